Source: an optimization exercise on an open RTL-to-GDS flow (aim: small area and a short achievable clock period). Production flows keep margins and buffers that such runs may drop. The RTL was checked by simulation tests, not by an equivalence proof against the original design. Order is by start time. A run may have started before the one above it ended, and the first run may already hold edits. Not every run is shown, and edits may drop behaviour that the tests do not exercise.

File: flow/design.v
module div64_top (
  input          clk,
  input  [63:0]  a,
  input  [63:0]  b,
  output [63:0]  quotient,
  output [63:0]  remainder
);
  reg  [63:0] a_q;
  reg  [63:0] b_q;
  reg  [63:0] q_q;
  reg  [63:0] r_q;
  wire [63:0] q;
  wire [63:0] r;
  divider u_core (.a(a_q), .b(b_q), .quotient(q), .remainder(r));
  always @(posedge clk) begin
    a_q <= a;
    b_q <= b;
    q_q <= q;
    r_q <= r;
  end
  assign quotient  = q_q;
  assign remainder = r_q;
endmodule

module divider (a, b, quotient, remainder);
  input  [63:0] a;
  input  [63:0] b;
  output [63:0] quotient;
  output [63:0] remainder;
  localparam NR = 33;    
  wire bz = ~|b;
  wire [63:0] b0 = b;
  wire t5 = ~|b0[63:32];
  wire [63:0] b1 = t5 ? {b0[31:0], 32'd0} : b0;
  wire t4 = ~|b1[63:48];
  wire [63:0] b2 = t4 ? {b1[47:0], 16'd0} : b1;
  wire t3 = ~|b2[63:56];
  wire [63:0] b3 = t3 ? {b2[55:0], 8'd0} : b2;
  wire t2 = ~|b3[63:60];
  wire [63:0] b4 = t2 ? {b3[59:0], 4'd0} : b3;
  wire t1 = ~|b4[63:62];
  wire [63:0] b5 = t1 ? {b4[61:0], 2'd0} : b4;
  wire t0 = ~b5[63];
  wire [63:0] D  = t0 ? {b5[62:0], 1'b0} : b5;
  wire [5:0] s = {t5, t4, t3, t2, t1, t0} & {6{~bz}};
  wire [127:0] X = {64'd0, a} << s;
  reg signed [6:0] m2, m1, m0, mm1;
  always @* begin
    case (D[62:60])
      3'd0: begin m2 = 7'sd12; mm1 = -7'sd13; end
      3'd1: begin m2 = 7'sd14; mm1 = -7'sd15; end
      3'd2: begin m2 = 7'sd15; mm1 = -7'sd16; end
      3'd3: begin m2 = 7'sd16; mm1 = -7'sd18; end
      3'd4: begin m2 = 7'sd18; mm1 = -7'sd20; end
      3'd5: begin m2 = 7'sd19; mm1 = -7'sd21; end
      3'd6: begin m2 = 7'sd20; mm1 = -7'sd22; end
      default: begin m2 = 7'sd22; mm1 = -7'sd24; end
    endcase
    m1 = D[62] ? 7'sd6 : 7'sd4;
    m0 = D[62] ? ((D[61:60] == 2'd3) ? -7'sd8 : -7'sd6) : -7'sd5;
  end
  wire [64:0] S [0:NR];
  wire [64:0] C [0:NR];
  wire [NR-1:0] qp2, qp1, qn1, qn2;
  assign S[0] = {3'd0, X[127:66]};
  assign C[0] = 65'd0;
  genvar j, k;
  generate
    for (j = 0; j < NR; j = j + 1) begin : row
      wire signed [6:0] y = S[j][64:58] + C[j][64:58];
      wire ge2 = y >= m2;
      wire ge1 = y >= m1;
      wire ge0 = y >= m0;
      wire gem = y >= mm1;
      wire sub = ge1;                        
      wire two = ge2 | ~gem;                 
      wire one = (ge1 & ~ge2) | (~ge0 & gem);  
      assign qp2[NR-1-j] = ge2;
      assign qp1[NR-1-j] = ge1 & ~ge2;
      assign qn1[NR-1-j] = ~ge0 & gem;
      assign qn2[NR-1-j] = ~gem;
      wire [64:0] dk  = {1'b0, D};
      wire [64:0] dk1 = {D, 1'b0};
      wire [64:0] m   = ((dk & {65{one}}) | (dk1 & {65{two}})) ^ {65{sub}};
      wire [64:0] sa  = {S[j][62:0], X[2*(NR-1-j)+1 -: 2]};
      wire [64:0] ca  = {C[j][62:0], 2'b00};
      wire [64:0] mj  = (sa & ca) | (sa & m) | (ca & m);
      assign S[j+1] = sa ^ ca ^ m;
      assign C[j+1] = {mj[63:0], sub};
    end
  endgenerate
  wire [64:0] P  = S[NR] + C[NR];
  wire neg = P[64];
  wire [64:0] dx = {1'b0, D};
  wire [64:0] s3 = S[NR] ^ C[NR] ^ dx;
  wire [64:0] c3 = (S[NR] & C[NR]) | (S[NR] & dx) | (C[NR] & dx);
  wire [64:0] P2 = s3 + {c3[63:0], 1'b0};
  wire [63:0] R  = neg ? P2[63:0] : P[63:0];
  wire [65:0] QP, QN;
  generate
    for (k = 0; k < NR; k = k + 1) begin : qd
      assign QP[2*k+1:2*k] = {qp2[k], qp1[k]};
      assign QN[2*k+1:2*k] = {qn2[k], qn1[k]};
    end
  endgenerate
  wire [63:0] Q = QP[63:0] + ~QN[63:0] + {63'd0, ~neg};
  assign quotient  = Q | {64{bz}};
  assign remainder = R >> s;
endmodule
File: flow/run.sh
#!/bin/bash
# synth_recipe.tcl (not shown) runs the flow's synth.tcl, then flattens the netlist and writes it again
# the make line also repeats each setting of config.mk as NAME=value (left out here)
make -C /OpenROAD-flow-scripts/flow DESIGN_CONFIG=/design/flow/config.mk WORK_HOME=/design/flow/orfs CLKGATE_MAP_FILE= SYNTH_SCRIPT=/design/flow/synth_recipe.tcl finish
File: flow/config.mk
export PLATFORM = sky130hd
export DESIGN_NAME = div64_top
export DESIGN_NICKNAME = div64_top
export VERILOG_FILES = /design/flow/design.v
export SDC_FILE = /design/flow/constraint.sdc
export NUM_CORES = 8
export LEC_CHECK = 0
export ABC_AREA = 1
export CAP_MARGIN = 50
export CORE_MARGIN = 2
export CORE_UTILIZATION = 35
export SLEW_MARGIN = 40
File: flow/constraint.sdc
create_clock -name core_clock -period 350.0 [get_ports {clk}]
set_input_delay 70.0000 -clock core_clock [delete_from_list [all_inputs] [get_ports {clk}]]
set_output_delay 70.0000 -clock core_clock [all_outputs]
set_load 0.01 [all_outputs]
==> results of run 1 <==
cell type report:
class,count,area [um2]
Clock inverter,16,214
Timing Repair Buffer,675,6730
Clock buffer,50,1070
Multi-Input combinational cell,12200,111000
Inverter,1991,7490
Sequential cell,256,5120
Antenna cell,36,90.1
Fill cell,37500,227000
Tap cell,4816,6030
per-stage QoR:
stage | worst slack (ns) | hold WS (ns) | utilization (%) | instance area [um2] | std cells
global route | 177.14 | 1.44 | 37.8 | 138000 | 20000
CTS | 190.06 | 1.49 | 37.6 | 137000 | 20000
floorplan | 202.74 | 0.808 | - | 129000 | 15900
detailed placement | 190.46 | 1.46 | 37.3 | 136000 | 19900
global placement | 192.30 | 1.45 | 37.1 | 135000 | 19900
finish | 190.86 | 1.37 | 37.8 | 138000 | 20100
layer usage:
| layer | vias up | global-route usage (%) | share of wire [%] | wire, um |
|---|---|---|---|---|
| li1 | 51500 | - | - | - |
| met2 | 6226 | 39.7 | 42 | 218000 |
| met4 | 30 | 13.5 | 5.7 | 29600 |
| met1 | 57700 | 35.9 | 41 | 210000 |
| met5 | - | 0 | 0.039 | 204 |
| met3 | 1128 | 8.59 | 12 | 59900 |
cell families after synthesis:
kind of cell / count (synthesis)
compound gates: 3685
buf+inv: 3383
fa+ha+maj: 3070
simple gates: 3025
xor+xnor: 2376
flops: 256
mux: 70
other cells: 1
flip-flops by register name, summed over array words and instances (netlist names):
signal,flops
a_q,64
q_q,64
b_q,64
r_q,64
placed cells by master, fill, tap and decap left out, types with 33 or more instances in the layout:
cell	synthesis	final
fa_1	2083	2083
xor2_1	2071	2071
o22ai_1	2017	2017
inv_1	1979	1972
nand2_1	1550	1479
ha_1	987	922
nand3_1	915	902
o21ai_0	724	703
a21oi_1	537	534
nor2_1	395	387
xnor2_1	305	305
buf_4	4	299
dfxtp_1	256	256
clkdlybuf4s50_1	0	256
mux2i_1	70	70
nand2_2	0	66
ha_2	0	65
a21boi_0	62	62
buf_12	0	62
or2_2	56	56
nand4_1	55	55
o311ai_0	56	55
clkbuf_16	0	39
o21a_1	38	38
a31oi_1	39	37
diode_2	0	36
a21o_1	34	34
o21bai_1	34	33
o211ai_1	33	33
==> impl_results.rst, run 1 <==
.. list-table::
   :header-rows: 1

   * - Metric
     - Value
   * - Status
     - finished clean
   * - Worst path depth
     - about 930
   * - Type of origin of the critical path
     - flop
   * - Global-route wire length before repair
     - roughly 770,000 um
   * - Pin count of the biggest net entering global routing
     - ~100
   * - Endpoint of the worst hold path
     - r_q[34]
   * - Type of the worst setup path
     - reg2reg
   * - Total negative slack for setup checks
     - 0 ns
   * - DRC violations left
     - 0
   * - Remaining global-route overflow
     - 0
   * - Actual slew at the worst max-slew pin
     - 0.933 ns
   * - Num rows
     - ~220
   * - Maximum achievable frequency
     - ~6.3 MHz
   * - Full die area
     - between 300,000 and 400,000 um2
   * - Fraction of registers with async set/reset
     - 0%
   * - Cell type group with the largest total delay on the critical path
     - adder cells
   * - Worst reg2reg path endpoint
     - q_q[62]
   * - Dominant combinational cell family by area after synthesis
     - adder cells
   * - Reg-to-reg critical path startpoint
     - b_q[35]
   * - Yosys top cell area share
     - 32.5%
   * - Final antenna-violating net count
     - 0
   * - Leading cell type by number of instances after synthesis
     - fa_1
   * - WP data arrival
     - around 160 ns
   * - Ratio of final minimum period to clock period
     - 45.5%
   * - CP Launch Point
     - b_q[35]
   * - Worst-case clock skew
     - around 0.051 ns
   * - Layout cells sized above 1
     - 4.87%
   * - Io pins
     - approximately 260
   * - Detailed-route vias per instance
     - about 5.8
   * - Final layout net count
     - 18,400
   * - Number of gates resized after CTS
     - 0
   * - Average footprint of a synthesized cell
     - about 8.1 um2
   * - Global Route Usage Sum
     - between 20% and 30%
   * - Worst-case headroom to the max-slew limit
     - about 38%
   * - CP required
     - 350.61 ns
   * - Netlist area before placement
     - approximately 130,000 um2
   * - Synthesized net count
     - 19,100
   * - Cell count of the worst reg-to-reg path
     - 768
   * - Xor-xnor portion of the synthesized cell area
     - about 16%
   * - Final critical path time including I/O delays and setup
     - ~160 ns
   * - Final Wtd Congestion
     - roughly 1.1
   * - Standard cell core area
     - 366,000 um2
   * - Post-synthesis adder-cell area fraction
     - a little over two fifths
   * - DIE WIDTH
     - 610 um
   * - Routed vias
     - between 100k and 150k
   * - Starting density of the core
     - 35.2%
   * - Synth cell count leaders
     - 2,083 x fa_1, 2,071 x xor2_1, 2,017 x o22ai_1, 1,979 x inv_1, 1,550 x nand2_1
   * - Final number of setup-violating endpoints
     - 0
   * - Top cell type by total area after synthesis
     - fa_1
   * - Capture point of the worst path
     - q_q[62]
   * - Worst-skew pair later-pin latency
     - 0.73 ns
   * - Unique cell type count in the Yosys netlist
     - 53
   * - Multiplexer share of the synthesized area
     - 0.545%
   * - Compound-gate portion of the synthesized area
     - ~17%
   * - Cells after Synth
     - between 15,000 and 20,000
   * - Number of clock buffers inserted by TritonCTS
     - 38
   * - Count of synthesis-stage warnings from yosys
     - 2
   * - Vias in the first global route
     - between 100k and 150k
   * - Number of maximum-capacitance constraint violations
     - 0
   * - Detailed placement HPWL
     - roughly 420,000 um
   * - RSZ-0062 raised after global routing
     - no
   * - Number of enable flip-flop cells after synthesis
     - 0
   * - Post-detailed-routing wire length
     - slightly above 500,000 um
   * - Final-report max-slew violation count
     - 0
   * - Average wire length per cell after detail routing
     - about 26 um
   * - Number of setup buffers added after CTS
     - 0
   * - Max stage delay on crit path
     - 0.68 ns
   * - Register area share after synthesis
     - under 10%
   * - TritonCTS clock tree
     - done
   * - Critical path's most frequent cell
     - inv_1
   * - Worst hold stages
     - 6
   * - CTS Sinks
     - ~260
   * - Hold path startpoint
     - b_q[3]
   * - Standard cell with the maximum stage delay on the critical path
     - o31ai_1
   * - Clock root buffer
     - clkbuf_16
   * - CP Buf/Inv Count
     - roughly 170
   * - Number of register bits inferred by synthesis
     - between 200 and 300
   * - Clock buffer depth
     - 3
   * - Initial antenna violation count
     - 42
   * - Largest driver fanout on the critical path
     - 64
   * - Number of buffers inserted for hold repair after clock tree synthesis
     - 0
   * - Share of synthesized cell area in and, or, nand and nor gates
     - 10.0%
   * - Clock-pin transition on the worst setup and hold timing paths
     - 0.06 ns
   * - Quantity of I/O buffers inserted on ports
     - ~260
   * - Number of design-rule violations left by the first detailed-router iteration
     - approximately 14,000
   * - Number of failing hold endpoints at the final stage
     - 0
   * - Vertical die dimension
     - 610 um
   * - Drt first pass iters
     - 7
   * - Largest cells by area after synthesis
     - fa_1 32%, xor2_1 14%, o22ai_1 9.8%
   * - Number of levels in the clock H-tree
     - 2
   * - Most used DFF post-synth
     - dfxtp_1
   * - Element type at the critical path end
     - flop
   * - Layout Area Growth over Synthesis
     - 7.54%
   * - Setup slack on the worst flop-to-flop path
     - roughly 190 ns
   * - Min-Delay Path Class
     - reg2reg
Power of run 1 is not shown: the default activity estimate is doubtful for this run.
## Run 2: large edit since run 1, in outline
flow/design.v: 109 -> 5897 lines; modules unchanged: 1
  divider: edited, 85 -> 245 lines, not shown
  dv_norm: new, 1063 lines, not shown
  dv_d3: new, 727 lines, not shown
  dv_row0: new, 148 lines, not shown
  dv_row: new, 222 lines, not shown
  dv_row1: new, 223 lines, not shown
  dv_rowl: new, 224 lines, not shown
  dv_pre: new, 41 lines
  dv_qds: new, 90 lines
  dv_qds1: new, 84 lines
  dv_qds0: new, 31 lines
  dv_static: new, 17 lines
  dv_qglue0: new, 11 lines
  dv_qglue: new, 18 lines
  dv_final: new, 2596 lines, shown in part
  dv_lzc: new, 36 lines
  c_inv: new, 5 lines
  c_buf8: new, 5 lines
  c_nand2: new, 5 lines
  c_nor2: new, 5 lines
  c_and2: new, 5 lines
  c_or2: new, 5 lines
  c_nand3: new, 5 lines
  c_nor3: new, 5 lines
  c_xor2: new, 5 lines
  c_xnor2: new, 5 lines
  c_aoi21: new, 5 lines
  c_oai21: new, 5 lines
  c_aoi22: new, 5 lines
  c_aoi222: new, 5 lines
  and 5 more new or edited modules, 5 of them shown
==> module dv_pre as of run 2 <==
module dv_pre (a, b, y);
  input [5:0] a;
  input [5:0] b;
  output [5:0] y;
  wire n_1, n_3, n_5, n_7, n_9, n_11, n_13, n_15, n_17, n_19, n_21, n_23, n_27, n_29, n_31, n_33;
  wire n_35, n_37, n_39, n_41, n_43, n_45, n_47, n_49, n_51, n_53, n_55, n_57;
  c_nand2 u2 (.a(a[0]), .b(b[0]), .y(n_1));
  c_nand2 u4 (.a(a[1]), .b(b[1]), .y(n_3));
  c_nand2 u6 (.a(a[2]), .b(b[2]), .y(n_5));
  c_nand2 u8 (.a(a[3]), .b(b[3]), .y(n_7));
  c_nand2 u10 (.a(a[4]), .b(b[4]), .y(n_9));
  c_nand2 u12 (.a(a[5]), .b(b[5]), .y(n_11));
  c_nor2 u14 (.a(a[0]), .b(b[0]), .y(n_13));
  c_nor2 u16 (.a(a[1]), .b(b[1]), .y(n_15));
  c_nor2 u18 (.a(a[2]), .b(b[2]), .y(n_17));
  c_nor2 u20 (.a(a[3]), .b(b[3]), .y(n_19));
  c_nor2 u22 (.a(a[4]), .b(b[4]), .y(n_21));
  c_nor2 u24 (.a(a[5]), .b(b[5]), .y(n_23));
  c_xor2 u26 (.a(a[0]), .b(b[0]), .y(y[0]));
  c_xor2 u28 (.a(a[1]), .b(b[1]), .y(n_27));
  c_xor2 u30 (.a(a[2]), .b(b[2]), .y(n_29));
  c_xor2 u32 (.a(a[3]), .b(b[3]), .y(n_31));
  c_xor2 u34 (.a(a[4]), .b(b[4]), .y(n_33));
  c_xor2 u36 (.a(a[5]), .b(b[5]), .y(n_35));
  c_oai21 u38 (.a(n_15), .b(n_1), .c(n_3), .y(n_37));
  c_oai21 u40 (.a(n_19), .b(n_5), .c(n_7), .y(n_39));
  c_nor2 u42 (.a(n_19), .b(n_17), .y(n_41));
  c_oai21 u44 (.a(n_23), .b(n_9), .c(n_11), .y(n_43));
  c_nor2 u46 (.a(n_23), .b(n_21), .y(n_45));
  c_inv u48 (.a(n_37), .y(n_47));
  c_oai21 u50 (.a(n_17), .b(n_47), .c(n_5), .y(n_49));
  c_aoi21 u52 (.a(n_41), .b(n_37), .c(n_39), .y(n_51));
  c_oai21 u54 (.a(n_21), .b(n_51), .c(n_9), .y(n_53));
  c_inv u56 (.a(n_51), .y(n_55));
  c_aoi21 u58 (.a(n_45), .b(n_55), .c(n_43), .y(n_57));
  c_xnor2 u60 (.a(n_27), .b(n_1), .y(y[1]));
  c_xor2 u62 (.a(n_29), .b(n_37), .y(y[2]));
  c_xor2 u64 (.a(n_31), .b(n_49), .y(y[3]));
  c_xnor2 u66 (.a(n_33), .b(n_51), .y(y[4]));
  c_xor2 u68 (.a(n_35), .b(n_53), .y(y[5]));
endmodule
==> module dv_qds as of run 2 <==
module dv_qds (a, mt, s59, c59, st, n, sub, m1, m2, m3);
  input [5:0] a;
  input [6:0] mt;
  input s59;
  input c59;
  input [5:0] st;
  output n;
  output sub;
  output m1;
  output m2;
  output m3;
  wire n_1, n_3, n_5, n_7, n_9, n_11, n_13, n_15, n_17, n_19, n_21, n_23, n_25, n_27, n_29, n_31;
  wire n_33, n_35, n_37, n_39, n_41, n_43, n_45, n_47, n_49, n_51, n_53, n_55, n_57, n_59, n_61, n_63;
  wire n_65, n_67, n_69, n_71, n_73, n_75, n_77, n_79, n_81, n_83, n_87, n_89, n_91, n_93, n_95, n_97;
  wire n_99, n_101, n_103, n_105, n_107, n_109, n_111, n_113, n_115, n_117, n_119, n_121, n_123, n_125, n_127, n_129;
  wire n_131, n_135, n_137, n_141;
  c_and2 u2 (.a(s59), .b(c59), .y(n_1));
  c_or2 u4 (.a(s59), .b(c59), .y(n_3));
  c_aoi21 u6 (.a(n_3), .b(mt[0]), .c(n_1), .y(n_5));
  c_nand2 u8 (.a(a[0]), .b(mt[1]), .y(n_7));
  c_nand2 u10 (.a(a[1]), .b(mt[2]), .y(n_9));
  c_nand2 u12 (.a(a[2]), .b(mt[3]), .y(n_11));
  c_nand2 u14 (.a(a[3]), .b(mt[4]), .y(n_13));
  c_nand2 u16 (.a(a[4]), .b(mt[5]), .y(n_15));
  c_nand2 u18 (.a(a[5]), .b(mt[6]), .y(n_17));
  c_nor2 u20 (.a(a[0]), .b(mt[1]), .y(n_19));
  c_nor2 u22 (.a(a[1]), .b(mt[2]), .y(n_21));
  c_nor2 u24 (.a(a[2]), .b(mt[3]), .y(n_23));
  c_nor2 u26 (.a(a[3]), .b(mt[4]), .y(n_25));
  c_nor2 u28 (.a(a[4]), .b(mt[5]), .y(n_27));
  c_nor2 u30 (.a(a[5]), .b(mt[6]), .y(n_29));
  c_xor2 u32 (.a(a[0]), .b(mt[1]), .y(n_31));
  c_xor2 u34 (.a(a[1]), .b(mt[2]), .y(n_33));
  c_xor2 u36 (.a(a[2]), .b(mt[3]), .y(n_35));
  c_xor2 u38 (.a(a[3]), .b(mt[4]), .y(n_37));
  c_xor2 u40 (.a(a[4]), .b(mt[5]), .y(n_39));
  c_xor2 u42 (.a(a[5]), .b(mt[6]), .y(n_41));
  c_oai21 u44 (.a(n_19), .b(n_5), .c(n_7), .y(n_43));
  c_oai21 u46 (.a(n_23), .b(n_9), .c(n_11), .y(n_45));
  c_nor2 u48 (.a(n_23), .b(n_21), .y(n_47));
  c_oai21 u50 (.a(n_27), .b(n_13), .c(n_15), .y(n_49));
  c_nor2 u52 (.a(n_27), .b(n_25), .y(n_51));
  c_inv u54 (.a(n_43), .y(n_53));
  c_oai21 u56 (.a(n_21), .b(n_53), .c(n_9), .y(n_55));
  c_aoi21 u58 (.a(n_47), .b(n_43), .c(n_45), .y(n_57));
  c_inv u60 (.a(n_49), .y(n_59));
  c_oai21 u62 (.a(n_29), .b(n_59), .c(n_17), .y(n_61));
  c_inv u64 (.a(n_51), .y(n_63));
  c_nor2 u66 (.a(n_29), .b(n_63), .y(n_65));
  c_oai21 u68 (.a(n_25), .b(n_57), .c(n_13), .y(n_67));
  c_inv u70 (.a(n_57), .y(n_69));
  c_aoi21 u72 (.a(n_51), .b(n_69), .c(n_49), .y(n_71));
  c_aoi21 u74 (.a(n_65), .b(n_69), .c(n_61), .y(n_73));
  c_xnor2 u76 (.a(n_31), .b(n_5), .y(n_75));
  c_xor2 u78 (.a(n_33), .b(n_43), .y(n_77));
  c_xor2 u80 (.a(n_35), .b(n_55), .y(n_79));
  c_xnor2 u82 (.a(n_37), .b(n_57), .y(n_81));
  c_xor2 u84 (.a(n_39), .b(n_67), .y(n_83));
  c_xnor2 u86 (.a(n_41), .b(n_71), .y(n));
  c_nand3 u88 (.a(n_77), .b(n_75), .c(st[1]), .y(n_87));
  c_nor3 u90 (.a(n_83), .b(n_81), .c(n_79), .y(n_89));
  c_nand2 u92 (.a(n_89), .b(n_87), .y(n_91));
  c_nand2 u94 (.a(st[4]), .b(n_75), .y(n_93));
  c_nand2 u96 (.a(st[0]), .b(n_93), .y(n_95));
  c_aoi22 u98 (.a(n_77), .b(n_95), .c(n_75), .d(st[2]), .y(n_97));
  c_inv u100 (.a(n_97), .y(n_99));
  c_aoi211 u102 (.a(n_79), .b(n_99), .c(n_83), .d(n_81), .y(n_101));
  c_nand3 u104 (.a(n_83), .b(n_81), .c(n_79), .y(n_103));
  c_nand2 u106 (.a(n_77), .b(n_75), .y(n_105));
  c_nor2 u108 (.a(n_103), .b(n_105), .y(n_107));
  c_nand3 u110 (.a(st[0]), .b(n_77), .c(n_75), .y(n_109));
  c_inv u112 (.a(n_79), .y(n_111));
  c_nand2 u114 (.a(n_111), .b(n_109), .y(n_113));
  c_nand3 u116 (.a(n_83), .b(n_81), .c(n_113), .y(n_115));
  c_nor3 u118 (.a(n_79), .b(n_77), .c(st[0]), .y(n_117));
  c_nand2 u120 (.a(st[3]), .b(n_75), .y(n_119));
  c_nand2 u122 (.a(n_117), .b(n_119), .y(n_121));
  c_nand3 u124 (.a(n_79), .b(n_77), .c(n_75), .y(n_123));
  c_nor2 u126 (.a(st[5]), .b(n_123), .y(n_125));
  c_aoi21 u128 (.a(n_81), .b(n_121), .c(n_125), .y(n_127));
  c_inv u130 (.a(n_83), .y(n_129));
  c_nor2 u132 (.a(n_129), .b(n_127), .y(n_131));
  c_mux2i u134 (.a0(n_101), .a1(n_131), .s(n), .y(m3));
  c_nand2 u136 (.a(n_115), .b(n_131), .y(n_135));
  c_nand2 u138 (.a(n_91), .b(n_101), .y(n_137));
  c_mux2i u140 (.a0(n_137), .a1(n_135), .s(n), .y(m2));
  c_or2 u142 (.a(n_107), .b(n_115), .y(n_141));
  c_mux2i u144 (.a0(n_91), .a1(n_141), .s(n), .y(m1));
  c_inv u146 (.a(n), .y(sub));
endmodule
==> module dv_qds1 as of run 2 <==
module dv_qds1 (a, mt, s59, st, n, sub, m1, m2, m3);
  input [5:0] a;
  input [6:0] mt;
  input s59;
  input [5:0] st;
  output n;
  output sub;
  output m1;
  output m2;
  output m3;
  wire n_1, n_3, n_5, n_7, n_9, n_11, n_13, n_15, n_17, n_19, n_21, n_23, n_25, n_27, n_29, n_31;
  wire n_33, n_35, n_37, n_39, n_41, n_43, n_45, n_47, n_49, n_51, n_53, n_55, n_57, n_59, n_61, n_63;
  wire n_65, n_67, n_69, n_71, n_73, n_75, n_79, n_81, n_83, n_85, n_87, n_89, n_91, n_93, n_95, n_97;
  wire n_99, n_101, n_103, n_105, n_107, n_109, n_111, n_113, n_115, n_117, n_119, n_121, n_123, n_127, n_129, n_133;
  c_nand2 u2 (.a(s59), .b(mt[0]), .y(n_1));
  c_nand2 u4 (.a(a[0]), .b(mt[1]), .y(n_3));
  c_nand2 u6 (.a(a[1]), .b(mt[2]), .y(n_5));
  c_nand2 u8 (.a(a[2]), .b(mt[3]), .y(n_7));
  c_nand2 u10 (.a(a[3]), .b(mt[4]), .y(n_9));
  c_nand2 u12 (.a(a[4]), .b(mt[5]), .y(n_11));
  c_nor2 u14 (.a(a[0]), .b(mt[1]), .y(n_13));
  c_nor2 u16 (.a(a[1]), .b(mt[2]), .y(n_15));
  c_nor2 u18 (.a(a[2]), .b(mt[3]), .y(n_17));
  c_nor2 u20 (.a(a[3]), .b(mt[4]), .y(n_19));
  c_nor2 u22 (.a(a[4]), .b(mt[5]), .y(n_21));
  c_inv u24 (.a(mt[6]), .y(n_23));
  c_xor2 u26 (.a(a[0]), .b(mt[1]), .y(n_25));
  c_xor2 u28 (.a(a[1]), .b(mt[2]), .y(n_27));
  c_xor2 u30 (.a(a[2]), .b(mt[3]), .y(n_29));
  c_xor2 u32 (.a(a[3]), .b(mt[4]), .y(n_31));
  c_xor2 u34 (.a(a[4]), .b(mt[5]), .y(n_33));
  c_oai21 u36 (.a(n_13), .b(n_1), .c(n_3), .y(n_35));
  c_oai21 u38 (.a(n_17), .b(n_5), .c(n_7), .y(n_37));
  c_nor2 u40 (.a(n_17), .b(n_15), .y(n_39));
  c_oai21 u42 (.a(n_21), .b(n_9), .c(n_11), .y(n_41));
  c_nor2 u44 (.a(n_21), .b(n_19), .y(n_43));
  c_inv u46 (.a(n_35), .y(n_45));
  c_oai21 u48 (.a(n_15), .b(n_45), .c(n_5), .y(n_47));
  c_aoi21 u50 (.a(n_39), .b(n_35), .c(n_37), .y(n_49));
  c_inv u52 (.a(n_41), .y(n_51));
  c_nor2 u54 (.a(n_23), .b(n_51), .y(n_53));
  c_inv u56 (.a(n_43), .y(n_55));
  c_nor2 u58 (.a(n_23), .b(n_55), .y(n_57));
  c_oai21 u60 (.a(n_19), .b(n_49), .c(n_9), .y(n_59));
  c_inv u62 (.a(n_49), .y(n_61));
  c_aoi21 u64 (.a(n_43), .b(n_61), .c(n_41), .y(n_63));
  c_aoi21 u66 (.a(n_57), .b(n_61), .c(n_53), .y(n_65));
  c_xnor2 u68 (.a(n_25), .b(n_1), .y(n_67));
  c_xor2 u70 (.a(n_27), .b(n_35), .y(n_69));
  c_xor2 u72 (.a(n_29), .b(n_47), .y(n_71));
  c_xnor2 u74 (.a(n_31), .b(n_49), .y(n_73));
  c_xor2 u76 (.a(n_33), .b(n_59), .y(n_75));
  c_xnor2 u78 (.a(mt[6]), .b(n_63), .y(n));
  c_nand3 u80 (.a(n_69), .b(n_67), .c(st[1]), .y(n_79));
  c_nor3 u82 (.a(n_75), .b(n_73), .c(n_71), .y(n_81));
  c_nand2 u84 (.a(n_81), .b(n_79), .y(n_83));
  c_nand2 u86 (.a(st[4]), .b(n_67), .y(n_85));
  c_nand2 u88 (.a(st[0]), .b(n_85), .y(n_87));
  c_aoi22 u90 (.a(n_69), .b(n_87), .c(n_67), .d(st[2]), .y(n_89));
  c_inv u92 (.a(n_89), .y(n_91));
  c_aoi211 u94 (.a(n_71), .b(n_91), .c(n_75), .d(n_73), .y(n_93));
  c_nand3 u96 (.a(n_75), .b(n_73), .c(n_71), .y(n_95));
  c_nand2 u98 (.a(n_69), .b(n_67), .y(n_97));
  c_nor2 u100 (.a(n_95), .b(n_97), .y(n_99));
  c_nand3 u102 (.a(st[0]), .b(n_69), .c(n_67), .y(n_101));
  c_inv u104 (.a(n_71), .y(n_103));
  c_nand2 u106 (.a(n_103), .b(n_101), .y(n_105));
  c_nand3 u108 (.a(n_75), .b(n_73), .c(n_105), .y(n_107));
  c_nor3 u110 (.a(n_71), .b(n_69), .c(st[0]), .y(n_109));
  c_nand2 u112 (.a(st[3]), .b(n_67), .y(n_111));
  c_nand2 u114 (.a(n_109), .b(n_111), .y(n_113));
  c_nand3 u116 (.a(n_71), .b(n_69), .c(n_67), .y(n_115));
  c_nor2 u118 (.a(st[5]), .b(n_115), .y(n_117));
  c_aoi21 u120 (.a(n_73), .b(n_113), .c(n_117), .y(n_119));
  c_inv u122 (.a(n_75), .y(n_121));
  c_nor2 u124 (.a(n_121), .b(n_119), .y(n_123));
  c_mux2i u126 (.a0(n_93), .a1(n_123), .s(n), .y(m3));
  c_nand2 u128 (.a(n_107), .b(n_123), .y(n_127));
  c_nand2 u130 (.a(n_83), .b(n_93), .y(n_129));
  c_mux2i u132 (.a0(n_129), .a1(n_127), .s(n), .y(m2));
  c_or2 u134 (.a(n_99), .b(n_107), .y(n_133));
  c_mux2i u136 (.a0(n_83), .a1(n_133), .s(n), .y(m1));
  c_inv u138 (.a(n), .y(sub));
endmodule
==> module dv_qds0 as of run 2 <==
module dv_qds0 (y, st, m1, m2, m3);
  input [2:0] y;
  input [5:0] st;
  output m1;
  output m2;
  output m3;
  wire n_1, n_3, n_5, n_7, n_9, n_11, n_13, n_15, n_17, n_19, n_21, n_23, n_25, n_27, n_29, n_31;
  wire n_33, n_35, n_39;
  c_nand3 u2 (.a(y[1]), .b(y[0]), .c(st[1]), .y(n_1));
  c_inv u4 (.a(y[2]), .y(n_3));
  c_nand2 u6 (.a(n_3), .b(n_1), .y(n_5));
  c_nand2 u8 (.a(st[4]), .b(y[0]), .y(n_7));
  c_nand2 u10 (.a(st[0]), .b(n_7), .y(n_9));
  c_aoi22 u12 (.a(y[1]), .b(n_9), .c(y[0]), .d(st[2]), .y(n_11));
  c_inv u14 (.a(n_11), .y(n_13));
  c_nand2 u16 (.a(y[2]), .b(n_13), .y(n_15));
  c_nand2 u18 (.a(y[1]), .b(y[0]), .y(n_17));
  c_nand3 u20 (.a(st[0]), .b(y[1]), .c(y[0]), .y(n_19));
  c_inv u22 (.a(y[2]), .y(n_21));
  c_nand2 u24 (.a(n_21), .b(n_19), .y(n_23));
  c_nor3 u26 (.a(y[2]), .b(y[1]), .c(st[0]), .y(n_25));
  c_nand2 u28 (.a(st[3]), .b(y[0]), .y(n_27));
  c_nand2 u30 (.a(n_25), .b(n_27), .y(n_29));
  c_nand3 u32 (.a(y[2]), .b(y[1]), .c(y[0]), .y(n_31));
  c_nor2 u34 (.a(st[5]), .b(n_31), .y(n_33));
  c_inv u36 (.a(n_33), .y(n_35));
  c_inv u38 (.a(n_15), .y(m3));
  c_nand2 u40 (.a(n_5), .b(n_15), .y(n_39));
  c_inv u42 (.a(n_39), .y(m2));
  c_inv u44 (.a(n_5), .y(m1));
endmodule
==> module dv_static as of run 2 <==
module dv_static (i, st);
  input [1:0] i;
  output [5:0] st;
  wire n_1, n_3, n_5, n_7, n_9, n_11;
  c_inv u2 (.a(i[1]), .y(n_1));
  c_inv u4 (.a(i[0]), .y(n_3));
  c_nor2 u6 (.a(i[1]), .b(i[0]), .y(n_5));
  c_nor2 u8 (.a(i[1]), .b(n_3), .y(n_7));
  c_nor2 u10 (.a(n_1), .b(i[0]), .y(n_9));
  c_nand2 u12 (.a(i[1]), .b(i[0]), .y(n_11));
  c_buf8 u14 (.a(i[1]), .y(st[0]));
  c_buf8 u16 (.a(n_1), .y(st[1]));
  c_buf8 u18 (.a(n_5), .y(st[2]));
  c_buf8 u20 (.a(n_7), .y(st[3]));
  c_buf8 u22 (.a(n_9), .y(st[4]));
  c_buf8 u24 (.a(n_11), .y(st[5]));
endmodule
==> module dv_qglue0 as of run 2 <==
module dv_qglue0 (m1, m2, m3, g, p);
  input m1;
  input m2;
  input m3;
  output [1:0] g;
  output [1:0] p;
  c_nor2 u2 (.a(m1), .b(m3), .y(p[0]));
  c_inv u4 (.a(p[0]), .y(g[0]));
  c_nor2 u6 (.a(m2), .b(m3), .y(p[1]));
  c_inv u8 (.a(p[1]), .y(g[1]));
endmodule
==> module dv_qglue as of run 2 <==
module dv_qglue (n, m1, m2, m3, g, t, p);
  input n;
  input m1;
  input m2;
  input m3;
  output [1:0] g;
  output [1:0] t;
  output [1:0] p;
  wire n_3, n_11;
  c_nor2 u2 (.a(m1), .b(m3), .y(p[0]));
  c_inv u4 (.a(p[0]), .y(n_3));
  c_nor2 u6 (.a(p[0]), .b(n), .y(g[0]));
  c_nand2 u8 (.a(n_3), .b(n), .y(t[0]));
  c_nor2 u10 (.a(m2), .b(m3), .y(p[1]));
  c_inv u12 (.a(p[1]), .y(n_11));
  c_nor2 u14 (.a(p[1]), .b(n), .y(g[1]));
  c_nand2 u16 (.a(n_11), .b(n), .y(t[1]));
endmodule
==> module dv_final as of run 2, first 24 of 2596 lines <==
module dv_final (S, C, D, s, bz, qg, qt, qp, quotient, remainder);
  input [65:0] S;
  input [65:0] C;
  input [63:0] D;
  input [5:0] s;
  input bz;
  input [63:0] qg;
  input [63:0] qt;
  input [63:0] qp;
  output [63:0] quotient;
  output [63:0] remainder;
  wire n_1, n_3, n_5, n_7, n_9, n_11, n_13, n_15, n_17, n_19, n_21, n_23, n_25, n_27, n_29, n_31;
  wire n_33, n_35, n_37, n_39, n_41, n_43, n_45, n_47, n_49, n_51, n_53, n_55, n_57, n_59, n_61, n_63;
  wire n_65, n_67, n_69, n_71, n_73, n_75, n_77, n_79, n_81, n_83, n_85, n_87, n_89, n_91, n_93, n_95;
  wire n_97, n_99, n_101, n_103, n_105, n_107, n_109, n_111, n_113, n_115, n_117, n_119, n_121, n_123, n_125, n_127;
  wire n_129, n_131, n_133, n_135, n_137, n_139, n_141, n_143, n_145, n_147, n_149, n_151, n_153, n_155, n_157, n_159;
  wire n_161, n_163, n_165, n_167, n_169, n_171, n_173, n_175, n_177, n_179, n_181, n_183, n_185, n_187, n_189, n_191;
  wire n_193, n_195, n_197, n_199, n_201, n_203, n_205, n_207, n_209, n_211, n_213, n_215, n_217, n_219, n_221, n_223;
  wire n_225, n_227, n_229, n_231, n_233, n_235, n_237, n_239, n_241, n_243, n_245, n_247, n_249, n_251, n_253, n_255;
  wire n_257, n_259, n_261, n_263, n_265, n_267, n_269, n_271, n_273, n_275, n_277, n_279, n_281, n_283, n_285, n_287;
  wire n_289, n_291, n_293, n_295, n_297, n_299, n_301, n_303, n_305, n_307, n_309, n_311, n_313, n_315, n_317, n_319;
  wire n_321, n_323, n_325, n_327, n_329, n_331, n_333, n_335, n_337, n_339, n_341, n_343, n_345, n_347, n_349, n_351;
  wire n_353, n_355, n_357, n_359, n_361, n_363, n_365, n_367, n_369, n_371, n_373, n_375, n_377, n_379, n_381, n_383;
  wire n_385, n_387, n_389, n_391, n_393, n_395, n_397, n_399, n_401, n_403, n_405, n_407, n_409, n_411, n_413, n_415;
==> module dv_lzc as of run 2 <==
module dv_lzc (b, s, bz);
  input  [63:0] b;
  output [5:0] s;
  output bz;
  wire [31:0] v1; wire [31:0] l1;
  wire [15:0] v2; wire [31:0] l2;
  wire [7:0]  v3; wire [23:0] l3;
  wire [3:0]  v4; wire [15:0] l4;
  wire [1:0]  v5; wire [9:0]  l5;
  genvar i;
  generate
    for (i = 0; i < 32; i = i + 1) begin : g1
      assign v1[i] = b[2*i+1] | b[2*i];
      assign l1[i] = ~b[2*i+1];
    end
    for (i = 0; i < 16; i = i + 1) begin : g2
      assign v2[i] = v1[2*i+1] | v1[2*i];
      assign l2[2*i+1:2*i] = v1[2*i+1] ? {1'b0, l1[2*i+1]} : {1'b1, l1[2*i]};
    end
    for (i = 0; i < 8; i = i + 1) begin : g3
      assign v3[i] = v2[2*i+1] | v2[2*i];
      assign l3[3*i+2:3*i] = v2[2*i+1] ? {1'b0, l2[4*i+3:4*i+2]} : {1'b1, l2[4*i+1:4*i]};
    end
    for (i = 0; i < 4; i = i + 1) begin : g4
      assign v4[i] = v3[2*i+1] | v3[2*i];
      assign l4[4*i+3:4*i] = v3[2*i+1] ? {1'b0, l3[6*i+5:6*i+3]} : {1'b1, l3[6*i+2:6*i]};
    end
    for (i = 0; i < 2; i = i + 1) begin : g5
      assign v5[i] = v4[2*i+1] | v4[2*i];
      assign l5[5*i+4:5*i] = v4[2*i+1] ? {1'b0, l4[8*i+7:8*i+4]} : {1'b1, l4[8*i+3:8*i]};
    end
  endgenerate
  wire [5:0] lz = v5[1] ? {1'b0, l5[9:5]} : {1'b1, l5[4:0]};
  assign bz = ~(v5[1] | v5[0]);
  assign s = lz & {6{~bz}};
endmodule
==> module c_inv as of run 2 <==
module c_inv (a, y);
  input a;
  output y;
  assign y = ~a;
endmodule
==> module c_buf8 as of run 2 <==
module c_buf8 (a, y);
  input a;
  output y;
  assign y = a;
endmodule
==> module c_nand2 as of run 2 <==
module c_nand2 (a, b, y);
  input a, b;
  output y;
  assign y = ~(a & b);
endmodule
==> module c_nor2 as of run 2 <==
module c_nor2 (a, b, y);
  input a, b;
  output y;
  assign y = ~(a | b);
endmodule
==> module c_and2 as of run 2 <==
module c_and2 (a, b, y);
  input a, b;
  output y;
  assign y = a & b;
endmodule
==> module c_or2 as of run 2 <==
module c_or2 (a, b, y);
  input a, b;
  output y;
  assign y = a | b;
endmodule
==> module c_nand3 as of run 2 <==
module c_nand3 (a, b, c, y);
  input a, b, c;
  output y;
  assign y = ~(a & b & c);
endmodule
==> module c_nor3 as of run 2 <==
module c_nor3 (a, b, c, y);
  input a, b, c;
  output y;
  assign y = ~(a | b | c);
endmodule
==> module c_xor2 as of run 2 <==
module c_xor2 (a, b, y);
  input a, b;
  output y;
  assign y = a ^ b;
endmodule
==> module c_xnor2 as of run 2 <==
module c_xnor2 (a, b, y);
  input a, b;
  output y;
  assign y = ~(a ^ b);
endmodule
==> module c_aoi21 as of run 2 <==
module c_aoi21 (a, b, c, y);
  input a, b, c;
  output y;
  assign y = ~((a & b) | c);
endmodule
==> module c_oai21 as of run 2 <==
module c_oai21 (a, b, c, y);
  input a, b, c;
  output y;
  assign y = ~((a | b) & c);
endmodule
==> module c_aoi22 as of run 2 <==
module c_aoi22 (a, b, c, d, y);
  input a, b, c, d;
  output y;
  assign y = ~((a & b) | (c & d));
endmodule
==> module c_aoi222 as of run 2 <==
module c_aoi222 (a, b, c, d, e, f, y);
  input a, b, c, d, e, f;
  output y;
  assign y = ~((a & b) | (c & d) | (e & f));
endmodule
==> module c_mux2 as of run 2 <==
module c_mux2 (a0, a1, s, y);
  input a0, a1, s;
  output y;
  assign y = s ? a1 : a0;
endmodule
==> module c_mux2i as of run 2 <==
module c_mux2i (a0, a1, s, y);
  input a0, a1, s;
  output y;
  assign y = ~(s ? a1 : a0);
endmodule
==> module c_aoi211 as of run 2 <==
module c_aoi211 (a, b, c, d, y);
  input a, b, c, d;
  output y;
  assign y = ~((a & b) | c | d);
endmodule
==> module c_ha as of run 2 <==
module c_ha (a, b, s, co);
  input a, b;
  output s, co;
  assign s = a ^ b;
  assign co = a & b;
endmodule
==> module c_fa as of run 2 <==
module c_fa (a, b, c, s, co);
  input a, b, c;
  output s, co;
  assign s = a ^ b ^ c;
  assign co = (a & b) | (a & c) | (b & c);
endmodule
--- a/flow/config.mk
+++ b/flow/config.mk
@@ -5,8 +5,10 @@
 export SDC_FILE = /design/flow/constraint.sdc
 export NUM_CORES = 8
 export LEC_CHECK = 0
-export ABC_AREA = 1
+export ABC_AREA = 0
 export CAP_MARGIN = 50
 export CORE_MARGIN = 2
 export CORE_UTILIZATION = 35
+export GPL_TIMING_DRIVEN = 0
 export SLEW_MARGIN = 40
+export SYNTH_HIERARCHICAL = 1
==> impl_results.rst, run 2 <==
.. list-table::
   :header-rows: 1

   * - Metric
     - Value
   * - Status
     - finished clean
   * - Post-detailed-routing wire length
     - 525,000 um
   * - Vertical die dimension
     - ~620 um
   * - Detailed placement HPWL
     - around 400,000 um
   * - Element type at the critical path end
     - flop
   * - Quantity of I/O buffers inserted on ports
     - 256
   * - RSZ-0062 raised after global routing
     - no
   * - Type of the worst setup path
     - reg2reg
   * - Layout cells sized above 1
     - 10.9%
   * - Clock-pin transition on the worst setup and hold timing paths
     - 0.06 ns
   * - Max stage delay on crit path
     - between 0.6 and 0.7 ns
   * - Pin count of the biggest net entering global routing
     - 65
   * - Drt first pass iters
     - 17
   * - Synthesized net count
     - around 16,000
   * - Final critical path time including I/O delays and setup
     - about 100 ns
   * - Global Route Usage Sum
     - approximately a quarter
   * - Commonest cells after routing, fill and taps aside
     - 2,313 x xnor2_1, 2,016 x a222oi_1, 1,985 x fa_1
   * - Detailed-route vias per instance
     - between 6 and 7
   * - Final layout net count
     - ~17,000
   * - Remaining global-route overflow
     - 0
   * - Number of gates resized after CTS
     - 0
   * - Total negative slack for setup checks
     - 0 ns
   * - Number of clock buffers inserted by TritonCTS
     - 30
   * - Ratio of final minimum period to clock period
     - between 20% and 30%
   * - Count of synthesis-stage warnings from yosys
     - 37
   * - Worst-skew pair later-pin latency
     - 0.75 ns
   * - Io pins
     - roughly 260
   * - Worst-case clock skew
     - 0.0360 ns
   * - Netlist area before placement
     - between 100,000 and 150,000 um2
   * - Cells after Synth
     - approximately 14,000
   * - TritonCTS clock tree
     - done
   * - Clock buffer depth
     - 3
   * - Full die area
     - ~380,000 um2
   * - Number of setup buffers added after CTS
     - 0
   * - DRC violations left
     - 0
   * - DIE WIDTH
     - between 600 and 700 um
   * - Critical path's most frequent cell
     - o21ai_1
   * - Type of origin of the critical path
     - flop
   * - Core utilization of the finished layout
     - 39.1%
   * - Number of failing hold endpoints at the final stage
     - 0
   * - Final Wtd Congestion
     - 0.978
   * - Worst-case headroom to the max-slew limit
     - a little under two fifths
   * - Clock root buffer
     - clkbuf_16
   * - Largest driver fanout on the critical path
     - between 50 and 60
   * - Standard cell with the maximum stage delay on the critical path
     - nor4_1
   * - Layout Area Growth over Synthesis
     - 11.3%
   * - Starting density of the core
     - 35.1%
   * - Final antenna-violating net count
     - 0
   * - Final-report max-slew violation count
     - 0
   * - Standard cell core area
     - 379,000 um2
   * - Num rows
     - around 230
   * - Global-route wire length before repair
     - about 800,000 um
   * - CTS Sinks
     - between 200 and 300
   * - Number of design-rule violations left by the first detailed-router iteration
     - approximately 24,000
   * - CP required
     - roughly 350 ns
   * - Vias in the first global route
     - between 100k and 150k
   * - Average footprint of a synthesized cell
     - approximately 9.6 um2
   * - Setup slack after layout
     - between 200 and 250 ns
   * - WP data arrival
     - about 100 ns
   * - Number of levels in the clock H-tree
     - 1
   * - Average wire length per cell after detail routing
     - 26.9 um
   * - Maximum achievable frequency
     - 9.84 MHz
   * - Setup WS pre-CTS
     - between 200 and 250 ns
   * - Final number of setup-violating endpoints
     - 0
   * - Actual slew at the worst max-slew pin
     - about 0.94 ns
   * - Routed vias
     - around 120k
   * - Number of buffers inserted for hold repair after clock tree synthesis
     - 0
   * - Commonest non-fill, non-tap cell in the layout
     - xnor2_1
   * - Initial antenna violation count
     - 11
   * - Min-Delay Path Class
     - reg2reg
   * - Number of maximum-capacitance constraint violations
     - 0
-- run 2: critical path, delay by kind of cell, from the launching register on --
kind / cells / cell delay, ns
mux: 38 / 15.52
buf+inv: 71 / 10.39
compound gates: 122 / 25.64
flops: 1 / 0.37
simple gates: 145 / 20.22
xor+xnor: 64 / 28.14
fa+ha+maj: 1 / 0.64
-- run 2: routing by layer --
| metal | share of wire (%) | wire length (um) | GRT usage (%) | up-vias |
|---|---|---|---|---|
| met5 | 0.0076 | 40 | 0 | - |
| met4 | 6.0 | 31700 | 14.6 | 6 |
| met3 | 10 | 53700 | 6.13 | 1024 |
| met2 | 44 | 232000 | 41.2 | 7027 |
| met1 | 40 | 208000 | 33.5 | 62800 |
| li1 | - | - | - | 53500 |
-- run 2: metrics by stage --
stage	std cells	cell area, um2	hold slack (ns)
2_1_floorplan	13900	133000	0.956
3_3_place_gp	19200	142000	1.71
3_5_place_dp	19400	145000	1.17
4_1_cts	19400	146000	1.19
5_1_grt	19500	148000	1.23
6_report	19600	148000	1.19
-- run 2: final timing paths --
path,start,end,slack [ns],depth (start not counted)
worst max-delay path,b_q[30],r_q[1],248.39,441
worst min-delay path,b_q[31],r_q[63],1.19,7
worst max register to register,b_q[30],r_q[1],248.39,441
worst min register to register,b_q[31],r_q[63],1.19,7
-- run 2: cell type report --
cell class	count	area, um2
Timing Repair Buffer	552	6860
Clock buffer	39	866
Sequential cell	256	5120
Fill cell	37900	231000
Buffer	319	2610
Multi-Input combinational cell	12800	124000
Tap cell	5016	6280
Antenna cell	7	17.5
Clock inverter	14	155
Inverter	540	2030
Power of run 2 is left out: the tool's default activity adds up to more than one toggle a clock period on the data nets, which glitch-free logic cannot reach.
==> run 3: changes to the inputs <==
==> flow/flow/run.sh (new file) <==
#!/bin/bash
# Layout flow: the standard flow (standard.sh, its synthesis included),
# with one addition: before detailed placement, repair.tcl runs the
# resizer's timing repair with a setup margin (the clock and the
# constraints stay the design's). Every tool's output goes to a log file
# in this folder.
set -euo pipefail
W=$(pwd)
export PRE_DETAIL_PLACE_TCL="$W/flow/repair.tcl"
export MY_SETUP_MARGIN=279.5
bash standard.sh > log_layout.txt 2>&1
==> flow/flow/repair.tcl (new file) <==
# Sourced before detailed placement (PRE_DETAIL_PLACE_TCL): the resizer's
# timing repair on the placed design with a setup margin, so that it
# shortens the critical path although the clock period is met with room.
# Pin swapping and gate cloning are left out (they change the netlist's
# structure beyond sizing and buffering).
source $::env(PLATFORM_DIR)/setRC.tcl
if { [env_var_exists_and_non_empty DONT_USE_CELLS] } {
  set_dont_use $::env(DONT_USE_CELLS)
}
estimate_parasitics -placement
report_worst_slack
log_cmd repair_timing -setup -setup_margin $::env(MY_SETUP_MARGIN) -repair_tns 0 \
  -skip_gate_cloning -skip_pin_swap
estimate_parasitics -placement
report_worst_slack
report_design_area
==> flow/standard.sh (new file) <==
#!/bin/bash
# synth_recipe.tcl (not shown) runs the flow's synth.tcl, then flattens the netlist and writes it again
# the make line also repeats each setting of config.mk as NAME=value (left out here)
make -C /OpenROAD-flow-scripts/flow DESIGN_CONFIG=/design/flow/config.mk WORK_HOME=/design/flow/orfs CLKGATE_MAP_FILE= SYNTH_SCRIPT=/design/flow/synth_recipe.tcl "${@:-finish}"
removed: flow/run.sh
==> impl_results.rst, run 3 <==
.. list-table::
   :header-rows: 1

   * - Metric
     - Value
   * - CP Buf/Inv Count
     - just over 80
   * - Final critical path time including I/O delays and setup
     - 79.87 ns
   * - Pin count of the biggest net entering global routing
     - 65
   * - Element type at the critical path end
     - flop
   * - Setup WS pre-CTS
     - approximately 270 ns
   * - Largest driver fanout on the critical path
     - 29
   * - Clock root buffer
     - clkbuf_16
   * - Clock buffer depth
     - 3
   * - Number of setup buffers added after CTS
     - 0
   * - Critical path's most frequent cell
     - o21ai_2
   * - Number of buffers inserted for hold repair after clock tree synthesis
     - 0
   * - Standard cell with the maximum stage delay on the critical path
     - fa_1
   * - Number of design-rule violations left by the first detailed-router iteration
     - ~24,000
   * - Detailed placement HPWL
     - about 420,000 um
   * - Number of gates resized after CTS
     - 0
   * - Final-report max-slew violation count
     - 0
   * - Initial antenna violation count
     - 21
   * - Number of clock buffers inserted by TritonCTS
     - 30
   * - Number of levels in the clock H-tree
     - 1
   * - Standard cell core area
     - approximately 380,000 um2
   * - Worst-skew pair later-pin latency
     - 0.75 ns
   * - Io pins
     - between 200 and 300
   * - Final antenna-violating net count
     - 0
   * - Full die area
     - between 300,000 and 400,000 um2
   * - Ratio of final minimum period to clock period
     - between 20 and 25%
   * - Min-Delay Path Class
     - reg2reg
   * - Netlist area before placement
     - 133,000 um2
   * - Status
     - finished clean
   * - Final number of setup-violating endpoints
     - 0
   * - Setup slack after layout
     - about 270 ns
   * - Final layout net count
     - roughly 17,000
   * - Number of failing hold endpoints at the final stage
     - 0
   * - Post-detailed-routing wire length
     - ~550,000 um
   * - Global Route Usage Sum
     - 27.4%
   * - Worst-case clock skew
     - ~0.036 ns
   * - Type of origin of the critical path
     - flop
   * - Global-route wire length before repair
     - 827,000 um
   * - RSZ-0062 raised after global routing
     - no
   * - Count of synthesis-stage warnings from yosys
     - 37
   * - Cells after Synth
     - approximately 14,000
   * - Average wire length per cell after detail routing
     - ~27 um
   * - Total negative slack for setup checks
     - 0 ns
   * - Average footprint of a synthesized cell
     - approximately 9.6 um2
   * - Commonest non-fill, non-tap cell in the layout
     - xnor2_1
   * - Remaining global-route overflow
     - 0
   * - Num rows
     - about 230
   * - Vias in the first global route
     - approximately 130k
   * - Quantity of I/O buffers inserted on ports
     - around 260
   * - Layout cells sized above 1
     - a little under 20%
   * - Type of the worst setup path
     - reg2reg
   * - DIE WIDTH
     - ~620 um
   * - Smallest hold slack
     - between 1 and 1.5 ns
   * - Final Wtd Congestion
     - 0.978
   * - Drt first pass iters
     - 17
   * - Max stage delay on crit path
     - approximately 0.67 ns
   * - Clock-pin transition on the worst setup and hold timing paths
     - ~0.070 ns
   * - Layout Area Growth over Synthesis
     - 19.5%
   * - Actual slew at the worst max-slew pin
     - between 1 and 1.5 ns
   * - TritonCTS clock tree
     - done
   * - CP required
     - ~350 ns
   * - Routed vias
     - 129,000
   * - DRC violations left
     - 0
   * - Starting density of the core
     - 35.1%
   * - Maximum achievable frequency
     - 12.5 MHz
   * - Filler instances
     - ~37,000
   * - Cell type group with the largest total delay on the critical path
     - compound AO/OA/AOI/OAI gates
   * - Commonest cells after routing, fill and taps aside
     - 2,260 x xnor2_1, 2,016 x a222oi_1, 1,977 x fa_1
   * - Detailed-route vias per instance
     - approximately 6.4
   * - Vertical die dimension
     - roughly 620 um
   * - Synthesized net count
     - around 16,000
   * - WP data arrival
     - roughly 80 ns
   * - CTS Sinks
     - 256
   * - Worst-case headroom to the max-slew limit
     - 33.3%
   * - Number of maximum-capacitance constraint violations
     - 0
-- run 3: cell count changes in the layout (fill, tap and decap cells not counted), sizes merged --
cell	change
clkinvlp	+7
clkbuf	-6
clkinv	-1
bufinv	+1
buf	+671
bufbuf	+1
inv	-5
diode	+4
-- run 3: final cells by class --
type / count / area (um2) / area share (%)
multi-input cells: 12800 / 129000 / 81.1
repair buffers: 1219 / 12600 / 7.95
well taps: 5016 / 6280 / 3.95
flip-flops and latches: 256 / 5140 / 3.23
plain buffers: 319 / 2900 / 1.83
inverters: 540 / 2050 / 1.29
clock buffers: 38 / 832 / 0.523
clock inverters: 16 / 181 / 0.114
diodes: 11 / 27.5 / 0.0173
-- run 3: final timing paths --
| check | startpoint | cells after the start | end | slack, ns |
|---|---|---|---|---|
| setup / recovery | b_q[7] | 434 | r_q[0] | 270.13 |
| hold / removal | b_q[47] | 8 | r_q[63] | 1.26 |
| setup reg to reg | b_q[7] | 434 | r_q[0] | 270.13 |
| hold reg to reg | b_q[47] | 8 | r_q[63] | 1.26 |
-- run 3: per-layer routing --
layer	vias to the layer above	part of all wire [%]	track usage (%)
met5	-	0.029	0
met4	24	6.4	16.1
met3	1227	11	7.01
met2	7674	45	43.2
met1	65200	38	33.9
li1	54800	-	-
-- run 3: worst min-delay path: cells and delay by family (launching register included) --
family                 cells  cell delay (ns)
and+or+nand+nor            3             0.29
AOI/OAI and AO/OA          2             0.24
DFF                        1             0.35
buffers and inverters      3             0.32
-- run 3: through the flow --
step	instances	instance area, um2	util, %
2_1_floorplan	13900	133000	-
3_3_place_gp	19200	142000	37.5
3_5_place_dp	20100	156000	41.3
4_1_cts	20100	157000	41.6
5_1_grt	20200	159000	42.0
6_report	20200	159000	42.0
Power of run 3 is left out for the same reason.
==> run 4: changes to the inputs <==
==> flow/flow/run.sh (replaced) <==
#!/bin/bash
set -euo pipefail
W=$(pwd)
export PRE_DETAIL_PLACE_TCL="$W/flow/repair.tcl"
export MY_SETUP_MARGIN=279.5
bash standard.sh cts > log_layout_1.txt 2>&1
export SETUP_SLACK_MARGIN=279.5
export TNS_END_PERCENT=0
export SKIP_PIN_SWAP=1
export SKIP_GATE_CLONING=1
bash standard.sh > log_layout_2.txt 2>&1
==> impl_results.rst, run 4 <==
.. list-table::
   :header-rows: 1

   * - Metric
     - Value
   * - Status
     - finished clean
   * - Pin count of the biggest net entering global routing
     - between 60 and 70
   * - Worst-skew pair later-pin latency
     - between 0.7 and 0.8 ns
   * - Hold path startpoint
     - b_q[47]
   * - Post-detailed-routing wire length
     - 552,000 um
   * - TritonCTS clock tree
     - done
   * - Clock-pin transition on the worst setup and hold timing paths
     - 0.07 ns
   * - Final critical path time including I/O delays and setup
     - between 70 and 80 ns
   * - DRC violations left
     - 0
   * - Routed vias
     - between 100k and 150k
   * - Average wire length per cell after detail routing
     - 27.0 um
   * - Global-route wire length before repair
     - roughly 830,000 um
   * - CP required
     - about 350 ns
   * - Quantity of I/O buffers inserted on ports
     - 256
   * - Met1 wire length
     - 209,000 um
   * - DIE WIDTH
     - about 620 um
   * - Worst reg2reg path endpoint
     - r_q[0]
   * - Initial antenna violation count
     - 16
   * - Final Wtd Congestion
     - approximately 0.98
   * - Reg-to-reg critical path startpoint
     - b_q[42]
   * - Drt first pass iters
     - 14
   * - Max stage delay on crit path
     - 0.61 ns
   * - Final number of setup-violating endpoints
     - 0
   * - Maximum achievable frequency
     - 12.7 MHz
   * - Cell type group with the largest total delay on the critical path
     - compound AO/OA/AOI/OAI gates
   * - Detailed-route vias per instance
     - between 6 and 7
   * - Type of origin of the critical path
     - flop
   * - Commonest cells after routing, fill and taps aside
     - 2,238 x xnor2_1, 2,016 x a222oi_1, 1,970 x fa_1
   * - Num rows
     - around 230
   * - Io pins
     - around 260
   * - Ratio of final minimum period to clock period
     - between 20% and 30%
   * - CP Launch Point
     - b_q[42]
   * - Full die area
     - between 300,000 and 400,000 um2
   * - Total negative slack for setup checks
     - 0 ns
   * - Worst-case headroom to the max-slew limit
     - 33.6%
   * - Number of clock buffers inserted by TritonCTS
     - 30
   * - Filler instances
     - 36,300
   * - Element type at the critical path end
     - flop
   * - Final antenna-violating net count
     - 0
   * - Netlist area before placement
     - 133,000 um2
   * - Type of the worst setup path
     - reg2reg
   * - Routed wire length on met3
     - 59,800 um
   * - Number of design-rule violations left by the first detailed-router iteration
     - approximately 24,000
   * - Final layout net count
     - roughly 18,000
   * - Clock buffer depth
     - 3
   * - Critical path's most frequent cell
     - buf_4
   * - Vias in the first global route
     - ~130k
   * - Largest driver fanout on the critical path
     - 10
   * - Average footprint of a synthesized cell
     - 9.55 um2
   * - Cell count of the worst reg-to-reg path
     - 449
   * - Min-Delay Path Class
     - reg2reg
   * - Actual slew at the worst max-slew pin
     - 0.996 ns
   * - Layout cells sized above 1
     - about 22%
   * - WP data arrival
     - slightly below 80 ns
   * - Remaining global-route overflow
     - 0
   * - Cells after Synth
     - about 14,000
   * - Count of synthesis-stage warnings from yosys
     - 37
   * - Standard cell with the maximum stage delay on the critical path
     - a222oi_1
   * - Uppermost layer routed
     - met5
   * - Commonest non-fill, non-tap cell in the layout
     - xnor2_1
   * - Endpoint of the worst hold path
     - r_q[63]
   * - Standard cell core area
     - roughly 380,000 um2
   * - Layout Area Growth over Synthesis
     - 21.9%
   * - Vertical die dimension
     - slightly above 600 um
   * - Global Route Usage Sum
     - between 20 and 30%
   * - Worst hold stages
     - 8
   * - CP Buf/Inv Count
     - 88
   * - Worst-case clock skew
     - 0.0426 ns
   * - Synthesized net count
     - roughly 16,000
   * - CTS Sinks
     - roughly 260
   * - RSZ-0062 raised after global routing
     - yes
   * - Starting density of the core
     - a little over a third
   * - Met2 routed wirelength
     - 247,000 um
   * - Final-report max-slew violation count
     - 0
   * - Number of maximum-capacitance constraint violations
     - 0
   * - Number of failing hold endpoints at the final stage
     - 0
   * - Clock root buffer
     - clkbuf_16
   * - Detailed placement HPWL
     - 421,000 um
   * - Number of levels in the clock H-tree
     - 1
   * - Setup slack on the worst flop-to-flop path
     - between 200 and 300 ns
## run 4: layout make-up
class / count / area (um2) / share of cell area [%]
tap: 5016 / 6280 / 3.87
multi-input combinational: 12800 / 131000 / 80.6
timing repair buffer: 1397 / 14100 / 8.68
clock inverter: 16 / 181 / 0.112
antenna: 10 / 25.0 / 0.0154
clock buffer: 38 / 832 / 0.513
buffer: 319 / 2920 / 1.80
sequential: 256 / 5140 / 3.17
inverter: 540 / 2050 / 1.27
## run 4: worst register-to-register path: cells and delay by family (launching register included)
family | cells | cell delay [ns]
flops | 1 | 0.36
fa+ha+maj | 2 | 1.14
simple gates | 106 | 14.05
compound gates | 144 | 25.52
buf+inv | 88 | 11.85
mux | 43 | 9.10
xor+xnor | 66 | 16.59
## run 4: stage by stage
step / std cells / worst slack, ns / area (um2) / utilization, % / hold WS [ns]
CTS: 20100 / 271.30 / 157000 / 41.6 / 1.27
global placement: 19200 / 241.32 / 142000 / 37.5 / 1.71
finish: 20400 / 271.26 / 162000 / 42.8 / 1.25
global route: 20400 / 266.42 / 162000 / 42.8 / 1.33
floorplan: 13900 / 266.29 / 133000 / - / 0.956
detailed placement: 20100 / 271.79 / 156000 / 41.3 / 1.26
## run 4: repair_timing
action / in CTS / in global routing
gates resized for setup: 0 / 346
hold buffers: 0 / 0
setup buffers: 0 / 178
setup endpoints to repair: 0 / 256
endpoints found under the hold margin: 0 / 0
## run 4: worst max-delay path by stage
stage	slack, ns	cells after the start	end
detailed placement	271.79	421	r_q[11]
global placement	241.32	416	q_q[63]
global route	266.42	472	r_q[0]
CTS	271.30	441	r_q[18]
finish	271.26	449	r_q[0]
floorplan	266.29	438	r_q[0]
## run 4: metal layers
metal,track usage [%],vias to the layer above
met2,43.2,7676
met4,16.1,18
met3,7.01,1312
li1,-,55200
met5,0,-
met1,33.9,65700
Power of run 4 is left out for the same reason.
==> run 5: changes to the inputs <==
--- a/flow/flow/run.sh
+++ b/flow/flow/run.sh
@@ -1,6 +1,19 @@
 #!/bin/bash
+# Layout flow: the standard flow (standard.sh, its synthesis included)
+# with these additions (the clock and the constraints stay the design's):
+#  - after floorplanning, downsize.tcl sets logic cells that synthesis had
+#    given a larger drive back to drive strength 1;
+#  - ports are buffered with sky130_fd_sc_hd__buf_1;
+#  - before detailed placement, repair.tcl runs the resizer's timing repair
+#    with a setup margin;
+#  - from global routing on, the standard flow's own timing repair after
+#    global routing runs with the same setup margin, on the worst path
+#    only, without pin swapping or gate cloning.
+# Every tool's output goes to a log file in this folder.
 set -euo pipefail
 W=$(pwd)
+export POST_FLOORPLAN_TCL="$W/flow/downsize.tcl"
+export BUFFER_PORTS_ARGS="-buffer_cell sky130_fd_sc_hd__buf_1"
 export PRE_DETAIL_PLACE_TCL="$W/flow/repair.tcl"
 export MY_SETUP_MARGIN=279.5
 bash standard.sh cts > log_layout_1.txt 2>&1
==> flow/flow/downsize.tcl (new file) <==
# POST_FLOORPLAN_TCL: logic cells that synthesis gave a larger drive go back
# to drive strength 1 (same function); the timing repair after placement
# sizes up what the critical path needs.
set db [ord::get_db]
set block [[$db getChip] getBlock]
set n 0
foreach inst [$block getInsts] {
  set m [[$inst getMaster] getName]
  if { [regexp {^(sky130_fd_sc_hd__(a21oi|a22oi|a211oi|a221oi|a222oi|nor2|nor3|nor4|nand2|nand3|nand4|o21ai|o22ai|mux2|mux2i|xor2|xnor2|inv|and2|or2|a21o|o21a))_([0-9]+)$} $m -> base fn size] } {
    if { $size == 1 } { continue }
    set nm [$db findMaster ${base}_1]
    if { $nm != "NULL" && $nm != "" } {
      $inst swapMaster $nm
      incr n
    }
  }
}
puts "downsize: $n instances set to drive strength 1"
--- a/flow/config.mk
+++ b/flow/config.mk
@@ -8,7 +8,7 @@
 export ABC_AREA = 0
 export CAP_MARGIN = 50
 export CORE_MARGIN = 2
-export CORE_UTILIZATION = 35
+export CORE_UTILIZATION = 55
 export GPL_TIMING_DRIVEN = 0
 export SLEW_MARGIN = 40
 export SYNTH_HIERARCHICAL = 1
==> impl_results.rst, run 5 <==
.. list-table::
   :header-rows: 1

   * - Metric
     - Value
   * - Detailed placement HPWL
     - between 400,000 and 500,000 um
   * - Setup WS pre-CTS
     - between 200 and 300 ns
   * - Netlist area before placement
     - 133,000 um2
   * - Final-report max-slew violation count
     - 0
   * - Worst-case headroom to the max-slew limit
     - between 30% and 40%
   * - Standard cell core area
     - 241,000 um2
   * - DIE WIDTH
     - 496 um
   * - Number of clock buffers inserted by TritonCTS
     - 31
   * - Worst-case clock skew
     - around 0.046 ns
   * - Number of maximum-capacitance constraint violations
     - 0
   * - Cells after Synth
     - 13,900
   * - Largest driver fanout on the critical path
     - 32
   * - Commonest cells after routing, fill and taps aside
     - 2,261 x xnor2_1, 2,016 x a222oi_1, 1,968 x fa_1
   * - Number of design-rule violations left by the first detailed-router iteration
     - 26,100
   * - Num rows
     - 180
   * - Cell type group with the largest total delay on the critical path
     - compound AO/OA/AOI/OAI gates
   * - Global Route Usage Sum
     - 43.4%
   * - Average footprint of a synthesized cell
     - ~9.6 um2
   * - Full die area
     - 246,000 um2
   * - Drt first pass iters
     - 19
   * - Initial antenna violation count
     - 14
   * - Final layout net count
     - 17,400
   * - Type of origin of the critical path
     - flop
   * - Max stage delay on crit path
     - roughly 0.65 ns
   * - Average wire length per cell after detail routing
     - 30.2 um
   * - Synthesized net count
     - 16,200
   * - Area of combinational cells with multiple inputs
     - roughly 130,000 um2
   * - Vertical die dimension
     - 496 um
   * - Worst-skew pair later-pin latency
     - ~0.75 ns
   * - CP Buf/Inv Count
     - 90
   * - DRC violations left
     - 0
   * - Final number of setup-violating endpoints
     - 0
   * - Count of synthesis-stage warnings from yosys
     - 37
   * - Status
     - finished clean
   * - Quantity of I/O buffers inserted on ports
     - roughly 260
   * - Type of the worst setup path
     - reg2reg
   * - Clock buffer depth
     - 3
   * - Fin cells
     - 18,300
   * - Pin count of the biggest net entering global routing
     - 65
   * - Maximum achievable frequency
     - roughly 12 MHz
   * - RSZ-0062 raised after global routing
     - yes
   * - CP required
     - about 350 ns
   * - Critical path's most frequent cell
     - o21ai_2
   * - Ratio of final minimum period to clock period
     - 23.6%
   * - Standard cell with the maximum stage delay on the critical path
     - xor2_1
   * - TritonCTS clock tree
     - done
   * - Element type at the critical path end
     - flop
   * - Vias in the first global route
     - roughly 130k
   * - Remaining global-route overflow
     - 0
   * - Min-Delay Path Class
     - reg2reg
   * - Actual slew at the worst max-slew pin
     - approximately 1.0 ns
   * - WP data arrival
     - 83.34 ns
   * - Total area of sequential cells
     - 5130 um2
   * - Clock root buffer
     - clkbuf_16
   * - Total negative slack for setup checks
     - 0 ns
   * - Clock-pin transition on the worst setup and hold timing paths
     - ~0.070 ns
   * - Layout cells sized above 1
     - 14.5%
   * - Final critical path time including I/O delays and setup
     - around 83 ns
   * - Number of levels in the clock H-tree
     - 1
   * - Setup slack after layout
     - 267.25 ns
   * - Post-detailed-routing wire length
     - around 550,000 um
   * - Detailed-route vias per instance
     - between 7 and 8
   * - Cell count after placement
     - approximately 18,000
   * - Final Wtd Congestion
     - around 1
   * - Commonest non-fill, non-tap cell in the layout
     - xnor2_1
   * - Global-route wire length before repair
     - slightly above 800,000 um
   * - Filler instances
     - 20,100
   * - Io pins
     - 257
   * - Starting density of the core
     - around 55%
   * - Routed vias
     - between 100k and 150k
   * - Number of failing hold endpoints at the final stage
     - 0
   * - CTS Sinks
     - 256
   * - Layout Area Growth over Synthesis
     - 14.0%
   * - Final antenna-violating net count
     - 0
## run 5: changes by cell type in the layout (fill, tap and decap cells not counted), moves of 47 or more
| cell | before | now |
|---|---|---|
| a21oi_1 | 15 | 439 |
| a21oi_2 | 502 | 86 |
| buf_1 | 0 | 256 |
| clkdlybuf4s50_1 | 256 | 0 |
| buf_4 | 1105 | 907 |
| a22oi_1 | 0 | 95 |
| a22oi_2 | 96 | 1 |
| nor2_1 | 1053 | 1141 |
| nor2_2 | 139 | 79 |
| nor3_1 | 6 | 66 |
| nor3_2 | 56 | 2 |
| mux2_4 | 64 | 17 |
| o21ai_1 | 570 | 617 |
## run 5: worst paths after layout
| kind | slack (ns) | depth (start not counted) | end | startpoint |
|---|---|---|---|---|
| worst max-delay path | 267.25 | 436 | r_q[2] | b_q[62] |
| worst max register to register | 267.25 | 436 | r_q[2] | b_q[62] |
| worst min register to register | 1.19 | 7 | r_q[63] | b_q[47] |
| worst min-delay path | 1.19 | 7 | r_q[63] | b_q[47] |
## run 5: metrics by stage
step	util, %	hold slack (ns)	cell area, um2
2_1_floorplan	-	0.956	133000
5_1_grt	63.0	1.28	152000
4_1_cts	61.2	1.21	147000
3_5_place_dp	60.7	1.19	146000
6_report	63.0	1.19	152000
3_3_place_gp	56.0	1.42	135000
## run 5: cell type report
| class | count | share of cell area (%) |
|---|---|---|
| Antenna cell | 7 | 0.0116 |
| Sequential cell | 256 | 3.38 |
| Tap cell | 3185 | 2.63 |
| Inverter | 540 | 1.35 |
| Timing Repair Buffer | 1173 | 7.07 |
| Multi-Input combinational cell | 12800 | 83.0 |
| Buffer | 319 | 1.83 |
| Clock inverter | 19 | 0.178 |
| Clock buffer | 38 | 0.549 |
## run 5: what timing repair did
item	CTS	global route
setup buffers	0	147
hold buffers	0	0
endpoints found under the setup margin	0	256
resized for setup	0	297
## run 5: worst min-delay path, stage by stage (launching register included)
cell and delay, ns:
dfxtp_2 0.36, nor3_1 0.17, a31oi_1 0.16, o21ai_4 0.15, inv_1 0.06, buf_4 0.13
nand2_1 0.07, nor2_1 0.04
## run 5: routing by layer
layer  GRT usage [%]  share of wire, %
met2            67.6                45
met5           0.174             0.016
met3            13.4                12
met4            31.4               8.1
met1            50.6                35
Power of run 5 is left out for the same reason.
==> run 6: changes to the inputs <==
==> flow/flow/run.sh (replaced) <==
#!/bin/bash
# Layout flow: the standard flow (standard.sh, its synthesis included)
# with these additions (the clock and the constraints stay the design's):
#  - after floorplanning, downsize.tcl sets logic cells that synthesis had
#    given a larger drive back to drive strength 1;
#  - ports are buffered with sky130_fd_sc_hd__buf_1;
#  - before detailed placement, repair.tcl runs the resizer's timing repair
#    with a setup margin.
# Every tool's output goes to a log file in this folder.
set -euo pipefail
W=$(pwd)
export POST_FLOORPLAN_TCL="$W/flow/downsize.tcl"
export BUFFER_PORTS_ARGS="-buffer_cell sky130_fd_sc_hd__buf_1"
export PRE_DETAIL_PLACE_TCL="$W/flow/repair.tcl"
export MY_SETUP_MARGIN=279.5
bash standard.sh > log_layout.txt 2>&1
==> impl_results.rst, run 6 <==
.. list-table::
   :header-rows: 1

   * - Metric
     - Value
   * - Number of setup buffers added after CTS
     - 0
   * - Global Route Usage Sum
     - 43.4%
   * - Final layout net count
     - ~17,000
   * - Worst-case clock skew
     - 0.0569 ns
   * - Io pins
     - 257
   * - Num rows
     - 180
   * - Final critical path time including I/O delays and setup
     - roughly 84 ns
   * - CP required
     - about 350 ns
   * - Final number of setup-violating endpoints
     - 0
   * - Min-Delay Path Class
     - reg2reg
   * - Ratio of final minimum period to clock period
     - 24.0%
   * - Drt first pass iters
     - 17
   * - Max stage delay on crit path
     - about 0.62 ns
   * - Commonest cells after routing, fill and taps aside
     - 2,292 x xnor2_1, 2,016 x a222oi_1, 1,972 x fa_1
   * - Type of origin of the critical path
     - flop
   * - Count of synthesis-stage warnings from yosys
     - 37
   * - Final antenna-violating net count
     - 0
   * - Commonest non-fill, non-tap cell in the layout
     - xnor2_1
   * - Starting density of the core
     - between 50% and 60%
   * - CTS Sinks
     - between 200 and 300
   * - Total negative slack for setup checks
     - 0 ns
   * - DRC violations left
     - 0
   * - Clock buffer depth
     - 3
   * - Number of buffers inserted for hold repair after clock tree synthesis
     - 0
   * - Netlist area before placement
     - 133,000 um2
   * - Element type at the critical path end
     - flop
   * - Vias in the first global route
     - about 130k
   * - TritonCTS clock tree
     - done
   * - Reg-to-reg critical path startpoint
     - b_q[42]
   * - Initial antenna violation count
     - 15
   * - WP data arrival
     - around 84 ns
   * - Quantity of I/O buffers inserted on ports
     - roughly 260
   * - Average footprint of a synthesized cell
     - approximately 9.6 um2
   * - Standard cell core area
     - roughly 240,000 um2
   * - Detailed-route vias per instance
     - between 7 and 8
   * - Routed vias
     - 131,000
   * - Number of failing hold endpoints at the final stage
     - 0
   * - Layout cells sized above 1
     - between 10% and 20%
   * - Post-detailed-routing wire length
     - between 500,000 and 600,000 um
   * - Final-report max-slew violation count
     - 0
   * - Detailed placement HPWL
     - between 400,000 and 500,000 um
   * - Worst-skew pair later-pin latency
     - between 0.7 and 0.8 ns
   * - Number of levels in the clock H-tree
     - 1
   * - Cells after Synth
     - 13,900
   * - RSZ-0062 raised after global routing
     - no
   * - DIE WIDTH
     - 496 um
   * - Pin count of the biggest net entering global routing
     - 65
   * - Filler instances
     - roughly 20,000
   * - Remaining global-route overflow
     - 0
   * - Number of clock buffers inserted by TritonCTS
     - 31
   * - Vertical die dimension
     - a little under 500 um
   * - Average wire length per cell after detail routing
     - between 30 and 40 um
   * - Number of design-rule violations left by the first detailed-router iteration
     - 26,300
   * - Status
     - finished clean
   * - Actual slew at the worst max-slew pin
     - about 0.94 ns
   * - CP Launch Point
     - b_q[42]
   * - Final Wtd Congestion
     - 1.03
   * - Hold path startpoint
     - b_q[46]
   * - Clock-pin transition on the worst setup and hold timing paths
     - 0.07 ns
   * - Critical path's most frequent cell
     - xnor2_1
   * - Type of the worst setup path
     - reg2reg
   * - Global-route wire length before repair
     - approximately 830,000 um
   * - Largest driver fanout on the critical path
     - 32
   * - Maximum achievable frequency
     - ~12 MHz
   * - Synthesized net count
     - ~16,000
   * - Full die area
     - approximately 250,000 um2
   * - Layout Area Growth over Synthesis
     - 12.0%
   * - Standard cell with the maximum stage delay on the critical path
     - xor2_1
   * - Clock root buffer
     - clkbuf_16
   * - Worst-case headroom to the max-slew limit
     - between 30% and 40%
   * - Number of gates resized after CTS
     - 0
   * - Number of maximum-capacitance constraint violations
     - 0
run 6: final timing paths:
kind | endpoint | slack [ns] | cells after the start
worst max register to register | r_q[2] | 266.12 | 430
worst min-delay path | r_q[63] | 1.23 | 7
worst max-delay path | r_q[2] | 266.12 | 430
worst min register to register | r_q[63] | 1.23 | 7
run 6: critical path: cells and delay by family, from the launching register on:
| kind | cells | cell delay, ns |
|---|---|---|
| adders and majority gates | 1 | 0.51 |
| buffers and inverters | 71 | 11.17 |
| DFF | 1 | 0.36 |
| muxes | 43 | 9.39 |
| and+or+nand+nor | 111 | 16.78 |
| AOI/OAI and AO/OA | 133 | 25.16 |
| xor gates and xnor gates | 71 | 19.96 |
run 6: layout make-up:
| type | instances | area [um2] | area share [%] |
|---|---|---|---|
| clock buffer | 38 | 832 | 0.558 |
| buffer | 319 | 2760 | 1.85 |
| sequential | 256 | 5120 | 3.44 |
| clock inverter | 19 | 270 | 0.181 |
| tap | 3185 | 3990 | 2.67 |
| multi-input combinational | 12800 | 124000 | 83.5 |
| inverter | 540 | 2040 | 1.37 |
| antenna | 8 | 20.0 | 0.0134 |
| timing repair buffer | 1026 | 9480 | 6.36 |
run 6: routing by layer:
layer,vias to the layer above,global-route usage (%),routed length [um]
met5,-,0.174,103
met4,12,31.4,44100
met3,1760,13.4,65500
met2,9118,67.6,245000
met1,65700,50.6,194000
li1,54500,-,-
run 6: through the flow:
step | hold slack, ns | worst slack (ns) | cell area, um2 | utilization [%] | instances
after CTS | 1.21 | 269.05 | 147000 | 61.2 | 18100
after detailed placement | 1.19 | 269.51 | 146000 | 60.7 | 18100
final | 1.23 | 266.12 | 149000 | 61.9 | 18200
after global placement | 1.42 | 243.59 | 135000 | 56.0 | 17400
after floorplan | 0.956 | 266.29 | 133000 | - | 13900
after global routing | 1.31 | 260.74 | 149000 | 61.9 | 18200
Power of run 6 is left out for the same reason.
==> run 7: changes to the inputs <==
--- a/flow/design.v
+++ b/flow/design.v
@@ -2074,136 +2074,135 @@
   c_buf8 u2 (.a(m1), .y(n_1));
   c_buf8 u4 (.a(m2), .y(n_3));
   c_buf8 u6 (.a(m3), .y(n_5));
-  c_aoi22 u8 (.a(n_1), .b(D[0]), .c(n_5), .d(D3[0]), .y(n_7));
+  c_nand2 u8 (.a(n_1), .b(D[0]), .y(n_7));
   c_ha u11 (.a(sa[0]), .b(n_7), .s(so[0]), .co(co[1]));
-  c_aoi222 u13 (.a(n_1), .b(D[1]), .c(n_3), .d(D[0]), .e(n_5), .f(D3[1]), .y(n_12));
+  c_aoi22 u13 (.a(n_1), .b(D[1]), .c(n_3), .d(D[0]), .y(n_12));
   c_ha u16 (.a(sa[1]), .b(n_12), .s(so[1]), .co(co[2]));
-  c_aoi222 u18 (.a(n_1), .b(D[2]), .c(n_3), .d(D[1]), .e(n_5), .f(D3[2]), .y(n_17));
+  c_aoi22 u18 (.a(n_1), .b(D[2]), .c(n_3), .d(D[1]), .y(n_17));
   c_ha u21 (.a(sa[2]), .b(n_17), .s(so[2]), .co(co[3]));
-  c_aoi222 u23 (.a(n_1), .b(D[3]), .c(n_3), .d(D[2]), .e(n_5), .f(D3[3]), .y(n_22));
+  c_aoi22 u23 (.a(n_1), .b(D[3]), .c(n_3), .d(D[2]), .y(n_22));
   c_ha u26 (.a(sa[3]), .b(n_22), .s(so[3]), .co(co[4]));
-  c_aoi222 u28 (.a(n_1), .b(D[4]), .c(n_3), .d(D[3]), .e(n_5), .f(D3[4]), .y(n_27));
+  c_aoi22 u28 (.a(n_1), .b(D[4]), .c(n_3), .d(D[3]), .y(n_27));
   c_ha u31 (.a(sa[4]), .b(n_27), .s(so[4]), .co(co[5]));
-  c_aoi222 u33 (.a(n_1), .b(D[5]), .c(n_3), .d(D[4]), .e(n_5), .f(D3[5]), .y(n_32));
+  c_aoi22 u33 (.a(n_1), .b(D[5]), .c(n_3), .d(D[4]), .y(n_32));
   c_ha u36 (.a(sa[5]), .b(n_32), .s(so[5]), .co(co[6]));
-  c_aoi222 u38 (.a(n_1), .b(D[6]), .c(n_3), .d(D[5]), .e(n_5), .f(D3[6]), .y(n_37));
+  c_aoi22 u38 (.a(n_1), .b(D[6]), .c(n_3), .d(D[5]), .y(n_37));
   c_ha u41 (.a(sa[6]), .b(n_37), .s(so[6]), .co(co[7]));
-  c_aoi222 u43 (.a(n_1), .b(D[7]), .c(n_3), .d(D[6]), .e(n_5), .f(D3[7]), .y(n_42));
+  c_aoi22 u43 (.a(n_1), .b(D[7]), .c(n_3), .d(D[6]), .y(n_42));
   c_ha u46 (.a(sa[7]), .b(n_42), .s(so[7]), .co(co[8]));
-  c_aoi222 u48 (.a(n_1), .b(D[8]), .c(n_3), .d(D[7]), .e(n_5), .f(D3[8]), .y(n_47));
+  c_aoi22 u48 (.a(n_1), .b(D[8]), .c(n_3), .d(D[7]), .y(n_47));
   c_ha u51 (.a(sa[8]), .b(n_47), .s(so[8]), .co(co[9]));
-  c_aoi222 u53 (.a(n_1), .b(D[9]), .c(n_3), .d(D[8]), .e(n_5), .f(D3[9]), .y(n_52));
+  c_aoi22 u53 (.a(n_1), .b(D[9]), .c(n_3), .d(D[8]), .y(n_52));
   c_ha u56 (.a(sa[9]), .b(n_52), .s(so[9]), .co(co[10]));
-  c_aoi222 u58 (.a(n_1), .b(D[10]), .c(n_3), .d(D[9]), .e(n_5), .f(D3[10]), .y(n_57));
+  c_aoi22 u58 (.a(n_1), .b(D[10]), .c(n_3), .d(D[9]), .y(n_57));
   c_ha u61 (.a(sa[10]), .b(n_57), .s(so[10]), .co(co[11]));
-  c_aoi222 u63 (.a(n_1), .b(D[11]), .c(n_3), .d(D[10]), .e(n_5), .f(D3[11]), .y(n_62));
+  c_aoi22 u63 (.a(n_1), .b(D[11]), .c(n_3), .d(D[10]), .y(n_62));
   c_ha u66 (.a(sa[11]), .b(n_62), .s(so[11]), .co(co[12]));
-  c_aoi222 u68 (.a(n_1), .b(D[12]), .c(n_3), .d(D[11]), .e(n_5), .f(D3[12]), .y(n_67));
+  c_aoi22 u68 (.a(n_1), .b(D[12]), .c(n_3), .d(D[11]), .y(n_67));
   c_ha u71 (.a(sa[12]), .b(n_67), .s(so[12]), .co(co[13]));
-  c_aoi222 u73 (.a(n_1), .b(D[13]), .c(n_3), .d(D[12]), .e(n_5), .f(D3[13]), .y(n_72));
+  c_aoi22 u73 (.a(n_1), .b(D[13]), .c(n_3), .d(D[12]), .y(n_72));
   c_ha u76 (.a(sa[13]), .b(n_72), .s(so[13]), .co(co[14]));
-  c_aoi222 u78 (.a(n_1), .b(D[14]), .c(n_3), .d(D[13]), .e(n_5), .f(D3[14]), .y(n_77));
+  c_aoi22 u78 (.a(n_1), .b(D[14]), .c(n_3), .d(D[13]), .y(n_77));
   c_ha u81 (.a(sa[14]), .b(n_77), .s(so[14]), .co(co[15]));
-  c_aoi222 u83 (.a(n_1), .b(D[15]), .c(n_3), .d(D[14]), .e(n_5), .f(D3[15]), .y(n_82));
+  c_aoi22 u83 (.a(n_1), .b(D[15]), .c(n_3), .d(D[14]), .y(n_82));
   c_ha u86 (.a(sa[15]), .b(n_82), .s(so[15]), .co(co[16]));
-  c_aoi222 u88 (.a(n_1), .b(D[16]), .c(n_3), .d(D[15]), .e(n_5), .f(D3[16]), .y(n_87));
+  c_aoi22 u88 (.a(n_1), .b(D[16]), .c(n_3), .d(D[15]), .y(n_87));
   c_ha u91 (.a(sa[16]), .b(n_87), .s(so[16]), .co(co[17]));
-  c_aoi222 u93 (.a(n_1), .b(D[17]), .c(n_3), .d(D[16]), .e(n_5), .f(D3[17]), .y(n_92));
+  c_aoi22 u93 (.a(n_1), .b(D[17]), .c(n_3), .d(D[16]), .y(n_92));
   c_ha u96 (.a(sa[17]), .b(n_92), .s(so[17]), .co(co[18]));
-  c_aoi222 u98 (.a(n_1), .b(D[18]), .c(n_3), .d(D[17]), .e(n_5), .f(D3[18]), .y(n_97));
+  c_aoi22 u98 (.a(n_1), .b(D[18]), .c(n_3), .d(D[17]), .y(n_97));
   c_ha u101 (.a(sa[18]), .b(n_97), .s(so[18]), .co(co[19]));
-  c_aoi222 u103 (.a(n_1), .b(D[19]), .c(n_3), .d(D[18]), .e(n_5), .f(D3[19]), .y(n_102));
+  c_aoi22 u103 (.a(n_1), .b(D[19]), .c(n_3), .d(D[18]), .y(n_102));
   c_ha u106 (.a(sa[19]), .b(n_102), .s(so[19]), .co(co[20]));
-  c_aoi222 u108 (.a(n_1), .b(D[20]), .c(n_3), .d(D[19]), .e(n_5), .f(D3[20]), .y(n_107));
+  c_aoi22 u108 (.a(n_1), .b(D[20]), .c(n_3), .d(D[19]), .y(n_107));
   c_ha u111 (.a(sa[20]), .b(n_107), .s(so[20]), .co(co[21]));
-  c_aoi222 u113 (.a(n_1), .b(D[21]), .c(n_3), .d(D[20]), .e(n_5), .f(D3[21]), .y(n_112));
+  c_aoi22 u113 (.a(n_1), .b(D[21]), .c(n_3), .d(D[20]), .y(n_112));
   c_ha u116 (.a(sa[21]), .b(n_112), .s(so[21]), .co(co[22]));
-  c_aoi222 u118 (.a(n_1), .b(D[22]), .c(n_3), .d(D[21]), .e(n_5), .f(D3[22]), .y(n_117));
+  c_aoi22 u118 (.a(n_1), .b(D[22]), .c(n_3), .d(D[21]), .y(n_117));
   c_ha u121 (.a(sa[22]), .b(n_117), .s(so[22]), .co(co[23]));
-  c_aoi222 u123 (.a(n_1), .b(D[23]), .c(n_3), .d(D[22]), .e(n_5), .f(D3[23]), .y(n_122));
+  c_aoi22 u123 (.a(n_1), .b(D[23]), .c(n_3), .d(D[22]), .y(n_122));
   c_ha u126 (.a(sa[23]), .b(n_122), .s(so[23]), .co(co[24]));
-  c_aoi222 u128 (.a(n_1), .b(D[24]), .c(n_3), .d(D[23]), .e(n_5), .f(D3[24]), .y(n_127));
+  c_aoi22 u128 (.a(n_1), .b(D[24]), .c(n_3), .d(D[23]), .y(n_127));
   c_ha u131 (.a(sa[24]), .b(n_127), .s(so[24]), .co(co[25]));
-  c_aoi222 u133 (.a(n_1), .b(D[25]), .c(n_3), .d(D[24]), .e(n_5), .f(D3[25]), .y(n_132));
+  c_aoi22 u133 (.a(n_1), .b(D[25]), .c(n_3), .d(D[24]), .y(n_132));
   c_ha u136 (.a(sa[25]), .b(n_132), .s(so[25]), .co(co[26]));
-  c_aoi222 u138 (.a(n_1), .b(D[26]), .c(n_3), .d(D[25]), .e(n_5), .f(D3[26]), .y(n_137));
+  c_aoi22 u138 (.a(n_1), .b(D[26]), .c(n_3), .d(D[25]), .y(n_137));
   c_ha u141 (.a(sa[26]), .b(n_137), .s(so[26]), .co(co[27]));
-  c_aoi222 u143 (.a(n_1), .b(D[27]), .c(n_3), .d(D[26]), .e(n_5), .f(D3[27]), .y(n_142));
+  c_aoi22 u143 (.a(n_1), .b(D[27]), .c(n_3), .d(D[26]), .y(n_142));
   c_ha u146 (.a(sa[27]), .b(n_142), .s(so[27]), .co(co[28]));
-  c_aoi222 u148 (.a(n_1), .b(D[28]), .c(n_3), .d(D[27]), .e(n_5), .f(D3[28]), .y(n_147));
+  c_aoi22 u148 (.a(n_1), .b(D[28]), .c(n_3), .d(D[27]), .y(n_147));
   c_ha u151 (.a(sa[28]), .b(n_147), .s(so[28]), .co(co[29]));
-  c_aoi222 u153 (.a(n_1), .b(D[29]), .c(n_3), .d(D[28]), .e(n_5), .f(D3[29]), .y(n_152));
+  c_aoi22 u153 (.a(n_1), .b(D[29]), .c(n_3), .d(D[28]), .y(n_152));
   c_ha u156 (.a(sa[29]), .b(n_152), .s(so[29]), .co(co[30]));
-  c_aoi222 u158 (.a(n_1), .b(D[30]), .c(n_3), .d(D[29]), .e(n_5), .f(D3[30]), .y(n_157));
+  c_aoi22 u158 (.a(n_1), .b(D[30]), .c(n_3), .d(D[29]), .y(n_157));
   c_ha u161 (.a(sa[30]), .b(n_157), .s(so[30]), .co(co[31]));
-  c_aoi222 u163 (.a(n_1), .b(D[31]), .c(n_3), .d(D[30]), .e(n_5), .f(D3[31]), .y(n_162));
+  c_aoi22 u163 (.a(n_1), .b(D[31]), .c(n_3), .d(D[30]), .y(n_162));
   c_ha u166 (.a(sa[31]), .b(n_162), .s(so[31]), .co(co[32]));
-  c_aoi222 u168 (.a(n_1), .b(D[32]), .c(n_3), .d(D[31]), .e(n_5), .f(D3[32]), .y(n_167));
+  c_aoi22 u168 (.a(n_1), .b(D[32]), .c(n_3), .d(D[31]), .y(n_167));
   c_ha u171 (.a(sa[32]), .b(n_167), .s(so[32]), .co(co[33]));
-  c_aoi222 u173 (.a(n_1), .b(D[33]), .c(n_3), .d(D[32]), .e(n_5), .f(D3[33]), .y(n_172));
+  c_aoi22 u173 (.a(n_1), .b(D[33]), .c(n_3), .d(D[32]), .y(n_172));
   c_ha u176 (.a(sa[33]), .b(n_172), .s(so[33]), .co(co[34]));
-  c_aoi222 u178 (.a(n_1), .b(D[34]), .c(n_3), .d(D[33]), .e(n_5), .f(D3[34]), .y(n_177));
+  c_aoi22 u178 (.a(n_1), .b(D[34]), .c(n_3), .d(D[33]), .y(n_177));
   c_ha u181 (.a(sa[34]), .b(n_177), .s(so[34]), .co(co[35]));
-  c_aoi222 u183 (.a(n_1), .b(D[35]), .c(n_3), .d(D[34]), .e(n_5), .f(D3[35]), .y(n_182));
+  c_aoi22 u183 (.a(n_1), .b(D[35]), .c(n_3), .d(D[34]), .y(n_182));
   c_ha u186 (.a(sa[35]), .b(n_182), .s(so[35]), .co(co[36]));
-  c_aoi222 u188 (.a(n_1), .b(D[36]), .c(n_3), .d(D[35]), .e(n_5), .f(D3[36]), .y(n_187));
+  c_aoi22 u188 (.a(n_1), .b(D[36]), .c(n_3), .d(D[35]), .y(n_187));
   c_ha u191 (.a(sa[36]), .b(n_187), .s(so[36]), .co(co[37]));
-  c_aoi222 u193 (.a(n_1), .b(D[37]), .c(n_3), .d(D[36]), .e(n_5), .f(D3[37]), .y(n_192));
+  c_aoi22 u193 (.a(n_1), .b(D[37]), .c(n_3), .d(D[36]), .y(n_192));
   c_ha u196 (.a(sa[37]), .b(n_192), .s(so[37]), .co(co[38]));
-  c_aoi222 u198 (.a(n_1), .b(D[38]), .c(n_3), .d(D[37]), .e(n_5), .f(D3[38]), .y(n_197));
+  c_aoi22 u198 (.a(n_1), .b(D[38]), .c(n_3), .d(D[37]), .y(n_197));
   c_ha u201 (.a(sa[38]), .b(n_197), .s(so[38]), .co(co[39]));
-  c_aoi222 u203 (.a(n_1), .b(D[39]), .c(n_3), .d(D[38]), .e(n_5), .f(D3[39]), .y(n_202));
+  c_aoi22 u203 (.a(n_1), .b(D[39]), .c(n_3), .d(D[38]), .y(n_202));
   c_ha u206 (.a(sa[39]), .b(n_202), .s(so[39]), .co(co[40]));
-  c_aoi222 u208 (.a(n_1), .b(D[40]), .c(n_3), .d(D[39]), .e(n_5), .f(D3[40]), .y(n_207));
+  c_aoi22 u208 (.a(n_1), .b(D[40]), .c(n_3), .d(D[39]), .y(n_207));
   c_ha u211 (.a(sa[40]), .b(n_207), .s(so[40]), .co(co[41]));
-  c_aoi222 u213 (.a(n_1), .b(D[41]), .c(n_3), .d(D[40]), .e(n_5), .f(D3[41]), .y(n_212));
+  c_aoi22 u213 (.a(n_1), .b(D[41]), .c(n_3), .d(D[40]), .y(n_212));
   c_ha u216 (.a(sa[41]), .b(n_212), .s(so[41]), .co(co[42]));
-  c_aoi222 u218 (.a(n_1), .b(D[42]), .c(n_3), .d(D[41]), .e(n_5), .f(D3[42]), .y(n_217));
+  c_aoi22 u218 (.a(n_1), .b(D[42]), .c(n_3), .d(D[41]), .y(n_217));
   c_ha u221 (.a(sa[42]), .b(n_217), .s(so[42]), .co(co[43]));
-  c_aoi222 u223 (.a(n_1), .b(D[43]), .c(n_3), .d(D[42]), .e(n_5), .f(D3[43]), .y(n_222));
+  c_aoi22 u223 (.a(n_1), .b(D[43]), .c(n_3), .d(D[42]), .y(n_222));
   c_ha u226 (.a(sa[43]), .b(n_222), .s(so[43]), .co(co[44]));
-  c_aoi222 u228 (.a(n_1), .b(D[44]), .c(n_3), .d(D[43]), .e(n_5), .f(D3[44]), .y(n_227));
+  c_aoi22 u228 (.a(n_1), .b(D[44]), .c(n_3), .d(D[43]), .y(n_227));
   c_ha u231 (.a(sa[44]), .b(n_227), .s(so[44]), .co(co[45]));
-  c_aoi222 u233 (.a(n_1), .b(D[45]), .c(n_3), .d(D[44]), .e(n_5), .f(D3[45]), .y(n_232));
+  c_aoi22 u233 (.a(n_1), .b(D[45]), .c(n_3), .d(D[44]), .y(n_232));
   c_ha u236 (.a(sa[45]), .b(n_232), .s(so[45]), .co(co[46]));
-  c_aoi222 u238 (.a(n_1), .b(D[46]), .c(n_3), .d(D[45]), .e(n_5), .f(D3[46]), .y(n_237));
+  c_aoi22 u238 (.a(n_1), .b(D[46]), .c(n_3), .d(D[45]), .y(n_237));
   c_ha u241 (.a(sa[46]), .b(n_237), .s(so[46]), .co(co[47]));
-  c_aoi222 u243 (.a(n_1), .b(D[47]), .c(n_3), .d(D[46]), .e(n_5), .f(D3[47]), .y(n_242));
+  c_aoi22 u243 (.a(n_1), .b(D[47]), .c(n_3), .d(D[46]), .y(n_242));
   c_ha u246 (.a(sa[47]), .b(n_242), .s(so[47]), .co(co[48]));
-  c_aoi222 u248 (.a(n_1), .b(D[48]), .c(n_3), .d(D[47]), .e(n_5), .f(D3[48]), .y(n_247));
+  c_aoi22 u248 (.a(n_1), .b(D[48]), .c(n_3), .d(D[47]), .y(n_247));
   c_ha u251 (.a(sa[48]), .b(n_247), .s(so[48]), .co(co[49]));
-  c_aoi222 u253 (.a(n_1), .b(D[49]), .c(n_3), .d(D[48]), .e(n_5), .f(D3[49]), .y(n_252));
+  c_aoi22 u253 (.a(n_1), .b(D[49]), .c(n_3), .d(D[48]), .y(n_252));
   c_ha u256 (.a(sa[49]), .b(n_252), .s(so[49]), .co(co[50]));
-  c_aoi222 u258 (.a(n_1), .b(D[50]), .c(n_3), .d(D[49]), .e(n_5), .f(D3[50]), .y(n_257));
+  c_aoi22 u258 (.a(n_1), .b(D[50]), .c(n_3), .d(D[49]), .y(n_257));
   c_ha u261 (.a(sa[50]), .b(n_257), .s(so[50]), .co(co[51]));
-  c_aoi222 u263 (.a(n_1), .b(D[51]), .c(n_3), .d(D[50]), .e(n_5), .f(D3[51]), .y(n_262));
+  c_aoi22 u263 (.a(n_1), .b(D[51]), .c(n_3), .d(D[50]), .y(n_262));
   c_ha u266 (.a(sa[51]), .b(n_262), .s(so[51]), .co(co[52]));
-  c_aoi222 u268 (.a(n_1), .b(D[52]), .c(n_3), .d(D[51]), .e(n_5), .f(D3[52]), .y(n_267));
+  c_aoi22 u268 (.a(n_1), .b(D[52]), .c(n_3), .d(D[51]), .y(n_267));
   c_ha u271 (.a(sa[52]), .b(n_267), .s(so[52]), .co(co[53]));
-  c_aoi222 u273 (.a(n_1), .b(D[53]), .c(n_3), .d(D[52]), .e(n_5), .f(D3[53]), .y(n_272));
+  c_aoi22 u273 (.a(n_1), .b(D[53]), .c(n_3), .d(D[52]), .y(n_272));
   c_ha u276 (.a(sa[53]), .b(n_272), .s(so[53]), .co(co[54]));
-  c_aoi222 u278 (.a(n_1), .b(D[54]), .c(n_3), .d(D[53]), .e(n_5), .f(D3[54]), .y(n_277));
+  c_aoi22 u278 (.a(n_1), .b(D[54]), .c(n_3), .d(D[53]), .y(n_277));
   c_ha u281 (.a(sa[54]), .b(n_277), .s(so[54]), .co(co[55]));
-  c_aoi222 u283 (.a(n_1), .b(D[55]), .c(n_3), .d(D[54]), .e(n_5), .f(D3[55]), .y(n_282));
+  c_aoi22 u283 (.a(n_1), .b(D[55]), .c(n_3), .d(D[54]), .y(n_282));
   c_ha u286 (.a(sa[55]), .b(n_282), .s(so[55]), .co(co[56]));
-  c_aoi222 u288 (.a(n_1), .b(D[56]), .c(n_3), .d(D[55]), .e(n_5), .f(D3[56]), .y(n_287));
+  c_aoi22 u288 (.a(n_1), .b(D[56]), .c(n_3), .d(D[55]), .y(n_287));
   c_ha u291 (.a(sa[56]), .b(n_287), .s(so[56]), .co(co[57]));
-  c_aoi222 u293 (.a(n_1), .b(D[57]), .c(n_3), .d(D[56]), .e(n_5), .f(D3[57]), .y(n_292));
+  c_aoi22 u293 (.a(n_1), .b(D[57]), .c(n_3), .d(D[56]), .y(n_292));
   c_ha u296 (.a(sa[57]), .b(n_292), .s(so[57]), .co(co[58]));
-  c_aoi222 u298 (.a(n_1), .b(D[58]), .c(n_3), .d(D[57]), .e(n_5), .f(D3[58]), .y(n_297));
+  c_aoi22 u298 (.a(n_1), .b(D[58]), .c(n_3), .d(D[57]), .y(n_297));
   c_ha u301 (.a(sa[58]), .b(n_297), .s(so[58]), .co(co[59]));
-  c_aoi222 u303 (.a(m1), .b(D[59]), .c(m2), .d(D[58]), .e(m3), .f(D3[59]), .y(mt[0]));
+  c_aoi22 u303 (.a(m1), .b(D[59]), .c(m2), .d(D[58]), .y(mt[0]));
   c_ha u306 (.a(sa[59]), .b(mt[0]), .s(so[59]), .co(co[60]));
-  c_aoi222 u308 (.a(m1), .b(D[60]), .c(m2), .d(D[59]), .e(m3), .f(D3[60]), .y(mt[1]));
+  c_aoi22 u308 (.a(m1), .b(D[60]), .c(m2), .d(D[59]), .y(mt[1]));
   c_ha u311 (.a(sa[60]), .b(mt[1]), .s(so[60]), .co(co[61]));
-  c_aoi222 u313 (.a(m1), .b(D[61]), .c(m2), .d(D[60]), .e(m3), .f(D3[61]), .y(mt[2]));
+  c_aoi22 u313 (.a(m1), .b(D[61]), .c(m2), .d(D[60]), .y(mt[2]));
   c_ha u316 (.a(sa[61]), .b(mt[2]), .s(so[61]), .co(co[62]));
-  c_aoi222 u318 (.a(m1), .b(D[62]), .c(m2), .d(D[61]), .e(m3), .f(D3[62]), .y(mt[3]));
+  c_aoi22 u318 (.a(m1), .b(D[62]), .c(m2), .d(D[61]), .y(mt[3]));
   c_ha u321 (.a(sa[62]), .b(mt[3]), .s(so[62]), .co(co[63]));
-  c_aoi222 u323 (.a(m1), .b(D[63]), .c(m2), .d(D[62]), .e(m3), .f(D3[63]), .y(mt[4]));
+  c_aoi222 u323 (.a(m1), .b(D[63]), .c(m2), .d(D[62]), .e(m3), .f(D[63]), .y(mt[4]));
   c_ha u326 (.a(sa[63]), .b(mt[4]), .s(so[63]), .co(co[64]));
-  c_aoi22 u328 (.a(m2), .b(D[63]), .c(m3), .d(D3[64]), .y(mt[5]));
-  c_nand2 u330 (.a(m3), .b(D3[65]), .y(mt[6]));
+  c_aoi22 u328 (.a(m2), .b(D[63]), .c(m3), .d(D[63]), .y(mt[5]));
 endmodule
 module dv_row (sa, ca, D, D3, sub, m1, m2, m3, so, co, mt);
   input [65:0] sa;
@@ -3016,9 +3015,9 @@
   output m2;
   output m3;
   wire n_1, n_3, n_5, n_7, n_9, n_11, n_13, n_15, n_17, n_19, n_21, n_23, n_25, n_27, n_29, n_31;
-  wire n_33, n_35, n_37, n_39, n_41, n_43, n_45, n_47, n_49, n_51, n_53, n_55, n_57, n_59, n_61, n_63;
-  wire n_65, n_67, n_69, n_71, n_73, n_75, n_79, n_81, n_83, n_85, n_87, n_89, n_91, n_93, n_95, n_97;
-  wire n_99, n_101, n_103, n_105, n_107, n_109, n_111, n_113, n_115, n_117, n_119, n_121, n_123, n_127, n_129, n_133;
+  wire n_33, n_35, n_37, n_39, n_41, n_43, n_45, n_47, n_49, n_51, n_53, n_55, n_57, n_59, n_63, n_65;
+  wire n_67, n_69, n_71, n_73, n_75, n_77, n_79, n_81, n_83, n_85, n_87, n_89, n_91, n_93, n_95, n_97;
+  wire n_99, n_101, n_103, n_105, n_107, n_109, n_111, n_113, n_115, n_117, n_119, n_123, n_125, n_129;
   c_nand2 u2 (.a(s59), .b(mt[0]), .y(n_1));
   c_nand2 u4 (.a(a[0]), .b(mt[1]), .y(n_3));
   c_nand2 u6 (.a(a[1]), .b(mt[2]), .y(n_5));
@@ -3030,64 +3029,62 @@
   c_nor2 u18 (.a(a[2]), .b(mt[3]), .y(n_17));
   c_nor2 u20 (.a(a[3]), .b(mt[4]), .y(n_19));
   c_nor2 u22 (.a(a[4]), .b(mt[5]), .y(n_21));
-  c_inv u24 (.a(mt[6]), .y(n_23));
-  c_xor2 u26 (.a(a[0]), .b(mt[1]), .y(n_25));
-  c_xor2 u28 (.a(a[1]), .b(mt[2]), .y(n_27));
-  c_xor2 u30 (.a(a[2]), .b(mt[3]), .y(n_29));
-  c_xor2 u32 (.a(a[3]), .b(mt[4]), .y(n_31));
-  c_xor2 u34 (.a(a[4]), .b(mt[5]), .y(n_33));
-  c_oai21 u36 (.a(n_13), .b(n_1), .c(n_3), .y(n_35));
-  c_oai21 u38 (.a(n_17), .b(n_5), .c(n_7), .y(n_37));
-  c_nor2 u40 (.a(n_17), .b(n_15), .y(n_39));
-  c_oai21 u42 (.a(n_21), .b(n_9), .c(n_11), .y(n_41));
-  c_nor2 u44 (.a(n_21), .b(n_19), .y(n_43));
-  c_inv u46 (.a(n_35), .y(n_45));
-  c_oai21 u48 (.a(n_15), .b(n_45), .c(n_5), .y(n_47));
-  c_aoi21 u50 (.a(n_39), .b(n_35), .c(n_37), .y(n_49));
-  c_inv u52 (.a(n_41), .y(n_51));
-  c_nor2 u54 (.a(n_23), .b(n_51), .y(n_53));
-  c_inv u56 (.a(n_43), .y(n_55));
-  c_nor2 u58 (.a(n_23), .b(n_55), .y(n_57));
-  c_oai21 u60 (.a(n_19), .b(n_49), .c(n_9), .y(n_59));
-  c_inv u62 (.a(n_49), .y(n_61));
-  c_aoi21 u64 (.a(n_43), .b(n_61), .c(n_41), .y(n_63));
-  c_aoi21 u66 (.a(n_57), .b(n_61), .c(n_53), .y(n_65));
-  c_xnor2 u68 (.a(n_25), .b(n_1), .y(n_67));
-  c_xor2 u70 (.a(n_27), .b(n_35), .y(n_69));
-  c_xor2 u72 (.a(n_29), .b(n_47), .y(n_71));
-  c_xnor2 u74 (.a(n_31), .b(n_49), .y(n_73));
-  c_xor2 u76 (.a(n_33), .b(n_59), .y(n_75));
-  c_xnor2 u78 (.a(mt[6]), .b(n_63), .y(n));
-  c_nand3 u80 (.a(n_69), .b(n_67), .c(st[1]), .y(n_79));
-  c_nor3 u82 (.a(n_75), .b(n_73), .c(n_71), .y(n_81));
-  c_nand2 u84 (.a(n_81), .b(n_79), .y(n_83));
-  c_nand2 u86 (.a(st[4]), .b(n_67), .y(n_85));
-  c_nand2 u88 (.a(st[0]), .b(n_85), .y(n_87));
-  c_aoi22 u90 (.a(n_69), .b(n_87), .c(n_67), .d(st[2]), .y(n_89));
-  c_inv u92 (.a(n_89), .y(n_91));
-  c_aoi211 u94 (.a(n_71), .b(n_91), .c(n_75), .d(n_73), .y(n_93));
-  c_nand3 u96 (.a(n_75), .b(n_73), .c(n_71), .y(n_95));
-  c_nand2 u98 (.a(n_69), .b(n_67), .y(n_97));
-  c_nor2 u100 (.a(n_95), .b(n_97), .y(n_99));
-  c_nand3 u102 (.a(st[0]), .b(n_69), .c(n_67), .y(n_101));
-  c_inv u104 (.a(n_71), .y(n_103));
-  c_nand2 u106 (.a(n_103), .b(n_101), .y(n_105));
-  c_nand3 u108 (.a(n_75), .b(n_73), .c(n_105), .y(n_107));
-  c_nor3 u110 (.a(n_71), .b(n_69), .c(st[0]), .y(n_109));
-  c_nand2 u112 (.a(st[3]), .b(n_67), .y(n_111));
-  c_nand2 u114 (.a(n_109), .b(n_111), .y(n_113));
-  c_nand3 u116 (.a(n_71), .b(n_69), .c(n_67), .y(n_115));
-  c_nor2 u118 (.a(st[5]), .b(n_115), .y(n_117));
-  c_aoi21 u120 (.a(n_73), .b(n_113), .c(n_117), .y(n_119));
-  c_inv u122 (.a(n_75), .y(n_121));
-  c_nor2 u124 (.a(n_121), .b(n_119), .y(n_123));
-  c_mux2i u126 (.a0(n_93), .a1(n_123), .s(n), .y(m3));
-  c_nand2 u128 (.a(n_107), .b(n_123), .y(n_127));
-  c_nand2 u130 (.a(n_83), .b(n_93), .y(n_129));
-  c_mux2i u132 (.a0(n_129), .a1(n_127), .s(n), .y(m2));
-  c_or2 u134 (.a(n_99), .b(n_107), .y(n_133));
-  c_mux2i u136 (.a0(n_83), .a1(n_133), .s(n), .y(m1));
-  c_inv u138 (.a(n), .y(sub));
+  c_xor2 u24 (.a(a[0]), .b(mt[1]), .y(n_23));
+  c_xor2 u26 (.a(a[1]), .b(mt[2]), .y(n_25));
+  c_xor2 u28 (.a(a[2]), .b(mt[3]), .y(n_27));
+  c_xor2 u30 (.a(a[3]), .b(mt[4]), .y(n_29));
+  c_xor2 u32 (.a(a[4]), .b(mt[5]), .y(n_31));
+  c_oai21 u34 (.a(n_13), .b(n_1), .c(n_3), .y(n_33));
+  c_oai21 u36 (.a(n_17), .b(n_5), .c(n_7), .y(n_35));
+  c_nor2 u38 (.a(n_17), .b(n_15), .y(n_37));
+  c_oai21 u40 (.a(n_21), .b(n_9), .c(n_11), .y(n_39));
+  c_nor2 u42 (.a(n_21), .b(n_19), .y(n_41));
+  c_inv u44 (.a(n_33), .y(n_43));
+  c_oai21 u46 (.a(n_15), .b(n_43), .c(n_5), .y(n_45));
+  c_aoi21 u48 (.a(n_37), .b(n_33), .c(n_35), .y(n_47));
+  c_inv u50 (.a(n_39), .y(n_49));
+  c_inv u52 (.a(n_49), .y(n_51));
+  c_inv u54 (.a(n_41), .y(n_53));
+  c_inv u56 (.a(n_53), .y(n_55));
+  c_oai21 u58 (.a(n_19), .b(n_47), .c(n_9), .y(n_57));
+  c_inv u60 (.a(n_47), .y(n_59));
+  c_aoi21 u62 (.a(n_41), .b(n_59), .c(n_39), .y(n));
+  c_aoi21 u64 (.a(n_55), .b(n_59), .c(n_51), .y(n_63));
+  c_xnor2 u66 (.a(n_23), .b(n_1), .y(n_65));
+  c_xor2 u68 (.a(n_25), .b(n_33), .y(n_67));
+  c_xor2 u70 (.a(n_27), .b(n_45), .y(n_69));
+  c_xnor2 u72 (.a(n_29), .b(n_47), .y(n_71));
+  c_xor2 u74 (.a(n_31), .b(n_57), .y(n_73));
+  c_nand3 u76 (.a(n_67), .b(n_65), .c(st[1]), .y(n_75));
+  c_nor3 u78 (.a(n_73), .b(n_71), .c(n_69), .y(n_77));
+  c_nand2 u80 (.a(n_77), .b(n_75), .y(n_79));
+  c_nand2 u82 (.a(st[4]), .b(n_65), .y(n_81));
+  c_nand2 u84 (.a(st[0]), .b(n_81), .y(n_83));
+  c_aoi22 u86 (.a(n_67), .b(n_83), .c(n_65), .d(st[2]), .y(n_85));
+  c_inv u88 (.a(n_85), .y(n_87));
+  c_aoi211 u90 (.a(n_69), .b(n_87), .c(n_73), .d(n_71), .y(n_89));
+  c_nand3 u92 (.a(n_73), .b(n_71), .c(n_69), .y(n_91));
+  c_nand2 u94 (.a(n_67), .b(n_65), .y(n_93));
+  c_nor2 u96 (.a(n_91), .b(n_93), .y(n_95));
+  c_nand3 u98 (.a(st[0]), .b(n_67), .c(n_65), .y(n_97));
+  c_inv u100 (.a(n_69), .y(n_99));
+  c_nand2 u102 (.a(n_99), .b(n_97), .y(n_101));
+  c_nand3 u104 (.a(n_73), .b(n_71), .c(n_101), .y(n_103));
+  c_nor3 u106 (.a(n_69), .b(n_67), .c(st[0]), .y(n_105));
+  c_nand2 u108 (.a(st[3]), .b(n_65), .y(n_107));
+  c_nand2 u110 (.a(n_105), .b(n_107), .y(n_109));
+  c_nand3 u112 (.a(n_69), .b(n_67), .c(n_65), .y(n_111));
+  c_nor2 u114 (.a(st[5]), .b(n_111), .y(n_113));
+  c_aoi21 u116 (.a(n_71), .b(n_109), .c(n_113), .y(n_115));
+  c_inv u118 (.a(n_73), .y(n_117));
+  c_nor2 u120 (.a(n_117), .b(n_115), .y(n_119));
+  c_mux2i u122 (.a0(n_89), .a1(n_119), .s(n), .y(m3));
+  c_nand2 u124 (.a(n_103), .b(n_119), .y(n_123));
+  c_nand2 u126 (.a(n_79), .b(n_89), .y(n_125));
+  c_mux2i u128 (.a0(n_125), .a1(n_123), .s(n), .y(m2));
+  c_or2 u130 (.a(n_95), .b(n_103), .y(n_129));
+  c_mux2i u132 (.a0(n_79), .a1(n_129), .s(n), .y(m1));
+  c_inv u134 (.a(n), .y(sub));
 endmodule
 module dv_qds0 (y, st, m1, m2, m3);
   input [2:0] y;
--- a/flow/config.mk
+++ b/flow/config.mk
@@ -8,7 +8,7 @@
 export ABC_AREA = 0
 export CAP_MARGIN = 50
 export CORE_MARGIN = 2
-export CORE_UTILIZATION = 55
+export CORE_UTILIZATION = 35
 export GPL_TIMING_DRIVEN = 0
 export SLEW_MARGIN = 40
 export SYNTH_HIERARCHICAL = 1
==> impl_results.rst, run 7 <==
.. list-table::
   :header-rows: 1

   * - Metric
     - Value
   * - Number of design-rule violations left by the first detailed-router iteration
     - 23,900
   * - Layout cells sized above 1
     - 11.7%
   * - Number of clock buffers inserted by TritonCTS
     - 30
   * - Synthesized net count
     - 16,200
   * - Post-detailed-routing wire length
     - 527,000 um
   * - RSZ-0062 raised after global routing
     - no
   * - GR peak layer
     - met2
   * - DIE WIDTH
     - around 620 um
   * - Actual slew at the worst max-slew pin
     - about 0.94 ns
   * - Average wire length per cell after detail routing
     - between 20 and 30 um
   * - Average footprint of a synthesized cell
     - 9.56 um2
   * - DRC violations left
     - 0
   * - GR Layer Usage met3
     - 5.72%
   * - Max stage delay on crit path
     - around 0.68 ns
   * - Worst-case clock skew
     - 0.0393 ns
   * - Final antenna-violating net count
     - 0
   * - WP data arrival
     - around 80 ns
   * - Global Route Usage Sum
     - between 20% and 30%
   * - Vertical die dimension
     - 621 um
   * - Drt first pass iters
     - 14
   * - Pin count of the biggest net entering global routing
     - 65
   * - Clock-pin transition on the worst setup and hold timing paths
     - ~0.060 ns
   * - Num rows
     - between 200 and 250
   * - Worst-skew pair later-pin latency
     - approximately 0.76 ns
   * - Standard cell core area
     - 379,000 um2
   * - TritonCTS clock tree
     - done
   * - Type of origin of the critical path
     - flop
   * - Final critical path time including I/O delays and setup
     - ~79 ns
   * - Critical path's most frequent cell
     - nor2_1
   * - Remaining global-route overflow
     - 0
   * - Number of buffers inserted for hold repair after clock tree synthesis
     - 0
   * - Full die area
     - between 300,000 and 400,000 um2
   * - Vias in the first global route
     - 127,000
   * - Final-report max-slew violation count
     - 0
   * - Type of the worst setup path
     - reg2reg
   * - Largest driver fanout on the critical path
     - 32
   * - CTS Sinks
     - between 200 and 300
   * - Layout Area Growth over Synthesis
     - 12.6%
   * - Number of setup buffers added after CTS
     - 0
   * - Quantity of I/O buffers inserted on ports
     - ~260
   * - Min-Delay Path Class
     - reg2reg
   * - Smallest hold slack
     - 1.33 ns
   * - Number of gates resized after CTS
     - 0
   * - Io pins
     - between 200 and 300
   * - Netlist area before placement
     - 133,000 um2
   * - Cell type group with the largest total delay on the critical path
     - compound AO/OA/AOI/OAI gates
   * - Met2 track utilization from global routing
     - 42.3%
   * - Cells after Synth
     - around 14,000
   * - Worst-case headroom to the max-slew limit
     - ~37%
   * - Number of maximum-capacitance constraint violations
     - 0
   * - Ratio of final minimum period to clock period
     - between 20% and 30%
   * - Final number of setup-violating endpoints
     - 0
   * - Routed vias
     - roughly 130k
   * - Global-route wire length before repair
     - 802,000 um
   * - Maximum achievable frequency
     - about 13 MHz
   * - Element type at the critical path end
     - flop
   * - Commonest cells after routing, fill and taps aside
     - 2,284 x xnor2_1, 1,957 x fa_1, 1,954 x a222oi_1
   * - Clock root buffer
     - clkbuf_16
   * - Total negative slack for setup checks
     - 0 ns
   * - Number of failing hold endpoints at the final stage
     - 0
   * - CP required
     - roughly 350 ns
   * - Detailed-route vias per instance
     - around 6.3
   * - Starting density of the core
     - 35.1%
   * - Fraction of met1 tracks used by global routing
     - between 30 and 40%
   * - Commonest non-fill, non-tap cell in the layout
     - xnor2_1
   * - Clock buffer depth
     - 3
   * - Filler instances
     - approximately 38,000
   * - Standard cell with the maximum stage delay on the critical path
     - fa_1
   * - Number of levels in the clock H-tree
     - 1
   * - Final layout net count
     - between 15,000 and 20,000
   * - Count of synthesis-stage warnings from yosys
     - 39
   * - Final Wtd Congestion
     - a little under 1
   * - Status
     - finished clean
   * - Initial antenna violation count
     - 15
   * - CP Buf/Inv Count
     - 68
   * - Detailed placement HPWL
     - approximately 410,000 um
[run 7: path summary, 6_finish.rpt]
path,depth (start not counted),to,slack [ns],start
min reg2reg,8,r_q[63],1.33,b_q[31]
max reg2reg,413,r_q[1],271.21,b_q[2]
max,413,r_q[1],271.21,b_q[2]
min,8,r_q[63],1.33,b_q[31]
[run 7: cell type report]
type	count	area (um2)	area share, %
diodes	9	22.5	0.0150
plain buffers	318	2790	1.86
clock buffers	36	803	0.536
clock inverters	20	193	0.128
inverters	540	2050	1.37
multi-input cells	12800	124000	82.4
flip-flops and latches	256	5130	3.42
well taps	5016	6280	4.19
repair buffers	1005	9160	6.11
[run 7: metrics by stage]
| stage | cells | util, % | cell area (um2) | worst slack, ns |
|---|---|---|---|---|
| floorplan | 13900 | - | 133000 | 267.72 |
| global placement | 19200 | 36.1 | 137000 | 245.49 |
| detailed placement | 19900 | 38.9 | 148000 | 273.17 |
| CTS | 19900 | 39.2 | 149000 | 272.67 |
| global route | 20000 | 39.6 | 150000 | 264.78 |
| finish | 20000 | 39.6 | 150000 | 271.21 |
[run 7: metal layers]
metal,up-vias,wire [um]
met5,-,12
met4,2,32100
met3,1206,53900
met2,7463,237000
met1,63800,205000
li1,54300,-
[run 7: worst register-to-register path, delay by kind of cell, from the launching register on]
kind | cells | cell delay, ns
adder cells (fa/ha/maj) | 1 | 0.68
flip-flops | 1 | 0.37
XOR/XNOR | 68 | 17.64
multiplexers | 42 | 8.37
AND/OR/NAND/NOR | 110 | 17.17
AO/OA/AOI/OAI | 124 | 24.00
buffers and inverters | 68 | 10.36
Power of run 7 is left out for the same reason.
==> run 8: changes to the inputs <==
==> flow/flow/run.sh (replaced) <==
#!/bin/bash
# Layout flow: the standard flow (standard.sh, its synthesis included)
# with these additions (the clock and the constraints stay the design's):
#  - after floorplanning, downsize.tcl sets logic cells that synthesis had
#    given a larger drive back to drive strength 1;
#  - ports are buffered with sky130_fd_sc_hd__buf_1;
#  - from global routing on, the standard flow's own timing repair after
#    global routing runs with a setup margin (SETUP_SLACK_MARGIN), on the
#    worst path only, without pin swapping or gate cloning.
# Every tool's output goes to a log file in this folder.
set -euo pipefail
W=$(pwd)
export POST_FLOORPLAN_TCL="$W/flow/downsize.tcl"
export BUFFER_PORTS_ARGS="-buffer_cell sky130_fd_sc_hd__buf_1"
bash standard.sh cts > log_layout_1.txt 2>&1
export SETUP_SLACK_MARGIN=279.5
export TNS_END_PERCENT=0
export SKIP_PIN_SWAP=1
export SKIP_GATE_CLONING=1
bash standard.sh > log_layout_2.txt 2>&1
removed: flow/flow/repair.tcl
==> impl_results.rst, run 8 <==
.. list-table::
   :header-rows: 1

   * - Metric
     - Value
   * - Status
     - finished clean
   * - Io pins
     - 257
   * - Type of the worst setup path
     - reg2reg
   * - Final Wtd Congestion
     - between 0.9 and 1
   * - Final antenna-violating net count
     - 0
   * - Core utilization of the finished layout
     - 39.9%
   * - Remaining global-route overflow
     - 0
   * - Type of origin of the critical path
     - flop
   * - CP Buf/Inv Count
     - between 90 and 100
   * - Clock buffer depth
     - 3
   * - Global-route wire length before repair
     - roughly 800,000 um
   * - Number of design-rule violations left by the first detailed-router iteration
     - 24,400
   * - TritonCTS clock tree
     - done
   * - Full die area
     - 385,000 um2
   * - Worst hold stages
     - 8
   * - Routed vias
     - 127,000
   * - Filler instances
     - about 38,000
   * - Number of clock buffers inserted by TritonCTS
     - 31
   * - Clock root buffer
     - clkbuf_16
   * - Average footprint of a synthesized cell
     - 9.56 um2
   * - RSZ-0062 raised after global routing
     - yes
   * - Initial antenna violation count
     - 13
   * - Netlist area before placement
     - between 100,000 and 150,000 um2
   * - Hold path startpoint
     - b_q[30]
   * - Max stage delay on crit path
     - around 0.62 ns
   * - Post-detailed-routing wire length
     - about 530,000 um
   * - Count of synthesis-stage warnings from yosys
     - 39
   * - Number of maximum-capacitance constraint violations
     - 0
   * - CP Launch Point
     - b_q[42]
   * - Ratio of final minimum period to clock period
     - between 20% and 30%
   * - Pin count of the biggest net entering global routing
     - between 60 and 70
   * - Synthesized net count
     - 16,200
   * - Commonest non-fill, non-tap cell in the layout
     - xnor2_1
   * - Setup slack after layout
     - roughly 270 ns
   * - Detailed-route vias per instance
     - approximately 6.4
   * - Global Route Usage Sum
     - approximately a quarter
   * - CTS Sinks
     - 256
   * - Commonest cells after routing, fill and taps aside
     - 2,246 x xnor2_1, 1,954 x a222oi_1, 1,941 x fa_1
   * - Standard cell with the maximum stage delay on the critical path
     - fa_2
   * - WP data arrival
     - between 80 and 90 ns
   * - Setup slack on the worst flop-to-flop path
     - about 270 ns
   * - Setup WS pre-CTS
     - approximately 250 ns
   * - DIE WIDTH
     - 621 um
   * - Area of combinational cells with multiple inputs
     - ~120,000 um2
   * - Reg-to-reg critical path startpoint
     - b_q[42]
   * - Total area of sequential cells
     - 5130 um2
   * - Number of failing hold endpoints at the final stage
     - 0
   * - Num rows
     - ~230
   * - Critical path's most frequent cell
     - o21ai_2
   * - Final layout net count
     - about 17,000
   * - Quantity of I/O buffers inserted on ports
     - between 200 and 300
   * - Largest driver fanout on the critical path
     - 24
   * - Starting density of the core
     - about a third
   * - Actual slew at the worst max-slew pin
     - ~0.91 ns
   * - Final-report max-slew violation count
     - 0
   * - Worst path depth
     - 441
   * - Drt first pass iters
     - 15
   * - Maximum achievable frequency
     - ~12 MHz
   * - Vias in the first global route
     - between 100k and 150k
   * - Total negative slack for setup checks
     - 0 ns
   * - Cell type group with the largest total delay on the critical path
     - compound AO/OA/AOI/OAI gates
   * - Standard cell core area
     - between 300,000 and 400,000 um2
   * - Worst-skew pair later-pin latency
     - between 0.7 and 0.8 ns
   * - Vertical die dimension
     - about 620 um
   * - Worst-case headroom to the max-slew limit
     - approximately 39%
   * - Element type at the critical path end
     - flop
   * - Number of buffers inserted for hold repair after clock tree synthesis
     - 0
   * - Final number of setup-violating endpoints
     - 0
   * - Average wire length per cell after detail routing
     - ~27 um
   * - Min-Delay Path Class
     - reg2reg
   * - Final critical path time including I/O delays and setup
     - roughly 81 ns
   * - Cells after Synth
     - between 10,000 and 15,000
   * - Smallest hold slack
     - approximately 1.4 ns
   * - Worst-case clock skew
     - roughly 0.071 ns
   * - Cell count of the worst reg-to-reg path
     - between 400 and 500
   * - DRC violations left
     - 0
   * - Clock-pin transition on the worst setup and hold timing paths
     - around 0.070 ns
   * - Layout cells sized above 1
     - about an eighth
   * - Detailed placement HPWL
     - approximately 400,000 um
   * - CP required
     - roughly 350 ns
   * - Number of levels in the clock H-tree
     - 1
   * - Layout Area Growth over Synthesis
     - 13.6%
==> run 8: per-layer routing <==
layer	track usage (%)	vias to the layer above	part of all wire, %
li1	-	54300	-
met1	32.6	63900	38
met2	40.9	7597	45
met3	5.39	1208	11
met4	13.2	6	5.9
met5	0	-	0.011
==> run 8: area by class of cell <==
cell class              count  area share (%)
multi-input cells       12800            82.4
repair buffers            994            6.13
well taps                5016            4.15
flip-flops and latches    256            3.40
plain buffers             318            1.85
inverters                 540            1.36
clock buffers              37           0.541
clock inverters            20           0.160
diodes                      6         0.00993
==> run 8: worst register-to-register path, delay by kind of cell (launching register included) <==
family,cells,cell delay [ns]
and+or+nand+nor,110,16.45
AOI/OAI and AO/OA,130,24.23
buffers and inverters,91,12.22
adders and majority gates,1,0.62
xor gates and xnor gates,65,17.51
muxes,44,8.93
DFF,1,0.34
==> run 8: metrics by stage <==
step	instances	cell area, um2
after detailed placement	19400	140000
after global routing	20000	151000
after floorplan	13900	133000
after CTS	19500	141000
final	20000	151000
after global placement	19200	137000
==> run 8: path summary, 6_finish.rpt <==
kind                                 to
worst max-delay path             r_q[0]
worst min-delay path            r_q[63]
worst max register to register   r_q[0]
worst min register to register  r_q[63]
==> run 8: timing repair <==
item | CTS | global route
endpoints found under the setup margin | 0 | 256
buffers inserted | 0 | 431
gates resized for setup | 0 | 1093
Power of run 8 is left out for the same reason.
## Run 9: large edit since run 8, in outline
flow/design.v: 5894 -> 6003 lines; modules unchanged: 27
  divider: edited, 245 -> 247 lines, not shown
  dv_norm: edited, 1063 -> 1077 lines, shown in part
  dv_d3: edited, 727 -> 743 lines
  dv_row: edited, 222 -> 237 lines
  dv_row1: edited, 223 -> 238 lines
  dv_rowl: edited, 224 -> 239 lines
  dv_qds: edited, 90 -> 102 lines
  dv_qds1: edited, 82 -> 94 lines
  dv_qds0: edited, 31 -> 34 lines
  c_aoi221: new, 5 lines
==> module dv_norm as of run 9, first 22 of 1077 lines <==
module dv_norm (a, b, D, Dr, Dn, X, s, bz);
  input [63:0] a;
  input [63:0] b;
  output [63:0] D;
  output [63:0] Dr;
  output [5:0] Dn;
  output [126:0] X;
  output [5:0] s;
  output bz;
  wire n_1, n_3, n_5, n_7, n_9, n_11, n_13, n_15, n_17, n_19, n_21, n_23, n_25, n_27, n_29, n_31;
  wire n_33, n_35, n_37, n_39, n_41, n_43, n_45, n_47, n_49, n_51, n_53, n_55, n_57, n_59, n_61, n_63;
  wire n_65, n_67, n_69, n_71, n_73, n_75, n_77, n_79, n_81, n_83, n_85, n_87, n_89, n_91, n_93, n_95;
  wire n_97, n_99, n_101, n_103, n_105, n_107, n_109, n_111, n_113, n_115, n_117, n_119, n_121, n_123, n_125, n_127;
  wire n_129, n_131, n_133, n_135, n_137, n_139, n_141, n_143, n_145, n_147, n_149, n_151, n_153, n_155, n_157, n_159;
  wire n_161, n_163, n_165, n_167, n_169, n_171, n_173, n_175, n_177, n_179, n_181, n_183, n_185, n_187, n_189, n_191;
  wire n_193, n_195, n_197, n_199, n_201, n_203, n_205, n_207, n_209, n_211, n_213, n_215, n_217, n_219, n_221, n_223;
  wire n_225, n_227, n_229, n_231, n_233, n_235, n_237, n_239, n_241, n_243, n_245, n_247, n_249, n_251, n_253, n_255;
  wire n_257, n_259, n_261, n_263, n_265, n_267, n_269, n_271, n_273, n_275, n_277, n_279, n_281, n_283, n_285, n_287;
  wire n_289, n_291, n_293, n_295, n_297, n_299, n_301, n_303, n_305, n_307, n_309, n_311, n_313, n_315, n_317, n_319;
  wire n_321, n_323, n_325, n_327, n_329, n_331, n_333, n_335, n_337, n_339, n_341, n_343, n_345, n_347, n_349, n_351;
  wire n_353, n_355, n_357, n_359, n_361, n_363, n_365, n_367, n_369, n_371, n_373, n_375, n_377, n_379, n_381, n_383;
  wire n_385, n_387, n_389, n_391, n_393, n_395, n_397, n_399, n_401, n_403, n_405, n_407, n_409, n_411, n_413, n_415;
==> module dv_d3, changes in run 9 <==
@@ -1,6 +1,7 @@
-module dv_d3 (D, D3r);
+module dv_d3 (D, D3r, D3n);
   input [63:0] D;
   output [65:0] D3r;
+  output [6:0] D3n;
   wire n_1, n_3, n_5, n_7, n_9, n_11, n_13, n_15, n_17, n_19, n_21, n_23, n_25, n_27, n_29, n_31;
   wire n_33, n_35, n_37, n_39, n_41, n_43, n_45, n_47, n_49, n_51, n_53, n_55, n_57, n_59, n_61, n_63;
   wire n_65, n_67, n_69, n_71, n_73, n_75, n_77, n_79, n_81, n_83, n_85, n_87, n_89, n_91, n_93, n_95;
@@ -35,7 +36,8 @@
   wire n_995, n_997, n_999, n_1001, n_1003, n_1005, n_1007, n_1009, n_1011, n_1013, n_1015, n_1017, n_1019, n_1021, n_1023, n_1025;
   wire n_1027, n_1029, n_1031, n_1033, n_1035, n_1037, n_1039, n_1041, n_1043, n_1045, n_1047, n_1049, n_1051, n_1053, n_1055, n_1057;
   wire n_1059, n_1061, n_1063, n_1065, n_1067, n_1069, n_1071, n_1073, n_1075, n_1077, n_1079, n_1081, n_1083, n_1085, n_1087, n_1089;
-  wire n_1091, n_1093, n_1095, n_1097, n_1099, n_1101, n_1103, n_1105, n_1107, n_1109, n_1111, n_1239;
+  wire n_1091, n_1093, n_1095, n_1097, n_1099, n_1101, n_1103, n_1105, n_1107, n_1109, n_1111, n_1239, n_1363, n_1369, n_1375, n_1381;
+  wire n_1387, n_1393, n_1399;
   wire [65:0] D3;
   c_nand2 u2 (.a(D[1]), .b(D[0]), .y(n_1));
   c_nand2 u4 (.a(D[2]), .b(D[1]), .y(n_3));
@@ -718,10 +720,24 @@
   c_buf8 u1358 (.a(D3[57]), .y(D3r[57]));
   c_buf8 u1360 (.a(D3[58]), .y(D3r[58]));
   c_buf8 u1362 (.a(D3[59]), .y(D3r[59]));
-  c_buf8 u1364 (.a(D3[60]), .y(D3r[60]));
-  c_buf8 u1366 (.a(D3[61]), .y(D3r[61]));
-  c_buf8 u1368 (.a(D3[62]), .y(D3r[62]));
-  c_buf8 u1370 (.a(D3[63]), .y(D3r[63]));
-  c_buf8 u1372 (.a(D3[64]), .y(D3r[64]));
-  c_buf8 u1374 (.a(D3[65]), .y(D3r[65]));
+  c_inv u1364 (.a(D3[59]), .y(n_1363));
+  c_buf8 u1366 (.a(n_1363), .y(D3n[0]));
+  c_buf8 u1368 (.a(D3[60]), .y(D3r[60]));
+  c_inv u1370 (.a(D3[60]), .y(n_1369));
+  c_buf8 u1372 (.a(n_1369), .y(D3n[1]));
+  c_buf8 u1374 (.a(D3[61]), .y(D3r[61]));
+  c_inv u1376 (.a(D3[61]), .y(n_1375));
+  c_buf8 u1378 (.a(n_1375), .y(D3n[2]));
+  c_buf8 u1380 (.a(D3[62]), .y(D3r[62]));
+  c_inv u1382 (.a(D3[62]), .y(n_1381));
+  c_buf8 u1384 (.a(n_1381), .y(D3n[3]));
+  c_buf8 u1386 (.a(D3[63]), .y(D3r[63]));
+  c_inv u1388 (.a(D3[63]), .y(n_1387));
+  c_buf8 u1390 (.a(n_1387), .y(D3n[4]));
+  c_buf8 u1392 (.a(D3[64]), .y(D3r[64]));
+  c_inv u1394 (.a(D3[64]), .y(n_1393));
+  c_buf8 u1396 (.a(n_1393), .y(D3n[5]));
+  c_buf8 u1398 (.a(D3[65]), .y(D3r[65]));
+  c_inv u1400 (.a(D3[65]), .y(n_1399));
+  c_buf8 u1402 (.a(n_1399), .y(D3n[6]));
 endmodule
==> module dv_row, changes in run 9 <==
@@ -1,4 +1,4 @@
-module dv_row (sa, ca, D, D3, sub, m1, m2, m3, so, co, mt);
+module dv_row (sa, ca, D, D3, sub, m1, m2, m3, p1, p2, p3, n1, n2, n3, Dn, D3n, so, co, mt);
   input [65:0] sa;
   input [65:0] ca;
   input [63:0] D;
@@ -7,6 +7,14 @@
   input m1;
   input m2;
   input m3;
+  input p1;
+  input p2;
+  input p3;
+  input n1;
+  input n2;
+  input n3;
+  input [5:0] Dn;
+  input [6:0] D3n;
   output [65:0] so;
   output [65:0] co;
   output [6:0] mt;
@@ -17,8 +25,8 @@
   wire n_219, n_221, n_226, n_228, n_233, n_235, n_240, n_242, n_247, n_249, n_254, n_256, n_261, n_263, n_268, n_270;
   wire n_275, n_277, n_282, n_284, n_289, n_291, n_296, n_298, n_303, n_305, n_310, n_312, n_317, n_319, n_324, n_326;
   wire n_331, n_333, n_338, n_340, n_345, n_347, n_352, n_354, n_359, n_361, n_366, n_368, n_373, n_375, n_380, n_382;
-  wire n_387, n_389, n_394, n_396, n_401, n_403, n_408, n_410, n_415, n_417, n_422, n_429, n_436, n_443, n_450, n_457;
-  wire n_461;
+  wire n_387, n_389, n_394, n_396, n_401, n_403, n_408, n_410, n_415, n_417, n_422, n_424, n_431, n_433, n_440, n_442;
+  wire n_449, n_451, n_458, n_460, n_467, n_469, n_473, n_475;
   c_buf8 u2 (.a(sub), .y(n_1));
   c_buf8 u4 (.a(m1), .y(n_3));
   c_buf8 u6 (.a(m2), .y(n_5));
@@ -200,23 +208,30 @@
   c_aoi222 u416 (.a(n_3), .b(D[58]), .c(n_5), .d(D[57]), .e(n_7), .f(D3[58]), .y(n_415));
   c_xnor2 u418 (.a(n_415), .b(n_1), .y(n_417));
   c_fa u421 (.a(sa[58]), .b(ca[58]), .c(n_417), .s(so[58]), .co(co[59]));
-  c_aoi222 u423 (.a(m1), .b(D[59]), .c(m2), .d(D[58]), .e(m3), .f(D3[59]), .y(n_422));
-  c_xnor2 u425 (.a(n_422), .b(sub), .y(mt[0]));
-  c_fa u428 (.a(sa[59]), .b(ca[59]), .c(mt[0]), .s(so[59]), .co(co[60]));
-  c_aoi222 u430 (.a(m1), .b(D[60]), .c(m2), .d(D[59]), .e(m3), .f(D3[60]), .y(n_429));
-  c_xnor2 u432 (.a(n_429), .b(sub), .y(mt[1]));
-  c_fa u435 (.a(sa[60]), .b(ca[60]), .c(mt[1]), .s(so[60]), .co(co[61]));
-  c_aoi222 u437 (.a(m1), .b(D[61]), .c(m2), .d(D[60]), .e(m3), .f(D3[61]), .y(n_436));
-  c_xnor2 u439 (.a(n_436), .b(sub), .y(mt[2]));
-  c_fa u442 (.a(sa[61]), .b(ca[61]), .c(mt[2]), .s(so[61]), .co(co[62]));
-  c_aoi222 u444 (.a(m1), .b(D[62]), .c(m2), .d(D[61]), .e(m3), .f(D3[62]), .y(n_443));
-  c_xnor2 u446 (.a(n_443), .b(sub), .y(mt[3]));
-  c_fa u449 (.a(sa[62]), .b(ca[62]), .c(mt[3]), .s(so[62]), .co(co[63]));
-  c_aoi222 u451 (.a(m1), .b(D[63]), .c(m2), .d(D[62]), .e(m3), .f(D3[63]), .y(n_450));
-  c_xnor2 u453 (.a(n_450), .b(sub), .y(mt[4]));
-  c_fa u456 (.a(sa[63]), .b(ca[63]), .c(mt[4]), .s(so[63]), .co(co[64]));
-  c_aoi22 u458 (.a(m2), .b(D[63]), .c(m3), .d(D3[64]), .y(n_457));
-  c_xnor2 u460 (.a(n_457), .b(sub), .y(mt[5]));
-  c_nand2 u462 (.a(m3), .b(D3[65]), .y(n_461));
-  c_xnor2 u464 (.a(n_461), .b(sub), .y(mt[6]));
+  c_aoi222 u423 (.a(p1), .b(Dn[1]), .c(p2), .d(Dn[0]), .e(p3), .f(D3n[0]), .y(n_422));
+  c_aoi222 u425 (.a(n3), .b(D3[59]), .c(n1), .d(D[59]), .e(n2), .f(D[58]), .y(n_424));
+  c_nand2 u427 (.a(n_422), .b(n_424), .y(mt[0]));
+  c_fa u430 (.a(sa[59]), .b(ca[59]), .c(mt[0]), .s(so[59]), .co(co[60]));
+  c_aoi222 u432 (.a(p1), .b(Dn[2]), .c(p2), .d(Dn[1]), .e(p3), .f(D3n[1]), .y(n_431));
+  c_aoi222 u434 (.a(n3), .b(D3[60]), .c(n1), .d(D[60]), .e(n2), .f(D[59]), .y(n_433));
+  c_nand2 u436 (.a(n_431), .b(n_433), .y(mt[1]));
+  c_fa u439 (.a(sa[60]), .b(ca[60]), .c(mt[1]), .s(so[60]), .co(co[61]));
+  c_aoi222 u441 (.a(p1), .b(Dn[3]), .c(p2), .d(Dn[2]), .e(p3), .f(D3n[2]), .y(n_440));
+  c_aoi222 u443 (.a(n3), .b(D3[61]), .c(n1), .d(D[61]), .e(n2), .f(D[60]), .y(n_442));
+  c_nand2 u445 (.a(n_440), .b(n_442), .y(mt[2]));
+  c_fa u448 (.a(sa[61]), .b(ca[61]), .c(mt[2]), .s(so[61]), .co(co[62]));
+  c_aoi222 u450 (.a(p1), .b(Dn[4]), .c(p2), .d(Dn[3]), .e(p3), .f(D3n[3]), .y(n_449));
+  c_aoi222 u452 (.a(n3), .b(D3[62]), .c(n1), .d(D[62]), .e(n2), .f(D[61]), .y(n_451));
+  c_nand2 u454 (.a(n_449), .b(n_451), .y(mt[3]));
+  c_fa u457 (.a(sa[62]), .b(ca[62]), .c(mt[3]), .s(so[62]), .co(co[63]));
+  c_aoi222 u459 (.a(p1), .b(Dn[5]), .c(p2), .d(Dn[4]), .e(p3), .f(D3n[4]), .y(n_458));
+  c_aoi222 u461 (.a(n3), .b(D3[63]), .c(n1), .d(D[63]), .e(n2), .f(D[62]), .y(n_460));
+  c_nand2 u463 (.a(n_458), .b(n_460), .y(mt[4]));
+  c_fa u466 (.a(sa[63]), .b(ca[63]), .c(mt[4]), .s(so[63]), .co(co[64]));
+  c_aoi221 u468 (.a(p2), .b(Dn[5]), .c(p3), .d(D3n[5]), .e(p1), .y(n_467));
+  c_aoi22 u470 (.a(n3), .b(D3[64]), .c(n2), .d(D[63]), .y(n_469));
+  c_nand2 u472 (.a(n_467), .b(n_469), .y(mt[5]));
+  c_aoi211 u474 (.a(p3), .b(D3n[6]), .c(p1), .d(p2), .y(n_473));
+  c_nand2 u476 (.a(n3), .b(D3[65]), .y(n_475));
+  c_nand2 u478 (.a(n_473), .b(n_475), .y(mt[6]));
 endmodule
==> module dv_row1, changes in run 9 <==
@@ -1,4 +1,4 @@
-module dv_row1 (sa, ca, D, D3, sub, m1, m2, m3, so, co, mt);
+module dv_row1 (sa, ca, D, D3, sub, m1, m2, m3, p1, p2, p3, n1, n2, n3, Dn, D3n, so, co, mt);
   input [65:0] sa;
   input [65:0] ca;
   input [63:0] D;
@@ -7,6 +7,14 @@
   input m1;
   input m2;
   input m3;
+  input p1;
+  input p2;
+  input p3;
+  input n1;
+  input n2;
+  input n3;
+  input [5:0] Dn;
+  input [6:0] D3n;
   output [65:0] so;
   output [65:0] co;
   output [6:0] mt;
@@ -17,8 +25,8 @@
   wire n_220, n_222, n_227, n_229, n_234, n_236, n_241, n_243, n_248, n_250, n_255, n_257, n_262, n_264, n_269, n_271;
   wire n_276, n_278, n_283, n_285, n_290, n_292, n_297, n_299, n_304, n_306, n_311, n_313, n_318, n_320, n_325, n_327;
   wire n_332, n_334, n_339, n_341, n_346, n_348, n_353, n_355, n_360, n_362, n_367, n_369, n_374, n_376, n_381, n_383;
-  wire n_388, n_390, n_395, n_397, n_402, n_404, n_409, n_411, n_416, n_418, n_423, n_430, n_437, n_444, n_451, n_458;
-  wire n_462;
+  wire n_388, n_390, n_395, n_397, n_402, n_404, n_409, n_411, n_416, n_418, n_423, n_425, n_432, n_434, n_441, n_443;
+  wire n_450, n_452, n_459, n_461, n_468, n_470, n_474, n_476;
   c_buf8 u2 (.a(sub), .y(n_1));
   c_buf8 u4 (.a(m1), .y(n_3));
   c_buf8 u6 (.a(m2), .y(n_5));
@@ -201,23 +209,30 @@
   c_aoi222 u417 (.a(n_3), .b(D[58]), .c(n_5), .d(D[57]), .e(n_7), .f(D3[58]), .y(n_416));
   c_xnor2 u419 (.a(n_416), .b(n_1), .y(n_418));
   c_fa u422 (.a(sa[58]), .b(ca[58]), .c(n_418), .s(so[58]), .co(co[59]));
-  c_aoi222 u424 (.a(m1), .b(D[59]), .c(m2), .d(D[58]), .e(m3), .f(D3[59]), .y(n_423));
-  c_xnor2 u426 (.a(n_423), .b(sub), .y(mt[0]));
-  c_fa u429 (.a(sa[59]), .b(ca[59]), .c(mt[0]), .s(so[59]), .co(co[60]));
-  c_aoi222 u431 (.a(m1), .b(D[60]), .c(m2), .d(D[59]), .e(m3), .f(D3[60]), .y(n_430));
-  c_xnor2 u433 (.a(n_430), .b(sub), .y(mt[1]));
-  c_fa u436 (.a(sa[60]), .b(ca[60]), .c(mt[1]), .s(so[60]), .co(co[61]));
-  c_aoi222 u438 (.a(m1), .b(D[61]), .c(m2), .d(D[60]), .e(m3), .f(D3[61]), .y(n_437));
-  c_xnor2 u440 (.a(n_437), .b(sub), .y(mt[2]));
-  c_fa u443 (.a(sa[61]), .b(ca[61]), .c(mt[2]), .s(so[61]), .co(co[62]));
-  c_aoi222 u445 (.a(m1), .b(D[62]), .c(m2), .d(D[61]), .e(m3), .f(D3[62]), .y(n_444));
-  c_xnor2 u447 (.a(n_444), .b(sub), .y(mt[3]));
-  c_fa u450 (.a(sa[62]), .b(ca[62]), .c(mt[3]), .s(so[62]), .co(co[63]));
-  c_aoi222 u452 (.a(m1), .b(D[63]), .c(m2), .d(D[62]), .e(m3), .f(D3[63]), .y(n_451));
-  c_xnor2 u454 (.a(n_451), .b(sub), .y(mt[4]));
-  c_fa u457 (.a(sa[63]), .b(ca[63]), .c(mt[4]), .s(so[63]), .co(co[64]));
-  c_aoi22 u459 (.a(m2), .b(D[63]), .c(m3), .d(D3[64]), .y(n_458));
-  c_xnor2 u461 (.a(n_458), .b(sub), .y(mt[5]));
-  c_nand2 u463 (.a(m3), .b(D3[65]), .y(n_462));
-  c_xnor2 u465 (.a(n_462), .b(sub), .y(mt[6]));
+  c_aoi222 u424 (.a(p1), .b(Dn[1]), .c(p2), .d(Dn[0]), .e(p3), .f(D3n[0]), .y(n_423));
+  c_aoi222 u426 (.a(n3), .b(D3[59]), .c(n1), .d(D[59]), .e(n2), .f(D[58]), .y(n_425));
+  c_nand2 u428 (.a(n_423), .b(n_425), .y(mt[0]));
+  c_fa u431 (.a(sa[59]), .b(ca[59]), .c(mt[0]), .s(so[59]), .co(co[60]));
+  c_aoi222 u433 (.a(p1), .b(Dn[2]), .c(p2), .d(Dn[1]), .e(p3), .f(D3n[1]), .y(n_432));
+  c_aoi222 u435 (.a(n3), .b(D3[60]), .c(n1), .d(D[60]), .e(n2), .f(D[59]), .y(n_434));
+  c_nand2 u437 (.a(n_432), .b(n_434), .y(mt[1]));
+  c_fa u440 (.a(sa[60]), .b(ca[60]), .c(mt[1]), .s(so[60]), .co(co[61]));
+  c_aoi222 u442 (.a(p1), .b(Dn[3]), .c(p2), .d(Dn[2]), .e(p3), .f(D3n[2]), .y(n_441));
+  c_aoi222 u444 (.a(n3), .b(D3[61]), .c(n1), .d(D[61]), .e(n2), .f(D[60]), .y(n_443));
+  c_nand2 u446 (.a(n_441), .b(n_443), .y(mt[2]));
+  c_fa u449 (.a(sa[61]), .b(ca[61]), .c(mt[2]), .s(so[61]), .co(co[62]));
+  c_aoi222 u451 (.a(p1), .b(Dn[4]), .c(p2), .d(Dn[3]), .e(p3), .f(D3n[3]), .y(n_450));
+  c_aoi222 u453 (.a(n3), .b(D3[62]), .c(n1), .d(D[62]), .e(n2), .f(D[61]), .y(n_452));
+  c_nand2 u455 (.a(n_450), .b(n_452), .y(mt[3]));
+  c_fa u458 (.a(sa[62]), .b(ca[62]), .c(mt[3]), .s(so[62]), .co(co[63]));
+  c_aoi222 u460 (.a(p1), .b(Dn[5]), .c(p2), .d(Dn[4]), .e(p3), .f(D3n[4]), .y(n_459));
+  c_aoi222 u462 (.a(n3), .b(D3[63]), .c(n1), .d(D[63]), .e(n2), .f(D[62]), .y(n_461));
+  c_nand2 u464 (.a(n_459), .b(n_461), .y(mt[4]));
+  c_fa u467 (.a(sa[63]), .b(ca[63]), .c(mt[4]), .s(so[63]), .co(co[64]));
+  c_aoi221 u469 (.a(p2), .b(Dn[5]), .c(p3), .d(D3n[5]), .e(p1), .y(n_468));
+  c_aoi22 u471 (.a(n3), .b(D3[64]), .c(n2), .d(D[63]), .y(n_470));
+  c_nand2 u473 (.a(n_468), .b(n_470), .y(mt[5]));
+  c_aoi211 u475 (.a(p3), .b(D3n[6]), .c(p1), .d(p2), .y(n_474));
+  c_nand2 u477 (.a(n3), .b(D3[65]), .y(n_476));
+  c_nand2 u479 (.a(n_474), .b(n_476), .y(mt[6]));
 endmodule
==> module dv_rowl, changes in run 9 <==
@@ -1,4 +1,4 @@
-module dv_rowl (sa, ca, D, D3, sub, m1, m2, m3, so, co, mt);
+module dv_rowl (sa, ca, D, D3, sub, m1, m2, m3, p1, p2, p3, n1, n2, n3, Dn, D3n, so, co, mt);
   input [65:0] sa;
   input [65:0] ca;
   input [63:0] D;
@@ -7,6 +7,14 @@
   input m1;
   input m2;
   input m3;
+  input p1;
+  input p2;
+  input p3;
+  input n1;
+  input n2;
+  input n3;
+  input [5:0] Dn;
+  input [6:0] D3n;
   output [65:0] so;
   output [65:0] co;
   output [6:0] mt;
@@ -17,8 +25,8 @@
   wire n_219, n_221, n_226, n_228, n_233, n_235, n_240, n_242, n_247, n_249, n_254, n_256, n_261, n_263, n_268, n_270;
   wire n_275, n_277, n_282, n_284, n_289, n_291, n_296, n_298, n_303, n_305, n_310, n_312, n_317, n_319, n_324, n_326;
   wire n_331, n_333, n_338, n_340, n_345, n_347, n_352, n_354, n_359, n_361, n_366, n_368, n_373, n_375, n_380, n_382;
-  wire n_387, n_389, n_394, n_396, n_401, n_403, n_408, n_410, n_415, n_417, n_422, n_429, n_436, n_443, n_450, n_457;
-  wire n_464, n_469;
+  wire n_387, n_389, n_394, n_396, n_401, n_403, n_408, n_410, n_415, n_417, n_422, n_424, n_431, n_433, n_440, n_442;
+  wire n_449, n_451, n_458, n_460, n_467, n_469, n_476, n_478, n_483;
   c_buf8 u2 (.a(sub), .y(n_1));
   c_buf8 u4 (.a(m1), .y(n_3));
   c_buf8 u6 (.a(m2), .y(n_5));
@@ -200,25 +208,32 @@
   c_aoi222 u416 (.a(n_3), .b(D[58]), .c(n_5), .d(D[57]), .e(n_7), .f(D3[58]), .y(n_415));
   c_xnor2 u418 (.a(n_415), .b(n_1), .y(n_417));
   c_fa u421 (.a(sa[58]), .b(ca[58]), .c(n_417), .s(so[58]), .co(co[59]));
-  c_aoi222 u423 (.a(m1), .b(D[59]), .c(m2), .d(D[58]), .e(m3), .f(D3[59]), .y(n_422));
-  c_xnor2 u425 (.a(n_422), .b(sub), .y(mt[0]));
-  c_fa u428 (.a(sa[59]), .b(ca[59]), .c(mt[0]), .s(so[59]), .co(co[60]));
-  c_aoi222 u430 (.a(m1), .b(D[60]), .c(m2), .d(D[59]), .e(m3), .f(D3[60]), .y(n_429));
-  c_xnor2 u432 (.a(n_429), .b(sub), .y(mt[1]));
-  c_fa u435 (.a(sa[60]), .b(ca[60]), .c(mt[1]), .s(so[60]), .co(co[61]));
-  c_aoi222 u437 (.a(m1), .b(D[61]), .c(m2), .d(D[60]), .e(m3), .f(D3[61]), .y(n_436));
-  c_xnor2 u439 (.a(n_436), .b(sub), .y(mt[2]));
-  c_fa u442 (.a(sa[61]), .b(ca[61]), .c(mt[2]), .s(so[61]), .co(co[62]));
-  c_aoi222 u444 (.a(m1), .b(D[62]), .c(m2), .d(D[61]), .e(m3), .f(D3[62]), .y(n_443));
-  c_xnor2 u446 (.a(n_443), .b(sub), .y(mt[3]));
-  c_fa u449 (.a(sa[62]), .b(ca[62]), .c(mt[3]), .s(so[62]), .co(co[63]));
-  c_aoi222 u451 (.a(m1), .b(D[63]), .c(m2), .d(D[62]), .e(m3), .f(D3[63]), .y(n_450));
-  c_xnor2 u453 (.a(n_450), .b(sub), .y(mt[4]));
-  c_fa u456 (.a(sa[63]), .b(ca[63]), .c(mt[4]), .s(so[63]), .co(co[64]));
-  c_aoi22 u458 (.a(m2), .b(D[63]), .c(m3), .d(D3[64]), .y(n_457));
-  c_xnor2 u460 (.a(n_457), .b(sub), .y(mt[5]));
-  c_fa u463 (.a(sa[64]), .b(ca[64]), .c(mt[5]), .s(so[64]), .co(co[65]));
-  c_nand2 u465 (.a(m3), .b(D3[65]), .y(n_464));
-  c_xnor2 u467 (.a(n_464), .b(sub), .y(mt[6]));
-  c_fa u470 (.a(sa[65]), .b(ca[65]), .c(mt[6]), .s(so[65]), .co(n_469));
+  c_aoi222 u423 (.a(p1), .b(Dn[1]), .c(p2), .d(Dn[0]), .e(p3), .f(D3n[0]), .y(n_422));
+  c_aoi222 u425 (.a(n3), .b(D3[59]), .c(n1), .d(D[59]), .e(n2), .f(D[58]), .y(n_424));
+  c_nand2 u427 (.a(n_422), .b(n_424), .y(mt[0]));
+  c_fa u430 (.a(sa[59]), .b(ca[59]), .c(mt[0]), .s(so[59]), .co(co[60]));
+  c_aoi222 u432 (.a(p1), .b(Dn[2]), .c(p2), .d(Dn[1]), .e(p3), .f(D3n[1]), .y(n_431));
+  c_aoi222 u434 (.a(n3), .b(D3[60]), .c(n1), .d(D[60]), .e(n2), .f(D[59]), .y(n_433));
+  c_nand2 u436 (.a(n_431), .b(n_433), .y(mt[1]));
+  c_fa u439 (.a(sa[60]), .b(ca[60]), .c(mt[1]), .s(so[60]), .co(co[61]));
+  c_aoi222 u441 (.a(p1), .b(Dn[3]), .c(p2), .d(Dn[2]), .e(p3), .f(D3n[2]), .y(n_440));
+  c_aoi222 u443 (.a(n3), .b(D3[61]), .c(n1), .d(D[61]), .e(n2), .f(D[60]), .y(n_442));
+  c_nand2 u445 (.a(n_440), .b(n_442), .y(mt[2]));
+  c_fa u448 (.a(sa[61]), .b(ca[61]), .c(mt[2]), .s(so[61]), .co(co[62]));
+  c_aoi222 u450 (.a(p1), .b(Dn[4]), .c(p2), .d(Dn[3]), .e(p3), .f(D3n[3]), .y(n_449));
+  c_aoi222 u452 (.a(n3), .b(D3[62]), .c(n1), .d(D[62]), .e(n2), .f(D[61]), .y(n_451));
+  c_nand2 u454 (.a(n_449), .b(n_451), .y(mt[3]));
+  c_fa u457 (.a(sa[62]), .b(ca[62]), .c(mt[3]), .s(so[62]), .co(co[63]));
+  c_aoi222 u459 (.a(p1), .b(Dn[5]), .c(p2), .d(Dn[4]), .e(p3), .f(D3n[4]), .y(n_458));
+  c_aoi222 u461 (.a(n3), .b(D3[63]), .c(n1), .d(D[63]), .e(n2), .f(D[62]), .y(n_460));
+  c_nand2 u463 (.a(n_458), .b(n_460), .y(mt[4]));
+  c_fa u466 (.a(sa[63]), .b(ca[63]), .c(mt[4]), .s(so[63]), .co(co[64]));
+  c_aoi221 u468 (.a(p2), .b(Dn[5]), .c(p3), .d(D3n[5]), .e(p1), .y(n_467));
+  c_aoi22 u470 (.a(n3), .b(D3[64]), .c(n2), .d(D[63]), .y(n_469));
+  c_nand2 u472 (.a(n_467), .b(n_469), .y(mt[5]));
+  c_fa u475 (.a(sa[64]), .b(ca[64]), .c(mt[5]), .s(so[64]), .co(co[65]));
+  c_aoi211 u477 (.a(p3), .b(D3n[6]), .c(p1), .d(p2), .y(n_476));
+  c_nand2 u479 (.a(n3), .b(D3[65]), .y(n_478));
+  c_nand2 u481 (.a(n_476), .b(n_478), .y(mt[6]));
+  c_fa u484 (.a(sa[65]), .b(ca[65]), .c(mt[6]), .s(so[65]), .co(n_483));
 endmodule
==> module dv_qds, changes in run 9 <==
@@ -1,4 +1,4 @@
-module dv_qds (a, mt, s59, c59, st, n, sub, m1, m2, m3);
+module dv_qds (a, mt, s59, c59, st, n, sub, m1, m2, m3, p1, p2, p3, n1, n2, n3);
   input [5:0] a;
   input [6:0] mt;
   input s59;
@@ -9,6 +9,12 @@
   output m1;
   output m2;
   output m3;
+  output p1;
+  output p2;
+  output p3;
+  output n1;
+  output n2;
+  output n3;
   wire n_1, n_3, n_5, n_7, n_9, n_11, n_13, n_15, n_17, n_19, n_21, n_23, n_25, n_27, n_29, n_31;
   wire n_33, n_35, n_37, n_39, n_41, n_43, n_45, n_47, n_49, n_51, n_53, n_55, n_57, n_59, n_61, n_63;
   wire n_65, n_67, n_69, n_71, n_73, n_75, n_77, n_79, n_81, n_83, n_87, n_89, n_91, n_93, n_95, n_97;
@@ -87,4 +93,10 @@
   c_or2 u142 (.a(n_107), .b(n_115), .y(n_141));
   c_mux2i u144 (.a0(n_91), .a1(n_141), .s(n), .y(m1));
   c_inv u146 (.a(n), .y(sub));
+  c_nor2 u148 (.a(n), .b(n_101), .y(p3));
+  c_nor2 u150 (.a(n), .b(n_137), .y(p2));
+  c_nor2 u152 (.a(n), .b(n_91), .y(p1));
+  c_nor2 u154 (.a(sub), .b(n_131), .y(n3));
+  c_nor2 u156 (.a(sub), .b(n_135), .y(n2));
+  c_nor2 u158 (.a(sub), .b(n_141), .y(n1));
 endmodule
==> module dv_qds1, changes in run 9 <==
@@ -1,4 +1,4 @@
-module dv_qds1 (a, mt, s59, st, n, sub, m1, m2, m3);
+module dv_qds1 (a, mt, s59, st, n, sub, m1, m2, m3, p1, p2, p3, n1, n2, n3);
   input [5:0] a;
   input [6:0] mt;
   input s59;
@@ -8,6 +8,12 @@
   output m1;
   output m2;
   output m3;
+  output p1;
+  output p2;
+  output p3;
+  output n1;
+  output n2;
+  output n3;
   wire n_1, n_3, n_5, n_7, n_9, n_11, n_13, n_15, n_17, n_19, n_21, n_23, n_25, n_27, n_29, n_31;
   wire n_33, n_35, n_37, n_39, n_41, n_43, n_45, n_47, n_49, n_51, n_53, n_55, n_57, n_59, n_63, n_65;
   wire n_67, n_69, n_71, n_73, n_75, n_77, n_79, n_81, n_83, n_85, n_87, n_89, n_91, n_93, n_95, n_97;
@@ -79,4 +85,10 @@
   c_or2 u130 (.a(n_95), .b(n_103), .y(n_129));
   c_mux2i u132 (.a0(n_79), .a1(n_129), .s(n), .y(m1));
   c_inv u134 (.a(n), .y(sub));
+  c_nor2 u136 (.a(n), .b(n_89), .y(p3));
+  c_nor2 u138 (.a(n), .b(n_125), .y(p2));
+  c_nor2 u140 (.a(n), .b(n_79), .y(p1));
+  c_nor2 u142 (.a(sub), .b(n_119), .y(n3));
+  c_nor2 u144 (.a(sub), .b(n_123), .y(n2));
+  c_nor2 u146 (.a(sub), .b(n_129), .y(n1));
 endmodule
==> module dv_qds0, changes in run 9 <==
@@ -5,7 +5,7 @@
   output m2;
   output m3;
   wire n_1, n_3, n_5, n_7, n_9, n_11, n_13, n_15, n_17, n_19, n_21, n_23, n_25, n_27, n_29, n_31;
-  wire n_33, n_35, n_39;
+  wire n_33, n_35, n_39, n_45, n_47, n_49;
   c_nand3 u2 (.a(y[1]), .b(y[0]), .c(st[1]), .y(n_1));
   c_inv u4 (.a(y[2]), .y(n_3));
   c_nand2 u6 (.a(n_3), .b(n_1), .y(n_5));
@@ -28,4 +28,7 @@
   c_nand2 u40 (.a(n_5), .b(n_15), .y(n_39));
   c_inv u42 (.a(n_39), .y(m2));
   c_inv u44 (.a(n_5), .y(m1));
+  c_inv u46 (.a(n_15), .y(n_45));
+  c_inv u48 (.a(n_39), .y(n_47));
+  c_inv u50 (.a(n_5), .y(n_49));
 endmodule
==> module c_aoi221 as of run 9 <==
module c_aoi221 (a, b, c, d, e, y);
  input a, b, c, d, e;
  output y;
  assign y = ~((a & b) | (c & d) | e);
endmodule
==> flow/flow/run.sh (replaced) <==
#!/bin/bash
# Layout flow: the standard flow (standard.sh, its synthesis included)
# with these additions (the clock and the constraints stay the design's):
#  - after floorplanning, downsize.tcl sets logic cells that synthesis had
#    given a larger drive back to drive strength 1;
#  - ports are buffered with sky130_fd_sc_hd__buf_1;
#  - before detailed placement, repair.tcl runs the resizer's timing repair
#    with a setup margin.
# Every tool's output goes to a log file in this folder.
set -euo pipefail
W=$(pwd)
export POST_FLOORPLAN_TCL="$W/flow/downsize.tcl"
export BUFFER_PORTS_ARGS="-buffer_cell sky130_fd_sc_hd__buf_1"
export PRE_DETAIL_PLACE_TCL="$W/flow/repair.tcl"
export MY_SETUP_MARGIN=279.5
bash standard.sh > log_layout.txt 2>&1
==> flow/flow/repair.tcl (new file) <==
# Sourced before detailed placement (PRE_DETAIL_PLACE_TCL): the resizer's
# timing repair on the placed design with a setup margin, so that it
# shortens the critical path although the clock period is met with room.
# Pin swapping and gate cloning are left out (they change the netlist's
# structure beyond sizing and buffering).
source $::env(PLATFORM_DIR)/setRC.tcl
if { [env_var_exists_and_non_empty DONT_USE_CELLS] } {
  set_dont_use $::env(DONT_USE_CELLS)
}
estimate_parasitics -placement
report_worst_slack
log_cmd repair_timing -setup -setup_margin $::env(MY_SETUP_MARGIN) -repair_tns 0 \
  -skip_gate_cloning -skip_pin_swap
estimate_parasitics -placement
report_worst_slack
report_design_area
==> impl_results.rst, run 9 <==
.. list-table::
   :header-rows: 1

   * - Metric
     - Value
   * - Starting density of the core
     - between 30% and 40%
   * - Worst-case clock skew
     - about 0.032 ns
   * - Setup slack on the worst flop-to-flop path
     - roughly 280 ns
   * - Number of design-rule violations left by the first detailed-router iteration
     - around 27,000
   * - Standard cell core area
     - 385,000 um2
   * - Clock-pin transition on the worst setup and hold timing paths
     - about 0.07 ns
   * - Number of maximum-capacitance constraint violations
     - 0
   * - Worst-case headroom to the max-slew limit
     - ~32%
   * - Min-Delay Path Class
     - reg2reg
   * - Average wire length per cell after detail routing
     - 27.8 um
   * - Clock buffer depth
     - 3
   * - Status
     - finished clean
   * - Reg-to-reg critical path startpoint
     - b_q[47]
   * - Num rows
     - between 200 and 250
   * - DIE WIDTH
     - between 600 and 700 um
   * - Number of clock buffers inserted by TritonCTS
     - 31
   * - Final number of setup-violating endpoints
     - 0
   * - Detailed-route vias per instance
     - about 6.5
   * - Global-route wire length before repair
     - around 840,000 um
   * - Type of the worst setup path
     - reg2reg
   * - Worst-skew pair later-pin latency
     - 0.75 ns
   * - Fin cells
     - around 20,000
   * - Standard cell with the maximum stage delay on the critical path
     - fa_1
   * - Type of origin of the critical path
     - flop
   * - Commonest non-fill, non-tap cell in the layout
     - a222oi_1
   * - Final antenna-violating net count
     - 0
   * - Largest driver fanout on the critical path
     - 59
   * - Pin count of the biggest net entering global routing
     - between 60 and 70
   * - Netlist area before placement
     - ~140,000 um2
   * - Max stage delay on crit path
     - roughly 0.67 ns
   * - Total area of sequential cells
     - approximately 5100 um2
   * - Detailed placement HPWL
     - ~430,000 um
   * - Worst reg2reg path endpoint
     - r_q[2]
   * - Number of setup buffers added after CTS
     - 0
   * - Io pins
     - 257
   * - Full die area
     - 391,000 um2
   * - Commonest cells after routing, fill and taps aside
     - 2,109 x a222oi_1, 2,075 x xnor2_1, 1,977 x fa_1
   * - Final critical path time including I/O delays and setup
     - 73.97 ns
   * - Layout Area Growth over Synthesis
     - 10.2%
   * - Cells after Synth
     - between 10,000 and 15,000
   * - Routed vias
     - around 130k
   * - Global Route Usage Sum
     - 27.5%
   * - TritonCTS clock tree
     - done
   * - CP required
     - about 350 ns
   * - Number of buffers inserted for hold repair after clock tree synthesis
     - 0
   * - Average footprint of a synthesized cell
     - about 9.4 um2
   * - Worst hold stages
     - 7
   * - Vertical die dimension
     - 626 um
   * - Element type at the critical path end
     - flop
   * - CTS Sinks
     - between 200 and 300
   * - Synthesized net count
     - approximately 17,000
   * - Number of levels in the clock H-tree
     - 1
   * - Vias in the first global route
     - 128,000
   * - Area of combinational cells with multiple inputs
     - roughly 130,000 um2
   * - RSZ-0062 raised after global routing
     - no
   * - Clock root buffer
     - clkbuf_16
   * - Final-report max-slew violation count
     - 0
   * - Setup WS pre-CTS
     - 277.89 ns
   * - Ratio of final minimum period to clock period
     - a little over a fifth
   * - Actual slew at the worst max-slew pin
     - 1.02 ns
   * - Maximum achievable frequency
     - 13.5 MHz
   * - Core utilization of the finished layout
     - between 30 and 40%
   * - Setup slack after layout
     - ~280 ns
   * - Cell count after placement
     - roughly 20,000
   * - Hold path startpoint
     - b_q[31]
   * - Initial antenna violation count
     - 18
   * - Filler instances
     - between 30,000 and 40,000
   * - Quantity of I/O buffers inserted on ports
     - about 260
   * - Number of gates resized after CTS
     - 0
   * - Final layout net count
     - about 17,000
   * - Count of synthesis-stage warnings from yosys
     - 39
   * - Layout cells sized above 1
     - 9.10%
   * - Drt first pass iters
     - 14
   * - Total negative slack for setup checks
     - 0 ns
   * - Post-detailed-routing wire length
     - 559,000 um
   * - DRC violations left
     - 0
   * - Number of failing hold endpoints at the final stage
     - 0
   * - Remaining global-route overflow
     - 0
   * - Cell count of the worst reg-to-reg path
     - ~420
   * - Critical path's most frequent cell
     - nand2_1
   * - WP data arrival
     - about 75 ns
   * - Final Wtd Congestion
     - around 0.98
   * - Endpoint of the worst hold path
     - r_q[63]
==> run 9: changes by cell type in the layout (fill, tap and decap cells not counted), moves of 50 or more <==
| cell | previous run | this run |
|---|---|---|
| buf_4 | 696 | 421 |
| a222oi_1 | 1954 | 2109 |
| mux2i_2 | 112 | 39 |
| nor2_1 | 1144 | 1237 |
| xnor2_2 | 73 | 17 |
| nor2_2 | 70 | 120 |
| mux2i_1 | 930 | 1029 |
| o21ai_2 | 90 | 37 |
| xnor2_1 | 2246 | 2075 |
| nand2_1 | 1289 | 1528 |
| o21ai_1 | 613 | 678 |
==> run 9: worst max-delay path, delay by kind of cell (launching register included) <==
kind | cells | cell delay (ns)
AND/OR/NAND/NOR | 174 | 28.99
adder cells (fa/ha/maj) | 3 | 1.86
buffers and inverters | 54 | 6.38
flip-flops | 1 | 0.38
AO/OA/AOI/OAI | 135 | 23.21
XOR/XNOR | 35 | 8.92
multiplexers | 15 | 3.79
==> run 9: layer usage <==
metal	vias up	wire (um)	global-route usage [%]	share of wire, %
li1	55700	-	-	-
met1	65000	212000	34.2	38
met2	8420	243000	42.5	44
met3	1293	63700	7.14	11
met4	20	39300	16.9	7.0
met5	-	447	0.148	0.080
==> run 9: how the worst max path moves through the flow <==
stage              end     from  slack [ns]
2_1_floorplan   r_q[0]  b_q[62]      276.72
3_3_place_gp   q_q[32]  b_q[26]      236.95
3_5_place_dp   r_q[16]  b_q[54]      277.89
4_1_cts        r_q[16]  b_q[54]      277.73
5_1_grt        r_q[16]  b_q[58]      270.24
6_report        r_q[2]  b_q[47]      276.03
==> run 9: per-stage QoR <==
stage / hold slack [ns] / area, um2
2_1_floorplan: 0.956 / 135000
3_3_place_gp: 1.71 / 139000
3_5_place_dp: 1.20 / 147000
4_1_cts: 1.22 / 148000
5_1_grt: 1.27 / 149000
6_report: 1.23 / 149000
==> run 9: area by class of cell <==
type                            instances  share of cell area (%)
Inverter                              553                    1.45
Clock buffer                           37                   0.549
Sequential cell                       256                    3.44
Clock inverter                         18                   0.154
Timing Repair Buffer                  647                    4.20
Multi-Input combinational cell      13200                    83.9
Tap cell                             5060                    4.25
Antenna cell                           17                  0.0285
Buffer                                331                    2.03
Power of run 9 is left out for the same reason.
==> run 10: changes to the inputs <==
==> flow/flow/repair.tcl (replaced) <==
# Sourced before detailed placement (PRE_DETAIL_PLACE_TCL): the resizer's
# timing repair on the placed design with a setup margin, so that it
# shortens the critical path although the clock period is met with room.
# The wire resistance and capacitance per micron are taken 25% above the
# platform's placement estimate, as routed wires come out longer. Pin
# swapping and gate cloning are left out (they change the netlist's
# structure beyond sizing and buffering).
source $::env(PLATFORM_DIR)/setRC.tcl
if { [env_var_exists_and_non_empty DONT_USE_CELLS] } {
  set_dont_use $::env(DONT_USE_CELLS)
}
set_wire_rc -signal -resistance [expr {8.929e-04 * 1.25}] -capacitance [expr {1.72375e-04 * 1.25}]
estimate_parasitics -placement
report_worst_slack
log_cmd repair_timing -setup -setup_margin $::env(MY_SETUP_MARGIN) -repair_tns 0 \
  -skip_gate_cloning -skip_pin_swap
estimate_parasitics -placement
report_worst_slack
report_design_area
source $::env(PLATFORM_DIR)/setRC.tcl
==> impl_results.rst, run 10 <==
.. list-table::
   :header-rows: 1

   * - Metric
     - Value
   * - Global Route Usage Sum
     - around 28%
   * - Number of gates resized after CTS
     - 0
   * - Number of clock buffers inserted by TritonCTS
     - 34
   * - Final layout net count
     - ~18,000
   * - Clock buffer depth
     - 3
   * - Worst-case headroom to the max-slew limit
     - 35.8%
   * - Number of buffers inserted for hold repair after clock tree synthesis
     - 0
   * - CP Buf/Inv Count
     - slightly below 50
   * - Critical path's most frequent cell
     - nand2_1
   * - CP required
     - 350.55 ns
   * - Num rows
     - around 230
   * - Clock root buffer
     - clkbuf_16
   * - Cells after Synth
     - approximately 14,000
   * - Worst-case clock skew
     - approximately 0.045 ns
   * - Final Wtd Congestion
     - 0.982
   * - Maximum achievable frequency
     - around 14 MHz
   * - RSZ-0062 raised after global routing
     - no
   * - Total negative slack for setup checks
     - 0 ns
   * - Final-report max-slew violation count
     - 0
   * - Layout Area Growth over Synthesis
     - 13.2%
   * - Filler instances
     - 38,400
   * - Element type at the critical path end
     - flop
   * - Initial antenna violation count
     - 15
   * - Final critical path time including I/O delays and setup
     - between 70 and 80 ns
   * - Detailed placement HPWL
     - approximately 430,000 um
   * - Count of synthesis-stage warnings from yosys
     - 39
   * - CTS Sinks
     - ~260
   * - Number of maximum-capacitance constraint violations
     - 0
   * - Routed vias
     - between 100k and 150k
   * - Actual slew at the worst max-slew pin
     - between 0.9 and 1 ns
   * - Netlist area before placement
     - around 140,000 um2
   * - Setup WS pre-CTS
     - 279.43 ns
   * - Max stage delay on crit path
     - ~0.63 ns
   * - Average wire length per cell after detail routing
     - between 20 and 30 um
   * - Vertical die dimension
     - roughly 630 um
   * - Detailed-route vias per instance
     - approximately 6.5
   * - Largest driver fanout on the critical path
     - 64
   * - Full die area
     - slightly below 400,000 um2
   * - Post-detailed-routing wire length
     - 566,000 um
   * - Worst-skew pair later-pin latency
     - 0.72 ns
   * - Number of failing hold endpoints at the final stage
     - 0
   * - Type of origin of the critical path
     - flop
   * - Pin count of the biggest net entering global routing
     - 67
   * - Final antenna-violating net count
     - 0
   * - Setup slack after layout
     - 278.06 ns
   * - Standard cell with the maximum stage delay on the critical path
     - fa_1
   * - Type of the worst setup path
     - reg2reg
   * - Cell type group with the largest total delay on the critical path
     - simple AND/OR/NAND/NOR gates
   * - Layout cells sized above 1
     - 12.3%
   * - Io pins
     - 257
   * - Number of design-rule violations left by the first detailed-router iteration
     - between 20,000 and 30,000
   * - Final number of setup-violating endpoints
     - 0
   * - Starting density of the core
     - approximately a third
   * - Number of setup buffers added after CTS
     - 0
   * - Clock-pin transition on the worst setup and hold timing paths
     - approximately 0.060 ns
   * - Quantity of I/O buffers inserted on ports
     - 256
   * - Global-route wire length before repair
     - 853,000 um
   * - Standard cell core area
     - roughly 390,000 um2
   * - WP data arrival
     - around 72 ns
   * - Remaining global-route overflow
     - 0
   * - Status
     - finished clean
   * - Vias in the first global route
     - 132,000
   * - Commonest cells after routing, fill and taps aside
     - 2,109 x a222oi_1, 2,050 x xnor2_1, 1,956 x fa_1
   * - Average footprint of a synthesized cell
     - between 9 and 10 um2
   * - Synthesized net count
     - 16,600
   * - Smallest hold slack
     - between 1 and 1.5 ns
   * - Drt first pass iters
     - 17
   * - Min-Delay Path Class
     - reg2reg
   * - Commonest non-fill, non-tap cell in the layout
     - a222oi_1
   * - Ratio of final minimum period to clock period
     - between 20% and 30%
   * - DIE WIDTH
     - between 600 and 700 um
   * - Number of levels in the clock H-tree
     - 2
   * - DRC violations left
     - 0
   * - Core utilization of the finished layout
     - between 30% and 40%
   * - TritonCTS clock tree
     - done
## run 10: through the flow
step	area (um2)	cells
finish	153000	20400
global route	153000	20300
CTS	152000	20300
detailed placement	151000	20300
global placement	139000	19700
floorplan	135000	14300
## run 10: routing by layer
metal,vias to the layer above,global-route usage (%),routed length [um]
li1,56100,-,-
met4,22,17.9,40700
met3,1418,7.62,66200
met5,-,0.185,153
met2,8700,43.2,247000
met1,65900,34.5,213000
## run 10: final cells by class
| type | count | area (um2) | share of cell area (%) |
|---|---|---|---|
| sequential | 256 | 5130 | 3.35 |
| timing repair buffer | 879 | 7930 | 5.18 |
| clock buffer | 40 | 873 | 0.570 |
| antenna | 5 | 12.5 | 0.00817 |
| clock inverter | 20 | 328 | 0.214 |
| buffer | 331 | 3520 | 2.30 |
| inverter | 553 | 2180 | 1.42 |
| multi-input combinational | 13200 | 127000 | 82.8 |
| tap | 5060 | 6330 | 4.13 |
## run 10: final timing paths
kind / startpoint / end / slack, ns / cells past startpoint
worst max register to register: b_q[22] / r_q[2] / 278.06 / 396
worst min-delay path: b_q[30] / r_q[63] / 1.21 / 7
worst max-delay path: b_q[22] / r_q[2] / 278.06 / 396
worst min register to register: b_q[30] / r_q[63] / 1.21 / 7
## run 10: tightest hold or removal path: stages, from the launching register on
cell and delay (ns):
dfxtp_1 0.44, nor2_1 0.10, o311ai_1 0.15, o21ai_4 0.15, inv_1 0.08, buf_4 0.10
nand2_1 0.07, nor2_1 0.08
Power of run 10 is left out for the same reason.
==> run 11: changes to the inputs <==
--- a/flow/design.v
+++ b/flow/design.v
@@ -70,68 +70,100 @@
   wire [65:0] S31, C31;
   wire [65:0] S32, C32;
   wire [6:0] MT0;
+  wire [5:0] MX0, MY0;
   wire [5:0] A0;
   wire [6:0] MT1;
+  wire [5:0] MX1, MY1;
   wire [5:0] A1;
   wire [6:0] MT2;
+  wire [5:0] MX2, MY2;
   wire [5:0] A2;
   wire [6:0] MT3;
+  wire [5:0] MX3, MY3;
   wire [5:0] A3;
   wire [6:0] MT4;
+  wire [5:0] MX4, MY4;
   wire [5:0] A4;
   wire [6:0] MT5;
+  wire [5:0] MX5, MY5;
   wire [5:0] A5;
   wire [6:0] MT6;
+  wire [5:0] MX6, MY6;
   wire [5:0] A6;
   wire [6:0] MT7;
+  wire [5:0] MX7, MY7;
   wire [5:0] A7;
   wire [6:0] MT8;
+  wire [5:0] MX8, MY8;
   wire [5:0] A8;
   wire [6:0] MT9;
+  wire [5:0] MX9, MY9;
   wire [5:0] A9;
   wire [6:0] MT10;
+  wire [5:0] MX10, MY10;
   wire [5:0] A10;
   wire [6:0] MT11;
+  wire [5:0] MX11, MY11;
   wire [5:0] A11;
   wire [6:0] MT12;
+  wire [5:0] MX12, MY12;
   wire [5:0] A12;
   wire [6:0] MT13;
+  wire [5:0] MX13, MY13;
   wire [5:0] A13;
   wire [6:0] MT14;
+  wire [5:0] MX14, MY14;
   wire [5:0] A14;
   wire [6:0] MT15;
+  wire [5:0] MX15, MY15;
   wire [5:0] A15;
   wire [6:0] MT16;
+  wire [5:0] MX16, MY16;
   wire [5:0] A16;
   wire [6:0] MT17;
+  wire [5:0] MX17, MY17;
   wire [5:0] A17;
   wire [6:0] MT18;
+  wire [5:0] MX18, MY18;
   wire [5:0] A18;
   wire [6:0] MT19;
+  wire [5:0] MX19, MY19;
   wire [5:0] A19;
   wire [6:0] MT20;
+  wire [5:0] MX20, MY20;
   wire [5:0] A20;
   wire [6:0] MT21;
+  wire [5:0] MX21, MY21;
   wire [5:0] A21;
   wire [6:0] MT22;
+  wire [5:0] MX22, MY22;
   wire [5:0] A22;
   wire [6:0] MT23;
+  wire [5:0] MX23, MY23;
   wire [5:0] A23;
   wire [6:0] MT24;
+  wire [5:0] MX24, MY24;
   wire [5:0] A24;
   wire [6:0] MT25;
+  wire [5:0] MX25, MY25;
   wire [5:0] A25;
   wire [6:0] MT26;
+  wire [5:0] MX26, MY26;
   wire [5:0] A26;
   wire [6:0] MT27;
+  wire [5:0] MX27, MY27;
   wire [5:0] A27;
   wire [6:0] MT28;
+  wire [5:0] MX28, MY28;
   wire [5:0] A28;
   wire [6:0] MT29;
+  wire [5:0] MX29, MY29;
   wire [5:0] A29;
   wire [6:0] MT30;
+  wire [5:0] MX30, MY30;
   wire [5:0] A30;
   wire [6:0] MT31;
+  wire [5:0] MX31, MY31;
   wire [5:0] A31;
   wire [31:0] nq, sub, m1, m2, m3, p1, p2, p3, n1, n2, n3;
   wire [5:0] st;
@@ -144,127 +176,127 @@
   dv_qglue0 u_g0 (.m1(m1[0]), .m2(m2[0]), .m3(m3[0]), .g(qg[63:62]), .p(qp[63:62]));
   assign A0 = {1'b0, X[126:122]};
   dv_qds1 u_q1 (.a(A0), .mt(MT0), .s59(X[121]), .st(st), .n(nq[1]), .sub(sub[1]), .m1(m1[1]), .m2(m2[1]), .m3(m3[1]), .p1(p1[1]), .p2(p2[1]), .p3(p3[1]), .n1(n1[1]), .n2(n2[1]), .n3(n3[1]));
-  dv_row1 u_r1 (.sa({S1[63:0], X[61:60]}), .ca({C1[63:1], 3'b100}), .D(Dr), .D3(D3r), .sub(sub[1]), .m1(m1[1]), .m2(m2[1]), .m3(m3[1]), .p1(p1[1]), .p2(p2[1]), .p3(p3[1]), .n1(n1[1]), .n2(n2[1]), .n3(n3[1]), .Dn(Dn), .D3n(D3n), .so(S2), .co(C2), .mt(MT1));
+  dv_row1 u_r1 (.sa({S1[63:0], X[61:60]}), .ca({C1[63:1], 3'b100}), .D(Dr), .D3(D3r), .sub(sub[1]), .m1(m1[1]), .m2(m2[1]), .m3(m3[1]), .p1(p1[1]), .p2(p2[1]), .p3(p3[1]), .n1(n1[1]), .n2(n2[1]), .n3(n3[1]), .Dn(Dn), .D3n(D3n), .mx(MX1), .my(MY1), .so(S2), .co(C2), .mt(MT1));
   dv_pre u_p1 (.a(S1[63:58]), .b(C1[63:58]), .y(A1));
   dv_qglue u_g1 (.n(nq[1]), .m1(m1[1]), .m2(m2[1]), .m3(m3[1]), .g(qg[61:60]), .t(qt[61:60]), .p(qp[61:60]));
-  dv_qds u_q2 (.a(A1), .mt(MT1), .s59(S1[57]), .c59(C1[57]), .st(st), .n(nq[2]), .sub(sub[2]), .m1(m1[2]), .m2(m2[2]), .m3(m3[2]), .p1(p1[2]), .p2(p2[2]), .p3(p3[2]), .n1(n1[2]), .n2(n2[2]), .n3(n3[2]));
-  dv_row u_r2 (.sa({S2[63:0], X[59:58]}), .ca({C2[63:1], sub[1], 2'b00}), .D(Dr), .D3(D3r), .sub(sub[2]), .m1(m1[2]), .m2(m2[2]), .m3(m3[2]), .p1(p1[2]), .p2(p2[2]), .p3(p3[2]), .n1(n1[2]), .n2(n2[2]), .n3(n3[2]), .Dn(Dn), .D3n(D3n), .so(S3), .co(C3), .mt(MT2));
+  dv_qds u_q2 (.a(A1), .mt(MT1), .mx(MX1), .my(MY1), .s59(S1[57]), .c59(C1[57]), .st(st), .n(nq[2]), .sub(sub[2]), .m1(m1[2]), .m2(m2[2]), .m3(m3[2]), .p1(p1[2]), .p2(p2[2]), .p3(p3[2]), .n1(n1[2]), .n2(n2[2]), .n3(n3[2]));
+  dv_row u_r2 (.sa({S2[63:0], X[59:58]}), .ca({C2[63:1], sub[1], 2'b00}), .D(Dr), .D3(D3r), .sub(sub[2]), .m1(m1[2]), .m2(m2[2]), .m3(m3[2]), .p1(p1[2]), .p2(p2[2]), .p3(p3[2]), .n1(n1[2]), .n2(n2[2]), .n3(n3[2]), .Dn(Dn), .D3n(D3n), .mx(MX2), .my(MY2), .so(S3), .co(C3), .mt(MT2));
   dv_pre u_p2 (.a(S2[63:58]), .b(C2[63:58]), .y(A2));
   dv_qglue u_g2 (.n(nq[2]), .m1(m1[2]), .m2(m2[2]), .m3(m3[2]), .g(qg[59:58]), .t(qt[59:58]), .p(qp[59:58]));
-  dv_qds u_q3 (.a(A2), .mt(MT2), .s59(S2[57]), .c59(C2[57]), .st(st), .n(nq[3]), .sub(sub[3]), .m1(m1[3]), .m2(m2[3]), .m3(m3[3]), .p1(p1[3]), .p2(p2[3]), .p3(p3[3]), .n1(n1[3]), .n2(n2[3]), .n3(n3[3]));
-  dv_row u_r3 (.sa({S3[63:0], X[57:56]}), .ca({C3[63:1], sub[2], 2'b00}), .D(Dr), .D3(D3r), .sub(sub[3]), .m1(m1[3]), .m2(m2[3]), .m3(m3[3]), .p1(p1[3]), .p2(p2[3]), .p3(p3[3]), .n1(n1[3]), .n2(n2[3]), .n3(n3[3]), .Dn(Dn), .D3n(D3n), .so(S4), .co(C4), .mt(MT3));
+  dv_qds u_q3 (.a(A2), .mt(MT2), .mx(MX2), .my(MY2), .s59(S2[57]), .c59(C2[57]), .st(st), .n(nq[3]), .sub(sub[3]), .m1(m1[3]), .m2(m2[3]), .m3(m3[3]), .p1(p1[3]), .p2(p2[3]), .p3(p3[3]), .n1(n1[3]), .n2(n2[3]), .n3(n3[3]));
+  dv_row u_r3 (.sa({S3[63:0], X[57:56]}), .ca({C3[63:1], sub[2], 2'b00}), .D(Dr), .D3(D3r), .sub(sub[3]), .m1(m1[3]), .m2(m2[3]), .m3(m3[3]), .p1(p1[3]), .p2(p2[3]), .p3(p3[3]), .n1(n1[3]), .n2(n2[3]), .n3(n3[3]), .Dn(Dn), .D3n(D3n), .mx(MX3), .my(MY3), .so(S4), .co(C4), .mt(MT3));
   dv_pre u_p3 (.a(S3[63:58]), .b(C3[63:58]), .y(A3));
   dv_qglue u_g3 (.n(nq[3]), .m1(m1[3]), .m2(m2[3]), .m3(m3[3]), .g(qg[57:56]), .t(qt[57:56]), .p(qp[57:56]));
-  dv_qds u_q4 (.a(A3), .mt(MT3), .s59(S3[57]), .c59(C3[57]), .st(st), .n(nq[4]), .sub(sub[4]), .m1(m1[4]), .m2(m2[4]), .m3(m3[4]), .p1(p1[4]), .p2(p2[4]), .p3(p3[4]), .n1(n1[4]), .n2(n2[4]), .n3(n3[4]));
-  dv_row u_r4 (.sa({S4[63:0], X[55:54]}), .ca({C4[63:1], sub[3], 2'b00}), .D(Dr), .D3(D3r), .sub(sub[4]), .m1(m1[4]), .m2(m2[4]), .m3(m3[4]), .p1(p1[4]), .p2(p2[4]), .p3(p3[4]), .n1(n1[4]), .n2(n2[4]), .n3(n3[4]), .Dn(Dn), .D3n(D3n), .so(S5), .co(C5), .mt(MT4));
+  dv_qds u_q4 (.a(A3), .mt(MT3), .mx(MX3), .my(MY3), .s59(S3[57]), .c59(C3[57]), .st(st), .n(nq[4]), .sub(sub[4]), .m1(m1[4]), .m2(m2[4]), .m3(m3[4]), .p1(p1[4]), .p2(p2[4]), .p3(p3[4]), .n1(n1[4]), .n2(n2[4]), .n3(n3[4]));
+  dv_row u_r4 (.sa({S4[63:0], X[55:54]}), .ca({C4[63:1], sub[3], 2'b00}), .D(Dr), .D3(D3r), .sub(sub[4]), .m1(m1[4]), .m2(m2[4]), .m3(m3[4]), .p1(p1[4]), .p2(p2[4]), .p3(p3[4]), .n1(n1[4]), .n2(n2[4]), .n3(n3[4]), .Dn(Dn), .D3n(D3n), .mx(MX4), .my(MY4), .so(S5), .co(C5), .mt(MT4));
   dv_pre u_p4 (.a(S4[63:58]), .b(C4[63:58]), .y(A4));
   dv_qglue u_g4 (.n(nq[4]), .m1(m1[4]), .m2(m2[4]), .m3(m3[4]), .g(qg[55:54]), .t(qt[55:54]), .p(qp[55:54]));
-  dv_qds u_q5 (.a(A4), .mt(MT4), .s59(S4[57]), .c59(C4[57]), .st(st), .n(nq[5]), .sub(sub[5]), .m1(m1[5]), .m2(m2[5]), .m3(m3[5]), .p1(p1[5]), .p2(p2[5]), .p3(p3[5]), .n1(n1[5]), .n2(n2[5]), .n3(n3[5]));
-  dv_row u_r5 (.sa({S5[63:0], X[53:52]}), .ca({C5[63:1], sub[4], 2'b00}), .D(Dr), .D3(D3r), .sub(sub[5]), .m1(m1[5]), .m2(m2[5]), .m3(m3[5]), .p1(p1[5]), .p2(p2[5]), .p3(p3[5]), .n1(n1[5]), .n2(n2[5]), .n3(n3[5]), .Dn(Dn), .D3n(D3n), .so(S6), .co(C6), .mt(MT5));
+  dv_qds u_q5 (.a(A4), .mt(MT4), .mx(MX4), .my(MY4), .s59(S4[57]), .c59(C4[57]), .st(st), .n(nq[5]), .sub(sub[5]), .m1(m1[5]), .m2(m2[5]), .m3(m3[5]), .p1(p1[5]), .p2(p2[5]), .p3(p3[5]), .n1(n1[5]), .n2(n2[5]), .n3(n3[5]));
+  dv_row u_r5 (.sa({S5[63:0], X[53:52]}), .ca({C5[63:1], sub[4], 2'b00}), .D(Dr), .D3(D3r), .sub(sub[5]), .m1(m1[5]), .m2(m2[5]), .m3(m3[5]), .p1(p1[5]), .p2(p2[5]), .p3(p3[5]), .n1(n1[5]), .n2(n2[5]), .n3(n3[5]), .Dn(Dn), .D3n(D3n), .mx(MX5), .my(MY5), .so(S6), .co(C6), .mt(MT5));
   dv_pre u_p5 (.a(S5[63:58]), .b(C5[63:58]), .y(A5));
   dv_qglue u_g5 (.n(nq[5]), .m1(m1[5]), .m2(m2[5]), .m3(m3[5]), .g(qg[53:52]), .t(qt[53:52]), .p(qp[53:52]));
-  dv_qds u_q6 (.a(A5), .mt(MT5), .s59(S5[57]), .c59(C5[57]), .st(st), .n(nq[6]), .sub(sub[6]), .m1(m1[6]), .m2(m2[6]), .m3(m3[6]), .p1(p1[6]), .p2(p2[6]), .p3(p3[6]), .n1(n1[6]), .n2(n2[6]), .n3(n3[6]));
-  dv_row u_r6 (.sa({S6[63:0], X[51:50]}), .ca({C6[63:1], sub[5], 2'b00}), .D(Dr), .D3(D3r), .sub(sub[6]), .m1(m1[6]), .m2(m2[6]), .m3(m3[6]), .p1(p1[6]), .p2(p2[6]), .p3(p3[6]), .n1(n1[6]), .n2(n2[6]), .n3(n3[6]), .Dn(Dn), .D3n(D3n), .so(S7), .co(C7), .mt(MT6));
+  dv_qds u_q6 (.a(A5), .mt(MT5), .mx(MX5), .my(MY5), .s59(S5[57]), .c59(C5[57]), .st(st), .n(nq[6]), .sub(sub[6]), .m1(m1[6]), .m2(m2[6]), .m3(m3[6]), .p1(p1[6]), .p2(p2[6]), .p3(p3[6]), .n1(n1[6]), .n2(n2[6]), .n3(n3[6]));
+  dv_row u_r6 (.sa({S6[63:0], X[51:50]}), .ca({C6[63:1], sub[5], 2'b00}), .D(Dr), .D3(D3r), .sub(sub[6]), .m1(m1[6]), .m2(m2[6]), .m3(m3[6]), .p1(p1[6]), .p2(p2[6]), .p3(p3[6]), .n1(n1[6]), .n2(n2[6]), .n3(n3[6]), .Dn(Dn), .D3n(D3n), .mx(MX6), .my(MY6), .so(S7), .co(C7), .mt(MT6));
   dv_pre u_p6 (.a(S6[63:58]), .b(C6[63:58]), .y(A6));
   dv_qglue u_g6 (.n(nq[6]), .m1(m1[6]), .m2(m2[6]), .m3(m3[6]), .g(qg[51:50]), .t(qt[51:50]), .p(qp[51:50]));
-  dv_qds u_q7 (.a(A6), .mt(MT6), .s59(S6[57]), .c59(C6[57]), .st(st), .n(nq[7]), .sub(sub[7]), .m1(m1[7]), .m2(m2[7]), .m3(m3[7]), .p1(p1[7]), .p2(p2[7]), .p3(p3[7]), .n1(n1[7]), .n2(n2[7]), .n3(n3[7]));
-  dv_row u_r7 (.sa({S7[63:0], X[49:48]}), .ca({C7[63:1], sub[6], 2'b00}), .D(Dr), .D3(D3r), .sub(sub[7]), .m1(m1[7]), .m2(m2[7]), .m3(m3[7]), .p1(p1[7]), .p2(p2[7]), .p3(p3[7]), .n1(n1[7]), .n2(n2[7]), .n3(n3[7]), .Dn(Dn), .D3n(D3n), .so(S8), .co(C8), .mt(MT7));
+  dv_qds u_q7 (.a(A6), .mt(MT6), .mx(MX6), .my(MY6), .s59(S6[57]), .c59(C6[57]), .st(st), .n(nq[7]), .sub(sub[7]), .m1(m1[7]), .m2(m2[7]), .m3(m3[7]), .p1(p1[7]), .p2(p2[7]), .p3(p3[7]), .n1(n1[7]), .n2(n2[7]), .n3(n3[7]));
+  dv_row u_r7 (.sa({S7[63:0], X[49:48]}), .ca({C7[63:1], sub[6], 2'b00}), .D(Dr), .D3(D3r), .sub(sub[7]), .m1(m1[7]), .m2(m2[7]), .m3(m3[7]), .p1(p1[7]), .p2(p2[7]), .p3(p3[7]), .n1(n1[7]), .n2(n2[7]), .n3(n3[7]), .Dn(Dn), .D3n(D3n), .mx(MX7), .my(MY7), .so(S8), .co(C8), .mt(MT7));
   dv_pre u_p7 (.a(S7[63:58]), .b(C7[63:58]), .y(A7));
   dv_qglue u_g7 (.n(nq[7]), .m1(m1[7]), .m2(m2[7]), .m3(m3[7]), .g(qg[49:48]), .t(qt[49:48]), .p(qp[49:48]));
-  dv_qds u_q8 (.a(A7), .mt(MT7), .s59(S7[57]), .c59(C7[57]), .st(st), .n(nq[8]), .sub(sub[8]), .m1(m1[8]), .m2(m2[8]), .m3(m3[8]), .p1(p1[8]), .p2(p2[8]), .p3(p3[8]), .n1(n1[8]), .n2(n2[8]), .n3(n3[8]));
-  dv_row u_r8 (.sa({S8[63:0], X[47:46]}), .ca({C8[63:1], sub[7], 2'b00}), .D(Dr), .D3(D3r), .sub(sub[8]), .m1(m1[8]), .m2(m2[8]), .m3(m3[8]), .p1(p1[8]), .p2(p2[8]), .p3(p3[8]), .n1(n1[8]), .n2(n2[8]), .n3(n3[8]), .Dn(Dn), .D3n(D3n), .so(S9), .co(C9), .mt(MT8));
+  dv_qds u_q8 (.a(A7), .mt(MT7), .mx(MX7), .my(MY7), .s59(S7[57]), .c59(C7[57]), .st(st), .n(nq[8]), .sub(sub[8]), .m1(m1[8]), .m2(m2[8]), .m3(m3[8]), .p1(p1[8]), .p2(p2[8]), .p3(p3[8]), .n1(n1[8]), .n2(n2[8]), .n3(n3[8]));
+  dv_row u_r8 (.sa({S8[63:0], X[47:46]}), .ca({C8[63:1], sub[7], 2'b00}), .D(Dr), .D3(D3r), .sub(sub[8]), .m1(m1[8]), .m2(m2[8]), .m3(m3[8]), .p1(p1[8]), .p2(p2[8]), .p3(p3[8]), .n1(n1[8]), .n2(n2[8]), .n3(n3[8]), .Dn(Dn), .D3n(D3n), .mx(MX8), .my(MY8), .so(S9), .co(C9), .mt(MT8));
   dv_pre u_p8 (.a(S8[63:58]), .b(C8[63:58]), .y(A8));
   dv_qglue u_g8 (.n(nq[8]), .m1(m1[8]), .m2(m2[8]), .m3(m3[8]), .g(qg[47:46]), .t(qt[47:46]), .p(qp[47:46]));
-  dv_qds u_q9 (.a(A8), .mt(MT8), .s59(S8[57]), .c59(C8[57]), .st(st), .n(nq[9]), .sub(sub[9]), .m1(m1[9]), .m2(m2[9]), .m3(m3[9]), .p1(p1[9]), .p2(p2[9]), .p3(p3[9]), .n1(n1[9]), .n2(n2[9]), .n3(n3[9]));
-  dv_row u_r9 (.sa({S9[63:0], X[45:44]}), .ca({C9[63:1], sub[8], 2'b00}), .D(Dr), .D3(D3r), .sub(sub[9]), .m1(m1[9]), .m2(m2[9]), .m3(m3[9]), .p1(p1[9]), .p2(p2[9]), .p3(p3[9]), .n1(n1[9]), .n2(n2[9]), .n3(n3[9]), .Dn(Dn), .D3n(D3n), .so(S10), .co(C10), .mt(MT9));
+  dv_qds u_q9 (.a(A8), .mt(MT8), .mx(MX8), .my(MY8), .s59(S8[57]), .c59(C8[57]), .st(st), .n(nq[9]), .sub(sub[9]), .m1(m1[9]), .m2(m2[9]), .m3(m3[9]), .p1(p1[9]), .p2(p2[9]), .p3(p3[9]), .n1(n1[9]), .n2(n2[9]), .n3(n3[9]));
+  dv_row u_r9 (.sa({S9[63:0], X[45:44]}), .ca({C9[63:1], sub[8], 2'b00}), .D(Dr), .D3(D3r), .sub(sub[9]), .m1(m1[9]), .m2(m2[9]), .m3(m3[9]), .p1(p1[9]), .p2(p2[9]), .p3(p3[9]), .n1(n1[9]), .n2(n2[9]), .n3(n3[9]), .Dn(Dn), .D3n(D3n), .mx(MX9), .my(MY9), .so(S10), .co(C10), .mt(MT9));
   dv_pre u_p9 (.a(S9[63:58]), .b(C9[63:58]), .y(A9));
   dv_qglue u_g9 (.n(nq[9]), .m1(m1[9]), .m2(m2[9]), .m3(m3[9]), .g(qg[45:44]), .t(qt[45:44]), .p(qp[45:44]));
-  dv_qds u_q10 (.a(A9), .mt(MT9), .s59(S9[57]), .c59(C9[57]), .st(st), .n(nq[10]), .sub(sub[10]), .m1(m1[10]), .m2(m2[10]), .m3(m3[10]), .p1(p1[10]), .p2(p2[10]), .p3(p3[10]), .n1(n1[10]), .n2(n2[10]), .n3(n3[10]));
-  dv_row u_r10 (.sa({S10[63:0], X[43:42]}), .ca({C10[63:1], sub[9], 2'b00}), .D(Dr), .D3(D3r), .sub(sub[10]), .m1(m1[10]), .m2(m2[10]), .m3(m3[10]), .p1(p1[10]), .p2(p2[10]), .p3(p3[10]), .n1(n1[10]), .n2(n2[10]), .n3(n3[10]), .Dn(Dn), .D3n(D3n), .so(S11), .co(C11), .mt(MT10));
+  dv_qds u_q10 (.a(A9), .mt(MT9), .mx(MX9), .my(MY9), .s59(S9[57]), .c59(C9[57]), .st(st), .n(nq[10]), .sub(sub[10]), .m1(m1[10]), .m2(m2[10]), .m3(m3[10]), .p1(p1[10]), .p2(p2[10]), .p3(p3[10]), .n1(n1[10]), .n2(n2[10]), .n3(n3[10]));
+  dv_row u_r10 (.sa({S10[63:0], X[43:42]}), .ca({C10[63:1], sub[9], 2'b00}), .D(Dr), .D3(D3r), .sub(sub[10]), .m1(m1[10]), .m2(m2[10]), .m3(m3[10]), .p1(p1[10]), .p2(p2[10]), .p3(p3[10]), .n1(n1[10]), .n2(n2[10]), .n3(n3[10]), .Dn(Dn), .D3n(D3n), .mx(MX10), .my(MY10), .so(S11), .co(C11), .mt(MT10));
   dv_pre u_p10 (.a(S10[63:58]), .b(C10[63:58]), .y(A10));
   dv_qglue u_g10 (.n(nq[10]), .m1(m1[10]), .m2(m2[10]), .m3(m3[10]), .g(qg[43:42]), .t(qt[43:42]), .p(qp[43:42]));
-  dv_qds u_q11 (.a(A10), .mt(MT10), .s59(S10[57]), .c59(C10[57]), .st(st), .n(nq[11]), .sub(sub[11]), .m1(m1[11]), .m2(m2[11]), .m3(m3[11]), .p1(p1[11]), .p2(p2[11]), .p3(p3[11]), .n1(n1[11]), .n2(n2[11]), .n3(n3[11]));
-  dv_row u_r11 (.sa({S11[63:0], X[41:40]}), .ca({C11[63:1], sub[10], 2'b00}), .D(Dr), .D3(D3r), .sub(sub[11]), .m1(m1[11]), .m2(m2[11]), .m3(m3[11]), .p1(p1[11]), .p2(p2[11]), .p3(p3[11]), .n1(n1[11]), .n2(n2[11]), .n3(n3[11]), .Dn(Dn), .D3n(D3n), .so(S12), .co(C12), .mt(MT11));
+  dv_qds u_q11 (.a(A10), .mt(MT10), .mx(MX10), .my(MY10), .s59(S10[57]), .c59(C10[57]), .st(st), .n(nq[11]), .sub(sub[11]), .m1(m1[11]), .m2(m2[11]), .m3(m3[11]), .p1(p1[11]), .p2(p2[11]), .p3(p3[11]), .n1(n1[11]), .n2(n2[11]), .n3(n3[11]));
+  dv_row u_r11 (.sa({S11[63:0], X[41:40]}), .ca({C11[63:1], sub[10], 2'b00}), .D(Dr), .D3(D3r), .sub(sub[11]), .m1(m1[11]), .m2(m2[11]), .m3(m3[11]), .p1(p1[11]), .p2(p2[11]), .p3(p3[11]), .n1(n1[11]), .n2(n2[11]), .n3(n3[11]), .Dn(Dn), .D3n(D3n), .mx(MX11), .my(MY11), .so(S12), .co(C12), .mt(MT11));
   dv_pre u_p11 (.a(S11[63:58]), .b(C11[63:58]), .y(A11));
   dv_qglue u_g11 (.n(nq[11]), .m1(m1[11]), .m2(m2[11]), .m3(m3[11]), .g(qg[41:40]), .t(qt[41:40]), .p(qp[41:40]));
-  dv_qds u_q12 (.a(A11), .mt(MT11), .s59(S11[57]), .c59(C11[57]), .st(st), .n(nq[12]), .sub(sub[12]), .m1(m1[12]), .m2(m2[12]), .m3(m3[12]), .p1(p1[12]), .p2(p2[12]), .p3(p3[12]), .n1(n1[12]), .n2(n2[12]), .n3(n3[12]));
-  dv_row u_r12 (.sa({S12[63:0], X[39:38]}), .ca({C12[63:1], sub[11], 2'b00}), .D(Dr), .D3(D3r), .sub(sub[12]), .m1(m1[12]), .m2(m2[12]), .m3(m3[12]), .p1(p1[12]), .p2(p2[12]), .p3(p3[12]), .n1(n1[12]), .n2(n2[12]), .n3(n3[12]), .Dn(Dn), .D3n(D3n), .so(S13), .co(C13), .mt(MT12));
+  dv_qds u_q12 (.a(A11), .mt(MT11), .mx(MX11), .my(MY11), .s59(S11[57]), .c59(C11[57]), .st(st), .n(nq[12]), .sub(sub[12]), .m1(m1[12]), .m2(m2[12]), .m3(m3[12]), .p1(p1[12]), .p2(p2[12]), .p3(p3[12]), .n1(n1[12]), .n2(n2[12]), .n3(n3[12]));
+  dv_row u_r12 (.sa({S12[63:0], X[39:38]}), .ca({C12[63:1], sub[11], 2'b00}), .D(Dr), .D3(D3r), .sub(sub[12]), .m1(m1[12]), .m2(m2[12]), .m3(m3[12]), .p1(p1[12]), .p2(p2[12]), .p3(p3[12]), .n1(n1[12]), .n2(n2[12]), .n3(n3[12]), .Dn(Dn), .D3n(D3n), .mx(MX12), .my(MY12), .so(S13), .co(C13), .mt(MT12));
   dv_pre u_p12 (.a(S12[63:58]), .b(C12[63:58]), .y(A12));
   dv_qglue u_g12 (.n(nq[12]), .m1(m1[12]), .m2(m2[12]), .m3(m3[12]), .g(qg[39:38]), .t(qt[39:38]), .p(qp[39:38]));
-  dv_qds u_q13 (.a(A12), .mt(MT12), .s59(S12[57]), .c59(C12[57]), .st(st), .n(nq[13]), .sub(sub[13]), .m1(m1[13]), .m2(m2[13]), .m3(m3[13]), .p1(p1[13]), .p2(p2[13]), .p3(p3[13]), .n1(n1[13]), .n2(n2[13]), .n3(n3[13]));
-  dv_row u_r13 (.sa({S13[63:0], X[37:36]}), .ca({C13[63:1], sub[12], 2'b00}), .D(Dr), .D3(D3r), .sub(sub[13]), .m1(m1[13]), .m2(m2[13]), .m3(m3[13]), .p1(p1[13]), .p2(p2[13]), .p3(p3[13]), .n1(n1[13]), .n2(n2[13]), .n3(n3[13]), .Dn(Dn), .D3n(D3n), .so(S14), .co(C14), .mt(MT13));
+  dv_qds u_q13 (.a(A12), .mt(MT12), .mx(MX12), .my(MY12), .s59(S12[57]), .c59(C12[57]), .st(st), .n(nq[13]), .sub(sub[13]), .m1(m1[13]), .m2(m2[13]), .m3(m3[13]), .p1(p1[13]), .p2(p2[13]), .p3(p3[13]), .n1(n1[13]), .n2(n2[13]), .n3(n3[13]));
+  dv_row u_r13 (.sa({S13[63:0], X[37:36]}), .ca({C13[63:1], sub[12], 2'b00}), .D(Dr), .D3(D3r), .sub(sub[13]), .m1(m1[13]), .m2(m2[13]), .m3(m3[13]), .p1(p1[13]), .p2(p2[13]), .p3(p3[13]), .n1(n1[13]), .n2(n2[13]), .n3(n3[13]), .Dn(Dn), .D3n(D3n), .mx(MX13), .my(MY13), .so(S14), .co(C14), .mt(MT13));
   dv_pre u_p13 (.a(S13[63:58]), .b(C13[63:58]), .y(A13));
   dv_qglue u_g13 (.n(nq[13]), .m1(m1[13]), .m2(m2[13]), .m3(m3[13]), .g(qg[37:36]), .t(qt[37:36]), .p(qp[37:36]));
-  dv_qds u_q14 (.a(A13), .mt(MT13), .s59(S13[57]), .c59(C13[57]), .st(st), .n(nq[14]), .sub(sub[14]), .m1(m1[14]), .m2(m2[14]), .m3(m3[14]), .p1(p1[14]), .p2(p2[14]), .p3(p3[14]), .n1(n1[14]), .n2(n2[14]), .n3(n3[14]));
-  dv_row u_r14 (.sa({S14[63:0], X[35:34]}), .ca({C14[63:1], sub[13], 2'b00}), .D(Dr), .D3(D3r), .sub(sub[14]), .m1(m1[14]), .m2(m2[14]), .m3(m3[14]), .p1(p1[14]), .p2(p2[14]), .p3(p3[14]), .n1(n1[14]), .n2(n2[14]), .n3(n3[14]), .Dn(Dn), .D3n(D3n), .so(S15), .co(C15), .mt(MT14));
+  dv_qds u_q14 (.a(A13), .mt(MT13), .mx(MX13), .my(MY13), .s59(S13[57]), .c59(C13[57]), .st(st), .n(nq[14]), .sub(sub[14]), .m1(m1[14]), .m2(m2[14]), .m3(m3[14]), .p1(p1[14]), .p2(p2[14]), .p3(p3[14]), .n1(n1[14]), .n2(n2[14]), .n3(n3[14]));
+  dv_row u_r14 (.sa({S14[63:0], X[35:34]}), .ca({C14[63:1], sub[13], 2'b00}), .D(Dr), .D3(D3r), .sub(sub[14]), .m1(m1[14]), .m2(m2[14]), .m3(m3[14]), .p1(p1[14]), .p2(p2[14]), .p3(p3[14]), .n1(n1[14]), .n2(n2[14]), .n3(n3[14]), .Dn(Dn), .D3n(D3n), .mx(MX14), .my(MY14), .so(S15), .co(C15), .mt(MT14));
   dv_pre u_p14 (.a(S14[63:58]), .b(C14[63:58]), .y(A14));
   dv_qglue u_g14 (.n(nq[14]), .m1(m1[14]), .m2(m2[14]), .m3(m3[14]), .g(qg[35:34]), .t(qt[35:34]), .p(qp[35:34]));
-  dv_qds u_q15 (.a(A14), .mt(MT14), .s59(S14[57]), .c59(C14[57]), .st(st), .n(nq[15]), .sub(sub[15]), .m1(m1[15]), .m2(m2[15]), .m3(m3[15]), .p1(p1[15]), .p2(p2[15]), .p3(p3[15]), .n1(n1[15]), .n2(n2[15]), .n3(n3[15]));
-  dv_row u_r15 (.sa({S15[63:0], X[33:32]}), .ca({C15[63:1], sub[14], 2'b00}), .D(Dr), .D3(D3r), .sub(sub[15]), .m1(m1[15]), .m2(m2[15]), .m3(m3[15]), .p1(p1[15]), .p2(p2[15]), .p3(p3[15]), .n1(n1[15]), .n2(n2[15]), .n3(n3[15]), .Dn(Dn), .D3n(D3n), .so(S16), .co(C16), .mt(MT15));
+  dv_qds u_q15 (.a(A14), .mt(MT14), .mx(MX14), .my(MY14), .s59(S14[57]), .c59(C14[57]), .st(st), .n(nq[15]), .sub(sub[15]), .m1(m1[15]), .m2(m2[15]), .m3(m3[15]), .p1(p1[15]), .p2(p2[15]), .p3(p3[15]), .n1(n1[15]), .n2(n2[15]), .n3(n3[15]));
+  dv_row u_r15 (.sa({S15[63:0], X[33:32]}), .ca({C15[63:1], sub[14], 2'b00}), .D(Dr), .D3(D3r), .sub(sub[15]), .m1(m1[15]), .m2(m2[15]), .m3(m3[15]), .p1(p1[15]), .p2(p2[15]), .p3(p3[15]), .n1(n1[15]), .n2(n2[15]), .n3(n3[15]), .Dn(Dn), .D3n(D3n), .mx(MX15), .my(MY15), .so(S16), .co(C16), .mt(MT15));
   dv_pre u_p15 (.a(S15[63:58]), .b(C15[63:58]), .y(A15));
   dv_qglue u_g15 (.n(nq[15]), .m1(m1[15]), .m2(m2[15]), .m3(m3[15]), .g(qg[33:32]), .t(qt[33:32]), .p(qp[33:32]));
-  dv_qds u_q16 (.a(A15), .mt(MT15), .s59(S15[57]), .c59(C15[57]), .st(st), .n(nq[16]), .sub(sub[16]), .m1(m1[16]), .m2(m2[16]), .m3(m3[16]), .p1(p1[16]), .p2(p2[16]), .p3(p3[16]), .n1(n1[16]), .n2(n2[16]), .n3(n3[16]));
-  dv_row u_r16 (.sa({S16[63:0], X[31:30]}), .ca({C16[63:1], sub[15], 2'b00}), .D(Dr), .D3(D3r), .sub(sub[16]), .m1(m1[16]), .m2(m2[16]), .m3(m3[16]), .p1(p1[16]), .p2(p2[16]), .p3(p3[16]), .n1(n1[16]), .n2(n2[16]), .n3(n3[16]), .Dn(Dn), .D3n(D3n), .so(S17), .co(C17), .mt(MT16));
+  dv_qds u_q16 (.a(A15), .mt(MT15), .mx(MX15), .my(MY15), .s59(S15[57]), .c59(C15[57]), .st(st), .n(nq[16]), .sub(sub[16]), .m1(m1[16]), .m2(m2[16]), .m3(m3[16]), .p1(p1[16]), .p2(p2[16]), .p3(p3[16]), .n1(n1[16]), .n2(n2[16]), .n3(n3[16]));
+  dv_row u_r16 (.sa({S16[63:0], X[31:30]}), .ca({C16[63:1], sub[15], 2'b00}), .D(Dr), .D3(D3r), .sub(sub[16]), .m1(m1[16]), .m2(m2[16]), .m3(m3[16]), .p1(p1[16]), .p2(p2[16]), .p3(p3[16]), .n1(n1[16]), .n2(n2[16]), .n3(n3[16]), .Dn(Dn), .D3n(D3n), .mx(MX16), .my(MY16), .so(S17), .co(C17), .mt(MT16));
   dv_pre u_p16 (.a(S16[63:58]), .b(C16[63:58]), .y(A16));
   dv_qglue u_g16 (.n(nq[16]), .m1(m1[16]), .m2(m2[16]), .m3(m3[16]), .g(qg[31:30]), .t(qt[31:30]), .p(qp[31:30]));
-  dv_qds u_q17 (.a(A16), .mt(MT16), .s59(S16[57]), .c59(C16[57]), .st(st), .n(nq[17]), .sub(sub[17]), .m1(m1[17]), .m2(m2[17]), .m3(m3[17]), .p1(p1[17]), .p2(p2[17]), .p3(p3[17]), .n1(n1[17]), .n2(n2[17]), .n3(n3[17]));
-  dv_row u_r17 (.sa({S17[63:0], X[29:28]}), .ca({C17[63:1], sub[16], 2'b00}), .D(Dr), .D3(D3r), .sub(sub[17]), .m1(m1[17]), .m2(m2[17]), .m3(m3[17]), .p1(p1[17]), .p2(p2[17]), .p3(p3[17]), .n1(n1[17]), .n2(n2[17]), .n3(n3[17]), .Dn(Dn), .D3n(D3n), .so(S18), .co(C18), .mt(MT17));
+  dv_qds u_q17 (.a(A16), .mt(MT16), .mx(MX16), .my(MY16), .s59(S16[57]), .c59(C16[57]), .st(st), .n(nq[17]), .sub(sub[17]), .m1(m1[17]), .m2(m2[17]), .m3(m3[17]), .p1(p1[17]), .p2(p2[17]), .p3(p3[17]), .n1(n1[17]), .n2(n2[17]), .n3(n3[17]));
+  dv_row u_r17 (.sa({S17[63:0], X[29:28]}), .ca({C17[63:1], sub[16], 2'b00}), .D(Dr), .D3(D3r), .sub(sub[17]), .m1(m1[17]), .m2(m2[17]), .m3(m3[17]), .p1(p1[17]), .p2(p2[17]), .p3(p3[17]), .n1(n1[17]), .n2(n2[17]), .n3(n3[17]), .Dn(Dn), .D3n(D3n), .mx(MX17), .my(MY17), .so(S18), .co(C18), .mt(MT17));
   dv_pre u_p17 (.a(S17[63:58]), .b(C17[63:58]), .y(A17));
   dv_qglue u_g17 (.n(nq[17]), .m1(m1[17]), .m2(m2[17]), .m3(m3[17]), .g(qg[29:28]), .t(qt[29:28]), .p(qp[29:28]));
-  dv_qds u_q18 (.a(A17), .mt(MT17), .s59(S17[57]), .c59(C17[57]), .st(st), .n(nq[18]), .sub(sub[18]), .m1(m1[18]), .m2(m2[18]), .m3(m3[18]), .p1(p1[18]), .p2(p2[18]), .p3(p3[18]), .n1(n1[18]), .n2(n2[18]), .n3(n3[18]));
-  dv_row u_r18 (.sa({S18[63:0], X[27:26]}), .ca({C18[63:1], sub[17], 2'b00}), .D(Dr), .D3(D3r), .sub(sub[18]), .m1(m1[18]), .m2(m2[18]), .m3(m3[18]), .p1(p1[18]), .p2(p2[18]), .p3(p3[18]), .n1(n1[18]), .n2(n2[18]), .n3(n3[18]), .Dn(Dn), .D3n(D3n), .so(S19), .co(C19), .mt(MT18));
+  dv_qds u_q18 (.a(A17), .mt(MT17), .mx(MX17), .my(MY17), .s59(S17[57]), .c59(C17[57]), .st(st), .n(nq[18]), .sub(sub[18]), .m1(m1[18]), .m2(m2[18]), .m3(m3[18]), .p1(p1[18]), .p2(p2[18]), .p3(p3[18]), .n1(n1[18]), .n2(n2[18]), .n3(n3[18]));
+  dv_row u_r18 (.sa({S18[63:0], X[27:26]}), .ca({C18[63:1], sub[17], 2'b00}), .D(Dr), .D3(D3r), .sub(sub[18]), .m1(m1[18]), .m2(m2[18]), .m3(m3[18]), .p1(p1[18]), .p2(p2[18]), .p3(p3[18]), .n1(n1[18]), .n2(n2[18]), .n3(n3[18]), .Dn(Dn), .D3n(D3n), .mx(MX18), .my(MY18), .so(S19), .co(C19), .mt(MT18));
   dv_pre u_p18 (.a(S18[63:58]), .b(C18[63:58]), .y(A18));
   dv_qglue u_g18 (.n(nq[18]), .m1(m1[18]), .m2(m2[18]), .m3(m3[18]), .g(qg[27:26]), .t(qt[27:26]), .p(qp[27:26]));
-  dv_qds u_q19 (.a(A18), .mt(MT18), .s59(S18[57]), .c59(C18[57]), .st(st), .n(nq[19]), .sub(sub[19]), .m1(m1[19]), .m2(m2[19]), .m3(m3[19]), .p1(p1[19]), .p2(p2[19]), .p3(p3[19]), .n1(n1[19]), .n2(n2[19]), .n3(n3[19]));
-  dv_row u_r19 (.sa({S19[63:0], X[25:24]}), .ca({C19[63:1], sub[18], 2'b00}), .D(Dr), .D3(D3r), .sub(sub[19]), .m1(m1[19]), .m2(m2[19]), .m3(m3[19]), .p1(p1[19]), .p2(p2[19]), .p3(p3[19]), .n1(n1[19]), .n2(n2[19]), .n3(n3[19]), .Dn(Dn), .D3n(D3n), .so(S20), .co(C20), .mt(MT19));
+  dv_qds u_q19 (.a(A18), .mt(MT18), .mx(MX18), .my(MY18), .s59(S18[57]), .c59(C18[57]), .st(st), .n(nq[19]), .sub(sub[19]), .m1(m1[19]), .m2(m2[19]), .m3(m3[19]), .p1(p1[19]), .p2(p2[19]), .p3(p3[19]), .n1(n1[19]), .n2(n2[19]), .n3(n3[19]));
+  dv_row u_r19 (.sa({S19[63:0], X[25:24]}), .ca({C19[63:1], sub[18], 2'b00}), .D(Dr), .D3(D3r), .sub(sub[19]), .m1(m1[19]), .m2(m2[19]), .m3(m3[19]), .p1(p1[19]), .p2(p2[19]), .p3(p3[19]), .n1(n1[19]), .n2(n2[19]), .n3(n3[19]), .Dn(Dn), .D3n(D3n), .mx(MX19), .my(MY19), .so(S20), .co(C20), .mt(MT19));
   dv_pre u_p19 (.a(S19[63:58]), .b(C19[63:58]), .y(A19));
   dv_qglue u_g19 (.n(nq[19]), .m1(m1[19]), .m2(m2[19]), .m3(m3[19]), .g(qg[25:24]), .t(qt[25:24]), .p(qp[25:24]));
-  dv_qds u_q20 (.a(A19), .mt(MT19), .s59(S19[57]), .c59(C19[57]), .st(st), .n(nq[20]), .sub(sub[20]), .m1(m1[20]), .m2(m2[20]), .m3(m3[20]), .p1(p1[20]), .p2(p2[20]), .p3(p3[20]), .n1(n1[20]), .n2(n2[20]), .n3(n3[20]));
-  dv_row u_r20 (.sa({S20[63:0], X[23:22]}), .ca({C20[63:1], sub[19], 2'b00}), .D(Dr), .D3(D3r), .sub(sub[20]), .m1(m1[20]), .m2(m2[20]), .m3(m3[20]), .p1(p1[20]), .p2(p2[20]), .p3(p3[20]), .n1(n1[20]), .n2(n2[20]), .n3(n3[20]), .Dn(Dn), .D3n(D3n), .so(S21), .co(C21), .mt(MT20));
+  dv_qds u_q20 (.a(A19), .mt(MT19), .mx(MX19), .my(MY19), .s59(S19[57]), .c59(C19[57]), .st(st), .n(nq[20]), .sub(sub[20]), .m1(m1[20]), .m2(m2[20]), .m3(m3[20]), .p1(p1[20]), .p2(p2[20]), .p3(p3[20]), .n1(n1[20]), .n2(n2[20]), .n3(n3[20]));
+  dv_row u_r20 (.sa({S20[63:0], X[23:22]}), .ca({C20[63:1], sub[19], 2'b00}), .D(Dr), .D3(D3r), .sub(sub[20]), .m1(m1[20]), .m2(m2[20]), .m3(m3[20]), .p1(p1[20]), .p2(p2[20]), .p3(p3[20]), .n1(n1[20]), .n2(n2[20]), .n3(n3[20]), .Dn(Dn), .D3n(D3n), .mx(MX20), .my(MY20), .so(S21), .co(C21), .mt(MT20));
   dv_pre u_p20 (.a(S20[63:58]), .b(C20[63:58]), .y(A20));
   dv_qglue u_g20 (.n(nq[20]), .m1(m1[20]), .m2(m2[20]), .m3(m3[20]), .g(qg[23:22]), .t(qt[23:22]), .p(qp[23:22]));
-  dv_qds u_q21 (.a(A20), .mt(MT20), .s59(S20[57]), .c59(C20[57]), .st(st), .n(nq[21]), .sub(sub[21]), .m1(m1[21]), .m2(m2[21]), .m3(m3[21]), .p1(p1[21]), .p2(p2[21]), .p3(p3[21]), .n1(n1[21]), .n2(n2[21]), .n3(n3[21]));
-  dv_row u_r21 (.sa({S21[63:0], X[21:20]}), .ca({C21[63:1], sub[20], 2'b00}), .D(Dr), .D3(D3r), .sub(sub[21]), .m1(m1[21]), .m2(m2[21]), .m3(m3[21]), .p1(p1[21]), .p2(p2[21]), .p3(p3[21]), .n1(n1[21]), .n2(n2[21]), .n3(n3[21]), .Dn(Dn), .D3n(D3n), .so(S22), .co(C22), .mt(MT21));
+  dv_qds u_q21 (.a(A20), .mt(MT20), .mx(MX20), .my(MY20), .s59(S20[57]), .c59(C20[57]), .st(st), .n(nq[21]), .sub(sub[21]), .m1(m1[21]), .m2(m2[21]), .m3(m3[21]), .p1(p1[21]), .p2(p2[21]), .p3(p3[21]), .n1(n1[21]), .n2(n2[21]), .n3(n3[21]));
+  dv_row u_r21 (.sa({S21[63:0], X[21:20]}), .ca({C21[63:1], sub[20], 2'b00}), .D(Dr), .D3(D3r), .sub(sub[21]), .m1(m1[21]), .m2(m2[21]), .m3(m3[21]), .p1(p1[21]), .p2(p2[21]), .p3(p3[21]), .n1(n1[21]), .n2(n2[21]), .n3(n3[21]), .Dn(Dn), .D3n(D3n), .mx(MX21), .my(MY21), .so(S22), .co(C22), .mt(MT21));
   dv_pre u_p21 (.a(S21[63:58]), .b(C21[63:58]), .y(A21));
   dv_qglue u_g21 (.n(nq[21]), .m1(m1[21]), .m2(m2[21]), .m3(m3[21]), .g(qg[21:20]), .t(qt[21:20]), .p(qp[21:20]));
-  dv_qds u_q22 (.a(A21), .mt(MT21), .s59(S21[57]), .c59(C21[57]), .st(st), .n(nq[22]), .sub(sub[22]), .m1(m1[22]), .m2(m2[22]), .m3(m3[22]), .p1(p1[22]), .p2(p2[22]), .p3(p3[22]), .n1(n1[22]), .n2(n2[22]), .n3(n3[22]));
-  dv_row u_r22 (.sa({S22[63:0], X[19:18]}), .ca({C22[63:1], sub[21], 2'b00}), .D(Dr), .D3(D3r), .sub(sub[22]), .m1(m1[22]), .m2(m2[22]), .m3(m3[22]), .p1(p1[22]), .p2(p2[22]), .p3(p3[22]), .n1(n1[22]), .n2(n2[22]), .n3(n3[22]), .Dn(Dn), .D3n(D3n), .so(S23), .co(C23), .mt(MT22));
+  dv_qds u_q22 (.a(A21), .mt(MT21), .mx(MX21), .my(MY21), .s59(S21[57]), .c59(C21[57]), .st(st), .n(nq[22]), .sub(sub[22]), .m1(m1[22]), .m2(m2[22]), .m3(m3[22]), .p1(p1[22]), .p2(p2[22]), .p3(p3[22]), .n1(n1[22]), .n2(n2[22]), .n3(n3[22]));
+  dv_row u_r22 (.sa({S22[63:0], X[19:18]}), .ca({C22[63:1], sub[21], 2'b00}), .D(Dr), .D3(D3r), .sub(sub[22]), .m1(m1[22]), .m2(m2[22]), .m3(m3[22]), .p1(p1[22]), .p2(p2[22]), .p3(p3[22]), .n1(n1[22]), .n2(n2[22]), .n3(n3[22]), .Dn(Dn), .D3n(D3n), .mx(MX22), .my(MY22), .so(S23), .co(C23), .mt(MT22));
   dv_pre u_p22 (.a(S22[63:58]), .b(C22[63:58]), .y(A22));
   dv_qglue u_g22 (.n(nq[22]), .m1(m1[22]), .m2(m2[22]), .m3(m3[22]), .g(qg[19:18]), .t(qt[19:18]), .p(qp[19:18]));
-  dv_qds u_q23 (.a(A22), .mt(MT22), .s59(S22[57]), .c59(C22[57]), .st(st), .n(nq[23]), .sub(sub[23]), .m1(m1[23]), .m2(m2[23]), .m3(m3[23]), .p1(p1[23]), .p2(p2[23]), .p3(p3[23]), .n1(n1[23]), .n2(n2[23]), .n3(n3[23]));
-  dv_row u_r23 (.sa({S23[63:0], X[17:16]}), .ca({C23[63:1], sub[22], 2'b00}), .D(Dr), .D3(D3r), .sub(sub[23]), .m1(m1[23]), .m2(m2[23]), .m3(m3[23]), .p1(p1[23]), .p2(p2[23]), .p3(p3[23]), .n1(n1[23]), .n2(n2[23]), .n3(n3[23]), .Dn(Dn), .D3n(D3n), .so(S24), .co(C24), .mt(MT23));
+  dv_qds u_q23 (.a(A22), .mt(MT22), .mx(MX22), .my(MY22), .s59(S22[57]), .c59(C22[57]), .st(st), .n(nq[23]), .sub(sub[23]), .m1(m1[23]), .m2(m2[23]), .m3(m3[23]), .p1(p1[23]), .p2(p2[23]), .p3(p3[23]), .n1(n1[23]), .n2(n2[23]), .n3(n3[23]));
+  dv_row u_r23 (.sa({S23[63:0], X[17:16]}), .ca({C23[63:1], sub[22], 2'b00}), .D(Dr), .D3(D3r), .sub(sub[23]), .m1(m1[23]), .m2(m2[23]), .m3(m3[23]), .p1(p1[23]), .p2(p2[23]), .p3(p3[23]), .n1(n1[23]), .n2(n2[23]), .n3(n3[23]), .Dn(Dn), .D3n(D3n), .mx(MX23), .my(MY23), .so(S24), .co(C24), .mt(MT23));
   dv_pre u_p23 (.a(S23[63:58]), .b(C23[63:58]), .y(A23));
   dv_qglue u_g23 (.n(nq[23]), .m1(m1[23]), .m2(m2[23]), .m3(m3[23]), .g(qg[17:16]), .t(qt[17:16]), .p(qp[17:16]));
-  dv_qds u_q24 (.a(A23), .mt(MT23), .s59(S23[57]), .c59(C23[57]), .st(st), .n(nq[24]), .sub(sub[24]), .m1(m1[24]), .m2(m2[24]), .m3(m3[24]), .p1(p1[24]), .p2(p2[24]), .p3(p3[24]), .n1(n1[24]), .n2(n2[24]), .n3(n3[24]));
-  dv_row u_r24 (.sa({S24[63:0], X[15:14]}), .ca({C24[63:1], sub[23], 2'b00}), .D(Dr), .D3(D3r), .sub(sub[24]), .m1(m1[24]), .m2(m2[24]), .m3(m3[24]), .p1(p1[24]), .p2(p2[24]), .p3(p3[24]), .n1(n1[24]), .n2(n2[24]), .n3(n3[24]), .Dn(Dn), .D3n(D3n), .so(S25), .co(C25), .mt(MT24));
+  dv_qds u_q24 (.a(A23), .mt(MT23), .mx(MX23), .my(MY23), .s59(S23[57]), .c59(C23[57]), .st(st), .n(nq[24]), .sub(sub[24]), .m1(m1[24]), .m2(m2[24]), .m3(m3[24]), .p1(p1[24]), .p2(p2[24]), .p3(p3[24]), .n1(n1[24]), .n2(n2[24]), .n3(n3[24]));
+  dv_row u_r24 (.sa({S24[63:0], X[15:14]}), .ca({C24[63:1], sub[23], 2'b00}), .D(Dr), .D3(D3r), .sub(sub[24]), .m1(m1[24]), .m2(m2[24]), .m3(m3[24]), .p1(p1[24]), .p2(p2[24]), .p3(p3[24]), .n1(n1[24]), .n2(n2[24]), .n3(n3[24]), .Dn(Dn), .D3n(D3n), .mx(MX24), .my(MY24), .so(S25), .co(C25), .mt(MT24));
   dv_pre u_p24 (.a(S24[63:58]), .b(C24[63:58]), .y(A24));
   dv_qglue u_g24 (.n(nq[24]), .m1(m1[24]), .m2(m2[24]), .m3(m3[24]), .g(qg[15:14]), .t(qt[15:14]), .p(qp[15:14]));
-  dv_qds u_q25 (.a(A24), .mt(MT24), .s59(S24[57]), .c59(C24[57]), .st(st), .n(nq[25]), .sub(sub[25]), .m1(m1[25]), .m2(m2[25]), .m3(m3[25]), .p1(p1[25]), .p2(p2[25]), .p3(p3[25]), .n1(n1[25]), .n2(n2[25]), .n3(n3[25]));
-  dv_row u_r25 (.sa({S25[63:0], X[13:12]}), .ca({C25[63:1], sub[24], 2'b00}), .D(Dr), .D3(D3r), .sub(sub[25]), .m1(m1[25]), .m2(m2[25]), .m3(m3[25]), .p1(p1[25]), .p2(p2[25]), .p3(p3[25]), .n1(n1[25]), .n2(n2[25]), .n3(n3[25]), .Dn(Dn), .D3n(D3n), .so(S26), .co(C26), .mt(MT25));
+  dv_qds u_q25 (.a(A24), .mt(MT24), .mx(MX24), .my(MY24), .s59(S24[57]), .c59(C24[57]), .st(st), .n(nq[25]), .sub(sub[25]), .m1(m1[25]), .m2(m2[25]), .m3(m3[25]), .p1(p1[25]), .p2(p2[25]), .p3(p3[25]), .n1(n1[25]), .n2(n2[25]), .n3(n3[25]));
+  dv_row u_r25 (.sa({S25[63:0], X[13:12]}), .ca({C25[63:1], sub[24], 2'b00}), .D(Dr), .D3(D3r), .sub(sub[25]), .m1(m1[25]), .m2(m2[25]), .m3(m3[25]), .p1(p1[25]), .p2(p2[25]), .p3(p3[25]), .n1(n1[25]), .n2(n2[25]), .n3(n3[25]), .Dn(Dn), .D3n(D3n), .mx(MX25), .my(MY25), .so(S26), .co(C26), .mt(MT25));
   dv_pre u_p25 (.a(S25[63:58]), .b(C25[63:58]), .y(A25));
   dv_qglue u_g25 (.n(nq[25]), .m1(m1[25]), .m2(m2[25]), .m3(m3[25]), .g(qg[13:12]), .t(qt[13:12]), .p(qp[13:12]));
-  dv_qds u_q26 (.a(A25), .mt(MT25), .s59(S25[57]), .c59(C25[57]), .st(st), .n(nq[26]), .sub(sub[26]), .m1(m1[26]), .m2(m2[26]), .m3(m3[26]), .p1(p1[26]), .p2(p2[26]), .p3(p3[26]), .n1(n1[26]), .n2(n2[26]), .n3(n3[26]));
-  dv_row u_r26 (.sa({S26[63:0], X[11:10]}), .ca({C26[63:1], sub[25], 2'b00}), .D(Dr), .D3(D3r), .sub(sub[26]), .m1(m1[26]), .m2(m2[26]), .m3(m3[26]), .p1(p1[26]), .p2(p2[26]), .p3(p3[26]), .n1(n1[26]), .n2(n2[26]), .n3(n3[26]), .Dn(Dn), .D3n(D3n), .so(S27), .co(C27), .mt(MT26));
+  dv_qds u_q26 (.a(A25), .mt(MT25), .mx(MX25), .my(MY25), .s59(S25[57]), .c59(C25[57]), .st(st), .n(nq[26]), .sub(sub[26]), .m1(m1[26]), .m2(m2[26]), .m3(m3[26]), .p1(p1[26]), .p2(p2[26]), .p3(p3[26]), .n1(n1[26]), .n2(n2[26]), .n3(n3[26]));
+  dv_row u_r26 (.sa({S26[63:0], X[11:10]}), .ca({C26[63:1], sub[25], 2'b00}), .D(Dr), .D3(D3r), .sub(sub[26]), .m1(m1[26]), .m2(m2[26]), .m3(m3[26]), .p1(p1[26]), .p2(p2[26]), .p3(p3[26]), .n1(n1[26]), .n2(n2[26]), .n3(n3[26]), .Dn(Dn), .D3n(D3n), .mx(MX26), .my(MY26), .so(S27), .co(C27), .mt(MT26));
   dv_pre u_p26 (.a(S26[63:58]), .b(C26[63:58]), .y(A26));
   dv_qglue u_g26 (.n(nq[26]), .m1(m1[26]), .m2(m2[26]), .m3(m3[26]), .g(qg[11:10]), .t(qt[11:10]), .p(qp[11:10]));
-  dv_qds u_q27 (.a(A26), .mt(MT26), .s59(S26[57]), .c59(C26[57]), .st(st), .n(nq[27]), .sub(sub[27]), .m1(m1[27]), .m2(m2[27]), .m3(m3[27]), .p1(p1[27]), .p2(p2[27]), .p3(p3[27]), .n1(n1[27]), .n2(n2[27]), .n3(n3[27]));
-  dv_row u_r27 (.sa({S27[63:0], X[9:8]}), .ca({C27[63:1], sub[26], 2'b00}), .D(Dr), .D3(D3r), .sub(sub[27]), .m1(m1[27]), .m2(m2[27]), .m3(m3[27]), .p1(p1[27]), .p2(p2[27]), .p3(p3[27]), .n1(n1[27]), .n2(n2[27]), .n3(n3[27]), .Dn(Dn), .D3n(D3n), .so(S28), .co(C28), .mt(MT27));
+  dv_qds u_q27 (.a(A26), .mt(MT26), .mx(MX26), .my(MY26), .s59(S26[57]), .c59(C26[57]), .st(st), .n(nq[27]), .sub(sub[27]), .m1(m1[27]), .m2(m2[27]), .m3(m3[27]), .p1(p1[27]), .p2(p2[27]), .p3(p3[27]), .n1(n1[27]), .n2(n2[27]), .n3(n3[27]));
+  dv_row u_r27 (.sa({S27[63:0], X[9:8]}), .ca({C27[63:1], sub[26], 2'b00}), .D(Dr), .D3(D3r), .sub(sub[27]), .m1(m1[27]), .m2(m2[27]), .m3(m3[27]), .p1(p1[27]), .p2(p2[27]), .p3(p3[27]), .n1(n1[27]), .n2(n2[27]), .n3(n3[27]), .Dn(Dn), .D3n(D3n), .mx(MX27), .my(MY27), .so(S28), .co(C28), .mt(MT27));
   dv_pre u_p27 (.a(S27[63:58]), .b(C27[63:58]), .y(A27));
   dv_qglue u_g27 (.n(nq[27]), .m1(m1[27]), .m2(m2[27]), .m3(m3[27]), .g(qg[9:8]), .t(qt[9:8]), .p(qp[9:8]));
-  dv_qds u_q28 (.a(A27), .mt(MT27), .s59(S27[57]), .c59(C27[57]), .st(st), .n(nq[28]), .sub(sub[28]), .m1(m1[28]), .m2(m2[28]), .m3(m3[28]), .p1(p1[28]), .p2(p2[28]), .p3(p3[28]), .n1(n1[28]), .n2(n2[28]), .n3(n3[28]));
-  dv_row u_r28 (.sa({S28[63:0], X[7:6]}), .ca({C28[63:1], sub[27], 2'b00}), .D(Dr), .D3(D3r), .sub(sub[28]), .m1(m1[28]), .m2(m2[28]), .m3(m3[28]), .p1(p1[28]), .p2(p2[28]), .p3(p3[28]), .n1(n1[28]), .n2(n2[28]), .n3(n3[28]), .Dn(Dn), .D3n(D3n), .so(S29), .co(C29), .mt(MT28));
+  dv_qds u_q28 (.a(A27), .mt(MT27), .mx(MX27), .my(MY27), .s59(S27[57]), .c59(C27[57]), .st(st), .n(nq[28]), .sub(sub[28]), .m1(m1[28]), .m2(m2[28]), .m3(m3[28]), .p1(p1[28]), .p2(p2[28]), .p3(p3[28]), .n1(n1[28]), .n2(n2[28]), .n3(n3[28]));
+  dv_row u_r28 (.sa({S28[63:0], X[7:6]}), .ca({C28[63:1], sub[27], 2'b00}), .D(Dr), .D3(D3r), .sub(sub[28]), .m1(m1[28]), .m2(m2[28]), .m3(m3[28]), .p1(p1[28]), .p2(p2[28]), .p3(p3[28]), .n1(n1[28]), .n2(n2[28]), .n3(n3[28]), .Dn(Dn), .D3n(D3n), .mx(MX28), .my(MY28), .so(S29), .co(C29), .mt(MT28));
   dv_pre u_p28 (.a(S28[63:58]), .b(C28[63:58]), .y(A28));
   dv_qglue u_g28 (.n(nq[28]), .m1(m1[28]), .m2(m2[28]), .m3(m3[28]), .g(qg[7:6]), .t(qt[7:6]), .p(qp[7:6]));
-  dv_qds u_q29 (.a(A28), .mt(MT28), .s59(S28[57]), .c59(C28[57]), .st(st), .n(nq[29]), .sub(sub[29]), .m1(m1[29]), .m2(m2[29]), .m3(m3[29]), .p1(p1[29]), .p2(p2[29]), .p3(p3[29]), .n1(n1[29]), .n2(n2[29]), .n3(n3[29]));
-  dv_row u_r29 (.sa({S29[63:0], X[5:4]}), .ca({C29[63:1], sub[28], 2'b00}), .D(Dr), .D3(D3r), .sub(sub[29]), .m1(m1[29]), .m2(m2[29]), .m3(m3[29]), .p1(p1[29]), .p2(p2[29]), .p3(p3[29]), .n1(n1[29]), .n2(n2[29]), .n3(n3[29]), .Dn(Dn), .D3n(D3n), .so(S30), .co(C30), .mt(MT29));
+  dv_qds u_q29 (.a(A28), .mt(MT28), .mx(MX28), .my(MY28), .s59(S28[57]), .c59(C28[57]), .st(st), .n(nq[29]), .sub(sub[29]), .m1(m1[29]), .m2(m2[29]), .m3(m3[29]), .p1(p1[29]), .p2(p2[29]), .p3(p3[29]), .n1(n1[29]), .n2(n2[29]), .n3(n3[29]));
+  dv_row u_r29 (.sa({S29[63:0], X[5:4]}), .ca({C29[63:1], sub[28], 2'b00}), .D(Dr), .D3(D3r), .sub(sub[29]), .m1(m1[29]), .m2(m2[29]), .m3(m3[29]), .p1(p1[29]), .p2(p2[29]), .p3(p3[29]), .n1(n1[29]), .n2(n2[29]), .n3(n3[29]), .Dn(Dn), .D3n(D3n), .mx(MX29), .my(MY29), .so(S30), .co(C30), .mt(MT29));
   dv_pre u_p29 (.a(S29[63:58]), .b(C29[63:58]), .y(A29));
   dv_qglue u_g29 (.n(nq[29]), .m1(m1[29]), .m2(m2[29]), .m3(m3[29]), .g(qg[5:4]), .t(qt[5:4]), .p(qp[5:4]));
-  dv_qds u_q30 (.a(A29), .mt(MT29), .s59(S29[57]), .c59(C29[57]), .st(st), .n(nq[30]), .sub(sub[30]), .m1(m1[30]), .m2(m2[30]), .m3(m3[30]), .p1(p1[30]), .p2(p2[30]), .p3(p3[30]), .n1(n1[30]), .n2(n2[30]), .n3(n3[30]));
-  dv_row u_r30 (.sa({S30[63:0], X[3:2]}), .ca({C30[63:1], sub[29], 2'b00}), .D(Dr), .D3(D3r), .sub(sub[30]), .m1(m1[30]), .m2(m2[30]), .m3(m3[30]), .p1(p1[30]), .p2(p2[30]), .p3(p3[30]), .n1(n1[30]), .n2(n2[30]), .n3(n3[30]), .Dn(Dn), .D3n(D3n), .so(S31), .co(C31), .mt(MT30));
+  dv_qds u_q30 (.a(A29), .mt(MT29), .mx(MX29), .my(MY29), .s59(S29[57]), .c59(C29[57]), .st(st), .n(nq[30]), .sub(sub[30]), .m1(m1[30]), .m2(m2[30]), .m3(m3[30]), .p1(p1[30]), .p2(p2[30]), .p3(p3[30]), .n1(n1[30]), .n2(n2[30]), .n3(n3[30]));
+  dv_row u_r30 (.sa({S30[63:0], X[3:2]}), .ca({C30[63:1], sub[29], 2'b00}), .D(Dr), .D3(D3r), .sub(sub[30]), .m1(m1[30]), .m2(m2[30]), .m3(m3[30]), .p1(p1[30]), .p2(p2[30]), .p3(p3[30]), .n1(n1[30]), .n2(n2[30]), .n3(n3[30]), .Dn(Dn), .D3n(D3n), .mx(MX30), .my(MY30), .so(S31), .co(C31), .mt(MT30));
   dv_pre u_p30 (.a(S30[63:58]), .b(C30[63:58]), .y(A30));
   dv_qglue u_g30 (.n(nq[30]), .m1(m1[30]), .m2(m2[30]), .m3(m3[30]), .g(qg[3:2]), .t(qt[3:2]), .p(qp[3:2]));
-  dv_qds u_q31 (.a(A30), .mt(MT30), .s59(S30[57]), .c59(C30[57]), .st(st), .n(nq[31]), .sub(sub[31]), .m1(m1[31]), .m2(m2[31]), .m3(m3[31]), .p1(p1[31]), .p2(p2[31]), .p3(p3[31]), .n1(n1[31]), .n2(n2[31]), .n3(n3[31]));
-  dv_rowl u_r31 (.sa({S31[63:0], X[1:0]}), .ca({C31[63:1], sub[30], 2'b00}), .D(Dr), .D3(D3r), .sub(sub[31]), .m1(m1[31]), .m2(m2[31]), .m3(m3[31]), .p1(p1[31]), .p2(p2[31]), .p3(p3[31]), .n1(n1[31]), .n2(n2[31]), .n3(n3[31]), .Dn(Dn), .D3n(D3n), .so(S32), .co(C32), .mt(MT31));
+  dv_qds u_q31 (.a(A30), .mt(MT30), .mx(MX30), .my(MY30), .s59(S30[57]), .c59(C30[57]), .st(st), .n(nq[31]), .sub(sub[31]), .m1(m1[31]), .m2(m2[31]), .m3(m3[31]), .p1(p1[31]), .p2(p2[31]), .p3(p3[31]), .n1(n1[31]), .n2(n2[31]), .n3(n3[31]));
+  dv_rowl u_r31 (.sa({S31[63:0], X[1:0]}), .ca({C31[63:1], sub[30], 2'b00}), .D(Dr), .D3(D3r), .sub(sub[31]), .m1(m1[31]), .m2(m2[31]), .m3(m3[31]), .p1(p1[31]), .p2(p2[31]), .p3(p3[31]), .n1(n1[31]), .n2(n2[31]), .n3(n3[31]), .Dn(Dn), .D3n(D3n), .mx(MX31), .my(MY31), .so(S32), .co(C32), .mt(MT31));
   dv_qglue u_g31 (.n(nq[31]), .m1(m1[31]), .m2(m2[31]), .m3(m3[31]), .g(qg[1:0]), .t(qt[1:0]), .p(qp[1:0]));
   dv_final u_f (.S(S32), .C({C32[65:1], sub[31]}), .D(D), .s(s), .bz(bz), .qg(qg), .qt(qt), .qp(qp),
                 .quotient(quotient), .remainder(remainder));
@@ -2236,7 +2268,7 @@
   c_ha u326 (.a(sa[63]), .b(mt[4]), .s(so[63]), .co(co[64]));
   c_aoi22 u328 (.a(m2), .b(D[63]), .c(m3), .d(D[63]), .y(mt[5]));
 endmodule
-module dv_row (sa, ca, D, D3, sub, m1, m2, m3, p1, p2, p3, n1, n2, n3, Dn, D3n, so, co, mt);
+module dv_row (sa, ca, D, D3, sub, m1, m2, m3, p1, p2, p3, n1, n2, n3, Dn, D3n, mx, my, so, co, mt);
   input [65:0] sa;
   input [65:0] ca;
   input [63:0] D;
@@ -2253,6 +2285,8 @@
   input n3;
   input [5:0] Dn;
   input [6:0] D3n;
+  output [5:0] mx;
+  output [5:0] my;
   output [65:0] so;
   output [65:0] co;
   output [6:0] mt;
@@ -2263,8 +2297,7 @@
   wire n_219, n_221, n_226, n_228, n_233, n_235, n_240, n_242, n_247, n_249, n_254, n_256, n_261, n_263, n_268, n_270;
   wire n_275, n_277, n_282, n_284, n_289, n_291, n_296, n_298, n_303, n_305, n_310, n_312, n_317, n_319, n_324, n_326;
   wire n_331, n_333, n_338, n_340, n_345, n_347, n_352, n_354, n_359, n_361, n_366, n_368, n_373, n_375, n_380, n_382;
-  wire n_387, n_389, n_394, n_396, n_401, n_403, n_408, n_410, n_415, n_417, n_422, n_424, n_431, n_433, n_440, n_442;
-  wire n_449, n_451, n_458, n_460, n_467, n_469, n_473, n_475;
+  wire n_387, n_389, n_394, n_396, n_401, n_403, n_408, n_410, n_415, n_417, n_422, n_424;
   c_buf8 u2 (.a(sub), .y(n_1));
   c_buf8 u4 (.a(m1), .y(n_3));
   c_buf8 u6 (.a(m2), .y(n_5));
@@ -2450,30 +2483,30 @@
   c_aoi222 u425 (.a(n3), .b(D3[59]), .c(n1), .d(D[59]), .e(n2), .f(D[58]), .y(n_424));
   c_nand2 u427 (.a(n_422), .b(n_424), .y(mt[0]));
   c_fa u430 (.a(sa[59]), .b(ca[59]), .c(mt[0]), .s(so[59]), .co(co[60]));
-  c_aoi222 u432 (.a(p1), .b(Dn[2]), .c(p2), .d(Dn[1]), .e(p3), .f(D3n[1]), .y(n_431));
-  c_aoi222 u434 (.a(n3), .b(D3[60]), .c(n1), .d(D[60]), .e(n2), .f(D[59]), .y(n_433));
-  c_nand2 u436 (.a(n_431), .b(n_433), .y(mt[1]));
+  c_aoi222 u432 (.a(p1), .b(Dn[2]), .c(p2), .d(Dn[1]), .e(p3), .f(D3n[1]), .y(mx[0]));
+  c_aoi222 u434 (.a(n3), .b(D3[60]), .c(n1), .d(D[60]), .e(n2), .f(D[59]), .y(my[0]));
+  c_nand2 u436 (.a(mx[0]), .b(my[0]), .y(mt[1]));
   c_fa u439 (.a(sa[60]), .b(ca[60]), .c(mt[1]), .s(so[60]), .co(co[61]));
-  c_aoi222 u441 (.a(p1), .b(Dn[3]), .c(p2), .d(Dn[2]), .e(p3), .f(D3n[2]), .y(n_440));
-  c_aoi222 u443 (.a(n3), .b(D3[61]), .c(n1), .d(D[61]), .e(n2), .f(D[60]), .y(n_442));
-  c_nand2 u445 (.a(n_440), .b(n_442), .y(mt[2]));
+  c_aoi222 u441 (.a(p1), .b(Dn[3]), .c(p2), .d(Dn[2]), .e(p3), .f(D3n[2]), .y(mx[1]));
+  c_aoi222 u443 (.a(n3), .b(D3[61]), .c(n1), .d(D[61]), .e(n2), .f(D[60]), .y(my[1]));
+  c_nand2 u445 (.a(mx[1]), .b(my[1]), .y(mt[2]));
   c_fa u448 (.a(sa[61]), .b(ca[61]), .c(mt[2]), .s(so[61]), .co(co[62]));
-  c_aoi222 u450 (.a(p1), .b(Dn[4]), .c(p2), .d(Dn[3]), .e(p3), .f(D3n[3]), .y(n_449));
-  c_aoi222 u452 (.a(n3), .b(D3[62]), .c(n1), .d(D[62]), .e(n2), .f(D[61]), .y(n_451));
-  c_nand2 u454 (.a(n_449), .b(n_451), .y(mt[3]));
+  c_aoi222 u450 (.a(p1), .b(Dn[4]), .c(p2), .d(Dn[3]), .e(p3), .f(D3n[3]), .y(mx[2]));
+  c_aoi222 u452 (.a(n3), .b(D3[62]), .c(n1), .d(D[62]), .e(n2), .f(D[61]), .y(my[2]));
+  c_nand2 u454 (.a(mx[2]), .b(my[2]), .y(mt[3]));
   c_fa u457 (.a(sa[62]), .b(ca[62]), .c(mt[3]), .s(so[62]), .co(co[63]));
-  c_aoi222 u459 (.a(p1), .b(Dn[5]), .c(p2), .d(Dn[4]), .e(p3), .f(D3n[4]), .y(n_458));
-  c_aoi222 u461 (.a(n3), .b(D3[63]), .c(n1), .d(D[63]), .e(n2), .f(D[62]), .y(n_460));
-  c_nand2 u463 (.a(n_458), .b(n_460), .y(mt[4]));
+  c_aoi222 u459 (.a(p1), .b(Dn[5]), .c(p2), .d(Dn[4]), .e(p3), .f(D3n[4]), .y(mx[3]));
+  c_aoi222 u461 (.a(n3), .b(D3[63]), .c(n1), .d(D[63]), .e(n2), .f(D[62]), .y(my[3]));
+  c_nand2 u463 (.a(mx[3]), .b(my[3]), .y(mt[4]));
   c_fa u466 (.a(sa[63]), .b(ca[63]), .c(mt[4]), .s(so[63]), .co(co[64]));
-  c_aoi221 u468 (.a(p2), .b(Dn[5]), .c(p3), .d(D3n[5]), .e(p1), .y(n_467));
-  c_aoi22 u470 (.a(n3), .b(D3[64]), .c(n2), .d(D[63]), .y(n_469));
-  c_nand2 u472 (.a(n_467), .b(n_469), .y(mt[5]));
-  c_aoi211 u474 (.a(p3), .b(D3n[6]), .c(p1), .d(p2), .y(n_473));
-  c_nand2 u476 (.a(n3), .b(D3[65]), .y(n_475));
-  c_nand2 u478 (.a(n_473), .b(n_475), .y(mt[6]));
+  c_aoi221 u468 (.a(p2), .b(Dn[5]), .c(p3), .d(D3n[5]), .e(p1), .y(mx[4]));
+  c_aoi22 u470 (.a(n3), .b(D3[64]), .c(n2), .d(D[63]), .y(my[4]));
+  c_nand2 u472 (.a(mx[4]), .b(my[4]), .y(mt[5]));
+  c_aoi211 u474 (.a(p3), .b(D3n[6]), .c(p1), .d(p2), .y(mx[5]));
+  c_nand2 u476 (.a(n3), .b(D3[65]), .y(my[5]));
+  c_nand2 u478 (.a(mx[5]), .b(my[5]), .y(mt[6]));
 endmodule
-module dv_row1 (sa, ca, D, D3, sub, m1, m2, m3, p1, p2, p3, n1, n2, n3, Dn, D3n, so, co, mt);
+module dv_row1 (sa, ca, D, D3, sub, m1, m2, m3, p1, p2, p3, n1, n2, n3, Dn, D3n, mx, my, so, co, mt);
   input [65:0] sa;
   input [65:0] ca;
   input [63:0] D;
@@ -2490,6 +2523,8 @@
   input n3;
   input [5:0] Dn;
   input [6:0] D3n;
+  output [5:0] mx;
+  output [5:0] my;
   output [65:0] so;
   output [65:0] co;
   output [6:0] mt;
@@ -2500,8 +2535,7 @@
   wire n_220, n_222, n_227, n_229, n_234, n_236, n_241, n_243, n_248, n_250, n_255, n_257, n_262, n_264, n_269, n_271;
   wire n_276, n_278, n_283, n_285, n_290, n_292, n_297, n_299, n_304, n_306, n_311, n_313, n_318, n_320, n_325, n_327;
   wire n_332, n_334, n_339, n_341, n_346, n_348, n_353, n_355, n_360, n_362, n_367, n_369, n_374, n_376, n_381, n_383;
-  wire n_388, n_390, n_395, n_397, n_402, n_404, n_409, n_411, n_416, n_418, n_423, n_425, n_432, n_434, n_441, n_443;
-  wire n_450, n_452, n_459, n_461, n_468, n_470, n_474, n_476;
+  wire n_388, n_390, n_395, n_397, n_402, n_404, n_409, n_411, n_416, n_418, n_423, n_425;
   c_buf8 u2 (.a(sub), .y(n_1));
   c_buf8 u4 (.a(m1), .y(n_3));
   c_buf8 u6 (.a(m2), .y(n_5));
@@ -2688,30 +2722,30 @@
   c_aoi222 u426 (.a(n3), .b(D3[59]), .c(n1), .d(D[59]), .e(n2), .f(D[58]), .y(n_425));
   c_nand2 u428 (.a(n_423), .b(n_425), .y(mt[0]));
   c_fa u431 (.a(sa[59]), .b(ca[59]), .c(mt[0]), .s(so[59]), .co(co[60]));
-  c_aoi222 u433 (.a(p1), .b(Dn[2]), .c(p2), .d(Dn[1]), .e(p3), .f(D3n[1]), .y(n_432));
-  c_aoi222 u435 (.a(n3), .b(D3[60]), .c(n1), .d(D[60]), .e(n2), .f(D[59]), .y(n_434));
-  c_nand2 u437 (.a(n_432), .b(n_434), .y(mt[1]));
+  c_aoi222 u433 (.a(p1), .b(Dn[2]), .c(p2), .d(Dn[1]), .e(p3), .f(D3n[1]), .y(mx[0]));
+  c_aoi222 u435 (.a(n3), .b(D3[60]), .c(n1), .d(D[60]), .e(n2), .f(D[59]), .y(my[0]));
+  c_nand2 u437 (.a(mx[0]), .b(my[0]), .y(mt[1]));
   c_fa u440 (.a(sa[60]), .b(ca[60]), .c(mt[1]), .s(so[60]), .co(co[61]));
-  c_aoi222 u442 (.a(p1), .b(Dn[3]), .c(p2), .d(Dn[2]), .e(p3), .f(D3n[2]), .y(n_441));
-  c_aoi222 u444 (.a(n3), .b(D3[61]), .c(n1), .d(D[61]), .e(n2), .f(D[60]), .y(n_443));
-  c_nand2 u446 (.a(n_441), .b(n_443), .y(mt[2]));
+  c_aoi222 u442 (.a(p1), .b(Dn[3]), .c(p2), .d(Dn[2]), .e(p3), .f(D3n[2]), .y(mx[1]));
+  c_aoi222 u444 (.a(n3), .b(D3[61]), .c(n1), .d(D[61]), .e(n2), .f(D[60]), .y(my[1]));
+  c_nand2 u446 (.a(mx[1]), .b(my[1]), .y(mt[2]));
   c_fa u449 (.a(sa[61]), .b(ca[61]), .c(mt[2]), .s(so[61]), .co(co[62]));
-  c_aoi222 u451 (.a(p1), .b(Dn[4]), .c(p2), .d(Dn[3]), .e(p3), .f(D3n[3]), .y(n_450));
-  c_aoi222 u453 (.a(n3), .b(D3[62]), .c(n1), .d(D[62]), .e(n2), .f(D[61]), .y(n_452));
-  c_nand2 u455 (.a(n_450), .b(n_452), .y(mt[3]));
+  c_aoi222 u451 (.a(p1), .b(Dn[4]), .c(p2), .d(Dn[3]), .e(p3), .f(D3n[3]), .y(mx[2]));
+  c_aoi222 u453 (.a(n3), .b(D3[62]), .c(n1), .d(D[62]), .e(n2), .f(D[61]), .y(my[2]));
+  c_nand2 u455 (.a(mx[2]), .b(my[2]), .y(mt[3]));
   c_fa u458 (.a(sa[62]), .b(ca[62]), .c(mt[3]), .s(so[62]), .co(co[63]));
-  c_aoi222 u460 (.a(p1), .b(Dn[5]), .c(p2), .d(Dn[4]), .e(p3), .f(D3n[4]), .y(n_459));
-  c_aoi222 u462 (.a(n3), .b(D3[63]), .c(n1), .d(D[63]), .e(n2), .f(D[62]), .y(n_461));
-  c_nand2 u464 (.a(n_459), .b(n_461), .y(mt[4]));
+  c_aoi222 u460 (.a(p1), .b(Dn[5]), .c(p2), .d(Dn[4]), .e(p3), .f(D3n[4]), .y(mx[3]));
+  c_aoi222 u462 (.a(n3), .b(D3[63]), .c(n1), .d(D[63]), .e(n2), .f(D[62]), .y(my[3]));
+  c_nand2 u464 (.a(mx[3]), .b(my[3]), .y(mt[4]));
   c_fa u467 (.a(sa[63]), .b(ca[63]), .c(mt[4]), .s(so[63]), .co(co[64]));
-  c_aoi221 u469 (.a(p2), .b(Dn[5]), .c(p3), .d(D3n[5]), .e(p1), .y(n_468));
-  c_aoi22 u471 (.a(n3), .b(D3[64]), .c(n2), .d(D[63]), .y(n_470));
-  c_nand2 u473 (.a(n_468), .b(n_470), .y(mt[5]));
-  c_aoi211 u475 (.a(p3), .b(D3n[6]), .c(p1), .d(p2), .y(n_474));
-  c_nand2 u477 (.a(n3), .b(D3[65]), .y(n_476));
-  c_nand2 u479 (.a(n_474), .b(n_476), .y(mt[6]));
+  c_aoi221 u469 (.a(p2), .b(Dn[5]), .c(p3), .d(D3n[5]), .e(p1), .y(mx[4]));
+  c_aoi22 u471 (.a(n3), .b(D3[64]), .c(n2), .d(D[63]), .y(my[4]));
+  c_nand2 u473 (.a(mx[4]), .b(my[4]), .y(mt[5]));
+  c_aoi211 u475 (.a(p3), .b(D3n[6]), .c(p1), .d(p2), .y(mx[5]));
+  c_nand2 u477 (.a(n3), .b(D3[65]), .y(my[5]));
+  c_nand2 u479 (.a(mx[5]), .b(my[5]), .y(mt[6]));
 endmodule
-module dv_rowl (sa, ca, D, D3, sub, m1, m2, m3, p1, p2, p3, n1, n2, n3, Dn, D3n, so, co, mt);
+module dv_rowl (sa, ca, D, D3, sub, m1, m2, m3, p1, p2, p3, n1, n2, n3, Dn, D3n, mx, my, so, co, mt);
   input [65:0] sa;
   input [65:0] ca;
   input [63:0] D;
@@ -2728,6 +2762,8 @@
   input n3;
   input [5:0] Dn;
   input [6:0] D3n;
+  output [5:0] mx;
+  output [5:0] my;
   output [65:0] so;
   output [65:0] co;
   output [6:0] mt;
@@ -2738,8 +2774,7 @@
   wire n_219, n_221, n_226, n_228, n_233, n_235, n_240, n_242, n_247, n_249, n_254, n_256, n_261, n_263, n_268, n_270;
   wire n_275, n_277, n_282, n_284, n_289, n_291, n_296, n_298, n_303, n_305, n_310, n_312, n_317, n_319, n_324, n_326;
   wire n_331, n_333, n_338, n_340, n_345, n_347, n_352, n_354, n_359, n_361, n_366, n_368, n_373, n_375, n_380, n_382;
-  wire n_387, n_389, n_394, n_396, n_401, n_403, n_408, n_410, n_415, n_417, n_422, n_424, n_431, n_433, n_440, n_442;
-  wire n_449, n_451, n_458, n_460, n_467, n_469, n_476, n_478, n_483;
+  wire n_387, n_389, n_394, n_396, n_401, n_403, n_408, n_410, n_415, n_417, n_422, n_424, n_483;
   c_buf8 u2 (.a(sub), .y(n_1));
   c_buf8 u4 (.a(m1), .y(n_3));
   c_buf8 u6 (.a(m2), .y(n_5));
@@ -2925,29 +2960,29 @@
   c_aoi222 u425 (.a(n3), .b(D3[59]), .c(n1), .d(D[59]), .e(n2), .f(D[58]), .y(n_424));
   c_nand2 u427 (.a(n_422), .b(n_424), .y(mt[0]));
   c_fa u430 (.a(sa[59]), .b(ca[59]), .c(mt[0]), .s(so[59]), .co(co[60]));
-  c_aoi222 u432 (.a(p1), .b(Dn[2]), .c(p2), .d(Dn[1]), .e(p3), .f(D3n[1]), .y(n_431));
-  c_aoi222 u434 (.a(n3), .b(D3[60]), .c(n1), .d(D[60]), .e(n2), .f(D[59]), .y(n_433));
-  c_nand2 u436 (.a(n_431), .b(n_433), .y(mt[1]));
+  c_aoi222 u432 (.a(p1), .b(Dn[2]), .c(p2), .d(Dn[1]), .e(p3), .f(D3n[1]), .y(mx[0]));
+  c_aoi222 u434 (.a(n3), .b(D3[60]), .c(n1), .d(D[60]), .e(n2), .f(D[59]), .y(my[0]));
+  c_nand2 u436 (.a(mx[0]), .b(my[0]), .y(mt[1]));
   c_fa u439 (.a(sa[60]), .b(ca[60]), .c(mt[1]), .s(so[60]), .co(co[61]));
-  c_aoi222 u441 (.a(p1), .b(Dn[3]), .c(p2), .d(Dn[2]), .e(p3), .f(D3n[2]), .y(n_440));
-  c_aoi222 u443 (.a(n3), .b(D3[61]), .c(n1), .d(D[61]), .e(n2), .f(D[60]), .y(n_442));
-  c_nand2 u445 (.a(n_440), .b(n_442), .y(mt[2]));
+  c_aoi222 u441 (.a(p1), .b(Dn[3]), .c(p2), .d(Dn[2]), .e(p3), .f(D3n[2]), .y(mx[1]));
+  c_aoi222 u443 (.a(n3), .b(D3[61]), .c(n1), .d(D[61]), .e(n2), .f(D[60]), .y(my[1]));
+  c_nand2 u445 (.a(mx[1]), .b(my[1]), .y(mt[2]));
   c_fa u448 (.a(sa[61]), .b(ca[61]), .c(mt[2]), .s(so[61]), .co(co[62]));
-  c_aoi222 u450 (.a(p1), .b(Dn[4]), .c(p2), .d(Dn[3]), .e(p3), .f(D3n[3]), .y(n_449));
-  c_aoi222 u452 (.a(n3), .b(D3[62]), .c(n1), .d(D[62]), .e(n2), .f(D[61]), .y(n_451));
-  c_nand2 u454 (.a(n_449), .b(n_451), .y(mt[3]));
+  c_aoi222 u450 (.a(p1), .b(Dn[4]), .c(p2), .d(Dn[3]), .e(p3), .f(D3n[3]), .y(mx[2]));
+  c_aoi222 u452 (.a(n3), .b(D3[62]), .c(n1), .d(D[62]), .e(n2), .f(D[61]), .y(my[2]));
+  c_nand2 u454 (.a(mx[2]), .b(my[2]), .y(mt[3]));
   c_fa u457 (.a(sa[62]), .b(ca[62]), .c(mt[3]), .s(so[62]), .co(co[63]));
-  c_aoi222 u459 (.a(p1), .b(Dn[5]), .c(p2), .d(Dn[4]), .e(p3), .f(D3n[4]), .y(n_458));
-  c_aoi222 u461 (.a(n3), .b(D3[63]), .c(n1), .d(D[63]), .e(n2), .f(D[62]), .y(n_460));
-  c_nand2 u463 (.a(n_458), .b(n_460), .y(mt[4]));
+  c_aoi222 u459 (.a(p1), .b(Dn[5]), .c(p2), .d(Dn[4]), .e(p3), .f(D3n[4]), .y(mx[3]));
+  c_aoi222 u461 (.a(n3), .b(D3[63]), .c(n1), .d(D[63]), .e(n2), .f(D[62]), .y(my[3]));
+  c_nand2 u463 (.a(mx[3]), .b(my[3]), .y(mt[4]));
   c_fa u466 (.a(sa[63]), .b(ca[63]), .c(mt[4]), .s(so[63]), .co(co[64]));
-  c_aoi221 u468 (.a(p2), .b(Dn[5]), .c(p3), .d(D3n[5]), .e(p1), .y(n_467));
-  c_aoi22 u470 (.a(n3), .b(D3[64]), .c(n2), .d(D[63]), .y(n_469));
-  c_nand2 u472 (.a(n_467), .b(n_469), .y(mt[5]));
+  c_aoi221 u468 (.a(p2), .b(Dn[5]), .c(p3), .d(D3n[5]), .e(p1), .y(mx[4]));
+  c_aoi22 u470 (.a(n3), .b(D3[64]), .c(n2), .d(D[63]), .y(my[4]));
+  c_nand2 u472 (.a(mx[4]), .b(my[4]), .y(mt[5]));
   c_fa u475 (.a(sa[64]), .b(ca[64]), .c(mt[5]), .s(so[64]), .co(co[65]));
-  c_aoi211 u477 (.a(p3), .b(D3n[6]), .c(p1), .d(p2), .y(n_476));
-  c_nand2 u479 (.a(n3), .b(D3[65]), .y(n_478));
-  c_nand2 u481 (.a(n_476), .b(n_478), .y(mt[6]));
+  c_aoi211 u477 (.a(p3), .b(D3n[6]), .c(p1), .d(p2), .y(mx[5]));
+  c_nand2 u479 (.a(n3), .b(D3[65]), .y(my[5]));
+  c_nand2 u481 (.a(mx[5]), .b(my[5]), .y(mt[6]));
   c_fa u484 (.a(sa[65]), .b(ca[65]), .c(mt[6]), .s(so[65]), .co(n_483));
 endmodule
 module dv_pre (a, b, y);
@@ -2991,7 +3026,7 @@
   c_xnor2 u66 (.a(n_33), .b(n_51), .y(y[4]));
   c_xor2 u68 (.a(n_35), .b(n_53), .y(y[5]));
 endmodule
-module dv_qds (a, mt, s59, c59, st, n, sub, m1, m2, m3, p1, p2, p3, n1, n2, n3);
+module dv_qds (a, mt, s59, c59, st, n, sub, m1, m2, m3, p1, p2, p3, n1, n2, n3, mx, my);
   input [5:0] a;
   input [6:0] mt;
   input s59;
@@ -3008,90 +3043,99 @@
   output n1;
   output n2;
   output n3;
+  input [5:0] mx;
+  input [5:0] my;
   wire n_1, n_3, n_5, n_7, n_9, n_11, n_13, n_15, n_17, n_19, n_21, n_23, n_25, n_27, n_29, n_31;
   wire n_33, n_35, n_37, n_39, n_41, n_43, n_45, n_47, n_49, n_51, n_53, n_55, n_57, n_59, n_61, n_63;
-  wire n_65, n_67, n_69, n_71, n_73, n_75, n_77, n_79, n_81, n_83, n_87, n_89, n_91, n_93, n_95, n_97;
-  wire n_99, n_101, n_103, n_105, n_107, n_109, n_111, n_113, n_115, n_117, n_119, n_121, n_123, n_125, n_127, n_129;
-  wire n_131, n_135, n_137, n_141;
+  wire n_65, n_67, n_69, n_71, n_73, n_75, n_77, n_79, n_81, n_83, n_85, n_87, n_89, n_91, n_93, n_95;
+  wire n_97, n_101, n_103, n_105, n_107, n_109, n_111, n_113, n_115, n_117, n_119, n_121, n_123, n_125, n_127, n_129;
+  wire n_131, n_133, n_135, n_137, n_139, n_141, n_143, n_145, n_149, n_151, n_155;
   c_and2 u2 (.a(s59), .b(c59), .y(n_1));
   c_or2 u4 (.a(s59), .b(c59), .y(n_3));
   c_aoi21 u6 (.a(n_3), .b(mt[0]), .c(n_1), .y(n_5));
-  c_nand2 u8 (.a(a[0]), .b(mt[1]), .y(n_7));
-  c_nand2 u10 (.a(a[1]), .b(mt[2]), .y(n_9));
-  c_nand2 u12 (.a(a[2]), .b(mt[3]), .y(n_11));
-  c_nand2 u14 (.a(a[3]), .b(mt[4]), .y(n_13));
-  c_nand2 u16 (.a(a[4]), .b(mt[5]), .y(n_15));
-  c_nand2 u18 (.a(a[5]), .b(mt[6]), .y(n_17));
-  c_nor2 u20 (.a(a[0]), .b(mt[1]), .y(n_19));
-  c_nor2 u22 (.a(a[1]), .b(mt[2]), .y(n_21));
-  c_nor2 u24 (.a(a[2]), .b(mt[3]), .y(n_23));
-  c_nor2 u26 (.a(a[3]), .b(mt[4]), .y(n_25));
-  c_nor2 u28 (.a(a[4]), .b(mt[5]), .y(n_27));
-  c_nor2 u30 (.a(a[5]), .b(mt[6]), .y(n_29));
-  c_xor2 u32 (.a(a[0]), .b(mt[1]), .y(n_31));
-  c_xor2 u34 (.a(a[1]), .b(mt[2]), .y(n_33));
-  c_xor2 u36 (.a(a[2]), .b(mt[3]), .y(n_35));
+  c_inv u8 (.a(a[0]), .y(n_7));
+  c_aoi21 u10 (.a(mx[0]), .b(my[0]), .c(n_7), .y(n_9));
+  c_nand3 u12 (.a(n_7), .b(mx[0]), .c(my[0]), .y(n_11));
+  c_xor2 u14 (.a(a[0]), .b(mt[1]), .y(n_13));
+  c_inv u16 (.a(a[1]), .y(n_15));
+  c_aoi21 u18 (.a(mx[1]), .b(my[1]), .c(n_15), .y(n_17));
+  c_nand3 u20 (.a(n_15), .b(mx[1]), .c(my[1]), .y(n_19));
+  c_xor2 u22 (.a(a[1]), .b(mt[2]), .y(n_21));
+  c_inv u24 (.a(a[2]), .y(n_23));
+  c_aoi21 u26 (.a(mx[2]), .b(my[2]), .c(n_23), .y(n_25));
+  c_nand3 u28 (.a(n_23), .b(mx[2]), .c(my[2]), .y(n_27));
+  c_xor2 u30 (.a(a[2]), .b(mt[3]), .y(n_29));
+  c_inv u32 (.a(a[3]), .y(n_31));
+  c_aoi21 u34 (.a(mx[3]), .b(my[3]), .c(n_31), .y(n_33));
+  c_nand3 u36 (.a(n_31), .b(mx[3]), .c(my[3]), .y(n_35));
   c_xor2 u38 (.a(a[3]), .b(mt[4]), .y(n_37));
-  c_xor2 u40 (.a(a[4]), .b(mt[5]), .y(n_39));
-  c_xor2 u42 (.a(a[5]), .b(mt[6]), .y(n_41));
-  c_oai21 u44 (.a(n_19), .b(n_5), .c(n_7), .y(n_43));
-  c_oai21 u46 (.a(n_23), .b(n_9), .c(n_11), .y(n_45));
-  c_nor2 u48 (.a(n_23), .b(n_21), .y(n_47));
-  c_oai21 u50 (.a(n_27), .b(n_13), .c(n_15), .y(n_49));
-  c_nor2 u52 (.a(n_27), .b(n_25), .y(n_51));
-  c_inv u54 (.a(n_43), .y(n_53));
-  c_oai21 u56 (.a(n_21), .b(n_53), .c(n_9), .y(n_55));
-  c_aoi21 u58 (.a(n_47), .b(n_43), .c(n_45), .y(n_57));
-  c_inv u60 (.a(n_49), .y(n_59));
-  c_oai21 u62 (.a(n_29), .b(n_59), .c(n_17), .y(n_61));
-  c_inv u64 (.a(n_51), .y(n_63));
-  c_nor2 u66 (.a(n_29), .b(n_63), .y(n_65));
-  c_oai21 u68 (.a(n_25), .b(n_57), .c(n_13), .y(n_67));
-  c_inv u70 (.a(n_57), .y(n_69));
-  c_aoi21 u72 (.a(n_51), .b(n_69), .c(n_49), .y(n_71));
-  c_aoi21 u74 (.a(n_65), .b(n_69), .c(n_61), .y(n_73));
-  c_xnor2 u76 (.a(n_31), .b(n_5), .y(n_75));
-  c_xor2 u78 (.a(n_33), .b(n_43), .y(n_77));
-  c_xor2 u80 (.a(n_35), .b(n_55), .y(n_79));
-  c_xnor2 u82 (.a(n_37), .b(n_57), .y(n_81));
-  c_xor2 u84 (.a(n_39), .b(n_67), .y(n_83));
-  c_xnor2 u86 (.a(n_41), .b(n_71), .y(n));
-  c_nand3 u88 (.a(n_77), .b(n_75), .c(st[1]), .y(n_87));
-  c_nor3 u90 (.a(n_83), .b(n_81), .c(n_79), .y(n_89));
-  c_nand2 u92 (.a(n_89), .b(n_87), .y(n_91));
-  c_nand2 u94 (.a(st[4]), .b(n_75), .y(n_93));
-  c_nand2 u96 (.a(st[0]), .b(n_93), .y(n_95));
-  c_aoi22 u98 (.a(n_77), .b(n_95), .c(n_75), .d(st[2]), .y(n_97));
-  c_inv u100 (.a(n_97), .y(n_99));
-  c_aoi211 u102 (.a(n_79), .b(n_99), .c(n_83), .d(n_81), .y(n_101));
-  c_nand3 u104 (.a(n_83), .b(n_81), .c(n_79), .y(n_103));
-  c_nand2 u106 (.a(n_77), .b(n_75), .y(n_105));
-  c_nor2 u108 (.a(n_103), .b(n_105), .y(n_107));
-  c_nand3 u110 (.a(st[0]), .b(n_77), .c(n_75), .y(n_109));
-  c_inv u112 (.a(n_79), .y(n_111));
-  c_nand2 u114 (.a(n_111), .b(n_109), .y(n_113));
-  c_nand3 u116 (.a(n_83), .b(n_81), .c(n_113), .y(n_115));
-  c_nor3 u118 (.a(n_79), .b(n_77), .c(st[0]), .y(n_117));
-  c_nand2 u120 (.a(st[3]), .b(n_75), .y(n_119));
-  c_nand2 u122 (.a(n_117), .b(n_119), .y(n_121));
-  c_nand3 u124 (.a(n_79), .b(n_77), .c(n_75), .y(n_123));
-  c_nor2 u126 (.a(st[5]), .b(n_123), .y(n_125));
-  c_aoi21 u128 (.a(n_81), .b(n_121), .c(n_125), .y(n_127));
-  c_inv u130 (.a(n_83), .y(n_129));
-  c_nor2 u132 (.a(n_129), .b(n_127), .y(n_131));
-  c_mux2i u134 (.a0(n_101), .a1(n_131), .s(n), .y(m3));
-  c_nand2 u136 (.a(n_115), .b(n_131), .y(n_135));
-  c_nand2 u138 (.a(n_91), .b(n_101), .y(n_137));
-  c_mux2i u140 (.a0(n_137), .a1(n_135), .s(n), .y(m2));
-  c_or2 u142 (.a(n_107), .b(n_115), .y(n_141));
-  c_mux2i u144 (.a0(n_91), .a1(n_141), .s(n), .y(m1));
-  c_inv u146 (.a(n), .y(sub));
-  c_nor2 u148 (.a(n), .b(n_101), .y(p3));
-  c_nor2 u150 (.a(n), .b(n_137), .y(p2));
-  c_nor2 u152 (.a(n), .b(n_91), .y(p1));
-  c_nor2 u154 (.a(sub), .b(n_131), .y(n3));
-  c_nor2 u156 (.a(sub), .b(n_135), .y(n2));
-  c_nor2 u158 (.a(sub), .b(n_141), .y(n1));
+  c_inv u40 (.a(a[4]), .y(n_39));
+  c_aoi21 u42 (.a(mx[4]), .b(my[4]), .c(n_39), .y(n_41));
+  c_nand3 u44 (.a(n_39), .b(mx[4]), .c(my[4]), .y(n_43));
+  c_xor2 u46 (.a(a[4]), .b(mt[5]), .y(n_45));
+  c_inv u48 (.a(a[5]), .y(n_47));
+  c_aoi21 u50 (.a(mx[5]), .b(my[5]), .c(n_47), .y(n_49));
+  c_nand3 u52 (.a(n_47), .b(mx[5]), .c(my[5]), .y(n_51));
+  c_xor2 u54 (.a(a[5]), .b(mt[6]), .y(n_53));
+  c_inv u56 (.a(n_5), .y(n_55));
+  c_aoi21 u58 (.a(n_11), .b(n_55), .c(n_9), .y(n_57));
+  c_aoi21 u60 (.a(n_27), .b(n_17), .c(n_25), .y(n_59));
+  c_nand2 u62 (.a(n_27), .b(n_19), .y(n_61));
+  c_aoi21 u64 (.a(n_43), .b(n_33), .c(n_41), .y(n_63));
+  c_nand2 u66 (.a(n_43), .b(n_35), .y(n_65));
+  c_inv u68 (.a(n_57), .y(n_67));
+  c_aoi21 u70 (.a(n_19), .b(n_67), .c(n_17), .y(n_69));
+  c_oai21 u72 (.a(n_61), .b(n_57), .c(n_59), .y(n_71));
+  c_inv u74 (.a(n_63), .y(n_73));
+  c_aoi21 u76 (.a(n_51), .b(n_73), .c(n_49), .y(n_75));
+  c_inv u78 (.a(n_65), .y(n_77));
+  c_nand2 u80 (.a(n_51), .b(n_77), .y(n_79));
+  c_aoi21 u82 (.a(n_35), .b(n_71), .c(n_33), .y(n_81));
+  c_inv u84 (.a(n_71), .y(n_83));
+  c_oai21 u86 (.a(n_65), .b(n_83), .c(n_63), .y(n_85));
+  c_oai21 u88 (.a(n_79), .b(n_83), .c(n_75), .y(n_87));
+  c_xnor2 u90 (.a(n_13), .b(n_5), .y(n_89));
+  c_xnor2 u92 (.a(n_21), .b(n_57), .y(n_91));
+  c_xnor2 u94 (.a(n_29), .b(n_69), .y(n_93));
+  c_xor2 u96 (.a(n_37), .b(n_71), .y(n_95));
+  c_xnor2 u98 (.a(n_45), .b(n_81), .y(n_97));
+  c_xor2 u100 (.a(n_53), .b(n_85), .y(n));
+  c_nand3 u102 (.a(n_91), .b(n_89), .c(st[1]), .y(n_101));
+  c_nor3 u104 (.a(n_97), .b(n_95), .c(n_93), .y(n_103));
+  c_nand2 u106 (.a(n_103), .b(n_101), .y(n_105));
+  c_nand2 u108 (.a(st[4]), .b(n_89), .y(n_107));
+  c_nand2 u110 (.a(st[0]), .b(n_107), .y(n_109));
+  c_aoi22 u112 (.a(n_91), .b(n_109), .c(n_89), .d(st[2]), .y(n_111));
+  c_inv u114 (.a(n_111), .y(n_113));
+  c_aoi211 u116 (.a(n_93), .b(n_113), .c(n_97), .d(n_95), .y(n_115));
+  c_nand3 u118 (.a(n_97), .b(n_95), .c(n_93), .y(n_117));
+  c_nand2 u120 (.a(n_91), .b(n_89), .y(n_119));
+  c_nor2 u122 (.a(n_117), .b(n_119), .y(n_121));
+  c_nand3 u124 (.a(st[0]), .b(n_91), .c(n_89), .y(n_123));
+  c_inv u126 (.a(n_93), .y(n_125));
+  c_nand2 u128 (.a(n_125), .b(n_123), .y(n_127));
+  c_nand3 u130 (.a(n_97), .b(n_95), .c(n_127), .y(n_129));
+  c_nor3 u132 (.a(n_93), .b(n_91), .c(st[0]), .y(n_131));
+  c_nand2 u134 (.a(st[3]), .b(n_89), .y(n_133));
+  c_nand2 u136 (.a(n_131), .b(n_133), .y(n_135));
+  c_nand3 u138 (.a(n_93), .b(n_91), .c(n_89), .y(n_137));
+  c_nor2 u140 (.a(st[5]), .b(n_137), .y(n_139));
+  c_aoi21 u142 (.a(n_95), .b(n_135), .c(n_139), .y(n_141));
+  c_inv u144 (.a(n_97), .y(n_143));
+  c_nor2 u146 (.a(n_143), .b(n_141), .y(n_145));
+  c_mux2i u148 (.a0(n_115), .a1(n_145), .s(n), .y(m3));
+  c_nand2 u150 (.a(n_129), .b(n_145), .y(n_149));
+  c_nand2 u152 (.a(n_105), .b(n_115), .y(n_151));
+  c_mux2i u154 (.a0(n_151), .a1(n_149), .s(n), .y(m2));
+  c_or2 u156 (.a(n_121), .b(n_129), .y(n_155));
+  c_mux2i u158 (.a0(n_105), .a1(n_155), .s(n), .y(m1));
+  c_inv u160 (.a(n), .y(sub));
+  c_nor2 u162 (.a(n), .b(n_115), .y(p3));
+  c_nor2 u164 (.a(n), .b(n_151), .y(p2));
+  c_nor2 u166 (.a(n), .b(n_105), .y(p1));
+  c_nor2 u168 (.a(sub), .b(n_145), .y(n3));
+  c_nor2 u170 (.a(sub), .b(n_149), .y(n2));
+  c_nor2 u172 (.a(sub), .b(n_155), .y(n1));
 endmodule
 module dv_qds1 (a, mt, s59, st, n, sub, m1, m2, m3, p1, p2, p3, n1, n2, n3);
   input [5:0] a;
==> flow/flow/repair.tcl (replaced) <==
# Sourced before detailed placement (PRE_DETAIL_PLACE_TCL): the resizer's
# timing repair on the placed design with a setup margin, so that it
# shortens the critical path although the clock period is met with room.
# Pin swapping and gate cloning are left out (they change the netlist's
# structure beyond sizing and buffering).
source $::env(PLATFORM_DIR)/setRC.tcl
if { [env_var_exists_and_non_empty DONT_USE_CELLS] } {
  set_dont_use $::env(DONT_USE_CELLS)
}
estimate_parasitics -placement
report_worst_slack
log_cmd repair_timing -setup -setup_margin $::env(MY_SETUP_MARGIN) -repair_tns 0 \
  -skip_gate_cloning -skip_pin_swap
estimate_parasitics -placement
report_worst_slack
report_design_area
==> impl_results.rst, run 11 <==
.. list-table::
   :header-rows: 1

   * - Metric
     - Value
   * - Clock buffer depth
     - 3
   * - CP required
     - between 300 and 400 ns
   * - Worst path depth
     - a little over 400
   * - CTS Sinks
     - 256
   * - Commonest cells after routing, fill and taps aside
     - 2,109 x a222oi_1, 2,066 x xnor2_1, 1,959 x fa_1
   * - Worst-skew pair later-pin latency
     - 0.73 ns
   * - Layout cells sized above 1
     - under 10%
   * - Vias in the first global route
     - around 130k
   * - TritonCTS clock tree
     - done
   * - Num rows
     - between 200 and 250
   * - Min-Delay Path Class
     - reg2reg
   * - Worst hold stages
     - 7
   * - Filler instances
     - about 39,000
   * - Max stage delay on crit path
     - 0.63 ns
   * - Global Route Usage Sum
     - 26.8%
   * - Final number of setup-violating endpoints
     - 0
   * - Total negative slack for setup checks
     - 0 ns
   * - Fin cells
     - 20,500
   * - Global-route wire length before repair
     - between 800,000 and 900,000 um
   * - Layout Area Growth over Synthesis
     - 9.86%
   * - Count of synthesis-stage warnings from yosys
     - 39
   * - Critical path's most frequent cell
     - nand2_1
   * - Netlist area before placement
     - around 140,000 um2
   * - Starting density of the core
     - a little over a third
   * - Number of maximum-capacitance constraint violations
     - 0
   * - Detailed-route vias per instance
     - 6.46
   * - Final Wtd Congestion
     - around 1.0
   * - Largest driver fanout on the critical path
     - 31
   * - Cell count after placement
     - 20,400
   * - RSZ-0062 raised after global routing
     - no
   * - Io pins
     - about 260
   * - Worst-case clock skew
     - 0.0176 ns
   * - Smallest hold slack
     - about 1.2 ns
   * - DIE WIDTH
     - around 630 um
   * - Quantity of I/O buffers inserted on ports
     - ~260
   * - Setup slack on the worst flop-to-flop path
     - around 280 ns
   * - Synthesized net count
     - 16,800
   * - Element type at the critical path end
     - flop
   * - Number of gates resized after CTS
     - 0
   * - Ratio of final minimum period to clock period
     - a little over a fifth
   * - Number of design-rule violations left by the first detailed-router iteration
     - 29,300
   * - Worst-case headroom to the max-slew limit
     - approximately a third
   * - Clock root buffer
     - clkbuf_16
   * - Cell count of the worst reg-to-reg path
     - ~410
   * - DRC violations left
     - 0
   * - Maximum achievable frequency
     - between 10 and 15 MHz
   * - Average footprint of a synthesized cell
     - between 9 and 10 um2
   * - WP data arrival
     - approximately 75 ns
   * - Detailed placement HPWL
     - between 400,000 and 500,000 um
   * - Standard cell core area
     - between 300,000 and 400,000 um2
   * - Routed vias
     - ~130k
   * - CP Buf/Inv Count
     - 72
   * - Full die area
     - slightly below 400,000 um2
   * - Number of setup buffers added after CTS
     - 0
   * - Commonest non-fill, non-tap cell in the layout
     - a222oi_1
   * - Status
     - finished clean
   * - Number of clock buffers inserted by TritonCTS
     - 28
   * - Actual slew at the worst max-slew pin
     - 0.997 ns
   * - Number of buffers inserted for hold repair after clock tree synthesis
     - 0
   * - Number of failing hold endpoints at the final stage
     - 0
   * - Cell type group with the largest total delay on the critical path
     - compound AO/OA/AOI/OAI gates
   * - Drt first pass iters
     - 14
   * - Clock-pin transition on the worst setup and hold timing paths
     - roughly 0.070 ns
   * - Initial antenna violation count
     - 13
   * - Type of origin of the critical path
     - flop
   * - Final antenna-violating net count
     - 0
   * - Number of levels in the clock H-tree
     - 1
   * - Final layout net count
     - 17,500
   * - Core utilization of the finished layout
     - 38.7%
   * - Post-detailed-routing wire length
     - about 560,000 um
   * - Standard cell with the maximum stage delay on the critical path
     - fa_1
   * - Remaining global-route overflow
     - 0
   * - Cells after Synth
     - approximately 15,000
   * - Vertical die dimension
     - 630 um
   * - Final critical path time including I/O delays and setup
     - between 70 and 80 ns
   * - Final-report max-slew violation count
     - 0
   * - Pin count of the biggest net entering global routing
     - 67
   * - Average wire length per cell after detail routing
     - 27.1 um
   * - Type of the worst setup path
     - reg2reg
run 11: stage by stage:
step	setup WS, ns	area (um2)
after CTS	277.45	150000
final	275.12	151000
after global placement	236.90	140000
after floorplan	275.47	137000
after global routing	268.79	151000
after detailed placement	277.79	149000
run 11: tightest hold or removal path, stage by stage, from the launching register on:
cell	delay (ns)
dfxtp_1	0.47
nor2_1	0.09
o311ai_1	0.14
o21ai_4	0.16
inv_1	0.08
buf_4	0.10
nand2_1	0.06
nor2_1	0.09
run 11: area by class of cell:
class                           count  area [um2]  area share, %
Antenna cell                        4        10.0        0.00664
Buffer                            331        3220           2.14
Clock buffer                       36         802          0.532
Clock inverter                     16         166          0.110
Inverter                          733        2840           1.88
Multi-Input combinational cell  13200      125000           83.1
Sequential cell                   256        5130           3.41
Tap cell                         5197        6500           4.31
Timing Repair Buffer              721        6730           4.46
run 11: final timing paths:
kind,to,start
worst max-delay path,r_q[1],b_q[15]
worst min-delay path,r_q[63],b_q[31]
worst max register to register,r_q[1],b_q[15]
worst min register to register,r_q[63],b_q[31]
run 11: layer usage:
metal	track usage (%)	vias to the layer above	routed length (um)
met3	6.49	1335	63500
met4	15.1	14	36600
met1	33.8	66100	211000
met5	0.0483	-	123
met2	42.0	8515	245000
li1	-	56500	-
Power of run 11 is left out for the same reason.
==> run 12: changes to the inputs <==
==> flow/design.v: back to that of run 9 <==
--- a/flow/flow/run.sh
+++ b/flow/flow/run.sh
@@ -12,5 +12,5 @@
 export POST_FLOORPLAN_TCL="$W/flow/downsize.tcl"
 export BUFFER_PORTS_ARGS="-buffer_cell sky130_fd_sc_hd__buf_1"
 export PRE_DETAIL_PLACE_TCL="$W/flow/repair.tcl"
-export MY_SETUP_MARGIN=279.5
+export MY_SETUP_MARGIN=279.2
 bash standard.sh > log_layout.txt 2>&1
==> flow/flow/repair.tcl (replaced) <==
# Sourced before detailed placement (PRE_DETAIL_PLACE_TCL): the resizer's
# timing repair on the placed design with a setup margin, so that it
# shortens the critical path although the clock period is met with room.
# The wire resistance and capacitance per micron are taken 12% above the
# platform's placement estimate, as routed wires come out longer. Pin
# swapping and gate cloning are left out (they change the netlist's
# structure beyond sizing and buffering).
source $::env(PLATFORM_DIR)/setRC.tcl
if { [env_var_exists_and_non_empty DONT_USE_CELLS] } {
  set_dont_use $::env(DONT_USE_CELLS)
}
set_wire_rc -signal -resistance [expr {8.929e-04 * 1.12}] -capacitance [expr {1.72375e-04 * 1.12}]
estimate_parasitics -placement
report_worst_slack
log_cmd repair_timing -setup -setup_margin $::env(MY_SETUP_MARGIN) -repair_tns 0 \
  -skip_gate_cloning -skip_pin_swap
estimate_parasitics -placement
report_worst_slack
report_design_area
source $::env(PLATFORM_DIR)/setRC.tcl
==> impl_results.rst, run 12 <==
.. list-table::
   :header-rows: 1

   * - Metric
     - Value
   * - Status
     - finished clean
   * - Worst-skew pair later-pin latency
     - 0.75 ns
   * - Largest driver fanout on the critical path
     - 33
   * - Clock buffer depth
     - 3
   * - Final Wtd Congestion
     - 0.982
   * - CTS Sinks
     - around 260
   * - Type of origin of the critical path
     - flop
   * - Standard cell with the maximum stage delay on the critical path
     - fa_1
   * - Number of buffers inserted for hold repair after clock tree synthesis
     - 0
   * - Layout Area Growth over Synthesis
     - 10.9%
   * - Average wire length per cell after detail routing
     - ~28 um
   * - Max stage delay on crit path
     - 0.62 ns
   * - Io pins
     - 257
   * - Vias in the first global route
     - between 100k and 150k
   * - Detailed placement HPWL
     - 431,000 um
   * - DIE WIDTH
     - about 630 um
   * - Final antenna-violating net count
     - 0
   * - Clock-pin transition on the worst setup and hold timing paths
     - around 0.060 ns
   * - RSZ-0062 raised after global routing
     - no
   * - Cells after Synth
     - between 10,000 and 15,000
   * - Average footprint of a synthesized cell
     - around 9.4 um2
   * - Detailed-route vias per instance
     - around 6.5
   * - WP data arrival
     - ~74 ns
   * - Final-report max-slew violation count
     - 0
   * - Global-route wire length before repair
     - between 800,000 and 900,000 um
   * - CP required
     - between 300 and 400 ns
   * - Number of maximum-capacitance constraint violations
     - 0
   * - TritonCTS clock tree
     - done
   * - Full die area
     - a little under 400,000 um2
   * - Commonest cells after routing, fill and taps aside
     - 2,109 x a222oi_1, 2,070 x xnor2_1, 1,966 x fa_1
   * - Filler instances
     - 38,800
   * - Starting density of the core
     - between 30% and 40%
   * - Pin count of the biggest net entering global routing
     - 67
   * - Drt first pass iters
     - 17
   * - Count of synthesis-stage warnings from yosys
     - 39
   * - Global Route Usage Sum
     - between 20% and 30%
   * - Synthesized net count
     - around 17,000
   * - DRC violations left
     - 0
   * - Total negative slack for setup checks
     - 0 ns
   * - Vertical die dimension
     - 626 um
   * - Type of the worst setup path
     - reg2reg
   * - Routed vias
     - 131,000
   * - Smallest hold slack
     - ~1.2 ns
   * - Clock root buffer
     - clkbuf_16
   * - Initial antenna violation count
     - 15
   * - Standard cell core area
     - 385,000 um2
   * - Post-detailed-routing wire length
     - around 560,000 um
   * - Maximum achievable frequency
     - 13.6 MHz
   * - Actual slew at the worst max-slew pin
     - just under 1 ns
   * - Ratio of final minimum period to clock period
     - about a fifth
   * - Final number of setup-violating endpoints
     - 0
   * - Min-Delay Path Class
     - reg2reg
   * - Core utilization of the finished layout
     - between 30% and 40%
   * - Number of clock buffers inserted by TritonCTS
     - 31
   * - Number of levels in the clock H-tree
     - 1
   * - Quantity of I/O buffers inserted on ports
     - approximately 260
   * - Number of design-rule violations left by the first detailed-router iteration
     - roughly 28,000
   * - Commonest non-fill, non-tap cell in the layout
     - a222oi_1
   * - Netlist area before placement
     - around 140,000 um2
   * - Final layout net count
     - 17,300
   * - Remaining global-route overflow
     - 0
   * - Worst-case clock skew
     - 0.0185 ns
   * - Number of setup buffers added after CTS
     - 0
   * - Layout cells sized above 1
     - about 9.9%
   * - Element type at the critical path end
     - flop
   * - Final critical path time including I/O delays and setup
     - about 73 ns
   * - Number of failing hold endpoints at the final stage
     - 0
   * - Number of gates resized after CTS
     - 0
   * - Worst-case headroom to the max-slew limit
     - 34.1%
   * - Num rows
     - about 230
   * - Critical path's most frequent cell
     - nand2_1
run 12: layout make-up:
type | count | area, um2 | area share (%)
multi-input cells | 13200 | 126000 | 83.7
repair buffers | 704 | 6610 | 4.41
well taps | 5060 | 6330 | 4.22
flip-flops and latches | 256 | 5120 | 3.42
plain buffers | 331 | 3200 | 2.13
inverters | 553 | 2170 | 1.45
clock buffers | 38 | 802 | 0.535
clock inverters | 18 | 185 | 0.123
diodes | 12 | 30.0 | 0.0200
run 12: worst paths after layout:
kind                start      end  slack, ns  cells past startpoint
setup / recovery  b_q[47]  r_q[12]     276.61                    408
hold / removal    b_q[30]  r_q[63]       1.24                      7
setup reg to reg  b_q[47]  r_q[12]     276.61                    408
hold reg to reg   b_q[30]  r_q[63]       1.24                      7
run 12: routing by layer:
metal / global-route usage (%) / routed length [um]
met1: 34.4 / 213000
met2: 42.5 / 244000
met3: 7.10 / 63200
met4: 18.1 / 41800
met5: 0.272 / 86
run 12: through the flow:
step                instances  area [um2]  worst slack (ns)
floorplan               14300      135000            276.72
CTS                     20100      149000            278.57
finish                  20200      150000            276.61
detailed placement      20100      148000            278.79
global placement        19700      139000            236.95
global route            20200      150000            271.07
run 12: critical path, delay by kind of cell, from the launching register on:
family | cells | cell delay, ns
fa+ha+maj | 2 | 1.15
mux | 13 | 2.96
flops | 1 | 0.38
buf+inv | 39 | 4.60
compound gates | 138 | 24.48
simple gates | 178 | 28.95
xor+xnor | 38 | 10.43
Power of run 12 is left out for the same reason.
==> run 13: changes to the inputs <==
--- a/flow/flow/run.sh
+++ b/flow/flow/run.sh
@@ -12,5 +12,5 @@
 export POST_FLOORPLAN_TCL="$W/flow/downsize.tcl"
 export BUFFER_PORTS_ARGS="-buffer_cell sky130_fd_sc_hd__buf_1"
 export PRE_DETAIL_PLACE_TCL="$W/flow/repair.tcl"
-export MY_SETUP_MARGIN=279.2
+export MY_SETUP_MARGIN=279.5
 bash standard.sh > log_layout.txt 2>&1
==> flow/flow/repair.tcl (replaced) <==
# Sourced before detailed placement (PRE_DETAIL_PLACE_TCL): the resizer's
# timing repair on the placed design with a setup margin, so that it
# shortens the critical path although the clock period is met with room.
# Pin swapping and gate cloning are left out (they change the netlist's
# structure beyond sizing and buffering).
source $::env(PLATFORM_DIR)/setRC.tcl
if { [env_var_exists_and_non_empty DONT_USE_CELLS] } {
  set_dont_use $::env(DONT_USE_CELLS)
}
estimate_parasitics -placement
report_worst_slack
log_cmd repair_timing -setup -setup_margin $::env(MY_SETUP_MARGIN) -repair_tns 0 \
  -skip_gate_cloning -skip_pin_swap
estimate_parasitics -placement
report_worst_slack
report_design_area
--- a/flow/config.mk
+++ b/flow/config.mk
@@ -8,7 +8,7 @@
 export ABC_AREA = 0
 export CAP_MARGIN = 50
 export CORE_MARGIN = 2
-export CORE_UTILIZATION = 35
+export CORE_UTILIZATION = 45
 export GPL_TIMING_DRIVEN = 0
 export SLEW_MARGIN = 40
 export SYNTH_HIERARCHICAL = 1
==> impl_results.rst, run 13 <==
.. list-table::
   :header-rows: 1

   * - Metric
     - Value
   * - Cell count of the worst reg-to-reg path
     - 402
   * - Global-route wire length before repair
     - 840,000 um
   * - Clock buffer depth
     - 3
   * - WP data arrival
     - around 74 ns
   * - Worst reg2reg path endpoint
     - r_q[11]
   * - Num rows
     - ~200
   * - Status
     - finished clean
   * - Worst-skew pair later-pin latency
     - 0.74 ns
   * - Reg-to-reg critical path startpoint
     - b_q[42]
   * - Average wire length per cell after detail routing
     - approximately 30 um
   * - Standard cell with the maximum stage delay on the critical path
     - fa_1
   * - Total negative slack for setup checks
     - 0 ns
   * - Number of clock buffers inserted by TritonCTS
     - 29
   * - Standard cell core area
     - between 200,000 and 300,000 um2
   * - Netlist area before placement
     - roughly 140,000 um2
   * - Worst hold stages
     - 7
   * - Full die area
     - ~310,000 um2
   * - Detailed-route vias per instance
     - ~6.9
   * - Final Wtd Congestion
     - between 1 and 1.5
   * - Post-detailed-routing wire length
     - roughly 560,000 um
   * - Number of failing hold endpoints at the final stage
     - 0
   * - Ratio of final minimum period to clock period
     - around a fifth
   * - Number of maximum-capacitance constraint violations
     - 0
   * - Setup slack after layout
     - between 200 and 300 ns
   * - Final antenna-violating net count
     - 0
   * - Final-report max-slew violation count
     - 0
   * - Layout Area Growth over Synthesis
     - 8.99%
   * - Clock-pin transition on the worst setup and hold timing paths
     - about 0.060 ns
   * - Initial antenna violation count
     - 9
   * - Final number of setup-violating endpoints
     - 0
   * - Element type at the critical path end
     - flop
   * - RSZ-0062 raised after global routing
     - no
   * - Actual slew at the worst max-slew pin
     - approximately 0.95 ns
   * - Number of setup buffers added after CTS
     - 0
   * - Starting density of the core
     - between 40% and 50%
   * - Quantity of I/O buffers inserted on ports
     - roughly 260
   * - Number of buffers inserted for hold repair after clock tree synthesis
     - 0
   * - Number of design-rule violations left by the first detailed-router iteration
     - ~28,000
   * - Setup slack on the worst flop-to-flop path
     - roughly 280 ns
   * - DIE WIDTH
     - 552 um
   * - Final critical path time including I/O delays and setup
     - ~74 ns
   * - Io pins
     - about 260
   * - Commonest non-fill, non-tap cell in the layout
     - a222oi_1
   * - Average footprint of a synthesized cell
     - around 9.4 um2
   * - Global Route Usage Sum
     - 35.4%
   * - Largest driver fanout on the critical path
     - 42
   * - Pin count of the biggest net entering global routing
     - 67
   * - Detailed placement HPWL
     - between 400,000 and 500,000 um
   * - Placement-stage cell area
     - ~140,000 um2
   * - Layout cells sized above 1
     - under 10%
   * - Remaining global-route overflow
     - 0
   * - Final layout net count
     - approximately 17,000
   * - Synthesized net count
     - between 15,000 and 20,000
   * - Count of synthesis-stage warnings from yosys
     - 39
   * - Drt first pass iters
     - 17
   * - Number of gates resized after CTS
     - 0
   * - Type of the worst setup path
     - reg2reg
   * - CTS Sinks
     - about 260
   * - CP required
     - around 350 ns
   * - Min-Delay Path Class
     - reg2reg
   * - Vias in the first global route
     - 129,000
   * - Setup WS pre-CTS
     - 278.40 ns
   * - DRC violations left
     - 0
   * - Commonest cells after routing, fill and taps aside
     - 2,109 x a222oi_1, 2,074 x xnor2_1, 1,982 x fa_1
   * - Number of levels in the clock H-tree
     - 1
   * - Worst-case clock skew
     - around 0.040 ns
   * - Hold path startpoint
     - b_q[31]
   * - Type of origin of the critical path
     - flop
   * - Core utilization of the finished layout
     - 49.2%
   * - Endpoint of the worst hold path
     - r_q[63]
   * - Routed vias
     - around 130k
   * - Max stage delay on crit path
     - ~0.7 ns
   * - Clock root buffer
     - clkbuf_16
   * - CP Launch Point
     - b_q[42]
   * - TritonCTS clock tree
     - done
   * - Cells after Synth
     - around 14,000
   * - Vertical die dimension
     - about 550 um
   * - Maximum achievable frequency
     - around 14 MHz
   * - Layout Cell Area excl Fill
     - 147,000 um2
   * - Worst-case headroom to the max-slew limit
     - 37.0%
   * - Critical path's most frequent cell
     - nand2_1
## run 13: worst max path at each step
stage	to	cells past startpoint	slack [ns]
3_3_place_gp	q_q[63]	341	237.45
5_1_grt	r_q[11]	412	269.94
3_5_place_dp	r_q[11]	425	278.40
4_1_cts	r_q[11]	416	278.12
2_1_floorplan	r_q[0]	439	276.72
6_report	r_q[11]	402	276.28
## run 13: stage by stage
stage | instances | hold WS (ns)
2_1_floorplan | 14300 | 0.956
6_report | 19000 | 1.26
3_3_place_gp | 18600 | 1.66
3_5_place_dp | 18900 | 1.19
5_1_grt | 19000 | 1.34
4_1_cts | 18900 | 1.21
## run 13: cell type report
cell class,instances,area (um2)
well taps,3958,4950
diodes,11,27.5
plain buffers,331,3090
repair buffers,631,6370
inverters,553,2170
clock inverters,19,244
multi-input cells,13200,125000
flip-flops and latches,256,5120
clock buffers,33,761
fillers,28500,152000
## run 13: critical path: cells and delay by family (launching register included)
family	cells	cell delay (ns)
buf+inv	50	6.35
fa+ha+maj	1	0.70
mux	14	3.27
compound gates	142	25.09
simple gates	158	26.84
flops	1	0.35
xor+xnor	37	10.52
## run 13: routing by layer
layer	global-route usage (%)	wire length [um]	share of wire, %	vias up
li1	-	-	-	55600
met1	43.5	210000	37	65100
met2	53.3	241000	43	8314
met3	10.4	66900	12	1403
met4	24.5	42800	7.6	2
met5	0.156	12	0.0021	-
Power of run 13 is left out for the same reason.
==> run 14: changes to the inputs <==
--- a/flow/config.mk
+++ b/flow/config.mk
@@ -8,7 +8,8 @@
 export ABC_AREA = 0
 export CAP_MARGIN = 50
 export CORE_MARGIN = 2
-export CORE_UTILIZATION = 45
+export CORE_UTILIZATION = 35
 export GPL_TIMING_DRIVEN = 0
+export PLACE_DENSITY = 0.7
 export SLEW_MARGIN = 40
 export SYNTH_HIERARCHICAL = 1
==> impl_results.rst, run 14 <==
.. list-table::
   :header-rows: 1

   * - Metric
     - Value
   * - Status
     - finished clean
   * - Synthesized net count
     - around 17,000
   * - Commonest cells after routing, fill and taps aside
     - 2,109 x a222oi_1, 2,079 x xnor2_1, 1,983 x fa_1
   * - Number of buffers inserted for hold repair after clock tree synthesis
     - 0
   * - Layout cells sized above 1
     - under 10%
   * - Total negative slack for setup checks
     - 0 ns
   * - Layout Area Growth over Synthesis
     - 9.64%
   * - Filler instances
     - ~38,000
   * - Routed vias
     - 133,000
   * - Initial antenna violation count
     - 24
   * - Detailed placement HPWL
     - about 420,000 um
   * - Count of synthesis-stage warnings from yosys
     - 39
   * - Ratio of final minimum period to clock period
     - a little over a fifth
   * - CP required
     - between 300 and 400 ns
   * - DRC violations left
     - 0
   * - Final Wtd Congestion
     - 1.02
   * - Number of levels in the clock H-tree
     - 1
   * - Setup slack on the worst flop-to-flop path
     - around 270 ns
   * - Worst-case clock skew
     - around 0.021 ns
   * - Largest driver fanout on the critical path
     - 32
   * - Num rows
     - 228
   * - Actual slew at the worst max-slew pin
     - around 0.89 ns
   * - Worst hold stages
     - 7
   * - Global-route wire length before repair
     - around 830,000 um
   * - Remaining global-route overflow
     - 0
   * - Netlist area before placement
     - between 100,000 and 150,000 um2
   * - Number of failing hold endpoints at the final stage
     - 0
   * - Clock-pin transition on the worst setup and hold timing paths
     - roughly 0.070 ns
   * - Starting density of the core
     - 35.1%
   * - Vertical die dimension
     - ~630 um
   * - Number of clock buffers inserted by TritonCTS
     - 30
   * - Clock root buffer
     - clkbuf_16
   * - Critical path's most frequent cell
     - nand2_1
   * - Fraction of met1 tracks used by global routing
     - about a third
   * - Full die area
     - between 300,000 and 400,000 um2
   * - Drt first pass iters
     - 17
   * - WP data arrival
     - 75.76 ns
   * - Quantity of I/O buffers inserted on ports
     - between 200 and 300
   * - Post-detailed-routing wire length
     - about 550,000 um
   * - Worst reg2reg path endpoint
     - r_q[3]
   * - GR peak layer
     - met2
   * - Cells after Synth
     - about 14,000
   * - Number of maximum-capacitance constraint violations
     - 0
   * - TritonCTS clock tree
     - done
   * - Number of gates resized after CTS
     - 0
   * - DIE WIDTH
     - ~630 um
   * - Pin count of the biggest net entering global routing
     - 65
   * - Average footprint of a synthesized cell
     - 9.43 um2
   * - GR Layer Usage met3
     - under 10%
   * - Commonest non-fill, non-tap cell in the layout
     - a222oi_1
   * - Hold path startpoint
     - b_q[30]
   * - Reg-to-reg critical path startpoint
     - b_q[15]
   * - RSZ-0062 raised after global routing
     - no
   * - Global Route Usage Sum
     - 26.9%
   * - Average wire length per cell after detail routing
     - ~27 um
   * - Vias in the first global route
     - about 130k
   * - CTS Sinks
     - ~260
   * - Io pins
     - approximately 260
   * - Met2 track utilization from global routing
     - around two fifths
   * - Number of setup buffers added after CTS
     - 0
   * - Maximum achievable frequency
     - ~13 MHz
   * - Type of origin of the critical path
     - flop
   * - Final layout net count
     - 17,200
   * - Final antenna-violating net count
     - 0
   * - Standard cell core area
     - 385,000 um2
   * - Clock buffer depth
     - 3
   * - Type of the worst setup path
     - reg2reg
   * - Worst-case headroom to the max-slew limit
     - 40.6%
   * - Endpoint of the worst hold path
     - r_q[63]
   * - Core utilization of the finished layout
     - 38.5%
   * - Detailed-route vias per instance
     - 6.62
   * - Number of design-rule violations left by the first detailed-router iteration
     - around 30,000
   * - Final critical path time including I/O delays and setup
     - 75.20 ns
   * - Final-report max-slew violation count
     - 0
   * - Element type at the critical path end
     - flop
   * - Max stage delay on crit path
     - 0.62 ns
   * - Final number of setup-violating endpoints
     - 0
   * - Worst-skew pair later-pin latency
     - roughly 0.73 ns
   * - Min-Delay Path Class
     - reg2reg
   * - Standard cell with the maximum stage delay on the critical path
     - mux2i_2
   * - Cell count of the worst reg-to-reg path
     - 414
[run 14: per-stage QoR]
step,hold slack (ns),area [um2],worst slack [ns],cells
after floorplan,0.956,135000,276.72,14300
after global routing,1.28,148000,269.11,20100
after global placement,1.71,139000,238.61,19700
after CTS,1.20,147000,277.32,20000
after detailed placement,1.16,146000,277.65,20000
final,1.19,148000,274.80,20100
[run 14: worst max path at each step]
stage / slack, ns / from / endpoint
floorplan: 276.72 / b_q[62] / r_q[0]
CTS: 277.32 / b_q[42] / r_q[3]
global placement: 238.61 / b_q[22] / q_q[56]
detailed placement: 277.65 / b_q[62] / r_q[17]
finish: 274.80 / b_q[15] / r_q[3]
global route: 269.11 / b_q[15] / r_q[5]
[run 14: final cells by class]
cell class / instances / area [um2] / area share (%)
multi-input combinational: 13200 / 124000 / 83.9
antenna: 18 / 45.0 / 0.0304
clock buffer: 35 / 811 / 0.547
buffer: 331 / 2930 / 1.97
clock inverter: 21 / 228 / 0.154
timing repair buffer: 615 / 6150 / 4.15
tap: 5060 / 6330 / 4.27
sequential: 256 / 5170 / 3.48
inverter: 553 / 2170 / 1.46
[run 14: critical path, delay by kind of cell (launching register included)]
| family | cells | cell delay, ns |
|---|---|---|
| muxes | 13 | 3.65 |
| xor gates and xnor gates | 34 | 8.98 |
| buffers and inverters | 51 | 7.06 |
| DFF | 1 | 0.40 |
| and+or+nand+nor | 174 | 29.45 |
| adders and majority gates | 1 | 0.52 |
| AOI/OAI and AO/OA | 141 | 24.62 |
[run 14: metal layers]
metal | vias up | wire (um)
met5 | - | 71
met3 | 1914 | 74300
met4 | 10 | 44200
li1 | 55600 | -
met1 | 65600 | 196000
met2 | 10000 | 237000
Power of run 14 is left out for the same reason.
==> run 15: too many edits to list; what changed since run 14 <==
flow/design.v: 6003 -> 6422 lines; modules unchanged: 34
  divider: edited, 247 -> 246 lines
  dv_norm: edited, 1077 -> 2240 lines, shown in part
  removed: dv_d3
==> module divider, changes in run 15 <==
@@ -10,8 +10,7 @@
   wire [6:0] D3n;
   wire [65:0] D3r;
   wire [126:0] X;
-  dv_norm u_norm (.a(a), .b(b), .D(D), .Dr(Dr), .Dn(Dn), .X(X), .s(s), .bz(bz));
-  dv_d3 u_d3 (.D(D), .D3r(D3r), .D3n(D3n));
+  dv_norm u_norm (.a(a), .b(b), .D(D), .Dr(Dr), .Dn(Dn), .D3r(D3r), .D3n(D3n), .X(X), .s(s), .bz(bz));
   wire [65:0] S0, C0;
   wire [65:0] S1, C1;
   wire [65:0] S2, C2;
==> module dv_norm, changes in run 15, first 25 of 2196 lines <==
@@ -1,9 +1,11 @@
-module dv_norm (a, b, D, Dr, Dn, X, s, bz);
+module dv_norm (a, b, D, Dr, Dn, D3r, D3n, X, s, bz);
   input [63:0] a;
   input [63:0] b;
   output [63:0] D;
   output [63:0] Dr;
   output [5:0] Dn;
+  output [65:0] D3r;
+  output [6:0] D3n;
   output [126:0] X;
   output [5:0] s;
   output bz;
@@ -54,7 +56,71 @@
   wire n_1677, n_1679, n_1681, n_1683, n_1685, n_1687, n_1689, n_1691, n_1693, n_1695, n_1697, n_1699, n_1701, n_1703, n_1705, n_1707;
   wire n_1709, n_1711, n_1713, n_1715, n_1717, n_1719, n_1721, n_1723, n_1725, n_1727, n_1729, n_1731, n_1733, n_1735, n_1737, n_1739;
   wire n_1741, n_1743, n_1745, n_1747, n_1749, n_1751, n_1753, n_1755, n_1757, n_1759, n_1761, n_1763, n_1765, n_1767, n_1769, n_1771;
-  wire n_1773, n_1775, n_1777, n_1779, n_1781;
+  wire n_1773, n_1775, n_1777, n_1779, n_1781, n_1783, n_1785, n_1787, n_1789, n_1791, n_1793, n_1795, n_1797, n_1799, n_1801, n_1803;
+  wire n_1805, n_1807, n_1809, n_1811, n_1813, n_1815, n_1817, n_1819, n_1821, n_1823, n_1825, n_1827, n_1829, n_1831, n_1833, n_1835;
+  wire n_1837, n_1839, n_1841, n_1843, n_1845, n_1847, n_1849, n_1851, n_1853, n_1855, n_1857, n_1859, n_1861, n_1863, n_1865, n_1867;
+  wire n_1869, n_1871, n_1873, n_1875, n_1877, n_1879, n_1881, n_1883, n_1885, n_1887, n_1889, n_1891, n_1893, n_1895, n_1897, n_1899;
+  wire n_1901, n_1903, n_1905, n_1907, n_1909, n_1911, n_1913, n_1915, n_1917, n_1919, n_1921, n_1923, n_1925, n_1927, n_1929, n_1931;
+  wire n_1933, n_1935, n_1937, n_1939, n_1941, n_1943, n_1945, n_1947, n_1949, n_1951, n_1953, n_1955, n_1957, n_1959, n_1961, n_1963;
+  wire n_1965, n_1967, n_1969, n_1971, n_1973, n_1975, n_1977, n_1979, n_1981, n_1983, n_1985, n_1987, n_1989, n_1991, n_1993, n_1995;
--- a/flow/flow/run.sh
+++ b/flow/flow/run.sh
@@ -12,5 +12,5 @@
 export POST_FLOORPLAN_TCL="$W/flow/downsize.tcl"
 export BUFFER_PORTS_ARGS="-buffer_cell sky130_fd_sc_hd__buf_1"
 export PRE_DETAIL_PLACE_TCL="$W/flow/repair.tcl"
-export MY_SETUP_MARGIN=279.5
+export MY_SETUP_MARGIN=279.2
 bash standard.sh > log_layout.txt 2>&1
==> flow/flow/repair.tcl (replaced) <==
# Sourced before detailed placement (PRE_DETAIL_PLACE_TCL): the resizer's
# timing repair on the placed design with a setup margin, so that it
# shortens the critical path although the clock period is met with room.
# The wire resistance and capacitance per micron are taken 12% above the
# platform's placement estimate, as routed wires come out longer. Pin
# swapping and gate cloning are left out (they change the netlist's
# structure beyond sizing and buffering).
source $::env(PLATFORM_DIR)/setRC.tcl
if { [env_var_exists_and_non_empty DONT_USE_CELLS] } {
  set_dont_use $::env(DONT_USE_CELLS)
}
set_wire_rc -signal -resistance [expr {8.929e-04 * 1.12}] -capacitance [expr {1.72375e-04 * 1.12}]
estimate_parasitics -placement
report_worst_slack
log_cmd repair_timing -setup -setup_margin $::env(MY_SETUP_MARGIN) -repair_tns 0 \
  -skip_gate_cloning -skip_pin_swap
estimate_parasitics -placement
report_worst_slack
report_design_area
source $::env(PLATFORM_DIR)/setRC.tcl
--- a/flow/config.mk
+++ b/flow/config.mk
@@ -10,6 +10,5 @@
 export CORE_MARGIN = 2
 export CORE_UTILIZATION = 35
 export GPL_TIMING_DRIVEN = 0
-export PLACE_DENSITY = 0.7
 export SLEW_MARGIN = 40
 export SYNTH_HIERARCHICAL = 1
==> impl_results.rst, run 15 <==
.. list-table::
   :header-rows: 1

   * - Metric
     - Value
   * - Number of design-rule violations left by the first detailed-router iteration
     - between 20,000 and 30,000
   * - Number of levels in the clock H-tree
     - 1
   * - Number of maximum-capacitance constraint violations
     - 0
   * - Standard cell with the maximum stage delay on the critical path
     - fa_1
   * - Final antenna-violating net count
     - 0
   * - Status
     - finished clean
   * - Clock buffer depth
     - 3
   * - Pin count of the biggest net entering global routing
     - 65
   * - Type of the worst setup path
     - reg2reg
   * - Num rows
     - approximately 230
   * - Number of gates resized after CTS
     - 0
   * - Commonest cells after routing, fill and taps aside
     - 2,109 x a222oi_1, 2,064 x xnor2_1, 1,965 x fa_1
   * - Final number of setup-violating endpoints
     - 0
   * - WP data arrival
     - approximately 74 ns
   * - Actual slew at the worst max-slew pin
     - between 0.9 and 1 ns
   * - CTS Sinks
     - 256
   * - Min-Delay Path Class
     - reg2reg
   * - Clock-pin transition on the worst setup and hold timing paths
     - approximately 0.07 ns
   * - Number of clock buffers inserted by TritonCTS
     - 28
   * - Largest driver fanout on the critical path
     - 64
   * - Final critical path time including I/O delays and setup
     - 73.23 ns
   * - Number of buffers inserted for hold repair after clock tree synthesis
     - 0
   * - Placement-stage cell area
     - roughly 150,000 um2
   * - Netlist area before placement
     - 139,000 um2
   * - Maximum achievable frequency
     - around 14 MHz
   * - Full die area
     - about 400,000 um2
   * - Post-detailed-routing wire length
     - 579,000 um
   * - Vias in the first global route
     - roughly 130k
   * - Final layout net count
     - between 15,000 and 20,000
   * - Total negative slack for setup checks
     - 0 ns
   * - Count of synthesis-stage warnings from yosys
     - 39
   * - Global Route Usage Sum
     - between 20% and 30%
   * - Routed vias
     - ~130k
   * - RSZ-0062 raised after global routing
     - no
   * - Ratio of final minimum period to clock period
     - about a fifth
   * - Worst-case clock skew
     - ~0.027 ns
   * - DRC violations left
     - 0
   * - Initial antenna violation count
     - 23
   * - Average wire length per cell after detail routing
     - between 20 and 30 um
   * - Worst hold stages
     - 12
   * - Element type at the critical path end
     - flop
   * - TritonCTS clock tree
     - done
   * - Starting density of the core
     - between 30% and 40%
   * - Clock root buffer
     - clkbuf_16
   * - Layout Cell Area excl Fill
     - about 150,000 um2
   * - Cell count of the worst reg-to-reg path
     - approximately 400
   * - Commonest non-fill, non-tap cell in the layout
     - a222oi_1
   * - Number of setup buffers added after CTS
     - 0
   * - Max stage delay on crit path
     - 0.62 ns
   * - Critical path's most frequent cell
     - nand2_1
   * - Final Wtd Congestion
     - 1.00
   * - Final-report max-slew violation count
     - 0
   * - Average footprint of a synthesized cell
     - ~9.4 um2
   * - Detailed-route vias per instance
     - 6.50
   * - Drt first pass iters
     - 14
   * - Global-route wire length before repair
     - 866,000 um
   * - Worst-skew pair later-pin latency
     - roughly 0.71 ns
   * - Layout cells sized above 1
     - under 10%
   * - Type of origin of the critical path
     - flop
   * - Quantity of I/O buffers inserted on ports
     - between 200 and 300
   * - Vertical die dimension
     - 634 um
   * - Layout Area Growth over Synthesis
     - 10.4%
   * - Number of failing hold endpoints at the final stage
     - 0
   * - Remaining global-route overflow
     - 0
   * - Cells after Synth
     - approximately 15,000
   * - Standard cell core area
     - 395,000 um2
   * - Io pins
     - 257
   * - Worst-case headroom to the max-slew limit
     - a little under two fifths
   * - CP required
     - between 300 and 400 ns
   * - Smallest hold slack
     - ~1.6 ns
   * - Detailed placement HPWL
     - 442,000 um
   * - Synthesized net count
     - about 17,000
   * - DIE WIDTH
     - between 600 and 700 um
-- run 15: cell type report --
class / instances / area, um2
antenna: 13 / 32.5
buffer: 338 / 3300
clock buffer: 35 / 768
clock inverter: 16 / 154
fill: 39700 / 242000
inverter: 553 / 2170
multi-input combinational: 13600 / 129000
sequential: 256 / 5150
tap: 5242 / 6560
timing repair buffer: 671 / 6450
-- run 15: final timing paths --
| check | from | endpoint | slack [ns] |
|---|---|---|---|
| hold / removal | a_q[63] | q_q[63] | 1.57 |
| setup reg to reg | b_q[26] | r_q[6] | 276.77 |
| setup / recovery | b_q[26] | r_q[6] | 276.77 |
| hold reg to reg | a_q[63] | q_q[63] | 1.57 |
-- run 15: worst max-delay path: cells and delay by family (launching register included) --
kind            cells  cell delay [ns]
xor+xnor           36             8.42
fa+ha+maj           2             1.18
compound gates    137            24.91
simple gates      170            28.80
buf+inv            43             5.60
mux                13             3.05
flops               1             0.46
-- run 15: routing by layer --
layer / global-route usage (%) / wire [um]
met3: 7.68 / 68700
met4: 14.7 / 32600
met1: 35.7 / 226000
met2: 42.2 / 251000
met5: 0 / 159
-- run 15: stage by stage --
stage,util [%],instances,setup WS [ns]
3_5_place_dp,38.2,20600,278.88
4_1_cts,38.5,20700,278.52
3_3_place_gp,36.1,20200,237.86
2_1_floorplan,-,14800,276.90
5_1_grt,38.8,20700,270.89
6_report,38.8,20700,276.77
Power of run 15 is left out for the same reason.
==> run 16: changes to the inputs <==
==> flow/design.v: back to that of run 9 <==
--- a/flow/config.mk
+++ b/flow/config.mk
@@ -8,7 +8,7 @@
 export ABC_AREA = 0
 export CAP_MARGIN = 50
 export CORE_MARGIN = 2
-export CORE_UTILIZATION = 35
+export CORE_UTILIZATION = 45
 export GPL_TIMING_DRIVEN = 0
 export SLEW_MARGIN = 40
 export SYNTH_HIERARCHICAL = 1
==> impl_results.rst, run 16 <==
.. list-table::
   :header-rows: 1

   * - Metric
     - Value
   * - Routed vias
     - between 100k and 150k
   * - Vertical die dimension
     - ~550 um
   * - Standard cell with the maximum stage delay on the critical path
     - fa_1
   * - Worst-skew pair later-pin latency
     - 0.72 ns
   * - Clock root buffer
     - clkbuf_16
   * - Total negative slack for setup checks
     - 0 ns
   * - Pin count of the biggest net entering global routing
     - 67
   * - Quantity of I/O buffers inserted on ports
     - 256
   * - Worst-case headroom to the max-slew limit
     - a little under a third
   * - Initial antenna violation count
     - 18
   * - Count of synthesis-stage warnings from yosys
     - 39
   * - Cell type group with the largest total delay on the critical path
     - simple AND/OR/NAND/NOR gates
   * - Cells after Synth
     - around 14,000
   * - Commonest cells after routing, fill and taps aside
     - 2,109 x a222oi_1, 2,070 x xnor2_1, 1,978 x fa_1
   * - TritonCTS clock tree
     - done
   * - Vias in the first global route
     - between 100k and 150k
   * - CTS Sinks
     - ~260
   * - Final layout net count
     - 17,300
   * - Average wire length per cell after detail routing
     - 29.5 um
   * - Type of origin of the critical path
     - flop
   * - Starting density of the core
     - about 45%
   * - Ratio of final minimum period to clock period
     - between 20% and 30%
   * - Max stage delay on crit path
     - 0.63 ns
   * - DRC violations left
     - 0
   * - Number of clock buffers inserted by TritonCTS
     - 29
   * - Netlist area before placement
     - 135,000 um2
   * - Cell count after placement
     - 18,900
   * - Status
     - finished clean
   * - Final-report max-slew violation count
     - 0
   * - Number of gates resized after CTS
     - 0
   * - Number of failing hold endpoints at the final stage
     - 0
   * - Full die area
     - between 300,000 and 400,000 um2
   * - Maximum achievable frequency
     - 13.7 MHz
   * - Element type at the critical path end
     - flop
   * - Number of setup buffers added after CTS
     - 0
   * - Commonest non-fill, non-tap cell in the layout
     - a222oi_1
   * - Final number of setup-violating endpoints
     - 0
   * - Setup slack after layout
     - roughly 280 ns
   * - Layout cells sized above 1
     - 9.42%
   * - Average footprint of a synthesized cell
     - around 9.4 um2
   * - Num rows
     - about 200
   * - Number of buffers inserted for hold repair after clock tree synthesis
     - 0
   * - Drt first pass iters
     - 22
   * - Global-route wire length before repair
     - approximately 840,000 um
   * - RSZ-0062 raised after global routing
     - no
   * - Smallest hold slack
     - 1.30 ns
   * - Remaining global-route overflow
     - 0
   * - Clock buffer depth
     - 3
   * - Detailed-route vias per instance
     - 6.87
   * - Standard cell core area
     - roughly 300,000 um2
   * - Final antenna-violating net count
     - 0
   * - Largest driver fanout on the critical path
     - 33
   * - Number of levels in the clock H-tree
     - 1
   * - Global Route Usage Sum
     - 35.6%
   * - Worst-case clock skew
     - 0.0249 ns
   * - Min-Delay Path Class
     - reg2reg
   * - Number of maximum-capacitance constraint violations
     - 0
   * - CP Buf/Inv Count
     - 47
   * - Post-detailed-routing wire length
     - 563,000 um
   * - Detailed placement HPWL
     - 424,000 um
   * - CP required
     - 350.56 ns
   * - Clock-pin transition on the worst setup and hold timing paths
     - roughly 0.070 ns
   * - Layout Area Growth over Synthesis
     - 9.65%
   * - Final critical path time including I/O delays and setup
     - ~73 ns
   * - Setup WS pre-CTS
     - ~280 ns
   * - WP data arrival
     - ~74 ns
   * - DIE WIDTH
     - between 500 and 600 um
   * - Type of the worst setup path
     - reg2reg
   * - Io pins
     - between 200 and 300
   * - Final Wtd Congestion
     - about 1
   * - Number of design-rule violations left by the first detailed-router iteration
     - approximately 28,000
   * - Critical path's most frequent cell
     - nand2_1
   * - Synthesized net count
     - between 15,000 and 20,000
   * - Actual slew at the worst max-slew pin
     - 1.04 ns
   * - Fin cells
     - between 15,000 and 20,000
-- run 16: layer usage --
metal / wire [um] / global-route usage, % / share of wire [%]
met4: 45200 / 25.2 / 8.0
met3: 68000 / 10.3 / 12
met5: 108 / 0.141 / 0.019
met1: 209000 / 43.8 / 37
met2: 240000 / 53.4 / 43
-- run 16: cell type report --
type | count | area (um2)
tap | 3958 | 4950
antenna | 9 | 22.5
sequential | 256 | 5120
fill | 28600 | 151000
timing repair buffer | 668 | 6520
buffer | 331 | 3260
multi-input combinational | 13200 | 125000
clock inverter | 24 | 283
clock buffer | 30 | 739
inverter | 553 | 2170
-- run 16: worst paths after layout --
path | startpoint | end | cells past startpoint | slack, ns
setup / recovery | b_q[42] | r_q[6] | 429 | 276.98
hold / removal | b_q[31] | r_q[63] | 7 | 1.30
setup reg to reg | b_q[42] | r_q[6] | 429 | 276.98
hold reg to reg | b_q[31] | r_q[63] | 7 | 1.30
-- run 16: metrics by stage --
| step | instance area (um2) | utilization, % |
|---|---|---|
| floorplan | 135000 | - |
| global placement | 137000 | 45.9 |
| detailed placement | 146000 | 48.8 |
| CTS | 147000 | 49.1 |
| global route | 148000 | 49.5 |
| finish | 148000 | 49.5 |
-- run 16: worst min-delay path, stage by stage, from the launching register on --
cell and delay, ns:
dfxtp_1 0.52, nor2_1 0.12, o311ai_1 0.16, o21ai_4 0.14
inv_1 0.08, buf_4 0.10, nand2_1 0.06, nor2_1 0.08
Power of run 16 is left out for the same reason.
==> run 17: changes to the inputs <==
--- a/flow/flow/run.sh
+++ b/flow/flow/run.sh
@@ -12,5 +12,5 @@
 export POST_FLOORPLAN_TCL="$W/flow/downsize.tcl"
 export BUFFER_PORTS_ARGS="-buffer_cell sky130_fd_sc_hd__buf_1"
 export PRE_DETAIL_PLACE_TCL="$W/flow/repair.tcl"
-export MY_SETUP_MARGIN=279.2
+export MY_SETUP_MARGIN=279.5
 bash standard.sh > log_layout.txt 2>&1
==> flow/flow/repair.tcl (replaced) <==
# Sourced before detailed placement (PRE_DETAIL_PLACE_TCL): the resizer's
# timing repair on the placed design with a setup margin, so that it
# shortens the critical path although the clock period is met with room.
# Pin swapping and gate cloning are left out (they change the netlist's
# structure beyond sizing and buffering).
source $::env(PLATFORM_DIR)/setRC.tcl
if { [env_var_exists_and_non_empty DONT_USE_CELLS] } {
  set_dont_use $::env(DONT_USE_CELLS)
}
estimate_parasitics -placement
report_worst_slack
log_cmd repair_timing -setup -setup_margin $::env(MY_SETUP_MARGIN) -repair_tns 0 \
  -skip_gate_cloning -skip_pin_swap
estimate_parasitics -placement
report_worst_slack
report_design_area
--- a/flow/config.mk
+++ b/flow/config.mk
@@ -6,9 +6,9 @@
 export NUM_CORES = 8
 export LEC_CHECK = 0
 export ABC_AREA = 0
-export CAP_MARGIN = 50
+export CAP_MARGIN = 20
 export CORE_MARGIN = 2
 export CORE_UTILIZATION = 45
 export GPL_TIMING_DRIVEN = 0
-export SLEW_MARGIN = 40
+export SLEW_MARGIN = 20
 export SYNTH_HIERARCHICAL = 1
==> impl_results.rst, run 17 <==
.. list-table::
   :header-rows: 1

   * - Metric
     - Value
   * - CTS Sinks
     - around 260
   * - Reg-to-reg critical path startpoint
     - b_q[14]
   * - Number of clock buffers inserted by TritonCTS
     - 29
   * - Final number of setup-violating endpoints
     - 0
   * - Clock-pin transition on the worst setup and hold timing paths
     - ~0.07 ns
   * - Status
     - finished clean
   * - Routed vias
     - 129,000
   * - Clock buffer depth
     - 3
   * - Commonest cells after routing, fill and taps aside
     - 2,109 x a222oi_1, 2,075 x xnor2_1, 1,982 x fa_1
   * - Min-Delay Path Class
     - reg2reg
   * - Final layout net count
     - approximately 17,000
   * - Cell type group with the largest total delay on the critical path
     - simple AND/OR/NAND/NOR gates
   * - Layout cells sized above 1
     - under 10%
   * - Worst-case headroom to the max-slew limit
     - between 15 and 20%
   * - Global-route wire length before repair
     - 836,000 um
   * - Number of maximum-capacitance constraint violations
     - 0
   * - CP required
     - between 300 and 400 ns
   * - Actual slew at the worst max-slew pin
     - approximately 1.3 ns
   * - Num rows
     - approximately 200
   * - Type of the worst setup path
     - reg2reg
   * - Met2 track utilization from global routing
     - 53.0%
   * - Critical path's most frequent cell
     - nand2_1
   * - Filler instances
     - ~29,000
   * - Post-detailed-routing wire length
     - 557,000 um
   * - Detailed-route vias per instance
     - slightly below 7
   * - Number of design-rule violations left by the first detailed-router iteration
     - about 27,000
   * - Detailed placement HPWL
     - around 400,000 um
   * - Core utilization of the finished layout
     - 48.1%
   * - Cells after Synth
     - between 10,000 and 15,000
   * - CP Launch Point
     - b_q[14]
   * - Number of setup buffers added after CTS
     - 0
   * - Quantity of I/O buffers inserted on ports
     - between 200 and 300
   * - Final Wtd Congestion
     - roughly 1
   * - Maximum achievable frequency
     - between 10 and 15 MHz
   * - GR peak layer
     - met2
   * - Largest driver fanout on the critical path
     - between 50 and 60
   * - TritonCTS clock tree
     - done
   * - Commonest non-fill, non-tap cell in the layout
     - a222oi_1
   * - Placement-stage cell area
     - 143,000 um2
   * - Final antenna-violating net count
     - 0
   * - Fraction of met1 tracks used by global routing
     - 43.5%
   * - Clock root buffer
     - clkbuf_16
   * - Number of gates resized after CTS
     - 0
   * - Element type at the critical path end
     - flop
   * - Layout Area Growth over Synthesis
     - 6.50%
   * - Global Route Usage Sum
     - a little over a third
   * - Worst-skew pair later-pin latency
     - 0.72 ns
   * - Max stage delay on crit path
     - between 0.9 and 1 ns
   * - Synthesized net count
     - 16,600
   * - GR Layer Usage met3
     - 10.0%
   * - RSZ-0062 raised after global routing
     - no
   * - Full die area
     - between 300,000 and 400,000 um2
   * - Average wire length per cell after detail routing
     - between 20 and 30 um
   * - Smallest hold slack
     - roughly 1.3 ns
   * - Total negative slack for setup checks
     - 0 ns
   * - Number of failing hold endpoints at the final stage
     - 0
   * - DIE WIDTH
     - approximately 550 um
   * - Remaining global-route overflow
     - 0
   * - WP data arrival
     - 74.47 ns
   * - Standard cell with the maximum stage delay on the critical path
     - buf_4
   * - Vertical die dimension
     - 552 um
   * - Io pins
     - 257
   * - Number of buffers inserted for hold repair after clock tree synthesis
     - 0
   * - Average footprint of a synthesized cell
     - approximately 9.4 um2
   * - Starting density of the core
     - between 40% and 50%
   * - Vias in the first global route
     - approximately 130k
   * - Type of origin of the critical path
     - flop
   * - Number of levels in the clock H-tree
     - 1
   * - Netlist area before placement
     - about 140,000 um2
   * - Layout Cell Area excl Fill
     - approximately 140,000 um2
   * - Worst-case clock skew
     - 0.0269 ns
   * - CP Buf/Inv Count
     - slightly below 50
   * - Drt first pass iters
     - 15
   * - Ratio of final minimum period to clock period
     - a little over a fifth
   * - Hold path startpoint
     - b_q[31]
   * - Final critical path time including I/O delays and setup
     - 73.85 ns
   * - Final-report max-slew violation count
     - 0
   * - Pin count of the biggest net entering global routing
     - between 70 and 80
   * - DRC violations left
     - 0
   * - Initial antenna violation count
     - 10
   * - Standard cell core area
     - ~300,000 um2
   * - Count of synthesis-stage warnings from yosys
     - 39
-- run 17: cell types whose count changed in the layout (fill, tap and decap cells not counted), moves of 8 or more --
cell	before	now
buf_12	120	25
buf_6	123	55
buf_4	388	439
buf_16	56	14
buf_2	28	0
nor2_4	79	59
nor2_1	1222	1239
mux2i_2	45	58
mux2i_4	32	20
a21oi_1	454	463
buf_8	22	13
mux2_1	48	57
inv_2	8	0
o21ai_1	671	679
-- run 17: worst min-delay path, stage by stage, from the launching register on --
cell and delay, ns:
dfxtp_1 0.49, nor2_1 0.11, o311ai_1 0.12, o21ai_2 0.11, buf_4 0.18, inv_1 0.05
buf_4 0.09, nand2_1 0.07, nor2_1 0.08
-- run 17: area by class of cell --
cell class / instances / area, um2 / share of cell area [%]
clock inverters: 18 / 198 / 0.137
inverters: 553 / 2200 / 1.53
plain buffers: 331 / 2960 / 2.05
clock buffers: 36 / 802 / 0.557
multi-input cells: 13200 / 125000 / 86.6
repair buffers: 476 / 3100 / 2.15
flip-flops and latches: 256 / 5120 / 3.56
diodes: 13 / 32.5 / 0.0226
well taps: 3958 / 4950 / 3.44
-- run 17: metal layers --
metal | vias up | wire [um]
li1 | 55300 | -
met1 | 64400 | 209000
met2 | 8190 | 236000
met3 | 1407 | 65600
met4 | 6 | 45400
met5 | - | 64
-- run 17: final timing paths --
path         slack [ns]  depth (start not counted)  endpoint
max reg2reg      276.15                        403   r_q[11]
max              276.15                        403   r_q[11]
min reg2reg        1.34                          8   r_q[63]
min                1.34                          8   r_q[63]
-- run 17: stage by stage --
stage | cells | setup slack (ns)
after floorplan | 14300 | 276.72
after global placement | 18600 | 237.45
final | 18800 | 276.15
after detailed placement | 18800 | 278.53
after global routing | 18800 | 269.89
after CTS | 18800 | 278.18
Power of run 17 is left out for the same reason.
==> run 18: changes to the inputs <==
--- a/flow/config.mk
+++ b/flow/config.mk
@@ -6,9 +6,9 @@
 export NUM_CORES = 8
 export LEC_CHECK = 0
 export ABC_AREA = 0
-export CAP_MARGIN = 20
+export CAP_MARGIN = 10
 export CORE_MARGIN = 2
 export CORE_UTILIZATION = 45
 export GPL_TIMING_DRIVEN = 0
-export SLEW_MARGIN = 20
+export SLEW_MARGIN = 10
 export SYNTH_HIERARCHICAL = 1
==> impl_results.rst, run 18 <==
.. list-table::
   :header-rows: 1

   * - Metric
     - Value
   * - Worst-case clock skew
     - ~0.028 ns
   * - Commonest cells after routing, fill and taps aside
     - 2,109 x a222oi_1, 2,076 x xnor2_1, 1,976 x fa_1
   * - SO Faults
     - max-slew violations
   * - Pin count of the biggest net entering global routing
     - between 60 and 70
   * - DRC violations left
     - 0
   * - Number of design-rule violations left by the first detailed-router iteration
     - roughly 28,000
   * - Number of setup buffers added after CTS
     - 0
   * - Cell type group with the largest total delay on the critical path
     - simple AND/OR/NAND/NOR gates
   * - Status
     - failed layout checks
   * - Count of synthesis-stage warnings from yosys
     - 39
   * - Total negative slack for setup checks
     - 0 ns
   * - Maximum achievable frequency
     - between 10 and 15 MHz
   * - TritonCTS clock tree
     - done
   * - Detailed-route vias per instance
     - approximately 6.9
   * - Final critical path time including I/O delays and setup
     - 73.89 ns
   * - Max stage delay on crit path
     - 0.64 ns
   * - Final Wtd Congestion
     - about 1.0
   * - Worst-case headroom to the max-slew limit
     - -2.28%
   * - RSZ-0062 raised after global routing
     - no
   * - Clock buffer depth
     - 3
   * - Number of levels in the clock H-tree
     - 1
   * - Ratio of final minimum period to clock period
     - a little over a fifth
   * - Layout Area Growth over Synthesis
     - 6.48%
   * - Global Route Usage Sum
     - 35.2%
   * - Critical path's most frequent cell
     - nand2_1
   * - Layout cells sized above 1
     - around 8%
   * - Clock root buffer
     - clkbuf_16
   * - Netlist area before placement
     - ~140,000 um2
   * - Standard cell with the maximum stage delay on the critical path
     - mux2i_2
   * - Worst-skew pair later-pin latency
     - between 0.7 and 0.8 ns
   * - WP data arrival
     - ~74 ns
   * - Average footprint of a synthesized cell
     - around 9.4 um2
   * - Smallest hold slack
     - about 1.4 ns
   * - Actual slew at the worst max-slew pin
     - 1.53 ns
   * - Num rows
     - around 200
   * - Detailed placement HPWL
     - approximately 400,000 um
   * - Number of gates resized after CTS
     - 0
   * - Post-detailed-routing wire length
     - between 500,000 and 600,000 um
   * - Global-route wire length before repair
     - 836,000 um
   * - Starting density of the core
     - between 40 and 50%
   * - Cells after Synth
     - 14,300
   * - Element type at the critical path end
     - flop
   * - Remaining global-route overflow
     - 0
   * - Final number of setup-violating endpoints
     - 0
   * - Initial antenna violation count
     - 12
   * - CP required
     - roughly 350 ns
   * - DIE WIDTH
     - 552 um
   * - Drt first pass iters
     - 17
   * - Standard cell core area
     - 300,000 um2
   * - Io pins
     - around 260
   * - Final antenna-violating net count
     - 0
   * - Vias in the first global route
     - between 100k and 150k
   * - Clock-pin transition on the worst setup and hold timing paths
     - about 0.070 ns
   * - Routed vias
     - 129,000
   * - Number of clock buffers inserted by TritonCTS
     - 29
   * - Final-report max-slew violation count
     - 32
   * - Type of the worst setup path
     - reg2reg
   * - Vertical die dimension
     - around 550 um
   * - Synthesized net count
     - between 15,000 and 20,000
   * - Number of failing hold endpoints at the final stage
     - 0
   * - CP Buf/Inv Count
     - 47
   * - CTS Sinks
     - 256
   * - Min-Delay Path Class
     - reg2reg
   * - Commonest non-fill, non-tap cell in the layout
     - a222oi_1
   * - Largest driver fanout on the critical path
     - 59
   * - Average wire length per cell after detail routing
     - roughly 30 um
   * - Final layout net count
     - approximately 17,000
   * - Number of maximum-capacitance constraint violations
     - 0
   * - Type of origin of the critical path
     - flop
   * - Setup slack on the worst flop-to-flop path
     - about 280 ns
   * - Full die area
     - 305,000 um2
   * - Number of buffers inserted for hold repair after clock tree synthesis
     - 0
   * - Quantity of I/O buffers inserted on ports
     - between 200 and 300
run 18: path summary, 6_finish.rpt:
| check | startpoint | endpoint | cells after the start |
|---|---|---|---|
| max | b_q[26] | r_q[1] | 398 |
| min | b_q[31] | r_q[63] | 8 |
| max reg2reg | b_q[26] | r_q[1] | 398 |
| min reg2reg | b_q[31] | r_q[63] | 8 |
run 18: worst reg2reg max path, delay by kind of cell (launching register included):
kind | cells | cell delay [ns]
AND/OR/NAND/NOR | 159 | 26.57
AO/OA/AOI/OAI | 140 | 25.39
XOR/XNOR | 36 | 9.68
buffers and inverters | 47 | 6.41
multiplexers | 14 | 4.07
adder cells (fa/ha/maj) | 2 | 1.25
flip-flops | 1 | 0.41
run 18: metrics by stage:
stage          setup WS [ns]  cell area (um2)  cells  utilization (%)
2_1_floorplan         276.72           135000  14300                -
4_1_cts               278.11           144000  18800             48.1
6_report              276.11           144000  18800             48.1
5_1_grt               269.98           144000  18800             48.1
3_3_place_gp          237.45           137000  18600             45.9
3_5_place_dp          278.37           143000  18800             47.7
run 18: cell type report:
class | instances | area [um2]
plain buffers | 331 | 2960
clock inverters | 24 | 234
fillers | 28900 | 155000
multi-input cells | 13200 | 125000
repair buffers | 468 | 3000
inverters | 553 | 2200
clock buffers | 30 | 739
well taps | 3958 | 4950
diodes | 9 | 22.5
flip-flops and latches | 256 | 5120
run 18: metal layers:
| layer | track usage (%) | vias up | wire, um |
|---|---|---|---|
| li1 | - | 55300 | - |
| met1 | 43.3 | 64200 | 208000 |
| met2 | 52.4 | 8163 | 236000 |
| met3 | 10.3 | 1403 | 66300 |
| met4 | 25.7 | 17 | 45100 |
| met5 | 0.266 | - | 286 |
Power of run 18 is left out for the same reason.
==> run 19: changes to the inputs <==
--- a/flow/flow/run.sh
+++ b/flow/flow/run.sh
@@ -12,5 +12,5 @@
 export POST_FLOORPLAN_TCL="$W/flow/downsize.tcl"
 export BUFFER_PORTS_ARGS="-buffer_cell sky130_fd_sc_hd__buf_1"
 export PRE_DETAIL_PLACE_TCL="$W/flow/repair.tcl"
-export MY_SETUP_MARGIN=279.5
+export MY_SETUP_MARGIN=279.2
 bash standard.sh > log_layout.txt 2>&1
==> flow/flow/repair.tcl (replaced) <==
# Sourced before detailed placement (PRE_DETAIL_PLACE_TCL): the resizer's
# timing repair on the placed design with a setup margin, so that it
# shortens the critical path although the clock period is met with room.
# The wire resistance and capacitance per micron are taken 12% above the
# platform's placement estimate, as routed wires come out longer. Pin
# swapping and gate cloning are left out (they change the netlist's
# structure beyond sizing and buffering).
source $::env(PLATFORM_DIR)/setRC.tcl
if { [env_var_exists_and_non_empty DONT_USE_CELLS] } {
  set_dont_use $::env(DONT_USE_CELLS)
}
set_wire_rc -signal -resistance [expr {8.929e-04 * 1.12}] -capacitance [expr {1.72375e-04 * 1.12}]
estimate_parasitics -placement
report_worst_slack
log_cmd repair_timing -setup -setup_margin $::env(MY_SETUP_MARGIN) -repair_tns 0 \
  -skip_gate_cloning -skip_pin_swap
estimate_parasitics -placement
report_worst_slack
report_design_area
source $::env(PLATFORM_DIR)/setRC.tcl
--- a/flow/config.mk
+++ b/flow/config.mk
@@ -6,9 +6,9 @@
 export NUM_CORES = 8
 export LEC_CHECK = 0
 export ABC_AREA = 0
-export CAP_MARGIN = 10
+export CAP_MARGIN = 20
 export CORE_MARGIN = 2
 export CORE_UTILIZATION = 45
 export GPL_TIMING_DRIVEN = 0
-export SLEW_MARGIN = 10
+export SLEW_MARGIN = 20
 export SYNTH_HIERARCHICAL = 1
==> impl_results.rst, run 19 <==
.. list-table::
   :header-rows: 1

   * - Metric
     - Value
   * - Actual slew at the worst max-slew pin
     - approximately 1.3 ns
   * - Number of maximum-capacitance constraint violations
     - 0
   * - Total negative slack for setup checks
     - 0 ns
   * - Final Wtd Congestion
     - 1.01
   * - Status
     - finished clean
   * - Post-detailed-routing wire length
     - around 560,000 um
   * - Cell type group with the largest total delay on the critical path
     - simple AND/OR/NAND/NOR gates
   * - Ratio of final minimum period to clock period
     - between 20% and 30%
   * - Initial antenna violation count
     - 10
   * - Number of levels in the clock H-tree
     - 1
   * - Full die area
     - roughly 310,000 um2
   * - RSZ-0062 raised after global routing
     - no
   * - Detailed placement HPWL
     - a little over 400,000 um
   * - Routed vias
     - around 130k
   * - Maximum achievable frequency
     - between 10 and 15 MHz
   * - Setup WS pre-CTS
     - 279.12 ns
   * - Clock-pin transition on the worst setup and hold timing paths
     - around 0.07 ns
   * - Min-Delay Path Class
     - reg2reg
   * - Cells after Synth
     - about 14,000
   * - Final number of setup-violating endpoints
     - 0
   * - Standard cell with the maximum stage delay on the critical path
     - fa_1
   * - Commonest non-fill, non-tap cell in the layout
     - a222oi_1
   * - CTS Sinks
     - about 260
   * - Global-route wire length before repair
     - between 800,000 and 900,000 um
   * - Number of gates resized after CTS
     - 0
   * - Standard cell core area
     - 300,000 um2
   * - DIE WIDTH
     - around 550 um
   * - Number of setup buffers added after CTS
     - 0
   * - CP Buf/Inv Count
     - 47
   * - Type of origin of the critical path
     - flop
   * - Remaining global-route overflow
     - 0
   * - Count of synthesis-stage warnings from yosys
     - 39
   * - Netlist area before placement
     - approximately 140,000 um2
   * - Num rows
     - 201
   * - Max stage delay on crit path
     - roughly 0.63 ns
   * - Layout Area Growth over Synthesis
     - 7.79%
   * - Drt first pass iters
     - 15
   * - Number of design-rule violations left by the first detailed-router iteration
     - approximately 28,000
   * - Layout cells sized above 1
     - 8.91%
   * - Average wire length per cell after detail routing
     - 29.6 um
   * - Critical path's most frequent cell
     - nand2_1
   * - Quantity of I/O buffers inserted on ports
     - around 260
   * - Global Route Usage Sum
     - between 30% and 40%
   * - Worst-case headroom to the max-slew limit
     - between 10% and 20%
   * - TritonCTS clock tree
     - done
   * - Final antenna-violating net count
     - 0
   * - Io pins
     - about 260
   * - Layout Cell Area excl Fill
     - around 150,000 um2
   * - Vias in the first global route
     - 129,000
   * - Number of clock buffers inserted by TritonCTS
     - 29
   * - Detailed-route vias per instance
     - ~6.9
   * - Clock buffer depth
     - 3
   * - Average footprint of a synthesized cell
     - approximately 9.4 um2
   * - Worst-skew pair later-pin latency
     - around 0.73 ns
   * - Core utilization of the finished layout
     - about half
   * - Synthesized net count
     - 16,600
   * - Pin count of the biggest net entering global routing
     - 73
   * - Clock root buffer
     - clkbuf_16
   * - Number of buffers inserted for hold repair after clock tree synthesis
     - 0
   * - Starting density of the core
     - 45.2%
   * - Placement-stage cell area
     - between 100,000 and 150,000 um2
   * - Setup slack after layout
     - approximately 280 ns
   * - Type of the worst setup path
     - reg2reg
   * - Element type at the critical path end
     - flop
   * - Largest driver fanout on the critical path
     - 32
   * - Worst-case clock skew
     - about 0.015 ns
   * - WP data arrival
     - roughly 74 ns
   * - Commonest cells after routing, fill and taps aside
     - 2,109 x a222oi_1, 2,068 x xnor2_1, 1,978 x fa_1
   * - Number of failing hold endpoints at the final stage
     - 0
   * - Vertical die dimension
     - about 550 um
   * - CP required
     - between 300 and 400 ns
   * - Final-report max-slew violation count
     - 0
   * - Filler instances
     - 28,800
   * - DRC violations left
     - 0
   * - Final layout net count
     - between 15,000 and 20,000
   * - Final critical path time including I/O delays and setup
     - 73.25 ns
run 19: worst reg2reg max path, delay by kind of cell, from the launching register on:
| kind | cells | cell delay [ns] |
|---|---|---|
| and+or+nand+nor | 172 | 28.35 |
| DFF | 1 | 0.43 |
| adders and majority gates | 3 | 1.78 |
| buffers and inverters | 47 | 5.71 |
| AOI/OAI and AO/OA | 139 | 24.19 |
| muxes | 13 | 3.00 |
| xor gates and xnor gates | 36 | 9.71 |
run 19: final cells by class:
| type | count | area, um2 | area share [%] |
|---|---|---|---|
| buffer | 331 | 3200 | 2.20 |
| clock buffer | 33 | 761 | 0.522 |
| inverter | 553 | 2200 | 1.51 |
| multi-input combinational | 13200 | 126000 | 86.1 |
| sequential | 256 | 5120 | 3.51 |
| antenna | 10 | 25.0 | 0.0172 |
| timing repair buffer | 565 | 3790 | 2.60 |
| tap | 3958 | 4950 | 3.40 |
| clock inverter | 21 | 255 | 0.175 |
run 19: final timing paths:
| kind | startpoint | to | slack [ns] | depth (start not counted) |
|---|---|---|---|---|
| setup / recovery | b_q[22] | r_q[3] | 276.75 | 410 |
| hold / removal | b_q[31] | r_q[63] | 1.38 | 8 |
| setup reg to reg | b_q[22] | r_q[3] | 276.75 | 410 |
| hold reg to reg | b_q[31] | r_q[63] | 1.38 | 8 |
run 19: routing by layer:
layer  part of all wire (%)  up-vias  wire [um]  track usage [%]
met5                 0.0055        -         31           0.0781
met4                    8.2        4      46000             25.7
met3                     12     1420      67100             10.5
met2                     43     8155     238000             53.1
met1                     37    65000     209000             43.3
li1                       -    55500          -                -
run 19: per-stage QoR:
step | std cells | hold WS [ns]
after floorplan | 14300 | 0.956
after global placement | 18600 | 1.66
after global routing | 18900 | 1.41
after detailed placement | 18900 | 1.28
after CTS | 18900 | 1.32
final | 18900 | 1.38
Power of run 19 is left out for the same reason.
==> run 20: changes to the inputs <==
--- a/flow/flow/run.sh
+++ b/flow/flow/run.sh
@@ -12,5 +12,5 @@
 export POST_FLOORPLAN_TCL="$W/flow/downsize.tcl"
 export BUFFER_PORTS_ARGS="-buffer_cell sky130_fd_sc_hd__buf_1"
 export PRE_DETAIL_PLACE_TCL="$W/flow/repair.tcl"
-export MY_SETUP_MARGIN=279.2
+export MY_SETUP_MARGIN=279.5
 bash standard.sh > log_layout.txt 2>&1
==> flow/flow/repair.tcl (replaced) <==
# Sourced before detailed placement (PRE_DETAIL_PLACE_TCL): the resizer's
# timing repair on the placed design with a setup margin, so that it
# shortens the critical path although the clock period is met with room.
# Pin swapping and gate cloning are left out (they change the netlist's
# structure beyond sizing and buffering).
source $::env(PLATFORM_DIR)/setRC.tcl
if { [env_var_exists_and_non_empty DONT_USE_CELLS] } {
  set_dont_use $::env(DONT_USE_CELLS)
}
estimate_parasitics -placement
report_worst_slack
log_cmd repair_timing -setup -setup_margin $::env(MY_SETUP_MARGIN) -repair_tns 0 \
  -skip_gate_cloning -skip_pin_swap
estimate_parasitics -placement
report_worst_slack
report_design_area
--- a/flow/config.mk
+++ b/flow/config.mk
@@ -8,7 +8,7 @@
 export ABC_AREA = 0
 export CAP_MARGIN = 20
 export CORE_MARGIN = 2
-export CORE_UTILIZATION = 45
+export CORE_UTILIZATION = 50
 export GPL_TIMING_DRIVEN = 0
 export SLEW_MARGIN = 20
 export SYNTH_HIERARCHICAL = 1
==> impl_results.rst, run 20 <==
.. list-table::
   :header-rows: 1

   * - Metric
     - Value
   * - Status
     - finished clean
   * - Layout Area Growth over Synthesis
     - 6.71%
   * - Cells after Synth
     - ~14,000
   * - Type of origin of the critical path
     - flop
   * - Quantity of I/O buffers inserted on ports
     - 256
   * - Setup slack on the worst flop-to-flop path
     - approximately 280 ns
   * - Clock root buffer
     - clkbuf_16
   * - Filler instances
     - 25,200
   * - DIE WIDTH
     - ~520 um
   * - CP Buf/Inv Count
     - 53
   * - CP required
     - approximately 350 ns
   * - Reg-to-reg critical path startpoint
     - b_q[11]
   * - Worst path depth
     - between 400 and 500
   * - Maximum achievable frequency
     - between 10 and 15 MHz
   * - CTS Sinks
     - approximately 260
   * - Post-detailed-routing wire length
     - 561,000 um
   * - Remaining global-route overflow
     - 0
   * - Final-report max-slew violation count
     - 0
   * - Full die area
     - between 200,000 and 300,000 um2
   * - Number of levels in the clock H-tree
     - 1
   * - Global-route wire length before repair
     - 835,000 um
   * - Final antenna-violating net count
     - 0
   * - Min-Delay Path Class
     - reg2reg
   * - Standard cell with the maximum stage delay on the critical path
     - buf_4
   * - Final Wtd Congestion
     - approximately 1.0
   * - Number of failing hold endpoints at the final stage
     - 0
   * - Detailed-route vias per instance
     - about 7.0
   * - Standard cell core area
     - roughly 270,000 um2
   * - Drt first pass iters
     - 15
   * - Number of maximum-capacitance constraint violations
     - 0
   * - Worst-case clock skew
     - between 0.04 and 0.05 ns
   * - Worst-case headroom to the max-slew limit
     - 12.5%
   * - Worst-skew pair later-pin latency
     - 0.76 ns
   * - Starting density of the core
     - 50.4%
   * - Largest driver fanout on the critical path
     - 32
   * - Critical path's most frequent cell
     - nand2_1
   * - Vias in the first global route
     - between 100k and 150k
   * - Layout cells sized above 1
     - around 8.3%
   * - Num rows
     - 190
   * - DRC violations left
     - 0
   * - Synthesized net count
     - 16,600
   * - Routed vias
     - about 130k
   * - Count of synthesis-stage warnings from yosys
     - 39
   * - Final number of setup-violating endpoints
     - 0
   * - Clock buffer depth
     - 3
   * - Detailed placement HPWL
     - roughly 400,000 um
   * - Io pins
     - approximately 260
   * - RSZ-0062 raised after global routing
     - no
   * - Number of clock buffers inserted by TritonCTS
     - 31
   * - Final critical path time including I/O delays and setup
     - between 70 and 80 ns
   * - Commonest non-fill, non-tap cell in the layout
     - a222oi_1
   * - CP Launch Point
     - b_q[11]
   * - Actual slew at the worst max-slew pin
     - roughly 1.3 ns
   * - Cell count of the worst reg-to-reg path
     - 414
   * - Average footprint of a synthesized cell
     - around 9.4 um2
   * - Number of design-rule violations left by the first detailed-router iteration
     - about 29,000
   * - Ratio of final minimum period to clock period
     - around a fifth
   * - Total negative slack for setup checks
     - 0 ns
   * - WP data arrival
     - between 70 and 80 ns
   * - Commonest cells after routing, fill and taps aside
     - 2,109 x a222oi_1, 2,073 x xnor2_1, 1,983 x fa_1
   * - Number of setup buffers added after CTS
     - 0
   * - Initial antenna violation count
     - 21
   * - Worst reg2reg path endpoint
     - r_q[0]
   * - Cell type group with the largest total delay on the critical path
     - simple AND/OR/NAND/NOR gates
   * - Element type at the critical path end
     - flop
   * - TritonCTS clock tree
     - done
   * - Pin count of the biggest net entering global routing
     - 72
   * - Capture point of the worst path
     - r_q[0]
   * - Vertical die dimension
     - between 500 and 600 um
   * - Average wire length per cell after detail routing
     - 30.4 um
   * - Number of gates resized after CTS
     - 0
   * - Netlist area before placement
     - 135,000 um2
   * - Global Route Usage Sum
     - about two fifths
   * - Number of buffers inserted for hold repair after clock tree synthesis
     - 0
   * - Final layout net count
     - between 15,000 and 20,000
   * - Clock-pin transition on the worst setup and hold timing paths
     - 0.06 ns
   * - Type of the worst setup path
     - reg2reg
   * - Max stage delay on crit path
     - between 0.9 and 1 ns
[run 20: tightest hold or removal path, stage by stage (launching register included)]
cell	delay, ns
dfxtp_1	0.46
nor2_1	0.10
o311ai_1	0.17
o21ai_4	0.09
buf_4	0.20
inv_1	0.07
buf_4	0.10
nand2_1	0.06
nor2_1	0.10
[run 20: routing by layer]
layer / part of all wire [%] / track usage, % / wire [um] / vias up
li1: - / - / - / 55400
met1: 37 / 48.8 / 208000 / 64700
met2: 43 / 59.7 / 240000 / 8454
met3: 12 / 11.3 / 66600 / 1506
met4: 8.2 / 28.3 / 46000 / 12
met5: 0.055 / 0.624 / 310 / -
[run 20: worst min-delay path by stage]
| stage | startpoint | end | slack [ns] | depth (start not counted) |
|---|---|---|---|---|
| 6_report | b_q[30] | r_q[63] | 1.39 | 8 |
| 5_1_grt | b_q[31] | r_q[63] | 1.48 | 8 |
| 4_1_cts | b_q[31] | r_q[63] | 1.36 | 8 |
| 3_5_place_dp | b_q[31] | r_q[63] | 1.34 | 8 |
| 3_3_place_gp | b_q[63] | r_q[63] | 1.57 | 5 |
| 2_1_floorplan | b_q[31] | r_q[63] | 0.96 | 7 |
[run 20: cell type report]
class | instances | area, um2 | share of cell area (%)
diodes | 19 | 47.5 | 0.0329
plain buffers | 331 | 3080 | 2.13
clock buffers | 39 | 856 | 0.593
clock inverters | 17 | 208 | 0.144
inverters | 553 | 2200 | 1.52
multi-input cells | 13200 | 125000 | 86.7
flip-flops and latches | 256 | 5120 | 3.55
well taps | 3552 | 4440 | 3.08
repair buffers | 504 | 3230 | 2.24
[run 20: through the flow]
| stage | instance area, um2 | hold slack, ns | setup WS (ns) | std cells | utilization (%) |
|---|---|---|---|---|---|
| 4_1_cts | 144000 | 1.36 | 278.09 | 18500 | 53.7 |
| 5_1_grt | 144000 | 1.48 | 270.04 | 18500 | 53.7 |
| 3_3_place_gp | 137000 | 1.57 | 236.75 | 18200 | 50.9 |
| 6_report | 144000 | 1.39 | 275.99 | 18500 | 53.7 |
| 3_5_place_dp | 143000 | 1.34 | 278.39 | 18400 | 53.3 |
| 2_1_floorplan | 135000 | 0.956 | 276.72 | 14300 | - |
Power of run 20 is left out for the same reason.
==> run 21: changes to the inputs <==
--- a/flow/config.mk
+++ b/flow/config.mk
@@ -6,9 +6,9 @@
 export NUM_CORES = 8
 export LEC_CHECK = 0
 export ABC_AREA = 0
-export CAP_MARGIN = 20
+export CAP_MARGIN = 10
 export CORE_MARGIN = 2
-export CORE_UTILIZATION = 50
+export CORE_UTILIZATION = 45
 export GPL_TIMING_DRIVEN = 0
 export SLEW_MARGIN = 20
 export SYNTH_HIERARCHICAL = 1
==> impl_results.rst, run 21 <==
.. list-table::
   :header-rows: 1

   * - Metric
     - Value
   * - Min-Delay Path Class
     - reg2reg
   * - Number of setup buffers added after CTS
     - 0
   * - Worst-case clock skew
     - 0.0360 ns
   * - TritonCTS clock tree
     - done
   * - Final Wtd Congestion
     - 1.01
   * - Vertical die dimension
     - approximately 550 um
   * - Drt first pass iters
     - 22
   * - Largest driver fanout on the critical path
     - 14
   * - Commonest non-fill, non-tap cell in the layout
     - a222oi_1
   * - Worst reg2reg path endpoint
     - r_q[11]
   * - Routed vias
     - 130,000
   * - Cell count after placement
     - ~19,000
   * - Maximum achievable frequency
     - roughly 14 MHz
   * - Cells after Synth
     - about 14,000
   * - Number of levels in the clock H-tree
     - 1
   * - Standard cell core area
     - 300,000 um2
   * - Io pins
     - ~260
   * - Detailed-route vias per instance
     - 6.88
   * - Standard cell with the maximum stage delay on the critical path
     - fa_1
   * - Setup slack on the worst flop-to-flop path
     - approximately 280 ns
   * - Layout cells sized above 1
     - 7.83%
   * - Num rows
     - approximately 200
   * - Final-report max-slew violation count
     - 0
   * - Full die area
     - 305,000 um2
   * - DRC violations left
     - 0
   * - Number of design-rule violations left by the first detailed-router iteration
     - 27,300
   * - Commonest cells after routing, fill and taps aside
     - 2,109 x a222oi_1, 2,075 x xnor2_1, 1,982 x fa_1
   * - Type of origin of the critical path
     - flop
   * - Max stage delay on crit path
     - between 0.6 and 0.7 ns
   * - Critical path's most frequent cell
     - nand2_1
   * - Final number of setup-violating endpoints
     - 0
   * - Vias in the first global route
     - roughly 130k
   * - Worst hold stages
     - 8
   * - Average footprint of a synthesized cell
     - around 9.4 um2
   * - Status
     - finished clean
   * - Total negative slack for setup checks
     - 0 ns
   * - Initial antenna violation count
     - 16
   * - Filler instances
     - approximately 29,000
   * - Element type at the critical path end
     - flop
   * - Smallest hold slack
     - between 1 and 1.5 ns
   * - Clock-pin transition on the worst setup and hold timing paths
     - approximately 0.060 ns
   * - Post-detailed-routing wire length
     - 558,000 um
   * - Number of failing hold endpoints at the final stage
     - 0
   * - Global-route wire length before repair
     - 837,000 um
   * - Netlist area before placement
     - 135,000 um2
   * - Detailed placement HPWL
     - 402,000 um
   * - Average wire length per cell after detail routing
     - 29.6 um
   * - Endpoint of the worst hold path
     - r_q[63]
   * - Layout Area Growth over Synthesis
     - 6.51%
   * - Count of synthesis-stage warnings from yosys
     - 39
   * - Worst-case headroom to the max-slew limit
     - ~15%
   * - Final critical path time including I/O delays and setup
     - approximately 74 ns
   * - Remaining global-route overflow
     - 0
   * - Global Route Usage Sum
     - 35.3%
   * - Clock buffer depth
     - 3
   * - Type of the worst setup path
     - reg2reg
   * - Ratio of final minimum period to clock period
     - 21.1%
   * - Hold path startpoint
     - b_q[31]
   * - WP data arrival
     - around 74 ns
   * - Number of buffers inserted for hold repair after clock tree synthesis
     - 0
   * - RSZ-0062 raised after global routing
     - no
   * - Final layout net count
     - approximately 17,000
   * - DIE WIDTH
     - 552 um
   * - Number of maximum-capacitance constraint violations
     - 0
   * - Worst-skew pair later-pin latency
     - ~0.73 ns
   * - CTS Sinks
     - 256
   * - Final antenna-violating net count
     - 0
   * - Cell count of the worst reg-to-reg path
     - roughly 430
   * - Quantity of I/O buffers inserted on ports
     - about 260
   * - CP required
     - 350.62 ns
   * - Number of clock buffers inserted by TritonCTS
     - 29
   * - Clock root buffer
     - clkbuf_16
   * - Core utilization of the finished layout
     - between 40 and 50%
   * - Actual slew at the worst max-slew pin
     - 1.24 ns
   * - Reg-to-reg critical path startpoint
     - b_q[42]
   * - Synthesized net count
     - 16,600
   * - Pin count of the biggest net entering global routing
     - between 70 and 80
   * - Number of gates resized after CTS
     - 0
   * - Fin cells
     - 18,900
   * - Starting density of the core
     - 45.2%
[run 21: critical path, delay by kind of cell, from the launching register on]
kind	cells	cell delay, ns
adders and majority gates	2	1.20
AOI/OAI and AO/OA	135	21.74
DFF	1	0.35
xor gates and xnor gates	37	9.91
muxes	14	3.33
and+or+nand+nor	191	31.97
buffers and inverters	52	5.07
[run 21: through the flow]
stage | worst slack, ns | cell area [um2]
floorplan | 276.72 | 135000
global placement | 237.45 | 137000
detailed placement | 278.40 | 143000
CTS | 278.04 | 144000
global route | 269.92 | 144000
finish | 276.18 | 144000
[run 21: routing by layer]
layer  up-vias  track usage, %  wire (um)
met2      8312            53.0     238000
met1     64600            43.1     208000
met4        12            25.2      45200
met5         -           0.156         78
met3      1469            10.3      66700
li1      55300               -          -
[run 21: how the worst max path moves through the flow]
stage / start / endpoint
5_1_grt: b_q[22] / r_q[11]
6_report: b_q[42] / r_q[11]
3_3_place_gp: b_q[26] / q_q[63]
4_1_cts: b_q[42] / r_q[11]
2_1_floorplan: b_q[62] / r_q[0]
3_5_place_dp: b_q[42] / r_q[11]
[run 21: layout make-up]
| class | instances | area [um2] | area share, % |
|---|---|---|---|
| timing repair buffer | 477 | 3110 | 2.16 |
| multi-input combinational | 13200 | 125000 | 86.5 |
| buffer | 331 | 2960 | 2.05 |
| inverter | 553 | 2200 | 1.53 |
| antenna | 23 | 57.6 | 0.0399 |
| tap | 3958 | 4950 | 3.44 |
| clock buffer | 37 | 816 | 0.566 |
| clock inverter | 17 | 173 | 0.120 |
| sequential | 256 | 5120 | 3.56 |
Power of run 21 is left out for the same reason.

==> re-timing with driven ports <==
No port has a modelled driver above. Below, the same layouts with a new extraction and two added sets of constraints. Step 1 assumes that a clkbuf_16 drives the clock port and a buf_2 every other input. Step 2 times the ports against the registers' clock, not the clock port: input delays grow and output delays shrink by t, the midpoint of the rising clock arrivals with the driver on. Three values: ideal, step 1, step 2; two values: the first two.
run	t, ns	slack for setup (ns)	hold slack, ns
run 1	0.807	190.861 / 190.861 / 190.861	1.368 / 1.368 / 1.368
run 2	0.844	248.388 / 248.388 / 248.388	1.188 / 1.188 / 1.188
run 3	0.847	270.134 / 270.134 / 270.134	1.255 / 1.255 / 1.255
run 4	0.845	271.256 / 271.256 / 271.256	1.252 / 1.252 / 1.252
run 5	0.837	267.248 / 267.249 / 267.249	1.192 / 1.192 / 1.192
run 6	0.839	266.123 / 266.123 / 266.123	1.230 / 1.230 / 1.230
run 7	0.847	271.207 / 271.207 / 271.207	1.335 / 1.335 / 1.335
run 8	0.849	269.439 / 269.439 / 269.439	1.352 / 1.352 / 1.352
run 9	0.856	276.028 / 276.028 / 276.028	1.230 / 1.230 / 1.230
run 10	0.806	278.064 / 278.064 / 278.064	1.210 / 1.210 / 1.210
run 11	0.831	275.115 / 275.115 / 275.115	1.246 / 1.246 / 1.246
run 12	0.847	276.607 / 276.607 / 276.607	1.245 / 1.245 / 1.245
run 13	0.823	276.277 / 276.277 / 276.277	1.260 / 1.260 / 1.260
run 14	0.823	274.803 / 274.803 / 274.803	1.188 / 1.188 / 1.188
run 15	0.823	276.773 / 276.773 / 276.773	1.567 / 1.567 / 1.567
run 16	0.817	276.978 / 276.978 / 276.978	1.299 / 1.299 / 1.299
run 17	0.818	276.150 / 276.150 / 276.150	1.340 / 1.340 / 1.340
run 18	0.810	276.113 / 276.113 / 276.113	1.357 / 1.357 / 1.357
run 19	0.830	276.753 / 276.753 / 276.753	1.377 / 1.377 / 1.377
run 20	0.841	275.991 / 275.991 / 275.991	1.394 / 1.394 / 1.394
run 21	0.826	276.184 / 276.184 / 276.184	1.332 / 1.332 / 1.332
